Context: an optimization exercise on an open-source flow, tuned for small area, a short achievable clock period and few clock cycles. The choices shown serve that exercise and are no tape-out recipe.
At most, simulation tests tie the RTL to the original design; equivalence was not proved.
The runs stand in the order in which they began. Some may have run side by side, so a run need not build on the results above it, and the first need not be the original design.
The series may have gaps, and a smaller design here may also do less where the tests do not look.
Function not checked in runs 1, 4, 5, 7 to 23, 28 to 30, 38, 39, 41, 44, 48, 51 to 54, 57, 58 and 67: the RTL went through the layout flow alone.

==> run.sh <==
#!/bin/bash
# synth_recipe.tcl (not shown) runs the flow's synth.tcl, then flattens the netlist and writes it again
# the make line also repeats each setting of config.mk as NAME=value (left out here)
make -C /OpenROAD-flow-scripts/flow DESIGN_CONFIG=/design/flow/config.mk WORK_HOME=/design/flow/orfs CLKGATE_MAP_FILE= SYNTH_SCRIPT=/design/flow/synth_recipe.tcl finish
==> config.mk <==
export PLATFORM = sky130hd
export DESIGN_NAME = MandelbrotGen
export DESIGN_NICKNAME = MandelbrotGen
export VERILOG_FILES = /design/flow/design.v
export SDC_FILE = /design/flow/constraint.sdc
export NUM_CORES = 8
export LEC_CHECK = 0
export CAP_MARGIN = 20
export CORE_MARGIN = 2
export CORE_UTILIZATION = 40
export SLEW_MARGIN = 20
==> constraint.sdc <==
create_clock -name core_clock -period 11.0 [get_ports {Clk_100M}]
set_input_delay 2.2000 -clock core_clock [delete_from_list [all_inputs] [get_ports {Clk_100M}]]
set_output_delay 2.2000 -clock core_clock [all_outputs]
set_load 0.01 [all_outputs]
==> design.v <==
module MandelbrotGen(
		input Clk_100M,           
		input  [4:0]BTNS,         
		input  SW0,               
		input  SW15,              
		output reg [18:0] addrA,  
		output reg [11:0] dinA,   
		output reg wea            
    );
reg [9:0] x_count;                  
reg [18:0] pix_addr;                
reg signed[17:0] shift_val;         
reg signed[17:0] C_real_start;      
reg signed[17:0] C_imag_start;      
reg signed [17:0] C_real;           
reg signed[17:0] C_imag ;           
reg [11:0] iterations;              
reg signed [17:0] Z_real;           
reg signed [17:0] Z_imag;           
reg signed[35:0] Temp_Z_imag_real;  
reg signed [35:0] temp_imag;        
reg signed [35:0] temp_real;        
reg signed[17:0] Z_real2;           
reg signed[17:0] Z_imag2;           
reg signed[17:0] Z_imag2_re2_sum;   
reg Count;                          
always @(posedge Clk_100M) begin
wea <= 1'b0;
if (SW15 == 1) begin
	x_count           = 0;
	pix_addr         <= 0;
	addrA            <= 0;
	dinA             <= 0;
	shift_val         = 18'sb0000_0000_0001_0000_00;  
	C_real            = 18'sb1110_1100_0000_0000_00;  
	C_imag            = 18'sb0000_1111_0000_0000_00;  
	C_real_start      = C_real;
	C_imag_start      = C_imag;
	Z_real            = C_real;
	Z_imag            = C_imag; 
	iterations       <= 1;
	Count            <= 0;
end  
else if (|BTNS) begin                                       
		pix_addr    <= 0;                                        
		x_count      = 0;                                        
		iterations  <= 1;                                        
		Count       <= Count + 1'b1;
		if (BTNS[0] == 1) begin                                  
			C_imag_start       = C_imag_start - (shift_val<<5);   
		end
		else if (BTNS[1] == 1) begin                             
			C_imag_start       = C_imag_start + (shift_val<<5) ;  
		end 
		else if (BTNS[3] == 1) begin                             
			C_real_start       = C_real_start  - (shift_val<<5);  
		end
		else if (BTNS[4] == 1) begin                             
			C_real_start       = C_real_start  + (shift_val<<5);  
		end
		if (SW0 == 0) begin                                     
			if(BTNS[2] == 1) begin                               
				shift_val          = shift_val <<1;               
				C_imag_start       = C_imag_start  <<1;
				C_real_start       = C_real_start  <<1;
			end
		end else begin                                          
			if(BTNS[2] == 1) begin		                          
				shift_val          = shift_val >> 1;              
				C_imag_start       = C_imag_start  >>>1;
				C_real_start       = C_real_start  >>>1;
			end
		end
		C_real           = C_real_start;                       
		C_imag           = C_imag_start;  
		Z_real           = C_real_start;
		Z_imag           = C_imag_start;   
end  
else begin
	Count <= Count + 1'b1;
	if (Count) begin
					temp_real       = Z_real*Z_real;             
					Z_real2         = temp_real[31:14];          
					temp_imag       = Z_imag*Z_imag;             
					Z_imag2         = temp_imag[31:14];			   
					Z_imag2_re2_sum = Z_real2 + Z_imag2;         
					if ((Z_imag2_re2_sum > (18'sb0100_0000_0000_0000_00)) || (iterations == 150)) begin   
						wea        <= 1'b1;                                      
						addrA      <= pix_addr;
						if (iterations == 150) begin                             
							dinA       <= 12'h000;                               
						end else begin
							dinA       <= iterations +12'b0100_0000_0000;        
						end
						C_real = C_real + shift_val;                            
						if (x_count == 639) begin                               
							x_count = 0;
							C_imag  = C_imag - shift_val;                        
							C_real  = C_real_start;                              
							if (pix_addr == 307199) begin                        
								C_imag = C_imag_start;                            
							end
						end else begin                                          
							x_count = x_count + 1;
						end
						if (pix_addr == 307199) pix_addr <= 0;                  
						else                    pix_addr <= pix_addr + 1'b1;
						Z_real      = C_real;                                   
						Z_imag      = C_imag;
						iterations <= 1;
					end else begin                                              
						Temp_Z_imag_real = Z_real*Z_imag;                        
						Temp_Z_imag_real = Temp_Z_imag_real<<1;                  
						Z_imag           = (Temp_Z_imag_real[31:14]) + C_imag;   
						Z_real           = Z_real2 - Z_imag2 + C_real;           
						iterations      <= iterations + 1'b1;                    
					end
	end 
end  
end
endmodule
==> summary.md, run 1 <==
| Metric | Value |
|---|---|
| Die height | 340 microns |
| DR iter-0 viols | 2,341 |
| Post-synth EDFFs | 0 |
| Later-pin clock latency in the skew report | 0.48 ns |
| Via density | 5.21 |
| Largest net degree at the start of global routing | just over 100 |
| Cell taking the most area after synthesis | fa_1 |
| Final core occ | between 40% and 50% |
| Fmax | slightly below 100 MHz |
| Area grow syn2layout | 6.10% |
| Drt drc | 0 |
| H-tree depth | 4 |
| Main synth FF type | dfxtp_1 |
| Total Routing Usage GR | between 20 and 25% |
| Critical path peak fanout | 14 |
| Crit path largest cell delay | between 0.6 and 0.7 ns |
| Fin crit period | slightly above 10 ns |
| Final #Nets | roughly 6,500 |
| Gate count after technology mapping | approximately 5,300 |
| Crit Path Class | reg2reg |
| Yosys cell types | 93 |
| Max-cap viol count | 0 |
| WL per Instance | approximately 19 microns |
| FF+latch count, synth | 200 |
| Cell area after synthesis | 45,300 sq um |
| Hold Path Class | reg2reg |
| Final standard cell count with taps included and fillers excluded | just under 7,000 |
| Area share of the largest cell type after synthesis | between 30 and 40% |
| Tightest Pin Transition | just over 1 ns |
| Critical Path RT | 11.35 ns |
| Slew Limit Fails | 0 |
| Largest cells by area after synthesis | fa_1, ha_1, inv_1 |
| CP max-delay cell | dfxtp_1 |
| CP Launch Type | register |
| Vias in the first global route | 36,700 |
| Routability cong. | around 0.94 |
| Worst Path Arrival | ~11 ns |
| Syn. warnings | 1 |
| Clock sink count | 200 |
| Setup Skew | between 0.015 and 0.02 ns |
| Post-route cell area | roughly 48,000 sq um |
| TritonCTS clock tree | yes |
| Row count | 123 |
| Starting Density | 40.3% |
| Inst Count DP | 6,726 |
| Mapped Avg Cell Area | ~8.5 sq um |
| Status | finished clean |
| Area of placed instances | roughly 47,000 sq um |
| First-pass iteration count of the detailed router | 6 |
| Max_slew headroom | about 33% |
| Clock Path Buffers | 2 |
| Final hold vios | 0 |
| Reg clk slew, reported paths | about 0.09 ns |
| DR vias | 35,200 |
| Die Area | 116,000 sq um |
| Post-detail-place hpwl | roughly 110 mm |
| Worst setup EP type | register |
| Ys async rst share | 0% |
| Crit-path most repeated cell | inv_1 |
| Detailed Route WL | roughly 130 mm |
| First-pass GRT wire length | about 210 mm |
| Share of cells above drive strength 1 | around 4% |
| Die X | 340 microns |
| Hold-fix buffers, CTS | 0 |
| Inserted Clock Buffers | 17 |
| Final Setup Violations | 0 |
| IO Port Bufs | 39 |
| Reg2reg setup slack | 0.61 ns |
| Ports | 40 |
| Grt ovf | 0 |
| Post-route antenna net violation count | 0 |
| Initial antenna violation count | 4 |
| CTS root buffer | clkbuf_16 |
| Post-route clock period utilization | 94.4% |
| Core box area | between 100,000 and 150,000 sq um |
| Sequential area share after synthesis | under 10% |
metrics by stage:
stage	hold slack (ns)	setup WS (ns)	TNS, ns
after floorplan	0.452	1.90	0
after global placement	0.442	0.499	0
after detailed placement	0.446	0.358	0
after CTS	0.460	0.363	0
after global routing	0.483	-0.0122	-0.0122
final	0.458	0.613	0
layout by cell type (no fill, tap or decap), types with 52 or more instances in the layout:
cell type	netlist	routed
inv_1	1160	1160
fa_1	843	843
nand2_1	592	592
ha_1	409	409
nor2_1	348	347
a21oi_1	230	230
dfxtp_1	200	192
and2_1	192	192
xnor2_1	161	161
o21ai_0	131	130
buf_4	5	113
xor2_1	73	73
nor3_1	68	68
nand3_1	54	54
a21o_1	52	52
mux2i_1	52	52
registers in the layout (all words and copies together) (netlist names):
register and count:
Count 1, addrA 19, dinA 12, x_count 10
shift_val 18, C_real 18, C_real_start 18, Z_real 18
Z_imag 18, C_imag_start 18, wea 1, iterations 12
pix_addr 19, C_imag 18
worst max-delay path: cells and delay by family, from the launching register on:
family	cells	cell delay (ns)
fa+ha+maj	8	3.22
buf+inv	6	0.69
compound gates	8	1.96
xor+xnor	1	0.21
simple gates	13	3.48
flops	1	0.68
repair_timing:
item | CTS | global route
setup endpoints to repair | 0 | 46
setup buffers | 0 | 0
gates resized for setup | 0 | 6
synthesized netlist by cell type (all sizes together), types with 23 or more instances:
library cell / number
and3: 25
a21oi: 232
o211ai: 25
and2: 193
ha: 409
xnor2: 162
mux2i: 52
o22ai: 23
nor2: 350
fa: 843
nand2: 594
nand2b: 39
o21ai: 142
nor3: 69
a211oi: 39
clkbuf: 192
inv: 1161
o21a: 30
nand3: 54
buf: 33
a21o: 52
nor2b: 39
xor2: 73
dfxtp: 200
layer usage:
metal | vias to the layer above | global-route usage, % | share of wire (%)
met5 | - | 0 | 0
met4 | 0 | 7.32 | 3.4
met3 | 205 | 3.59 | 6.5
met2 | 1070 | 38.4 | 47
met1 | 17600 | 31.3 | 43
li1 | 16300 | - | -
worst paths after layout:
path,startpoint,endpoint,cells after the start
worst max-delay path,Z_imag[2],Z_real[4],36
worst min-delay path,addrA[8],addrA[8],2
worst max register to register,Z_imag[2],Z_real[4],36
worst min register to register,addrA[8],addrA[8],2
kinds of logic after synthesis:
logic type,share of synthesized area (%)
AOI/OAI and AO/OA,10.1
DFF,8.85
buffers and inverters,11.8
adders and majority gates,48.6
xor gates and xnor gates,4.56
muxes,1.45
and+or+nand+nor,14.7
final cells by class:
| class | count | area [sq um] |
|---|---|---|
| clock buffers | 18 | 439 |
| inverters | 1168 | 4380 |
| multi-input cells | 3706 | 35900 |
| well taps | 1500 | 1880 |
| flip-flops and latches | 200 | 4010 |
| fillers | 11400 | 64300 |
| clock inverters | 12 | 111 |
| repair buffers | 152 | 1240 |
| diodes | 1 | 2.50 |
Power of run 1 is not shown: default switching activity piles up to over one toggle a cycle in this logic, so the estimate is an artifact.
--- run 2: outline of the changes from run 1 ---
design.v: 121 -> 1333 lines; modules unchanged: 0
  MandelbrotGen: edited, 121 -> 1325 lines, shown in part
  mfa: new, 4 lines
  mha: new, 4 lines
==> module MandelbrotGen as of run 2, first 19 of 1325 lines <==
module MandelbrotGen(
		input Clk_100M,           
		input  [4:0]BTNS,         
		input  SW0,               
		input  SW15,              
		output reg [18:0] addrA,  
		output reg [11:0] dinA,   
		output reg wea            
    );
reg [4:0] btn_q;
reg sw0_q, rst_q;
always @(posedge Clk_100M) begin
	btn_q <= BTNS;
	sw0_q <= SW0;
	rst_q <= SW15;
end
wire restart     = rst_q | (|btn_q);
wire raw_restart = SW15 | (|BTNS);
reg [17:0] shift, re0, im0;
==> module mfa as of run 2 <==
module mfa(input a, input b, input c, output s, output co);
	assign s  = a ^ b ^ c;
	assign co = (a & b) | (a & c) | (b & c);
endmodule
==> module mha as of run 2 <==
module mha(input a, input b, output s, output co);
	assign s  = a ^ b;
	assign co = a & b;
endmodule
--- a/config.mk
+++ b/config.mk
@@ -7,2 +7,3 @@
 export LEC_CHECK = 0
+export ABC_CLOCK_PERIOD_IN_PS = 3000
 export CAP_MARGIN = 20
@@ -10,2 +11,5 @@
 export CORE_UTILIZATION = 40
+export SETUP_SLACK_MARGIN = 5
 export SLEW_MARGIN = 20
+export SYNTH_HIERARCHICAL = 1
+export SYNTH_MINIMUM_KEEP_SIZE = 0
==> summary.md, run 2 <==
| Metric | Value |
|---|---|
| Critical Path RT | approximately 11 ns |
| Vias in the first global route | approximately 27,000 |
| WHS | ~0.32 ns |
| Syn. warnings | 7 |
| Synth Area in Compound Gates | between 10% and 20% |
| Mapped Avg Cell Area | 9.74 sq um |
| Post CTS Setup Buffer Count | 0 |
| Synth Area in Adders | between 30% and 40% |
| Later-pin clock latency in the skew report | 0.61 ns |
| Crit path buffers/inverters | 1 |
| Clock sink count | slightly below 400 |
| Via density | 5.64 |
| Cell taking the most area after synthesis | fa_1 |
| FF+latch count, synth | 386 |
| Commonest cells after routing, fill and taps aside | fa_1, nor2_1, nand2_1 |
| Main synth FF type | dfxtp_1 |
| Hold Path Class | reg2reg |
| Setup Skew | just under 0.05 ns |
| Post-route antenna net violation count | 0 |
| Die height | 302 microns |
| Reg with most FFs | addrA |
| Final Setup Violations | 0 |
| Reg clk slew, reported paths | around 0.060 ns |
| Commonest cells post-synth | fa_1, nor2_1, dfxtp_1 |
| Layout fillers | 8,595 |
| Simple-Gate Fraction of Synth Area | between 10% and 20% |
| Routability cong. | 0.874 |
| CP Launch Type | register |
| Crit path max-delay family | adder cells |
| Storage element area | ~8700 sq um |
| Final #Nets | ~4,300 |
| Largest net degree at the start of global routing | ~80 |
| Status | finished clean |
| Post-route cell area | around 38,000 sq um |
| Area grow syn2layout | 8.23% |
| Xor and xnor area share after synthesis | 6.01% |
| Initial antenna violation count | 0 |
| Setup TNS | 0 ns |
| Post-synth EDFFs | between 90 and 100 |
| Fmax | about 180 MHz |
| First-pass GRT wire length | between 150 and 200 mm |
| Area of placed instances | approximately 37,000 sq um |
| Fin crit period | between 5 and 6 ns |
| CP max-delay cell | dfxtp_1 |
| Cell with the most instances after synthesis | fa_1 |
| PnR worst setup slack | 5.44 ns |
| Grt ovf | 0 |
| Drt drc | 0 |
| Core box area | ~88,000 sq um |
| Total Routing Usage GR | between 20% and 30% |
| Post-synthesis mux area share | around 1.5% |
| Crit path largest cell delay | 1.07 ns |
| H-tree depth | 2 |
| Ports | 40 |
| Post-detail-place hpwl | between 70 and 80 mm |
| Hold-fix buffers, CTS | 0 |
| Inst Count DP | around 4,700 |
| Max_slew headroom | around a quarter |
| DR vias | approximately 27,000 |
| Crit Path Class | reg2reg |
| Largest family of logic cells by synthesized area | adder cells |
| Final standard cell count with taps included and fillers excluded | roughly 4,800 |
| # diodes | 0 |
| WL per Instance | roughly 21 microns |
| Row count | 109 |
| Worst Path Arrival | about 6.0 ns |
| Post-route clock period utilization | just over 50% |
| Final core occ | between 40% and 50% |
| Critical path peak fanout | 23 |
| Max-cap viol count | 0 |
| Worst setup EP type | register |
-- run 2: changes by cell type in the layout (fill, tap and decap cells not counted), sizes merged, moves of 22 or more --
| cell | change |
|---|---|
| buf | -66 |
| a21oi | -63 |
| and2 | -30 |
| dfxtp | +87 |
| nor2 | -24 |
| fa | -401 |
| a22oi | +98 |
| nand2 | -308 |
| edfxtp | +99 |
| ha | -155 |
| clkbuf | +48 |
| or3 | +22 |
| inv | -1023 |
-- run 2: modules after synthesis, one instance, submodules excluded --
module         cell area (sq um)  cells inside  copies in the design  flops+latches
mha                         12.5             1                    71              0
mfa                         20.0             1                   433              0
MandelbrotGen              25900          3133                     1            386
-- run 2: cells by family after synthesis --
| kind of cell | count (synthesis) |
|---|---|
| xor+xnor | 243 |
| compound gates | 769 |
| fa+ha+maj | 696 |
| buf+inv | 389 |
| other cells | 2 |
| flops | 386 |
| simple gates | 1101 |
| mux | 51 |
-- run 2: metal layers --
metal	part of all wire, %	track usage (%)
met5	0	0
met4	2.7	6.19
met3	6.5	3.08
met2	47	35.9
met1	44	30.8
-- run 2: area by class of cell --
type                       count  area share, %
multi-input combinational   2873           65.7
tap                         1165           3.80
clock inverter                22          0.685
inverter                     160           1.57
clock buffer                  66           3.54
sequential                   386           22.7
timing repair buffer          86           1.92
-- run 2: worst paths after layout --
check	start	end	slack (ns)	depth (start not counted)
worst max-delay path	zr1[8]	d1_q[12]	5.44	9
worst min-delay path	n1[6]	n2[6]	0.32	0
worst min register to register	n1[6]	n2[6]	0.32	0
worst max register to register	zr1[8]	d1_q[12]	5.44	9
Testbench counts for the RTL of run 2, summed over its fixed seeds: cycles 10,588,466.
Power of run 2 is left out for the same reason.
==> run 3, diff against run 2 <==
==> flow/run.sh (new file) <==
#!/bin/bash
# Standard synthesis, then the standard layout steps with a larger setup
# margin for the resizer's timing repair.
set -euo pipefail
MARGIN=${MARGIN:-7}
bash standard.sh synth > synth.log 2>&1
sed "s/SETUP_SLACK_MARGIN=[0-9.]*/SETUP_SLACK_MARGIN=$MARGIN/" standard.sh > layout.sh
bash layout.sh > layout.log 2>&1
==> standard.sh (new file) <==
#!/bin/bash
# synth_recipe.tcl (not shown) runs the flow's synth.tcl, then flattens the netlist and writes it again
# the make line also repeats each setting of config.mk as NAME=value (left out here)
make -C /OpenROAD-flow-scripts/flow DESIGN_CONFIG=/design/flow/config.mk WORK_HOME=/design/flow/orfs CLKGATE_MAP_FILE= SYNTH_SCRIPT=/design/flow/synth_recipe.tcl "${@:-finish}"
--- a/config.mk
+++ b/config.mk
@@ -8,3 +8,3 @@
 export ABC_CLOCK_PERIOD_IN_PS = 3000
-export CAP_MARGIN = 20
+export CAP_MARGIN = 70
 export CORE_MARGIN = 2
@@ -12,3 +12,3 @@
 export SETUP_SLACK_MARGIN = 5
-export SLEW_MARGIN = 20
+export SLEW_MARGIN = 70
 export SYNTH_HIERARCHICAL = 1
removed: run.sh
==> summary.md, run 3 <==
| Metric | Value |
|---|---|
| Core box area | ~88,000 sq um |
| Final hold vios | 0 |
| Cell with the most instances after synthesis | fa_1 |
| Inserted Clock Buffers | between 40 and 50 |
| FF+latch count, synth | between 300 and 400 |
| Starting Density | roughly two fifths |
| Reg clk slew, reported paths | ~0.060 ns |
| Commonest cells post-synth | fa_1, nor2_1, dfxtp_1 |
| Post-detail-place hpwl | ~74 mm |
| Area share of the largest cell type after synthesis | around a quarter |
| Crit Path Class | reg2reg |
| Crit-path most repeated cell | fa_2 |
| Max_slew headroom | roughly two thirds |
| Later-pin clock latency in the skew report | around 0.62 ns |
| Crit path largest cell delay | approximately 0.57 ns |
| Drt drc | 0 |
| CP max-delay cell | fa_1 |
| Mapped Avg Cell Area | a little under 10 sq um |
| IO Port Bufs | 36 |
| Fin crit period | about 4.2 ns |
| Initial antenna violation count | 0 |
| First-pass GRT wire length | ~170 mm |
| Largest cells by area after synthesis | fa_1, dfxtp_1, ha_1 |
| Final Setup Violations | 0 |
| Reg with most FFs | addrA |
| Total Routing Usage GR | between 20% and 30% |
| DR vias | between 20,000 and 30,000 |
| Slew Limit Fails | 0 |
| Commonest cells after routing, fill and taps aside | fa_1, nor2_1, nand2_1 |
| Die X | a little over 300 microns |
| Fmax | 236 MHz |
| Main synth FF type | dfxtp_1 |
| Commonest non-fill, non-tap cell in the layout | fa_1 |
| WL per Instance | roughly 23 microns |
| Hold Path Class | reg2reg |
| Share of cells above drive strength 1 | around a fifth |
| # diodes | 0 |
| Post-route antenna net violation count | 0 |
| Ports | 40 |
| Clock sink count | roughly 390 |
| Cell area after synthesis | about 35,000 sq um |
| Post CTS Setup Buffer Count | between 100 and 150 |
| Worst setup EP type | register |
| TritonCTS clock tree | yes |
| First-pass iteration count of the detailed router | 8 |
| Syn. warnings | 7 |
| CTS root buffer | clkbuf_16 |
| Worst Path Arrival | approximately 4.7 ns |
| Via density | about 5.7 |
| H-tree depth | 2 |
| Die height | between 300 and 400 microns |
| Area of placed instances | between 30,000 and 40,000 sq um |
| Largest net degree at the start of global routing | 64 |
| Max-cap viol count | 0 |
| DR iter-0 viols | 2,699 |
| Max FFs per register | 19 |
| Clock Path Buffers | 3 |
| Die Area | between 90,000 and 100,000 sq um |
| Gate count after technology mapping | 3,637 |
| RSZ-0062 raised after global routing | yes |
| CP cell instances | buf_12 -> clkinv_16 -> buf_8 -> nor2_4 -> fa_2 -> fa_2 -> fa_2 -> fa_1 -> ha_4 -> fa_2 -> fa_1 -> ha_4 |
| CP Launch Type | register |
| Critical Path RT | between 10 and 15 ns |
| Detailed Route WL | 113 mm |
| Vias in the first global route | 28,900 |
| Post-route clock period utilization | around 39% |
| Final #Nets | 4,495 |
| Sequential area share after synthesis | 24.6% |
| Setup Skew | around 0.039 ns |
| Hold-fix buffers, CTS | 0 |
| Tightest Pin Transition | roughly 0.49 ns |
| Post-CTS Resized | 248 |
| Row count | roughly 110 |
| Critical path peak fanout | 6 |
| Crit path max-delay family | adder cells |
| Area grow syn2layout | 21.4% |
| WHS | between 0.3 and 0.4 ns |
| Setup TNS | 0 ns |
| Post-route cell area | between 40,000 and 50,000 sq um |
| Routability cong. | between 0.8 and 0.9 |
| Post-synth EDFFs | slightly below 100 |
| Crit path buffers/inverters | 3 |
| Final core occ | around half |
| Cell taking the most area after synthesis | fa_1 |
| Ys async rst share | 0% |
| Grt ovf | 0 |
| Status | finished clean |
| Yosys cell types | 100 |
## run 3: final cells by class
cell class	count	area, sq um
clock buffer	60	1320
tap	1165	1460
multi-input combinational	2873	26300
inverter	160	947
timing repair buffer	321	3850
fill	8021	45100
sequential	386	8850
clock inverter	27	314
timing repair inverter	2	25.0
## run 3: cells by family (layout without fill, tap and decap cells)
kind of cell / Yosys count / after routing / synth area share (%)
AO/OA/AOI/OAI: 769 / 769 / 14.6
other: 2 / 13 / 0.0212
flip-flops: 386 / 386 / 24.6
AND/OR/NAND/NOR: 1101 / 1101 / 15.0
buffers and inverters: 389 / 570 / 4.40
multiplexers: 51 / 51 / 1.45
adder cells (fa/ha/maj): 696 / 696 / 33.9
XOR/XNOR: 243 / 243 / 6.01
## run 3: metrics by stage
step,std cells,setup slack (ns)
2_1_floorplan,3648,6.73
3_3_place_gp,4669,6.01
3_5_place_dp,4688,6.15
4_1_cts,4921,6.77
5_1_grt,4994,6.66
6_report,4994,6.76
## run 3: final timing paths
kind / start / to / slack [ns] / cells past startpoint
min: cr1[1] / cr2[1] / 0.32 / 0
max reg2reg: zr1[4] / d1_q[4] / 6.76 / 12
max: zr1[4] / d1_q[4] / 6.76 / 12
min reg2reg: cr1[1] / cr2[1] / 0.32 / 0
## run 3: per-layer routing
layer | share of wire [%] | routed length [microns] | vias to the layer above | global-route usage, %
li1 | - | - | 12900 | -
met1 | 41 | 46900 | 14200 | 33.4
met2 | 44 | 50400 | 1291 | 37.9
met3 | 9.4 | 10600 | 341 | 6.34
met4 | 4.7 | 5280 | 2 | 8.92
met5 | 0.067 | 76 | - | 0
Power of run 3 is left out for the same reason.
## Run 4: large edit since run 3, in outline
design.v: 1333 -> 1309 lines; modules unchanged: 2
  MandelbrotGen: edited, 1325 -> 1301 lines, not shown
removed: flow/run.sh
removed: standard.sh
==> run.sh (new file) <==
#!/bin/bash
# synth_recipe.tcl (not shown) runs the flow's synth.tcl, then flattens the netlist and writes it again
# the make line also repeats each setting of config.mk as NAME=value (left out here)
make -C /OpenROAD-flow-scripts/flow DESIGN_CONFIG=/design/flow/config.mk WORK_HOME=/design/flow/orfs CLKGATE_MAP_FILE= SYNTH_SCRIPT=/design/flow/synth_recipe.tcl finish
==> summary.md, run 4 <==
| Metric | Value |
|---|---|
| CTS root buffer | clkbuf_16 |
| Largest class | multi-input combinational cells |
| Largest cells by area after synthesis | fa_1, dfxtp_1, edfxtp_1 |
| Post-route clock period utilization | around 51% |
| Core box area | approximately 84,000 sq um |
| Final standard cell count with taps included and fillers excluded | 4,382 |
| CP max-delay cell | fa_1 |
| TritonCTS clock tree | yes |
| Crit path max-delay family | compound AO/OA/AOI/OAI gates |
| N_taps | 1,080 |
| Multi-input gate share of total cell area | between 60% and 70% |
| Area share of the largest cell type after synthesis | 26.0% |
| Inserted Clock Buffers | 44 |
| Vias in the first global route | 25,000 |
| FF-to-FF Start | xh0_q[1] |
| Fmax | between 150 and 200 MHz |
| IO Port Bufs | 36 |
| Clk_buf instances | between 60 and 70 |
| Post CTS Setup Buffer Count | 0 |
| Row count | around 110 |
| Area of placed instances | between 30,000 and 40,000 sq um |
| Reg with most FFs | addrA |
| CP cell instances | fa_1 -> fa_1 -> ha_1 -> a211oi_2 -> o211ai_1 -> a21o_1 -> a2111oi_2 -> o2111a_1 -> o2111ai_1 -> nor4_4 -> buf_2 -> buf_2 -> clkdlybuf4s15_2 -> o31ai_4 -> buf_4 -> nand2_2 -> buf_12 -> buf_12 -> mux2_2 |
| DR iter-0 viols | ~2,100 |
| Worst Path Arrival | around 6.1 ns |
| Clock-cell share | between 3 and 4% |
| Ys async rst share | 0% |
| Final Setup Violations | 0 |
| Sequential cell area share | a little under a quarter |
| Commonest cells post-synth | fa_1, dfxtp_1, nand2_1 |
| Setup TNS | 0 ns |
| RSZ-0062 raised after global routing | no |
| Max FFs per register | 19 |
| Crit Path Class | reg2reg |
| CP Launch Type | register |
| Storage element area | roughly 8800 sq um |
| Reg2reg setup slack | around 5.4 ns |
| Non-clock buffer count in the final layout | around 120 |
| Post-CTS Resized | 0 |
| Critical path peak fanout | 32 |
| Reg clk slew, reported paths | 0.07 ns |
| Commonest cells after routing, fill and taps aside | fa_1, dfxtp_1, nand2_1 |
| WL per Instance | 21.4 microns |
| Mapped Avg Cell Area | about 10 sq um |
| # diodes | 0 |
| Post-synth EDFFs | 99 |
| Status | finished clean |
| Final core occ | 44.6% |
| First-pass iteration count of the detailed router | 6 |
| Cell taking the most area after synthesis | fa_1 |
| Max-cap viol count | 0 |
| Post-Place Setup Slack | 5.38 ns |
| Post-detail-place hpwl | about 66 mm |
| Sequential area share after synthesis | approximately 26% |
| Total Routing Usage GR | ~22% |
| Final #Nets | just under 4,000 |
| Footprint of the multi-input gates | between 20,000 and 25,000 sq um |
| Yosys cell types | 87 |
| Syn. warnings | 7 |
| Slew Limit Fails | 0 |
| DR vias | ~25,000 |
| Inst Count DP | roughly 4,300 |
| PnR worst setup slack | between 5 and 6 ns |
| Post-route cell area | 37,200 sq um |
| FF+latch count, synth | 388 |
| Main synth FF type | dfxtp_1 |
| Ports | 40 |
| Hold path startpoint | ci1[4] |
| Die height | roughly 290 microns |
| Clock sink count | slightly below 400 |
| First-pass GRT wire length | between 100 and 150 mm |
run 4: cell types whose count changed after synthesis, sizes merged, moves of 11 or more:
| cell | before | now |
|---|---|---|
| nor2 | 326 | 166 |
| and2 | 163 | 262 |
| ha | 254 | 170 |
| mux2 | 4 | 63 |
| inv | 140 | 83 |
| xor2 | 60 | 25 |
| a21oi | 169 | 141 |
| nor3 | 58 | 35 |
| and3 | 30 | 50 |
| o21ai | 158 | 138 |
| or3 | 30 | 15 |
| clkbuf | 184 | 198 |
| a211oi | 46 | 35 |
| clkinv | 20 | 9 |
run 4: per-layer routing:
metal	vias to the layer above	GRT usage, %	part of all wire (%)
met2	849	35.2	47
met5	-	0	0
met4	0	6.20	2.4
met1	12500	30.6	44
met3	132	3.27	6.6
li1	11400	-	-
run 4: cells by family (layout without fill, tap and decap cells):
logic type / after synthesis / count (layout) / share of synthesized area (%)
buffers and inverters: 329 / 292 / 3.82
adders and majority gates: 607 / 607 / 32.3
AOI/OAI and AO/OA: 655 / 655 / 13.0
muxes: 118 / 118 / 3.92
and+or+nand+nor: 1024 / 1024 / 15.7
DFF: 388 / 388 / 26.0
xor gates and xnor gates: 205 / 205 / 5.33
other: 2 / 13 / 0.0223
run 4: worst max-delay path by stage:
stage               startpoint       to  slack (ns)  cells after the start
floorplan             btn_q[0]  re0[17]        6.04                     18
global placement         rst_q  re0[17]        5.22                     17
detailed placement    xh0_q[1]  ci1[17]        5.38                     19
CTS                   xh0_q[1]   zi1[0]        5.32                     19
global route          xh0_q[1]   zi1[0]        5.04                     19
finish                xh0_q[1]   zi1[0]        5.38                     19
Power of run 4 is left out for the same reason.
## Run 5: large edit since run 4, in outline
design.v: 1309 -> 1309 lines; modules unchanged: 2
  MandelbrotGen: edited, 1301 -> 1301 lines, shown in part
==> module MandelbrotGen, changes in run 5, first 25 of 872 lines <==
@@ -27,11 +27,15 @@
 reg v1, d1, t1;
+reg [8:0] bone1, btwo1;          
 reg [17:0] xh0_q;
 reg [17:0] xh1_q;
-reg [0:0] xc_q;
+reg [13:0] xl0_q;
+reg [13:0] xl1_q;
 reg [17:0] yh0_q;
 reg [17:0] yh1_q;
-reg [0:0] yc_q;
+reg [13:0] yl0_q;
+reg [13:0] yl1_q;
 reg [17:0] zh0_q;
 reg [17:0] zh1_q;
-reg [0:0] zc_q;
+reg [12:0] zl0_q;
+reg [12:0] zl1_q;
 reg [17:0] cr2, ci2;
@@ -277,3 +281,2 @@
 mha u_p236 (p231, p234, p236, p237);
-wire [14:0] x_lo = {1'b0, {p46, p31, p30, p17, p11, p7, p4, p1, (zr1[1] & zr1[2]), (zr1[0] & zr1[3]), (zr1[0] & zr1[2]), (zr1[1] & ~zr1[0]), 1'b0, zr1[0]}} + {1'b0, {p48, p38, p23, p22, p16, p10, p6, p2, p0, (zr1[2] & ~zr1[1]), (zr1[0] & zr1[1]), 1'b0, 1'b0, 1'b0}};
 wire p238, p239;
@@ -516,326 +519,325 @@
 mha u_p474 (p469, p472, p474, p475);
==> summary.md, run 5 <==
| Metric | Value |
|---|---|
| Final standard cell count with taps included and fillers excluded | approximately 4,600 |
| GRT met3 Usage | 3.12% |
| DR vias | roughly 25,000 |
| Largest net degree at the start of global routing | 65 |
| Routed wire length on met3 | ~6.0 mm |
| Critical path peak fanout | 50 |
| Die height | 301 microns |
| Hold Path Class | reg2reg |
| Crit path largest cell delay | around 0.57 ns |
| Status | finished clean |
| Post-detail-place hpwl | 65.4 mm |
| Total Routing Usage GR | between 20% and 30% |
| Via density | approximately 5.5 |
| Vias in the first global route | ~26,000 |
| Core box area | slightly below 90,000 sq um |
| Commonest cells after routing, fill and taps aside | fa_1, dfxtp_1, and2_1 |
| Post-Place Setup Slack | 4.74 ns |
| Cell area after synthesis | ~35,000 sq um |
| Final hold vios | 0 |
| Gate count after technology mapping | between 3,000 and 4,000 |
| FF+latch count, synth | about 470 |
| WHS | between 0.3 and 0.4 ns |
| Drt drc | 0 |
| Area of placed instances | approximately 37,000 sq um |
| Share of cells above drive strength 1 | about a tenth |
| CP Launch Type | register |
| Setup Skew | around 0.051 ns |
| Post-synth EDFFs | between 90 and 100 |
| Post-route antenna net violation count | 0 |
| Ys async rst share | 0% |
| Starting Density | 40.2% |
| Post-route clock period utilization | just over 50% |
| Commonest cells post-synth | fa_1, dfxtp_1, and2_1 |
| Met2 Routed Length | 43.2 mm |
| Worst r2r path cells | 28 |
| Layout fillers | a little over 8,000 |
| Initial antenna violation count | 1 |
| Post-route cell area | a little under 40,000 sq um |
| Setup crit start | xl0_q[4] |
| Cell taking the most area after synthesis | fa_1 |
| Cell with the most instances after synthesis | fa_1 |
| Met1 Use GR | around 30% |
| Sequential area share after synthesis | 29.4% |
| Die X | 301 microns |
| Main synth FF type | dfxtp_1 |
| FF-to-FF Start | xl0_q[4] |
| Clock sink count | 471 |
| Crit Path Class | reg2reg |
| Hold path startpoint | n1[7] |
| Final Setup Violations | 0 |
| Yosys cell types | 89 |
| Final core occ | roughly 45% |
| Inst Count DP | around 4,500 |
| Die Area | about 91,000 sq um |
| Grt ovf | 0 |
| Max FFs per register | 19 |
| RSZ-0062 raised after global routing | no |
| Mapped Avg Cell Area | 10.3 sq um |
| DR iter-0 viols | between 2,000 and 2,500 |
| Largest cells by area after synthesis | fa_1, dfxtp_1, edfxtp_1 |
| Worst setup EP type | register |
| Reg clk slew, reported paths | ~0.060 ns |
| Setup crit end | btwo1[5] |
| Commonest non-fill, non-tap cell in the layout | fa_1 |
| WL met1 | about 42 mm |
| Later-pin clock latency in the skew report | 0.66 ns |
| Reg with most FFs | addrA |
| Row count | approximately 110 |
| H-tree depth | 2 |
| Crit-path most repeated cell | a21oi_1 |
| First-pass iteration count of the detailed router | 6 |
-- run 5: changes by cell type in the layout (fill, tap and decap cells not counted), moves of 14 or more --
cell,before,now
a22oi_1,105,152
and2_1,260,288
dfxtp_1,279,339
dfxtp_4,3,18
inv_1,75,99
mux2_2,58,29
nand2b_1,30,13
nand3_1,69,30
o211ai_1,30,16
o21ai_0,114,130
xnor2_1,173,209
xor2_1,22,39
-- run 5: cell families (layout without fill, tap and decap cells) --
logic type | Yosys count | in the layout | synth area share, %
AO/OA/AOI/OAI | 688 | 688 | 13.0
XOR/XNOR | 266 | 266 | 6.58
adder cells (fa/ha/maj) | 593 | 593 | 30.2
buffers and inverters | 358 | 330 | 4.05
flip-flops | 471 | 471 | 29.4
multiplexers | 89 | 89 | 2.68
other | 2 | 13 | 0.0212
AND/OR/NAND/NOR | 967 | 967 | 14.0
-- run 5: critical path: cells and delay by family (launching register included) --
family / cells / cell delay (ns)
buffers and inverters: 4 / 0.76
adder cells (fa/ha/maj): 2 / 0.56
AND/OR/NAND/NOR: 7 / 1.42
AO/OA/AOI/OAI: 14 / 2.24
multiplexers: 1 / 0.19
flip-flops: 1 / 0.30
-- run 5: timing repair --
item,CTS,global route
pin swaps,2,2
gates cloned,0,2
setup buffers,1,1
gates resized for setup,4,6
setup endpoints to repair,35,57
-- run 5: area by class of cell --
class	instances	area (sq um)	area share, %
Multi-Input combinational cell	2616	23900	60.4
Sequential cell	471	10500	26.5
Clock buffer	77	1600	4.04
Tap cell	1165	1460	3.68
Timing Repair Buffer	121	1320	3.32
Clock inverter	29	423	1.07
Inverter	103	389	0.982
Power of run 5 is left out for the same reason.
==> run 6, diff against run 5 <==
==> design.v: back to that of run 2 <==
==> summary.md, run 6 <==
| Metric | Value |
|---|---|
| Drt drc | 0 |
| Crit path max-delay family | adder cells |
| Row count | between 100 and 150 |
| Setup Skew | around 0.040 ns |
| TritonCTS clock tree | yes |
| Commonest cells post-synth | fa_1, nor2_1, dfxtp_1 |
| Die Area | 91,000 sq um |
| Hold-fix buffers, CTS | 0 |
| Clock Path Buffers | 3 |
| Detailed Route WL | 100 mm |
| Largest net degree at the start of global routing | between 60 and 70 |
| Later-pin clock latency in the skew report | between 0.6 and 0.7 ns |
| Worst r2r path cells | 11 |
| RSZ-0062 raised after global routing | no |
| H-tree depth | 2 |
| First-pass iteration count of the detailed router | 6 |
| Ys async rst share | 0% |
| Hold path startpoint | cr1[1] |
| Clock sink count | 386 |
| Post-CTS Resized | 0 |
| Routability cong. | approximately 0.87 |
| Largest cells by area after synthesis | fa_1, dfxtp_1, ha_1 |
| CP cell instances | buf_4 -> clkinv_2 -> nor2_1 -> fa_1 -> fa_1 -> fa_1 -> fa_1 -> fa_1 -> fa_1 -> fa_1 -> ha_1 |
| Slew Limit Fails | 0 |
| FF+latch count, synth | approximately 390 |
| Post-route antenna net violation count | 0 |
| Starting Density | roughly two fifths |
| Share of cells above drive strength 1 | a little under 8% |
| # diodes | 0 |
| Crit path buffers/inverters | 2 |
| Critical Path RT | 11.49 ns |
| Post-route clock period utilization | 44.0% |
| Area share of the largest cell type after synthesis | around 25% |
| Fmax | roughly 210 MHz |
| Via density | 5.66 |
| Reg with most FFs | addrA |
| Post CTS Setup Buffer Count | 0 |
| Mapped Avg Cell Area | just under 10 sq um |
| IO Port Bufs | 36 |
| Setup TNS | 0 ns |
| Worst setup EP type | register |
| Syn. warnings | 7 |
| Worst Hold End | cr2[1] |
| Reg2reg setup slack | 6.16 ns |
| Cell with the most instances after synthesis | fa_1 |
| Status | finished clean |
| Total Routing Usage GR | 22.2% |
| Initial antenna violation count | 0 |
| Area grow syn2layout | 10.1% |
| Die X | approximately 300 microns |
| Reg2reg end | d1_q[6] |
| Setup crit start | zr1[11] |
| CTS root buffer | clkbuf_16 |
| Final #Nets | 4,280 |
| Cell taking the most area after synthesis | fa_1 |
| Worst Path Arrival | 5.34 ns |
| Crit Path Class | reg2reg |
| Yosys cell types | 100 |
| Max FFs per register | 19 |
| Critical path peak fanout | 23 |
| Final hold vios | 0 |
| Crit-path most repeated cell | fa_1 |
| CP max-delay cell | fa_1 |
| Die height | 302 microns |
| WL per Instance | roughly 21 microns |
| FF-to-FF Start | zr1[11] |
| Final core occ | about 44% |
| DR iter-0 viols | 2,109 |
| Crit path largest cell delay | approximately 0.58 ns |
| DR vias | 27,100 |
| Post-detail-place hpwl | around 74 mm |
run 6: changes by cell type after synthesis, moves of 20 or more:
cell and change:
a21oi_1 +27, ha_1 +98, xnor2_1 -37, inv_1 +38
nor3_1 +23, dfxtp_1 -85, mux2_2 -25, nand3_1 +32
or3_1 +23, and2_1 -125, a22oi_1 -49, a211oi_1 +20
nor2_1 +146
run 6: through the flow:
step                      std cells  area [sq um]  hold WS [ns]  setup slack, ns
after floorplan                3648         35500         0.310             6.19
after global placement         4670         36700         0.310             5.65
after detailed placement       4690         37200         0.312             6.17
after CTS                      4776         38900         0.322             6.14
after global routing           4779         39000         0.331             5.87
final                          4779         39000         0.324             6.16
run 6: kinds of logic after synthesis:
group,count (synthesis),share of synthesized area [%]
buffers and inverters,389,4.40
flip-flops,386,24.6
XOR/XNOR,243,6.01
multiplexers,51,1.45
AND/OR/NAND/NOR,1101,15.0
AO/OA/AOI/OAI,769,14.6
other,2,0.0212
adder cells (fa/ha/maj),696,33.9
run 6: per-module statistics from Yosys, one instance, submodules excluded:
module	area, sq um	cells inside
MandelbrotGen	25900	3133
mha	12.5	1
mfa	20.0	1
run 6: layer usage:
layer | share of wire, % | vias to the layer above | GRT usage (%)
li1 | - | 12400 | -
met1 | 44 | 13600 | 31.1
met2 | 47 | 905 | 36.3
met3 | 6.0 | 165 | 2.80
met4 | 2.7 | 0 | 5.63
met5 | 0 | - | 0
run 6: cell type report:
| type | instances | area (sq um) |
|---|---|---|
| Timing Repair Buffer | 109 | 1010 |
| Inverter | 160 | 624 |
| Clock inverter | 20 | 314 |
| Tap cell | 1165 | 1460 |
| Sequential cell | 386 | 8760 |
| Multi-Input combinational cell | 2873 | 25400 |
| Fill cell | 8502 | 49100 |
| Clock buffer | 66 | 1410 |
Testbench counts for the RTL of run 6, summed over its fixed seeds: cycles 10,588,466.
Power of run 6 is left out for the same reason.
--- run 7: outline of the changes from run 6 ---
design.v: 1333 -> 1317 lines; modules unchanged: 2
  MandelbrotGen: edited, 1325 -> 1309 lines, shown in part
==> module MandelbrotGen, changes in run 7, first 35 of 1516 lines <==
@@ -9,47 +9,26 @@
     );
-reg [4:0] btn_q;
-reg sw0_q, rst_q;
-always @(posedge Clk_100M) begin
-	btn_q <= BTNS;
-	sw0_q <= SW0;
-	rst_q <= SW15;
-end
-wire restart     = rst_q | (|btn_q);
+reg rst_q;        
+reg restart;      
+reg pan_im;       
+reg pan_re;       
+reg pan_sub;      
+reg zoom;         
+reg sw0_q;        
 wire raw_restart = SW15 | (|BTNS);
-reg [17:0] shift, re0, im0;
-reg [17:0] nshift, nre0, nim0;
-wire [17:0] sh32 = {shift[12:0], 5'b0};
-always @* begin
-	nshift = shift; nre0 = re0; nim0 = im0;
-	if (btn_q[0])      nim0 = im0 - sh32;
-	else if (btn_q[1]) nim0 = im0 + sh32;
-	else if (btn_q[3]) nre0 = re0 - sh32;
-	else if (btn_q[4]) nre0 = re0 + sh32;
-	if (btn_q[2]) begin
-		if (!sw0_q) begin
-			nshift = {shift[16:0], 1'b0};
-			nre0   = {nre0[16:0], 1'b0};
-			nim0   = {nim0[16:0], 1'b0};
-		end else begin
-			nshift = {1'b0, shift[17:1]};
-			nre0   = {nre0[17], nre0[17:1]};
--- a/config.mk
+++ b/config.mk
@@ -7,3 +7,2 @@
 export LEC_CHECK = 0
-export ABC_CLOCK_PERIOD_IN_PS = 3000
 export CAP_MARGIN = 70
==> summary.md, run 7 <==
| Metric | Value |
|---|---|
| Status | finished clean |
| Post-route cell area | 36,900 sq um |
| Cell with the most instances after synthesis | fa_1 |
| Instance count on the critical path | 14 |
| Sequential area share after synthesis | 26.3% |
| Final core occ | roughly 45% |
| PnR worst setup slack | approximately 6.4 ns |
| Reg2reg end | cin[14] |
| Crit path buffers/inverters | 2 |
| CP Launch Type | register |
| Setup Skew | about 0.030 ns |
| Max FFs per register | 19 |
| Ys async rst share | 0% |
| Core box area | approximately 82,000 sq um |
| IO Port Bufs | 36 |
| CP max-delay cell | dfxtp_2 |
| Critical Path RT | 11.33 ns |
| H-tree depth | 2 |
| Detailed Route WL | a little under 90 mm |
| Later-pin clock latency in the skew report | between 0.6 and 0.7 ns |
| Yosys cell types | 83 |
| Starting Density | 40.5% |
| Gate count after technology mapping | approximately 3,300 |
| Post-synth EDFFs | 99 |
| # diodes | 0 |
| Worst Path Arrival | a little under 5 ns |
| Layout fillers | around 8,000 |
| Fin crit period | around 4.6 ns |
| Crit path max-delay family | compound AO/OA/AOI/OAI gates |
| Setup crit end | cin[14] |
| Routed wire length on met3 | just under 6 mm |
| RSZ-0062 raised after global routing | no |
| Syn. warnings | 7 |
| Reg clk slew, reported paths | about 0.060 ns |
| Top Metal Used | met4 |
| Final Setup Violations | 0 |
| Die height | 293 microns |
| Post CTS Setup Buffer Count | 0 |
| Max-cap viol count | 0 |
| Die X | around 300 microns |
| Critical path peak fanout | 42 |
| Worst r2r path cells | 14 |
| Ports | 40 |
| Reg2reg setup slack | ~6.4 ns |
| Mapped Avg Cell Area | ~10 sq um |
| Crit Path Class | reg2reg |
| FF-to-FF Start | row_end |
| Area of placed instances | between 30,000 and 40,000 sq um |
| Die Area | roughly 86,000 sq um |
| Post-route clock period utilization | 42.0% |
| CP cell instances | buf_6 -> a21boi_1 -> buf_4 -> xor2_1 -> ha_1 -> a2111oi_0 -> o21ai_1 -> o21ai_0 -> o21ai_0 -> or4_1 -> and2_1 -> mux2_2 -> a222oi_1 -> a21oi_1 |
| Crit path largest cell delay | between 0.5 and 0.6 ns |
| Post-route antenna net violation count | 0 |
| Post-Place Setup Slack | 6.34 ns |
| Setup crit start | row_end |
| Cell taking the most area after synthesis | fa_1 |
| Grt ovf | 0 |
| Reg with most FFs | addrA |
| Largest cells by area after synthesis | fa_1, dfxtp_1, edfxtp_1 |
| Area share of the largest cell type after synthesis | 26.2% |
| Cell area after synthesis | roughly 33,000 sq um |
| Slew Limit Fails | 0 |
| WHS | between 0.3 and 0.4 ns |
| Final #Nets | between 3,000 and 4,000 |
| Inst Count DP | between 4,000 and 5,000 |
| Main synth FF type | dfxtp_1 |
| Hold Path Class | reg2reg |
| Post-detail-place hpwl | between 60 and 70 mm |
| First-pass iteration count of the detailed router | 6 |
| Clock sink count | ~400 |
| Crit-path most repeated cell | o21ai_0 |
==> run 7: changes by cell type after synthesis, sizes merged, moves of 20 or more <==
cell   delta
nand2    +51
a21oi    -25
ha       -83
nor3     -22
mux2i    +25
and2     +89
xnor2    -20
nor2    -138
nor2b    +27
inv      -54
==> run 7: modules after synthesis (local to each module, per instance) <==
module	flops+latches	copies in the design	cells inside
mha	0	53	1
mfa	0	433	1
MandelbrotGen	389	1	2856
==> run 7: worst min path at each step <==
stage,start,to,cells after the start
4_1_cts,cr1[5],cr2[5],0
5_1_grt,n1[6],n2[6],0
3_5_place_dp,n1[1],n2[1],0
3_3_place_gp,cr1[10],cr2[10],0
2_1_floorplan,ci1[0],ci2[0],0
6_report,cr1[5],cr2[5],0
==> run 7: layout make-up <==
type | count | area (sq um) | area share [%]
Inverter | 95 | 369 | 1.00
Clock inverter | 20 | 191 | 0.519
Clock buffer | 71 | 1430 | 3.88
Tap cell | 1070 | 1340 | 3.63
Multi-Input combinational cell | 2636 | 23700 | 64.2
Sequential cell | 389 | 8800 | 23.9
Timing Repair Buffer | 103 | 1060 | 2.89
==> run 7: per-layer routing <==
metal	vias to the layer above	GRT usage, %
li1	11200	-
met1	12100	30.3
met2	810	33.3
met3	119	3.08
met4	0	5.39
met5	-	0
==> run 7: kinds of logic (layout without fill, tap and decap cells) <==
logic type,after synthesis,in the layout,share of synthesized area (%)
and+or+nand+nor,1064,1064,15.9
DFF,389,389,26.3
other,2,13,0.0225
buffers and inverters,328,289,3.80
muxes,89,89,2.73
adders and majority gates,608,608,32.6
xor gates and xnor gates,229,229,6.01
AOI/OAI and AO/OA,633,633,12.5
Power of run 7 is left out for the same reason.
## Run 8: large edit since run 7, in outline
design.v: 1317 -> 1311 lines; modules unchanged: 2
  MandelbrotGen: edited, 1309 -> 1303 lines, shown in part
==> module MandelbrotGen as of run 8, first 41 of 1303 lines <==
module MandelbrotGen(
		input Clk_100M,           
		input  [4:0]BTNS,         
		input  SW0,               
		input  SW15,              
		output reg [18:0] addrA,  
		output reg [11:0] dinA,   
		output reg wea            
    );
reg rst_q;        
reg restart;      
reg pan_im;       
reg pan_re;       
reg pan_sub;      
reg zoom;         
reg sw0_q;        
wire raw_restart = SW15 | (|BTNS);
always @(posedge Clk_100M) begin
	rst_q   <= SW15;
	restart <= raw_restart;
	pan_im  <= ~SW15 & (BTNS[0] | BTNS[1]);
	pan_re  <= ~SW15 & ~BTNS[0] & ~BTNS[1] & (BTNS[3] | BTNS[4]);
	pan_sub <= BTNS[0] | (~BTNS[1] & BTNS[3]);
	zoom    <= BTNS[2];
	sw0_q   <= SW0;
end
reg [17:0] shift, re0, im0;    
reg [17:0] crn, cin;           
reg [9:0] xn;                  
reg [8:0] yn;                  
reg ipar;                      
reg row_end;                   
reg hpar;                      
reg [17:0] zr1, zi1, cr1, ci1;
reg [7:0] n1;
reg v1, d1, t1;
reg [8:0] bone1, btwo1;          
reg [17:0] xh0_q;
reg [17:0] xh1_q;
reg [0:0] xc_q;
reg [17:0] yh0_q;
==> summary.md, run 8 <==
| Metric | Value |
|---|---|
| Mapped Avg Cell Area | around 11 sq um |
| Row count | between 100 and 150 |
| Inst Count DP | 4,245 |
| Post-detail-place hpwl | ~60 mm |
| Final Setup Violations | 0 |
| Core box area | roughly 84,000 sq um |
| Max FFs per register | 19 |
| GR peak layer | met2 |
| DR iter-0 viols | ~1,700 |
| Critical path peak fanout | 3 |
| Die Area | 87,000 sq um |
| Worst r2r path cells | 21 |
| Detailed Route WL | roughly 87 mm |
| TritonCTS clock tree | yes |
| Yosys cell types | 85 |
| GRT met3 Usage | under 10% |
| WL per Instance | roughly 20 microns |
| Cell taking the most area after synthesis | fa_1 |
| Via density | roughly 5.4 |
| Footprint of the multi-input gates | about 23,000 sq um |
| Layout fillers | 7,893 |
| Drt drc | 0 |
| FF+latch count, synth | 430 |
| Worst Hold End | cr2[14] |
| Reg2reg setup slack | 6.25 ns |
| Hold-fix buffers, CTS | 0 |
| First-pass GRT wire length | 140 mm |
| Ys async rst share | 0% |
| Post-Place Setup Slack | between 6 and 7 ns |
| Die height | approximately 300 microns |
| PnR worst setup slack | roughly 6.2 ns |
| Largest cells by area after synthesis | fa_1, dfxtp_1, edfxtp_1 |
| Later-pin clock latency in the skew report | between 0.6 and 0.7 ns |
| Post-CTS Resized | 0 |
| Inserted Clock Buffers | slightly below 50 |
| Area grow syn2layout | 11.0% |
| Reg clk slew, reported paths | roughly 0.070 ns |
| Status | finished clean |
| Syn. warnings | 7 |
| Cell area after synthesis | about 34,000 sq um |
| Gate count after technology mapping | approximately 3,200 |
| Routing usage on met2 | between 30% and 40% |
| Clock sink count | 430 |
| Hold Path Class | reg2reg |
| Final #Nets | between 3,000 and 4,000 |
| Crit Path Class | reg2reg |
| Commonest cells post-synth | fa_1, dfxtp_1, and2_1 |
| Share of cells above drive strength 1 | between 8 and 9% |
| H-tree depth | 2 |
| RSZ-0062 raised after global routing | no |
| Final standard cell count with taps included and fillers excluded | roughly 4,300 |
| Total Routing Usage GR | about a fifth |
| Max-cap viol count | 0 |
| Fin crit period | ~4.8 ns |
| Clock Path Buffers | 3 |
| # diodes | 0 |
| Critical Path RT | between 10 and 15 ns |
| CP Launch Type | register |
| Setup crit end | btwo1[8] |
| Ports | 40 |
| Post-synth EDFFs | between 90 and 100 |
| Routability cong. | approximately 0.84 |
| Commonest cells after routing, fill and taps aside | fa_1, dfxtp_1, and2_1 |
| Main synth FF type | dfxtp_1 |
| Commonest non-fill, non-tap cell in the layout | fa_1 |
| IO Port Bufs | 36 |
| Area share of the largest cell type after synthesis | 25.8% |
| Slew Limit Fails | 0 |
| Post-route clock period utilization | a little over two fifths |
| Post CTS Setup Buffer Count | 0 |
| Grt ovf | 0 |
[run 8: cells by family after synthesis]
logic type / Yosys count / synth area share, %
and+or+nand+nor: 917 / 13.9
DFF: 430 / 28.3
xor gates and xnor gates: 272 / 7.03
adders and majority gates: 594 / 31.6
AOI/OAI and AO/OA: 577 / 11.5
buffers and inverters: 305 / 3.43
muxes: 128 / 4.18
other: 2 / 0.0222
[run 8: final cells by class]
class | count | share of cell area [%]
Timing Repair Buffer | 103 | 2.92
Clock inverter | 22 | 0.642
Clock buffer | 70 | 3.85
Tap cell | 1134 | 3.77
Multi-Input combinational cell | 2501 | 62.3
Sequential cell | 430 | 25.7
Inverter | 79 | 0.792
[run 8: critical path: stages (launching register included)]
cell      delay, ns
dfxtp_1        0.30
ha_1           0.28
a41o_1         0.18
a21o_1         0.17
a21o_1         0.17
a21oi_1        0.12
o21ai_0        0.11
a211oi_1       0.25
o21bai_1       0.11
a21o_1         0.18
a21o_1         0.17
ha_1           0.23
fa_1           0.42
a21o_1         0.20
a221oi_2       0.32
a31oi_2        0.21
a41oi_1        0.38
a21oi_1        0.13
a21oi_1        0.19
xnor2_1        0.08
a21boi_1       0.30
mux2i_1        0.21
[run 8: per-layer routing]
| metal | vias to the layer above | part of all wire [%] |
|---|---|---|
| met5 | - | 0 |
| met4 | 0 | 2.8 |
| met3 | 118 | 4.6 |
| met2 | 610 | 48 |
| met1 | 11900 | 44 |
| li1 | 10800 | - |
[run 8: stage by stage]
stage | utilization [%] | hold slack (ns) | instance area, sq um
after floorplan | - | 0.310 | 33900
after global placement | 42.1 | 0.310 | 35300
after detailed placement | 42.7 | 0.312 | 35700
after CTS | 44.7 | 0.320 | 37400
after global routing | 44.9 | 0.330 | 37600
final | 44.9 | 0.319 | 37600
Power of run 8 is left out for the same reason.
## Run 9: large edit since run 8, in outline
design.v: 1311 -> 1318 lines; modules unchanged: 2
  MandelbrotGen: edited, 1303 -> 1310 lines, shown in part
==> module MandelbrotGen, changes in run 9, first 27 of 897 lines <==
@@ -27,12 +27,11 @@
 reg [17:0] shift, re0, im0;    
-reg [17:0] crn, cin;           
 reg [9:0] xn;                  
 reg [8:0] yn;                  
+reg col0;                      
+reg pix0;                      
 reg ipar;                      
-reg row_end;                   
 reg hpar;                      
 reg [17:0] zr1, zi1, cr1, ci1;
-reg [7:0] n1;
-reg v1, d1, t1;
-reg [8:0] bone1, btwo1;          
+reg [7:0] n1;                  
+reg v1, d1, t1;                
 reg [17:0] xh0_q;
@@ -45,4 +44,3 @@
 reg [17:0] zh1_q;
-reg [12:0] zl0_q;
-reg [12:0] zl1_q;
+reg [0:0] zc_q;
 reg [17:0] cr2, ci2;
@@ -528,325 +526,325 @@
 wire [14:0] y_lo = {1'b0, {p284, p269, p268, p255, p249, p245, p242, p239, (zi1[1] & zi1[2]), (zi1[0] & zi1[3]), (zi1[0] & zi1[2]), (zi1[1] & ~zi1[0]), 1'b0, zi1[0]}} + {1'b0, {p286, p276, p261, p260, p254, p248, p244, p240, p238, (zi1[2] & ~zi1[1]), (zi1[0] & zi1[1]), 1'b0, 1'b0, 1'b0}};
-wire p476 = zi1[1] ^ (bone1[0] & zr1[0]);
-wire p477 = zi1[1] ^ ((bone1[0] & zr1[1]) | (btwo1[0] & zr1[0]));
==> summary.md, run 9 <==
| Metric | Value |
|---|---|
| Post-route antenna net violation count | 0 |
| Total Routing Usage GR | roughly a fifth |
| Setup TNS | 0 ns |
| Critical path peak fanout | 3 |
| Fmax | slightly above 200 MHz |
| FF+latch count, synth | roughly 350 |
| IO Port Bufs | 36 |
| Clock sink count | roughly 350 |
| Starting Density | 40.4% |
| Grt ovf | 0 |
| CP max-delay cell | fa_1 |
| Largest net degree at the start of global routing | 73 |
| Area of placed instances | approximately 34,000 sq um |
| Crit-path most repeated cell | fa_1 |
| Critical Path RT | approximately 12 ns |
| Die height | 287 microns |
| Initial antenna violation count | 1 |
| Post-route clock period utilization | between 40% and 50% |
| WL per Instance | roughly 20 microns |
| Cell area after synthesis | between 30,000 and 40,000 sq um |
| Worst setup EP type | register |
| Hold-fix buffers, CTS | 0 |
| Simple-Gate Fraction of Synth Area | 14.8% |
| Yosys cell types | slightly below 90 |
| Die X | around 290 microns |
| Inst Count DP | between 4,000 and 5,000 |
| Row count | 103 |
| Xor and xnor area share after synthesis | 6.63% |
| Largest cells by area after synthesis | fa_1, dfxtp_1, ha_1 |
| Crit path largest cell delay | around 0.56 ns |
| Via density | about 5.5 |
| TritonCTS clock tree | yes |
| Synth Area in Compound Gates | between 10% and 20% |
| Commonest cells after routing, fill and taps aside | fa_1, dfxtp_1, and2_1 |
| Reg with most FFs | addrA |
| Final core occ | 44.6% |
| Final Setup Violations | 0 |
| CP cell instances | inv_1 -> fa_1 -> fa_1 -> fa_1 -> ha_1 -> inv_1 -> fa_1 -> nand2b_1 -> a31oi_1 -> o221ai_1 -> a21oi_1 -> o41ai_2 -> buf_2 -> o21ai_0 -> xor2_1 -> mux2_2 |
| Detailed Route WL | between 80 and 90 mm |
| Slew Limit Fails | 0 |
| Syn. warnings | 7 |
| Hold Path Class | reg2reg |
| Reg clk slew, reported paths | about 0.07 ns |
| DR vias | roughly 23,000 |
| Post-route cell area | ~35,000 sq um |
| Crit Path Class | reg2reg |
| Area share of the largest cell type after synthesis | approximately 27% |
| H-tree depth | 2 |
| CTS root buffer | clkbuf_16 |
| Status | finished clean |
| Main synth FF type | dfxtp_1 |
| Fin crit period | between 4 and 5 ns |
| Worst Path Arrival | ~5.4 ns |
| Inserted Clock Buffers | 41 |
| Post-detail-place hpwl | between 60 and 70 mm |
| RSZ-0062 raised after global routing | no |
| Clock Path Buffers | 3 |
| Post-synthesis mux area share | about 3.3% |
| Drt drc | 0 |
| Cell taking the most area after synthesis | fa_1 |
| First-pass iteration count of the detailed router | 6 |
| Max-cap viol count | 0 |
| CP Launch Type | register |
| First-pass GRT wire length | 136 mm |
| Mapped Avg Cell Area | ~10 sq um |
| Max FFs per register | 19 |
| WHS | 0.321 ns |
| Commonest non-fill, non-tap cell in the layout | fa_1 |
| Post CTS Setup Buffer Count | 0 |
| Cell with the most instances after synthesis | fa_1 |
| Die Area | slightly above 80,000 sq um |
-- run 9: final cells by class --
class / count / area, sq um
clock inverter: 18 / 168
timing repair buffer: 100 / 1090
fill: 7451 / 43800
inverter: 95 / 373
clock buffer: 56 / 1230
sequential: 354 / 7740
multi-input combinational: 2528 / 23300
antenna: 2 / 5.00
tap: 1050 / 1310
-- run 9: worst max-delay path: cells and delay by family (launching register included) --
kind	cells	cell delay, ns
fa+ha+maj	5	2.23
compound gates	5	1.18
flops	1	0.35
xor+xnor	1	0.33
buf+inv	3	0.29
mux	1	0.21
simple gates	1	0.18
-- run 9: per-module statistics from Yosys, one instance, submodules excluded --
module | cells | copies in the design | flip-flops and latches
mha | 1 | 53 | 0
MandelbrotGen | 2703 | 1 | 354
mfa | 1 | 433 | 0
-- run 9: routing by layer --
metal / up-vias / global-route usage [%] / routed length (microns)
met2: 624 / 33.4 / 39400
met4: 0 / 6.90 / 2660
met3: 133 / 3.49 / 4710
met1: 11600 / 29.9 / 39200
li1: 10700 / - / -
met5: - / 0 / 0
-- run 9: path summary, 6_finish.rpt --
check | start | endpoint | slack, ns | depth (start not counted)
min reg2reg | n1[2] | n2[2] | 0.32 | 0
max reg2reg | yh0_q[0] | zr1[14] | 6.15 | 16
max | yh0_q[0] | zr1[14] | 6.15 | 16
min | n1[2] | n2[2] | 0.32 | 0
-- run 9: cell families after synthesis --
group,count (synthesis)
adder cells (fa/ha/maj),608
other,2
multiplexers,103
XOR/XNOR,242
AND/OR/NAND/NOR,940
buffers and inverters,318
AO/OA/AOI/OAI,622
flip-flops,354
Power of run 9 is left out for the same reason.
==> run 10: too many edits to list; what changed since run 9 <==
design.v: 1318 -> 1324 lines; modules unchanged: 2
  MandelbrotGen: edited, 1310 -> 1316 lines, shown in part
==> module MandelbrotGen, changes in run 10, first 40 of 1247 lines <==
@@ -36,6 +36,7 @@
 reg v1, d1, t1;                
-reg [17:0] xh0_q;
-reg [17:0] xh1_q;
 reg [0:0] xc_q;
-reg [17:0] yh0_q;
+reg [17:0] t0_q;
+reg [17:0] t1_q;
+reg [17:0] u0_q;
+reg [17:0] u1_q;
 reg [17:0] yh1_q;
@@ -44,3 +45,4 @@
 reg [17:0] zh1_q;
-reg [0:0] zc_q;
+reg [12:0] zl0_q;
+reg [12:0] zl1_q;
 reg [17:0] cr2, ci2;
@@ -525,697 +527,699 @@
 mha u_p474 (p469, p472, p474, p475);
+wire p476, p477;
+mfa u_p476 (p49, p58, p287, p476, p477);
+wire p478, p479;
+mfa u_p478 (p59, p70, p297, p478, p479);
+wire p480, p481;
+mfa u_p480 (p71, p82, p309, p480, p481);
+wire p482, p483;
+mfa u_p482 (p94, p96, p332, p482, p483);
+wire p484, p485;
+mfa u_p484 (p97, p112, p335, p484, p485);
+wire p486, p487;
+mfa u_p486 (p113, p128, p351, p486, p487);
+wire p488, p489;
+mfa u_p488 (p129, p142, p367, p488, p489);
+wire p490, p491;
+mfa u_p490 (p156, p143, p394, p490, p491);
+wire p492, p493;
+mfa u_p492 (p157, p168, p395, p492, p493);
+wire p494, p495;
+mfa u_p494 (p180, p169, p418, p494, p495);
+wire p496, p497;
==> summary.md, run 10 <==
| Metric | Value |
|---|---|
| GRT met3 Usage | about 4% |
| Critical path peak fanout | 38 |
| Fmax | between 200 and 250 MHz |
| Critical Path RT | around 11 ns |
| # diodes | 0 |
| Mapped Avg Cell Area | around 10 sq um |
| Post-synthesis mux area share | about 3.3% |
| DR vias | 23,600 |
| Inserted Clock Buffers | 45 |
| Worst r2r path cells | 12 |
| Commonest cells post-synth | fa_1, nor2_1, dfxtp_1 |
| Main synth FF type | dfxtp_1 |
| Post-CTS Resized | 0 |
| Die height | just under 300 microns |
| Post-route cell area | about 36,000 sq um |
| Core box area | 80,300 sq um |
| DR iter-0 viols | 2,016 |
| Vias in the first global route | approximately 24,000 |
| Commonest cells after routing, fill and taps aside | fa_1, nor2_1, dfxtp_1 |
| Status | finished clean |
| Tightest Pin Transition | between 0.4 and 0.5 ns |
| Reg2reg setup slack | between 6 and 7 ns |
| Reg with most FFs | addrA |
| FF+latch count, synth | ~400 |
| Routing usage on met2 | between 30% and 40% |
| Worst Path Arrival | ~5.1 ns |
| Clock sink count | roughly 400 |
| FF-to-FF Start | zi1[15] |
| Cell area after synthesis | around 32,000 sq um |
| RSZ-0062 raised after global routing | no |
| Setup crit end | zh1_q[9] |
| Simple-Gate Fraction of Synth Area | 12.8% |
| Post-Place Setup Slack | between 6 and 7 ns |
| Largest family of logic cells by synthesized area | adder cells |
| Total Routing Usage GR | 22.1% |
| Clock Path Buffers | 3 |
| Max-cap viol count | 0 |
| GR peak layer | met2 |
| Area grow syn2layout | 10.7% |
| Initial antenna violation count | 1 |
| Final hold vios | 0 |
| Post CTS Setup Buffer Count | 0 |
| Cell with the most instances after synthesis | fa_1 |
| Via density | around 5.5 |
| PnR worst setup slack | roughly 6.4 ns |
| Max_slew headroom | around 66% |
| Routability cong. | roughly 0.87 |
| Final #Nets | 3,791 |
| Met1 Use GR | 30.7% |
| Post-route clock period utilization | 42.2% |
| Inst Count DP | 4,183 |
| Yosys cell types | 85 |
| Largest cells by area after synthesis | fa_1, dfxtp_1, ha_1 |
| Hold Path Class | reg2reg |
| Die Area | 83,100 sq um |
| Detailed Route WL | just over 90 mm |
| Ports | 40 |
| Hold path startpoint | n1[2] |
| CTS root buffer | clkbuf_16 |
| Row count | about 100 |
| Die X | 288 microns |
| Setup TNS | 0 ns |
| WL per Instance | around 21 microns |
| Ys async rst share | 0% |
| Xor and xnor area share after synthesis | under 10% |
| Setup crit start | zi1[15] |
| Area share of the largest cell type after synthesis | 27.1% |
| Cell taking the most area after synthesis | fa_1 |
| Worst setup EP type | register |
| CP Launch Type | register |
| Largest net degree at the start of global routing | 67 |
[run 10: cell types whose count changed after synthesis, sizes merged, moves of 18 or more]
cell    delta
nor2     +175
dfxtp     +40
a211oi    +27
nand2     -34
nor2b     -25
and2     -137
nand2b    -18
[run 10: worst max-delay path: stages (launching register included)]
cell	delay (ns)
dfxtp_2	0.32
clkbuf_8	0.34
nand2_2	0.27
buf_4	0.28
a211oi_1	0.24
nor2_1	0.06
a221oi_1	0.25
clkdlybuf4s50_1	0.60
fa_1	0.45
fa_1	0.39
fa_1	0.40
fa_1	0.42
fa_1	0.46
[run 10: cells by family (layout without fill, tap and decap cells)]
family / after synthesis / after routing
AO/OA/AOI/OAI: 631 / 631
XOR/XNOR: 256 / 256
adder cells (fa/ha/maj): 608 / 608
buffers and inverters: 327 / 300
flip-flops: 394 / 394
multiplexers: 102 / 102
other: 2 / 14
AND/OR/NAND/NOR: 904 / 904
[run 10: final cells by class]
class / count / area [sq um]
multi-input combinational: 2515 / 23000
timing repair buffer: 108 / 1040
sequential: 394 / 8530
clock inverter: 18 / 138
inverter: 111 / 452
clock buffer: 63 / 1310
fill: 7532 / 44500
tap: 1060 / 1330
[run 10: modules after synthesis, one instance, submodules excluded]
| module | flops+latches | cells |
|---|---|---|
| mha | 0 | 1 |
| mfa | 0 | 1 |
| MandelbrotGen | 394 | 2738 |
[run 10: routing by layer]
metal  up-vias  part of all wire [%]
met5         -                     0
met4         0                   3.2
met3       170                   6.6
met2       767                    45
met1     11800                    45
li1      10800                     -
Power of run 10 is left out for the same reason.
==> run 11: too many edits to list; what changed since run 10 <==
design.v: 1324 -> 1321 lines; modules unchanged: 2
  MandelbrotGen: edited, 1316 -> 1313 lines, shown in part
==> module MandelbrotGen as of run 11, first 40 of 1313 lines <==
module MandelbrotGen(
		input Clk_100M,           
		input  [4:0]BTNS,         
		input  SW0,               
		input  SW15,              
		output reg [18:0] addrA,  
		output reg [11:0] dinA,   
		output reg wea            
    );
reg rst_q;        
reg restart;      
reg pan_im;       
reg pan_re;       
reg pan_sub;      
reg zoom;         
reg sw0_q;        
wire raw_restart = SW15 | (|BTNS);
always @(posedge Clk_100M) begin
	rst_q   <= SW15;
	restart <= raw_restart;
	pan_im  <= ~SW15 & (BTNS[0] | BTNS[1]);
	pan_re  <= ~SW15 & ~BTNS[0] & ~BTNS[1] & (BTNS[3] | BTNS[4]);
	pan_sub <= BTNS[0] | (~BTNS[1] & BTNS[3]);
	zoom    <= BTNS[2];
	sw0_q   <= SW0;
end
reg [17:0] shift, re0, im0;    
reg [9:0] xn;                  
reg [8:0] yn;                  
reg col0;                      
reg pix0;                      
reg ipar;                      
reg hpar;                      
reg [17:0] zr1, zi1, cr1, ci1;
reg [7:0] n1;                  
reg v1, d1, t1;                
reg [17:0] xh0_q;
reg [17:0] xh1_q;
reg [0:0] xc_q;
reg [17:0] yh0_q;
==> summary.md, run 11 <==
| Metric | Value |
|---|---|
| Setup crit start | zl0_q[2] |
| Routability cong. | slightly below 0.9 |
| Starting Density | around 40% |
| First-pass GRT wire length | about 140 mm |
| Clock sink count | 378 |
| CTS root buffer | clkbuf_16 |
| FF-to-FF Start | zl0_q[2] |
| RSZ-0062 raised after global routing | no |
| IO Port Bufs | 36 |
| Clock Path Buffers | 3 |
| Post-CTS Resized | 0 |
| Worst Path Arrival | around 5.2 ns |
| Mapped Avg Cell Area | approximately 10 sq um |
| Inserted Clock Buffers | 44 |
| DR vias | approximately 23,000 |
| Inst Count DP | 4,115 |
| Fin crit period | between 4 and 5 ns |
| H-tree depth | 2 |
| Commonest cells after routing, fill and taps aside | fa_1, nor2_1, dfxtp_1 |
| Final hold vios | 0 |
| GR peak layer | met2 |
| Slew Limit Fails | 0 |
| Share of cells above drive strength 1 | about 8.2% |
| Critical path peak fanout | 3 |
| First-pass iteration count of the detailed router | 6 |
| Yosys cell types | 85 |
| Post-detail-place hpwl | approximately 63 mm |
| Area of placed instances | around 33,000 sq um |
| Hold-fix buffers, CTS | 0 |
| Later-pin clock latency in the skew report | roughly 0.59 ns |
| Met1 Use GR | 29.8% |
| DR iter-0 viols | between 1,500 and 2,000 |
| Post-route clock period utilization | about 43% |
| Post-route antenna net violation count | 0 |
| Reg clk slew, reported paths | about 0.06 ns |
| Setup Skew | around 0.011 ns |
| Critical Path RT | about 11 ns |
| Max-cap viol count | 0 |
| WL per Instance | between 20 and 25 microns |
| Cell taking the most area after synthesis | fa_1 |
| Setup TNS | 0 ns |
| TritonCTS clock tree | yes |
| Core box area | between 70,000 and 80,000 sq um |
| Layout fillers | between 7,000 and 8,000 |
| Routing usage on met2 | 34.1% |
| Hold Path Class | reg2reg |
| Vias in the first global route | approximately 23,000 |
| Die X | roughly 290 microns |
| Die Area | a little over 80,000 sq um |
| Detailed Route WL | around 86 mm |
| Max FFs per register | 19 |
| Fmax | roughly 210 MHz |
| Largest net degree at the start of global routing | 62 |
| Row count | between 100 and 150 |
| Initial antenna violation count | 0 |
| Die height | between 200 and 300 microns |
| Total Routing Usage GR | 21.1% |
| Post-Place Setup Slack | approximately 6.3 ns |
| WHS | about 0.32 ns |
| Gate count after technology mapping | 3,173 |
| Final standard cell count with taps included and fillers excluded | roughly 4,200 |
| Sequential area share after synthesis | approximately a quarter |
| Top Metal Used | met4 |
| Post-route cell area | around 35,000 sq um |
| Cell area after synthesis | 31,800 sq um |
| Hold path startpoint | n1[0] |
| Post CTS Setup Buffer Count | 0 |
| Drt drc | 0 |
| Worst setup EP type | register |
| Crit Path Class | reg2reg |
| Largest cells by area after synthesis | fa_1, dfxtp_1, ha_1 |
| Routed wire length on met3 | 4.80 mm |
| Area grow syn2layout | 10.4% |
| Met2 Routed Length | 40.1 mm |
| Final #Nets | between 3,000 and 4,000 |
| Status | finished clean |
| Commonest cells post-synth | fa_1, nor2_1, dfxtp_1 |
| # diodes | 0 |
| Final Setup Violations | 0 |
| Reg with most FFs | addrA |
| Syn. warnings | 7 |
| CP Launch Type | register |
| GRT met3 Usage | ~2.6% |
| Grt ovf | 0 |
| PnR worst setup slack | ~6.3 ns |
| FF+latch count, synth | ~380 |
| Area share of the largest cell type after synthesis | about 28% |
| Ys async rst share | 0% |
| Commonest non-fill, non-tap cell in the layout | fa_1 |
| WL met1 | between 30 and 40 mm |
| Via density | between 5 and 6 |
| Final core occ | about 45% |
| Cell with the most instances after synthesis | fa_1 |
| Main synth FF type | dfxtp_1 |
| Post-synth EDFFs | 63 |
| Ports | 40 |
==> run 11: kinds of logic after synthesis <==
family / share of synthesized area (%)
xor+xnor: 7.06
mux: 3.46
simple gates: 12.5
fa+ha+maj: 34.3
buf+inv: 3.86
compound gates: 13.0
flops: 25.8
other cells: 0.0236
==> run 11: critical path: stages (launching register included) <==
cell       delay, ns
dfxtp_1         0.32
ha_1            0.28
a41o_1          0.19
a21o_1          0.18
a21o_1          0.17
a21o_1          0.18
a21o_1          0.17
a21oi_1         0.15
nor2b_1         0.07
o211ai_1        0.17
a21oi_1         0.16
ha_1            0.27
a211oi_1        0.36
nor2_1          0.14
o21a_1          0.27
a41o_1          0.31
o41ai_2         0.32
o2111ai_1       0.25
o31ai_1         0.29
xnor2_1         0.20
o211ai_1        0.11
==> run 11: final cells by class <==
cell class,instances,area [sq um],share of cell area [%]
Clock inverter,30,344,0.981
Sequential cell,378,8230,23.5
Multi-Input combinational cell,2485,22600,64.4
Clock buffer,51,1170,3.33
Inverter,105,424,1.21
Tap cell,1050,1310,3.75
Timing Repair Buffer,101,1000,2.86
==> run 11: Yosys stat by module (local to each module, per instance) <==
module | cell area [sq um] | copies in the design | flops+latches | cells
mha | 12.5 | 53 | 0 | 1
MandelbrotGen | 22400 | 1 | 378 | 2687
mfa | 20.0 | 433 | 0 | 1
==> run 11: worst paths after layout <==
path / end / slack [ns] / cells after the start
max: zi1[17] / 6.30 / 20
min reg2reg: n2[0] / 0.32 / 0
max reg2reg: zi1[17] / 6.30 / 20
min: n2[0] / 0.32 / 0
Power of run 11 is left out for the same reason.
--- run 12: outline of the changes from run 11 ---
design.v: 1321 -> 1321 lines; modules unchanged: 2
  MandelbrotGen: edited, 1313 -> 1313 lines, shown in part
==> module MandelbrotGen, changes in run 12, first 40 of 1247 lines <==
@@ -36,6 +36,7 @@
 reg v1, d1, t1;                
-reg [17:0] xh0_q;
-reg [17:0] xh1_q;
 reg [0:0] xc_q;
-reg [17:0] yh0_q;
+reg [17:0] t0_q;
+reg [17:0] t1_q;
+reg [17:0] u0_q;
+reg [17:0] u1_q;
 reg [17:0] yh1_q;
@@ -44,4 +45,3 @@
 reg [17:0] zh1_q;
-reg [12:0] zl0_q;
-reg [12:0] zl1_q;
+reg [0:0] zc_q;
 reg [17:0] cr2, ci2;
@@ -526,698 +526,698 @@
 mha u_p474 (p469, p472, p474, p475);
+wire p476, p477;
+mfa u_p476 (p49, p58, p287, p476, p477);
+wire p478, p479;
+mfa u_p478 (p59, p70, p297, p478, p479);
+wire p480, p481;
+mfa u_p480 (p71, p82, p309, p480, p481);
+wire p482, p483;
+mfa u_p482 (p94, p96, p332, p482, p483);
+wire p484, p485;
+mfa u_p484 (p97, p112, p335, p484, p485);
+wire p486, p487;
+mfa u_p486 (p113, p128, p351, p486, p487);
+wire p488, p489;
+mfa u_p488 (p129, p142, p367, p488, p489);
+wire p490, p491;
+mfa u_p490 (p156, p143, p394, p490, p491);
+wire p492, p493;
+mfa u_p492 (p157, p168, p395, p492, p493);
+wire p494, p495;
+mfa u_p494 (p180, p169, p418, p494, p495);
+wire p496, p497;
==> summary.md, run 12 <==
| Metric | Value |
|---|---|
| Status | finished clean |
| Later-pin clock latency in the skew report | 0.58 ns |
| Ports | 40 |
| FF-to-FF Start | pan_re |
| Die X | approximately 290 microns |
| Routing usage on met2 | 35.1% |
| Post-synth EDFFs | 63 |
| Final core occ | between 40 and 50% |
| Inserted Clock Buffers | 43 |
| Cell area after synthesis | about 32,000 sq um |
| Worst setup EP type | register |
| First-pass iteration count of the detailed router | 5 |
| Vias in the first global route | ~24,000 |
| H-tree depth | 2 |
| Reg2reg setup slack | 6.00 ns |
| FF+latch count, synth | 370 |
| Commonest cells post-synth | fa_1, dfxtp_1, and2_1 |
| Crit Path Class | reg2reg |
| Die Area | between 80,000 and 90,000 sq um |
| Via density | 5.54 |
| CP cell instances | buf_6 -> buf_12 -> nor2_2 -> buf_4 -> nor2_1 -> a21o_1 -> inv_1 -> ha_1 -> and2_1 -> a221oi_2 -> dlymetal6s2s_1 -> and2_1 -> o31ai_2 -> a31o_2 -> a221oi_1 -> clkdlybuf4s50_1 -> buf_1 -> nor2b_1 -> a211oi_1 |
| Critical path peak fanout | 35 |
| Post CTS Setup Buffer Count | 0 |
| Grt ovf | 0 |
| Slew Limit Fails | 0 |
| Reg with most FFs | addrA |
| Share of cells above drive strength 1 | under 10% |
| TritonCTS clock tree | yes |
| Clock Path Buffers | 3 |
| Commonest non-fill, non-tap cell in the layout | fa_1 |
| Fin crit period | 5.00 ns |
| Largest net degree at the start of global routing | 66 |
| Crit path largest cell delay | 0.58 ns |
| Worst Hold End | n2[4] |
| Post-detail-place hpwl | 65.0 mm |
| Commonest cells after routing, fill and taps aside | fa_1, dfxtp_1, and2_1 |
| Mapped Avg Cell Area | between 9 and 10 sq um |
| Final #Nets | about 3,800 |
| Routed wire length on met3 | around 5.4 mm |
| Crit path buffers/inverters | 7 |
| Reg clk slew, reported paths | around 0.060 ns |
| Cell taking the most area after synthesis | fa_1 |
| Top Metal Used | met4 |
| Hold depth | 0 |
| Layout fillers | between 7,000 and 8,000 |
| RSZ-0062 raised after global routing | no |
| Reg2reg end | im0[12] |
| CP Launch Type | register |
| Worst Path Arrival | between 5 and 6 ns |
| GR peak layer | met2 |
| Met1 Use GR | 31.8% |
| Total Routing Usage GR | about 22% |
| Initial antenna violation count | 0 |
| Ys async rst share | 0% |
| WL per Instance | 21.2 microns |
| Drt drc | 0 |
| First-pass GRT wire length | 144 mm |
| Core box area | between 80,000 and 90,000 sq um |
| Crit path max-delay family | buffers and inverters |
| CTS root buffer | clkbuf_16 |
| CP max-delay cell | dfxtp_2 |
| Starting Density | between 40% and 50% |
| Crit-path most repeated cell | and2_1 |
| Max FFs per register | 19 |
| Cell with the most instances after synthesis | fa_1 |
| DR vias | about 24,000 |
| Setup TNS | 0 ns |
| WL met1 | roughly 40 mm |
| Fmax | 200 MHz |
| Clock sink count | 370 |
| Inst Count DP | approximately 4,200 |
[run 12: cell types whose count changed in the layout (fill, tap and decap cells not counted), moves of 19 or more]
cell / change
and2_1: +127
nand2_1: +24
nand2b_1: +20
nor2_1: -160
nor2b_1: +40
nor3_1: +19
[run 12: stage by stage]
step	hold slack [ns]	area, sq um	setup WS (ns)
floorplan	0.310	32400	6.84
global placement	0.310	33600	6.03
detailed placement	0.312	34000	6.30
CTS	0.323	35500	6.30
global route	0.333	35900	5.77
finish	0.324	35900	6.00
[run 12: layout make-up]
class | count | area, sq um | share of cell area [%]
tap | 1060 | 1330 | 3.69
antenna | 1 | 2.50 | 0.00697
inverter | 92 | 359 | 1.00
clock buffer | 58 | 1210 | 3.38
timing repair buffer | 115 | 1240 | 3.45
clock inverter | 20 | 272 | 0.756
sequential | 370 | 8080 | 22.5
multi-input combinational | 2557 | 23400 | 65.2
[run 12: worst max path at each step]
stage | startpoint | to | slack, ns | depth (start not counted)
global placement | zi1[3] | zc_q | 6.03 | 15
global route | pan_re | im0[12] | 5.77 | 19
CTS | pan_re | re0[15] | 6.30 | 15
detailed placement | pan_re | re0[15] | 6.30 | 15
finish | pan_re | im0[12] | 6.00 | 19
floorplan | zi1[1] | zc_q | 6.84 | 16
[run 12: logic make-up (layout without fill, tap and decap cells)]
kind of cell             Yosys count  in the layout  share of synthesized area [%]
other                              2             15                         0.0232
AO/OA/AOI/OAI                    654            654                           13.7
buffers and inverters            321            285                           3.85
AND/OR/NAND/NOR                  961            961                           14.8
multiplexers                      85             85                           2.70
XOR/XNOR                         235            235                           6.39
adder cells (fa/ha/maj)          608            608                           33.7
flip-flops                       370            370                           24.9
Power of run 12 is left out for the same reason.
==> run 13, diff against run 12 <==
--- a/design.v
+++ b/design.v
@@ -45,3 +45,4 @@
 reg [17:0] zh1_q;
-reg [0:0] zc_q;
+reg [12:0] zl0_q;
+reg [12:0] zl1_q;
 reg [17:0] cr2, ci2;
@@ -1062,3 +1063,2 @@
 mfa u_p1009 (p1002, p1007, p1004, p1009, p1010);
-wire [13:0] z_lo = {1'b0, {p790, p780, p777, p767, p754, p751, p745, p739, p735, p732, p571, p551, zi1[1]}} + {1'b0, {p801, p789, p779, p769, p761, p753, p747, p741, p737, p733, p731, 1'b0, p550}};
 wire [0:0] xc_w = {x_lo[14]};
@@ -1072,3 +1072,5 @@
 wire [17:0] zh1_w = {p1009, p1000, p999, p986, p985, p968, p967, p946, p945, p920, p919, p890, p889, p873, p857, p841, p827, p813};
-wire [0:0] zc_w = {z_lo[13]};
+wire [12:0] zl0_w = {p790, p780, p777, p767, p754, p751, p745, p739, p735, p732, p571, p551, zi1[1]};
+wire [12:0] zl1_w = {p801, p789, p779, p769, p761, p753, p747, p741, p737, p733, p731, 1'b0, p550};
+wire [13:0] z_lo = {1'b0, zl0_q} + {1'b0, zl1_q};
 wire q0, q1;
@@ -1221,3 +1223,3 @@
 wire [17:0] nzr = nzr_t[18:1];
-wire [18:0] nzi_t = {{q142, q140, q138, q136, q134, q132, q130, q128, q126, q124, q122, q120, q118, q116, q114, q112, q110, q108}, 1'b0} + {{q141, q139, q137, q135, q133, q131, q129, q127, q125, q123, q121, q119, q117, q115, q113, q111, q109, zc_q[0]}, 1'b0};
+wire [18:0] nzi_t = {{q142, q140, q138, q136, q134, q132, q130, q128, q126, q124, q122, q120, q118, q116, q114, q112, q110, q108}, 1'b0} + {{q141, q139, q137, q135, q133, q131, q129, q127, q125, q123, q121, q119, q117, q115, q113, q111, q109, z_lo[13]}, 1'b0};
 wire [17:0] nzi = nzi_t[18:1];
@@ -1268,3 +1270,4 @@
 	zh1_q <= zh1_w;
-	zc_q <= zc_w;
+	zl0_q <= zl0_w;
+	zl1_q <= zl1_w;
 	cr2 <= cr1; ci2 <= ci1; n2 <= n1; d2 <= d1; t2 <= t1;
==> flow/run.sh (new file) <==
#!/bin/bash
# Standard synthesis, then the standard layout steps with a larger setup
# margin for the resizer's timing repair.
set -euo pipefail
MARGIN=6
bash standard.sh synth > synth.log 2>&1
sed "s/SETUP_SLACK_MARGIN=[0-9.]*/SETUP_SLACK_MARGIN=$MARGIN/" standard.sh > layout.sh
bash layout.sh > layout.log 2>&1
==> standard.sh (new file) <==
#!/bin/bash
# synth_recipe.tcl (not shown) runs the flow's synth.tcl, then flattens the netlist and writes it again
# the make line also repeats each setting of config.mk as NAME=value (left out here)
make -C /OpenROAD-flow-scripts/flow DESIGN_CONFIG=/design/flow/config.mk WORK_HOME=/design/flow/orfs CLKGATE_MAP_FILE= SYNTH_SCRIPT=/design/flow/synth_recipe.tcl "${@:-finish}"
removed: run.sh
==> summary.md, run 13 <==
| Metric | Value |
|---|---|
| Status | finished clean |
| Final #Nets | ~3,800 |
| N_taps | 1,060 |
| H-tree depth | 2 |
| Fmax | approximately 220 MHz |
| Clk_buf instances | 63 |
| Tightest Pin Transition | between 0.4 and 0.5 ns |
| Post-Place Setup Slack | roughly 6.4 ns |
| Gate count after technology mapping | ~3,200 |
| Crit path largest cell delay | around 0.60 ns |
| PnR worst setup slack | 6.36 ns |
| Crit-path most repeated cell | fa_1 |
| FF+latch count, synth | between 300 and 400 |
| Reg with most FFs | addrA |
| Seq cells | 394 |
| Largest net degree at the start of global routing | 67 |
| Drt drc | 0 |
| Starting Density | 40.3% |
| Layout fillers | 7,532 |
| Critical Path RT | approximately 11 ns |
| Met1 Use GR | roughly 30% |
| Commonest non-fill, non-tap cell in the layout | fa_1 |
| Routed wire length on met3 | about 6.0 mm |
| Later-pin clock latency in the skew report | ~0.60 ns |
| DR vias | 23,600 |
| Reg2reg setup slack | roughly 6.4 ns |
| Hold Path Class | reg2reg |
| Max_slew headroom | roughly two thirds |
| WL per Instance | approximately 21 microns |
| Share of cells above drive strength 1 | under 10% |
| Max FFs per register | 19 |
| Final core occ | approximately 45% |
| Core box area | around 80,000 sq um |
| Die X | between 200 and 300 microns |
| RSZ-0062 raised after global routing | no |
| Area share of the largest cell type after synthesis | between 20% and 30% |
| Non-clock buffer count in the final layout | around 110 |
| Setup Skew | roughly 0.042 ns |
| CP cell instances | clkbuf_8 -> nand2_2 -> buf_4 -> a211oi_1 -> nor2_1 -> a221oi_1 -> clkdlybuf4s50_1 -> fa_1 -> fa_1 -> fa_1 -> fa_1 -> fa_1 |
| Critical path peak fanout | 38 |
| Multi-input gate share of total cell area | between 60% and 70% |
| Clock sink count | slightly below 400 |
| Setup TNS | 0 ns |
| WHS | between 0.3 and 0.4 ns |
| Post-route antenna net violation count | 0 |
| Setup crit start | zi1[15] |
| Largest cells by area after synthesis | fa_1, dfxtp_1, ha_1 |
| Top Metal Used | met4 |
| Post-route clock period utilization | ~42% |
| Main synth FF type | dfxtp_1 |
| Routing usage on met2 | roughly a third |
| IO Port Bufs | 36 |
| Die height | about 290 microns |
| Grt ovf | 0 |
| Area grow syn2layout | 10.7% |
| Worst Path Arrival | about 5 ns |
| Ports | 40 |
| Storage element area | about 8500 sq um |
| Crit path buffers/inverters | 3 |
| First-pass iteration count of the detailed router | 6 |
| Post-synth EDFFs | between 60 and 70 |
| Mapped Avg Cell Area | ~10 sq um |
| Crit Path Class | reg2reg |
| Worst r2r path cells | 12 |
| Met2 Routed Length | slightly above 40 mm |
| CTS root buffer | clkbuf_16 |
| Crit path max-delay family | adder cells |
| Footprint of the multi-input gates | roughly 23,000 sq um |
| Total Routing Usage GR | between 20% and 30% |
| Via density | roughly 5.5 |
| Clock-cell share | 4.03% |
[run 13: cell count changes in the layout (fill, tap and decap cells not counted), sizes merged, moves of 13 or more]
cell,previous run,this run
nor2,227,389
and2,249,119
nor2b,55,21
nand2,235,210
dfxtp,307,331
a211oi,28,51
nand2b,27,11
o21ai,116,132
xor2,67,82
nand3,46,33
[run 13: what timing repair did]
action | 4_1_cts | 5_1_grt
endpoints found under the setup margin | 0 | 1
buffers inserted | 0 | 0
gates resized for setup | 0 | 1
[run 13: worst min path at each step]
stage	from	end	slack, ns	depth (start not counted)
6_report	n1[2]	n2[2]	0.32	0
3_3_place_gp	n1[2]	n2[2]	0.31	0
2_1_floorplan	d1	d2	0.31	0
4_1_cts	n1[4]	n2[4]	0.33	0
3_5_place_dp	n1[4]	n2[4]	0.31	0
5_1_grt	n1[0]	n2[0]	0.33	0
[run 13: worst register-to-register path, stage by stage (launching register included)]
cell             delay, ns
dfxtp_2               0.32
clkbuf_8              0.34
nand2_2               0.33
buf_4                 0.28
a211oi_1              0.24
nor2_1                0.06
a221oi_1              0.25
clkdlybuf4s50_1       0.60
fa_1                  0.45
fa_1                  0.39
fa_1                  0.40
fa_1                  0.42
fa_1                  0.46
[run 13: cell families after synthesis]
logic type      count (synthesis)  synth area share (%)
flops                         394                  26.3
compound gates                631                  13.0
fa+ha+maj                     608                  33.7
mux                           102                  3.29
simple gates                  904                  12.8
other cells                     2                0.0232
xor+xnor                      256                  6.94
buf+inv                       327                  3.86
[run 13: Yosys stat by module, one instance, submodules excluded]
module	area, sq um	flip-flops and latches	copies in the design	cells
mfa	20.0	0	434	1
MandelbrotGen	23000	394	1	2738
mha	12.5	0	52	1
Power of run 13 is left out for the same reason.
==> run 14, diff against run 13 <==
--- a/flow/run.sh
+++ b/flow/run.sh
@@ -4,3 +4,3 @@
 set -euo pipefail
-MARGIN=6
+MARGIN=7
 bash standard.sh synth > synth.log 2>&1
==> summary.md, run 14 <==
| Metric | Value |
|---|---|
| Status | finished clean |
| First-pass GRT wire length | ~150 mm |
| Slew Limit Fails | 0 |
| GR peak layer | met2 |
| Total Routing Usage GR | between 20% and 30% |
| Area of placed instances | approximately 34,000 sq um |
| WL per Instance | about 22 microns |
| Post-detail-place hpwl | between 60 and 70 mm |
| Inserted Clock Buffers | 46 |
| Largest cells by area after synthesis | fa_1, dfxtp_1, ha_1 |
| Max-cap viol count | 0 |
| Setup Skew | 0.0207 ns |
| Worst setup EP type | register |
| Setup crit start | zi1[3] |
| Final hold vios | 0 |
| Final #Nets | roughly 3,900 |
| Grt ovf | 0 |
| Hold-fix buffers, CTS | 0 |
| Reg with most FFs | addrA |
| Final standard cell count with taps included and fillers excluded | approximately 4,400 |
| Ys async rst share | 0% |
| Crit-path most repeated cell | fa_1 |
| Post-route clock period utilization | between 30% and 40% |
| Row count | about 100 |
| Syn. warnings | 7 |
| Worst r2r path cells | 12 |
| Via density | ~5.6 |
| Post-route cell area | approximately 38,000 sq um |
| Fmax | ~250 MHz |
| Area share of the largest cell type after synthesis | between 20 and 30% |
| RSZ-0062 raised after global routing | yes |
| WHS | ~0.33 ns |
| Layout fillers | roughly 7,400 |
| Final Setup Violations | 0 |
| Die X | roughly 290 microns |
| Die Area | about 83,000 sq um |
| Cell area after synthesis | approximately 32,000 sq um |
| Main synth FF type | dfxtp_1 |
| Sequential area share after synthesis | between 20% and 30% |
| Reg2reg end | zh1_q[9] |
| Routed wire length on met3 | between 7 and 8 mm |
| CP Launch Type | register |
| Ports | 40 |
| CTS root buffer | clkbuf_16 |
| Detailed Route WL | approximately 96 mm |
| Post-route antenna net violation count | 0 |
| Max FFs per register | 19 |
| Yosys cell types | 85 |
| CP max-delay cell | fa_1 |
| PnR worst setup slack | 6.98 ns |
| FF-to-FF Start | zi1[3] |
| DR iter-0 viols | 2,112 |
| Starting Density | about two fifths |
| Routability cong. | between 0.8 and 0.9 |
| Met2 Routed Length | 43.6 mm |
| Initial antenna violation count | 0 |
| DR vias | approximately 24,000 |
| Inst Count DP | 4,185 |
| # diodes | 0 |
| Commonest cells post-synth | fa_1, nor2_1, dfxtp_1 |
| Footprint of the multi-input gates | roughly 23,000 sq um |
| Commonest non-fill, non-tap cell in the layout | fa_1 |
| Setup crit end | zh1_q[9] |
| Crit Path Class | reg2reg |
| Later-pin clock latency in the skew report | around 0.62 ns |
| Reg clk slew, reported paths | 0.06 ns |
| H-tree depth | 2 |
| Largest net degree at the start of global routing | 67 |
| Cell taking the most area after synthesis | fa_1 |
| Post-Place Setup Slack | 6.34 ns |
| Drt drc | 0 |
-- run 14: cell counts after synthesis --
No cell type changed its count.
-- run 14: worst min path at each step --
stage | depth (start not counted) | end | start
after floorplan | 0 | d2 | d1
after global placement | 0 | t2 | t1
after detailed placement | 0 | t2 | t1
after CTS | 0 | n2[2] | n1[2]
after global routing | 0 | n2[2] | n1[2]
final | 0 | t2 | t1
-- run 14: timing repair --
item	4_1_cts	5_1_grt
pin swaps	20	45
buffers inserted	52	25
resized for setup	98	99
gates cloned	10	3
endpoints found under the setup margin	98	53
-- run 14: worst max-delay path: cells and delay by family (launching register included) --
kind / cells / cell delay [ns]
buffers and inverters: 3 / 0.36
adders and majority gates: 5 / 2.21
xor gates and xnor gates: 1 / 0.39
AOI/OAI and AO/OA: 2 / 0.15
and+or+nand+nor: 1 / 0.40
DFF: 1 / 0.38
-- run 14: cells by family (layout without fill, tap and decap cells) --
logic type	after synthesis	count (layout)	share of synthesized area (%)
other cells	2	14	0.0232
buf+inv	327	393	3.86
flops	394	394	26.3
compound gates	631	631	13.0
xor+xnor	256	256	6.94
fa+ha+maj	608	608	33.7
simple gates	904	904	12.8
mux	102	102	3.29
-- run 14: area by class of cell --
cell class / count / share of cell area [%]
Multi-Input combinational cell: 2515 / 62.1
Clock inverter: 24 / 0.821
Tap cell: 1060 / 3.51
Inverter: 111 / 1.40
Sequential cell: 394 / 22.7
Clock buffer: 61 / 3.47
Timing Repair Buffer: 197 / 6.03
-- run 14: modules after synthesis, one instance, submodules excluded --
module         copies in the design  cells inside  area (sq um)  flops+latches
mfa                             434             1          20.0              0
MandelbrotGen                     1          2738         23000            394
mha                              52             1          12.5              0
Power of run 14 is left out for the same reason.
==> run 15, diff against run 14 <==
==> design.v: back to that of run 11 <==
==> run.sh (new file) <==
#!/bin/bash
# synth_recipe.tcl (not shown) runs the flow's synth.tcl, then flattens the netlist and writes it again
# the make line also repeats each setting of config.mk as NAME=value (left out here)
make -C /OpenROAD-flow-scripts/flow DESIGN_CONFIG=/design/flow/config.mk WORK_HOME=/design/flow/orfs CLKGATE_MAP_FILE= SYNTH_SCRIPT=/design/flow/synth_recipe.tcl finish
--- a/config.mk
+++ b/config.mk
@@ -9,3 +9,5 @@
 export CORE_MARGIN = 2
-export CORE_UTILIZATION = 40
+export CORE_UTILIZATION = 55
+export CTS_BUF_LIST = sky130_fd_sc_hd__clkbuf_4 sky130_fd_sc_hd__clkbuf_8
+export PLACE_DENSITY = 0.7
 export SETUP_SLACK_MARGIN = 5
removed: flow/run.sh
removed: standard.sh
==> summary.md, run 15 <==
| Metric | Value |
|---|---|
| Status | finished clean |
| CTS root buffer | clkbuf_8 |
| Row count | 88 |
| Final #Nets | between 3,000 and 4,000 |
| Cell area after synthesis | about 32,000 sq um |
| Area grow syn2layout | 9.53% |
| Worst r2r path cells | 13 |
| Clock sink count | around 380 |
| IO Port Bufs | 36 |
| Worst Hold End | n2[2] |
| Largest cells by area after synthesis | fa_1, dfxtp_1, ha_1 |
| Post CTS Setup Buffer Count | 0 |
| Setup Skew | 0.0448 ns |
| First-pass GRT wire length | ~140 mm |
| Routability cong. | 0.929 |
| Gate count after technology mapping | 3,173 |
| Ys async rst share | 0% |
| Crit Path Class | reg2reg |
| Via density | a little over 6 |
| H-tree depth | 3 |
| Reg2reg end | zr1[11] |
| Commonest non-fill, non-tap cell in the layout | fa_1 |
| WL per Instance | roughly 22 microns |
| Hold depth | 0 |
| WL met1 | 36.4 mm |
| Fin crit period | roughly 4.7 ns |
| PnR worst setup slack | about 6.3 ns |
| Slew Limit Fails | 0 |
| Routed wire length on met3 | 7.22 mm |
| Post-route clock period utilization | a little over two fifths |
| DR iter-0 viols | 2,248 |
| Crit-path most repeated cell | fa_1 |
| Post-Place Setup Slack | 6.36 ns |
| Inst Count DP | between 3,000 and 4,000 |
| Mapped Avg Cell Area | 10.0 sq um |
| Die X | about 240 microns |
| Die height | roughly 240 microns |
| Post-detail-place hpwl | around 65 mm |
| CP Launch Type | register |
| GR peak layer | met2 |
| CP max-delay cell | fa_1 |
| Share of cells above drive strength 1 | ~9.8% |
| First-pass iteration count of the detailed router | 6 |
| Setup TNS | 0 ns |
| Critical Path RT | about 11 ns |
| Area share of the largest cell type after synthesis | 27.5% |
| Reg with most FFs | addrA |
| Final hold vios | 0 |
| Die Area | ~60,000 sq um |
| Core box area | roughly 57,000 sq um |
| Yosys cell types | 85 |
| Reg2reg setup slack | approximately 6.3 ns |
| Hold path startpoint | n1[2] |
| Top Metal Used | met4 |
| FF-to-FF Start | xh1_q[1] |
| Main synth FF type | dfxtp_1 |
| Drt drc | 0 |
| Grt ovf | 0 |
| Largest net degree at the start of global routing | 63 |
| Post-route antenna net violation count | 0 |
| Ports | 40 |
| Met1 Use GR | about two fifths |
| Routing usage on met2 | around 47% |
| Setup crit start | xh1_q[1] |
| Sequential area share after synthesis | 25.8% |
| RSZ-0062 raised after global routing | no |
| Max-cap viol count | 0 |
| CP cell instances | fa_1 -> fa_1 -> fa_1 -> ha_1 -> a211o_1 -> a211oi_1 -> o21bai_1 -> a21oi_1 -> o21ai_0 -> a21o_1 -> a21oi_1 -> xor2_1 -> o21ai_0 |
| Final standard cell count with taps included and fillers excluded | 3,967 |
| FF+latch count, synth | roughly 380 |
| GRT met3 Usage | approximately 6.2% |
[run 15: cell types whose count changed after synthesis, moves of 14 or more]
cell / previous run / this run
a21o_1: 54 / 75
a21oi_1: 139 / 157
dfxtp_1: 331 / 315
a211oi_1: 51 / 36
clkbuf_1: 179 / 165
nor3_1: 37 / 23
[run 15: per-stage QoR]
step / cell area [sq um] / hold slack (ns) / util (%)
final: 34800 / 0.311 / 60.6
after detailed placement: 33100 / 0.314 / 57.7
after CTS: 34600 / 0.314 / 60.3
after floorplan: 31800 / 0.310 / -
after global placement: 32700 / 0.312 / 57.0
after global routing: 34800 / 0.318 / 60.6
[run 15: kinds of logic after synthesis]
family          share of synthesized area (%)
xor+xnor                                 7.06
compound gates                           13.0
fa+ha+maj                                34.3
buf+inv                                  3.86
flops                                    25.8
mux                                      3.46
simple gates                             12.5
other cells                            0.0236
[run 15: critical path, delay by kind of cell (launching register included)]
| kind | cells | cell delay [ns] |
|---|---|---|
| DFF | 1 | 0.50 |
| AOI/OAI and AO/OA | 8 | 1.82 |
| xor gates and xnor gates | 1 | 0.31 |
| adders and majority gates | 4 | 1.92 |
[run 15: area by class of cell]
cell class | instances | area [sq um] | area share (%)
tap | 765 | 957 | 2.75
clock inverter | 22 | 196 | 0.565
antenna | 1 | 2.50 | 0.00719
multi-input combinational | 2485 | 22600 | 65.0
timing repair buffer | 107 | 1070 | 3.06
inverter | 105 | 425 | 1.22
clock buffer | 104 | 1300 | 3.74
sequential | 378 | 8220 | 23.6
[run 15: Yosys stat by module (local to each module, per instance)]
module | cells inside | times used
MandelbrotGen | 2687 | 1
mha | 1 | 53
mfa | 1 | 433
Power of run 15 is left out for the same reason.
==> run 16, diff against run 15 <==
==> flow/run.sh (new file) <==
#!/bin/bash
# Standard synthesis, then the standard layout steps with a larger setup
# margin for the resizer's timing repair.
set -euo pipefail
MARGIN=7
bash standard.sh synth > synth.log 2>&1
sed "s/SETUP_SLACK_MARGIN=[0-9.]*/SETUP_SLACK_MARGIN=$MARGIN/" standard.sh > layout.sh
bash layout.sh > layout.log 2>&1
==> standard.sh (new file) <==
#!/bin/bash
# synth_recipe.tcl (not shown) runs the flow's synth.tcl, then flattens the netlist and writes it again
# the make line also repeats each setting of config.mk as NAME=value (left out here)
make -C /OpenROAD-flow-scripts/flow DESIGN_CONFIG=/design/flow/config.mk WORK_HOME=/design/flow/orfs CLKGATE_MAP_FILE= SYNTH_SCRIPT=/design/flow/synth_recipe.tcl "${@:-finish}"
--- a/config.mk
+++ b/config.mk
@@ -9,5 +9,3 @@
 export CORE_MARGIN = 2
-export CORE_UTILIZATION = 55
-export CTS_BUF_LIST = sky130_fd_sc_hd__clkbuf_4 sky130_fd_sc_hd__clkbuf_8
-export PLACE_DENSITY = 0.7
+export CORE_UTILIZATION = 40
 export SETUP_SLACK_MARGIN = 5
removed: run.sh
==> summary.md, run 16 <==
| Metric | Value |
|---|---|
| Area of placed instances | about 34,000 sq um |
| Sequential area share after synthesis | roughly 26% |
| Met2 Routed Length | about 43 mm |
| FF-to-FF Start | yh0_q[0] |
| Largest cells by area after synthesis | fa_1, dfxtp_1, ha_1 |
| Die Area | 81,700 sq um |
| Grt ovf | 0 |
| First-pass iteration count of the detailed router | 6 |
| Die height | 286 microns |
| Vias in the first global route | around 24,000 |
| Crit Path Class | reg2reg |
| DR iter-0 viols | roughly 1,900 |
| Yosys cell types | 85 |
| Status | finished clean |
| Reg with most FFs | addrA |
| Inserted Clock Buffers | between 40 and 50 |
| WL met1 | just over 40 mm |
| PnR worst setup slack | around 6.7 ns |
| Hold Path Class | reg2reg |
| WL per Instance | between 20 and 25 microns |
| CP cell instances | inv_2 -> fa_2 -> fa_1 -> fa_1 -> ha_2 -> inv_2 -> fa_2 -> nor2b_2 -> o21ai_2 -> a31oi_4 -> o2111ai_2 -> a31o_2 -> a31oi_4 -> buf_12 -> a2111oi_2 -> a2bb2oi_1 |
| RSZ-0062 raised after global routing | yes |
| Commonest cells after routing, fill and taps aside | fa_1, nor2_1, dfxtp_1 |
| Max-cap viol count | 0 |
| Post-route cell area | ~37,000 sq um |
| Routability cong. | 0.906 |
| DR vias | 24,300 |
| H-tree depth | 2 |
| CP max-delay cell | fa_2 |
| Clock Path Buffers | 3 |
| Final standard cell count with taps included and fillers excluded | between 4,000 and 5,000 |
| Worst r2r path cells | 16 |
| Cell area after synthesis | around 32,000 sq um |
| Setup Skew | around 0.024 ns |
| Routed wire length on met3 | 7.23 mm |
| Mapped Avg Cell Area | around 10 sq um |
| Gate count after technology mapping | 3,173 |
| Area grow syn2layout | 17.3% |
| Largest net degree at the start of global routing | 62 |
| Syn. warnings | 7 |
| Slew Limit Fails | 0 |
| Final hold vios | 0 |
| Drt drc | 0 |
| Setup TNS | 0 ns |
| Final core occ | 47.3% |
| CP Launch Type | register |
| TritonCTS clock tree | yes |
| Post-Place Setup Slack | between 6 and 7 ns |
| GR peak layer | met2 |
| Clock sink count | around 380 |
| Area share of the largest cell type after synthesis | between 20 and 30% |
| Reg2reg end | zr1[16] |
| Inst Count DP | 4,122 |
| Total Routing Usage GR | between 20 and 25% |
| Reg2reg setup slack | 6.70 ns |
| Final #Nets | around 3,900 |
| Post-detail-place hpwl | between 60 and 70 mm |
| Commonest non-fill, non-tap cell in the layout | fa_1 |
| Hold depth | 0 |
| Starting Density | between 40% and 50% |
| Ports | 40 |
| GRT met3 Usage | between 4 and 5% |
| Later-pin clock latency in the skew report | 0.60 ns |
| WHS | roughly 0.33 ns |
| Main synth FF type | dfxtp_1 |
| Max FFs per register | 19 |
| Hold-fix buffers, CTS | 0 |
| Routing usage on met2 | about 36% |
| Post-route antenna net violation count | 0 |
| Detailed Route WL | about 96 mm |
| Core box area | roughly 79,000 sq um |
==> run 16: cell types whose count changed in the layout (fill, tap and decap cells not counted), moves of 12 or more <==
cell / change
a21oi_2: +12
o21ai_0: -15
clkbuf_8: -81
fa_1: -29
fa_2: +29
buf_4: +106
a21oi_1: -12
clkbuf_16: +51
ha_1: -12
clkbuf_4: -21
dfxtp_1: -17
==> run 16: kinds of logic after synthesis <==
logic type	share of synthesized area (%)
adders and majority gates	34.3
muxes	3.46
DFF	25.8
xor gates and xnor gates	7.06
and+or+nand+nor	12.5
other	0.0236
buffers and inverters	3.86
AOI/OAI and AO/OA	13.0
==> run 16: what timing repair did <==
action	in CTS	in global routing
buffers inserted	60	58
gates resized for setup	97	134
gates cloned	8	6
pin swaps	49	74
setup endpoints to repair	62	53
==> run 16: modules after synthesis (local to each module, per instance) <==
module | flip-flops and latches | cell area [sq um] | cells inside | times used
mha | 0 | 12.5 | 1 | 53
mfa | 0 | 20.0 | 1 | 433
MandelbrotGen | 378 | 22400 | 2687 | 1
==> run 16: how the worst min path moves through the flow <==
stage | endpoint | slack (ns) | from
floorplan | d2 | 0.31 | d1
global placement | n2[6] | 0.31 | n1[6]
detailed placement | n2[1] | 0.31 | n1[1]
CTS | n2[1] | 0.33 | n1[1]
global route | n2[1] | 0.33 | n1[1]
finish | n2[1] | 0.33 | n1[1]
==> run 16: cell type report <==
class	instances	area, sq um
tap	1050	1310
multi-input combinational	2486	23300
inverter	105	472
timing repair inverter	1	5.00
clock buffer	59	1230
clock inverter	20	173
sequential	378	8260
timing repair buffer	237	2470
fill	7239	41500
Power of run 16 is left out for the same reason.
==> run 17, diff against run 16 <==
--- a/flow/run.sh
+++ b/flow/run.sh
@@ -4,3 +4,3 @@
 set -euo pipefail
-MARGIN=7
+MARGIN=7.5
 bash standard.sh synth > synth.log 2>&1
==> summary.md, run 17 <==
| Metric | Value |
|---|---|
| Grt ovf | 0 |
| Slew Limit Fails | 0 |
| Hold Path Class | reg2reg |
| Inst Count DP | approximately 4,100 |
| Ys async rst share | 0% |
| Die X | between 200 and 300 microns |
| Reg with most FFs | addrA |
| Final hold vios | 0 |
| Final standard cell count with taps included and fillers excluded | 4,424 |
| Worst setup EP type | register |
| Routing usage on met2 | between 30 and 40% |
| Starting Density | approximately two fifths |
| Drt drc | 0 |
| Core box area | roughly 79,000 sq um |
| First-pass iteration count of the detailed router | 6 |
| Area grow syn2layout | 24.8% |
| Syn. warnings | 7 |
| Post-route clock period utilization | about two fifths |
| Crit path largest cell delay | ~0.6 ns |
| Status | finished clean |
| Post-route cell area | 39,600 sq um |
| Area share of the largest cell type after synthesis | approximately 28% |
| Post-Place Setup Slack | ~6.6 ns |
| CP cell instances | fa_1 -> fa_2 -> fa_1 -> ha_1 -> a211o_1 -> a211oi_2 -> o21bai_1 -> a21oi_2 -> buf_4 -> buf_6 -> o21ai_4 -> a21o_1 -> a21oi_2 -> xor2_2 -> o21ai_2 |
| Largest cells by area after synthesis | fa_1, dfxtp_1, ha_1 |
| Reg clk slew, reported paths | roughly 0.060 ns |
| Clock sink count | between 300 and 400 |
| Initial antenna violation count | 0 |
| Setup crit start | xh0_q[1] |
| Ports | 40 |
| Setup Skew | approximately 0.032 ns |
| Max-cap viol count | 0 |
| Routability cong. | ~0.85 |
| WL per Instance | about 22 microns |
| WHS | between 0.3 and 0.4 ns |
| Fmax | 237 MHz |
| Post CTS Setup Buffer Count | 105 |
| Via density | between 5 and 6 |
| Share of cells above drive strength 1 | between 20% and 30% |
| Setup TNS | 0 ns |
| Detailed Route WL | between 90 and 100 mm |
| Clock Path Buffers | 3 |
| Worst Path Arrival | ~4.7 ns |
| Commonest cells post-synth | fa_1, nor2_1, dfxtp_1 |
| Cell with the most instances after synthesis | fa_1 |
| Critical Path RT | 11.50 ns |
| Commonest cells after routing, fill and taps aside | nor2_1, fa_1, dfxtp_1 |
| Inserted Clock Buffers | 44 |
| RSZ-0062 raised after global routing | yes |
| Hold-fix buffers, CTS | 0 |
| Tightest Pin Transition | 0.503 ns |
| Yosys cell types | 85 |
| Die Area | roughly 80,000 sq um |
| GR peak layer | met2 |
| Row count | roughly 100 |
| DR vias | between 20,000 and 25,000 |
| Final core occ | roughly half |
| Post-route antenna net violation count | 0 |
| Area of placed instances | around 34,000 sq um |
| Commonest non-fill, non-tap cell in the layout | nor2_1 |
| FF-to-FF Start | xh0_q[1] |
| Total Routing Usage GR | 23.2% |
| PnR worst setup slack | around 6.8 ns |
| Final #Nets | slightly below 4,000 |
| IO Port Bufs | 36 |
| Layout fillers | slightly below 7,000 |
| Largest net degree at the start of global routing | 64 |
| Max FFs per register | 19 |
| Met1 Use GR | 33.1% |
| First-pass GRT wire length | around 150 mm |
| H-tree depth | 2 |
[run 17: per-module statistics from Yosys (local to each module, per instance)]
module / cells / flip-flops and latches
MandelbrotGen: 2687 / 378
mfa: 1 / 0
mha: 1 / 0
[run 17: area by class of cell]
class,instances,area [sq um],share of cell area (%)
repair inverters,1,16.3,0.0410
flip-flops and latches,378,8300,20.9
clock inverters,21,205,0.518
repair buffers,322,3530,8.91
well taps,1050,1310,3.31
multi-input cells,2486,24500,61.8
clock buffers,60,1240,3.12
inverters,105,543,1.37
diodes,1,2.50,0.00631
[run 17: metal layers]
metal,part of all wire [%],up-vias
met5,0.070,-
met4,3.0,2
met3,7.8,202
met2,46,976
met1,43,12400
li1,-,11000
[run 17: worst max-delay path, delay by kind of cell, from the launching register on]
family,cells,cell delay [ns]
fa+ha+maj,4,1.84
compound gates,8,1.41
flops,1,0.34
buf+inv,2,0.27
xor+xnor,1,0.27
[run 17: path summary, 6_finish.rpt]
kind | end | slack [ns] | depth (start not counted)
setup / recovery | zr1[11] | 6.78 | 15
setup reg to reg | zr1[11] | 6.78 | 15
hold reg to reg | n2[3] | 0.33 | 0
hold / removal | n2[3] | 0.33 | 0
[run 17: cell families (layout without fill, tap and decap cells)]
| kind of cell | count (synthesis) | in the layout | share of synthesized area (%) |
|---|---|---|---|
| flops | 378 | 378 | 25.8 |
| mux | 106 | 106 | 3.46 |
| fa+ha+maj | 608 | 608 | 34.3 |
| xor+xnor | 256 | 256 | 7.06 |
| other cells | 2 | 14 | 0.0236 |
| compound gates | 628 | 629 | 13.0 |
| buf+inv | 321 | 509 | 3.86 |
| simple gates | 874 | 874 | 12.5 |
Power of run 17 is left out for the same reason.
==> run 18, diff against run 17 <==
==> run.sh (new file) <==
#!/bin/bash
# synth_recipe.tcl (not shown) runs the flow's synth.tcl, then flattens the netlist and writes it again
# the make line also repeats each setting of config.mk as NAME=value (left out here)
make -C /OpenROAD-flow-scripts/flow DESIGN_CONFIG=/design/flow/config.mk WORK_HOME=/design/flow/orfs CLKGATE_MAP_FILE= SYNTH_SCRIPT=/design/flow/synth_recipe.tcl finish
--- a/config.mk
+++ b/config.mk
@@ -10,2 +10,4 @@
 export CORE_UTILIZATION = 40
+export CTS_CLUSTER_DIAMETER = 80
+export CTS_CLUSTER_SIZE = 40
 export SETUP_SLACK_MARGIN = 5
removed: flow/run.sh
removed: standard.sh
==> summary.md, run 18 <==
| Metric | Value |
|---|---|
| Worst setup EP type | register |
| Routability cong. | 0.885 |
| Largest family of logic cells by synthesized area | adder cells |
| GRT met3 Usage | between 2 and 2.5% |
| Clock sink count | between 300 and 400 |
| Ports | 40 |
| Setup TNS | 0 ns |
| Synth Area in Compound Gates | ~13% |
| Initial antenna violation count | 0 |
| Cell with the most instances after synthesis | fa_1 |
| Critical path peak fanout | 3 |
| Cell area after synthesis | between 30,000 and 40,000 sq um |
| FF+latch count, synth | approximately 380 |
| Post-detail-place hpwl | 63.0 mm |
| CP max-delay cell | a211oi_1 |
| Die Area | a little over 80,000 sq um |
| Largest net degree at the start of global routing | a little over 60 |
| WL per Instance | just over 20 microns |
| Reg clk slew, reported paths | around 0.10 ns |
| Post CTS Setup Buffer Count | 0 |
| Grt ovf | 0 |
| Reg with most FFs | addrA |
| Inserted Clock Buffers | 29 |
| Xor and xnor area share after synthesis | 7.06% |
| DR iter-0 viols | 1,628 |
| First-pass GRT wire length | about 130 mm |
| Post-route clock period utilization | roughly 43% |
| Max FFs per register | 19 |
| TritonCTS clock tree | yes |
| Crit path largest cell delay | 0.36 ns |
| Largest cells by area after synthesis | fa_1, dfxtp_1, ha_1 |
| RSZ-0062 raised after global routing | no |
| Hold-fix buffers, CTS | 0 |
| Post-CTS Resized | 0 |
| Crit path max-delay family | compound AO/OA/AOI/OAI gates |
| Total Routing Usage GR | 20.8% |
| Crit-path most repeated cell | a21o_1 |
| Drt drc | 0 |
| Crit path buffers/inverters | 0 |
| CP Launch Type | register |
| Die height | 286 microns |
| Detailed Route WL | approximately 85 mm |
| Status | finished clean |
| Critical Path RT | around 11 ns |
| DR vias | about 23,000 |
| Commonest non-fill, non-tap cell in the layout | fa_1 |
| Via density | approximately 5.4 |
| Share of cells above drive strength 1 | roughly 7.4% |
| Crit Path Class | reg2reg |
| Yosys cell types | 85 |
| CP cell instances | ha_1 -> a41o_1 -> a21o_1 -> a21o_1 -> a21o_1 -> a21o_1 -> a21oi_1 -> nor2b_1 -> o211ai_1 -> a21oi_1 -> ha_1 -> a211oi_1 -> nor2_1 -> o21a_1 -> a41o_1 -> o41ai_2 -> o2111ai_1 -> o31ai_1 -> xnor2_1 -> o211ai_1 |
| Simple-Gate Fraction of Synth Area | between 10 and 15% |
| Final Setup Violations | 0 |
| Fin crit period | approximately 4.8 ns |
| Commonest cells after routing, fill and taps aside | fa_1, nor2_1, dfxtp_1 |
| Core box area | 78,700 sq um |
| Area grow syn2layout | 9.07% |
| Met1 Use GR | roughly 30% |
| Layout fillers | ~7,500 |
| Commonest cells post-synth | fa_1, nor2_1, dfxtp_1 |
| Starting Density | between 40% and 50% |
| Post-synth EDFFs | 63 |
| Row count | about 100 |
| Cell taking the most area after synthesis | fa_1 |
| Later-pin clock latency in the skew report | roughly 0.61 ns |
| Vias in the first global route | around 23,000 |
| Post-route antenna net violation count | 0 |
| Die X | 286 microns |
| GR peak layer | met2 |
| Final hold vios | 0 |
| Mapped Avg Cell Area | ~10 sq um |
==> run 18: worst paths after layout <==
kind,start,end,slack (ns),cells after the start
min,n1[7],n2[7],0.33,0
max,zl0_q[2],zi1[17],6.24,20
max reg2reg,zl0_q[2],zi1[17],6.24,20
min reg2reg,n1[7],n2[7],0.33,0
==> run 18: final cells by class <==
type	instances	area, sq um	share of cell area [%]
Clock inverter	23	347	1.00
Sequential cell	378	8230	23.8
Multi-Input combinational cell	2485	22600	65.2
Clock buffer	30	729	2.11
Tap cell	1050	1310	3.79
Inverter	105	424	1.22
Timing Repair Buffer	101	998	2.88
==> run 18: metrics by stage <==
stage | hold WS [ns] | instances | util [%] | area (sq um) | worst slack [ns]
2_1_floorplan | 0.310 | 3184 | - | 31800 | 6.81
3_3_place_gp | 0.310 | 4105 | 42.0 | 33100 | 6.10
3_5_place_dp | 0.312 | 4115 | 42.4 | 33400 | 6.34
4_1_cts | 0.335 | 4168 | 43.8 | 34500 | 6.28
5_1_grt | 0.343 | 4172 | 44.0 | 34600 | 5.99
6_report | 0.329 | 4172 | 44.0 | 34600 | 6.24
==> run 18: cells by family after synthesis <==
logic type	Yosys count
mux	106
xor+xnor	256
compound gates	628
buf+inv	321
fa+ha+maj	608
other cells	2
flops	378
simple gates	874
==> run 18: metal layers <==
metal / wire (microns) / vias to the layer above
met5: 0 / -
met4: 2570 / 0
met3: 4430 / 98
met2: 39800 / 667
met1: 38200 / 11400
li1: - / 10600
==> run 18: Yosys stat by module (local to each module, per instance) <==
| module | cell area, sq um | flops+latches |
|---|---|---|
| mha | 12.5 | 0 |
| MandelbrotGen | 22400 | 378 |
| mfa | 20.0 | 0 |
Power of run 18 is left out for the same reason.
==> run 19: too many edits to list; what changed since run 18 <==
design.v: 1321 -> 1325 lines; modules unchanged: 2
  MandelbrotGen: edited, 1313 -> 1317 lines, shown in part
==> module MandelbrotGen, changes in run 19, first 6 of 1801 lines <==
@@ -27,6 +27,6 @@
 reg [17:0] shift, re0, im0;    
+reg [17:0] crn, cin;           
 reg [9:0] xn;                  
 reg [8:0] yn;                  
-reg col0;                      
removed: run.sh
==> flow/run.sh (new file) <==
#!/bin/bash
# Standard synthesis, then the standard layout steps with a larger setup
# margin for the resizer's timing repair.
set -euo pipefail
MARGIN=7
bash standard.sh synth > synth.log 2>&1
sed "s/SETUP_SLACK_MARGIN=[0-9.]*/SETUP_SLACK_MARGIN=$MARGIN/" standard.sh > layout.sh
bash layout.sh > layout.log 2>&1
==> standard.sh (new file) <==
#!/bin/bash
# synth_recipe.tcl (not shown) runs the flow's synth.tcl, then flattens the netlist and writes it again
# the make line also repeats each setting of config.mk as NAME=value (left out here)
make -C /OpenROAD-flow-scripts/flow DESIGN_CONFIG=/design/flow/config.mk WORK_HOME=/design/flow/orfs CLKGATE_MAP_FILE= SYNTH_SCRIPT=/design/flow/synth_recipe.tcl "${@:-finish}"
--- a/config.mk
+++ b/config.mk
@@ -10,4 +10,2 @@
 export CORE_UTILIZATION = 40
-export CTS_CLUSTER_DIAMETER = 80
-export CTS_CLUSTER_SIZE = 40
 export SETUP_SLACK_MARGIN = 5
@@ -16 +14,2 @@
 export SYNTH_MINIMUM_KEEP_SIZE = 0
+export TNS_END_PERCENT = 0
==> summary.md, run 19 <==
| Metric | Value |
|---|---|
| Reg clk slew, reported paths | about 0.070 ns |
| Cell taking the most area after synthesis | fa_1 |
| N_taps | roughly 1,100 |
| Post-route cell area | between 40,000 and 50,000 sq um |
| Sequential area share after synthesis | approximately 28% |
| Syn. warnings | 7 |
| FF+latch count, synth | between 400 and 500 |
| Multi-input gate share of total cell area | between 50% and 60% |
| Fmax | 194 MHz |
| Detailed Route WL | 101 mm |
| Inst Count DP | around 4,300 |
| Post-route antenna net violation count | 0 |
| DR iter-0 viols | 2,626 |
| Critical Path RT | between 10 and 15 ns |
| Clk_buf instances | 61 |
| PnR worst setup slack | approximately 5.8 ns |
| Main synth FF type | dfxtp_1 |
| Initial antenna violation count | 0 |
| Layout fillers | 7,441 |
| Mapped Avg Cell Area | ~10 sq um |
| Multi-In Gates | 2,596 |
| Clock sink count | around 430 |
| WL per Instance | between 20 and 25 microns |
| Status | finished clean |
| Final core occ | between 40% and 50% |
| Sequential cell area share | about a quarter |
| Starting Density | slightly above 40% |
| Grt ovf | 0 |
| TritonCTS clock tree | yes |
| Inserted Clock Buffers | 49 |
| CP Launch Type | register |
| Post-detail-place hpwl | about 67 mm |
| DR vias | roughly 26,000 |
| Row count | approximately 110 |
| Setup Skew | 0.0374 ns |
| Setup TNS | 0 ns |
| Area share of the largest cell type after synthesis | roughly a quarter |
| Max FFs per register | 19 |
| Ports | 40 |
| Post-route clock period utilization | a little under half |
| Post-Place Setup Slack | 4.83 ns |
| Crit Path Class | reg2reg |
| H-tree depth | 2 |
| Vias in the first global route | roughly 25,000 |
| Clock-cell share | between 4 and 5% |
| Critical path peak fanout | 11 |
| Worst Path Arrival | ~5.7 ns |
| Yosys cell types | 88 |
| Final standard cell count with taps included and fillers excluded | approximately 4,600 |
| Final Setup Violations | 0 |
| Storage element area | 9500 sq um |
| Post-synth EDFFs | 90 |
| Max-cap viol count | 0 |
| Area grow syn2layout | 20.7% |
| First-pass iteration count of the detailed router | 6 |
| Later-pin clock latency in the skew report | about 0.65 ns |
| Non-clock buffer count in the final layout | 294 |
| Cell area after synthesis | approximately 34,000 sq um |
| Commonest cells after routing, fill and taps aside | nor2_1, fa_1, dfxtp_1 |
| Core box area | 83,300 sq um |
| Buffering overhead | between 8 and 9% |
| Via density | about 5.6 |
| Drt drc | 0 |
| First-pass GRT wire length | 149 mm |
| Reg with most FFs | addrA |
| Die height | between 200 and 300 microns |
| Commonest non-fill, non-tap cell in the layout | nor2_1 |
| Final #Nets | about 4,100 |
| Share of cells above drive strength 1 | between 10% and 20% |
| # diodes | 0 |
| Worst setup EP type | register |
-- run 19: critical path, cell delays in order (launching register included) --
cell,delay [ns]
dfxtp_4,0.36
buf_16,0.14
buf_16,0.14
o31ai_4,0.24
buf_6,0.16
and2_4,0.19
buf_16,0.16
buf_16,0.16
nand2_2,0.07
and2_4,0.16
buf_12,0.14
buf_4,0.16
nor3_4,0.17
nor2_4,0.07
buf_12,0.16
o22ai_2,0.11
xnor2_1,0.15
fa_1,0.50
fa_2,0.42
fa_2,0.36
fa_1,0.53
fa_1,0.41
-- run 19: worst paths after layout --
path | from | to | slack, ns | cells past startpoint
hold / removal | cr2[7] | cr1[7] | 0.34 | 0
hold reg to reg | cr2[7] | cr1[7] | 0.34 | 0
setup reg to reg | restart | zh1_q[9] | 5.84 | 21
setup / recovery | restart | zh1_q[9] | 5.84 | 21
-- run 19: per-module statistics from Yosys (local to each module, per instance) --
module         cells  cell area (sq um)
MandelbrotGen   2857              24200
mfa                1               20.0
mha                1               12.5
-- run 19: logic make-up after synthesis --
family | after synthesis | synth area share (%)
other | 2 | 0.0224
adders and majority gates | 619 | 32.8
muxes | 112 | 3.46
DFF | 429 | 28.3
buffers and inverters | 331 | 4.21
and+or+nand+nor | 1012 | 13.1
AOI/OAI and AO/OA | 603 | 11.9
xor gates and xnor gates | 235 | 6.14
-- run 19: layer usage --
metal	vias up	track usage, %	share of wire [%]
met5	-	0	0
met4	0	8.26	4.3
met3	245	3.68	7.8
met2	1135	35.5	46
met1	12600	30.5	42
li1	11600	-	-
-- run 19: what timing repair did --
action,CTS,global route
gates cloned,7,18
buffers inserted,42,119
pin swaps,11,78
endpoints found under the setup margin,190,211
gates resized for setup,79,155
hold buffers,0,0
Power of run 19 is left out for the same reason.
==> run 20, diff against run 19 <==
==> run.sh (new file) <==
#!/bin/bash
# synth_recipe.tcl (not shown) runs the flow's synth.tcl, then flattens the netlist and writes it again
# the make line also repeats each setting of config.mk as NAME=value (left out here)
make -C /OpenROAD-flow-scripts/flow DESIGN_CONFIG=/design/flow/config.mk WORK_HOME=/design/flow/orfs CLKGATE_MAP_FILE= SYNTH_SCRIPT=/design/flow/synth_recipe.tcl finish
--- a/config.mk
+++ b/config.mk
@@ -14,2 +14 @@
 export SYNTH_MINIMUM_KEEP_SIZE = 0
-export TNS_END_PERCENT = 0
removed: flow/run.sh
removed: standard.sh
==> summary.md, run 20 <==
| Metric | Value |
|---|---|
| Mapped Avg Cell Area | 10.0 sq um |
| Yosys cell types | between 80 and 90 |
| Storage element area | 9500 sq um |
| Share of cells above drive strength 1 | 10.0% |
| Crit Path Class | reg2reg |
| Sequential area share after synthesis | between 20% and 30% |
| Routability cong. | 0.859 |
| Starting Density | between 40% and 50% |
| Later-pin clock latency in the skew report | roughly 0.63 ns |
| Non-clock buffer count in the final layout | approximately 130 |
| Commonest cells post-synth | nor2_1, fa_1, dfxtp_1 |
| Post-route clock period utilization | a little over half |
| Main synth FF type | dfxtp_1 |
| Post-CTS Resized | 11 |
| Critical Path RT | between 10 and 15 ns |
| DR iter-0 viols | around 2,100 |
| Final standard cell count with taps included and fillers excluded | 4,423 |
| Drt drc | 0 |
| Largest net degree at the start of global routing | 61 |
| Final Setup Violations | 0 |
| CP Launch Type | register |
| Core box area | about 83,000 sq um |
| Worst Path Arrival | 6.21 ns |
| Layout fillers | between 7,000 and 8,000 |
| Hold depth | 0 |
| # diodes | 1 |
| Syn. warnings | 7 |
| Largest cells by area after synthesis | fa_1, dfxtp_1, edfxtp_1 |
| Clock sink count | ~430 |
| Final #Nets | ~4,000 |
| Footprint of the multi-input gates | between 20,000 and 25,000 sq um |
| Detailed Route WL | 92.3 mm |
| Area grow syn2layout | 11.8% |
| IO Port Bufs | 36 |
| H-tree depth | 2 |
| Area of placed instances | between 30,000 and 40,000 sq um |
| Status | finished clean |
| Post-route cell area | around 37,000 sq um |
| Slew Limit Fails | 0 |
| WL per Instance | about 21 microns |
| TritonCTS clock tree | yes |
| Cell with the most instances after synthesis | nor2_1 |
| Reg with most FFs | addrA |
| Commonest cells after routing, fill and taps aside | nor2_1, fa_1, dfxtp_1 |
| Via density | between 5 and 6 |
| FF+latch count, synth | between 400 and 500 |
| Multi-In Gates | approximately 2,600 |
| Initial antenna violation count | 1 |
| Clk_buf instances | 67 |
| Gate count after technology mapping | between 3,000 and 4,000 |
| Sequential cell area share | between 20 and 30% |
| Clock-cell share | ~4.4% |
| Post-route antenna net violation count | 0 |
| Post-Place Setup Slack | between 4 and 5 ns |
| Die X | about 290 microns |
| Total Routing Usage GR | about 21% |
| PnR worst setup slack | approximately 5.3 ns |
| Max FFs per register | 19 |
| Grt ovf | 0 |
| Post-synth EDFFs | 90 |
| Reg clk slew, reported paths | roughly 0.060 ns |
| Ports | 40 |
| Inst Count DP | roughly 4,300 |
| Setup TNS | 0 ns |
| Buffering overhead | 3.71% |
| Final core occ | between 40 and 50% |
| Inverters | 97 |
| Hold-fix buffers, CTS | 0 |
| FF-to-FF Start | restart |
| Setup Skew | around 0.033 ns |
| DR vias | ~25,000 |
-- run 20: how the worst max path moves through the flow --
stage / end / slack [ns] / startpoint / cells after the start
2_1_floorplan: zh1_q[9] / 5.32 / restart / 17
3_3_place_gp: zh1_q[5] / 4.33 / t1 / 17
3_5_place_dp: zh1_q[5] / 4.83 / restart / 20
4_1_cts: zh1_q[9] / 5.00 / restart / 20
5_1_grt: zh1_q[7] / 5.01 / d1 / 19
6_report: zh1_q[9] / 5.26 / restart / 20
-- run 20: Yosys stat by module, one instance, submodules excluded --
| module | cell area, sq um | flip-flops and latches | cells | times used |
|---|---|---|---|---|
| MandelbrotGen | 24200 | 429 | 2857 | 1 |
| mha | 12.5 | 0 | 1 | 52 |
| mfa | 20.0 | 0 | 1 | 434 |
-- run 20: cell families after synthesis --
kind of cell	count (synthesis)	share of synthesized area, %
and+or+nand+nor	1012	13.1
adders and majority gates	619	32.8
AOI/OAI and AO/OA	603	11.9
DFF	429	28.3
buffers and inverters	331	4.21
xor gates and xnor gates	235	6.14
muxes	112	3.46
other	2	0.0224
-- run 20: per-layer routing --
metal,wire [microns],vias up,global-route usage (%)
met1,39300,12100,29.4
met2,42900,966,34.4
met5,0,-,0
met4,3370,0,7.75
met3,6730,195,3.54
li1,-,11300,-
-- run 20: worst max-delay path, cell delays in order, from the launching register on --
cell and delay, ns:
dfxtp_4 0.45, clkinvlp_4 0.19, buf_12 0.23, and2_4 0.22, buf_8 0.17, buf_16 0.16
buf_16 0.17, nand2_1 0.19, and2_4 0.27, clkinvlp_4 0.22, nor2_2 0.25, a21oi_4 0.08
buf_4 0.18, buf_4 0.19, o22ai_1 0.16, xnor2_1 0.17, fa_1 0.46, fa_1 0.40
fa_1 0.51, fa_1 0.41, fa_1 0.47
Power of run 20 is left out for the same reason.
==> run 21, diff against run 20 <==
==> design.v: back to that of run 10 <==
==> flow/run.sh (new file) <==
#!/bin/bash
# Standard synthesis, then the standard layout steps with a larger setup
# margin for the resizer's timing repair.
set -euo pipefail
MARGIN=6.8
bash standard.sh synth > synth.log 2>&1
sed "s/SETUP_SLACK_MARGIN=[0-9.]*/SETUP_SLACK_MARGIN=$MARGIN/" standard.sh > layout.sh
bash layout.sh > layout.log 2>&1
==> standard.sh (new file) <==
#!/bin/bash
# synth_recipe.tcl (not shown) runs the flow's synth.tcl, then flattens the netlist and writes it again
# the make line also repeats each setting of config.mk as NAME=value (left out here)
make -C /OpenROAD-flow-scripts/flow DESIGN_CONFIG=/design/flow/config.mk WORK_HOME=/design/flow/orfs CLKGATE_MAP_FILE= SYNTH_SCRIPT=/design/flow/synth_recipe.tcl "${@:-finish}"
--- a/config.mk
+++ b/config.mk
@@ -14 +14,2 @@
 export SYNTH_MINIMUM_KEEP_SIZE = 0
+export TNS_END_PERCENT = 0
removed: run.sh
==> summary.md, run 21 <==
| Metric | Value |
|---|---|
| WL per Instance | 21.4 microns |
| Ports | 40 |
| Commonest cells post-synth | fa_1, nor2_1, dfxtp_1 |
| Cell area after synthesis | 32,300 sq um |
| Cell with the most instances after synthesis | fa_1 |
| Die X | between 200 and 300 microns |
| Hold-fix buffers, CTS | 0 |
| First-pass iteration count of the detailed router | 5 |
| Reg clk slew, reported paths | 0.06 ns |
| Crit path max-delay family | adder cells |
| Inserted Clock Buffers | 45 |
| CP max-delay cell | fa_1 |
| CP Launch Type | register |
| Hold path startpoint | n1[1] |
| Routed wire length on met3 | between 5 and 6 mm |
| Setup TNS | 0 ns |
| Via density | 5.60 |
| FF-to-FF Start | zr1[1] |
| First-pass GRT wire length | 142 mm |
| Top Metal Used | met4 |
| DR vias | 24,100 |
| Largest net degree at the start of global routing | 67 |
| Routability cong. | between 0.8 and 0.9 |
| GR peak layer | met2 |
| Die height | 288 microns |
| IO Port Bufs | 36 |
| Detailed Route WL | 92.1 mm |
| Final #Nets | around 3,800 |
| Mapped Avg Cell Area | approximately 10 sq um |
| Reg2reg end | t0_q[6] |
| Main synth FF type | dfxtp_1 |
| Final core occ | 45.6% |
| Grt ovf | 0 |
| GRT met3 Usage | roughly 3.2% |
| Crit Path Class | reg2reg |
| Area share of the largest cell type after synthesis | 27.1% |
| Post-route clock period utilization | between 30% and 40% |
| WL met1 | ~41 mm |
| Commonest non-fill, non-tap cell in the layout | fa_1 |
| Initial antenna violation count | 1 |
| Total Routing Usage GR | between 20% and 30% |
| TritonCTS clock tree | yes |
| Cell taking the most area after synthesis | fa_1 |
| Max FFs per register | 19 |
| Post-route antenna net violation count | 0 |
| Post-CTS Resized | 33 |
| Reg with most FFs | addrA |
| Post-route cell area | between 30,000 and 40,000 sq um |
| Reg2reg setup slack | 6.78 ns |
| Gate count after technology mapping | roughly 3,200 |
| Worst r2r path cells | 9 |
| Layout fillers | about 7,500 |
| Worst Path Arrival | 4.68 ns |
| Share of cells above drive strength 1 | roughly a tenth |
| Setup Skew | 0.0321 ns |
| Vias in the first global route | 23,900 |
| Critical path peak fanout | 21 |
| Later-pin clock latency in the skew report | 0.62 ns |
| Slew Limit Fails | 0 |
| # diodes | 0 |
| Yosys cell types | 85 |
| Post CTS Setup Buffer Count | 17 |
| Clock sink count | a little under 400 |
| Sequential area share after synthesis | a little over a quarter |
| Status | finished clean |
| Hold depth | 0 |
| Post-detail-place hpwl | roughly 65 mm |
| Area grow syn2layout | 13.3% |
| DR iter-0 viols | a little over 2,000 |
| Worst setup EP type | register |
| Critical Path RT | between 10 and 15 ns |
## run 21: changes by cell type after synthesis, sizes merged, moves of 33 or more
cell    before  now
o22ai      147    6
a22oi       14  104
buf        125   37
nand2      297  210
nor2       473  389
clkbuf     109  179
and2        51  119
o21ai       97  132
xor2        49   82
## run 21: stage by stage
stage          cells  setup slack [ns]
2_1_floorplan   3236              6.80
3_3_place_gp    4172              5.95
3_5_place_dp    4184              6.24
4_1_cts         4283              6.72
5_1_grt         4298              6.67
6_report        4298              6.78
## run 21: Yosys stat by module, one instance, submodules excluded
module         cell area [sq um]  cells inside  copies in the design  flops+latches
MandelbrotGen              23000          2738                     1            394
mha                         12.5             1                    52              0
mfa                         20.0             1                   434              0
## run 21: cells by family (layout without fill, tap and decap cells)
kind of cell | Yosys count | in the layout | synth area share, %
xor gates and xnor gates | 256 | 256 | 6.94
DFF | 394 | 394 | 26.3
other | 2 | 14 | 0.0232
and+or+nand+nor | 904 | 904 | 12.8
muxes | 102 | 102 | 3.29
buffers and inverters | 327 | 329 | 3.86
AOI/OAI and AO/OA | 631 | 631 | 13.0
adders and majority gates | 608 | 608 | 33.7
## run 21: cell type report
type	count	area [sq um]	share of cell area (%)
Clock buffer	63	1310	3.57
Tap cell	1060	1330	3.62
Timing Repair Buffer	137	1440	3.93
Multi-Input combinational cell	2515	23300	63.5
Sequential cell	394	8550	23.3
Clock inverter	18	280	0.765
Inverter	111	479	1.31
## run 21: worst max-delay path by stage
stage,cells after the start,startpoint,to
detailed placement,15,pan_re,re0[16]
global route,15,pan_im,re0[16]
floorplan,15,pan_re,re0[16]
global placement,13,pan_re,re0[16]
finish,9,zr1[1],t0_q[6]
CTS,16,pan_im,re0[16]
Power of run 21 is left out for the same reason.
==> run 22, diff against run 21 <==
--- a/flow/run.sh
+++ b/flow/run.sh
@@ -4,3 +4,3 @@
 set -euo pipefail
-MARGIN=6.8
+MARGIN=7.2
 bash standard.sh synth > synth.log 2>&1
==> summary.md, run 22 <==
| Metric | Value |
|---|---|
| Reg2reg end | zh1_q[11] |
| Setup crit start | zi1[7] |
| Main synth FF type | dfxtp_1 |
| Final Setup Violations | 0 |
| Final hold vios | 0 |
| Simple-Gate Fraction of Synth Area | between 10% and 20% |
| Post-route antenna net violation count | 0 |
| Row count | approximately 100 |
| Die X | roughly 290 microns |
| Yosys cell types | 85 |
| Die Area | 83,100 sq um |
| Crit path buffers/inverters | 4 |
| Worst setup EP type | register |
| DR iter-0 viols | roughly 1,900 |
| Layout fillers | approximately 7,400 |
| Setup Skew | between 0.03 and 0.04 ns |
| Reg2reg setup slack | approximately 7 ns |
| Drt drc | 0 |
| CP cell instances | buf_8 -> buf_12 -> clkinvlp_4 -> nor2_1 -> a21o_4 -> buf_4 -> o21ai_1 -> xnor2_2 -> fa_1 -> fa_1 -> fa_1 -> fa_1 |
| Max-cap viol count | 0 |
| Routability cong. | between 0.8 and 0.9 |
| FF+latch count, synth | a little under 400 |
| Hold Path Class | reg2reg |
| Post-detail-place hpwl | 65.4 mm |
| First-pass GRT wire length | between 100 and 150 mm |
| Crit path largest cell delay | 0.51 ns |
| Crit-path most repeated cell | fa_1 |
| Instance count on the critical path | 12 |
| Crit path max-delay family | adder cells |
| Crit Path Class | reg2reg |
| Total Routing Usage GR | between 20% and 30% |
| Cell area after synthesis | roughly 32,000 sq um |
| Cell with the most instances after synthesis | fa_1 |
| Ports | 40 |
| Largest net degree at the start of global routing | 64 |
| Cell taking the most area after synthesis | fa_1 |
| Post-synth EDFFs | between 60 and 70 |
| Fin crit period | just under 4 ns |
| Die height | about 290 microns |
| WL per Instance | between 20 and 25 microns |
| Hold depth | 0 |
| TritonCTS clock tree | yes |
| Grt ovf | 0 |
| CP Launch Type | register |
| Starting Density | between 40% and 50% |
| Critical path peak fanout | 12 |
| Post-route clock period utilization | a little over a third |
| Clock sink count | just under 400 |
| Share of cells above drive strength 1 | 13.3% |
| Reg clk slew, reported paths | about 0.070 ns |
| RSZ-0062 raised after global routing | yes |
| Critical Path RT | ~11 ns |
| Status | finished clean |
| Via density | 5.59 |
| Synth Area in Adders | between 30% and 40% |
| Syn. warnings | 7 |
| Detailed Route WL | ~94 mm |
| Fmax | 252 MHz |
| Clock Path Buffers | 3 |
| Footprint of the multi-input gates | between 20,000 and 25,000 sq um |
| Slew Limit Fails | 0 |
| Core box area | approximately 80,000 sq um |
| Inst Count DP | between 4,000 and 5,000 |
| Later-pin clock latency in the skew report | around 0.62 ns |
| Final standard cell count with taps included and fillers excluded | approximately 4,300 |
| Worst Path Arrival | between 4 and 5 ns |
| Commonest cells post-synth | fa_1, nor2_1, dfxtp_1 |
| Gate count after technology mapping | between 3,000 and 4,000 |
| CP max-delay cell | fa_1 |
| Max_slew headroom | between 60% and 70% |
| Xor and xnor area share after synthesis | 6.94% |
[run 22: cell counts after synthesis]
Identical to the previous run, type by type.
[run 22: per-stage QoR]
| step | hold slack [ns] | area [sq um] | worst slack [ns] | utilization [%] |
|---|---|---|---|---|
| final | 0.324 | 37500 | 7.03 | 46.8 |
| after global routing | 0.328 | 37500 | 6.89 | 46.8 |
| after CTS | 0.326 | 37300 | 7.09 | 46.5 |
| after detailed placement | 0.314 | 34300 | 6.37 | 42.7 |
| after global placement | 0.310 | 33800 | 5.96 | 42.1 |
| after floorplan | 0.310 | 32700 | 7.18 | - |
[run 22: area by class of cell]
class / instances / share of cell area (%)
Clock buffer: 59 / 3.44
Timing Repair Buffer: 181 / 5.58
Clock inverter: 26 / 0.823
Multi-Input combinational cell: 2516 / 62.3
Tap cell: 1060 / 3.53
Sequential cell: 394 / 22.8
Inverter: 111 / 1.46
Antenna cell: 2 / 0.0133
[run 22: per-module statistics from Yosys (local to each module, per instance)]
| module | area (sq um) | times used |
|---|---|---|
| mfa | 20.0 | 434 |
| mha | 12.5 | 52 |
| MandelbrotGen | 23000 | 1 |
[run 22: what timing repair did]
item                                    4_1_cts  5_1_grt
setup buffers                                56        3
endpoints found under the setup margin      144      121
pin swaps                                    35       21
endpoints found under the hold margin         0        0
resized for setup                           146       15
cloned                                       12        0
[run 22: routing by layer]
| layer | wire length (microns) | part of all wire, % | track usage (%) | up-vias |
|---|---|---|---|---|
| li1 | - | - | - | 11000 |
| met1 | 41100 | 44 | 31.7 | 12300 |
| met2 | 42900 | 45 | 36.2 | 864 |
| met3 | 6770 | 7.2 | 4.00 | 200 |
| met4 | 3610 | 3.8 | 8.51 | 0 |
| met5 | 0 | 0 | 0 | - |
Power of run 22 is left out for the same reason.
==> run 23, diff against run 22 <==
--- a/flow/run.sh
+++ b/flow/run.sh
@@ -4,3 +4,3 @@
 set -euo pipefail
-MARGIN=7.2
+MARGIN=7.5
 bash standard.sh synth > synth.log 2>&1
==> summary.md, run 23 <==
| Metric | Value |
|---|---|
| Status | finished clean |
| Cell area after synthesis | about 32,000 sq um |
| Detailed Route WL | around 96 mm |
| CTS root buffer | clkbuf_16 |
| Setup crit end | zh1_q[5] |
| Cell taking the most area after synthesis | fa_1 |
| Drt drc | 0 |
| Commonest cells post-synth | fa_1, nor2_1, dfxtp_1 |
| Grt ovf | 0 |
| CP max-delay cell | fa_1 |
| FF+latch count, synth | between 300 and 400 |
| DR iter-0 viols | 2,062 |
| Crit path largest cell delay | between 0.5 and 0.6 ns |
| Ports | 40 |
| Post-route cell area | 37,600 sq um |
| Initial antenna violation count | 2 |
| Slew Limit Fails | 0 |
| Final core occ | a little under half |
| CP cell instances | buf_12 -> clkinvlp_4 -> nor2_1 -> a21o_4 -> a22oi_1 -> xnor2_1 -> fa_2 -> fa_2 -> fa_1 -> fa_1 -> fa_1 |
| WHS | 0.326 ns |
| Setup crit start | zi1[5] |
| Main synth FF type | dfxtp_1 |
| Routability cong. | a little under 0.9 |
| Final #Nets | between 3,000 and 4,000 |
| CP Launch Type | register |
| Footprint of the multi-input gates | 23,500 sq um |
| H-tree depth | 2 |
| Largest cells by area after synthesis | fa_1, dfxtp_1, ha_1 |
| Max-cap viol count | 0 |
| Final hold vios | 0 |
| Post-synth EDFFs | 63 |
| Commonest non-fill, non-tap cell in the layout | fa_1 |
| Die X | a little under 300 microns |
| Crit-path most repeated cell | fa_1 |
| Total Routing Usage GR | a little under a quarter |
| Inst Count DP | between 4,000 and 5,000 |
| Area grow syn2layout | 16.2% |
| Post-detail-place hpwl | 65.2 mm |
| Layout fillers | ~7,400 |
| Post-Place Setup Slack | ~6.5 ns |
| Via density | between 5 and 6 |
| Worst r2r path cells | 11 |
| First-pass GRT wire length | about 150 mm |
| Final standard cell count with taps included and fillers excluded | ~4,300 |
| PnR worst setup slack | 6.96 ns |
| Hold Path Class | reg2reg |
| Starting Density | around two fifths |
| Crit path buffers/inverters | 2 |
| Instance count on the critical path | 11 |
| Die Area | 83,100 sq um |
| Setup TNS | 0 ns |
| Critical Path RT | roughly 11 ns |
| Row count | 104 |
| Area share of the largest cell type after synthesis | 27.1% |
| Fin crit period | 4.04 ns |
| IO Port Bufs | 36 |
| Reg2reg setup slack | 6.96 ns |
| Reg with most FFs | addrA |
| Critical path peak fanout | 18 |
| RSZ-0062 raised after global routing | yes |
| TritonCTS clock tree | yes |
| Setup Skew | ~0.026 ns |
| Vias in the first global route | approximately 25,000 |
| Clock Path Buffers | 3 |
| Ys async rst share | 0% |
| Mapped Avg Cell Area | around 10 sq um |
| Cell with the most instances after synthesis | fa_1 |
| Gate count after technology mapping | approximately 3,200 |
| Post-route antenna net violation count | 0 |
| Sequential area share after synthesis | approximately a quarter |
| First-pass iteration count of the detailed router | 6 |
-- run 23: changes by cell type in the layout (fill, tap and decap cells not counted), moves of 6 or more --
| cell | previous run | this run |
|---|---|---|
| a22oi_2 | 15 | 8 |
| clkinvlp_4 | 10 | 4 |
| a22oi_1 | 89 | 96 |
| buf_4 | 78 | 66 |
| buf_8 | 12 | 6 |
| clkinv_2 | 6 | 14 |
-- run 23: timing repair --
action	CTS	global route
endpoints found under the setup margin	212	196
gates resized for setup	117	13
pin swaps	37	9
setup buffers	38	2
gates cloned	12	0
-- run 23: worst min-delay path by stage --
stage,startpoint,end,slack (ns),cells after the start
finish,n1[2],n2[2],0.33,0
floorplan,d1,d2,0.31,0
global placement,n1[1],n2[1],0.31,0
detailed placement,n1[2],n2[2],0.31,0
global route,n1[7],n2[7],0.33,0
CTS,n1[5],n2[5],0.33,0
-- run 23: logic make-up (layout without fill, tap and decap cells) --
family	count (synthesis)	in the layout	share of synthesized area, %
AO/OA/AOI/OAI	631	631	13.0
XOR/XNOR	256	256	6.94
multiplexers	102	102	3.29
buffers and inverters	327	358	3.86
other	2	15	0.0232
flip-flops	394	394	26.3
AND/OR/NAND/NOR	904	904	12.8
adder cells (fa/ha/maj)	608	608	33.7
-- run 23: layout make-up --
class | instances | area share, %
sequential | 394 | 22.8
timing repair buffer | 163 | 5.30
clock buffer | 61 | 3.52
multi-input combinational | 2515 | 62.6
antenna | 1 | 0.00666
tap | 1060 | 3.53
inverter | 111 | 1.39
clock inverter | 23 | 0.836
-- run 23: layer usage --
metal	track usage, %	part of all wire (%)	wire (microns)
met5	0	0.014	13
met4	8.17	3.6	3470
met3	4.16	7.4	7040
met2	36.0	45	42800
met1	32.6	44	42200
Power of run 23 is left out for the same reason.
==> run 24, diff against run 23 <==
--- a/design.v
+++ b/design.v
@@ -1311,5 +1311,5 @@
 		addrA <= (addrA == 19'd307199) ? 19'd0 : addrA + 19'd1;
-		dinA  <= (n2 == 8'd150) ? 12'h000 : {4'b0100, n2};
 		hpar  <= ~hpar;
 	end
+	dinA <= (n2 == 8'd150) ? 12'h000 : {4'b0100, n2};
 end
==> flow/run.sh (replaced) <==
#!/bin/bash
# Layout flow: the standard synthesis, then the standard ORFS layout steps
# with two changes: the resizer's timing repair aims for a larger setup slack
# margin (so that it shortens the critical paths below the clock period), and
# the port buffers are plain buffers. Each tool's output goes to a log here.
set -euo pipefail
MARGIN=${MARGIN:-7.2}
PORTBUF=sky130_fd_sc_hd__buf_2
bash standard.sh synth > synth.log 2>&1
sed -e "s/SETUP_SLACK_MARGIN=[0-9.]*/SETUP_SLACK_MARGIN=$MARGIN/" \
    -e "s/\"\${@:-finish}\"/BUFFER_PORTS_ARGS=\"-buffer_cell $PORTBUF\" \"\${@:-finish}\"/" standard.sh > layout.sh
bash layout.sh > layout.log 2>&1
==> summary.md, run 24 <==
| Metric | Value |
|---|---|
| Status | finished clean |
| CP cell instances | buf_12 -> buf_4 -> or3_1 -> o21ai_4 -> buf_6 -> a22oi_2 -> xnor2_1 -> fa_2 -> fa_2 -> fa_2 -> fa_1 -> fa_1 |
| Clock sink count | between 300 and 400 |
| Reg with most FFs | addrA |
| Yosys cell types | 80 |
| CP max-delay cell | fa_1 |
| # diodes | 0 |
| Max-cap viol count | 0 |
| Mapped Avg Cell Area | 9.97 sq um |
| FF-to-FF Start | zi1[11] |
| Layout fillers | about 7,500 |
| WL per Instance | 22.2 microns |
| IO Port Bufs | 36 |
| Post-detail-place hpwl | about 66 mm |
| Hold Path Class | reg2reg |
| Die Area | 82,900 sq um |
| Slew Limit Fails | 0 |
| Setup crit start | zi1[11] |
| Inserted Clock Buffers | 47 |
| Final hold vios | 0 |
| Syn. warnings | 7 |
| PnR worst setup slack | about 7.0 ns |
| Largest net degree at the start of global routing | 67 |
| Commonest cells after routing, fill and taps aside | fa_1, nor2_1, dfxtp_1 |
| Via density | 5.64 |
| Synth Area in Compound Gates | about an eighth |
| Footprint of the multi-input gates | approximately 23,000 sq um |
| Post-route clock period utilization | between 30% and 40% |
| Top Metal Used | met4 |
| Ports | 40 |
| Hold depth | 0 |
| Storage element area | 8500 sq um |
| Die height | 288 microns |
| Area grow syn2layout | 14.6% |
| Crit-path most repeated cell | fa_2 |
| Sequential area share after synthesis | between 20% and 30% |
| Cell area after synthesis | between 30,000 and 40,000 sq um |
| Critical Path RT | 11.45 ns |
| Core box area | ~80,000 sq um |
| RSZ-0062 raised after global routing | yes |
| Ys async rst share | 0% |
| WL met1 | a little over 40 mm |
| Crit path largest cell delay | 0.51 ns |
| Post-route antenna net violation count | 0 |
| Area of placed instances | 33,800 sq um |
| Inst Count DP | between 4,000 and 5,000 |
| Reg2reg end | zh1_q[5] |
| Final #Nets | approximately 3,900 |
| Detailed Route WL | 96.4 mm |
| Clock Path Buffers | 3 |
| Routability cong. | approximately 0.9 |
| Worst Path Arrival | approximately 4.5 ns |
| Fin crit period | ~4 ns |
| H-tree depth | 2 |
| Drt drc | 0 |
| Total Routing Usage GR | a little under a quarter |
| CTS root buffer | clkbuf_16 |
| Largest family of logic cells by synthesized area | adder cells |
| First-pass GRT wire length | 149 mm |
| Final Setup Violations | 0 |
| Hold path startpoint | n1[2] |
| Reg clk slew, reported paths | around 0.060 ns |
| Worst r2r path cells | 12 |
| Share of cells above drive strength 1 | between 10% and 20% |
| Simple-Gate Fraction of Synth Area | approximately an eighth |
| Initial antenna violation count | 2 |
| Commonest non-fill, non-tap cell in the layout | fa_1 |
| FF+latch count, synth | about 400 |
| Reg2reg setup slack | ~7.0 ns |
| Largest cells by area after synthesis | fa_1, dfxtp_1, ha_1 |
| Post-synth EDFFs | 54 |
run 24: changes by cell type in the layout (fill, tap and decap cells not counted), sizes merged, moves of 7 or more:
cell	change
buf	+41
clkdlybuf4s50	-35
nand2	-21
a21oi	+16
a211oi	-10
nor2b	+10
dfxtp	+9
edfxtp	-9
o211ai	-9
xnor2	+9
xor2	-9
or3	+7
run 24: worst max-delay path: cells and delay by family, from the launching register on:
family	cells	cell delay (ns)
compound gates	2	0.20
fa+ha+maj	5	2.18
xor+xnor	1	0.25
flops	1	0.35
simple gates	1	0.40
buf+inv	3	0.49
run 24: per-stage QoR:
step | hold WS [ns] | util, %
floorplan | 0.310 | -
global placement | 0.310 | 41.6
detailed placement | 0.312 | 42.2
CTS | 0.327 | 45.5
global route | 0.334 | 46.1
finish | 0.325 | 46.1
run 24: cell type report:
| cell class | instances | area share (%) |
|---|---|---|
| timing repair buffer | 168 | 4.74 |
| clock inverter | 26 | 0.732 |
| sequential | 394 | 23.0 |
| tap | 1060 | 3.59 |
| clock buffer | 62 | 3.58 |
| multi-input combinational | 2523 | 63.0 |
| inverter | 110 | 1.39 |
run 24: repair_timing:
item                                    CTS  global route
cloned                                   10             2
gates resized for setup                  99            26
endpoints found under the setup margin  112           119
hold endpoints to repair                  0             0
pin swaps                                28            15
buffers inserted                         44            14
hold buffers                              0             0
run 24: kinds of logic after synthesis:
group                    count (synthesis)
XOR/XNOR                               256
AO/OA/AOI/OAI                          639
AND/OR/NAND/NOR                        903
flip-flops                             394
adder cells (fa/ha/maj)                608
buffers and inverters                  329
other                                    2
multiplexers                           102
run 24: modules after synthesis (local to each module, per instance):
module | flops+latches | cells inside
mha | 0 | 1
MandelbrotGen | 394 | 2747
mfa | 0 | 1
Testbench counts for the RTL of run 24, summed over its fixed seeds: cycles 10,830,570.
Power of run 24 is left out for the same reason.
==> run 25, diff against run 24 <==
==> flow/run.sh (replaced) <==
#!/bin/bash
# Layout flow: the standard synthesis, then the standard ORFS layout steps
# with the resizer's timing repair aiming for a larger setup slack margin, so
# that it shortens the critical paths below the clock period. Each tool's
# output goes to a log here.
set -euo pipefail
MARGIN=7.2
bash standard.sh synth > synth.log 2>&1
sed -e "s/SETUP_SLACK_MARGIN=[0-9.]*/SETUP_SLACK_MARGIN=$MARGIN/" standard.sh > layout.sh
bash layout.sh > layout.log 2>&1
==> summary.md, run 25 <==
| Metric | Value |
|---|---|
| IO Port Bufs | 36 |
| Die height | around 290 microns |
| Yosys cell types | 80 |
| CP Launch Type | register |
| Largest cells by area after synthesis | fa_1, dfxtp_1, ha_1 |
| Reg clk slew, reported paths | 0.06 ns |
| Footprint of the multi-input gates | around 23,000 sq um |
| Crit path buffers/inverters | 1 |
| Post-route antenna net violation count | 0 |
| WL per Instance | ~22 microns |
| Syn. warnings | 7 |
| TritonCTS clock tree | yes |
| FF-to-FF Start | zr1[15] |
| Critical Path RT | 11.46 ns |
| Layout fillers | 7,593 |
| Later-pin clock latency in the skew report | about 0.60 ns |
| Fin crit period | between 3 and 4 ns |
| Detailed Route WL | roughly 96 mm |
| Starting Density | roughly two fifths |
| Cell taking the most area after synthesis | fa_1 |
| Max-cap viol count | 0 |
| Total Routing Usage GR | between 20% and 30% |
| First-pass iteration count of the detailed router | 6 |
| CP cell instances | clkinv_2 -> nor2_1 -> fa_1 -> fa_1 -> fa_1 -> fa_1 -> fa_1 -> fa_1 |
| Ports | 40 |
| Final #Nets | 3,856 |
| Simple-Gate Fraction of Synth Area | 13.0% |
| Worst Path Arrival | between 4 and 5 ns |
| Post CTS Setup Buffer Count | 49 |
| H-tree depth | 2 |
| Worst Hold End | n2[5] |
| Die X | about 290 microns |
| Area grow syn2layout | 14.4% |
| Clock sink count | 394 |
| Vias in the first global route | 24,500 |
| Grt ovf | 0 |
| Sequential area share after synthesis | 26.1% |
| Core box area | about 80,000 sq um |
| Die Area | around 83,000 sq um |
| Max FFs per register | 19 |
| Crit Path Class | reg2reg |
| Synth Area in Adders | about a third |
| Clock Path Buffers | 3 |
| FF+latch count, synth | 394 |
| Storage element area | 8500 sq um |
| Share of cells above drive strength 1 | a little under an eighth |
| Mapped Avg Cell Area | between 9 and 10 sq um |
| Commonest cells after routing, fill and taps aside | fa_1, nor2_1, dfxtp_1 |
| Largest family of logic cells by synthesized area | adder cells |
| Ys async rst share | 0% |
| Setup Skew | 0.0202 ns |
| Crit-path most repeated cell | fa_1 |
| Post-route clock period utilization | approximately 36% |
| Via density | 5.57 |
| Worst r2r path cells | 8 |
| CP max-delay cell | fa_1 |
| Cell area after synthesis | ~32,000 sq um |
| Crit path max-delay family | adder cells |
| Post-CTS Resized | between 100 and 150 |
| Cell with the most instances after synthesis | fa_1 |
| Largest net degree at the start of global routing | between 60 and 70 |
| Hold depth | 0 |
| Setup TNS | 0 ns |
| Final Setup Violations | 0 |
| CTS root buffer | clkbuf_16 |
| Status | finished clean |
| Commonest non-fill, non-tap cell in the layout | fa_1 |
| Commonest cells post-synth | fa_1, nor2_1, dfxtp_1 |
| Row count | roughly 100 |
| DR iter-0 viols | between 2,000 and 2,500 |
| Slew Limit Fails | 0 |
==> run 25: cell counts after synthesis <==
No cell type changed its count.
==> run 25: worst max path at each step <==
stage | cells after the start | to | from
after floorplan | 16 | im0[16] | pan_im
after global placement | 9 | zh1_q[5] | zr1[2]
after detailed placement | 12 | zh1_q[9] | zi1[3]
after CTS | 20 | zi1[16] | zl0_q[2]
after global routing | 14 | re0[12] | pan_re
final | 8 | t0_q[6] | zr1[15]
==> run 25: final cells by class <==
class / instances / share of cell area (%)
tap: 1060 / 3.60
clock buffer: 65 / 3.50
multi-input combinational: 2523 / 62.9
sequential: 394 / 23.0
inverter: 110 / 1.41
clock inverter: 16 / 0.502
antenna: 1 / 0.00678
timing repair buffer: 166 / 5.08
==> run 25: stage by stage <==
stage	hold WS [ns]	cell area, sq um	setup slack (ns)	util, %	std cells
5_1_grt	0.328	36900	6.91	46.0	4334
3_3_place_gp	0.310	33500	5.96	41.8	4171
3_5_place_dp	0.312	34000	6.32	42.5	4183
2_1_floorplan	0.310	32400	7.17	-	3245
6_report	0.325	36900	7.02	46.0	4335
4_1_cts	0.326	36600	7.06	45.7	4323
==> run 25: layer usage <==
layer / up-vias / share of wire (%) / GRT usage, %
li1: 11000 / - / -
met1: 12000 / 43 / 32.4
met2: 952 / 46 / 36.7
met3: 190 / 8.4 / 4.82
met4: 4 / 3.3 / 7.28
met5: - / 0.022 / 0
==> run 25: Yosys stat by module (local to each module, per instance) <==
module / times used / area [sq um] / cells / flops+latches
MandelbrotGen: 1 / 22900 / 2747 / 394
mfa: 434 / 20.0 / 1 / 0
mha: 52 / 12.5 / 1 / 0
Power of run 25 is left out for the same reason.
==> run 26, diff against run 25 <==
--- a/config.mk
+++ b/config.mk
@@ -9,3 +9,4 @@
 export CORE_MARGIN = 2
-export CORE_UTILIZATION = 40
+export CORE_UTILIZATION = 55
+export PLACE_DENSITY = 0.7
 export SETUP_SLACK_MARGIN = 5
==> summary.md, run 26 <==
| Metric | Value |
|---|---|
| Storage element area | between 8000 and 9000 sq um |
| Inserted Clock Buffers | between 40 and 50 |
| Gate count after technology mapping | between 3,000 and 4,000 |
| WL per Instance | approximately 24 microns |
| IO Port Bufs | 36 |
| H-tree depth | 2 |
| Die height | approximately 250 microns |
| Commonest cells after routing, fill and taps aside | fa_1, nor2_1, dfxtp_1 |
| Final #Nets | slightly below 4,000 |
| Synth Area in Compound Gates | between 10% and 20% |
| Post-route antenna net violation count | 0 |
| Synth Area in Adders | around a third |
| CP Launch Type | register |
| First-pass GRT wire length | roughly 150 mm |
| Setup crit end | zh1_q[11] |
| Reg2reg setup slack | around 7 ns |
| Largest net degree at the start of global routing | 56 |
| Status | finished clean |
| Ys async rst share | 0% |
| Core box area | approximately 58,000 sq um |
| Final hold vios | 0 |
| Hold path startpoint | d1 |
| Post CTS Setup Buffer Count | 45 |
| Simple-Gate Fraction of Synth Area | 13.0% |
| Slew Limit Fails | 0 |
| Hold Path Class | reg2reg |
| DR vias | roughly 25,000 |
| Critical path peak fanout | 10 |
| Crit Path Class | reg2reg |
| Drt drc | 0 |
| Clock Path Buffers | 3 |
| Row count | around 90 |
| Post-synthesis mux area share | 3.29% |
| Largest family of logic cells by synthesized area | adder cells |
| Yosys cell types | 80 |
| Ports | 40 |
| Hold-fix buffers, CTS | 0 |
| Post-route clock period utilization | 36.1% |
| Critical Path RT | between 10 and 15 ns |
| FF+latch count, synth | around 400 |
| Cell taking the most area after synthesis | fa_1 |
| Via density | a little over 6 |
| Grt ovf | 0 |
| Routability cong. | between 0.9 and 1 |
| Worst r2r path cells | 12 |
| Worst Path Arrival | between 4 and 5 ns |
| Initial antenna violation count | 1 |
| Setup Skew | about 0.027 ns |
| First-pass iteration count of the detailed router | 6 |
| Footprint of the multi-input gates | roughly 23,000 sq um |
| Final Setup Violations | 0 |
| TritonCTS clock tree | yes |
| Largest cells by area after synthesis | fa_1, dfxtp_1, ha_1 |
| Layout fillers | around 4,600 |
| Clock sink count | just under 400 |
| Setup TNS | 0 ns |
| Main synth FF type | dfxtp_1 |
| Share of cells above drive strength 1 | between 10% and 20% |
| Area of placed instances | about 34,000 sq um |
| Commonest cells post-synth | fa_1, nor2_1, dfxtp_1 |
| Area grow syn2layout | 13.8% |
| Setup crit start | zi1[5] |
| Fin crit period | roughly 4.0 ns |
| Area share of the largest cell type after synthesis | a little over a quarter |
| Reg2reg end | zh1_q[11] |
| Total Routing Usage GR | between 30% and 40% |
| Max FFs per register | 19 |
| Fmax | about 250 MHz |
| Max-cap viol count | 0 |
| Post-detail-place hpwl | roughly 65 mm |
| Cell area after synthesis | around 32,000 sq um |
run 26: layout make-up:
cell class / instances / area share, %
inverters: 110 / 1.43
clock buffers: 65 / 3.61
flip-flops and latches: 394 / 23.2
well taps: 765 / 2.61
diodes: 1 / 0.00682
clock inverters: 16 / 0.382
repair buffers: 168 / 5.39
multi-input cells: 2522 / 63.4
run 26: worst min path at each step:
stage / end / slack, ns
after floorplan: d2 / 0.31
after global placement: t2 / 0.31
after global routing: d2 / 0.33
final: d2 / 0.33
after detailed placement: d2 / 0.31
after CTS: n2[0] / 0.33
run 26: layer usage:
metal  vias to the layer above  routed length (microns)  share of wire, %  global-route usage, %
li1                      10900                        -                 -                      -
met1                     12600                    38600                40                   43.1
met2                      1348                    44000                46                   49.6
met3                       257                     8950               9.3                   6.34
met4                         0                     4240               4.4                   13.7
met5                         -                        0                 0                      0
run 26: stage by stage:
stage | utilization [%] | std cells | hold slack [ns] | setup slack [ns]
after floorplan | - | 3245 | 0.310 | 7.17
after global placement | 57.3 | 3871 | 0.311 | 5.75
after detailed placement | 58.1 | 3879 | 0.313 | 6.44
after CTS | 62.5 | 4016 | 0.327 | 7.05
after global routing | 63.4 | 4040 | 0.334 | 6.92
final | 63.4 | 4041 | 0.325 | 7.03
run 26: worst max-delay path: stages (launching register included):
cell        delay, ns
dfxtp_4          0.39
buf_12           0.13
clkinvlp_4       0.13
buf_4            0.16
and3_1           0.18
a21o_4           0.25
buf_4            0.19
o21ai_0          0.29
xnor2_2          0.19
fa_1             0.58
fa_1             0.49
fa_1             0.42
fa_1             0.45
run 26: modules after synthesis, one instance, submodules excluded:
module,cells,copies in the design
mha,1,52
MandelbrotGen,2747,1
mfa,1,434
Power of run 26 is left out for the same reason.
==> run 27, diff against run 26 <==
--- a/config.mk
+++ b/config.mk
@@ -7,8 +7,7 @@
 export LEC_CHECK = 0
-export CAP_MARGIN = 70
+export CAP_MARGIN = 20
 export CORE_MARGIN = 2
-export CORE_UTILIZATION = 55
-export PLACE_DENSITY = 0.7
+export CORE_UTILIZATION = 40
 export SETUP_SLACK_MARGIN = 5
-export SLEW_MARGIN = 70
+export SLEW_MARGIN = 20
 export SYNTH_HIERARCHICAL = 1
==> summary.md, run 27 <==
| Metric | Value |
|---|---|
| Footprint of the multi-input gates | between 20,000 and 25,000 sq um |
| Cell taking the most area after synthesis | fa_1 |
| Post-Place Setup Slack | around 6 ns |
| Ports | 40 |
| Crit path largest cell delay | approximately 0.64 ns |
| Critical Path RT | 11.48 ns |
| Met1 Use GR | 33.3% |
| Worst Path Arrival | ~4.6 ns |
| CP max-delay cell | dfxtp_2 |
| Commonest cells post-synth | fa_1, nor2_1, dfxtp_1 |
| FF+latch count, synth | 394 |
| Commonest non-fill, non-tap cell in the layout | fa_1 |
| Inserted Clock Buffers | between 40 and 50 |
| Slew Limit Fails | 0 |
| Critical path peak fanout | 17 |
| Cell area after synthesis | between 30,000 and 40,000 sq um |
| Setup TNS | 0 ns |
| Clock sink count | 394 |
| Setup Skew | 0.0547 ns |
| Die height | between 200 and 300 microns |
| Detailed Route WL | 98.7 mm |
| WL met1 | around 42 mm |
| Commonest cells after routing, fill and taps aside | fa_1, nor2_1, dfxtp_1 |
| Met2 Routed Length | around 45 mm |
| CP cell instances | clkinv_4 -> a21oi_1 -> a21oi_1 -> fa_1 -> fa_1 -> fa_1 -> fa_1 -> fa_1 |
| Max FFs per register | 19 |
| Ys async rst share | 0% |
| Largest net degree at the start of global routing | 70 |
| Cell with the most instances after synthesis | fa_1 |
| Gate count after technology mapping | around 3,200 |
| Routability cong. | between 0.9 and 1 |
| Final Setup Violations | 0 |
| Clock Path Buffers | 3 |
| Crit Path Class | reg2reg |
| WHS | roughly 0.33 ns |
| Grt ovf | 0 |
| GRT met3 Usage | under 10% |
| Post-route antenna net violation count | 0 |
| Top Metal Used | met5 |
| Die Area | a little over 80,000 sq um |
| Largest cells by area after synthesis | fa_1, dfxtp_1, ha_1 |
| Final #Nets | ~3,900 |
| Starting Density | between 40% and 50% |
| Status | finished clean |
| Main synth FF type | dfxtp_1 |
| CTS root buffer | clkbuf_16 |
| PnR worst setup slack | ~6.9 ns |
| Final standard cell count with taps included and fillers excluded | ~4,400 |
| Via density | 5.65 |
| TritonCTS clock tree | yes |
| Yosys cell types | 80 |
| Routing usage on met2 | between 30% and 40% |
| Core box area | ~80,000 sq um |
| Final core occ | between 40% and 50% |
| Worst setup EP type | register |
| Reg clk slew, reported paths | about 0.060 ns |
| Die X | 288 microns |
| Drt drc | 0 |
| Share of cells above drive strength 1 | 11.8% |
| Max_slew headroom | approximately a fifth |
| Area grow syn2layout | 14.4% |
| Storage element area | approximately 8500 sq um |
| Hold Path Class | reg2reg |
| Post-route clock period utilization | between 30% and 40% |
| Post-route cell area | 36,900 sq um |
| Fmax | 244 MHz |
| Tightest Pin Transition | 1.19 ns |
| Later-pin clock latency in the skew report | 0.63 ns |
| WL per Instance | between 20 and 25 microns |
| First-pass iteration count of the detailed router | 6 |
| Area of placed instances | 33,500 sq um |
-- run 27: cell count changes in the layout (fill, tap and decap cells not counted), moves of 6 or more --
| cell | previous run | this run |
|---|---|---|
| buf_4 | 74 | 105 |
| xnor2_1 | 171 | 179 |
| buf_8 | 6 | 0 |
| xnor2_2 | 12 | 4 |
| clkinvlp_4 | 8 | 25 |
-- run 27: cell families (layout without fill, tap and decap cells) --
kind of cell	after synthesis	after routing	synth area share, %
muxes	102	102	3.29
AOI/OAI and AO/OA	639	640	12.9
adders and majority gates	608	608	33.8
other	2	16	0.0233
xor gates and xnor gates	256	256	6.96
and+or+nand+nor	903	904	13.0
DFF	394	394	26.1
buffers and inverters	329	386	3.88
-- run 27: final cells by class --
cell class                      count  area share (%)
Clock buffer                       65            3.82
Antenna cell                        2          0.0136
Timing Repair Buffer              177            5.08
Inverter                          110            1.43
Multi-Input combinational cell   2524            62.3
Clock inverter                     23           0.533
Sequential cell                   394            23.0
Tap cell                         1060            3.60
Timing Repair inverter             11           0.183
-- run 27: what timing repair did --
action                                  in CTS  in global routing
cloned                                      22                  0
endpoints found under the setup margin     224                169
gates resized for setup                    163                 28
buffers inserted                            70                 13
pin swaps                                   31                 26
-- run 27: worst paths after layout --
path | start | endpoint | cells after the start
worst max-delay path | zr1[16] | zh1_q[7] | 8
worst min register to register | n1[0] | n2[0] | 0
worst max register to register | zr1[16] | zh1_q[7] | 8
worst min-delay path | n1[0] | n2[0] | 0
-- run 27: critical path, delay by kind of cell (launching register included) --
kind / cells / cell delay (ns)
fa+ha+maj: 5 / 2.37
buf+inv: 1 / 0.28
flops: 1 / 0.64
compound gates: 2 / 0.71
Power of run 27 is left out for the same reason.
## Run 28: large edit since run 27, in outline
design.v: 1324 -> 1320 lines; modules unchanged: 2
  MandelbrotGen: edited, 1316 -> 1312 lines, shown in part
==> module MandelbrotGen, changes in run 28, first 21 of 1347 lines <==
@@ -27,16 +27,17 @@
 reg [17:0] shift, re0, im0;    
+reg [17:0] crn, cin;           
 reg [9:0] xn;                  
 reg [8:0] yn;                  
-reg col0;                      
-reg pix0;                      
-reg ipar;                      
-reg hpar;                      
+reg row_end;                   
+reg [1:0] ipar;                
+reg [1:0] hpar;                
 reg [17:0] zr1, zi1, cr1, ci1;
 reg [7:0] n1;                  
-reg v1, d1, t1;                
+reg v1, d1;                    
+reg [1:0] t1;                  
+reg [8:0] bone1, btwo1;          
+reg [17:0] xh0_q;
+reg [17:0] xh1_q;
 reg [0:0] xc_q;
--- a/flow/run.sh
+++ b/flow/run.sh
@@ -6,3 +6,3 @@
 set -euo pipefail
-MARGIN=7.2
+MARGIN=7.6
 bash standard.sh synth > synth.log 2>&1
--- a/config.mk
+++ b/config.mk
@@ -7,3 +7,3 @@
 export LEC_CHECK = 0
-export CAP_MARGIN = 20
+export CAP_MARGIN = 70
 export CORE_MARGIN = 2
@@ -11,3 +11,3 @@
 export SETUP_SLACK_MARGIN = 5
-export SLEW_MARGIN = 20
+export SLEW_MARGIN = 70
 export SYNTH_HIERARCHICAL = 1
==> summary.md, run 28 <==
| Metric | Value |
|---|---|
| Post-synth EDFFs | 90 |
| IO Port Bufs | 36 |
| Via density | 5.29 |
| Area grow syn2layout | 11.5% |
| Crit path largest cell delay | approximately 0.46 ns |
| Ports | 40 |
| CP Launch Type | register |
| Post-CTS Resized | 11 |
| Vias in the first global route | 25,100 |
| Setup TNS | 0 ns |
| Sequential area share after synthesis | a little under a third |
| DR iter-0 viols | ~1,600 |
| First-pass iteration count of the detailed router | 6 |
| Crit Path Class | reg2reg |
| H-tree depth | 2 |
| Clock Path Buffers | 3 |
| Grt ovf | 0 |
| Clock sink count | 519 |
| Crit-path most repeated cell | buf_4 |
| Largest net degree at the start of global routing | 62 |
| Worst Path Arrival | 4.53 ns |
| Later-pin clock latency in the skew report | about 0.64 ns |
| Max-cap viol count | 0 |
| Cell taking the most area after synthesis | fa_1 |
| Final #Nets | slightly below 4,000 |
| Yosys cell types | 95 |
| Commonest non-fill, non-tap cell in the layout | fa_1 |
| # diodes | 0 |
| Routed wire length on met3 | 4.45 mm |
| Crit path max-delay family | simple AND/OR/NAND/NOR gates |
| Area share of the largest cell type after synthesis | roughly a quarter |
| Die Area | between 90,000 and 100,000 sq um |
| Post-route antenna net violation count | 0 |
| Hold Path Class | reg2reg |
| Largest cells by area after synthesis | fa_1, dfxtp_1, edfxtp_1 |
| Initial antenna violation count | 0 |
| FF+latch count, synth | just over 500 |
| Share of cells above drive strength 1 | ~9.0% |
| Top Metal Used | met4 |
| Starting Density | approximately two fifths |
| Detailed Route WL | 88.2 mm |
| Row count | 109 |
| Routability cong. | between 0.8 and 0.9 |
| Total Routing Usage GR | just under 20% |
| Post CTS Setup Buffer Count | 6 |
| Met2 Routed Length | between 40 and 50 mm |
| Fin crit period | approximately 4.1 ns |
| Fmax | approximately 240 MHz |
| Post-route clock period utilization | a little under two fifths |
| Layout fillers | 8,264 |
| DR vias | approximately 24,000 |
| Max FFs per register | 19 |
| Critical Path RT | between 10 and 15 ns |
| Status | finished clean |
| Mapped Avg Cell Area | between 10 and 15 sq um |
| Setup Skew | approximately 0.018 ns |
| RSZ-0062 raised after global routing | yes |
| Critical path peak fanout | 61 |
| Slew Limit Fails | 0 |
| Crit path buffers/inverters | 3 |
| CP max-delay cell | mux4_2 |
| Die X | 302 microns |
| Ys async rst share | 0% |
| Drt drc | 0 |
| Cell area after synthesis | 35,600 sq um |
| Main synth FF type | dfxtp_1 |
| Reg with most FFs | addrA |
| CP cell instances | buf_12 -> nor2_4 -> buf_4 -> mux2i_1 -> buf_4 -> xor2_1 -> ha_1 -> nor3_2 -> or2b_1 -> o2111ai_2 -> a21boi_2 -> or3_4 -> and2_4 -> mux4_2 -> a21bo_1 -> o21a_1 |
| First-pass GRT wire length | around 140 mm |
| Core box area | roughly 88,000 sq um |
| Post-detail-place hpwl | a little over 60 mm |
[run 28: layout make-up]
| type | count | area, sq um | area share (%) |
|---|---|---|---|
| flip-flops and latches | 519 | 11400 | 28.7 |
| multi-input cells | 2541 | 23400 | 59.0 |
| clock buffers | 79 | 1660 | 4.19 |
| repair buffers | 105 | 1130 | 2.86 |
| well taps | 1165 | 1460 | 3.67 |
| inverters | 85 | 320 | 0.807 |
| clock inverters | 27 | 288 | 0.725 |
[run 28: metal layers]
layer | track usage [%] | up-vias
li1 | - | 11200
met1 | 27.4 | 12000
met2 | 31.8 | 637
met3 | 2.75 | 133
met4 | 7.31 | 0
met5 | 0 | -
[run 28: final timing paths]
check | cells past startpoint | start | end | slack [ns]
min reg2reg | 0 | cr1[13] | cr2[13] | 0.32
max | 16 | pan_im | crn[15] | 6.86
max reg2reg | 16 | pan_im | crn[15] | 6.86
min | 0 | cr1[13] | cr2[13] | 0.32
[run 28: kinds of logic (layout without fill, tap and decap cells)]
| family | count (synthesis) | after routing | synth area share, % |
|---|---|---|---|
| fa+ha+maj | 594 | 594 | 30.1 |
| other cells | 2 | 13 | 0.0211 |
| flops | 519 | 519 | 31.7 |
| compound gates | 537 | 537 | 10.5 |
| simple gates | 1005 | 1005 | 14.2 |
| xor+xnor | 284 | 284 | 7.01 |
| buf+inv | 311 | 296 | 3.35 |
| mux | 108 | 108 | 3.14 |
[run 28: metrics by stage]
stage	hold slack, ns	cell area [sq um]	util (%)	setup slack [ns]	std cells
CTS	0.321	39500	44.8	6.80	4516
finish	0.319	39700	45.0	6.86	4521
floorplan	0.310	35700	-	7.10	3371
global route	0.331	39700	45.0	6.62	4521
detailed placement	0.312	37500	42.5	6.51	4404
global placement	0.310	37000	42.0	6.13	4396
Power of run 28 is left out for the same reason.
==> run 29, diff against run 28 <==
--- a/design.v
+++ b/design.v
@@ -40,6 +40,8 @@
 reg [17:0] xh1_q;
-reg [0:0] xc_q;
+reg [13:0] xl0_q;
+reg [13:0] xl1_q;
 reg [17:0] yh0_q;
 reg [17:0] yh1_q;
-reg [0:0] yc_q;
+reg [13:0] yl0_q;
+reg [13:0] yl1_q;
 reg [17:0] zh0_q;
@@ -294,3 +296,2 @@
 mha u_p236 (p231, p234, p236, p237);
-wire [14:0] x_lo = {1'b0, {p46, p31, p30, p17, p11, p7, p4, p1, (zr1[1] & zr1[2]), (zr1[0] & zr1[3]), (zr1[0] & zr1[2]), (zr1[1] & ~zr1[0]), 1'b0, zr1[0]}} + {1'b0, {p48, p38, p23, p22, p16, p10, p6, p2, p0, (zr1[2] & ~zr1[1]), (zr1[0] & zr1[1]), 1'b0, 1'b0, 1'b0}};
 wire p238, p239;
@@ -533,3 +534,2 @@
 mha u_p474 (p469, p472, p474, p475);
-wire [14:0] y_lo = {1'b0, {p284, p269, p268, p255, p249, p245, p242, p239, (zi1[1] & zi1[2]), (zi1[0] & zi1[3]), (zi1[0] & zi1[2]), (zi1[1] & ~zi1[0]), 1'b0, zi1[0]}} + {1'b0, {p286, p276, p261, p260, p254, p248, p244, p240, p238, (zi1[2] & ~zi1[1]), (zi1[0] & zi1[1]), 1'b0, 1'b0, 1'b0}};
 wire p476 = zi1[1] ^ (bone1[0] & zr1[0]);
@@ -981,6 +981,8 @@
 wire [17:0] xh1_w = {p233, p232, p223, p222, p209, p208, p191, p190, p169, p168, p143, p142, p128, p112, p96, p82, p70, p58};
-wire [0:0] xc_w = {x_lo[14]};
+wire [13:0] xl0_w = {p46, p31, p30, p17, p11, p7, p4, p1, (zr1[1] & zr1[2]), (zr1[0] & zr1[3]), (zr1[0] & zr1[2]), (zr1[1] & ~zr1[0]), 1'b0, zr1[0]};
+wire [13:0] xl1_w = {p48, p38, p23, p22, p16, p10, p6, p2, p0, (zr1[2] & ~zr1[1]), (zr1[0] & zr1[1]), 1'b0, 1'b0, 1'b0};
 wire [17:0] yh0_w = {p474, p467, p466, p455, p454, p439, p438, p419, p418, p395, p394, p367, p351, p335, p332, p309, p297, p287};
 wire [17:0] yh1_w = {p471, p470, p461, p460, p447, p446, p429, p428, p407, p406, p381, p380, p366, p350, p334, p320, p308, p296};
-wire [0:0] yc_w = {y_lo[14]};
+wire [13:0] yl0_w = {p284, p269, p268, p255, p249, p245, p242, p239, (zi1[1] & zi1[2]), (zi1[0] & zi1[3]), (zi1[0] & zi1[2]), (zi1[1] & ~zi1[0]), 1'b0, zi1[0]};
+wire [13:0] yl1_w = {p286, p276, p261, p260, p254, p248, p244, p240, p238, (zi1[2] & ~zi1[1]), (zi1[0] & zi1[1]), 1'b0, 1'b0, 1'b0};
 wire [17:0] zh0_w = {p916, p915, p904, p903, p888, p887, p868, p867, p844, p843, p816, p815, p784, p768, p752, p738, p724, p721};
@@ -989,2 +991,4 @@
 wire [12:0] zl1_w = {p711, p699, p689, p679, p671, p663, p657, p651, p647, p643, p641, 1'b0, p476};
+wire [14:0] x_lo = {1'b0, xl0_q} + {1'b0, xl1_q};
+wire [14:0] y_lo = {1'b0, yl0_q} + {1'b0, yl1_q};
 wire [13:0] z_lo = {1'b0, zl0_q} + {1'b0, zl1_q};
@@ -1135,3 +1139,3 @@
 wire q144, q145;
-mfa u_q144 (q108, xc_q[0], cr2[0], q144, q145);
+mfa u_q144 (q108, x_lo[14], cr2[0], q144, q145);
 wire q146, q147;
@@ -1206,5 +1210,5 @@
 mfa u_q214 (zh0_q[17], zh1_q[17], ci2[17], q214, q215);
-wire [18:0] s_sum_t = {{q70, q68, q66, q64, q62, q60, q58, q56, q54, q52, q50, q48, q46, q44, q42, q40, q38, q36}, yc_q[0]} + {{q69, q67, q65, q63, q61, q59, q57, q55, q53, q51, q49, q47, q45, q43, q41, q39, q37, xc_q[0]}, yc_q[0]};
+wire [18:0] s_sum_t = {{q70, q68, q66, q64, q62, q60, q58, q56, q54, q52, q50, q48, q46, q44, q42, q40, q38, q36}, y_lo[14]} + {{q69, q67, q65, q63, q61, q59, q57, q55, q53, q51, q49, q47, q45, q43, q41, q39, q37, x_lo[14]}, y_lo[14]};
 wire [17:0] s_sum = s_sum_t[18:1];
-wire [18:0] nzr_t = {{q178, q176, q174, q172, q170, q168, q166, q164, q162, q160, q158, q156, q154, q152, q150, q148, q146, q144}, 1'b0} + {{q177, q175, q173, q171, q169, q167, q165, q163, q161, q159, q157, q155, q153, q151, q149, q147, q145, ~yc_q[0]}, 1'b0};
+wire [18:0] nzr_t = {{q178, q176, q174, q172, q170, q168, q166, q164, q162, q160, q158, q156, q154, q152, q150, q148, q146, q144}, 1'b0} + {{q177, q175, q173, q171, q169, q167, q165, q163, q161, q159, q157, q155, q153, q151, q149, q147, q145, ~y_lo[14]}, 1'b0};
 wire [17:0] nzr = nzr_t[18:1];
@@ -1254,6 +1258,8 @@
 	xh1_q <= xh1_w;
-	xc_q <= xc_w;
+	xl0_q <= xl0_w;
+	xl1_q <= xl1_w;
 	yh0_q <= yh0_w;
 	yh1_q <= yh1_w;
-	yc_q <= yc_w;
+	yl0_q <= yl0_w;
+	yl1_q <= yl1_w;
 	zh0_q <= zh0_w;
==> summary.md, run 29 <==
| Metric | Value |
|---|---|
| CP max-delay cell | fa_1 |
| Yosys cell types | 82 |
| Routability cong. | about 0.91 |
| Ys async rst share | 0% |
| Final Setup Violations | 0 |
| Drt drc | 0 |
| Worst setup EP type | register |
| Starting Density | between 40% and 50% |
| WL met1 | roughly 41 mm |
| Post-route antenna net violation count | 0 |
| Critical path peak fanout | 3 |
| Initial antenna violation count | 0 |
| IO Port Bufs | 36 |
| Via density | between 5 and 6 |
| Detailed Route WL | 91.8 mm |
| Post-detail-place hpwl | ~64 mm |
| Area share of the largest cell type after synthesis | around 26% |
| Later-pin clock latency in the skew report | ~0.62 ns |
| Gate count after technology mapping | 3,440 |
| Die Area | ~94,000 sq um |
| GR peak layer | met2 |
| CP Launch Type | register |
| Mapped Avg Cell Area | 10.6 sq um |
| CTS root buffer | clkbuf_16 |
| Footprint of the multi-input gates | 23,400 sq um |
| Total Routing Usage GR | about a fifth |
| Reg with most FFs | addrA |
| Post-Place Setup Slack | 6.18 ns |
| Crit Path Class | reg2reg |
| Main synth FF type | dfxtp_1 |
| Share of cells above drive strength 1 | ~8.6% |
| Grt ovf | 0 |
| Routed wire length on met3 | between 4 and 5 mm |
| Commonest non-fill, non-tap cell in the layout | fa_1 |
| Layout fillers | between 8,000 and 9,000 |
| Post-route cell area | around 41,000 sq um |
| DR iter-0 viols | 1,683 |
| Area grow syn2layout | 12.3% |
| Crit path largest cell delay | 0.49 ns |
| Core box area | 90,100 sq um |
| Inst Count DP | about 4,500 |
| Clock Path Buffers | 3 |
| First-pass GRT wire length | 146 mm |
| Crit-path most repeated cell | a21o_1 |
| Vias in the first global route | 25,800 |
| PnR worst setup slack | 6.47 ns |
| RSZ-0062 raised after global routing | yes |
| Sequential area share after synthesis | 33.3% |
| Met1 Use GR | 27.1% |
| Setup crit start | xl1_q[4] |
| Final #Nets | between 3,000 and 4,000 |
| Largest cells by area after synthesis | dfxtp_1, fa_1, edfxtp_1 |
| Largest net degree at the start of global routing | slightly below 70 |
| FF+latch count, synth | roughly 560 |
| Clock sink count | between 500 and 600 |
| WL per Instance | 19.8 microns |
| Die height | ~300 microns |
| Setup Skew | roughly 0.039 ns |
| Setup TNS | 0 ns |
| Final core occ | between 40% and 50% |
| Inserted Clock Buffers | 66 |
| WHS | around 0.3 ns |
| H-tree depth | 3 |
| Top Metal Used | met4 |
| CP cell instances | ha_1 -> a31o_2 -> a21o_1 -> a21o_1 -> a21o_1 -> a21oi_2 -> o21ai_1 -> a211oi_2 -> nor2_2 -> or2_4 -> fa_1 -> ha_2 -> inv_2 -> fa_2 -> nor2b_2 -> o21ai_2 -> a21boi_2 -> o211ai_1 -> a21oi_2 -> o31ai_4 -> o211ai_1 -> a21oi_1 -> xnor2_1 |
| Reg clk slew, reported paths | 0.06 ns |
| Routing usage on met2 | about a third |
| Max FFs per register | 19 |
| Commonest cells after routing, fill and taps aside | fa_1, dfxtp_1, nand2_1 |
| TritonCTS clock tree | yes |
| Status | finished clean |
==> run 29: cell types whose count changed after synthesis, sizes merged, moves of 13 or more <==
cell	previous run	this run
nand4	10	23
o21ai	83	96
xnor2	225	212
dfxtp	429	471
nand2	320	335
inv	84	97
==> run 29: what timing repair did <==
item                                    in CTS  in global routing
hold endpoints to repair                     0                  0
endpoints found under the setup margin     142                156
hold buffers                                 0                  0
pin swaps                                   13                 11
cloned                                       0                  0
gates resized for setup                      9                  3
setup buffers                                2                  2
==> run 29: layout make-up <==
class,instances,share of cell area (%)
well taps,1176,3.60
clock buffers,94,4.60
inverters,100,0.920
multi-input cells,2566,57.2
repair buffers,102,2.91
clock inverters,27,0.874
flip-flops and latches,561,29.9
==> run 29: path summary, 6_finish.rpt <==
kind         cells past startpoint      end  slack [ns]
max                             23  zr3[16]        6.47
min                              0   cr2[4]        0.30
max reg2reg                     23  zr3[16]        6.47
min reg2reg                      0   cr2[4]        0.30
==> run 29: worst max-delay path: cells and delay by family (launching register included) <==
family | cells | cell delay (ns)
adders and majority gates | 4 | 1.29
AOI/OAI and AO/OA | 14 | 2.21
buffers and inverters | 1 | 0.04
and+or+nand+nor | 3 | 0.45
xor gates and xnor gates | 1 | 0.13
DFF | 1 | 0.30
==> run 29: kinds of logic (layout without fill, tap and decap cells) <==
family / after synthesis / in the layout / synth area share [%]
other cells: 2 / 13 / 0.0206
buf+inv: 324 / 323 / 3.39
mux: 104 / 104 / 2.92
compound gates: 568 / 568 / 10.6
flops: 561 / 561 / 33.3
fa+ha+maj: 594 / 594 / 29.4
simple gates: 1014 / 1014 / 13.8
xor+xnor: 273 / 273 / 6.56
Power of run 29 is left out for the same reason.
==> run 30, diff against run 29 <==
--- a/design.v
+++ b/design.v
@@ -40,8 +40,6 @@
 reg [17:0] xh1_q;
-reg [13:0] xl0_q;
-reg [13:0] xl1_q;
+reg [0:0] xc_q;
 reg [17:0] yh0_q;
 reg [17:0] yh1_q;
-reg [13:0] yl0_q;
-reg [13:0] yl1_q;
+reg [0:0] yc_q;
 reg [17:0] zh0_q;
@@ -296,2 +294,3 @@
 mha u_p236 (p231, p234, p236, p237);
+wire [14:0] x_lo = {1'b0, {p46, p31, p30, p17, p11, p7, p4, p1, (zr1[1] & zr1[2]), (zr1[0] & zr1[3]), (zr1[0] & zr1[2]), (zr1[1] & ~zr1[0]), 1'b0, zr1[0]}} + {1'b0, {p48, p38, p23, p22, p16, p10, p6, p2, p0, (zr1[2] & ~zr1[1]), (zr1[0] & zr1[1]), 1'b0, 1'b0, 1'b0}};
 wire p238, p239;
@@ -534,2 +533,3 @@
 mha u_p474 (p469, p472, p474, p475);
+wire [14:0] y_lo = {1'b0, {p284, p269, p268, p255, p249, p245, p242, p239, (zi1[1] & zi1[2]), (zi1[0] & zi1[3]), (zi1[0] & zi1[2]), (zi1[1] & ~zi1[0]), 1'b0, zi1[0]}} + {1'b0, {p286, p276, p261, p260, p254, p248, p244, p240, p238, (zi1[2] & ~zi1[1]), (zi1[0] & zi1[1]), 1'b0, 1'b0, 1'b0}};
 wire p476 = zi1[1] ^ (bone1[0] & zr1[0]);
@@ -981,8 +981,6 @@
 wire [17:0] xh1_w = {p233, p232, p223, p222, p209, p208, p191, p190, p169, p168, p143, p142, p128, p112, p96, p82, p70, p58};
-wire [13:0] xl0_w = {p46, p31, p30, p17, p11, p7, p4, p1, (zr1[1] & zr1[2]), (zr1[0] & zr1[3]), (zr1[0] & zr1[2]), (zr1[1] & ~zr1[0]), 1'b0, zr1[0]};
-wire [13:0] xl1_w = {p48, p38, p23, p22, p16, p10, p6, p2, p0, (zr1[2] & ~zr1[1]), (zr1[0] & zr1[1]), 1'b0, 1'b0, 1'b0};
+wire [0:0] xc_w = {x_lo[14]};
 wire [17:0] yh0_w = {p474, p467, p466, p455, p454, p439, p438, p419, p418, p395, p394, p367, p351, p335, p332, p309, p297, p287};
 wire [17:0] yh1_w = {p471, p470, p461, p460, p447, p446, p429, p428, p407, p406, p381, p380, p366, p350, p334, p320, p308, p296};
-wire [13:0] yl0_w = {p284, p269, p268, p255, p249, p245, p242, p239, (zi1[1] & zi1[2]), (zi1[0] & zi1[3]), (zi1[0] & zi1[2]), (zi1[1] & ~zi1[0]), 1'b0, zi1[0]};
-wire [13:0] yl1_w = {p286, p276, p261, p260, p254, p248, p244, p240, p238, (zi1[2] & ~zi1[1]), (zi1[0] & zi1[1]), 1'b0, 1'b0, 1'b0};
+wire [0:0] yc_w = {y_lo[14]};
 wire [17:0] zh0_w = {p916, p915, p904, p903, p888, p887, p868, p867, p844, p843, p816, p815, p784, p768, p752, p738, p724, p721};
@@ -991,4 +989,2 @@
 wire [12:0] zl1_w = {p711, p699, p689, p679, p671, p663, p657, p651, p647, p643, p641, 1'b0, p476};
-wire [14:0] x_lo = {1'b0, xl0_q} + {1'b0, xl1_q};
-wire [14:0] y_lo = {1'b0, yl0_q} + {1'b0, yl1_q};
 wire [13:0] z_lo = {1'b0, zl0_q} + {1'b0, zl1_q};
@@ -1139,3 +1135,3 @@
 wire q144, q145;
-mfa u_q144 (q108, x_lo[14], cr2[0], q144, q145);
+mfa u_q144 (q108, xc_q[0], cr2[0], q144, q145);
 wire q146, q147;
@@ -1210,5 +1206,5 @@
 mfa u_q214 (zh0_q[17], zh1_q[17], ci2[17], q214, q215);
-wire [18:0] s_sum_t = {{q70, q68, q66, q64, q62, q60, q58, q56, q54, q52, q50, q48, q46, q44, q42, q40, q38, q36}, y_lo[14]} + {{q69, q67, q65, q63, q61, q59, q57, q55, q53, q51, q49, q47, q45, q43, q41, q39, q37, x_lo[14]}, y_lo[14]};
+wire [18:0] s_sum_t = {{q70, q68, q66, q64, q62, q60, q58, q56, q54, q52, q50, q48, q46, q44, q42, q40, q38, q36}, yc_q[0]} + {{q69, q67, q65, q63, q61, q59, q57, q55, q53, q51, q49, q47, q45, q43, q41, q39, q37, xc_q[0]}, yc_q[0]};
 wire [17:0] s_sum = s_sum_t[18:1];
-wire [18:0] nzr_t = {{q178, q176, q174, q172, q170, q168, q166, q164, q162, q160, q158, q156, q154, q152, q150, q148, q146, q144}, 1'b0} + {{q177, q175, q173, q171, q169, q167, q165, q163, q161, q159, q157, q155, q153, q151, q149, q147, q145, ~y_lo[14]}, 1'b0};
+wire [18:0] nzr_t = {{q178, q176, q174, q172, q170, q168, q166, q164, q162, q160, q158, q156, q154, q152, q150, q148, q146, q144}, 1'b0} + {{q177, q175, q173, q171, q169, q167, q165, q163, q161, q159, q157, q155, q153, q151, q149, q147, q145, ~yc_q[0]}, 1'b0};
 wire [17:0] nzr = nzr_t[18:1];
@@ -1217,4 +1213,6 @@
 wire esc_s = ~s_sum[17] & s_sum[16] & (|s_sum[15:0]);
-wire retire = v3 & d3 & (t3 == hpar) & ~restart;
+wire fin    = v3 & (d3 | e3);
+wire retire = fin & (t3 == hpar) & ~restart;
 wire take   = (~v3 | retire) & ~restart;
+wire [7:0] n_fin = d3 ? n3 : n3 + 8'd1;    
 wire pan = pan_im | pan_re;
@@ -1258,8 +1256,6 @@
 	xh1_q <= xh1_w;
-	xl0_q <= xl0_w;
-	xl1_q <= xl1_w;
+	xc_q <= xc_w;
 	yh0_q <= yh0_w;
 	yh1_q <= yh1_w;
-	yl0_q <= yl0_w;
-	yl1_q <= yl1_w;
+	yc_q <= yc_w;
 	zh0_q <= zh0_w;
@@ -1281,3 +1277,3 @@
 		cr1 <= cr3; ci1 <= ci3;
-		n1 <= d3 ? n3 : n3 + 8'd1;
+		n1 <= n_fin;
 		d1 <= d3 | e3; t1 <= t3;
@@ -1315,3 +1311,3 @@
 	end
-	dinA <= (n3 == 8'd150) ? 12'h000 : {4'b0100, n3};
+	dinA <= (n_fin == 8'd150) ? 12'h000 : {4'b0100, n_fin};
 end
==> summary.md, run 30 <==
| Metric | Value |
|---|---|
| Via density | between 5 and 6 |
| Commonest cells post-synth | fa_1, dfxtp_1, nand2_1 |
| Ys async rst share | 0% |
| Core box area | 88,400 sq um |
| Die height | around 300 microns |
| Xor and xnor area share after synthesis | 7.01% |
| Fin crit period | just over 4 ns |
| WL per Instance | about 20 microns |
| Clock Path Buffers | 3 |
| Routability cong. | roughly 0.86 |
| Post-route antenna net violation count | 0 |
| Crit path largest cell delay | slightly below 0.5 ns |
| Synth Area in Adders | a little under a third |
| Mapped Avg Cell Area | between 10 and 15 sq um |
| Inserted Clock Buffers | 58 |
| Area grow syn2layout | 12.2% |
| Clock sink count | between 500 and 600 |
| RSZ-0062 raised after global routing | yes |
| Reg clk slew, reported paths | 0.06 ns |
| Top Metal Used | met4 |
| Main synth FF type | dfxtp_1 |
| Final Setup Violations | 0 |
| Share of cells above drive strength 1 | under 10% |
| Yosys cell types | a little under 90 |
| Routing usage on met2 | between 30% and 40% |
| Ports | 40 |
| Gate count after technology mapping | around 3,400 |
| Setup TNS | 0 ns |
| Inverters | 84 |
| Final #Nets | about 3,900 |
| Commonest cells after routing, fill and taps aside | fa_1, dfxtp_1, nand2_1 |
| WL met1 | 40.1 mm |
| Status | finished clean |
| Non-clock buffer count in the final layout | 110 |
| Post-synth EDFFs | 90 |
| Post-CTS Resized | 13 |
| Critical path peak fanout | 34 |
| Final core occ | a little under half |
| Initial antenna violation count | 0 |
| Post-detail-place hpwl | about 62 mm |
| Post-route clock period utilization | between 30% and 40% |
| Clock-cell share | between 5 and 6% |
| First-pass iteration count of the detailed router | 8 |
| GR peak layer | met2 |
| DR iter-0 viols | about 1,700 |
| Met2 Routed Length | about 43 mm |
| CTS root buffer | clkbuf_16 |
| Largest cells by area after synthesis | fa_1, dfxtp_1, edfxtp_1 |
| Worst setup EP type | register |
| Critical Path RT | between 10 and 15 ns |
| Die Area | between 90,000 and 100,000 sq um |
| Row count | roughly 110 |
| Starting Density | approximately 40% |
| DR vias | between 20,000 and 25,000 |
| Vias in the first global route | between 20,000 and 30,000 |
| Hold-fix buffers, CTS | 0 |
| Cell with the most instances after synthesis | fa_1 |
| Cell taking the most area after synthesis | fa_1 |
| Commonest non-fill, non-tap cell in the layout | fa_1 |
| Crit path max-delay family | compound AO/OA/AOI/OAI gates |
| TritonCTS clock tree | yes |
| N_taps | about 1,200 |
| Largest family of logic cells by synthesized area | adder cells |
| Max FFs per register | 19 |
| Largest net degree at the start of global routing | a little under 70 |
| Layout fillers | 8,304 |
| Setup Skew | 0.0374 ns |
| Cell area after synthesis | 35,600 sq um |
| Multi-In Gates | 2,574 |
| Drt drc | 0 |
| GRT met3 Usage | under 10% |
==> run 30: kinds of logic (layout without fill, tap and decap cells) <==
| group | after synthesis | after routing |
|---|---|---|
| and+or+nand+nor | 1012 | 1012 |
| adders and majority gates | 593 | 593 |
| AOI/OAI and AO/OA | 572 | 572 |
| DFF | 519 | 519 |
| buffers and inverters | 311 | 303 |
| xor gates and xnor gates | 285 | 285 |
| muxes | 99 | 99 |
| other | 2 | 15 |
==> run 30: worst reg2reg max path, cell delays in order, from the launching register on <==
cell	delay (ns)
dfxtp_2	0.36
buf_12	0.17
or2_4	0.31
mux2i_4	0.21
buf_4	0.18
xor2_1	0.16
ha_1	0.39
a21oi_4	0.20
o211ai_2	0.18
o21ai_2	0.28
o21ai_4	0.12
a2111o_1	0.49
nand2_1	0.16
a21oi_2	0.10
o211a_1	0.23
mux2_2	0.26
==> run 30: worst paths after layout <==
| check | startpoint | to | slack (ns) | depth (start not counted) |
|---|---|---|---|---|
| worst max register to register | pan_im | cin[17] | 6.96 | 15 |
| worst max-delay path | pan_im | cin[17] | 6.96 | 15 |
| worst min register to register | n1[5] | n2[5] | 0.32 | 0 |
| worst min-delay path | n1[5] | n2[5] | 0.32 | 0 |
==> run 30: through the flow <==
step | hold WS (ns) | instance area (sq um) | std cells | setup WS [ns]
after floorplan | 0.310 | 35700 | 3404 | 7.24
after global placement | 0.310 | 37000 | 4426 | 5.40
after detailed placement | 0.312 | 37500 | 4433 | 6.44
after CTS | 0.322 | 39700 | 4551 | 6.81
after global routing | 0.328 | 40000 | 4561 | 6.79
final | 0.324 | 40000 | 4563 | 6.96
Power of run 30 is left out for the same reason.
==> run 31, diff against run 30 <==
==> design.v: back to that of run 24 <==
--- a/flow/run.sh
+++ b/flow/run.sh
@@ -6,3 +6,3 @@
 set -euo pipefail
-MARGIN=7.6
+MARGIN=7.2
 bash standard.sh synth > synth.log 2>&1
--- a/config.mk
+++ b/config.mk
@@ -7,2 +7,3 @@
 export LEC_CHECK = 0
+export ABC_AREA = 1
 export CAP_MARGIN = 70
==> summary.md, run 31 <==
| Metric | Value |
|---|---|
| FF+latch count, synth | slightly below 400 |
| Initial antenna violation count | 1 |
| Final standard cell count with taps included and fillers excluded | 4,915 |
| Fmax | between 200 and 300 MHz |
| Row count | ~100 |
| Main synth FF type | dfxtp_1 |
| Met2 Routed Length | 42.9 mm |
| Post-route cell area | 37,300 sq um |
| CP cell instances | buf_12 -> clkinvlp_4 -> buf_4 -> ha_4 -> o22ai_1 -> xor2_1 -> fa_1 -> fa_1 -> fa_2 -> fa_2 -> fa_1 |
| Syn. warnings | 7 |
| DR vias | 26,100 |
| H-tree depth | 2 |
| Final Setup Violations | 0 |
| Post-route clock period utilization | 35.2% |
| Layout fillers | 7,662 |
| WL met1 | between 40 and 50 mm |
| Status | finished clean |
| Cell taking the most area after synthesis | fa_1 |
| Post-Place Setup Slack | between 6 and 7 ns |
| TritonCTS clock tree | yes |
| Largest net degree at the start of global routing | 60 |
| Worst setup EP type | register |
| GRT met3 Usage | between 4 and 5% |
| IO Port Bufs | 36 |
| PnR worst setup slack | 7.13 ns |
| Area share of the largest cell type after synthesis | roughly 27% |
| Final #Nets | approximately 4,400 |
| Crit path max-delay family | adder cells |
| Post-synth EDFFs | 54 |
| Core box area | about 81,000 sq um |
| Critical path peak fanout | 9 |
| Hold depth | 0 |
| Reg clk slew, reported paths | 0.06 ns |
| Largest cells by area after synthesis | fa_1, dfxtp_1, nand2_1 |
| WL per Instance | approximately 20 microns |
| Sequential area share after synthesis | about a quarter |
| Commonest cells after routing, fill and taps aside | nand2_1, inv_1, fa_1 |
| Hold-fix buffers, CTS | 0 |
| Post-route antenna net violation count | 0 |
| GR peak layer | met2 |
| Vias in the first global route | around 26,000 |
| WHS | about 0.32 ns |
| Total Routing Usage GR | between 20% and 30% |
| CTS root buffer | clkbuf_16 |
| Reg with most FFs | addrA |
| Routability cong. | between 0.9 and 1 |
| DR iter-0 viols | ~2,600 |
| Final core occ | 46.1% |
| Crit path largest cell delay | 0.54 ns |
| Commonest cells post-synth | nand2_1, inv_1, fa_1 |
| Hold Path Class | reg2reg |
| Gate count after technology mapping | roughly 3,800 |
| Via density | roughly 5.3 |
| Worst Hold End | d2 |
| Crit path buffers/inverters | 3 |
| Die height | 290 microns |
| Die X | roughly 290 microns |
| Yosys cell types | 64 |
| Final hold vios | 0 |
| Ys async rst share | 0% |
| Clock sink count | ~400 |
| Slew Limit Fails | 0 |
| Routing usage on met2 | 35.3% |
| CP max-delay cell | fa_1 |
| Starting Density | about two fifths |
| Share of cells above drive strength 1 | between 10% and 20% |
| Grt ovf | 0 |
| Reg2reg end | zh1_q[5] |
| Later-pin clock latency in the skew report | 0.61 ns |
| # diodes | 0 |
| Clock Path Buffers | 3 |
[run 31: changes by cell type after synthesis, moves of 137 or more]
cell	delta
xnor2_1	-198
a22oi_1	-145
inv_1	+462
nand2_1	+453
xor2_1	+137
and2_1	-272
o22ai_1	+162
[run 31: worst max path at each step]
stage / start / endpoint / slack [ns] / cells past startpoint
after CTS: zi1[11] / zh1_q[5] / 7.02 / 13
after floorplan: zi1[9] / zh1_q[7] / 7.18 / 12
final: zi1[11] / zh1_q[5] / 7.13 / 11
after detailed placement: zi1[1] / zh1_q[9] / 6.53 / 11
after global routing: zl0_q[4] / zi1[12] / 7.04 / 20
after global placement: zi1[5] / zh1_q[9] / 6.22 / 13
[run 31: layout make-up]
type / instances / area, sq um / share of cell area (%)
inverters: 573 / 2270 / 6.08
well taps: 1060 / 1330 / 3.56
repair inverters: 3 / 15.0 / 0.0403
flip-flops and latches: 394 / 8540 / 22.9
repair buffers: 157 / 1750 / 4.69
clock buffers: 60 / 1270 / 3.42
clock inverters: 23 / 204 / 0.547
multi-input cells: 2645 / 21900 / 58.8
[run 31: modules after synthesis, one instance, submodules excluded]
module / area, sq um / flip-flops and latches
mha: 12.5 / 0
MandelbrotGen: 23400 / 394
mfa: 20.0 / 0
[run 31: timing repair]
action	4_1_cts	5_1_grt
endpoints found under the hold margin	0	0
setup endpoints to repair	88	127
resized for setup	41	99
pin swaps	7	40
cloned	7	5
setup buffers	22	51
[run 31: cells by family after synthesis]
family	after synthesis	share of synthesized area, %
compound gates	603	10.7
xor+xnor	225	6.04
fa+ha+maj	608	33.2
buf+inv	767	8.95
flops	394	25.7
mux	2	0.0611
other cells	2	0.0229
simple gates	1193	15.3
Testbench counts for the RTL of run 31, summed over its fixed seeds: cycles 10,830,570.
Power of run 31 is left out for the same reason.
==> run 32, diff against run 31 <==
--- a/config.mk
+++ b/config.mk
@@ -7,3 +7,2 @@
 export LEC_CHECK = 0
-export ABC_AREA = 1
 export CAP_MARGIN = 70
@@ -11,2 +10,4 @@
 export CORE_UTILIZATION = 40
+export CTS_CLUSTER_DIAMETER = 60
+export CTS_CLUSTER_SIZE = 30
 export SETUP_SLACK_MARGIN = 5
==> summary.md, run 32 <==
| Metric | Value |
|---|---|
| Crit path buffers/inverters | 5 |
| Layout fillers | 7,585 |
| Post-detail-place hpwl | between 60 and 70 mm |
| Syn. warnings | 7 |
| Die X | 288 microns |
| Worst setup EP type | register |
| Detailed Route WL | about 96 mm |
| Largest family of logic cells by synthesized area | adder cells |
| Worst Path Arrival | approximately 4.5 ns |
| Reg clk slew, reported paths | roughly 0.090 ns |
| Crit Path Class | reg2reg |
| IO Port Bufs | 36 |
| Commonest cells post-synth | fa_1, nor2_1, dfxtp_1 |
| PnR worst setup slack | 6.98 ns |
| Yosys cell types | 80 |
| Xor and xnor area share after synthesis | under 10% |
| DR vias | roughly 24,000 |
| Max_slew headroom | 65.9% |
| Hold Path Class | reg2reg |
| Max-cap viol count | 0 |
| CP max-delay cell | fa_1 |
| Largest net degree at the start of global routing | 67 |
| Ys async rst share | 0% |
| First-pass GRT wire length | approximately 150 mm |
| Grt ovf | 0 |
| Starting Density | about two fifths |
| Final #Nets | between 3,000 and 4,000 |
| Post-route cell area | between 30,000 and 40,000 sq um |
| Via density | around 5.6 |
| Status | finished clean |
| Gate count after technology mapping | roughly 3,200 |
| Crit path max-delay family | adder cells |
| Die height | 288 microns |
| Total Routing Usage GR | a little under a quarter |
| TritonCTS clock tree | yes |
| Clock sink count | between 300 and 400 |
| Synth Area in Adders | roughly a third |
| Row count | ~100 |
| Ports | 40 |
| Cell area after synthesis | 32,200 sq um |
| Crit-path most repeated cell | fa_1 |
| Hold-fix buffers, CTS | 0 |
| RSZ-0062 raised after global routing | yes |
| Simple-Gate Fraction of Synth Area | between 10 and 15% |
| Die Area | approximately 83,000 sq um |
| Drt drc | 0 |
| CP cell instances | buf_12 -> clkinvlp_4 -> buf_4 -> and3_2 -> a21o_4 -> buf_4 -> buf_4 -> a22oi_1 -> xnor2_1 -> fa_1 -> fa_1 -> fa_1 -> fa_1 |
| Share of cells above drive strength 1 | 11.6% |
| Fmax | 249 MHz |
| Commonest non-fill, non-tap cell in the layout | fa_1 |
| Cell taking the most area after synthesis | fa_1 |
| Cell with the most instances after synthesis | fa_1 |
| Fin crit period | 4.02 ns |
| Largest cells by area after synthesis | fa_1, dfxtp_1, ha_1 |
| Main synth FF type | dfxtp_1 |
| CP Launch Type | register |
| First-pass iteration count of the detailed router | 9 |
| Mapped Avg Cell Area | about 10 sq um |
| DR iter-0 viols | between 2,000 and 2,500 |
| GR peak layer | met2 |
| Later-pin clock latency in the skew report | 0.63 ns |
| Commonest cells after routing, fill and taps aside | fa_1, nor2_1, dfxtp_1 |
| Setup TNS | 0 ns |
| Reg with most FFs | addrA |
| Met1 Use GR | between 30% and 40% |
| Crit path largest cell delay | about 0.52 ns |
| Area of placed instances | between 30,000 and 40,000 sq um |
| H-tree depth | 2 |
| Final hold vios | 0 |
| Area share of the largest cell type after synthesis | 27.2% |
| Post-route antenna net violation count | 0 |
## run 32: cell types whose count changed after synthesis, sizes merged, moves of 50 or more
| cell | delta |
|---|---|
| xnor2 | +157 |
| o22ai | -163 |
| nand2 | -613 |
| and2 | +113 |
| nand3 | -99 |
| xor2 | -126 |
| clkbuf | +50 |
| nor2 | +226 |
| mux2i | +81 |
| a22oi | +99 |
| inv | -451 |
| o21ai | -64 |
## run 32: final cells by class
cell class / count / area, sq um / share of cell area, %
multi-input cells: 2523 / 23200 / 62.8
flip-flops and latches: 394 / 8500 / 23.1
repair buffers: 161 / 1790 / 4.85
well taps: 1060 / 1330 / 3.60
clock buffers: 44 / 1070 / 2.90
inverters: 110 / 513 / 1.39
clock inverters: 34 / 495 / 1.34
repair inverters: 1 / 5.00 / 0.0136
diodes: 1 / 2.50 / 0.00679
## run 32: timing repair
action / CTS / global route
setup buffers: 47 / 5
pin swaps: 29 / 16
gates cloned: 10 / 1
resized for setup: 92 / 23
endpoints found under the setup margin: 158 / 141
## run 32: Yosys stat by module (local to each module, per instance)
module | flip-flops and latches | cell area [sq um] | times used | cells inside
MandelbrotGen | 394 | 22900 | 1 | 2747
mha | 0 | 12.5 | 52 | 1
mfa | 0 | 20.0 | 434 | 1
## run 32: path summary, 6_finish.rpt
path	end	startpoint	cells past startpoint	slack, ns
hold / removal	n2[7]	n1[7]	0	0.33
setup reg to reg	zh1_q[11]	zi1[11]	13	6.98
setup / recovery	zh1_q[11]	zi1[11]	13	6.98
hold reg to reg	n2[7]	n1[7]	0	0.33
## run 32: per-layer routing
layer  up-vias  share of wire, %
li1      11000                 -
met1     12100                43
met2      1059                45
met3       202               8.6
met4         4               3.7
met5         -             0.025
Power of run 32 is left out for the same reason.
==> run 33, diff against run 32 <==
==> flow/run.sh (replaced) <==
#!/bin/bash
# Layout flow: the standard synthesis (standard.sh synth), then the
# standard ORFS layout steps (standard.sh's make command) with these changes:
#  - the resizer's timing repair aims for a larger setup slack margin, so that
#    it shortens the critical paths below the clock period;
#  - extra ORFS variables given in EXTRA below.
# Each tool's output goes to a log file in this folder.
set -euo pipefail
MARGIN=7.2
EXTRA='RECOVER_POWER=100'
bash standard.sh synth > synth.log 2>&1
sed -e "s/SETUP_SLACK_MARGIN=[0-9.]*/SETUP_SLACK_MARGIN=$MARGIN/" \
    -e "s|\"\${@:-finish}\"|$EXTRA \"\${@:-finish}\"|" standard.sh > layout.sh
bash layout.sh > layout.log 2>&1
--- a/config.mk
+++ b/config.mk
@@ -10,4 +10,2 @@
 export CORE_UTILIZATION = 40
-export CTS_CLUSTER_DIAMETER = 60
-export CTS_CLUSTER_SIZE = 30
 export SETUP_SLACK_MARGIN = 5
==> summary.md, run 33 <==
| Metric | Value |
|---|---|
| Status | complete, but fails checks |
| Layout check faults | max-capacitance violations, max-slew violations |
| Hold-fix buffers, CTS | 0 |
| FF-to-FF Start | zr1[12] |
| Largest class | multi-input combinational cells |
| Share of cells above drive strength 1 | roughly a tenth |
| Max FFs per register | 19 |
| Crit Path Class | reg2reg |
| Vias in the first global route | between 20,000 and 25,000 |
| Worst setup EP type | register |
| Commonest non-fill, non-tap cell in the layout | fa_1 |
| Commonest cells after routing, fill and taps aside | fa_1, nor2_1, dfxtp_1 |
| Crit path largest cell delay | between 1 and 1.5 ns |
| FF+latch count, synth | slightly below 400 |
| Synth Area in Adders | around a third |
| Critical Path RT | between 10 and 15 ns |
| Largest family of logic cells by synthesized area | adder cells |
| IO Port Bufs | 36 |
| Post-route clock period utilization | between 50% and 60% |
| CP Launch Type | register |
| Post-synth EDFFs | 54 |
| Drt drc | 0 |
| Slew Limit Fails | roughly 180 |
| Sequential cell area share | a little under a quarter |
| Area share of the largest cell type after synthesis | a little over a quarter |
| Final Setup Violations | 0 |
| Core box area | around 80,000 sq um |
| Crit path max-delay family | buffers and inverters |
| Reg2reg setup slack | just under 5 ns |
| DR vias | roughly 24,000 |
| Largest net degree at the start of global routing | 67 |
| Setup TNS | 0 ns |
| Clk_buf instances | between 60 and 70 |
| Via density | about 5.6 |
| Crit path buffers/inverters | 2 |
| Layout fillers | approximately 7,700 |
| Cell area after synthesis | ~32,000 sq um |
| Max_slew headroom | -69.1% |
| Setup crit end | t0_q[6] |
| Multi-In Gates | about 2,500 |
| CTS root buffer | clkbuf_16 |
| Inserted Clock Buffers | 45 |
| Mapped Avg Cell Area | approximately 10 sq um |
| Storage element area | ~8500 sq um |
| Cell taking the most area after synthesis | fa_1 |
| Clock sink count | 394 |
| Clock-cell share | 4.05% |
| Syn. warnings | 7 |
| WHS | between 0.3 and 0.4 ns |
| Xor and xnor area share after synthesis | under 10% |
| RSZ-0062 raised after global routing | yes |
| Initial antenna violation count | 3 |
| CP max-delay cell | clkinvlp_2 |
| Instance count on the critical path | 9 |
| DR iter-0 viols | between 2,000 and 2,500 |
| Setup crit start | zr1[12] |
| Max-cap viol count | 5 |
| Reg with most FFs | addrA |
| Multi-input gate share of total cell area | 63.0% |
| Gate count after technology mapping | roughly 3,200 |
| Fin crit period | slightly above 6 ns |
| Worst r2r path cells | 9 |
| Area grow syn2layout | 13.1% |
| First-pass GRT wire length | roughly 150 mm |
| Reg clk slew, reported paths | 0.06 ns |
| TritonCTS clock tree | yes |
| Detailed Route WL | ~96 mm |
| Routability cong. | roughly 0.9 |
| Simple-Gate Fraction of Synth Area | approximately 13% |
| Die X | between 200 and 300 microns |
| WL per Instance | around 22 microns |
-- run 33: cell counts after synthesis --
No cell type changed its count.
-- run 33: through the flow --
stage / instances / util [%] / worst slack (ns) / instance area, sq um
4_1_cts: 4323 / 45.7 / 7.06 / 36600
3_3_place_gp: 4171 / 41.8 / 5.96 / 33500
6_report: 4335 / 45.5 / 4.92 / 36400
2_1_floorplan: 3245 / - / 7.17 / 32400
5_1_grt: 4334 / 45.5 / 4.53 / 36400
3_5_place_dp: 4183 / 42.5 / 6.32 / 34000
-- run 33: worst min path at each step --
stage               startpoint     to  slack [ns]
global placement         n1[6]  n2[6]        0.31
floorplan                   d1     d2        0.31
finish                   n1[5]  n2[5]        0.32
global route             n1[5]  n2[5]        0.33
detailed placement          d1     d2        0.31
CTS                      n1[5]  n2[5]        0.33
-- run 33: modules after synthesis, one instance, submodules excluded --
module         cells  copies in the design  cell area, sq um
mfa                1                   434              20.0
MandelbrotGen   2747                     1             22900
mha                1                    52              12.5
-- run 33: kinds of logic (layout without fill, tap and decap cells) --
kind of cell	after synthesis	in the layout
AOI/OAI and AO/OA	639	640
adders and majority gates	608	608
other	2	15
xor gates and xnor gates	256	256
DFF	394	394
muxes	102	102
buffers and inverters	329	357
and+or+nand+nor	903	903
-- run 33: routing by layer --
metal | vias to the layer above | share of wire, % | global-route usage (%)
met3 | 176 | 8.5 | 4.82
li1 | 11000 | - | -
met1 | 12000 | 43 | 32.4
met4 | 4 | 3.3 | 7.28
met5 | - | 0.022 | 0
met2 | 1023 | 46 | 36.7
-- run 33: what timing repair did --
item / CTS / global route
buffers inserted: 49 / 7
setup endpoints to repair: 151 / 130
gates cloned: 10 / 1
pin swaps: 33 / 17
gates resized for setup: 108 / 23
Power of run 33 is left out for the same reason.
==> run 34, diff against run 33 <==
--- a/flow/run.sh
+++ b/flow/run.sh
@@ -8,4 +8,4 @@
 set -euo pipefail
-MARGIN=7.2
-EXTRA='RECOVER_POWER=100'
+MARGIN=7.5
+EXTRA=''
 bash standard.sh synth > synth.log 2>&1
--- a/config.mk
+++ b/config.mk
@@ -7,2 +7,3 @@
 export LEC_CHECK = 0
+export ABC_AREA = 1
 export CAP_MARGIN = 70
==> summary.md, run 34 <==
| Metric | Value |
|---|---|
| Status | finished clean |
| Sequential area share after synthesis | 25.7% |
| Syn. warnings | 7 |
| Mapped Avg Cell Area | roughly 8.6 sq um |
| Final Setup Violations | 0 |
| Via density | ~5.3 |
| Post-route clock period utilization | roughly 34% |
| Hold path startpoint | n1[4] |
| Largest cells by area after synthesis | fa_1, dfxtp_1, nand2_1 |
| Commonest non-fill, non-tap cell in the layout | nand2_1 |
| Reg with most FFs | addrA |
| Worst Path Arrival | roughly 4.2 ns |
| FF+latch count, synth | approximately 400 |
| Final standard cell count with taps included and fillers excluded | 4,931 |
| FF-to-FF Start | zi1[1] |
| Inserted Clock Buffers | 45 |
| Cell with the most instances after synthesis | nand2_1 |
| WHS | roughly 0.32 ns |
| Starting Density | between 40% and 50% |
| Max FFs per register | 19 |
| Setup crit end | zh1_q[9] |
| Post-CTS Resized | 82 |
| Final hold vios | 0 |
| Worst setup EP type | register |
| Post-route antenna net violation count | 0 |
| # diodes | 0 |
| Yosys cell types | 64 |
| Critical Path RT | 11.47 ns |
| Area of placed instances | approximately 35,000 sq um |
| Fin crit period | about 3.8 ns |
| Area share of the largest cell type after synthesis | between 20% and 30% |
| Hold Path Class | reg2reg |
| Post CTS Setup Buffer Count | 43 |
| Crit Path Class | reg2reg |
| Later-pin clock latency in the skew report | slightly above 0.6 ns |
| Worst r2r path cells | 11 |
| Ports | 40 |
| Cell area after synthesis | around 33,000 sq um |
| Post-synth EDFFs | 54 |
| Detailed Route WL | between 90 and 100 mm |
| Layout fillers | ~7,600 |
| Commonest cells post-synth | nand2_1, inv_1, fa_1 |
| Cell taking the most area after synthesis | fa_1 |
| DR iter-0 viols | 2,579 |
| First-pass iteration count of the detailed router | 6 |
| PnR worst setup slack | slightly above 7 ns |
| Inst Count DP | ~4,800 |
| H-tree depth | 2 |
| Reg clk slew, reported paths | ~0.06 ns |
| Area grow syn2layout | 15.8% |
| Routability cong. | about 0.9 |
| TritonCTS clock tree | yes |
| Post-route cell area | roughly 38,000 sq um |
| Total Routing Usage GR | between 20% and 30% |
| Share of cells above drive strength 1 | roughly 12% |
| Clock sink count | 394 |
| Reg2reg end | zh1_q[9] |
| Fmax | around 270 MHz |
| Max-cap viol count | 0 |
| Hold depth | 0 |
| Critical path peak fanout | 4 |
| RSZ-0062 raised after global routing | yes |
| Footprint of the multi-input gates | 22,200 sq um |
| WL per Instance | roughly 20 microns |
| CTS root buffer | clkbuf_16 |
| Vias in the first global route | 26,000 |
| Largest net degree at the start of global routing | 60 |
| Setup crit start | zi1[1] |
| Core box area | roughly 80,000 sq um |
| Clock Path Buffers | 3 |
| Setup Skew | approximately 0.027 ns |
| Final core occ | 47.0% |
| DR vias | roughly 26,000 |
| Main synth FF type | dfxtp_1 |
| Setup TNS | 0 ns |
| Die height | about 290 microns |
| Gate count after technology mapping | 3,794 |
| Reg2reg setup slack | slightly above 7 ns |
| First-pass GRT wire length | roughly 150 mm |
| Row count | 104 |
| Storage element area | 8520 sq um |
| Commonest cells after routing, fill and taps aside | nand2_1, inv_1, fa_1 |
| Post-Place Setup Slack | 6.60 ns |
| Drt drc | 0 |
| Ys async rst share | 0% |
| Grt ovf | 0 |
| Die Area | about 84,000 sq um |
| Slew Limit Fails | 0 |
| Worst Hold End | n2[4] |
| CP Launch Type | register |
| Post-detail-place hpwl | around 69 mm |
| Initial antenna violation count | 0 |
| IO Port Bufs | 36 |
| Hold-fix buffers, CTS | 0 |
| Final #Nets | 4,450 |
| Die X | a little under 300 microns |
run 34: changes by cell type after synthesis, sizes merged, moves of 50 or more:
cell    previous run  this run
a22oi            104         5
and2             117         4
clkbuf           180       130
inv               96       547
mux2i             83         2
nand2            189       802
nand3             37       136
nor2             388       162
o21ai            136       200
o22ai             12       175
xnor2            183        26
xor2              73       199
run 34: worst max-delay path, cell delays in order, from the launching register on:
cell	delay [ns]
dfxtp_4	0.39
buf_12	0.12
clkinvlp_4	0.12
ha_4	0.30
inv_1	0.08
o21ai_4	0.18
xor2_2	0.26
fa_1	0.50
fa_2	0.37
fa_1	0.41
fa_1	0.50
fa_1	0.41
run 34: cell type report:
cell class	instances	share of cell area (%)
Clock buffer	60	3.46
Clock inverter	24	0.827
Inverter	573	6.01
Multi-Input combinational cell	2645	58.6
Sequential cell	394	22.4
Tap cell	1060	3.49
Timing Repair Buffer	171	5.11
Timing Repair inverter	4	0.0593
run 34: cell families after synthesis:
group	after synthesis	synth area share, %
and+or+nand+nor	1193	15.3
DFF	394	25.7
xor gates and xnor gates	225	6.04
buffers and inverters	767	8.95
muxes	2	0.0611
adders and majority gates	608	33.2
other	2	0.0229
AOI/OAI and AO/OA	603	10.7
run 34: routing by layer:
metal / GRT usage, % / part of all wire, % / up-vias
met5: 0 / 0 / -
met4: 7.52 / 3.4 / 0
met3: 4.30 / 8.0 / 190
met2: 36.5 / 46 / 1036
met1: 31.0 / 43 / 12700
li1: - / - / 12100
run 34: Yosys stat by module, one instance, submodules excluded:
module	times used	cells	flops+latches	cell area, sq um
MandelbrotGen	1	3308	394	23400
mfa	434	1	0	20.0
mha	52	1	0	12.5
Power of run 34 is left out for the same reason.
==> run 35, diff against run 34 <==
--- a/flow/run.sh
+++ b/flow/run.sh
@@ -8,4 +8,4 @@
 set -euo pipefail
-MARGIN=7.5
-EXTRA=''
+MARGIN=7.2
+EXTRA='BUFFER_PORTS_ARGS="-buffer_cell sky130_fd_sc_hd__buf_2"'
 bash standard.sh synth > synth.log 2>&1
==> summary.md, run 35 <==
| Metric | Value |
|---|---|
| Largest net degree at the start of global routing | 68 |
| Slew Limit Fails | 0 |
| Area grow syn2layout | 13.6% |
| # diodes | 0 |
| Status | finished clean |
| Routability cong. | slightly below 0.9 |
| Post-route cell area | approximately 37,000 sq um |
| Clock Path Buffers | 3 |
| Grt ovf | 0 |
| Vias in the first global route | 25,800 |
| Mapped Avg Cell Area | 8.64 sq um |
| TritonCTS clock tree | yes |
| Critical Path RT | approximately 11 ns |
| First-pass GRT wire length | about 150 mm |
| First-pass iteration count of the detailed router | 6 |
| Final Setup Violations | 0 |
| DR vias | between 20,000 and 30,000 |
| Clock sink count | ~400 |
| Area share of the largest cell type after synthesis | between 20% and 30% |
| Area of placed instances | 34,100 sq um |
| DR iter-0 viols | around 2,500 |
| Hold Path Class | reg2reg |
| Detailed Route WL | 94.7 mm |
| Worst Path Arrival | 4.34 ns |
| Final hold vios | 0 |
| Hold depth | 0 |
| Inserted Clock Buffers | 46 |
| Cell with the most instances after synthesis | nand2_1 |
| RSZ-0062 raised after global routing | yes |
| Die Area | roughly 84,000 sq um |
| Final standard cell count with taps included and fillers excluded | between 4,000 and 5,000 |
| Max-cap viol count | 0 |
| PnR worst setup slack | roughly 7.1 ns |
| Largest cells by area after synthesis | fa_1, dfxtp_1, nand2_1 |
| WL per Instance | 19.3 microns |
| Yosys cell types | 64 |
| Ys async rst share | 0% |
| Post-synth EDFFs | 54 |
| Fin crit period | 3.88 ns |
| Post CTS Setup Buffer Count | 44 |
| Commonest non-fill, non-tap cell in the layout | nand2_1 |
| Commonest cells post-synth | nand2_1, inv_1, fa_1 |
| Layout fillers | 7,685 |
| Worst setup EP type | register |
| Max FFs per register | 19 |
| Inst Count DP | 4,745 |
| Ports | 40 |
| Starting Density | about 40% |
| Critical path peak fanout | 7 |
| Fmax | between 200 and 300 MHz |
| Commonest cells after routing, fill and taps aside | nand2_1, inv_1, fa_1 |
| Post-route antenna net violation count | 0 |
| Setup TNS | 0 ns |
| Crit Path Class | reg2reg |
| Core box area | between 80,000 and 90,000 sq um |
| Post-Place Setup Slack | about 6.6 ns |
| Main synth FF type | dfxtp_1 |
| Drt drc | 0 |
| Total Routing Usage GR | between 20% and 30% |
| Cell area after synthesis | 32,800 sq um |
| WHS | 0.322 ns |
| Gate count after technology mapping | ~3,800 |
| Cell taking the most area after synthesis | fa_1 |
| Sequential area share after synthesis | about 26% |
| FF+latch count, synth | a little under 400 |
| Worst r2r path cells | 13 |
| Row count | roughly 100 |
| Hold-fix buffers, CTS | 0 |
| CTS root buffer | clkbuf_16 |
| H-tree depth | 2 |
| Reg with most FFs | addrA |
| Post-CTS Resized | between 70 and 80 |
| Post-route clock period utilization | roughly a third |
| Die X | between 200 and 300 microns |
| IO Port Bufs | 36 |
| Later-pin clock latency in the skew report | 0.59 ns |
| Share of cells above drive strength 1 | a little under an eighth |
| Die height | 290 microns |
| Final #Nets | ~4,400 |
| Setup Skew | ~0.021 ns |
| CP Launch Type | register |
| Reg clk slew, reported paths | around 0.060 ns |
| Via density | about 5.3 |
| Post-detail-place hpwl | 68.1 mm |
| Initial antenna violation count | 2 |
| Final core occ | 46.1% |
| Syn. warnings | 7 |
==> run 35: layer usage <==
layer / part of all wire (%) / vias to the layer above / routed length, microns / GRT usage [%]
met2: 45 / 1082 / 42800 / 35.2
met1: 43 / 12500 / 40800 / 30.2
li1: - / 12100 / - / -
met5: 0.011 / - / 10 / 0
met3: 7.6 / 221 / 7150 / 3.66
met4: 4.2 / 2 / 3930 / 9.04
==> run 35: modules after synthesis (local to each module, per instance) <==
module         copies in the design  cells
mfa                             434      1
mha                              52      1
MandelbrotGen                     1   3308
==> run 35: final cells by class <==
class                   count  area [sq um]  area share (%)
multi-input cells        2645         22000            59.0
clock inverters            19           168           0.450
repair inverters            2          11.3          0.0302
clock buffers              66          1390            3.73
flip-flops and latches    394          8540            22.9
inverters                 573          2280            6.12
repair buffers            155          1560            4.19
well taps                1060          1330            3.56
==> run 35: path summary, 6_finish.rpt <==
| path | slack (ns) | to | start |
|---|---|---|---|
| max reg2reg | 7.12 | zh1_q[0] | zi1[7] |
| max | 7.12 | zh1_q[0] | zi1[7] |
| min | 0.32 | n2[7] | n1[7] |
| min reg2reg | 0.32 | n2[7] | n1[7] |
==> run 35: kinds of logic after synthesis <==
group,after synthesis,synth area share [%]
other cells,2,0.0229
xor+xnor,225,6.04
simple gates,1193,15.3
mux,2,0.0611
buf+inv,767,8.95
fa+ha+maj,608,33.2
flops,394,25.7
compound gates,603,10.7
==> run 35: critical path, stage by stage (launching register included) <==
cell,delay (ns)
dfxtp_4,0.39
buf_12,0.12
clkinvlp_4,0.11
buf_4,0.16
ha_4,0.37
buf_6,0.17
buf_4,0.12
o22ai_1,0.09
xor2_1,0.18
fa_1,0.45
fa_1,0.48
fa_1,0.53
ha_1,0.25
ha_1,0.31
Power of run 35 is left out for the same reason.
==> run 36: too many edits to list; what changed since run 35 <==
design.v: 1324 -> 1302 lines; modules unchanged: 2
  MandelbrotGen: edited, 1316 -> 1294 lines, shown in part
==> module MandelbrotGen, changes in run 36, first 35 of 1063 lines <==
@@ -39,3 +39,2 @@
 reg [17:0] t1_q;
-reg [17:0] u0_q;
 reg [17:0] u1_q;
@@ -563,502 +562,483 @@
 mfa u_p510 (p236, p233, p474, p510, p511);
-wire p512, p513;
-mfa u_p512 (p49, p58, ~p287, p512, p513);
-wire p514, p515;
-mfa u_p514 (p59, p70, ~p297, p514, p515);
-wire p516, p517;
-mfa u_p516 (p71, p82, ~p309, p516, p517);
-wire p518, p519;
-mfa u_p518 (p94, p96, ~p332, p518, p519);
-wire p520, p521;
-mfa u_p520 (p97, p112, ~p335, p520, p521);
-wire p522, p523;
-mfa u_p522 (p113, p128, ~p351, p522, p523);
-wire p524, p525;
-mfa u_p524 (p129, p142, ~p367, p524, p525);
-wire p526, p527;
-mfa u_p526 (p156, p143, ~p394, p526, p527);
-wire p528, p529;
-mfa u_p528 (p157, p168, ~p395, p528, p529);
-wire p530, p531;
-mfa u_p530 (p180, p169, ~p418, p530, p531);
-wire p532, p533;
-mfa u_p532 (p181, p190, ~p419, p532, p533);
-wire p534, p535;
-mfa u_p534 (p200, p191, ~p438, p534, p535);
-wire p536, p537;
-mfa u_p536 (p201, p208, ~p439, p536, p537);
-wire p538, p539;
-mfa u_p538 (p216, p209, ~p454, p538, p539);
-wire p540, p541;
==> summary.md, run 36 <==
| Metric | Value |
|---|---|
| Status | finished clean |
| Crit path buffers/inverters | 2 |
| Mapped Avg Cell Area | ~8.5 sq um |
| Via density | between 5 and 6 |
| GRT met3 Usage | 3.87% |
| Cell with the most instances after synthesis | nand2_1 |
| CP cell instances | buf_4 -> inv_4 -> nand2_4 -> o22ai_1 -> xor2_1 -> fa_1 -> fa_1 -> fa_1 -> fa_1 -> fa_1 |
| Clock sink count | between 300 and 400 |
| Worst r2r path cells | 10 |
| Hold path startpoint | n1[0] |
| Setup Skew | 0.0210 ns |
| Reg2reg end | zh1_q[7] |
| Post-synthesis mux area share | 0% |
| Reg clk slew, reported paths | around 0.080 ns |
| Main synth FF type | dfxtp_1 |
| Post-CTS Resized | 52 |
| Die height | between 200 and 300 microns |
| Grt ovf | 0 |
| WHS | between 0.3 and 0.4 ns |
| Routability cong. | around 0.94 |
| Final Setup Violations | 0 |
| FF+latch count, synth | roughly 380 |
| Reg with most FFs | addrA |
| TritonCTS clock tree | yes |
| Die Area | 82,400 sq um |
| Drt drc | 0 |
| Area grow syn2layout | 13.6% |
| Post-route cell area | approximately 36,000 sq um |
| Layout fillers | roughly 7,700 |
| Storage element area | approximately 8100 sq um |
| Final core occ | 46.0% |
| First-pass iteration count of the detailed router | 6 |
| Ys async rst share | 0% |
| Cell taking the most area after synthesis | fa_1 |
| Post-route antenna net violation count | 0 |
| Largest family of logic cells by synthesized area | adder cells |
| Hold-fix buffers, CTS | 0 |
| Crit Path Class | reg2reg |
| Area of placed instances | 33,500 sq um |
| First-pass GRT wire length | ~150 mm |
| Crit-path most repeated cell | fa_1 |
| IO Port Bufs | 36 |
| Largest net degree at the start of global routing | 60 |
| Fin crit period | around 3.9 ns |
| Met1 Use GR | between 30% and 40% |
| Post-detail-place hpwl | about 69 mm |
| Worst Path Arrival | ~4.3 ns |
| Syn. warnings | 7 |
| Final standard cell count with taps included and fillers excluded | a little under 5,000 |
| Xor and xnor area share after synthesis | 5.98% |
| Instance count on the critical path | 10 |
| GR peak layer | met2 |
| Initial antenna violation count | 1 |
| Reg2reg setup slack | slightly above 7 ns |
| Post CTS Setup Buffer Count | 38 |
| WL met1 | between 40 and 50 mm |
| Commonest cells post-synth | nand2_1, inv_1, fa_1 |
| Final hold vios | 0 |
| Vias in the first global route | 25,700 |
| H-tree depth | 2 |
| Worst setup EP type | register |
| Yosys cell types | 54 |
| Crit path max-delay family | adder cells |
| DR vias | between 20,000 and 30,000 |
| Max FFs per register | 19 |
| Clock Path Buffers | 3 |
| CTS root buffer | clkbuf_16 |
| Max-cap viol count | 0 |
| WL per Instance | between 15 and 20 microns |
| Fmax | 259 MHz |
| Slew Limit Fails | 0 |
==> run 36: cell count changes in the layout (fill, tap and decap cells not counted), sizes merged, moves of 10 or more <==
cell	previous run	this run
nand2	802	779
fa	438	420
o221ai	13	2
dfxtp	340	322
a22oi	5	17
xor2	199	209
nand3	136	159
nor2	162	203
inv	548	535
xnor2	26	10
==> run 36: final cells by class <==
class / instances / share of cell area [%]
inverters: 558 / 6.07
repair inverters: 2 / 0.0344
well taps: 1050 / 3.61
clock inverters: 18 / 0.694
clock buffers: 61 / 3.45
flip-flops and latches: 376 / 22.3
multi-input cells: 2675 / 59.5
repair buffers: 160 / 4.32
==> run 36: worst max path at each step <==
stage	startpoint	end	slack (ns)
after floorplan	zi1[15]	zh1_q[7]	7.12
after CTS	zr1[12]	zh1_q[5]	7.10
after global placement	zi1[1]	zh1_q[9]	6.10
after detailed placement	zi1[1]	zh1_q[9]	6.59
after global routing	zi1[1]	zh1_q[5]	7.09
final	zi1[0]	zh1_q[7]	7.14
==> run 36: worst register-to-register path, cell delays in order, from the launching register on <==
cell and delay, ns:
dfxtp_1 0.31, buf_4 0.21, inv_4 0.23, nand2_4 0.19
o22ai_1 0.18, xor2_1 0.39, fa_1 0.50, fa_1 0.45
fa_1 0.40, fa_1 0.42, fa_1 0.45
==> run 36: cell families (layout without fill, tap and decap cells) <==
family	Yosys count	after routing
other	2	14
XOR/XNOR	219	219
AND/OR/NAND/NOR	1232	1232
flip-flops	376	376
AO/OA/AOI/OAI	620	620
buffers and inverters	751	799
adder cells (fa/ha/maj)	590	590
==> run 36: per-module statistics from Yosys (local to each module, per instance) <==
module | flip-flops and latches | copies in the design
mha | 0 | 52
mfa | 0 | 416
MandelbrotGen | 376 | 1
Testbench counts for the RTL of run 36, summed over its fixed seeds: cycles 10,830,570.
Power of run 36 is left out for the same reason.
==> run 37, diff against run 36 <==
--- a/flow/run.sh
+++ b/flow/run.sh
@@ -8,3 +8,3 @@
 set -euo pipefail
-MARGIN=7.2
+MARGIN=7.8
 EXTRA='BUFFER_PORTS_ARGS="-buffer_cell sky130_fd_sc_hd__buf_2"'
==> summary.md, run 37 <==
| Metric | Value |
|---|---|
| Status | finished clean |
| Row count | 103 |
| Setup TNS | 0 ns |
| Post-detail-place hpwl | between 60 and 70 mm |
| Final hold vios | 0 |
| Area share of the largest cell type after synthesis | between 20% and 30% |
| Detailed Route WL | 95.1 mm |
| Cell with the most instances after synthesis | nand2_1 |
| Final #Nets | 4,412 |
| DR iter-0 viols | 2,365 |
| First-pass iteration count of the detailed router | 6 |
| Fmax | 268 MHz |
| Top Metal Used | met5 |
| Post-route antenna net violation count | 0 |
| Crit path max-delay family | adder cells |
| Drt drc | 0 |
| Die X | 287 microns |
| Initial antenna violation count | 1 |
| Commonest non-fill, non-tap cell in the layout | nand2_1 |
| TritonCTS clock tree | yes |
| IO Port Bufs | 36 |
| Total Routing Usage GR | 23.2% |
| Sequential area share after synthesis | between 20% and 30% |
| Largest cells by area after synthesis | fa_1, dfxtp_1, nand2_1 |
| Routing usage on met2 | roughly two fifths |
| Routed wire length on met3 | 7.79 mm |
| Reg with most FFs | addrA |
| First-pass GRT wire length | ~150 mm |
| Later-pin clock latency in the skew report | 0.60 ns |
| Yosys cell types | 54 |
| Commonest cells after routing, fill and taps aside | nand2_1, inv_1, fa_1 |
| Syn. warnings | 7 |
| WL per Instance | around 19 microns |
| CP max-delay cell | fa_1 |
| Final Setup Violations | 0 |
| Critical Path RT | approximately 11 ns |
| Largest net degree at the start of global routing | 60 |
| Reg2reg setup slack | 7.27 ns |
| Area grow syn2layout | 14.3% |
| Max FFs per register | 19 |
| Vias in the first global route | approximately 26,000 |
| Core box area | between 70,000 and 80,000 sq um |
| Synth Area in Compound Gates | between 10 and 15% |
| Clock sink count | roughly 380 |
| Main synth FF type | dfxtp_1 |
| Gate count after technology mapping | roughly 3,800 |
| Simple-Gate Fraction of Synth Area | about 16% |
| Fin crit period | ~3.7 ns |
| Max-cap viol count | 0 |
| Worst Path Arrival | approximately 4.2 ns |
| Clock Path Buffers | 3 |
| Slew Limit Fails | 0 |
| Grt ovf | 0 |
| Hold Path Class | reg2reg |
| Critical path peak fanout | 13 |
| Largest family of logic cells by synthesized area | adder cells |
| GRT met3 Usage | approximately 4.0% |
| Commonest cells post-synth | nand2_1, inv_1, fa_1 |
| Cell area after synthesis | around 32,000 sq um |
| H-tree depth | 2 |
| Mapped Avg Cell Area | around 8.5 sq um |
| Hold-fix buffers, CTS | 0 |
| CP Launch Type | register |
| Synth Area in Adders | approximately a third |
| RSZ-0062 raised after global routing | yes |
| FF+latch count, synth | 376 |
| CTS root buffer | clkbuf_16 |
| WL met1 | 39.7 mm |
| Xor and xnor area share after synthesis | between 5 and 6% |
| Crit path largest cell delay | between 0.5 and 0.6 ns |
| CP cell instances | buf_12 -> inv_2 -> ha_4 -> inv_1 -> o21ai_1 -> xor2_2 -> fa_1 -> fa_1 -> fa_1 -> fa_1 |
run 37: cell count changes in the layout (fill, tap and decap cells not counted), moves of 4 or more:
| cell | delta |
|---|---|
| dfxtp_1 | -9 |
| clkbuf_16 | +4 |
| buf_2 | -4 |
| fa_1 | -24 |
| buf_4 | -14 |
| clkbuf_8 | -5 |
| clkinvlp_4 | -4 |
| clkinv_4 | +4 |
| fa_2 | +24 |
| nand2_2 | +4 |
| dfxtp_4 | +9 |
run 37: worst paths after layout:
kind                            depth (start not counted)    from        end
worst max-delay path                                   10  zi1[5]  zh1_q[11]
worst min-delay path                                    0   n1[2]      n2[2]
worst max register to register                         10  zi1[5]  zh1_q[11]
worst min register to register                          0   n1[2]      n2[2]
run 37: metrics by stage:
stage                     area, sq um  cells  setup slack (ns)  hold slack, ns  util [%]
final                           36600   4899              7.27           0.325      46.3
after global routing            36600   4899              7.18           0.329      46.3
after CTS                       36200   4879              7.32           0.325      45.8
after detailed placement        33600   4738              6.61           0.312      42.5
after global placement          33300   4729              6.25           0.310      42.1
after floorplan                 32500   3802              7.36           0.310         -
run 37: modules after synthesis (local to each module, per instance):
module	copies in the design	cell area, sq um
MandelbrotGen	1	23100
mfa	416	20.0
mha	52	12.5
run 37: cell type report:
class	count	area, sq um
clock inverters	19	225
well taps	1050	1310
fillers	7693	42500
multi-input cells	2676	21800
clock buffers	62	1290
inverters	558	2220
repair buffers	154	1610
flip-flops and latches	376	8150
repair inverters	4	20.0
run 37: what timing repair did:
action / CTS / global route
setup buffers: 48 / 10
resized for setup: 105 / 46
pin swaps: 35 / 25
cloned: 12 / 5
setup endpoints to repair: 218 / 213
Power of run 37 is left out for the same reason.
==> run 38, diff against run 37 <==
--- a/design.v
+++ b/design.v
@@ -26,3 +26,6 @@
 end
-reg [17:0] shift, re0, im0;    
+reg [17:0] re0, im0;           
+reg [4:0] sexp;                
+reg szero;                     
+wire [17:0] shift = szero ? 18'd0 : (18'd1 << sexp);
 reg [9:0] xn;                  
@@ -1217,8 +1220,11 @@
 wire [17:0] pim0 = pan_im ? add_r : im0;
-reg [17:0] nshift, nre0, nim0;
+reg [17:0] nre0, nim0;
+reg [4:0] nsexp;
+reg nszero;
 always @* begin
-	nshift = shift; nre0 = pre0; nim0 = pim0;
+	nsexp = sexp; nszero = szero; nre0 = pre0; nim0 = pim0;
 	if (zoom) begin
 		if (!sw0_q) begin
-			nshift = {shift[16:0], 1'b0};
+			if (sexp == 5'd17) nszero = 1'b1;
+			else               nsexp  = sexp + 5'd1;
 			nre0   = {pre0[16:0], 1'b0};
@@ -1226,3 +1232,4 @@
 		end else begin
-			nshift = {1'b0, shift[17:1]};
+			if (sexp == 5'd0)  nszero = 1'b1;
+			else               nsexp  = sexp - 5'd1;
 			nre0   = {pre0[17], pre0[17:1]};
@@ -1232,3 +1239,4 @@
 	if (rst_q) begin
-		nshift = 18'd64;
+		nsexp  = 5'd6;         
+		nszero = 1'b0;
 		nre0   = 18'h3B000;    
@@ -1264,3 +1272,3 @@
 	if (restart) begin
-		shift <= nshift; re0 <= nre0; im0 <= nim0;
+		sexp <= nsexp; szero <= nszero; re0 <= nre0; im0 <= nim0;
 		xn <= 10'd0; yn <= 9'd0; col0 <= 1'b1; pix0 <= 1'b1; ipar <= 1'b0;
--- a/flow/run.sh
+++ b/flow/run.sh
@@ -8,3 +8,3 @@
 set -euo pipefail
-MARGIN=7.8
+MARGIN=7.5
 EXTRA='BUFFER_PORTS_ARGS="-buffer_cell sky130_fd_sc_hd__buf_2"'
==> summary.md, run 38 <==
| Metric | Value |
|---|---|
| Main synth FF type | dfxtp_1 |
| Fin crit period | 3.77 ns |
| Final hold vios | 0 |
| Synth Area in Compound Gates | a little over a tenth |
| Commonest cells after routing, fill and taps aside | nand2_1, inv_1, fa_1 |
| Commonest non-fill, non-tap cell in the layout | nand2_1 |
| Die height | 287 microns |
| Area grow syn2layout | 15.9% |
| Post-detail-place hpwl | 68.2 mm |
| Crit Path Class | reg2reg |
| Grt ovf | 0 |
| CP cell instances | buf_12 -> clkinvlp_4 -> nor2_2 -> nand2_2 -> o21ai_4 -> inv_4 -> buf_4 -> o22ai_2 -> xor2_2 -> fa_1 -> fa_2 -> fa_2 -> fa_2 -> fa_1 |
| Largest family of logic cells by synthesized area | adder cells |
| Critical path peak fanout | 5 |
| Hold Path Class | reg2reg |
| DR vias | ~26,000 |
| Clock Path Buffers | 3 |
| Worst setup EP type | register |
| IO Port Bufs | 36 |
| DR iter-0 viols | 2,741 |
| Gate count after technology mapping | between 3,000 and 4,000 |
| Post-route antenna net violation count | 0 |
| Cell taking the most area after synthesis | fa_1 |
| Post-synthesis mux area share | 0.0940% |
| Worst Path Arrival | between 4 and 5 ns |
| Routability cong. | around 0.91 |
| Setup Skew | about 0.043 ns |
| Drt drc | 0 |
| Crit path buffers/inverters | 4 |
| Ports | 40 |
| # diodes | 0 |
| Cell area after synthesis | between 30,000 and 40,000 sq um |
| Final Setup Violations | 0 |
| Crit-path most repeated cell | fa_2 |
| Reg with most FFs | addrA |
| Starting Density | ~40% |
| Vias in the first global route | between 20,000 and 30,000 |
| CP Launch Type | register |
| Post-route cell area | approximately 37,000 sq um |
| Via density | ~5.4 |
| FF+latch count, synth | 364 |
| Cell with the most instances after synthesis | nand2_1 |
| Largest cells by area after synthesis | fa_1, dfxtp_1, nand2_1 |
| WL per Instance | a little under 20 microns |
| Die Area | slightly above 80,000 sq um |
| Simple-Gate Fraction of Synth Area | approximately 16% |
| Core box area | between 70,000 and 80,000 sq um |
| H-tree depth | 2 |
| Xor and xnor area share after synthesis | under 10% |
| Commonest cells post-synth | nand2_1, inv_1, fa_1 |
| First-pass GRT wire length | roughly 150 mm |
| Later-pin clock latency in the skew report | 0.61 ns |
| CTS root buffer | clkbuf_16 |
| Sequential area share after synthesis | about a quarter |
| Yosys cell types | 68 |
| Final core occ | a little under half |
| Detailed Route WL | 96.6 mm |
| Max-cap viol count | 0 |
| Synth Area in Adders | between 30% and 40% |
| Syn. warnings | 7 |
| Crit path max-delay family | adder cells |
| Ys async rst share | 0% |
| Clock sink count | about 360 |
| Slew Limit Fails | 0 |
| Share of cells above drive strength 1 | 13.8% |
| Critical Path RT | ~11 ns |
| Die X | between 200 and 300 microns |
| Fmax | approximately 270 MHz |
| CP max-delay cell | fa_1 |
| Status | finished clean |
| Crit path largest cell delay | ~0.5 ns |
run 38: cell count changes after synthesis, sizes merged, moves of 12 or more:
cell and delta:
o21ai -38, nand2 +25, nor2 -25, o22ai -17, a21oi +15, a22oi -15
edfxtp -12, xnor2 +12
run 38: worst paths after layout:
check / cells past startpoint / to / start / slack [ns]
setup / recovery: 14 / zh1_q[7] / zi1[3] / 7.23
hold / removal: 0 / d2 / d1 / 0.33
setup reg to reg: 14 / zh1_q[7] / zi1[3] / 7.23
hold reg to reg: 0 / d2 / d1 / 0.33
run 38: cell type report:
type                       instances  area, sq um
sequential                       364         7820
fill                            7481        42000
clock inverter                    24          295
timing repair inverter             5         28.8
clock buffer                      54         1220
timing repair buffer             181         1820
inverter                         548         2210
tap                             1050         1310
multi-input combinational       2679        22300
run 38: per-layer routing:
| layer | share of wire, % | track usage (%) | routed length, microns |
|---|---|---|---|
| met1 | 41 | 31.2 | 39900 |
| met2 | 45 | 36.5 | 43100 |
| met3 | 8.7 | 4.71 | 8370 |
| met4 | 5.5 | 11.4 | 5280 |
| met5 | 0 | 0 | 0 |
run 38: repair_timing:
item | CTS | global route
gates cloned | 14 | 5
pin swaps | 29 | 37
endpoints found under the hold margin | 0 | 0
buffers inserted | 53 | 31
endpoints found under the setup margin | 144 | 131
resized for setup | 112 | 97
run 38: Yosys stat by module, one instance, submodules excluded:
module / area, sq um / copies in the design
MandelbrotGen: 23000 / 1
mfa: 20.0 / 416
mha: 12.5 / 52
run 38: metrics by stage:
step	cells	hold slack, ns	setup slack [ns]
after floorplan	3789	0.310	7.36
after global placement	4710	0.310	6.34
after detailed placement	4722	0.312	6.67
after CTS	4867	0.326	7.32
after global routing	4905	0.331	7.06
final	4905	0.325	7.23
Power of run 38 is left out for the same reason.
==> run 39, diff against run 38 <==
--- a/design.v
+++ b/design.v
@@ -47,4 +47,3 @@
 reg [17:0] zh1_q;
-reg [12:0] zl0_q;
-reg [12:0] zl1_q;
+reg [0:0] zc_q;
 reg [17:0] cr2, ci2;
@@ -1046,2 +1045,3 @@
 mfa u_p990 (p983, p988, p985, p990, p991);
+wire [13:0] z_lo = {1'b0, {p771, p761, p758, p748, p735, p732, p726, p720, p716, p713, p552, p532, zi1[1]}} + {1'b0, {p782, p770, p760, p750, p742, p734, p728, p722, p718, p714, p712, 1'b0, p531}};
 wire [0:0] xc_w = {x_lo[14]};
@@ -1054,5 +1054,3 @@
 wire [17:0] zh1_w = {p990, p981, p980, p967, p966, p949, p948, p927, p926, p901, p900, p871, p870, p854, p838, p822, p808, p794};
-wire [12:0] zl0_w = {p771, p761, p758, p748, p735, p732, p726, p720, p716, p713, p552, p532, zi1[1]};
-wire [12:0] zl1_w = {p782, p770, p760, p750, p742, p734, p728, p722, p718, p714, p712, 1'b0, p531};
-wire [13:0] z_lo = {1'b0, zl0_q} + {1'b0, zl1_q};
+wire [0:0] zc_w = {z_lo[13]};
 wire q0, q1;
@@ -1205,3 +1203,3 @@
 wire [17:0] nzr = nzr_t[18:1];
-wire [18:0] nzi_t = {{q142, q140, q138, q136, q134, q132, q130, q128, q126, q124, q122, q120, q118, q116, q114, q112, q110, q108}, 1'b0} + {{q141, q139, q137, q135, q133, q131, q129, q127, q125, q123, q121, q119, q117, q115, q113, q111, q109, z_lo[13]}, 1'b0};
+wire [18:0] nzi_t = {{q142, q140, q138, q136, q134, q132, q130, q128, q126, q124, q122, q120, q118, q116, q114, q112, q110, q108}, 1'b0} + {{q141, q139, q137, q135, q133, q131, q129, q127, q125, q123, q121, q119, q117, q115, q113, q111, q109, zc_q[0]}, 1'b0};
 wire [17:0] nzi = nzi_t[18:1];
@@ -1256,4 +1254,3 @@
 	zh1_q <= zh1_w;
-	zl0_q <= zl0_w;
-	zl1_q <= zl1_w;
+	zc_q <= zc_w;
 	cr2 <= cr1; ci2 <= ci1; n2 <= n1; d2 <= d1; t2 <= t1;
==> summary.md, run 39 <==
| Metric | Value |
|---|---|
| Status | finished clean |
| Cell taking the most area after synthesis | fa_1 |
| Synth Area in Adders | roughly a third |
| Core box area | 77,700 sq um |
| Reg with most FFs | addrA |
| DR vias | around 26,000 |
| Die height | about 280 microns |
| Commonest non-fill, non-tap cell in the layout | nand2_1 |
| Simple-Gate Fraction of Synth Area | around 17% |
| TritonCTS clock tree | yes |
| Hold Path Class | reg2reg |
| DR iter-0 viols | 2,675 |
| Post-synth EDFFs | 42 |
| Die Area | just over 80,000 sq um |
| Final hold vios | 0 |
| Ports | 40 |
| Max-cap viol count | 0 |
| Post-detail-place hpwl | roughly 68 mm |
| Fin crit period | around 3.8 ns |
| Ys async rst share | 0% |
| Crit path largest cell delay | 0.47 ns |
| WHS | 0.324 ns |
| WL per Instance | approximately 20 microns |
| Gate count after technology mapping | roughly 3,800 |
| Setup Skew | between 0.03 and 0.04 ns |
| CP cell instances | buf_12 -> inv_6 -> nor2_4 -> nand2_1 -> nand2_4 -> clkinv_4 -> o22ai_1 -> xor2_1 -> fa_1 -> fa_1 -> fa_1 -> fa_2 -> fa_1 |
| Critical Path RT | between 10 and 15 ns |
| Vias in the first global route | about 26,000 |
| Yosys cell types | 64 |
| Worst setup EP type | register |
| Inserted Clock Buffers | 41 |
| Row count | ~100 |
| Setup TNS | 0 ns |
| Post-synthesis mux area share | less than 1% |
| CTS root buffer | clkbuf_16 |
| Fmax | roughly 260 MHz |
| Synth Area in Compound Gates | around 11% |
| Grt ovf | 0 |
| Largest net degree at the start of global routing | 68 |
| Drt drc | 0 |
| Area share of the largest cell type after synthesis | a little over a quarter |
| Final #Nets | approximately 4,400 |
| Starting Density | between 40 and 50% |
| Footprint of the multi-input gates | 22,400 sq um |
| IO Port Bufs | 36 |
| Critical path peak fanout | 8 |
| Crit path buffers/inverters | 3 |
| Routability cong. | a little over 0.9 |
| # diodes | 0 |
| Crit Path Class | reg2reg |
| Layout fillers | 7,388 |
| Largest family of logic cells by synthesized area | adder cells |
| Storage element area | roughly 7300 sq um |
| Initial antenna violation count | 0 |
| Reg clk slew, reported paths | roughly 0.060 ns |
| Worst Path Arrival | 4.24 ns |
| Max FFs per register | 19 |
| Cell with the most instances after synthesis | nand2_1 |
| Die X | 285 microns |
| Detailed Route WL | ~96 mm |
| Crit path max-delay family | adder cells |
| Area grow syn2layout | 15.8% |
| Final Setup Violations | 0 |
| First-pass iteration count of the detailed router | 6 |
| Share of cells above drive strength 1 | between 10% and 20% |
| Clock sink count | 340 |
| Clock Path Buffers | 3 |
| Post-route clock period utilization | about 34% |
| Xor and xnor area share after synthesis | between 6 and 7% |
| CP max-delay cell | fa_1 |
| Via density | 5.35 |
| Later-pin clock latency in the skew report | slightly below 0.6 ns |
| Total Routing Usage GR | 23.6% |
| Sequential area share after synthesis | approximately 23% |
| Syn. warnings | 7 |
| RSZ-0062 raised after global routing | yes |
| Cell area after synthesis | about 32,000 sq um |
| Crit-path most repeated cell | fa_1 |
| First-pass GRT wire length | 150 mm |
| Main synth FF type | dfxtp_1 |
| Commonest cells after routing, fill and taps aside | nand2_1, inv_1, fa_1 |
| Largest cells by area after synthesis | fa_1, dfxtp_1, nand2_1 |
| Mapped Avg Cell Area | roughly 8.4 sq um |
| Post-route antenna net violation count | 0 |
| Commonest cells post-synth | nand2_1, inv_1, fa_1 |
| H-tree depth | 2 |
| CP Launch Type | register |
| Slew Limit Fails | 0 |
| FF+latch count, synth | 340 |
[run 39: stage by stage]
stage          std cells  utilization [%]  setup WS (ns)  instance area [sq um]
2_1_floorplan       3782                -           7.24                  31900
6_report            4878             47.0           7.22                  36500
4_1_cts             4846             45.9           7.26                  35700
3_3_place_gp        4702             42.1           6.32                  32700
3_5_place_dp        4709             42.4           6.58                  33000
5_1_grt             4878             47.0           7.11                  36500
[run 39: timing repair]
action | 4_1_cts | 5_1_grt
setup endpoints to repair | 149 | 134
setup buffers | 48 | 28
cloned | 15 | 0
pin swaps | 35 | 53
hold buffers | 0 | 0
resized for setup | 115 | 105
[run 39: per-layer routing]
layer  vias to the layer above  global-route usage (%)  share of wire, %
li1                      12100                       -                 -
met1                     12700                    32.7                42
met2                      1128                    37.5                46
met3                       220                    3.75               7.8
met4                         0                    8.46               4.0
met5                         -                       0                 0
[run 39: final timing paths]
| kind | from | endpoint | slack [ns] | cells past startpoint |
|---|---|---|---|---|
| hold / removal | n1[7] | n2[7] | 0.32 | 0 |
| setup reg to reg | zi1[7] | zh1_q[7] | 7.22 | 13 |
| hold reg to reg | n1[7] | n2[7] | 0.32 | 0 |
| setup / recovery | zi1[7] | zh1_q[7] | 7.22 | 13 |
[run 39: area by class of cell]
cell class                 instances  area share, %
clock buffer                      55           3.35
clock inverter                    19          0.726
inverter                         550           6.05
multi-input combinational       2696           61.3
sequential                       340           20.0
tap                             1040           3.56
timing repair buffer             174           4.92
timing repair inverter             4         0.0822
[run 39: per-module statistics from Yosys (local to each module, per instance)]
module | cell area (sq um) | times used | cells inside
MandelbrotGen | 22600 | 1 | 3302
mfa | 20.0 | 416 | 1
mha | 12.5 | 52 | 1
Power of run 39 is left out for the same reason.
==> run 40, diff against run 39 <==
==> design.v: back to that of run 36 <==
==> summary.md, run 40 <==
| Metric | Value |
|---|---|
| Status | finished clean |
| Largest net degree at the start of global routing | 60 |
| DR iter-0 viols | between 2,000 and 2,500 |
| Ys async rst share | 0% |
| Inst Count DP | 4,738 |
| Drt drc | 0 |
| Die height | between 200 and 300 microns |
| Grt ovf | 0 |
| Area grow syn2layout | 14.3% |
| Worst setup EP type | register |
| Max-cap viol count | 0 |
| Final #Nets | around 4,400 |
| Vias in the first global route | 25,700 |
| Row count | 103 |
| Cell with the most instances after synthesis | nand2_1 |
| Commonest cells post-synth | nand2_1, inv_1, fa_1 |
| Share of cells above drive strength 1 | about an eighth |
| Gate count after technology mapping | 3,790 |
| Final hold vios | 0 |
| Area of placed instances | between 30,000 and 40,000 sq um |
| Hold Path Class | reg2reg |
| Routing usage on met2 | a little under two fifths |
| DR vias | roughly 26,000 |
| Clock sink count | 376 |
| Crit path max-delay family | adder cells |
| Final Setup Violations | 0 |
| Max FFs per register | 19 |
| Post-route antenna net violation count | 0 |
| GR peak layer | met2 |
| Routability cong. | roughly 0.91 |
| TritonCTS clock tree | yes |
| Commonest cells after routing, fill and taps aside | nand2_1, inv_1, fa_1 |
| Mapped Avg Cell Area | 8.46 sq um |
| PnR worst setup slack | a little over 7 ns |
| Commonest non-fill, non-tap cell in the layout | nand2_1 |
| Critical Path RT | 11.45 ns |
| Core box area | 79,100 sq um |
| Cell taking the most area after synthesis | fa_1 |
| Cell area after synthesis | around 32,000 sq um |
| First-pass GRT wire length | approximately 150 mm |
| Post-detail-place hpwl | approximately 68 mm |
| FF+latch count, synth | 376 |
| Yosys cell types | 54 |
| Crit path buffers/inverters | 3 |
| Ports | 40 |
| Die X | around 290 microns |
| Area share of the largest cell type after synthesis | a little over a quarter |
| WL met1 | between 30 and 40 mm |
| Post-route clock period utilization | 33.9% |
| # diodes | 0 |
| H-tree depth | 2 |
| Later-pin clock latency in the skew report | 0.60 ns |
| Crit Path Class | reg2reg |
| Detailed Route WL | approximately 95 mm |
| Post-synth EDFFs | 54 |
| CTS root buffer | clkbuf_16 |
| Worst Path Arrival | 4.18 ns |
| Clock Path Buffers | 3 |
| GRT met3 Usage | between 4 and 5% |
| Reg clk slew, reported paths | around 0.060 ns |
| CP cell instances | buf_12 -> inv_2 -> ha_4 -> inv_1 -> o21ai_1 -> xor2_2 -> fa_1 -> fa_1 -> fa_1 -> fa_1 |
| RSZ-0062 raised after global routing | yes |
| Met2 Routed Length | about 45 mm |
| Fmax | roughly 270 MHz |
| Final standard cell count with taps included and fillers excluded | about 4,900 |
| WL per Instance | 19.4 microns |
| Hold-fix buffers, CTS | 0 |
| Largest cells by area after synthesis | fa_1, dfxtp_1, nand2_1 |
| Starting Density | between 40% and 50% |
| First-pass iteration count of the detailed router | 6 |
| Met1 Use GR | about 31% |
-- run 40: cell families (layout without fill, tap and decap cells) --
logic type                 count (synthesis)  after routing  synth area share [%]
xor gates and xnor gates                 219            219                  5.98
buffers and inverters                    751            797                  8.89
adders and majority gates                590            590                  32.9
and+or+nand+nor                         1232           1233                  15.9
other                                      2             14                0.0234
DFF                                      376            376                  25.2
AOI/OAI and AO/OA                        620            620                  11.2
-- run 40: what timing repair did --
action,4_1_cts,5_1_grt
setup endpoints to repair,136,141
gates resized for setup,105,46
pin swaps,35,25
setup buffers,48,10
gates cloned,12,5
-- run 40: worst paths after layout --
path | startpoint | slack (ns) | end | cells past startpoint
max reg2reg | zi1[5] | 7.27 | zh1_q[11] | 10
max | zi1[5] | 7.27 | zh1_q[11] | 10
min | n1[2] | 0.32 | n2[2] | 0
min reg2reg | n1[2] | 0.32 | n2[2] | 0
-- run 40: metrics by stage --
step,util [%],hold WS [ns]
floorplan,-,0.310
global placement,42.1,0.310
detailed placement,42.5,0.312
CTS,45.8,0.325
global route,46.3,0.329
finish,46.3,0.325
-- run 40: layout make-up --
| cell class | instances | area (sq um) | share of cell area (%) |
|---|---|---|---|
| repair buffers | 154 | 1610 | 4.40 |
| clock inverters | 19 | 225 | 0.615 |
| flip-flops and latches | 376 | 8150 | 22.3 |
| multi-input cells | 2676 | 21800 | 59.5 |
| repair inverters | 4 | 20.0 | 0.0547 |
| well taps | 1050 | 1310 | 3.59 |
| clock buffers | 62 | 1290 | 3.53 |
| inverters | 558 | 2220 | 6.06 |
-- run 40: per-module statistics from Yosys, one instance, submodules excluded --
module,area [sq um],times used,flops+latches
MandelbrotGen,23100,1,376
mha,12.5,52,0
mfa,20.0,416,0
Testbench counts for the RTL of run 40, summed over its fixed seeds: cycles 10,830,570.
Power of run 40 is left out for the same reason.
==> run 41: too many edits to list; what changed since run 40 <==
design.v: 1302 -> 1307 lines; modules unchanged: 2
  MandelbrotGen: edited, 1294 -> 1299 lines, not shown
==> summary.md, run 41 <==
| Metric | Value |
|---|---|
| Status | finished clean |
| Crit-path most repeated cell | fa_1 |
| Final Setup Violations | 0 |
| Largest net degree at the start of global routing | between 50 and 60 |
| FF+latch count, synth | between 400 and 500 |
| Grt ovf | 0 |
| Setup TNS | 0 ns |
| Storage element area | 9000 sq um |
| Via density | between 5 and 6 |
| Sequential area share after synthesis | between 20% and 30% |
| Area share of the largest cell type after synthesis | 25.3% |
| Total Routing Usage GR | 22.5% |
| Post-route clock period utilization | around 33% |
| Hold path startpoint | n1[3] |
| CP max-delay cell | fa_1 |
| H-tree depth | 2 |
| Setup crit start | zi1n[5] |
| Vias in the first global route | approximately 27,000 |
| Seq cells | between 400 and 500 |
| Ports | 40 |
| Die X | roughly 290 microns |
| Largest cells by area after synthesis | fa_1, dfxtp_1, nand2_1 |
| Drt drc | 0 |
| CP Launch Type | register |
| Post-synth EDFFs | 54 |
| Commonest non-fill, non-tap cell in the layout | nand2_1 |
| TritonCTS clock tree | yes |
| Core box area | around 82,000 sq um |
| Fin crit period | 3.58 ns |
| Slew Limit Fails | 0 |
| Mapped Avg Cell Area | roughly 8.4 sq um |
| Critical path peak fanout | 6 |
| Ys async rst share | 0% |
| Commonest cells after routing, fill and taps aside | nand2_1, inv_1, fa_1 |
| Max FFs per register | 19 |
| # diodes | 1 |
| Yosys cell types | 66 |
| N_taps | roughly 1,100 |
| Gate count after technology mapping | around 3,900 |
| Critical Path RT | 11.47 ns |
| Crit Path Class | reg2reg |
| Fmax | ~280 MHz |
| Sequential cell area share | 23.4% |
| Row count | roughly 110 |
| Inserted Clock Buffers | between 40 and 50 |
| Worst Path Arrival | roughly 4.1 ns |
| Reg2reg end | zh1_q[9] |
| Setup Skew | approximately 0.036 ns |
| CP cell instances | nand2_2 -> inv_1 -> nor2_4 -> clkinv_4 -> buf_4 -> buf_4 -> o22ai_1 -> xor2_1 -> fa_2 -> fa_1 -> fa_1 -> fa_1 |
| First-pass iteration count of the detailed router | 6 |
| Hold depth | 0 |
| Multi-input gate share of total cell area | about 58% |
| Detailed Route WL | about 97 mm |
| Crit path largest cell delay | roughly 0.58 ns |
| FF-to-FF Start | zi1n[5] |
| DR iter-0 viols | 2,115 |
| DR vias | ~27,000 |
| Worst r2r path cells | 12 |
| Hold Path Class | reg2reg |
| Syn. warnings | 7 |
| WL per Instance | about 19 microns |
| Crit path max-delay family | adder cells |
| Reg clk slew, reported paths | ~0.060 ns |
| Cell with the most instances after synthesis | nand2_1 |
| Later-pin clock latency in the skew report | approximately 0.63 ns |
| Reg with most FFs | addrA |
| Max-cap viol count | 0 |
| Inst Count DP | between 4,000 and 5,000 |
| Largest class | multi-input combinational cells |
| Share of cells above drive strength 1 | around 14% |
| Inverters | approximately 630 |
## run 41: worst max path at each step
stage	end	slack, ns	cells after the start
2_1_floorplan	zh1_q[5]	7.45	11
3_3_place_gp	zh1_q[5]	6.41	9
3_5_place_dp	zh1_q[7]	6.96	12
4_1_cts	zh1_q[9]	7.45	11
5_1_grt	zh1_q[3]	7.32	12
6_report	zh1_q[9]	7.42	12
## run 41: what timing repair did
item / CTS / global route
endpoints found under the setup margin: 151 / 133
gates cloned: 7 / 7
setup buffers: 45 / 44
pin swaps: 28 / 72
gates resized for setup: 136 / 130
## run 41: metrics by stage
| step | hold slack, ns | setup WS [ns] | util, % | area [sq um] |
|---|---|---|---|---|
| 3_5_place_dp | 0.312 | 6.96 | 42.2 | 34700 |
| 2_1_floorplan | 0.310 | 7.45 | - | 33500 |
| 4_1_cts | 0.326 | 7.45 | 45.5 | 37400 |
| 3_3_place_gp | 0.311 | 6.41 | 41.7 | 34300 |
| 6_report | 0.325 | 7.42 | 46.7 | 38400 |
| 5_1_grt | 0.329 | 7.32 | 46.7 | 38400 |
## run 41: logic make-up (layout without fill, tap and decap cells)
logic type,after synthesis,count (layout),share of synthesized area [%]
AOI/OAI and AO/OA,595,595,10.5
muxes,4,4,0.120
buffers and inverters,826,892,9.51
xor gates and xnor gates,221,221,5.84
adders and majority gates,576,576,31.1
and+or+nand+nor,1306,1306,16.4
other,2,15,0.0226
DFF,412,412,26.4
## run 41: routing by layer
layer | GRT usage [%] | wire (microns)
met5 | 0 | 0
met4 | 8.53 | 4020
met3 | 2.97 | 6910
met2 | 35.9 | 43900
met1 | 31.1 | 41900
Power of run 41 is left out for the same reason.
==> run 42, diff against run 41 <==
==> design.v: back to that of run 36 <==
--- a/config.mk
+++ b/config.mk
@@ -10,3 +10,3 @@
 export CORE_MARGIN = 2
-export CORE_UTILIZATION = 40
+export CORE_UTILIZATION = 50
 export SETUP_SLACK_MARGIN = 5
==> summary.md, run 42 <==
| Metric | Value |
|---|---|
| Final #Nets | between 4,000 and 5,000 |
| Final Setup Violations | 0 |
| FF+latch count, synth | ~380 |
| Commonest cells after routing, fill and taps aside | nand2_1, inv_1, fa_1 |
| Post-route clock period utilization | around a third |
| Critical path peak fanout | 6 |
| Grt ovf | 0 |
| Mapped Avg Cell Area | 8.46 sq um |
| Layout fillers | between 5,000 and 6,000 |
| WHS | around 0.32 ns |
| Initial antenna violation count | 0 |
| Sequential area share after synthesis | 25.2% |
| Ports | 40 |
| Main synth FF type | dfxtp_1 |
| Post-CTS Resized | about 160 |
| Multi-In Gates | roughly 2,700 |
| Reg2reg end | zh1_q[5] |
| Setup TNS | 0 ns |
| Share of cells above drive strength 1 | a little over an eighth |
| Slew Limit Fails | 0 |
| Ys async rst share | 0% |
| CP Launch Type | register |
| Non-clock buffer count in the final layout | between 150 and 200 |
| Fin crit period | between 3 and 4 ns |
| Post-synth EDFFs | 54 |
| Inverters | 562 |
| Starting Density | 50.7% |
| H-tree depth | 2 |
| Total Routing Usage GR | between 20% and 30% |
| Reg with most FFs | addrA |
| Via density | ~5.6 |
| Status | finished clean |
| N_taps | between 800 and 900 |
| Final hold vios | 0 |
| Die X | roughly 260 microns |
| Hold path startpoint | n1[3] |
| Seq cells | about 380 |
| First-pass iteration count of the detailed router | 6 |
| Area of placed instances | approximately 33,000 sq um |
| Hold Path Class | reg2reg |
| Syn. warnings | 7 |
| Largest cells by area after synthesis | fa_1, dfxtp_1, nand2_1 |
| Detailed Route WL | approximately 99 mm |
| Max FFs per register | 19 |
| Sequential cell area share | between 20 and 25% |
| Row count | between 90 and 100 |
| Clock-cell share | 4.18% |
| Critical Path RT | 11.47 ns |
| IO Port Bufs | 36 |
| Later-pin clock latency in the skew report | roughly 0.6 ns |
| Die Area | ~66,000 sq um |
| CTS root buffer | clkbuf_16 |
| First-pass GRT wire length | 153 mm |
| Yosys cell types | 54 |
| Worst setup EP type | register |
| Hold-fix buffers, CTS | 0 |
| Commonest non-fill, non-tap cell in the layout | nand2_1 |
| Worst Hold End | n2[3] |
| Post-route cell area | between 30,000 and 40,000 sq um |
| Largest class | multi-input combinational cells |
| TritonCTS clock tree | yes |
| DR vias | 26,400 |
| Footprint of the multi-input gates | about 22,000 sq um |
| # diodes | 0 |
| Cell taking the most area after synthesis | fa_1 |
| Worst r2r path cells | 11 |
| Vias in the first global route | approximately 26,000 |
| Die height | between 200 and 300 microns |
| FF-to-FF Start | zi1[3] |
| Post-route antenna net violation count | 0 |
| Crit Path Class | reg2reg |
-- run 42: cell count changes in the layout (fill, tap and decap cells not counted), sizes merged, moves of 22 or more --
cell / previous run / this run
dfxtp: 358 / 322
inv: 616 / 546
o21ai: 153 / 207
nand2: 813 / 779
a21oi: 170 / 137
clkbuf: 83 / 61
-- run 42: how the worst max path moves through the flow --
stage	startpoint	endpoint	slack, ns	depth (start not counted)
6_report	zi1[3]	zh1_q[5]	7.30	11
3_5_place_dp	zi1[1]	zh1_q[9]	6.58	11
5_1_grt	pan_im	im0[17]	7.21	19
2_1_floorplan	zi1[13]	zh1_q[5]	7.36	12
3_3_place_gp	zr1[7]	zh1_q[9]	6.18	8
4_1_cts	zi1[3]	zh1_q[5]	7.38	13
-- run 42: through the flow --
step	worst slack, ns	util, %	std cells
after floorplan	7.36	-	3802
after global placement	6.18	52.3	4530
after detailed placement	6.58	52.7	4537
after CTS	7.38	57.6	4701
after global routing	7.21	58.4	4716
final	7.30	58.4	4716
-- run 42: logic make-up after synthesis --
logic type	share of synthesized area, %
flip-flops	25.2
buffers and inverters	8.89
adder cells (fa/ha/maj)	32.9
AND/OR/NAND/NOR	15.9
XOR/XNOR	5.98
AO/OA/AOI/OAI	11.2
other	0.0234
-- run 42: worst max-delay path, stage by stage, from the launching register on --
cell        delay [ns]
dfxtp_4           0.36
buf_12            0.11
clkinvlp_4        0.16
ha_4              0.29
buf_12            0.14
o22ai_4           0.16
xor2_2            0.11
fa_2              0.41
fa_1              0.48
fa_2              0.39
fa_1              0.54
fa_1              0.43
-- run 42: metal layers --
layer	GRT usage, %	routed length, microns	vias up
met5	0	0	-
met4	11.1	4050	0
met3	5.06	7780	226
met2	47.6	45900	1148
met1	41.2	41700	12800
li1	-	-	12200
Testbench counts for the RTL of run 42, summed over its fixed seeds: cycles 10,830,570.
Power of run 42 is left out for the same reason.
==> run 43, diff against run 42 <==
--- a/config.mk
+++ b/config.mk
@@ -10,3 +10,4 @@
 export CORE_MARGIN = 2
-export CORE_UTILIZATION = 50
+export CORE_UTILIZATION = 40
+export GPL_ROUTABILITY_DRIVEN = 0
 export SETUP_SLACK_MARGIN = 5
==> summary.md, run 43 <==
| Metric | Value |
|---|---|
| Post-route clock period utilization | approximately 34% |
| Post-Place Setup Slack | approximately 6.7 ns |
| Commonest non-fill, non-tap cell in the layout | nand2_1 |
| Sequential area share after synthesis | ~25% |
| Crit path buffers/inverters | 3 |
| Crit path max-delay family | adder cells |
| Final core occ | between 40% and 50% |
| Seq cells | about 380 |
| PnR worst setup slack | roughly 7.3 ns |
| Clock-cell share | 3.94% |
| Via density | 5.32 |
| Fin crit period | between 3 and 4 ns |
| Setup TNS | 0 ns |
| Instance count on the critical path | 11 |
| WL per Instance | ~20 microns |
| CP max-delay cell | fa_1 |
| Detailed Route WL | ~96 mm |
| First-pass GRT wire length | around 150 mm |
| Max-cap viol count | 0 |
| Largest cells by area after synthesis | fa_1, dfxtp_1, nand2_1 |
| Final Setup Violations | 0 |
| Later-pin clock latency in the skew report | roughly 0.60 ns |
| Reg clk slew, reported paths | 0.07 ns |
| Crit path largest cell delay | roughly 0.50 ns |
| Crit Path Class | reg2reg |
| Final standard cell count with taps included and fillers excluded | approximately 5,000 |
| Area share of the largest cell type after synthesis | around a quarter |
| Worst Path Arrival | between 4 and 5 ns |
| Vias in the first global route | ~26,000 |
| First-pass iteration count of the detailed router | 6 |
| Post-route antenna net violation count | 0 |
| Area grow syn2layout | 15.0% |
| Footprint of the multi-input gates | approximately 22,000 sq um |
| Final #Nets | around 4,400 |
| Initial antenna violation count | 0 |
| Critical path peak fanout | 5 |
| Sequential cell area share | between 20% and 30% |
| Max FFs per register | 19 |
| Commonest cells post-synth | nand2_1, inv_1, fa_1 |
| DR vias | around 26,000 |
| Largest net degree at the start of global routing | 59 |
| Non-clock buffer count in the final layout | 173 |
| Post-detail-place hpwl | 67.6 mm |
| Row count | around 100 |
| Status | finished clean |
| Syn. warnings | 7 |
| Worst r2r path cells | 11 |
| Inverters | ~560 |
| Storage element area | between 8000 and 9000 sq um |
| Mapped Avg Cell Area | ~8.5 sq um |
| Total Routing Usage GR | a little under a quarter |
| Cell taking the most area after synthesis | fa_1 |
| Commonest cells after routing, fill and taps aside | nand2_1, inv_1, fa_1 |
| Die Area | between 80,000 and 90,000 sq um |
| CP Launch Type | register |
| Share of cells above drive strength 1 | between 10% and 20% |
| Slew Limit Fails | 0 |
| Largest class | multi-input combinational cells |
| FF+latch count, synth | between 300 and 400 |
| Clock sink count | about 380 |
| Reg with most FFs | addrA |
| Area of placed instances | 33,600 sq um |
| N_taps | about 1,100 |
| Post-route cell area | approximately 37,000 sq um |
| Gate count after technology mapping | between 3,000 and 4,000 |
| Core box area | 79,100 sq um |
| Ports | 40 |
| Cell with the most instances after synthesis | nand2_1 |
| Die X | about 290 microns |
| # diodes | 0 |
| Main synth FF type | dfxtp_1 |
[run 43: cell counts after synthesis]
No cell type changed its count.
[run 43: kinds of logic after synthesis]
logic type	share of synthesized area (%)
AOI/OAI and AO/OA	11.2
and+or+nand+nor	15.9
other	0.0234
adders and majority gates	32.9
xor gates and xnor gates	5.98
DFF	25.2
buffers and inverters	8.89
[run 43: modules after synthesis, one instance, submodules excluded]
| module | copies in the design | flops+latches |
|---|---|---|
| MandelbrotGen | 1 | 376 |
| mfa | 416 | 0 |
| mha | 52 | 0 |
[run 43: final timing paths]
path,start,slack (ns),to
hold / removal,n1[0],0.32,n2[0]
setup / recovery,zi1[3],7.28,zh1_q[9]
hold reg to reg,n1[0],0.32,n2[0]
setup reg to reg,zi1[3],7.28,zh1_q[9]
[run 43: what timing repair did]
item / CTS / global route
setup buffers: 64 / 8
resized for setup: 148 / 38
cloned: 15 / 2
pin swaps: 48 / 23
endpoints found under the setup margin: 147 / 131
hold buffers: 0 / 0
[run 43: worst reg2reg max path: stages (launching register included)]
cell and delay (ns):
dfxtp_4 0.36, buf_12 0.11, clkinvlp_4 0.16, ha_4 0.30, buf_12 0.14, o22ai_2 0.18, xor2_2 0.18, fa_1 0.47
fa_2 0.39, fa_2 0.36, fa_1 0.50, fa_1 0.42
[run 43: layer usage]
metal / global-route usage (%) / share of wire, % / up-vias
met3: 4.12 / 8.5 / 216
li1: - / - / 12200
met4: 8.10 / 3.6 / 0
met5: 0 / 0 / -
met2: 38.3 / 47 / 1107
met1: 31.8 / 41 / 12600
Power of run 43 is left out for the same reason.
==> run 44: too many edits to list; what changed since run 43 <==
design.v: 1302 -> 1974 lines; modules unchanged: 2
  MandelbrotGen: edited, 1294 -> 1960 lines, shown in part
  mnor2: new, 3 lines
  mnand2: new, 3 lines
==> module MandelbrotGen as of run 44, first 26 of 1960 lines <==
module MandelbrotGen(
		input Clk_100M,           
		input  [4:0]BTNS,         
		input  SW0,               
		input  SW15,              
		output reg [18:0] addrA,  
		output reg [11:0] dinA,   
		output reg wea            
    );
reg rst_q;        
reg restart;      
reg pan_im;       
reg pan_re;       
reg pan_sub;      
reg zoom;         
reg sw0_q;        
wire raw_restart = SW15 | (|BTNS);
always @(posedge Clk_100M) begin
	rst_q   <= SW15;
	restart <= raw_restart;
	pan_im  <= ~SW15 & (BTNS[0] | BTNS[1]);
	pan_re  <= ~SW15 & ~BTNS[0] & ~BTNS[1] & (BTNS[3] | BTNS[4]);
	pan_sub <= BTNS[0] | (~BTNS[1] & BTNS[3]);
	zoom    <= BTNS[2];
	sw0_q   <= SW0;
end
==> module mnor2 as of run 44 <==
module mnor2(input a, input b, output y);
	assign y = ~(a | b);
endmodule
==> module mnand2 as of run 44 <==
module mnand2(input a, input b, output y);
	assign y = ~(a & b);
endmodule
--- a/config.mk
+++ b/config.mk
@@ -11,3 +11,2 @@
 export CORE_UTILIZATION = 40
-export GPL_ROUTABILITY_DRIVEN = 0
 export SETUP_SLACK_MARGIN = 5
==> summary.md, run 44 <==
| Metric | Value |
|---|---|
| TritonCTS clock tree | yes |
| First-pass iteration count of the detailed router | 6 |
| CP Launch Type | register |
| FF+latch count, synth | 376 |
| Final standard cell count with taps included and fillers excluded | between 4,000 and 5,000 |
| Row count | approximately 100 |
| Setup crit start | zi1[3] |
| Die Area | approximately 80,000 sq um |
| H-tree depth | 2 |
| Sequential area share after synthesis | 26.2% |
| WHS | 0.325 ns |
| Final Setup Violations | 0 |
| Main synth FF type | dfxtp_1 |
| Die height | ~280 microns |
| Initial antenna violation count | 1 |
| Final #Nets | roughly 4,200 |
| IO Port Bufs | 36 |
| Area share of the largest cell type after synthesis | approximately 27% |
| WL per Instance | ~21 microns |
| Syn. warnings | 7 |
| Final hold vios | 0 |
| Fin crit period | 3.67 ns |
| Reg with most FFs | addrA |
| Share of cells above drive strength 1 | between 10% and 20% |
| Gate count after technology mapping | roughly 3,500 |
| Mapped Avg Cell Area | 8.85 sq um |
| Post-detail-place hpwl | between 60 and 70 mm |
| First-pass GRT wire length | 155 mm |
| Grt ovf | 0 |
| Largest cells by area after synthesis | fa_1, dfxtp_1, nand2_1 |
| DR iter-0 viols | approximately 2,800 |
| Reg clk slew, reported paths | around 0.07 ns |
| WL met1 | approximately 41 mm |
| Routed wire length on met3 | 9.60 mm |
| Reg2reg setup slack | 7.33 ns |
| Ports | 40 |
| Total Routing Usage GR | about a quarter |
| Area of placed instances | approximately 33,000 sq um |
| Cell area after synthesis | approximately 31,000 sq um |
| Starting Density | around 40% |
| Commonest cells after routing, fill and taps aside | nand2_1, nor2_1, fa_1 |
| Area grow syn2layout | 18.6% |
| Post-route cell area | roughly 37,000 sq um |
| Detailed Route WL | slightly above 100 mm |
| Crit Path Class | reg2reg |
| RSZ-0062 raised after global routing | yes |
| Post-synth EDFFs | between 50 and 60 |
| Worst setup EP type | register |
| Die X | between 200 and 300 microns |
| Via density | around 5.6 |
| Critical Path RT | ~11 ns |
| Ys async rst share | 0% |
| Status | finished clean |
| Routing usage on met2 | about two fifths |
| Commonest non-fill, non-tap cell in the layout | nand2_1 |
| Critical path peak fanout | 8 |
| Drt drc | 0 |
| Layout fillers | 7,192 |
| Final core occ | 48.0% |
| Slew Limit Fails | 0 |
| Setup TNS | 0 ns |
| Max-cap viol count | 0 |
| Vias in the first global route | ~26,000 |
| Met2 Routed Length | approximately 45 mm |
| Routability cong. | a little over 0.9 |
| Post-route antenna net violation count | 0 |
| DR vias | ~26,000 |
| Core box area | around 76,000 sq um |
| Clock sink count | around 380 |
| Post-Place Setup Slack | ~6.5 ns |
| Hold path startpoint | n1[4] |
| Inserted Clock Buffers | 45 |
| PnR worst setup slack | approximately 7.3 ns |
| Setup Skew | 0.0266 ns |
| Top Metal Used | met5 |
| Fmax | roughly 270 MHz |
| Commonest cells post-synth | nand2_1, nor2_1, fa_1 |
| Max FFs per register | 19 |
| Cell with the most instances after synthesis | nand2_1 |
| Yosys cell types | 61 |
| Later-pin clock latency in the skew report | around 0.6 ns |
| CTS root buffer | clkbuf_16 |
| Post-route clock period utilization | around 33% |
| GRT met3 Usage | ~5.8% |
| Cell taking the most area after synthesis | fa_1 |
| GR peak layer | met2 |
| Hold Path Class | reg2reg |
| Inst Count DP | 4,477 |
| Clock Path Buffers | 3 |
| Met1 Use GR | between 30% and 40% |
| Worst Path Arrival | 4.15 ns |
| Largest net degree at the start of global routing | between 60 and 70 |
| FF-to-FF Start | zi1[3] |
run 44: changes by cell type in the layout (fill, tap and decap cells not counted), sizes merged, moves of 14 or more:
cell	delta
nor2	+268
inv	-249
xor2	-29
a22oi	-15
xnor2	+25
buf	+45
a21oi	+23
o21ai	-25
nand2	-223
ha	-14
run 44: area by class of cell:
type / instances / area (sq um) / share of cell area (%)
multi-input cells: 2688 / 21900 / 59.9
flip-flops and latches: 376 / 8170 / 22.3
repair buffers: 213 / 2140 / 5.84
inverters: 310 / 1390 / 3.78
well taps: 1030 / 1290 / 3.52
clock buffers: 62 / 1250 / 3.42
clock inverters: 22 / 300 / 0.821
repair inverters: 17 / 138 / 0.376
diodes: 1 / 2.50 / 0.00684
run 44: cells by family after synthesis:
kind of cell | Yosys count | share of synthesized area, %
xor+xnor | 215 | 6.10
mux | 3 | 0.0973
simple gates | 1263 | 16.9
buf+inv | 434 | 5.39
flops | 376 | 26.2
other cells | 2 | 0.0243
compound gates | 617 | 11.7
fa+ha+maj | 576 | 33.6
run 44: critical path, cell delays in order, from the launching register on:
cell and delay [ns]:
dfxtp_4 0.36, buf_12 0.13, buf_4 0.24, nand2_1 0.16, fa_1 0.49, fa_1 0.42
fa_1 0.50, fa_1 0.47, ha_1 0.35, fa_1 0.43
run 44: final timing paths:
check,endpoint,depth (start not counted)
worst max-delay path,t0_q[9],9
worst min register to register,n2[4],0
worst min-delay path,n2[4],0
worst max register to register,t0_q[9],9
run 44: repair_timing:
item	4_1_cts	5_1_grt
pin swaps	47	35
gates cloned	27	2
endpoints found under the hold margin	0	0
buffers inserted	104	20
setup endpoints to repair	168	132
gates resized for setup	183	72
hold buffers	0	0
Power of run 44 is left out for the same reason.
==> run 45: too many edits to list; what changed since run 44 <==
design.v: 1974 -> 1966 lines; modules unchanged: 4
  MandelbrotGen: edited, 1960 -> 1952 lines, shown in part
==> module MandelbrotGen, changes in run 45, first 31 of 1974 lines <==
@@ -481,1240 +481,1232 @@
 wire p264, p265;
-mfa u_p264 (1'b1, p15, p29, p264, p265);
+mfa u_p264 (p15, p29, p42, p264, p265);
 wire p266, p267;
-mfa u_p266 (p42, p54, p65, p266, p267);
+mfa u_p266 (p54, p65, p75, p266, p267);
 wire p268, p269;
-mfa u_p268 (p75, p84, p92, p268, p269);
+mfa u_p268 (p84, p92, p150, p268, p269);
 wire p270, p271;
-mfa u_p270 (p150, p251, p253, p270, p271);
+mfa u_p270 (p251, p253, p255, p270, p271);
 wire p272, p273;
-mfa u_p272 (p255, p264, p266, p272, p273);
+mfa u_p272 (p264, p266, p268, p272, p273);
 wire p274, p275;
-mfa u_p274 (p268, p270, p257, p274, p275);
+mfa u_p274 (p270, p257, p272, p274, p275);
 wire p276, p277;
-mfa u_p276 (p272, p259, p274, p276, p277);
+mfa u_p276 (p259, p274, p261, p276, p277);
 wire p278, p279;
-mha u_p278 (p261, p276, p278, p279);
+mfa u_p278 (p30, p43, p55, p278, p279);
 wire p280, p281;
-mfa u_p280 (p30, p43, p55, p280, p281);
+mfa u_p280 (p66, p76, p85, p280, p281);
 wire p282, p283;
-mfa u_p282 (p66, p76, p85, p282, p283);
+mfa u_p282 (p93, p100, p151, p282, p283);
==> summary.md, run 45 <==
| Metric | Value |
|---|---|
| Status | finished clean |
| Routed wire length on met3 | approximately 8.7 mm |
| WHS | 0.318 ns |
| DR vias | 26,000 |
| CP Launch Type | register |
| Fmax | roughly 270 MHz |
| Inserted Clock Buffers | between 40 and 50 |
| Main synth FF type | dfxtp_1 |
| Max-cap viol count | 0 |
| Met2 Routed Length | ~43 mm |
| Hold depth | 0 |
| Slew Limit Fails | 0 |
| Met1 Use GR | between 30% and 40% |
| Commonest cells after routing, fill and taps aside | nand2_1, nor2_1, fa_1 |
| Worst r2r path cells | 10 |
| Critical path peak fanout | 17 |
| Storage element area | between 8000 and 9000 sq um |
| Sequential area share after synthesis | between 20% and 30% |
| Detailed Route WL | ~96 mm |
| Crit path max-delay family | adder cells |
| DR iter-0 viols | approximately 2,500 |
| Ys async rst share | 0% |
| Critical Path RT | 11.49 ns |
| RSZ-0062 raised after global routing | yes |
| Clock sink count | ~380 |
| Synth Area in Compound Gates | between 10 and 15% |
| Die X | between 200 and 300 microns |
| Post-route antenna net violation count | 0 |
| Xor and xnor area share after synthesis | around 5.9% |
| Reg clk slew, reported paths | approximately 0.060 ns |
| First-pass iteration count of the detailed router | 7 |
| Layout fillers | ~7,400 |
| Area share of the largest cell type after synthesis | roughly 27% |
| Initial antenna violation count | 2 |
| Vias in the first global route | around 26,000 |
| Largest family of logic cells by synthesized area | adder cells |
| Setup Skew | roughly 0.049 ns |
| Syn. warnings | 7 |
| Routability cong. | between 0.9 and 1 |
| WL per Instance | between 20 and 25 microns |
| Worst Hold End | cr2[9] |
| Simple-Gate Fraction of Synth Area | around 18% |
| CTS root buffer | clkbuf_16 |
| Gate count after technology mapping | about 3,600 |
| FF-to-FF Start | zi1[12] |
| Final Setup Violations | 0 |
| Routing usage on met2 | between 30% and 40% |
| Post-synthesis mux area share | 0.0323% |
| Post-Place Setup Slack | roughly 6.5 ns |
| Setup TNS | 0 ns |
| Crit path buffers/inverters | 1 |
| Hold path startpoint | cr1[9] |
| Via density | 5.46 |
| Core box area | between 70,000 and 80,000 sq um |
| Footprint of the multi-input gates | between 20,000 and 25,000 sq um |
| Crit-path most repeated cell | fa_2 |
| Reg with most FFs | addrA |
| Share of cells above drive strength 1 | about an eighth |
| TritonCTS clock tree | yes |
| Largest cells by area after synthesis | fa_1, dfxtp_1, nand2_1 |
| Cell with the most instances after synthesis | nand2_1 |
| Final standard cell count with taps included and fillers excluded | between 4,000 and 5,000 |
| Reg2reg end | zh1_q[5] |
| Mapped Avg Cell Area | slightly below 9 sq um |
| CP max-delay cell | fa_1 |
| Total Routing Usage GR | ~24% |
| Post-route clock period utilization | approximately a third |
| Later-pin clock latency in the skew report | ~0.63 ns |
| Die Area | 79,800 sq um |
| FF+latch count, synth | between 300 and 400 |
| Yosys cell types | 61 |
-- run 45: stage by stage --
step	cell area [sq um]	util (%)
4_1_cts	35500	46.1
6_report	36100	46.8
5_1_grt	36100	46.8
3_3_place_gp	32400	42.0
2_1_floorplan	31500	-
3_5_place_dp	32800	42.5
-- run 45: per-module statistics from Yosys (local to each module, per instance) --
| module | area, sq um | copies in the design | flip-flops and latches | cells |
|---|---|---|---|---|
| MandelbrotGen | 20900 | 1 | 376 | 2777 |
| mnand2 | 3.75 | 28 | 0 | 1 |
| mnor2 | 3.75 | 298 | 0 | 1 |
| mha | 12.5 | 50 | 0 | 1 |
| mfa | 20.0 | 414 | 0 | 1 |
-- run 45: final cells by class --
cell class                 instances  share of cell area, %
inverter                         345                   4.04
antenna                            2                 0.0139
tap                             1040                   3.60
clock inverter                    27                  0.939
multi-input combinational       2731                   60.3
clock buffer                      56                   3.46
timing repair inverter            11                  0.239
sequential                       376                   22.6
timing repair buffer             166                   4.80
-- run 45: repair_timing --
item | in CTS | in global routing
setup buffers | 59 | 16
gates cloned | 15 | 4
gates resized for setup | 140 | 64
setup endpoints to repair | 165 | 130
pin swaps | 41 | 31
-- run 45: worst max path at each step --
stage	start	endpoint	depth (start not counted)	slack (ns)
2_1_floorplan	zi1[9]	zh1_q[5]	10	7.42
3_3_place_gp	zi1[15]	zh1_q[7]	9	6.43
3_5_place_dp	zi1[7]	zh1_q[9]	10	6.53
4_1_cts	zi1[13]	zh1_q[5]	13	7.34
5_1_grt	t0_q[2]	zr1[15]	13	7.23
6_report	zi1[12]	zh1_q[5]	10	7.33
Testbench counts for the RTL of run 45, summed over its fixed seeds: cycles 10,830,570.
Power of run 45 is left out for the same reason.
==> run 46, diff against run 45 <==
--- a/config.mk
+++ b/config.mk
@@ -11,2 +11,5 @@
 export CORE_UTILIZATION = 40
+export CTS_BUF_LIST = sky130_fd_sc_hd__clkbuf_8
+export CTS_CLUSTER_DIAMETER = 113
+export CTS_CLUSTER_SIZE = 14
 export SETUP_SLACK_MARGIN = 5
==> summary.md, run 46 <==
| Metric | Value |
|---|---|
| Status | finished clean |
| Commonest cells after routing, fill and taps aside | nand2_1, nor2_1, fa_1 |
| Reg2reg end | zh1_q[5] |
| Worst Path Arrival | 4.22 ns |
| Setup Skew | between 0.07 and 0.08 ns |
| Final Setup Violations | 0 |
| Final hold vios | 0 |
| WHS | about 0.33 ns |
| Fin crit period | roughly 3.7 ns |
| Routing usage on met2 | roughly 38% |
| Post-synth EDFFs | 54 |
| TritonCTS clock tree | yes |
| Routability cong. | 0.952 |
| Met1 Use GR | about a third |
| RSZ-0062 raised after global routing | yes |
| IO Port Bufs | 36 |
| Critical Path RT | ~12 ns |
| Inst Count DP | 4,573 |
| First-pass GRT wire length | 150 mm |
| WL met1 | ~41 mm |
| Final #Nets | ~4,300 |
| FF-to-FF Start | zi1[1] |
| Starting Density | around 40% |
| Post-detail-place hpwl | 67.4 mm |
| PnR worst setup slack | between 7 and 8 ns |
| Cell with the most instances after synthesis | nand2_1 |
| Grt ovf | 0 |
| DR iter-0 viols | ~2,600 |
| CP max-delay cell | fa_1 |
| Syn. warnings | 7 |
| Cell area after synthesis | 31,000 sq um |
| H-tree depth | 2 |
| Max-cap viol count | 0 |
| Drt drc | 0 |
| Gate count after technology mapping | 3,567 |
| Later-pin clock latency in the skew report | 0.66 ns |
| Met2 Routed Length | ~44 mm |
| Largest net degree at the start of global routing | between 50 and 60 |
| Commonest cells post-synth | nand2_1, nor2_1, fa_1 |
| Top Metal Used | met5 |
| Worst Hold End | cr2[9] |
| Core box area | 77,100 sq um |
| Crit path largest cell delay | roughly 0.52 ns |
| Via density | around 5.5 |
| Total Routing Usage GR | 24.4% |
| CP cell instances | buf_12 -> nand2_4 -> inv_2 -> nor2_4 -> clkinv_2 -> buf_12 -> o22ai_4 -> xor2_2 -> fa_2 -> fa_2 -> fa_2 -> fa_1 -> fa_1 |
| Clock sink count | approximately 380 |
| Row count | around 100 |
| Share of cells above drive strength 1 | between 10 and 15% |
| Reg with most FFs | addrA |
| Detailed Route WL | 97.9 mm |
| Initial antenna violation count | 2 |
| Largest cells by area after synthesis | fa_1, dfxtp_1, nand2_1 |
| Yosys cell types | 61 |
| Area share of the largest cell type after synthesis | between 20% and 30% |
| Routed wire length on met3 | 8.95 mm |
| Ys async rst share | 0% |
| Post-route antenna net violation count | 0 |
| Inserted Clock Buffers | 35 |
| CP Launch Type | register |
| Critical path peak fanout | 6 |
| FF+latch count, synth | approximately 380 |
| Crit Path Class | reg2reg |
| Area grow syn2layout | 15.5% |
| Fmax | around 270 MHz |
| Worst setup EP type | register |
| DR vias | roughly 26,000 |
| GRT met3 Usage | 5.03% |
| Post-route cell area | 35,800 sq um |
| Reg2reg setup slack | ~7.3 ns |
| First-pass iteration count of the detailed router | 6 |
run 46: cell families (layout without fill, tap and decap cells):
group	Yosys count	after routing	share of synthesized area, %
AND/OR/NAND/NOR	1326	1326	17.5
multiplexers	1	1	0.0323
buffers and inverters	470	622	5.85
other	2	14	0.0242
AO/OA/AOI/OAI	610	610	11.4
XOR/XNOR	210	210	5.93
flip-flops	376	376	26.0
adder cells (fa/ha/maj)	572	572	33.2
run 46: repair_timing:
item,in CTS,in global routing
hold buffers,0,0
setup buffers,73,41
pin swaps,49,51
gates cloned,18,6
setup endpoints to repair,169,139
gates resized for setup,169,98
run 46: critical path: cells and delay by family (launching register included):
kind	cells	cell delay (ns)
fa+ha+maj	5	2.20
buf+inv	4	0.48
flops	1	0.36
xor+xnor	1	0.19
compound gates	1	0.18
simple gates	2	0.16
run 46: cell type report:
class	count	area, sq um
Timing Repair inverter	12	91.3
Tap cell	1040	1300
Clock buffer	36	495
Clock inverter	20	135
Sequential cell	376	8170
Inverter	345	1470
Timing Repair Buffer	209	2170
Fill cell	7412	41300
Multi-Input combinational cell	2731	22000
Antenna cell	2	5.00
run 46: how the worst max path moves through the flow:
stage | from | end | slack (ns) | depth (start not counted)
floorplan | zi1[9] | zh1_q[5] | 7.42 | 10
global placement | zi1[15] | zh1_q[7] | 6.43 | 9
detailed placement | zi1[7] | zh1_q[9] | 6.53 | 10
CTS | zi1[13] | zh1_q[5] | 7.37 | 13
global route | zi1[1] | zh1_q[5] | 7.25 | 13
finish | zi1[1] | zh1_q[5] | 7.34 | 13
Power of run 46 is left out for the same reason.
==> run 47, diff against run 46 <==
--- a/config.mk
+++ b/config.mk
@@ -11,5 +11,3 @@
 export CORE_UTILIZATION = 40
-export CTS_BUF_LIST = sky130_fd_sc_hd__clkbuf_8
-export CTS_CLUSTER_DIAMETER = 113
-export CTS_CLUSTER_SIZE = 14
+export CTS_BUF_LIST = sky130_fd_sc_hd__clkbuf_8 sky130_fd_sc_hd__clkbuf_16
 export SETUP_SLACK_MARGIN = 5
==> summary.md, run 47 <==
| Metric | Value |
|---|---|
| PnR worst setup slack | ~7.3 ns |
| Status | finished clean |
| CP max-delay cell | fa_2 |
| Share of cells above drive strength 1 | between 10% and 20% |
| Max-cap viol count | 0 |
| First-pass iteration count of the detailed router | 12 |
| H-tree depth | 2 |
| Area grow syn2layout | 16.4% |
| Crit Path Class | reg2reg |
| Crit path buffers/inverters | 1 |
| Post-CTS Resized | between 100 and 150 |
| Main synth FF type | dfxtp_1 |
| Post-route antenna net violation count | 0 |
| Row count | 102 |
| Commonest cells after routing, fill and taps aside | nand2_1, nor2_1, fa_1 |
| Reg clk slew, reported paths | roughly 0.06 ns |
| Slew Limit Fails | 0 |
| Setup TNS | 0 ns |
| Hold Path Class | reg2reg |
| Fmax | around 270 MHz |
| FF+latch count, synth | ~380 |
| Post CTS Setup Buffer Count | 59 |
| Final #Nets | approximately 4,300 |
| Post-route clock period utilization | 33.8% |
| CTS root buffer | clkbuf_16 |
| Reg2reg end | zh1_q[9] |
| Mapped Avg Cell Area | 8.69 sq um |
| Setup Skew | roughly 0.047 ns |
| Post-Place Setup Slack | between 6 and 7 ns |
| Vias in the first global route | approximately 26,000 |
| DR iter-0 viols | 2,398 |
| Drt drc | 0 |
| Post-detail-place hpwl | 67.4 mm |
| Max FFs per register | 19 |
| TritonCTS clock tree | yes |
| Total Routing Usage GR | approximately a quarter |
| Largest net degree at the start of global routing | 56 |
| CP cell instances | nor2_1 -> nor2_2 -> clkinv_4 -> o22ai_2 -> xor2_1 -> fa_2 -> fa_1 -> fa_2 -> fa_2 -> fa_1 |
| Ports | 40 |
| Area share of the largest cell type after synthesis | a little over a quarter |
| Hold depth | 0 |
| Worst Path Arrival | 4.21 ns |
| Initial antenna violation count | 2 |
| Clock Path Buffers | 3 |
| Largest cells by area after synthesis | fa_1, dfxtp_1, nand2_1 |
| Cell taking the most area after synthesis | fa_1 |
| Fin crit period | about 3.7 ns |
| Later-pin clock latency in the skew report | between 0.6 and 0.7 ns |
| Cell with the most instances after synthesis | nand2_1 |
| Worst setup EP type | register |
| Detailed Route WL | 96.0 mm |
| Post-synth EDFFs | 54 |
| Gate count after technology mapping | between 3,000 and 4,000 |
| Post-route cell area | ~36,000 sq um |
| Clock sink count | 376 |
| Grt ovf | 0 |
| Critical path peak fanout | 17 |
| Core box area | 77,100 sq um |
| Worst Hold End | cr2[9] |
| Die height | between 200 and 300 microns |
| Yosys cell types | roughly 60 |
| Instance count on the critical path | 10 |
| Final core occ | 46.8% |
| Sequential area share after synthesis | a little over a quarter |
| Crit path largest cell delay | approximately 0.49 ns |
| Reg with most FFs | addrA |
| Crit-path most repeated cell | fa_2 |
| Hold path startpoint | cr1[9] |
| Final hold vios | 0 |
| FF-to-FF Start | zi1[12] |
| Crit path max-delay family | adder cells |
-- run 47: cell counts after synthesis --
No cell type changed its count.
-- run 47: routing by layer --
layer	part of all wire, %	GRT usage [%]	wire (microns)
met5	0.015	0	14
met4	3.9	8.56	3790
met3	8.9	4.67	8510
met2	45	38.2	43300
met1	42	32.8	40400
-- run 47: worst max-delay path by stage --
stage / from / endpoint / slack (ns)
6_report: zi1[12] / zh1_q[9] / 7.28
5_1_grt: t0_q[2] / zr1[15] / 7.23
4_1_cts: zi1[13] / zh1_q[5] / 7.34
3_5_place_dp: zi1[7] / zh1_q[9] / 6.53
3_3_place_gp: zi1[15] / zh1_q[7] / 6.43
2_1_floorplan: zi1[9] / zh1_q[5] / 7.42
-- run 47: stage by stage --
step,instances,hold slack [ns]
finish,4754,0.316
global route,4752,0.333
CTS,4730,0.313
detailed placement,4573,0.312
global placement,4554,0.310
floorplan,3577,0.310
-- run 47: logic make-up (layout without fill, tap and decap cells) --
group | after synthesis | in the layout | synth area share [%]
buf+inv | 470 | 605 | 5.85
compound gates | 610 | 610 | 11.4
flops | 376 | 376 | 26.0
fa+ha+maj | 572 | 572 | 33.2
other cells | 2 | 14 | 0.0242
xor+xnor | 210 | 210 | 5.93
simple gates | 1326 | 1326 | 17.5
mux | 1 | 1 | 0.0323
-- run 47: final cells by class --
class | count | area, sq um | area share (%)
antenna | 2 | 5.00 | 0.0139
clock inverter | 31 | 354 | 0.981
sequential | 376 | 8150 | 22.6
clock buffer | 52 | 1230 | 3.42
timing repair buffer | 166 | 1730 | 4.80
multi-input combinational | 2731 | 21800 | 60.3
timing repair inverter | 11 | 86.3 | 0.239
inverter | 345 | 1460 | 4.04
tap | 1040 | 1300 | 3.60
Power of run 47 is left out for the same reason.
==> run 48, diff against run 47 <==
--- a/design.v
+++ b/design.v
@@ -44,4 +44,3 @@
 reg [17:0] zh1_q;
-reg [12:0] zl0_q;
-reg [12:0] zl1_q;
+reg [0:0] zc_q;
 reg [17:0] cr2, ci2;
@@ -1701,2 +1700,3 @@
 mfa u_p1314 (p1307, p1312, p1309, p1314, p1315);
+wire [13:0] z_lo = {1'b0, {p1095, p1085, p1082, p1072, p1059, p1056, p1050, p1044, p1040, p1037, p876, p856, zi1[1]}} + {1'b0, {p1106, p1094, p1084, p1074, p1066, p1058, p1052, p1046, p1042, p1038, p1036, 1'b0, p855}};
 wire [0:0] xc_w = {x_lo[14]};
@@ -1709,5 +1709,3 @@
 wire [17:0] zh1_w = {p1314, p1305, p1304, p1291, p1290, p1273, p1272, p1251, p1250, p1225, p1224, p1195, p1194, p1178, p1162, p1146, p1132, p1118};
-wire [12:0] zl0_w = {p1095, p1085, p1082, p1072, p1059, p1056, p1050, p1044, p1040, p1037, p876, p856, zi1[1]};
-wire [12:0] zl1_w = {p1106, p1094, p1084, p1074, p1066, p1058, p1052, p1046, p1042, p1038, p1036, 1'b0, p855};
-wire [13:0] z_lo = {1'b0, zl0_q} + {1'b0, zl1_q};
+wire [0:0] zc_w = {z_lo[13]};
 wire q0, q1;
@@ -1860,3 +1858,3 @@
 wire [17:0] nzr = nzr_t[18:1];
-wire [18:0] nzi_t = {{q142, q140, q138, q136, q134, q132, q130, q128, q126, q124, q122, q120, q118, q116, q114, q112, q110, q108}, 1'b0} + {{q141, q139, q137, q135, q133, q131, q129, q127, q125, q123, q121, q119, q117, q115, q113, q111, q109, z_lo[13]}, 1'b0};
+wire [18:0] nzi_t = {{q142, q140, q138, q136, q134, q132, q130, q128, q126, q124, q122, q120, q118, q116, q114, q112, q110, q108}, 1'b0} + {{q141, q139, q137, q135, q133, q131, q129, q127, q125, q123, q121, q119, q117, q115, q113, q111, q109, zc_q[0]}, 1'b0};
 wire [17:0] nzi = nzi_t[18:1];
@@ -1906,4 +1904,3 @@
 	zh1_q <= zh1_w;
-	zl0_q <= zl0_w;
-	zl1_q <= zl1_w;
+	zc_q <= zc_w;
 	cr2 <= cr1; ci2 <= ci1; n2 <= n1; d2 <= d1; t2 <= t1;
--- a/config.mk
+++ b/config.mk
@@ -11,3 +11,5 @@
 export CORE_UTILIZATION = 40
-export CTS_BUF_LIST = sky130_fd_sc_hd__clkbuf_8 sky130_fd_sc_hd__clkbuf_16
+export CTS_BUF_LIST = sky130_fd_sc_hd__clkbuf_8
+export CTS_CLUSTER_DIAMETER = 100
+export CTS_CLUSTER_SIZE = 10
 export SETUP_SLACK_MARGIN = 5
==> summary.md, run 48 <==
| Metric | Value |
|---|---|
| Xor and xnor area share after synthesis | around 6.0% |
| Die Area | approximately 80,000 sq um |
| CTS root buffer | clkbuf_8 |
| TritonCTS clock tree | yes |
| Grt ovf | 0 |
| Area grow syn2layout | 11.4% |
| Gate count after technology mapping | 3,497 |
| Starting Density | about two fifths |
| Syn. warnings | 7 |
| Ports | 40 |
| Max FFs per register | 19 |
| Inserted Clock Buffers | 43 |
| Cell taking the most area after synthesis | fa_1 |
| First-pass iteration count of the detailed router | 6 |
| RSZ-0062 raised after global routing | yes |
| Vias in the first global route | around 26,000 |
| Setup Skew | around 0.07 ns |
| Post-synth EDFFs | 54 |
| Crit Path Class | reg2reg |
| Detailed Route WL | 88.7 mm |
| Ys async rst share | 0% |
| Clock sink count | 352 |
| Met2 Routed Length | around 40 mm |
| Max-cap viol count | 0 |
| Post-synthesis mux area share | less than 1% |
| Later-pin clock latency in the skew report | about 0.68 ns |
| Worst r2r path cells | 16 |
| Final Setup Violations | 0 |
| Final core occ | 44.8% |
| Final #Nets | 4,170 |
| Final standard cell count with taps included and fillers excluded | about 4,600 |
| H-tree depth | 2 |
| CP Launch Type | register |
| Main synth FF type | dfxtp_1 |
| Mapped Avg Cell Area | approximately 8.7 sq um |
| Routed wire length on met3 | 7.44 mm |
| Reg2reg setup slack | approximately 6.9 ns |
| Die height | approximately 280 microns |
| DR iter-0 viols | ~2,000 |
| Slew Limit Fails | 0 |
| Commonest cells post-synth | nand2_1, nor2_1, fa_1 |
| Largest cells by area after synthesis | fa_1, dfxtp_1, nand2_1 |
| Post-Place Setup Slack | a little over 6 ns |
| Die X | around 280 microns |
| Top Metal Used | met4 |
| Routability cong. | 0.901 |
| Hold Path Class | reg2reg |
| Post-detail-place hpwl | approximately 65 mm |
| DR vias | between 20,000 and 25,000 |
| Post-route cell area | around 34,000 sq um |
| First-pass GRT wire length | approximately 140 mm |
| IO Port Bufs | 36 |
| Synth Area in Adders | 33.9% |
| Status | finished clean |
| Cell area after synthesis | between 30,000 and 40,000 sq um |
| Post-route clock period utilization | between 30 and 40% |
| Core box area | roughly 76,000 sq um |
| Synth Area in Compound Gates | 11.8% |
| Cell with the most instances after synthesis | nand2_1 |
| Initial antenna violation count | 0 |
| Sequential area share after synthesis | 24.9% |
| Fin crit period | slightly above 4 ns |
| WL per Instance | between 15 and 20 microns |
| Hold-fix buffers, CTS | 0 |
| Critical Path RT | ~12 ns |
| Area share of the largest cell type after synthesis | between 20 and 30% |
| Share of cells above drive strength 1 | a little over a tenth |
| Yosys cell types | 60 |
| PnR worst setup slack | a little under 7 ns |
| Commonest cells after routing, fill and taps aside | nand2_1, nor2_1, fa_1 |
| Fmax | between 200 and 250 MHz |
[run 48: cell types whose count changed after synthesis, moves of 4 or more]
cell      previous run  this run
dfxtp_1            322       298
inv_1              317       297
nand2_1            614       600
nand3_1            141       127
nor2_1             470       457
xor2_1             183       174
nand2_2              5        10
clkinv_1            23        27
o21a_1               6         2
o22ai_1            173       169
xnor2_1             27        31
[run 48: area by class of cell]
cell class	instances	area (sq um)
diodes	1	2.50
multi-input cells	2707	21600
well taps	978	1220
repair inverters	3	20.0
inverters	330	1310
flip-flops and latches	352	7640
fillers	7467	41700
clock buffers	43	592
repair buffers	153	1350
clock inverters	21	123
[run 48: critical path, cell delays in order (launching register included)]
cell and delay (ns):
dfxtp_4 0.39, clkinvlp_4 0.12, buf_12 0.14, o21ai_4 0.15, buf_8 0.16, buf_4 0.16
o22ai_2 0.08, xor2_2 0.18, fa_1 0.53, fa_1 0.46, fa_1 0.43, ha_4 0.29
ha_4 0.19, nand4_1 0.14, inv_2 0.06, a2111oi_4 0.35, o41ai_2 0.12
[run 48: repair_timing]
| item | CTS | global route |
|---|---|---|
| cloned | 4 | 2 |
| pin swaps | 16 | 25 |
| resized for setup | 46 | 60 |
| endpoints found under the setup margin | 184 | 168 |
| buffers inserted | 35 | 31 |
[run 48: per-module statistics from Yosys, one instance, submodules excluded]
module	copies in the design	cells
MandelbrotGen	1	2707
mfa	414	1
mha	50	1
mnand2	28	1
mnor2	298	1
[run 48: metal layers]
layer,track usage [%],vias to the layer above
li1,-,11700
met2,36.2,922
met4,8.01,0
met3,5.10,169
met1,31.2,12100
met5,0,-
[run 48: worst paths after layout]
check          end    from
max           zc_q  zi1[3]
min          n2[6]   n1[6]
max reg2reg   zc_q  zi1[3]
min reg2reg  n2[6]   n1[6]
Power of run 48 is left out for the same reason.
==> run 49, diff against run 48 <==
--- a/design.v
+++ b/design.v
@@ -44,3 +44,4 @@
 reg [17:0] zh1_q;
-reg [0:0] zc_q;
+reg [12:0] zl0_q;
+reg [12:0] zl1_q;
 reg [17:0] cr2, ci2;
@@ -1700,3 +1701,2 @@
 mfa u_p1314 (p1307, p1312, p1309, p1314, p1315);
-wire [13:0] z_lo = {1'b0, {p1095, p1085, p1082, p1072, p1059, p1056, p1050, p1044, p1040, p1037, p876, p856, zi1[1]}} + {1'b0, {p1106, p1094, p1084, p1074, p1066, p1058, p1052, p1046, p1042, p1038, p1036, 1'b0, p855}};
 wire [0:0] xc_w = {x_lo[14]};
@@ -1709,3 +1709,5 @@
 wire [17:0] zh1_w = {p1314, p1305, p1304, p1291, p1290, p1273, p1272, p1251, p1250, p1225, p1224, p1195, p1194, p1178, p1162, p1146, p1132, p1118};
-wire [0:0] zc_w = {z_lo[13]};
+wire [12:0] zl0_w = {p1095, p1085, p1082, p1072, p1059, p1056, p1050, p1044, p1040, p1037, p876, p856, zi1[1]};
+wire [12:0] zl1_w = {p1106, p1094, p1084, p1074, p1066, p1058, p1052, p1046, p1042, p1038, p1036, 1'b0, p855};
+wire [13:0] z_lo = {1'b0, zl0_q} + {1'b0, zl1_q};
 wire q0, q1;
@@ -1858,3 +1860,3 @@
 wire [17:0] nzr = nzr_t[18:1];
-wire [18:0] nzi_t = {{q142, q140, q138, q136, q134, q132, q130, q128, q126, q124, q122, q120, q118, q116, q114, q112, q110, q108}, 1'b0} + {{q141, q139, q137, q135, q133, q131, q129, q127, q125, q123, q121, q119, q117, q115, q113, q111, q109, zc_q[0]}, 1'b0};
+wire [18:0] nzi_t = {{q142, q140, q138, q136, q134, q132, q130, q128, q126, q124, q122, q120, q118, q116, q114, q112, q110, q108}, 1'b0} + {{q141, q139, q137, q135, q133, q131, q129, q127, q125, q123, q121, q119, q117, q115, q113, q111, q109, z_lo[13]}, 1'b0};
 wire [17:0] nzi = nzi_t[18:1];
@@ -1904,3 +1906,4 @@
 	zh1_q <= zh1_w;
-	zc_q <= zc_w;
+	zl0_q <= zl0_w;
+	zl1_q <= zl1_w;
 	cr2 <= cr1; ci2 <= ci1; n2 <= n1; d2 <= d1; t2 <= t1;
--- a/flow/run.sh
+++ b/flow/run.sh
@@ -8,3 +8,3 @@
 set -euo pipefail
-MARGIN=7.5
+MARGIN=7.0
 EXTRA='BUFFER_PORTS_ARGS="-buffer_cell sky130_fd_sc_hd__buf_2"'
==> summary.md, run 49 <==
| Metric | Value |
|---|---|
| Fin crit period | 3.99 ns |
| Area share of the largest cell type after synthesis | a little over a quarter |
| Critical path peak fanout | 29 |
| WHS | 0.327 ns |
| Status | finished clean |
| Mapped Avg Cell Area | slightly below 9 sq um |
| Vias in the first global route | between 20,000 and 30,000 |
| Layout fillers | between 7,000 and 8,000 |
| Die Area | 79,800 sq um |
| Row count | 102 |
| Core box area | roughly 77,000 sq um |
| Cell taking the most area after synthesis | fa_1 |
| H-tree depth | 2 |
| Final standard cell count with taps included and fillers excluded | between 4,000 and 5,000 |
| Commonest non-fill, non-tap cell in the layout | nand2_1 |
| First-pass GRT wire length | 140 mm |
| WL per Instance | 18.9 microns |
| Post-route antenna net violation count | 0 |
| Ys async rst share | 0% |
| Cell area after synthesis | between 30,000 and 40,000 sq um |
| Setup crit start | zr1[2] |
| Worst setup EP type | register |
| Critical Path RT | approximately 12 ns |
| IO Port Bufs | 36 |
| Routability cong. | 0.886 |
| RSZ-0062 raised after global routing | yes |
| Commonest cells after routing, fill and taps aside | nand2_1, nor2_1, fa_1 |
| Via density | roughly 5.4 |
| Met1 Use GR | a little under a third |
| CP Launch Type | register |
| Main synth FF type | dfxtp_1 |
| Post CTS Setup Buffer Count | 3 |
| Final #Nets | ~4,200 |
| Initial antenna violation count | 1 |
| Worst Path Arrival | between 4 and 5 ns |
| GR peak layer | met2 |
| Hold Path Class | reg2reg |
| Post-synth EDFFs | between 50 and 60 |
| Total Routing Usage GR | between 20% and 30% |
| Gate count after technology mapping | 3,567 |
| Sequential area share after synthesis | 26.0% |
| Max FFs per register | 19 |
| Die X | approximately 280 microns |
| DR vias | 25,000 |
| Drt drc | 0 |
| Inst Count DP | about 4,600 |
| Fmax | about 250 MHz |
| Largest cells by area after synthesis | fa_1, dfxtp_1, nand2_1 |
| Max-cap viol count | 0 |
| Hold depth | 0 |
| CP max-delay cell | fa_1 |
| Hold-fix buffers, CTS | 0 |
| Routing usage on met2 | a little over a third |
| Die height | between 200 and 300 microns |
| Post-route cell area | 33,700 sq um |
| Slew Limit Fails | 0 |
| Worst r2r path cells | 9 |
| Setup TNS | 0 ns |
| Post-route clock period utilization | between 30% and 40% |
| Post-Place Setup Slack | approximately 6.7 ns |
| Detailed Route WL | about 90 mm |
| Post-CTS Resized | 34 |
| DR iter-0 viols | 2,007 |
| Share of cells above drive strength 1 | 7.29% |
| Cell with the most instances after synthesis | nand2_1 |
| Reg with most FFs | addrA |
| Setup crit end | t0_q[8] |
| PnR worst setup slack | roughly 7.0 ns |
| Later-pin clock latency in the skew report | roughly 0.70 ns |
| Instance count on the critical path | 9 |
| Commonest cells post-synth | nand2_1, nor2_1, fa_1 |
run 49: cell types whose count changed after synthesis, moves of 4 or more:
cell and change:
nand2_1 +14, inv_1 +20, xor2_1 +9, o22ai_1 +4, nand3_1 +14, nand2_2 -5
nor2_1 +13, o21a_1 +4, xnor2_1 -4, clkinv_1 -4, dfxtp_1 +24
run 49: modules after synthesis, one instance, submodules excluded:
module	cell area, sq um	flip-flops and latches	cells	copies in the design
MandelbrotGen	20900	376	2777	1
mfa	20.0	0	1	414
mnand2	3.75	0	1	28
mha	12.5	0	1	50
mnor2	3.75	0	1	298
run 49: layer usage:
layer	share of wire (%)	wire length, microns
met1	44	38700
met2	45	39800
met3	7.4	6460
met4	3.3	2890
met5	0	0
run 49: cells by family (layout without fill, tap and decap cells):
family,count (synthesis),in the layout,share of synthesized area (%)
XOR/XNOR,210,210,5.93
adder cells (fa/ha/maj),572,572,33.2
buffers and inverters,470,513,5.85
multiplexers,1,1,0.0323
other,2,13,0.0242
flip-flops,376,376,26.0
AND/OR/NAND/NOR,1326,1326,17.5
AO/OA/AOI/OAI,610,610,11.4
run 49: final cells by class:
| cell class | instances | area, sq um | area share, % |
|---|---|---|---|
| clock buffers | 46 | 633 | 1.88 |
| clock inverters | 19 | 141 | 0.419 |
| flip-flops and latches | 376 | 8100 | 24.0 |
| well taps | 1040 | 1300 | 3.86 |
| multi-input cells | 2731 | 21300 | 63.0 |
| repair inverters | 1 | 5.00 | 0.0148 |
| repair buffers | 102 | 932 | 2.76 |
| inverters | 345 | 1370 | 4.06 |
| diodes | 1 | 2.50 | 0.00741 |
Testbench counts for the RTL of run 49, summed over its fixed seeds: cycles 10,830,570.
Power of run 49 is left out for the same reason.
==> run 50, diff against run 49 <==
--- a/flow/run.sh
+++ b/flow/run.sh
@@ -8,3 +8,3 @@
 set -euo pipefail
-MARGIN=7.0
+MARGIN=7.5
 EXTRA='BUFFER_PORTS_ARGS="-buffer_cell sky130_fd_sc_hd__buf_2"'
==> summary.md, run 50 <==
| Metric | Value |
|---|---|
| Status | finished clean |
| Post-route clock period utilization | between 30% and 40% |
| Starting Density | 40.2% |
| CP cell instances | buf_16 -> clkinvlp_4 -> nand2_2 -> o21ai_4 -> buf_6 -> buf_6 -> o22ai_1 -> xor2_1 -> fa_2 -> fa_2 -> fa_2 -> fa_2 -> fa_1 |
| Buffering overhead | between 5 and 6% |
| Commonest cells after routing, fill and taps aside | nand2_1, nor2_1, fa_1 |
| Critical path peak fanout | 8 |
| DR vias | around 26,000 |
| Footprint of the multi-input gates | around 22,000 sq um |
| Crit path largest cell delay | 0.50 ns |
| H-tree depth | 2 |
| Multi-In Gates | about 2,700 |
| Clock sink count | 376 |
| Mapped Avg Cell Area | ~8.7 sq um |
| Max FFs per register | 19 |
| Routability cong. | about 0.95 |
| Inverters | between 300 and 400 |
| Vias in the first global route | approximately 26,000 |
| Hold Path Class | reg2reg |
| Reg with most FFs | addrA |
| Largest cells by area after synthesis | fa_1, dfxtp_1, nand2_1 |
| Synth Area in Compound Gates | 11.4% |
| Grt ovf | 0 |
| # diodes | 2 |
| Layout fillers | roughly 7,400 |
| CP max-delay cell | fa_2 |
| Ports | 40 |
| Commonest cells post-synth | nand2_1, nor2_1, fa_1 |
| Post CTS Setup Buffer Count | 82 |
| Largest family of logic cells by synthesized area | adder cells |
| Area grow syn2layout | 15.7% |
| Cell with the most instances after synthesis | nand2_1 |
| DR iter-0 viols | 2,606 |
| Total Routing Usage GR | 24.7% |
| Max-cap viol count | 0 |
| Final hold vios | 0 |
| Clock-cell share | between 2 and 2.5% |
| Simple-Gate Fraction of Synth Area | about 18% |
| Final #Nets | between 4,000 and 5,000 |
| Final standard cell count with taps included and fillers excluded | roughly 4,800 |
| Post-route antenna net violation count | 0 |
| Storage element area | around 8200 sq um |
| Gate count after technology mapping | approximately 3,600 |
| Area share of the largest cell type after synthesis | 27.0% |
| Die Area | roughly 80,000 sq um |
| Commonest non-fill, non-tap cell in the layout | nand2_1 |
| Detailed Route WL | 98.6 mm |
| Ys async rst share | 0% |
| Crit path buffers/inverters | 4 |
| Reg clk slew, reported paths | approximately 0.080 ns |
| FF+latch count, synth | 376 |
| Via density | between 5 and 6 |
| Syn. warnings | 7 |
| Seq cells | roughly 380 |
| CP Launch Type | register |
| Post-synth EDFFs | 54 |
| WL per Instance | about 21 microns |
| Worst setup EP type | register |
| First-pass iteration count of the detailed router | 6 |
| Drt drc | 0 |
| Later-pin clock latency in the skew report | around 0.72 ns |
| Largest net degree at the start of global routing | 56 |
| Die X | ~280 microns |
| Sequential cell area share | 22.7% |
| IO Port Bufs | 36 |
| Setup Skew | between 0.07 and 0.08 ns |
| Clk_buf instances | 47 |
| Initial antenna violation count | 2 |
| Main synth FF type | dfxtp_1 |
| Post-CTS Resized | 180 |
| Slew Limit Fails | 0 |
## run 50: cell types whose count changed in the layout (fill, tap and decap cells not counted), sizes merged, moves of 4 or more
cell      previous run  this run
clkinv              31        37
buf                 99       189
bufbuf               0         8
clkinvlp             2        15
clkbuf              47        51
## run 50: Yosys stat by module (local to each module, per instance)
module | cells inside | flip-flops and latches | times used | area (sq um)
MandelbrotGen | 2777 | 376 | 1 | 20900
mfa | 1 | 0 | 414 | 20.0
mha | 1 | 0 | 50 | 12.5
mnand2 | 1 | 0 | 28 | 3.75
mnor2 | 1 | 0 | 298 | 3.75
## run 50: final timing paths
path / from / endpoint / slack [ns] / depth (start not counted)
worst max register to register: zi1[13] / zh1_q[9] / 7.36 / 13
worst min register to register: ci1[7] / ci2[7] / 0.33 / 0
worst min-delay path: ci1[7] / ci2[7] / 0.33 / 0
worst max-delay path: zi1[13] / zh1_q[9] / 7.36 / 13
## run 50: metal layers
metal,part of all wire (%),vias to the layer above,wire length [microns],global-route usage [%]
li1,-,12000,-,-
met1,41,12800,40900,33.8
met2,44,1310,43700,38.3
met3,9.6,275,9430,4.83
met4,4.7,2,4600,9.90
met5,0.013,-,13,0
## run 50: stage by stage
stage / utilization [%] / area, sq um / setup WS, ns
after global placement: 42.0 / 32400 / 6.43
final: 46.6 / 35900 / 7.36
after detailed placement: 42.5 / 32800 / 6.53
after global routing: 46.6 / 35900 / 7.26
after floorplan: - / 31500 / 7.42
after CTS: 45.6 / 35200 / 7.39
## run 50: cell families after synthesis
family | count (synthesis)
simple gates | 1326
compound gates | 610
fa+ha+maj | 572
buf+inv | 470
flops | 376
xor+xnor | 210
other cells | 2
mux | 1
Power of run 50 is left out for the same reason.
==> run 51, diff against run 50 <==
--- a/design.v
+++ b/design.v
@@ -399,3 +399,3 @@
 wire p182, p183;
-mha u_p182 (p178, p180, p182, p183);
+mha u_p182 (p178, p177, p182, p183);
 wire p184, p185;
@@ -429,5 +429,5 @@
 wire p212, p213;
-mfa u_p212 (p206, p208, p210, p212, p213);
+mfa u_p212 (p206, p208, p203, p212, p213);
 wire p214, p215;
-mha u_p214 (p203, p205, p214, p215);
+mha u_p214 (p210, p205, p214, p215);
 wire p216, p217;
@@ -463,3 +463,3 @@
 wire p246, p247;
-mfa u_p246 (p231, p242, p233, p246, p247);
+mfa u_p246 (p231, p233, p242, p246, p247);
 wire p248, p249;
@@ -491,3 +491,3 @@
 wire p274, p275;
-mfa u_p274 (p270, p257, p272, p274, p275);
+mfa u_p274 (p257, p270, p272, p274, p275);
 wire p276, p277;
@@ -505,3 +505,3 @@
 wire p288, p289;
-mfa u_p288 (p271, p284, p273, p288, p289);
+mfa u_p288 (p271, p273, p284, p288, p289);
 wire p290, p291;
@@ -517,5 +517,5 @@
 wire p300, p301;
-mfa u_p300 (p294, p285, p296, p300, p301);
+mfa u_p300 (p294, p285, p287, p300, p301);
 wire p302, p303;
-mfa u_p302 (p287, p298, p289, p302, p303);
+mfa u_p302 (p296, p298, p289, p302, p303);
 wire p304, p305;
@@ -531,3 +531,3 @@
 wire p314, p315;
-mfa u_p314 (p297, p310, p299, p314, p315);
+mfa u_p314 (p297, p299, p310, p314, p315);
 wire p316, p317;
@@ -545,3 +545,3 @@
 wire p328, p329;
-mfa u_p328 (p324, p313, p315, p328, p329);
+mfa u_p328 (p313, p324, p315, p328, p329);
 wire p330, p331;
@@ -585,5 +585,5 @@
 wire p368, p369;
-mfa u_p368 (p357, p364, p366, p368, p369);
+mfa u_p368 (p357, p364, p359, p368, p369);
 wire p370, p371;
-mfa u_p370 (p359, p361, p368, p370, p371);
+mfa u_p370 (p366, p361, p368, p370, p371);
 wire p372, p373;
@@ -616,3 +616,3 @@
 mha u_p398 (p393, p396, p398, p399);
-wire [14:0] x_lo = {1'b0, {p212, p197, p196, p183, p177, p173, p170, p167, p137, p1, p0, p134, 1'b0, zr1[0]}} + {1'b0, {p214, p204, p189, p188, p182, p176, p172, p168, p166, p136, p135, 1'b0, 1'b0, 1'b0}};
+wire [14:0] x_lo = {1'b0, {p212, p197, p189, p183, p180, p173, p170, p167, p137, p1, p0, p134, 1'b0, zr1[0]}} + {1'b0, {p214, p204, p196, p188, p182, p176, p172, p168, p166, p136, p135, 1'b0, 1'b0, 1'b0}};
 wire [17:0] zi1_n = ~zi1;
@@ -967,3 +967,3 @@
 wire p582, p583;
-mha u_p582 (p578, p580, p582, p583);
+mha u_p582 (p578, p577, p582, p583);
 wire p584, p585;
@@ -997,5 +997,5 @@
 wire p612, p613;
-mfa u_p612 (p606, p608, p610, p612, p613);
+mfa u_p612 (p606, p608, p603, p612, p613);
 wire p614, p615;
-mha u_p614 (p603, p605, p614, p615);
+mha u_p614 (p610, p605, p614, p615);
 wire p616, p617;
@@ -1031,3 +1031,3 @@
 wire p646, p647;
-mfa u_p646 (p631, p642, p633, p646, p647);
+mfa u_p646 (p631, p633, p642, p646, p647);
 wire p648, p649;
@@ -1059,3 +1059,3 @@
 wire p674, p675;
-mfa u_p674 (p670, p657, p672, p674, p675);
+mfa u_p674 (p657, p670, p672, p674, p675);
 wire p676, p677;
@@ -1073,3 +1073,3 @@
 wire p688, p689;
-mfa u_p688 (p671, p684, p673, p688, p689);
+mfa u_p688 (p671, p673, p684, p688, p689);
 wire p690, p691;
@@ -1085,5 +1085,5 @@
 wire p700, p701;
-mfa u_p700 (p694, p685, p696, p700, p701);
+mfa u_p700 (p694, p685, p687, p700, p701);
 wire p702, p703;
-mfa u_p702 (p687, p698, p689, p702, p703);
+mfa u_p702 (p696, p698, p689, p702, p703);
 wire p704, p705;
@@ -1099,3 +1099,3 @@
 wire p714, p715;
-mfa u_p714 (p697, p710, p699, p714, p715);
+mfa u_p714 (p697, p699, p710, p714, p715);
 wire p716, p717;
@@ -1113,3 +1113,3 @@
 wire p728, p729;
-mfa u_p728 (p724, p713, p715, p728, p729);
+mfa u_p728 (p713, p724, p715, p728, p729);
 wire p730, p731;
@@ -1153,5 +1153,5 @@
 wire p768, p769;
-mfa u_p768 (p757, p764, p766, p768, p769);
+mfa u_p768 (p757, p764, p759, p768, p769);
 wire p770, p771;
-mfa u_p770 (p759, p761, p768, p770, p771);
+mfa u_p770 (p766, p761, p768, p770, p771);
 wire p772, p773;
@@ -1185,37 +1185,37 @@
 wire p800, p801;
-mfa u_p800 (p215, p224, p615, p800, p801);
+mfa u_p800 (p215, p615, p224, p800, p801);
 wire p802, p803;
-mfa u_p802 (p225, p236, p625, p802, p803);
+mfa u_p802 (p225, p625, p236, p802, p803);
 wire p804, p805;
-mfa u_p804 (p237, p248, p637, p804, p805);
+mfa u_p804 (p237, p637, p248, p804, p805);
 wire p806, p807;
-mfa u_p806 (p260, p262, p660, p806, p807);
+mfa u_p806 (p260, p660, p262, p806, p807);
 wire p808, p809;
-mfa u_p808 (p263, p276, p663, p808, p809);
+mfa u_p808 (p263, p663, p276, p808, p809);
 wire p810, p811;
-mfa u_p810 (p290, p277, p690, p810, p811);
+mfa u_p810 (p290, p690, p277, p810, p811);
 wire p812, p813;
-mfa u_p812 (p302, p304, p702, p812, p813);
+mfa u_p812 (p302, p702, p304, p812, p813);
 wire p814, p815;
-mfa u_p814 (p305, p318, p705, p814, p815);
+mfa u_p814 (p305, p705, p318, p814, p815);
 wire p816, p817;
-mfa u_p816 (p319, p330, p719, p816, p817);
+mfa u_p816 (p319, p719, p330, p816, p817);
 wire p818, p819;
-mfa u_p818 (p342, p331, p742, p818, p819);
+mfa u_p818 (p342, p742, p331, p818, p819);
 wire p820, p821;
-mfa u_p820 (p343, p352, p743, p820, p821);
+mfa u_p820 (p343, p743, p352, p820, p821);
 wire p822, p823;
-mfa u_p822 (p362, p353, p762, p822, p823);
+mfa u_p822 (p362, p762, p353, p822, p823);
 wire p824, p825;
-mfa u_p824 (p363, p370, p763, p824, p825);
+mfa u_p824 (p363, p763, p370, p824, p825);
 wire p826, p827;
-mfa u_p826 (p378, p371, p778, p826, p827);
+mfa u_p826 (p378, p778, p371, p826, p827);
 wire p828, p829;
-mfa u_p828 (p379, p384, p779, p828, p829);
+mfa u_p828 (p379, p779, p384, p828, p829);
 wire p830, p831;
-mfa u_p830 (p390, p385, p790, p830, p831);
+mfa u_p830 (p390, p790, p385, p830, p831);
 wire p832, p833;
-mfa u_p832 (p391, p394, p791, p832, p833);
+mfa u_p832 (p391, p791, p394, p832, p833);
 wire p834, p835;
-mfa u_p834 (p398, p395, p798, p834, p835);
+mfa u_p834 (p398, p798, p395, p834, p835);
 wire p836 = (p215 & p224) | (p215 & ~p615) | (p224 & ~p615);
@@ -1237,3 +1237,3 @@
 wire p852 = (p391 & p394) | (p391 & ~p791) | (p394 & ~p791);
-wire [14:0] y_lo = {1'b0, {p612, p597, p596, p583, p577, p573, p570, p567, p537, p401, p400, p534, 1'b0, zi1[0]}} + {1'b0, {p614, p604, p589, p588, p582, p576, p572, p568, p566, p536, p535, 1'b0, 1'b0, 1'b0}};
+wire [14:0] y_lo = {1'b0, {p612, p597, p589, p583, p580, p573, p570, p567, p537, p401, p400, p534, 1'b0, zi1[0]}} + {1'b0, {p614, p604, p596, p588, p582, p576, p572, p568, p566, p536, p535, 1'b0, 1'b0, 1'b0}};
 wire p853 = zi1[0] ^ 1'b0;
@@ -1707,4 +1707,4 @@
 wire [0:0] yc_w = {y_lo[14]};
-wire [17:0] zh0_w = {p1311, p1310, p1299, p1298, p1283, p1282, p1263, p1262, p1239, p1238, p1211, p1210, p1179, p1163, p1147, p1133, p1119, p1116};
-wire [17:0] zh1_w = {p1314, p1305, p1304, p1291, p1290, p1273, p1272, p1251, p1250, p1225, p1224, p1195, p1194, p1178, p1162, p1146, p1132, p1118};
+wire [17:0] zh0_w = {p1311, p1310, p1299, p1298, p1283, p1282, p1263, p1262, p1239, p1225, p1211, p1195, p1179, p1163, p1147, p1133, p1119, p1116};
+wire [17:0] zh1_w = {p1314, p1305, p1304, p1291, p1290, p1273, p1272, p1251, p1250, p1238, p1224, p1210, p1194, p1178, p1162, p1146, p1132, p1118};
 wire [12:0] zl0_w = {p1095, p1085, p1082, p1072, p1059, p1056, p1050, p1044, p1040, p1037, p876, p856, zi1[1]};
@@ -1785,37 +1785,37 @@
 wire q72, q73;
-mfa u_q72 (q36, xc_q[0], cr2[0], q72, q73);
+mfa u_q72 (cr2[0], q36, xc_q[0], q72, q73);
 wire q74, q75;
-mfa u_q74 (q38, q37, cr2[1], q74, q75);
+mfa u_q74 (cr2[1], q37, q38, q74, q75);
 wire q76, q77;
-mfa u_q76 (q40, q39, cr2[2], q76, q77);
+mfa u_q76 (cr2[2], q39, q40, q76, q77);
 wire q78, q79;
-mfa u_q78 (q42, q41, cr2[3], q78, q79);
+mfa u_q78 (cr2[3], q41, q42, q78, q79);
 wire q80, q81;
-mfa u_q80 (q44, q43, cr2[4], q80, q81);
+mfa u_q80 (cr2[4], q43, q44, q80, q81);
 wire q82, q83;
-mfa u_q82 (q46, q45, cr2[5], q82, q83);
+mfa u_q82 (cr2[5], q45, q46, q82, q83);
 wire q84, q85;
-mfa u_q84 (q48, q47, cr2[6], q84, q85);
+mfa u_q84 (cr2[6], q47, q48, q84, q85);
 wire q86, q87;
-mfa u_q86 (q50, q49, cr2[7], q86, q87);
+mfa u_q86 (cr2[7], q49, q50, q86, q87);
 wire q88, q89;
-mfa u_q88 (q52, q51, cr2[8], q88, q89);
+mfa u_q88 (cr2[8], q51, q52, q88, q89);
 wire q90, q91;
-mfa u_q90 (q54, q53, cr2[9], q90, q91);
+mfa u_q90 (cr2[9], q53, q54, q90, q91);
 wire q92, q93;
-mfa u_q92 (q56, q55, cr2[10], q92, q93);
+mfa u_q92 (cr2[10], q55, q56, q92, q93);
 wire q94, q95;
-mfa u_q94 (q58, q57, cr2[11], q94, q95);
+mfa u_q94 (cr2[11], q57, q58, q94, q95);
 wire q96, q97;
-mfa u_q96 (q60, q59, cr2[12], q96, q97);
+mfa u_q96 (cr2[12], q59, q60, q96, q97);
 wire q98, q99;
-mfa u_q98 (q62, q61, cr2[13], q98, q99);
+mfa u_q98 (cr2[13], q61, q62, q98, q99);
 wire q100, q101;
-mfa u_q100 (q64, q63, cr2[14], q100, q101);
+mfa u_q100 (cr2[14], q63, q64, q100, q101);
 wire q102, q103;
-mfa u_q102 (q66, q65, cr2[15], q102, q103);
+mfa u_q102 (cr2[15], q65, q66, q102, q103);
 wire q104, q105;
-mfa u_q104 (q68, q67, cr2[16], q104, q105);
+mfa u_q104 (cr2[16], q67, q68, q104, q105);
 wire q106, q107;
-mfa u_q106 (q70, q69, cr2[17], q106, q107);
+mfa u_q106 (cr2[17], q69, q70, q106, q107);
 wire q108, q109;
==> summary.md, run 51 <==
| Metric | Value |
|---|---|
| Setup Skew | about 0.036 ns |
| Crit path largest cell delay | approximately 0.53 ns |
| Initial antenna violation count | 0 |
| H-tree depth | 2 |
| Mapped Avg Cell Area | 8.69 sq um |
| Area share of the largest cell type after synthesis | 27.0% |
| Inserted Clock Buffers | 44 |
| FF+latch count, synth | about 380 |
| Post-route cell area | between 30,000 and 40,000 sq um |
| Commonest cells post-synth | nand2_1, nor2_1, fa_1 |
| DR vias | ~26,000 |
| Crit path max-delay family | adder cells |
| PnR worst setup slack | 7.25 ns |
| Sequential area share after synthesis | approximately a quarter |
| CP max-delay cell | fa_1 |
| Worst r2r path cells | 12 |
| Routability cong. | between 0.9 and 1 |
| Inst Count DP | approximately 4,600 |
| Hold path startpoint | n1[7] |
| Row count | between 100 and 150 |
| Largest cells by area after synthesis | fa_1, dfxtp_1, nand2_1 |
| Clock Path Buffers | 3 |
| Yosys cell types | 61 |
| Reg clk slew, reported paths | about 0.090 ns |
| Storage element area | around 8000 sq um |
| Max-cap viol count | 0 |
| Hold-fix buffers, CTS | 0 |
| IO Port Bufs | 36 |
| Hold Path Class | reg2reg |
| Crit Path Class | reg2reg |
| Final standard cell count with taps included and fillers excluded | roughly 4,700 |
| Detailed Route WL | 95.1 mm |
| Worst Path Arrival | ~4.3 ns |
| Critical Path RT | between 10 and 15 ns |
| Die Area | 79,800 sq um |
| Starting Density | 40.2% |
| Fin crit period | roughly 3.7 ns |
| WHS | between 0.3 and 0.4 ns |
| Grt ovf | 0 |
| Total Routing Usage GR | 24.4% |
| Drt drc | 0 |
| CTS root buffer | clkbuf_8 |
| WL per Instance | about 20 microns |
| Final hold vios | 0 |
| Ports | 40 |
| Cell with the most instances after synthesis | nand2_1 |
| Critical path peak fanout | 4 |
| Final #Nets | 4,248 |
| Setup TNS | 0 ns |
| TritonCTS clock tree | yes |
| Share of cells above drive strength 1 | about an eighth |
| Final core occ | between 40% and 50% |
| FF-to-FF Start | zi1[5] |
| Post-route clock period utilization | between 30% and 40% |
| Post-Place Setup Slack | between 6 and 7 ns |
| Layout fillers | 7,518 |
| # diodes | 0 |
| First-pass iteration count of the detailed router | 6 |
| Main synth FF type | dfxtp_1 |
| Footprint of the multi-input gates | ~22,000 sq um |
| Post-CTS Resized | ~160 |
| Post-detail-place hpwl | between 60 and 70 mm |
| CP Launch Type | register |
| Clock sink count | approximately 380 |
| Status | finished clean |
| DR iter-0 viols | between 2,000 and 2,500 |
| Ys async rst share | 0% |
| Syn. warnings | 7 |
| Commonest non-fill, non-tap cell in the layout | nand2_1 |
| Area of placed instances | around 33,000 sq um |
| Later-pin clock latency in the skew report | roughly 0.7 ns |
==> run 51: cell counts after synthesis <==
No cell type changed its count.
==> run 51: kinds of logic (layout without fill, tap and decap cells) <==
family,after synthesis,after routing,synth area share (%)
multiplexers,1,1,0.0323
adder cells (fa/ha/maj),572,572,33.2
buffers and inverters,470,577,5.85
XOR/XNOR,210,210,5.93
AND/OR/NAND/NOR,1326,1326,17.5
other,2,12,0.0242
flip-flops,376,376,26.0
AO/OA/AOI/OAI,610,611,11.4
==> run 51: routing by layer <==
layer / track usage, % / vias to the layer above / routed length [microns]
met5: 0 / - / 0
met4: 9.09 / 0 / 3680
met3: 4.76 / 247 / 8330
met2: 39.1 / 1187 / 43900
met1: 32.8 / 12600 / 39200
li1: - / 11900 / -
==> run 51: how the worst max path moves through the flow <==
| stage | startpoint | endpoint | depth (start not counted) |
|---|---|---|---|
| floorplan | zi1[9] | zh1_q[5] | 10 |
| global placement | zi1[3] | zh1_q[7] | 10 |
| detailed placement | zi1[7] | zh1_q[9] | 10 |
| CTS | zi1[6] | zh1_q[7] | 10 |
| global route | pan_im | re0[14] | 22 |
| finish | zi1[5] | zh1_q[9] | 12 |
==> run 51: cell type report <==
cell class / count / share of cell area (%)
clock buffers: 44 / 1.72
clock inverters: 19 / 0.324
inverters: 345 / 4.48
multi-input cells: 2732 / 61.8
flip-flops and latches: 376 / 23.3
well taps: 1040 / 3.71
repair buffers: 153 / 4.32
repair inverters: 16 / 0.378
==> run 51: worst reg2reg max path: cells and delay by family (launching register included) <==
kind,cells,cell delay (ns)
AOI/OAI and AO/OA,2,0.22
adders and majority gates,5,2.15
xor gates and xnor gates,1,0.20
and+or+nand+nor,1,0.16
buffers and inverters,3,0.48
DFF,1,0.43
Power of run 51 is left out for the same reason.
==> run 52: too many edits to list; what changed since run 51 <==
design.v: 1966 -> 3817 lines; modules unchanged: 4
  MandelbrotGen: edited, 1952 -> 3803 lines, shown in part
==> module MandelbrotGen as of run 52, first 38 of 3803 lines <==
module MandelbrotGen(
		input Clk_100M,           
		input  [4:0]BTNS,         
		input  SW0,               
		input  SW15,              
		output reg [18:0] addrA,  
		output reg [11:0] dinA,   
		output reg wea            
    );
reg rst_q;        
reg restart;      
reg pan_im;       
reg pan_re;       
reg pan_sub;      
reg zoom;         
reg sw0_q;        
wire raw_restart = SW15 | (|BTNS);
always @(posedge Clk_100M) begin
	rst_q   <= SW15;
	restart <= raw_restart;
	pan_im  <= ~SW15 & (BTNS[0] | BTNS[1]);
	pan_re  <= ~SW15 & ~BTNS[0] & ~BTNS[1] & (BTNS[3] | BTNS[4]);
	pan_sub <= BTNS[0] | (~BTNS[1] & BTNS[3]);
	zoom    <= BTNS[2];
	sw0_q   <= SW0;
end
reg [17:0] shift, re0, im0;    
reg [17:0] crn, cin;           
reg [9:0] xn;                  
reg [8:0] yn;                  
reg row_end;                   
reg [1:0] ipar;                
reg [1:0] hpar;                
reg [17:0] zr1a, zi1a, cr1a, ci1a, cr2a, ci2a;
reg [7:0] n1a, n2a;            
reg v1a, d1a, v2a, d2a;        
reg [1:0] t1a, t2a;            
wire [136-1:0] cuta_w;
==> summary.md, run 52 <==
| Metric | Value |
|---|---|
| Status | finished clean |
| Cell taking the most area after synthesis | fa_1 |
| Met1 Use GR | between 30% and 40% |
| Routed wire length on met3 | between 15 and 20 mm |
| Final Setup Violations | 0 |
| Inst Count DP | 7,767 |
| Worst Hold End | ci2b[4] |
| Post-CTS Resized | about 360 |
| Starting Density | approximately two fifths |
| Largest net degree at the start of global routing | 64 |
| Final standard cell count with taps included and fillers excluded | 8,078 |
| Hold path startpoint | ci1b[4] |
| Post-route antenna net violation count | 0 |
| Regs by FF count | cuta_q: 133 flops, cutb_q: 133 flops, addrA: 19 flops |
| Critical path peak fanout | 6 |
| Area share of the largest cell type after synthesis | between 30% and 40% |
| Detailed Route WL | around 170 mm |
| Commonest cells after routing, fill and taps aside | nand2_1, nor2_1, fa_1 |
| Setup crit start | zi1b[7] |
| Critical Path RT | 11.65 ns |
| Final #Nets | roughly 7,400 |
| Met2 Routed Length | between 70 and 80 mm |
| Reg clk slew, reported paths | roughly 0.080 ns |
| Gate count after technology mapping | around 6,000 |
| Final hold vios | 0 |
| Via density | 5.52 |
| FF-to-FF Start | zi1b[7] |
| Slew Limit Fails | 0 |
| Cell with the most instances after synthesis | nand2_1 |
| Grt ovf | 0 |
| Main synth FF type | dfxtp_1 |
| Post-Place Setup Slack | approximately 6.6 ns |
| Yosys cell types | approximately 70 |
| Area grow syn2layout | 14.7% |
| Synth Area in Compound Gates | 10.2% |
| Hold-fix buffers, CTS | 0 |
| Clock sink count | between 600 and 700 |
| Initial antenna violation count | 6 |
| Layout fillers | roughly 13,000 |
| Fin crit period | 3.69 ns |
| Top Metal Used | met4 |
| Final core occ | around 46% |
| IO Port Bufs | 36 |
| Die Area | between 100,000 and 150,000 sq um |
| Later-pin clock latency in the skew report | ~0.80 ns |
| Largest family of logic cells by synthesized area | adder cells |
| CTS root buffer | clkbuf_8 |
| Routability cong. | a little over 0.9 |
| Mapped Avg Cell Area | just over 9 sq um |
| GR peak layer | met2 |
| TritonCTS clock tree | yes |
| Row count | roughly 140 |
| PnR worst setup slack | ~7.3 ns |
| Reg2reg setup slack | 7.31 ns |
| Share of cells above drive strength 1 | 14.4% |
| Footprint of the multi-input gates | approximately 40,000 sq um |
| Drt drc | 0 |
| WL met1 | 71.3 mm |
| Vias in the first global route | 45,700 |
| First-pass iteration count of the detailed router | 6 |
| FF+latch count, synth | between 600 and 700 |
| Routing usage on met2 | a little under two fifths |
| Commonest cells post-synth | nand2_1, nor2_1, fa_1 |
| Hold Path Class | reg2reg |
| Post-detail-place hpwl | 118 mm |
| Xor and xnor area share after synthesis | ~6.5% |
| Total Routing Usage GR | 23.9% |
| Die height | around 380 microns |
| Worst r2r path cells | 10 |
| Post-synth EDFFs | 90 |
| Worst Path Arrival | roughly 4.4 ns |
## run 52: cell count changes after synthesis, sizes merged, moves of 44 or more
cell,before,now
fa,418,835
nor2,475,867
nand2,620,952
dfxtp,322,590
xor2,183,357
o22ai,173,323
ha,154,288
inv,320,431
o21ai,186,268
a21oi,155,235
nand3,143,203
buf,35,79
## run 52: stage by stage
stage | hold WS, ns | cell area, sq um
6_report | 0.316 | 63800
3_5_place_dp | 0.312 | 58900
4_1_cts | 0.318 | 63300
3_3_place_gp | 0.310 | 58100
5_1_grt | 0.319 | 63800
2_1_floorplan | 0.310 | 56500
## run 52: cell type report
cell class / count / share of cell area (%)
multi-input cells: 4685 / 62.3
flip-flops and latches: 680 / 23.0
repair buffers: 317 / 5.67
well taps: 1794 / 3.52
inverters: 474 / 3.25
clock buffers: 82 / 1.77
clock inverters: 30 / 0.276
repair inverters: 14 / 0.171
diodes: 2 / 0.00784
## run 52: modules after synthesis (local to each module, per instance)
module,cells inside,cell area [sq um]
mnand2,1,3.75
mha,1,12.5
mfa,1,20.0
MandelbrotGen,4443,35400
mnor2,1,3.75
## run 52: critical path, cell delays in order, from the launching register on
cell	delay [ns]
dfxtp_4	0.42
clkinvlp_4	0.20
o21ai_4	0.26
buf_6	0.15
o22ai_2	0.06
xor2_1	0.20
fa_2	0.42
fa_1	0.51
fa_2	0.39
fa_1	0.53
fa_1	0.41
## run 52: how the worst max path moves through the flow
| stage | end | cells past startpoint |
|---|---|---|
| after floorplan | cuta_q[97] | 10 |
| after global placement | cutb_q[101] | 10 |
| after detailed placement | cutb_q[101] | 11 |
| after CTS | cuta_q[97] | 13 |
| after global routing | crn[9] | 22 |
| final | cutb_q[97] | 10 |
Power of run 52 is left out for the same reason.
==> run 53, diff against run 52 <==
--- a/config.mk
+++ b/config.mk
@@ -11,5 +11,2 @@
 export CORE_UTILIZATION = 40
-export CTS_BUF_LIST = sky130_fd_sc_hd__clkbuf_8
-export CTS_CLUSTER_DIAMETER = 100
-export CTS_CLUSTER_SIZE = 10
 export SETUP_SLACK_MARGIN = 5
==> summary.md, run 53 <==
| Metric | Value |
|---|---|
| Post-CTS Resized | between 300 and 400 |
| Commonest cells after routing, fill and taps aside | nand2_1, nor2_1, fa_1 |
| Later-pin clock latency in the skew report | 0.71 ns |
| CP cell instances | buf_12 -> clkinvlp_4 -> o21ai_4 -> buf_6 -> buf_6 -> o22ai_1 -> xor2_1 -> fa_1 -> fa_2 -> fa_2 -> fa_1 -> ha_1 |
| Ports | 40 |
| Final core occ | a little under half |
| Final #Nets | between 7,000 and 8,000 |
| Crit path buffers/inverters | 4 |
| Largest net degree at the start of global routing | between 60 and 70 |
| Post-route cell area | ~66,000 sq um |
| Commonest non-fill, non-tap cell in the layout | nand2_1 |
| Critical path peak fanout | 11 |
| CTS root buffer | clkbuf_16 |
| Area share of the largest cell type after synthesis | a little under a third |
| Mapped Avg Cell Area | between 9 and 10 sq um |
| RSZ-0062 raised after global routing | yes |
| Sequential area share after synthesis | 26.1% |
| Post-route clock period utilization | about a third |
| Reg clk slew, reported paths | about 0.060 ns |
| Die height | 377 microns |
| First-pass GRT wire length | around 270 mm |
| Main synth FF type | dfxtp_1 |
| Fin crit period | between 3 and 4 ns |
| Setup TNS | 0 ns |
| Grt ovf | 0 |
| Gate count after technology mapping | around 6,000 |
| Crit Path Class | reg2reg |
| Setup Skew | a little under 0.03 ns |
| Hold-fix buffers, CTS | 0 |
| Largest cells by area after synthesis | fa_1, dfxtp_1, ha_1 |
| Detailed Route WL | between 150 and 200 mm |
| CP Launch Type | register |
| Final hold vios | 0 |
| DR vias | about 45,000 |
| Clock sink count | a little under 700 |
| FF+latch count, synth | slightly below 700 |
| Post-synth EDFFs | 90 |
| Total Routing Usage GR | between 20% and 30% |
| Post-route antenna net violation count | 0 |
| Initial antenna violation count | 4 |
| WL per Instance | approximately 21 microns |
| Row count | between 100 and 150 |
| Post-Place Setup Slack | approximately 6.6 ns |
| Final Setup Violations | 0 |
| Commonest cells post-synth | nand2_1, nor2_1, fa_1 |
| Crit path max-delay family | adder cells |
| Routability cong. | 0.924 |
| Inserted Clock Buffers | 84 |
| Critical Path RT | 11.57 ns |
| Regs by FF count | cuta_q: 133 flops, cutb_q: 133 flops, addrA: 19 flops |
| Share of cells above drive strength 1 | between 15 and 20% |
| TritonCTS clock tree | yes |
| Cell taking the most area after synthesis | fa_1 |
| Die X | about 380 microns |
| Cell with the most instances after synthesis | nand2_1 |
| Yosys cell types | slightly above 70 |
| Post-detail-place hpwl | 118 mm |
| Status | finished clean |
| Via density | around 5.5 |
| Post CTS Setup Buffer Count | 149 |
| Area of placed instances | 58,900 sq um |
| Area grow syn2layout | 17.7% |
| Ys async rst share | 0% |
| Worst setup EP type | register |
| First-pass iteration count of the detailed router | 6 |
| IO Port Bufs | 36 |
| Starting Density | between 40% and 50% |
| Core box area | roughly 140,000 sq um |
| Max-cap viol count | 0 |
| Syn. warnings | 7 |
| H-tree depth | 3 |
| Crit path largest cell delay | approximately 0.56 ns |
| Slew Limit Fails | 0 |
| Die Area | ~140,000 sq um |
| CP max-delay cell | fa_2 |
| Fmax | 270 MHz |
| Clock Path Buffers | 3 |
| Hold Path Class | reg2reg |
| Drt drc | 0 |
| Cell area after synthesis | ~56,000 sq um |
| PnR worst setup slack | between 7 and 8 ns |
| Vias in the first global route | around 46,000 |
| DR iter-0 viols | roughly 4,200 |
| Worst Path Arrival | between 4 and 5 ns |
==> run 53: stage by stage <==
step                hold WS (ns)  std cells
finish                     0.316       8124
CTS                        0.322       8099
floorplan                  0.310       6042
detailed placement         0.312       7767
global placement           0.310       7724
global route               0.321       8124
==> run 53: final cells by class <==
type,count,area [sq um]
diodes,1,2.50
inverters,474,2070
well taps,1794,2240
fillers,12800,72300
flip-flops and latches,680,14700
clock buffers,109,2370
clock inverters,45,557
repair inverters,13,103
repair buffers,323,3620
multi-input cells,4685,39900
==> run 53: kinds of logic after synthesis <==
kind of cell | after synthesis | share of synthesized area (%)
AO/OA/AOI/OAI | 967 | 10.2
buffers and inverters | 677 | 4.73
adder cells (fa/ha/maj) | 1123 | 36.5
XOR/XNOR | 411 | 6.48
flip-flops | 680 | 26.1
other | 2 | 0.0135
multiplexers | 4 | 0.0719
AND/OR/NAND/NOR | 2159 | 15.9
==> run 53: modules after synthesis (local to each module, per instance) <==
module / copies in the design / cells inside
mha: 100 / 1
mnand2: 56 / 1
mfa: 828 / 1
MandelbrotGen: 1 / 4443
mnor2: 596 / 1
==> run 53: final timing paths <==
check                           startpoint         end  depth (start not counted)  slack (ns)
worst max-delay path               zi1a[9]  cuta_q[95]                         12        7.30
worst min-delay path               ci1b[4]     ci2b[4]                          0        0.32
worst max register to register     zi1a[9]  cuta_q[95]                         12        7.30
worst min register to register     ci1b[4]     ci2b[4]                          0        0.32
==> run 53: per-layer routing <==
metal | wire length (microns) | GRT usage (%) | vias up
li1 | - | - | 20200
met1 | 70600 | 32.2 | 22000
met2 | 77400 | 38.1 | 2067
met3 | 15700 | 5.35 | 373
met4 | 5950 | 8.82 | 2
met5 | 13 | 0 | -
Power of run 53 is left out for the same reason.
--- run 54: outline of the changes from run 53 ---
design.v: 3817 -> 5670 lines; modules unchanged: 4
  MandelbrotGen: edited, 3803 -> 5656 lines, shown in part
==> module MandelbrotGen, changes in run 54, first 25 of 1918 lines <==
@@ -31,4 +31,4 @@
 reg row_end;                   
-reg [1:0] ipar;                
-reg [1:0] hpar;                
+reg [2:0] ipar;                
+reg [2:0] hpar;                
 reg [17:0] zr1a, zi1a, cr1a, ci1a, cr2a, ci2a;
@@ -36,3 +36,3 @@
 reg v1a, d1a, v2a, d2a;        
-reg [1:0] t1a, t2a;            
+reg [2:0] t1a, t2a;            
 wire [136-1:0] cuta_w;
@@ -1868,6 +1868,9 @@
 assign esca = (s_sum_u_s2a >= 18'd65505) & (s_sum_u_s2a <= 18'd131039);
+wire stopa = esca | (n2a == 8'd149);
+wire reta  = v2a & d2a & (t2a == hpar) & ~restart;
+wire freea = ~v2a | reta;
 reg [17:0] zr1b, zi1b, cr1b, ci1b, cr2b, ci2b;
-reg [7:0] n1b, n2b;
-reg v1b, d1b, v2b, d2b;
-reg [1:0] t1b, t2b;
+reg [7:0] n1b, n2b;            
+reg v1b, d1b, v2b, d2b;        
+reg [2:0] t1b, t2b;            
 wire [136-1:0] cutb_w;
--- a/config.mk
+++ b/config.mk
@@ -11,2 +11,5 @@
 export CORE_UTILIZATION = 40
+export CTS_BUF_LIST = sky130_fd_sc_hd__clkbuf_8
+export CTS_CLUSTER_DIAMETER = 100
+export CTS_CLUSTER_SIZE = 10
 export SETUP_SLACK_MARGIN = 5
==> summary.md, run 54 <==
| Metric | Value |
|---|---|
| Status | finished clean |
| CTS root buffer | clkbuf_8 |
| Clock Path Buffers | 3 |
| First-pass iteration count of the detailed router | 7 |
| RSZ-0062 raised after global routing | yes |
| Fmax | 258 MHz |
| Vias in the first global route | 66,000 |
| Post-detail-place hpwl | 174 mm |
| Largest family of logic cells by synthesized area | adder cells |
| Routing usage on met2 | slightly below 40% |
| Die height | ~450 microns |
| Worst setup EP type | register |
| CP cell instances | buf_12 -> nand2_1 -> inv_1 -> nor2_4 -> clkinv_2 -> o22ai_1 -> xor2_1 -> fa_2 -> fa_2 -> fa_2 -> fa_2 -> ha_1 |
| Setup Skew | between 0.08 and 0.09 ns |
| Total Routing Usage GR | between 20% and 30% |
| Area share of the largest cell type after synthesis | a little under a third |
| Commonest non-fill, non-tap cell in the layout | nor2_1 |
| Commonest cells post-synth | fa_1, nor2_1, nand2_1 |
| Simple-Gate Fraction of Synth Area | between 10% and 20% |
| Fin crit period | 3.88 ns |
| Setup TNS | 0 ns |
| Area grow syn2layout | 13.6% |
| Ys async rst share | 0% |
| Yosys cell types | 62 |
| Die X | approximately 450 microns |
| Detailed Route WL | 240 mm |
| Clock sink count | approximately 950 |
| CP Launch Type | register |
| Hold Path Class | reg2reg |
| Syn. warnings | 7 |
| Reg clk slew, reported paths | around 0.08 ns |
| Routed wire length on met3 | 18.7 mm |
| Crit path max-delay family | adder cells |
| Gate count after technology mapping | 8,450 |
| Drt drc | 0 |
| Post-route clock period utilization | a little over a third |
| IO Port Bufs | 36 |
| DR vias | roughly 63,000 |
| Final #Nets | roughly 10,000 |
| Die Area | 201,000 sq um |
| DR iter-0 viols | 5,691 |
| Worst Path Arrival | around 4.6 ns |
| Grt ovf | 0 |
| Post-route antenna net violation count | 0 |
| Cell taking the most area after synthesis | fa_1 |
| WL met1 | ~100 mm |
| Largest cells by area after synthesis | fa_1, dfxtp_1, ha_1 |
| Main synth FF type | dfxtp_1 |
| TritonCTS clock tree | yes |
| Later-pin clock latency in the skew report | 0.92 ns |
| Largest net degree at the start of global routing | 71 |
| H-tree depth | 3 |
| Slew Limit Fails | 0 |
| Routability cong. | roughly 0.91 |
| Met1 Use GR | 30.8% |
| Mapped Avg Cell Area | between 9 and 10 sq um |
| Core box area | between 150,000 and 200,000 sq um |
| Post-synthesis mux area share | less than 1% |
| Cell area after synthesis | 79,100 sq um |
| Synth Area in Adders | approximately two fifths |
| Commonest cells after routing, fill and taps aside | nor2_1, nand2_1, fa_1 |
| Regs by FF count | cuta_q: 133 flops, cutb_q: 133 flops, cutc_q: 133 flops |
| Via density | roughly 5.5 |
| Share of cells above drive strength 1 | between 10% and 20% |
| Hold-fix buffers, CTS | 0 |
| Post CTS Setup Buffer Count | 128 |
| Ports | 40 |
| GRT met3 Usage | under 10% |
| WL per Instance | around 21 microns |
| Final Setup Violations | 0 |
| Crit path largest cell delay | between 0.5 and 0.6 ns |
[run 54: worst register-to-register path, delay by kind of cell (launching register included)]
family	cells	cell delay [ns]
fa+ha+maj	5	2.17
buf+inv	3	0.43
flops	1	0.37
simple gates	2	0.29
compound gates	1	0.26
xor+xnor	1	0.26
[run 54: cell type report]
class                   count  area, sq um
multi-input cells        6615        57200
clock inverters            46          364
diodes                      6         15.0
repair buffers            434         4560
fillers                 18800       107000
repair inverters           10         65.1
clock buffers             109         1500
inverters                 632         2730
flip-flops and latches    953        20200
well taps                2640         3300
[run 54: modules after synthesis (local to each module, per instance)]
| module | flip-flops and latches | cell area [sq um] | times used |
|---|---|---|---|
| MandelbrotGen | 953 | 48700 | 1 |
| mfa | 0 | 20.0 | 1242 |
| mha | 0 | 12.5 | 150 |
| mnand2 | 0 | 3.75 | 84 |
| mnor2 | 0 | 3.75 | 894 |
[run 54: stage by stage]
step                hold slack [ns]  worst slack (ns)  instances  utilization, %  instance area [sq um]
floorplan                     0.310              7.41       8478               -                  80400
global placement              0.310              6.04      11000            42.0                  82700
detailed placement            0.312              6.58      11100            42.8                  84300
CTS                           0.284              7.21      11300            44.8                  88200
global route                  0.287              7.11      11400            45.6                  89900
finish                        0.285              7.12      11400            45.6                  89900
[run 54: worst paths after layout]
| path | startpoint | endpoint | slack (ns) | depth (start not counted) |
|---|---|---|---|---|
| max | zi1b[5] | cutb_q[96] | 7.12 | 12 |
| min | n1b[7] | n2b[7] | 0.29 | 0 |
| max reg2reg | zi1b[5] | cutb_q[96] | 7.12 | 12 |
| min reg2reg | n1b[7] | n2b[7] | 0.29 | 0 |
Power of run 54 is left out for the same reason.
==> run 55: too many edits to list; what changed since run 54 <==
design.v: 5670 -> 3817 lines; modules unchanged: 4
  MandelbrotGen: edited, 5656 -> 3803 lines, shown in part
==> module MandelbrotGen, changes in run 55, first 33 of 1901 lines <==
@@ -31,4 +31,4 @@
 reg row_end;                   
-reg [2:0] ipar;                
-reg [2:0] hpar;                
+reg [1:0] ipar;                
+reg [1:0] hpar;                
 reg [17:0] zr1a, zi1a, cr1a, ci1a, cr2a, ci2a;
@@ -36,3 +36,3 @@
 reg v1a, d1a, v2a, d2a;        
-reg [2:0] t1a, t2a;            
+reg [1:0] t1a, t2a;            
 wire [136-1:0] cuta_w;
@@ -1874,3 +1874,3 @@
 reg v1b, d1b, v2b, d2b;        
-reg [2:0] t1b, t2b;            
+reg [1:0] t1b, t2b;            
 wire [136-1:0] cutb_w;
@@ -3709,1846 +3709,7 @@
 wire freeb = ~v2b | retb;
-reg [17:0] zr1c, zi1c, cr1c, ci1c, cr2c, ci2c;
-reg [7:0] n1c, n2c;            
-reg v1c, d1c, v2c, d2c;        
-reg [2:0] t1c, t2c;            
-wire [136-1:0] cutc_w;
-reg  [136-1:0] cutc_q;
-wire [17:0] nzrc, nzic;
-wire escc;
-wire [17:0] zr1_n_u_s1c = ~zr1c;
-wire p0_u_s1c;
-mnor2 u_p0_u_s1c (zr1_n_u_s1c[0], zr1_n_u_s1c[2], p0_u_s1c);
-wire p1_u_s1c;
-mnor2 u_p1_u_s1c (zr1_n_u_s1c[0], zr1_n_u_s1c[3], p1_u_s1c);
-wire p2_u_s1c;
==> summary.md, run 55 <==
| Metric | Value |
|---|---|
| RSZ-0062 raised after global routing | yes |
| Commonest cells after routing, fill and taps aside | nand2_1, nor2_1, fa_1 |
| Hold path startpoint | ci1b[4] |
| Clock sink count | about 700 |
| Xor and xnor area share after synthesis | 6.48% |
| Largest net degree at the start of global routing | 64 |
| Commonest non-fill, non-tap cell in the layout | nand2_1 |
| Sequential cell area share | roughly 23% |
| Final hold vios | 0 |
| Setup Skew | 0.0543 ns |
| Cell area after synthesis | around 56,000 sq um |
| Post-CTS Resized | between 300 and 400 |
| Fmax | between 200 and 300 MHz |
| Hold Path Class | reg2reg |
| Clock-cell share | under 10% |
| Cell with the most instances after synthesis | nand2_1 |
| FF-to-FF Start | zi1b[7] |
| FF+latch count, synth | slightly below 700 |
| Post-route antenna net violation count | 0 |
| Worst Hold End | ci2b[4] |
| Crit Path Class | reg2reg |
| Multi-In Gates | 4,685 |
| Post-synth EDFFs | 90 |
| Slew Limit Fails | 0 |
| Layout fillers | roughly 13,000 |
| Synth Area in Compound Gates | between 10% and 20% |
| Reg2reg end | cutb_q[97] |
| Initial antenna violation count | 6 |
| Starting Density | 40.4% |
| Buffering overhead | under 10% |
| Simple-Gate Fraction of Synth Area | between 15 and 20% |
| CP max-delay cell | fa_1 |
| Final core occ | 46.3% |
| Storage element area | ~15,000 sq um |
| WL per Instance | between 20 and 25 microns |
| Final Setup Violations | 0 |
| IO Port Bufs | 36 |
| CTS root buffer | clkbuf_8 |
| # diodes | 2 |
| Seq cells | between 600 and 700 |
| DR iter-0 viols | 4,253 |
| Inverters | 488 |
| Commonest cells post-synth | nand2_1, nor2_1, fa_1 |
| Mapped Avg Cell Area | between 9 and 10 sq um |
| Clk_buf instances | about 80 |
| Inserted Clock Buffers | 80 |
| Footprint of the multi-input gates | approximately 40,000 sq um |
| Post CTS Setup Buffer Count | ~150 |
| Cell taking the most area after synthesis | fa_1 |
| Later-pin clock latency in the skew report | approximately 0.8 ns |
| Largest class | multi-input combinational cells |
| Largest cells by area after synthesis | fa_1, dfxtp_1, ha_1 |
| Post-detail-place hpwl | between 100 and 150 mm |
| Critical path peak fanout | 6 |
| Share of cells above drive strength 1 | between 10% and 20% |
| Final #Nets | between 7,000 and 8,000 |
| Regs by FF count | cuta_q: 133 flops, cutb_q: 133 flops, addrA: 19 flops |
| Post-synthesis mux area share | less than 1% |
| Worst r2r path cells | 10 |
| N_taps | approximately 1,800 |
| Area grow syn2layout | 14.7% |
| Core box area | about 140,000 sq um |
| Status | finished clean |
| Detailed Route WL | 169 mm |
| Syn. warnings | 7 |
| Worst setup EP type | register |
| Synth Area in Adders | a little over a third |
| Ys async rst share | 0% |
| Drt drc | 0 |
| TritonCTS clock tree | yes |
| Crit path largest cell delay | 0.53 ns |
[run 55: cell types whose count changed in the layout (fill, tap and decap cells not counted), moves of 40 or more]
cell,delta
o22ai_1,-154
xor2_1,-185
a21oi_1,-119
dfxtp_1,-266
nor2_1,-391
inv_1,-133
nand2_1,-279
ha_1,-134
fa_1,-401
nand3_1,-47
buf_4,-71
o21ai_0,-40
[run 55: routing by layer]
layer / up-vias / routed length (microns) / global-route usage [%] / share of wire [%]
met2: 2127 / 76700 / 37.7 / 45
li1: 20200 / - / - / -
met5: - / 0 / 0 / 0
met3: 358 / 15000 / 4.50 / 8.9
met1: 21900 / 71300 / 32.8 / 42
met4: 0 / 5830 / 8.48 / 3.5
[run 55: per-stage QoR]
step	hold WS, ns	setup WS, ns	instances	instance area [sq um]
after CTS	0.318	7.36	8056	63300
after floorplan	0.310	7.41	6042	56500
after global routing	0.319	7.20	8078	63800
final	0.316	7.31	8078	63800
after detailed placement	0.312	6.60	7767	58900
after global placement	0.310	6.44	7724	58100
[run 55: how the worst max path moves through the flow]
stage	start	end	slack (ns)	cells past startpoint
6_report	zi1b[7]	cutb_q[97]	7.31	10
5_1_grt	pan_im	crn[9]	7.20	22
4_1_cts	zi1a[7]	cuta_q[97]	7.36	13
3_5_place_dp	zi1b[15]	cutb_q[101]	6.60	11
3_3_place_gp	zi1b[3]	cutb_q[101]	6.44	10
2_1_floorplan	zi1a[9]	cuta_q[97]	7.41	10
[run 55: critical path, delay by kind of cell, from the launching register on]
kind	cells	cell delay, ns
buffers and inverters	2	0.35
adder cells (fa/ha/maj)	5	2.26
AO/OA/AOI/OAI	2	0.32
XOR/XNOR	1	0.20
flip-flops	1	0.42
Testbench counts for the RTL of run 55, summed over its fixed seeds: cycles 5,504,892.
Power of run 55 is left out for the same reason.
==> run 56: too many edits to list; what changed since run 55 <==
design.v: 3817 -> 7523 lines; modules unchanged: 4
  MandelbrotGen: edited, 3803 -> 7509 lines, shown in part
==> module MandelbrotGen, changes in run 56, first 28 of 3754 lines <==
@@ -31,4 +31,4 @@
 reg row_end;                   
-reg [1:0] ipar;                
-reg [1:0] hpar;                
+reg [2:0] ipar;                
+reg [2:0] hpar;                
 reg [17:0] zr1a, zi1a, cr1a, ci1a, cr2a, ci2a;
@@ -36,3 +36,3 @@
 reg v1a, d1a, v2a, d2a;        
-reg [1:0] t1a, t2a;            
+reg [2:0] t1a, t2a;            
 wire [136-1:0] cuta_w;
@@ -1874,3 +1874,3 @@
 reg v1b, d1b, v2b, d2b;        
-reg [1:0] t1b, t2b;            
+reg [2:0] t1b, t2b;            
 wire [136-1:0] cutb_w;
@@ -3709,7 +3709,3685 @@
 wire freeb = ~v2b | retb;
+reg [17:0] zr1c, zi1c, cr1c, ci1c, cr2c, ci2c;
+reg [7:0] n1c, n2c;            
+reg v1c, d1c, v2c, d2c;        
+reg [2:0] t1c, t2c;            
+wire [136-1:0] cutc_w;
+reg  [136-1:0] cutc_q;
+wire [17:0] nzrc, nzic;
+wire escc;
+wire [17:0] zr1_n_u_s1c = ~zr1c;
--- a/config.mk
+++ b/config.mk
@@ -11,5 +11,2 @@
 export CORE_UTILIZATION = 40
-export CTS_BUF_LIST = sky130_fd_sc_hd__clkbuf_8
-export CTS_CLUSTER_DIAMETER = 100
-export CTS_CLUSTER_SIZE = 10
 export SETUP_SLACK_MARGIN = 5
==> summary.md, run 56 <==
| Metric | Value |
|---|---|
| Crit Path Class | reg2reg |
| Post-route cell area | 118,000 sq um |
| First-pass iteration count of the detailed router | 6 |
| Starting Density | 40.3% |
| FF+latch count, synth | between 1,000 and 1,500 |
| Clock sink count | between 1,000 and 1,500 |
| Via density | 5.57 |
| CP Launch Type | register |
| Drt drc | 0 |
| H-tree depth | 4 |
| Ys async rst share | 0% |
| CP cell instances | nor2_1 -> nor2_2 -> clkinv_4 -> o22ai_2 -> xor2_1 -> fa_2 -> fa_2 -> fa_2 -> fa_2 -> ha_1 |
| DR iter-0 viols | between 7,000 and 8,000 |
| WL per Instance | around 22 microns |
| Post-synthesis mux area share | less than 1% |
| Crit path buffers/inverters | 1 |
| Die X | slightly above 500 microns |
| Detailed Route WL | 318 mm |
| CP max-delay cell | fa_2 |
| Die Area | ~260,000 sq um |
| Later-pin clock latency in the skew report | ~0.80 ns |
| Gate count after technology mapping | between 10,000 and 15,000 |
| Simple-Gate Fraction of Synth Area | between 10% and 20% |
| Syn. warnings | 7 |
| Final standard cell count with taps included and fillers excluded | 14,700 |
| First-pass GRT wire length | between 400 and 500 mm |
| Ports | 40 |
| Total Routing Usage GR | approximately 24% |
| Synth Area in Adders | between 30% and 40% |
| Post-synth EDFFs | 90 |
| PnR worst setup slack | 7.13 ns |
| Critical Path RT | approximately 12 ns |
| Crit path largest cell delay | about 0.56 ns |
| Largest cells by area after synthesis | fa_1, dfxtp_1, ha_1 |
| Die height | 510 microns |
| RSZ-0062 raised after global routing | yes |
| Commonest non-fill, non-tap cell in the layout | nor2_1 |
| Reg clk slew, reported paths | approximately 0.06 ns |
| Critical path peak fanout | 17 |
| Commonest cells after routing, fill and taps aside | nor2_1, fa_1, nand2_1 |
| Inst Count DP | approximately 14,000 |
| TritonCTS clock tree | yes |
| Mapped Avg Cell Area | 9.42 sq um |
| Row count | roughly 190 |
| Status | finished clean |
| Cell taking the most area after synthesis | fa_1 |
| Core box area | about 250,000 sq um |
| Main synth FF type | dfxtp_1 |
| Setup TNS | 0 ns |
| Area grow syn2layout | 14.9% |
| Routability cong. | just over 0.9 |
| Share of cells above drive strength 1 | approximately an eighth |
| Area share of the largest cell type after synthesis | between 30% and 40% |
| IO Port Bufs | 36 |
| Crit path max-delay family | adder cells |
| Post-Place Setup Slack | 6.49 ns |
| Max-cap viol count | 0 |
| Slew Limit Fails | 0 |
| Commonest cells post-synth | fa_1, nor2_1, nand2_1 |
| Reg2reg setup slack | around 7 ns |
| DR vias | a little over 80,000 |
| Cell area after synthesis | about 100,000 sq um |
| Grt ovf | 0 |
| Final hold vios | 0 |
| Hold Path Class | reg2reg |
| Clock Path Buffers | 3 |
| Post-route clock period utilization | a little over a third |
| Area of placed instances | approximately 110,000 sq um |
| Post-detail-place hpwl | between 200 and 250 mm |
| Worst setup EP type | register |
| Inserted Clock Buffers | 143 |
run 56: cell count changes in the layout (fill, tap and decap cells not counted), moves of 235 or more:
cell     delta
dfxtp_1   +525
inv_1     +235
xor2_1    +371
nand2_1   +593
ha_1      +274
nor2_1    +784
o22ai_1   +313
fa_1      +833
run 56: per-module statistics from Yosys, one instance, submodules excluded:
module | copies in the design | cell area [sq um] | flip-flops and latches
mha | 200 | 12.5 | 0
mnand2 | 112 | 3.75 | 0
mfa | 1656 | 20.0 | 0
MandelbrotGen | 1 | 61800 | 1220
mnor2 | 1192 | 3.75 | 0
run 56: cell type report:
cell class / count / area [sq um]
Clock inverter: 62 / 632
Tap cell: 3366 / 4210
Inverter: 805 / 3500
Sequential cell: 1220 / 25500
Timing Repair inverter: 15 / 105
Timing Repair Buffer: 501 / 5190
Multi-Input combinational cell: 8529 / 74300
Clock buffer: 199 / 4150
Antenna cell: 11 / 27.5
Fill cell: 23800 / 137000
run 56: repair_timing:
action                     4_1_cts  5_1_grt
gates cloned                    17       11
hold buffers                     0        0
pin swaps                       74       76
setup endpoints to repair      506      469
resized for setup              249      175
setup buffers                  168       47
run 56: per-layer routing:
metal | part of all wire, % | wire (microns) | global-route usage (%) | up-vias
met5 | 0.0085 | 27 | 0 | -
met4 | 4.4 | 13900 | 10.1 | 4
met3 | 7.9 | 25100 | 4.34 | 804
met2 | 47 | 148000 | 39.4 | 3758
met1 | 41 | 130000 | 31.7 | 41100
li1 | - | - | - | 36300
run 56: worst paths after layout:
path,from,endpoint,cells after the start
worst max register to register,zi1d[6],cutd_q[80],10
worst max-delay path,zi1d[6],cutd_q[80],10
worst min-delay path,ci1c[17],ci2c[17],0
worst min register to register,ci1c[17],ci2c[17],0
Testbench counts for the RTL of run 56, summed over its fixed seeds: cycles 2,839,990.
Power of run 56 is left out for the same reason.
==> run 57, diff against run 56 <==
--- a/design.v
+++ b/design.v
@@ -31,4 +31,4 @@
 reg row_end;                   
-reg [2:0] ipar;                
-reg [2:0] hpar;                
+reg [3:0] ipar;                
+reg [3:0] hpar;                
 reg [17:0] zr1a, zi1a, cr1a, ci1a, cr2a, ci2a;
@@ -36,3 +36,3 @@
 reg v1a, d1a, v2a, d2a;        
-reg [2:0] t1a, t2a;            
+reg [3:0] t1a, t2a;            
 wire [136-1:0] cuta_w;
@@ -1870,3 +1870,2 @@
 wire reta  = v2a & d2a & (t2a == hpar) & ~restart;
-wire freea = ~v2a | reta;
 reg [17:0] zr1b, zi1b, cr1b, ci1b, cr2b, ci2b;
@@ -1874,3 +1873,3 @@
 reg v1b, d1b, v2b, d2b;        
-reg [2:0] t1b, t2b;            
+reg [3:0] t1b, t2b;            
 wire [136-1:0] cutb_w;
@@ -3708,3 +3707,2 @@
 wire retb  = v2b & d2b & (t2b == hpar) & ~restart;
-wire freeb = ~v2b | retb;
 reg [17:0] zr1c, zi1c, cr1c, ci1c, cr2c, ci2c;
@@ -3712,3 +3710,3 @@
 reg v1c, d1c, v2c, d2c;        
-reg [2:0] t1c, t2c;            
+reg [3:0] t1c, t2c;            
 wire [136-1:0] cutc_w;
@@ -5546,3 +5544,2 @@
 wire retc  = v2c & d2c & (t2c == hpar) & ~restart;
-wire freec = ~v2c | retc;
 reg [17:0] zr1d, zi1d, cr1d, ci1d, cr2d, ci2d;
@@ -5550,3 +5547,3 @@
 reg v1d, d1d, v2d, d2d;        
-reg [2:0] t1d, t2d;            
+reg [3:0] t1d, t2d;            
 wire [136-1:0] cutd_w;
@@ -7384,3 +7381,25 @@
 wire retd  = v2d & d2d & (t2d == hpar) & ~restart;
-wire freed = ~v2d | retd;
+reg pv0;                
+reg [7:0] pn0;          
+reg [3:0] pt0;          
+wire phit0 = pv0 & (pt0 == hpar) & ~restart;
+reg pv1;                
+reg [7:0] pn1;          
+reg [3:0] pt1;          
+wire phit1 = pv1 & (pt1 == hpar) & ~restart;
+wire pret = phit0 | phit1;
+wire pfree = ~pv0 | ~pv1;
+wire parka = v2a & d2a & ~reta & ~restart & pfree;
+wire parkb = v2b & d2b & ~retb & ~restart & pfree & ~parka;
+wire parkc = v2c & d2c & ~retc & ~restart & pfree & ~parka & ~parkb;
+wire parkd = v2d & d2d & ~retd & ~restart & pfree & ~parka & ~parkb & ~parkc;
+wire park = parka | parkb | parkc | parkd;
+wire [7:0] pn_in = parka ? n2a : parkb ? n2b : parkc ? n2c : n2d;
+wire [3:0] pt_in = parka ? t2a : parkb ? t2b : parkc ? t2c : t2d;
+wire palloc0 = park & ~pv0;
+wire palloc1 = park & ~pv1 & pv0;
+wire freea = ~v2a | reta | parka;
+wire freeb = ~v2b | retb | parkb;
+wire freec = ~v2c | retc | parkc;
+wire freed = ~v2d | retd | parkd;
 wire takea = freea & ~restart;
@@ -7390,4 +7409,5 @@
 wire take  = takea | takeb | takec | taked;
-wire ret   = reta | retb | retc | retd;
-wire [7:0] n_out = reta ? n2a : retb ? n2b : retc ? n2c : n2d;
+wire cret  = reta | retb | retc | retd;
+wire ret   = cret | pret;
+wire [7:0] n_out = pret ? (phit0 ? pn0 : pn1) : (reta ? n2a : retb ? n2b : retc ? n2c : n2d);
 wire pan = pan_im | pan_re;
@@ -7433,3 +7453,3 @@
 	end
-	v1a <= ~restart & ((v2a & ~reta) | takea);
+	v1a <= ~restart & ((v2a & ~freea) | takea);
 	cutb_q <= cutb_w;
@@ -7447,3 +7467,3 @@
 	end
-	v1b <= ~restart & ((v2b & ~retb) | takeb);
+	v1b <= ~restart & ((v2b & ~freeb) | takeb);
 	cutc_q <= cutc_w;
@@ -7461,3 +7481,3 @@
 	end
-	v1c <= ~restart & ((v2c & ~retc) | takec);
+	v1c <= ~restart & ((v2c & ~freec) | takec);
 	cutd_q <= cutd_w;
@@ -7475,3 +7495,11 @@
 	end
-	v1d <= ~restart & ((v2d & ~retd) | taked);
+	v1d <= ~restart & ((v2d & ~freed) | taked);
+	if (restart | phit0) pv0 <= 1'b0;
+	else if (palloc0) begin
+		pv0 <= 1'b1; pn0 <= pn_in; pt0 <= pt_in;
+	end
+	if (restart | phit1) pv1 <= 1'b0;
+	else if (palloc1) begin
+		pv1 <= 1'b1; pn1 <= pn_in; pt1 <= pt_in;
+	end
 	if (restart) begin
@@ -7479,5 +7507,5 @@
 		crn <= nre0; cin <= nim0; xn <= 10'd0; yn <= 9'd0;
-		row_end <= 1'b0; ipar <= 3'd0;
+		row_end <= 1'b0; ipar <= 4'd0;
 	end else if (take) begin
-		ipar <= ipar + 3'd1;
+		ipar <= ipar + 4'd1;
 		row_end <= (xn == 10'd638);
@@ -7501,6 +7529,6 @@
 		addrA <= 19'd307199;
-		hpar  <= 3'd0;
+		hpar  <= 4'd0;
 	end else if (ret) begin
 		addrA <= (addrA == 19'd307199) ? 19'd0 : addrA + 19'd1;
-		hpar  <= hpar + 3'd1;
+		hpar  <= hpar + 4'd1;
 	end
--- a/config.mk
+++ b/config.mk
@@ -11,2 +11,5 @@
 export CORE_UTILIZATION = 40
+export CTS_BUF_LIST = sky130_fd_sc_hd__clkbuf_8
+export CTS_CLUSTER_DIAMETER = 100
+export CTS_CLUSTER_SIZE = 10
 export SETUP_SLACK_MARGIN = 5
==> summary.md, run 57 <==
| Metric | Value |
|---|---|
| Sequential cell area share | 22.2% |
| Reg2reg setup slack | between 7 and 8 ns |
| Clock Path Buffers | 3 |
| Instance count on the critical path | 12 |
| Crit path buffers/inverters | 4 |
| Status | finished clean |
| Hold depth | 0 |
| FF+latch count, synth | ~1,300 |
| First-pass GRT wire length | about 500 mm |
| DR iter-0 viols | ~8,500 |
| Via density | approximately 5.6 |
| Routability cong. | a little over 0.9 |
| Critical Path RT | between 10 and 15 ns |
| Commonest cells post-synth | fa_1, nor2_1, nand2_1 |
| Die Area | between 200,000 and 300,000 sq um |
| Row count | approximately 190 |
| Tightest Pin Transition | 0.514 ns |
| Largest family of logic cells by synthesized area | adder cells |
| Die height | around 520 microns |
| Critical path peak fanout | 6 |
| Clock-cell share | between 2 and 2.5% |
| Later-pin clock latency in the skew report | 0.98 ns |
| Final standard cell count with taps included and fillers excluded | roughly 15,000 |
| Xor and xnor area share after synthesis | slightly below 7% |
| Multi-In Gates | just under 9,000 |
| Reg clk slew, reported paths | ~0.080 ns |
| Synth Area in Compound Gates | between 10% and 20% |
| Largest cells by area after synthesis | fa_1, dfxtp_1, ha_1 |
| Inserted Clock Buffers | 151 |
| Grt ovf | 0 |
| CP Launch Type | register |
| Final #Nets | ~14,000 |
| Non-clock buffer count in the final layout | just over 600 |
| Setup TNS | 0 ns |
| CP max-delay cell | fa_1 |
| Drt drc | 0 |
| Hold-fix buffers, CTS | 0 |
| Slew Limit Fails | 0 |
| Fmax | 264 MHz |
| RSZ-0062 raised after global routing | yes |
| Final hold vios | 0 |
| Core box area | 260,000 sq um |
| Area grow syn2layout | 14.6% |
| CP cell instances | buf_16 -> clkinvlp_4 -> buf_6 -> o21ai_4 -> buf_6 -> o22ai_2 -> xor2_2 -> fa_2 -> fa_1 -> fa_2 -> fa_2 -> fa_1 |
| IO Port Bufs | 36 |
| Mapped Avg Cell Area | approximately 9.4 sq um |
| Post-synth EDFFs | roughly 110 |
| Cell with the most instances after synthesis | fa_1 |
| Storage element area | between 20,000 and 30,000 sq um |
| Detailed Route WL | ~330 mm |
| FF-to-FF Start | zi1c[9] |
| Post-detail-place hpwl | roughly 240 mm |
| Die X | approximately 500 microns |
| Ports | 40 |
| Hold path startpoint | t1c[1] |
| Crit Path Class | reg2reg |
| Inst Count DP | ~14,000 |
| Seq cells | 1,256 |
| Post-synthesis mux area share | 0% |
| Largest class | multi-input combinational cells |
| Layout fillers | about 24,000 |
| Post-route antenna net violation count | 0 |
| Max-cap viol count | 0 |
| # diodes | 11 |
| Area share of the largest cell type after synthesis | 32.0% |
| Vias in the first global route | roughly 87,000 |
| Share of cells above drive strength 1 | between 10% and 20% |
| Clock sink count | ~1,300 |
| Largest net degree at the start of global routing | 70 |
| Multi-input gate share of total cell area | between 60 and 70% |
| Total Routing Usage GR | between 20 and 25% |
-- run 57: per-module statistics from Yosys (local to each module, per instance) --
| module | area (sq um) | flip-flops and latches | cells inside | times used |
|---|---|---|---|---|
| mfa | 20.0 | 0 | 1 | 1656 |
| mnor2 | 3.75 | 0 | 1 | 1192 |
| mnand2 | 3.75 | 0 | 1 | 112 |
| MandelbrotGen | 64000 | 1256 | 7960 | 1 |
| mha | 12.5 | 0 | 1 | 200 |
-- run 57: cells by family (layout without fill, tap and decap cells) --
logic type	count (synthesis)	after routing
simple gates	3797	3799
fa+ha+maj	2227	2227
compound gates	1844	1844
flops	1256	1256
buf+inv	1174	1654
xor+xnor	820	820
other cells	2	50
-- run 57: what timing repair did --
action | CTS | global route
setup endpoints to repair | 618 | 588
cloned | 32 | 9
pin swaps | 115 | 153
gates resized for setup | 502 | 270
buffers inserted | 231 | 91
-- run 57: metrics by stage --
step	instance area, sq um	setup WS, ns	util, %	hold WS, ns
4_1_cts	118000	7.26	45.3	0.301
2_1_floorplan	106000	7.41	-	0.310
5_1_grt	120000	7.14	46.1	0.324
3_5_place_dp	111000	6.50	42.7	0.312
3_3_place_gp	109000	6.38	42.0	0.310
6_report	120000	7.22	46.1	0.310
-- run 57: metal layers --
layer / global-route usage (%) / share of wire [%] / vias to the layer above
met1: 34.4 / 43 / 42000
met5: 0 / 0.0073 / -
li1: - / - / 37400
met4: 9.47 / 4.0 / 4
met3: 4.53 / 8.9 / 787
met2: 37.6 / 44 / 4384
Power of run 57 is left out for the same reason.
==> run 58, diff against run 57 <==
--- a/design.v
+++ b/design.v
@@ -7389,4 +7389,12 @@
 wire phit1 = pv1 & (pt1 == hpar) & ~restart;
-wire pret = phit0 | phit1;
-wire pfree = ~pv0 | ~pv1;
+reg pv2;                
+reg [7:0] pn2;          
+reg [3:0] pt2;          
+wire phit2 = pv2 & (pt2 == hpar) & ~restart;
+reg pv3;                
+reg [7:0] pn3;          
+reg [3:0] pt3;          
+wire phit3 = pv3 & (pt3 == hpar) & ~restart;
+wire pret = phit0 | phit1 | phit2 | phit3;
+wire pfree = ~pv0 | ~pv1 | ~pv2 | ~pv3;
 wire parka = v2a & d2a & ~reta & ~restart & pfree;
@@ -7400,2 +7408,4 @@
 wire palloc1 = park & ~pv1 & pv0;
+wire palloc2 = park & ~pv2 & pv0 & pv1;
+wire palloc3 = park & ~pv3 & pv0 & pv1 & pv2;
 wire freea = ~v2a | reta | parka;
@@ -7411,3 +7421,3 @@
 wire ret   = cret | pret;
-wire [7:0] n_out = pret ? (phit0 ? pn0 : pn1) : (reta ? n2a : retb ? n2b : retc ? n2c : n2d);
+wire [7:0] n_out = pret ? (phit0 ? pn0 : phit1 ? pn1 : phit2 ? pn2 : pn3) : (reta ? n2a : retb ? n2b : retc ? n2c : n2d);
 wire pan = pan_im | pan_re;
@@ -7504,2 +7514,10 @@
 	end
+	if (restart | phit2) pv2 <= 1'b0;
+	else if (palloc2) begin
+		pv2 <= 1'b1; pn2 <= pn_in; pt2 <= pt_in;
+	end
+	if (restart | phit3) pv3 <= 1'b0;
+	else if (palloc3) begin
+		pv3 <= 1'b1; pn3 <= pn_in; pt3 <= pt_in;
+	end
 	if (restart) begin
==> summary.md, run 58 <==
| Metric | Value |
|---|---|
| Worst r2r path cells | 12 |
| Main synth FF type | dfxtp_1 |
| Reg clk slew, reported paths | about 0.1 ns |
| Area share of the largest cell type after synthesis | 31.6% |
| Setup Skew | 0.0708 ns |
| CTS root buffer | clkbuf_8 |
| Mapped Avg Cell Area | approximately 9.4 sq um |
| Setup TNS | 0 ns |
| H-tree depth | 4 |
| Die height | between 500 and 600 microns |
| First-pass GRT wire length | just over 500 mm |
| Met2 Routed Length | ~150 mm |
| Status | finished clean |
| Top Metal Used | met5 |
| Layout fillers | between 20,000 and 25,000 |
| DR vias | between 80,000 and 90,000 |
| Inserted Clock Buffers | 152 |
| DR iter-0 viols | between 7,000 and 8,000 |
| Hold depth | 0 |
| Worst setup EP type | register |
| Routed wire length on met3 | 27.4 mm |
| Post-route cell area | between 100,000 and 150,000 sq um |
| Final standard cell count with taps included and fillers excluded | roughly 15,000 |
| TritonCTS clock tree | yes |
| Total Routing Usage GR | roughly a quarter |
| Clock Path Buffers | 3 |
| Sequential area share after synthesis | between 20% and 30% |
| WL met1 | around 140 mm |
| GR peak layer | met2 |
| Post CTS Setup Buffer Count | 206 |
| Crit Path Class | reg2reg |
| Drt drc | 0 |
| Final Setup Violations | 0 |
| Detailed Route WL | 334 mm |
| Ys async rst share | 0% |
| Post-route clock period utilization | between 30% and 40% |
| Crit path max-delay family | adder cells |
| Die Area | about 270,000 sq um |
| Worst Path Arrival | between 4 and 5 ns |
| Core box area | 263,000 sq um |
| Commonest non-fill, non-tap cell in the layout | nor2_1 |
| Row count | around 190 |
| Post-route antenna net violation count | 0 |
| Final hold vios | 0 |
| Clock sink count | around 1,300 |
| Post-CTS Resized | about 380 |
| Post-detail-place hpwl | 237 mm |
| Cell area after synthesis | around 110,000 sq um |
| Initial antenna violation count | 11 |
| Cell with the most instances after synthesis | nor2_1 |
| Gate count after technology mapping | approximately 11,000 |
| Met1 Use GR | 32.2% |
| FF+latch count, synth | approximately 1,300 |
| Yosys cell types | 63 |
| IO Port Bufs | 36 |
| CP Launch Type | register |
| Commonest cells after routing, fill and taps aside | nor2_1, fa_1, nand2_1 |
| Area grow syn2layout | 15.1% |
| CP max-delay cell | fa_2 |
| Vias in the first global route | between 80,000 and 90,000 |
| WL per Instance | roughly 22 microns |
| Commonest cells post-synth | nor2_1, fa_1, nand2_1 |
| PnR worst setup slack | about 7.3 ns |
| Post-synth EDFFs | roughly 140 |
| Reg2reg end | cuta_q[99] |
| Max-cap viol count | 0 |
| Via density | 5.56 |
| Area of placed instances | ~110,000 sq um |
| Final #Nets | ~14,000 |
| Share of cells above drive strength 1 | about 14% |
| First-pass iteration count of the detailed router | 6 |
==> run 58: changes by cell type in the layout (fill, tap and decap cells not counted), sizes merged, moves of 13 or more <==
| cell | before | now |
|---|---|---|
| inv | 759 | 808 |
| o21ai | 506 | 470 |
| nand3 | 332 | 362 |
| nand2 | 1566 | 1595 |
| edfxtp | 114 | 138 |
| clkbuf | 155 | 176 |
| nor2 | 1667 | 1686 |
| xnor2 | 78 | 95 |
| a21oi | 467 | 453 |
| buf | 583 | 570 |
| clkinv | 93 | 80 |
==> run 58: logic make-up after synthesis <==
logic type | count (synthesis) | synth area share [%]
and+or+nand+nor | 3874 | 14.8
adders and majority gates | 2227 | 38.2
AOI/OAI and AO/OA | 1820 | 10.1
DFF | 1282 | 25.6
buffers and inverters | 1209 | 4.41
xor gates and xnor gates | 827 | 6.85
other | 2 | 0.00711
==> run 58: cell type report <==
cell class / instances / area, sq um / share of cell area [%]
Clock buffer: 156 / 2150 / 1.77
Antenna cell: 6 / 15.0 / 0.0123
Clock inverter: 66 / 428 / 0.352
Sequential cell: 1282 / 27400 / 22.5
Timing Repair inverter: 27 / 200 / 0.165
Multi-Input combinational cell: 8787 / 76800 / 63.1
Inverter: 840 / 3660 / 3.01
Timing Repair Buffer: 601 / 6590 / 5.42
Tap cell: 3515 / 4400 / 3.62
==> run 58: worst max-delay path by stage <==
stage | slack (ns) | to | depth (start not counted)
finish | 7.26 | cuta_q[99] | 12
global route | 7.13 | cin[16] | 24
CTS | 7.23 | addrA[10] | 1
detailed placement | 6.42 | cutb_q[80] | 10
global placement | 6.35 | cutc_q[99] | 10
floorplan | 7.40 | cutd_q[97] | 11
Power of run 58 is left out for the same reason.
==> run 59, diff against run 58 <==
==> design.v: back to that of run 56 <==
==> summary.md, run 59 <==
| Metric | Value |
|---|---|
| Status | finished clean |
| Instance count on the critical path | 11 |
| Met2 Routed Length | ~150 mm |
| Hold depth | 0 |
| DR iter-0 viols | 7,567 |
| Clock Path Buffers | 3 |
| Yosys cell types | 65 |
| Largest cells by area after synthesis | fa_1, dfxtp_1, ha_1 |
| Die X | between 500 and 600 microns |
| Main synth FF type | dfxtp_1 |
| Hold Path Class | reg2reg |
| Inserted Clock Buffers | between 100 and 150 |
| Max-cap viol count | 0 |
| Area of placed instances | 109,000 sq um |
| Post-synth EDFFs | 90 |
| Cell taking the most area after synthesis | fa_1 |
| First-pass GRT wire length | 490 mm |
| Starting Density | just over 40% |
| Ports | 40 |
| Final #Nets | 13,500 |
| Clock sink count | approximately 1,200 |
| Post-route antenna net violation count | 0 |
| RSZ-0062 raised after global routing | yes |
| Vias in the first global route | around 85,000 |
| WL per Instance | between 20 and 25 microns |
| Routing usage on met2 | 39.5% |
| Worst Hold End | cr2b[14] |
| TritonCTS clock tree | yes |
| CP max-delay cell | fa_2 |
| First-pass iteration count of the detailed router | 8 |
| Total Routing Usage GR | 24.2% |
| Sequential area share after synthesis | 24.7% |
| Detailed Route WL | ~320 mm |
| Critical path peak fanout | 13 |
| Commonest cells post-synth | fa_1, nor2_1, nand2_1 |
| Largest net degree at the start of global routing | a little under 60 |
| Crit path max-delay family | adder cells |
| Grt ovf | 0 |
| Drt drc | 0 |
| H-tree depth | 4 |
| Routability cong. | just over 0.9 |
| Routed wire length on met3 | roughly 25 mm |
| Commonest non-fill, non-tap cell in the layout | nor2_1 |
| Final Setup Violations | 0 |
| Worst r2r path cells | 11 |
| Mapped Avg Cell Area | about 9.4 sq um |
| CP Launch Type | register |
| Commonest cells after routing, fill and taps aside | nor2_1, fa_1, nand2_1 |
| Cell with the most instances after synthesis | fa_1 |
| Crit path buffers/inverters | 2 |
| Setup crit end | cutd_q[80] |
| Core box area | about 250,000 sq um |
| Setup Skew | 0.0765 ns |
| Hold-fix buffers, CTS | 0 |
| Row count | 185 |
| Later-pin clock latency in the skew report | around 0.96 ns |
| Setup TNS | 0 ns |
| Share of cells above drive strength 1 | between 10% and 20% |
| Ys async rst share | 0% |
| CTS root buffer | clkbuf_8 |
| WL met1 | approximately 130 mm |
| Die Area | between 200,000 and 300,000 sq um |
| Fin crit period | 3.85 ns |
| Critical Path RT | 11.83 ns |
| Syn. warnings | 7 |
| Final hold vios | 0 |
| GR peak layer | met2 |
| Reg2reg end | cutd_q[80] |
| Crit-path most repeated cell | fa_1 |
| Area grow syn2layout | 13.0% |
| Gate count after technology mapping | 10,900 |
## run 59: area by class of cell
cell class              instances  area, sq um  share of cell area (%)
well taps                    3366         4210                    3.64
repair buffers                521         5400                    4.67
flip-flops and latches       1220        25600                    22.1
diodes                          9         22.5                  0.0195
clock inverters                54          439                   0.380
inverters                     805         3500                    3.03
multi-input cells            8529        74400                    64.3
repair inverters               14          101                  0.0877
clock buffers                 145         2000                    1.73
## run 59: what timing repair did
| action | CTS | global route |
|---|---|---|
| setup buffers | 184 | 52 |
| pin swaps | 90 | 81 |
| resized for setup | 307 | 194 |
| cloned | 20 | 8 |
| setup endpoints to repair | 525 | 492 |
| endpoints found under the hold margin | 0 | 0 |
## run 59: metrics by stage
step                      setup slack [ns]  hold slack [ns]  instances  util (%)
after global placement                6.38            0.310      14100      42.1
after floorplan                       7.41            0.310      10900         -
final                                 7.15            0.306      14700      45.5
after detailed placement              6.49            0.312      14200      42.9
after global routing                  7.09            0.312      14700      45.5
after CTS                             7.21            0.301      14600      44.9
## run 59: kinds of logic after synthesis
group                    Yosys count  share of synthesized area [%]
AO/OA/AOI/OAI                   1742                           9.94
flip-flops                      1220                           24.7
buffers and inverters           1157                           4.35
XOR/XNOR                         795                           6.81
AND/OR/NAND/NOR                 3717                           14.6
multiplexers                       8                         0.0783
other                              2                        0.00734
adder cells (fa/ha/maj)         2227                           39.5
## run 59: per-module statistics from Yosys (local to each module, per instance)
module         cells  times used  area [sq um]  flip-flops and latches
mha                1         200          12.5                       0
mnor2              1        1192          3.75                       0
mnand2             1         112          3.75                       0
mfa                1        1656          20.0                       0
MandelbrotGen   7708           1         61800                    1220
Testbench counts for the RTL of run 59, summed over its fixed seeds: cycles 2,839,990.
Power of run 59 is left out for the same reason.
==> run 60, diff against run 59 <==
--- a/config.mk
+++ b/config.mk
@@ -10,3 +10,3 @@
 export CORE_MARGIN = 2
-export CORE_UTILIZATION = 40
+export CORE_UTILIZATION = 55
 export CTS_BUF_LIST = sky130_fd_sc_hd__clkbuf_8
@@ -14,2 +14,3 @@
 export CTS_CLUSTER_SIZE = 10
+export PLACE_DENSITY = 0.7
 export SETUP_SLACK_MARGIN = 5
==> summary.md, run 60 <==
| Metric | Value |
|---|---|
| Crit path max-delay family | adder cells |
| H-tree depth | 4 |
| Die Area | 190,000 sq um |
| Clock sink count | ~1,200 |
| WL per Instance | ~23 microns |
| PnR worst setup slack | just over 7 ns |
| Post-route clock period utilization | a little over a third |
| Inst Count DP | approximately 13,000 |
| Main synth FF type | dfxtp_1 |
| Critical path peak fanout | 6 |
| Status | finished clean |
| Final Setup Violations | 0 |
| Slew Limit Fails | 0 |
| Crit path buffers/inverters | 3 |
| Post-synth EDFFs | 90 |
| Ys async rst share | 0% |
| RSZ-0062 raised after global routing | yes |
| Mapped Avg Cell Area | around 9.4 sq um |
| Initial antenna violation count | 9 |
| Hold Path Class | reg2reg |
| Final hold vios | 0 |
| Cell with the most instances after synthesis | fa_1 |
| FF+latch count, synth | between 1,000 and 1,500 |
| Commonest non-fill, non-tap cell in the layout | nor2_1 |
| Max-cap viol count | 0 |
| Largest cells by area after synthesis | fa_1, dfxtp_1, ha_1 |
| Grt ovf | 0 |
| Worst Path Arrival | roughly 4.7 ns |
| Reg clk slew, reported paths | roughly 0.080 ns |
| Area grow syn2layout | 13.3% |
| Gate count after technology mapping | between 10,000 and 15,000 |
| IO Port Bufs | 36 |
| Fin crit period | about 3.8 ns |
| Commonest cells after routing, fill and taps aside | nor2_1, fa_1, nand2_1 |
| Post-route cell area | ~120,000 sq um |
| Area share of the largest cell type after synthesis | roughly a third |
| WHS | ~0.27 ns |
| Row count | between 150 and 200 |
| Die height | ~440 microns |
| Later-pin clock latency in the skew report | 1.00 ns |
| Commonest cells post-synth | fa_1, nor2_1, nand2_1 |
| CP Launch Type | register |
| Routability cong. | between 0.9 and 1 |
| CTS root buffer | clkbuf_8 |
| Final #Nets | about 14,000 |
| CP cell instances | buf_12 -> nand2_2 -> inv_1 -> nor2_4 -> clkinv_4 -> o22ai_2 -> xor2_2 -> fa_2 -> fa_1 -> fa_2 -> fa_2 -> fa_1 |
| DR vias | 84,000 |
| Cell taking the most area after synthesis | fa_1 |
| Crit Path Class | reg2reg |
| Largest net degree at the start of global routing | 58 |
| Layout fillers | around 15,000 |
| Cell area after synthesis | 102,000 sq um |
| Setup TNS | 0 ns |
| Worst setup EP type | register |
| Die X | approximately 440 microns |
| Post-route antenna net violation count | 0 |
| Post-Place Setup Slack | between 6 and 7 ns |
| Crit-path most repeated cell | fa_2 |
| Syn. warnings | 7 |
| Via density | 6.08 |
| TritonCTS clock tree | yes |
| First-pass GRT wire length | ~490 mm |
| Inserted Clock Buffers | 141 |
| Detailed Route WL | about 320 mm |
| Core box area | between 150,000 and 200,000 sq um |
| DR iter-0 viols | roughly 9,200 |
| Critical Path RT | between 10 and 15 ns |
| Clock Path Buffers | 3 |
| First-pass iteration count of the detailed router | 10 |
| Fmax | roughly 260 MHz |
| Final core occ | around 63% |
| Post-detail-place hpwl | 226 mm |
| Area of placed instances | about 110,000 sq um |
| Vias in the first global route | 86,800 |
| Setup Skew | 0.0656 ns |
| Total Routing Usage GR | about a third |
| Starting Density | 55.2% |
| Final standard cell count with taps included and fillers excluded | 13,800 |
| Hold-fix buffers, CTS | 0 |
| Crit path largest cell delay | 0.55 ns |
| Drt drc | 0 |
| CP max-delay cell | fa_1 |
| Share of cells above drive strength 1 | between 10% and 20% |
| Yosys cell types | between 60 and 70 |
| Ports | 40 |
| Sequential area share after synthesis | ~25% |
-- run 60: per-module statistics from Yosys (local to each module, per instance) --
module	cell area, sq um	flops+latches	times used
MandelbrotGen	61800	1220	1
mfa	20.0	0	1656
mha	12.5	0	200
mnand2	3.75	0	112
mnor2	3.75	0	1192
-- run 60: kinds of logic after synthesis --
family                     after synthesis  synth area share (%)
other                                    2               0.00734
buffers and inverters                 1157                  4.35
muxes                                    8                0.0783
adders and majority gates             2227                  39.5
and+or+nand+nor                       3717                  14.6
AOI/OAI and AO/OA                     1742                  9.94
xor gates and xnor gates               795                  6.81
DFF                                   1220                  24.7
-- run 60: area by class of cell --
type                            instances  area [sq um]  area share, %
Timing Repair inverter                 24           176          0.152
Inverter                              805          3520           3.04
Sequential cell                      1220         25700           22.1
Multi-Input combinational cell       8530         74900           64.6
Timing Repair Buffer                  564          6250           5.39
Clock buffer                          147          2020           1.75
Tap cell                             2480          3100           2.68
Clock inverter                         47           253          0.218
Antenna cell                            8          20.0         0.0173
-- run 60: path summary, 6_finish.rpt --
kind	depth (start not counted)	to	from	slack (ns)
max	12	cutc_q[97]	zi1c[3]	7.18
min	0	ci2b[2]	ci1b[2]	0.27
max reg2reg	12	cutc_q[97]	zi1c[3]	7.18
min reg2reg	0	ci2b[2]	ci1b[2]	0.27
-- run 60: repair_timing --
action                                  4_1_cts  5_1_grt
setup buffers                               191      105
cloned                                       32       15
endpoints found under the setup margin      486      438
pin swaps                                    91      137
gates resized for setup                     440      328
-- run 60: layer usage --
layer	vias to the layer above	wire (microns)	GRT usage (%)
li1	36400	-	-
met1	41500	124000	43.3
met2	4848	145000	52.2
met3	1268	32800	7.53
met4	14	19200	16.6
met5	-	93	0
Power of run 60 is left out for the same reason.
==> run 61, diff against run 60 <==
--- a/design.v
+++ b/design.v
@@ -33,3 +33,6 @@
 reg [2:0] hpar;                
-reg [17:0] zr1a, zi1a, cr1a, ci1a, cr2a, ci2a;
+reg [17:0] ci_even, ci_odd;
+reg [17:0] zr1a, zi1a, cr1a, cr2a;
+reg rp1a, rp2a;                    
+wire [17:0] ci2a = rp2a ? ci_odd : ci_even;
 reg [7:0] n1a, n2a;            
@@ -1871,3 +1874,5 @@
 wire freea = ~v2a | reta;
-reg [17:0] zr1b, zi1b, cr1b, ci1b, cr2b, ci2b;
+reg [17:0] zr1b, zi1b, cr1b, cr2b;
+reg rp1b, rp2b;                    
+wire [17:0] ci2b = rp2b ? ci_odd : ci_even;
 reg [7:0] n1b, n2b;            
@@ -3709,3 +3714,5 @@
 wire freeb = ~v2b | retb;
-reg [17:0] zr1c, zi1c, cr1c, ci1c, cr2c, ci2c;
+reg [17:0] zr1c, zi1c, cr1c, cr2c;
+reg rp1c, rp2c;                    
+wire [17:0] ci2c = rp2c ? ci_odd : ci_even;
 reg [7:0] n1c, n2c;            
@@ -5547,3 +5554,5 @@
 wire freec = ~v2c | retc;
-reg [17:0] zr1d, zi1d, cr1d, ci1d, cr2d, ci2d;
+reg [17:0] zr1d, zi1d, cr1d, cr2d;
+reg rp1d, rp2d;                    
+wire [17:0] ci2d = rp2d ? ci_odd : ci_even;
 reg [7:0] n1d, n2d;            
@@ -7421,3 +7430,3 @@
 	cuta_q <= cuta_w;
-	cr2a <= cr1a; ci2a <= ci1a; n2a <= n1a; d2a <= d1a; t2a <= t1a;
+	cr2a <= cr1a; rp2a <= rp1a; n2a <= n1a; d2a <= d1a; t2a <= t1a;
 	v2a <= v1a & ~restart;
@@ -7426,6 +7435,6 @@
 	if (takea) begin
-		cr1a <= crn; ci1a <= cin;
+		cr1a <= crn; rp1a <= yn[0];
 		n1a <= 8'd0; d1a <= 1'b0; t1a <= ipar;
 	end else begin
-		cr1a <= cr2a; ci1a <= ci2a;
+		cr1a <= cr2a; rp1a <= rp2a;
 		n1a <= d2a ? n2a : n2a + 8'd1;
@@ -7435,3 +7444,3 @@
 	cutb_q <= cutb_w;
-	cr2b <= cr1b; ci2b <= ci1b; n2b <= n1b; d2b <= d1b; t2b <= t1b;
+	cr2b <= cr1b; rp2b <= rp1b; n2b <= n1b; d2b <= d1b; t2b <= t1b;
 	v2b <= v1b & ~restart;
@@ -7440,6 +7449,6 @@
 	if (takeb) begin
-		cr1b <= crn; ci1b <= cin;
+		cr1b <= crn; rp1b <= yn[0];
 		n1b <= 8'd0; d1b <= 1'b0; t1b <= ipar;
 	end else begin
-		cr1b <= cr2b; ci1b <= ci2b;
+		cr1b <= cr2b; rp1b <= rp2b;
 		n1b <= d2b ? n2b : n2b + 8'd1;
@@ -7449,3 +7458,3 @@
 	cutc_q <= cutc_w;
-	cr2c <= cr1c; ci2c <= ci1c; n2c <= n1c; d2c <= d1c; t2c <= t1c;
+	cr2c <= cr1c; rp2c <= rp1c; n2c <= n1c; d2c <= d1c; t2c <= t1c;
 	v2c <= v1c & ~restart;
@@ -7454,6 +7463,6 @@
 	if (takec) begin
-		cr1c <= crn; ci1c <= cin;
+		cr1c <= crn; rp1c <= yn[0];
 		n1c <= 8'd0; d1c <= 1'b0; t1c <= ipar;
 	end else begin
-		cr1c <= cr2c; ci1c <= ci2c;
+		cr1c <= cr2c; rp1c <= rp2c;
 		n1c <= d2c ? n2c : n2c + 8'd1;
@@ -7463,3 +7472,3 @@
 	cutd_q <= cutd_w;
-	cr2d <= cr1d; ci2d <= ci1d; n2d <= n1d; d2d <= d1d; t2d <= t1d;
+	cr2d <= cr1d; rp2d <= rp1d; n2d <= n1d; d2d <= d1d; t2d <= t1d;
 	v2d <= v1d & ~restart;
@@ -7468,6 +7477,6 @@
 	if (taked) begin
-		cr1d <= crn; ci1d <= cin;
+		cr1d <= crn; rp1d <= yn[0];
 		n1d <= 8'd0; d1d <= 1'b0; t1d <= ipar;
 	end else begin
-		cr1d <= cr2d; ci1d <= ci2d;
+		cr1d <= cr2d; rp1d <= rp2d;
 		n1d <= d2d ? n2d : n2d + 8'd1;
@@ -7479,2 +7488,3 @@
 		crn <= nre0; cin <= nim0; xn <= 10'd0; yn <= 9'd0;
+		ci_even <= nim0;
 		row_end <= 1'b0; ipar <= 3'd0;
@@ -7489,2 +7499,3 @@
 				cin <= im0;
+				ci_even <= im0;
 			end else begin
@@ -7492,2 +7503,4 @@
 				cin <= add_r;
+				if (yn[0]) ci_even <= add_r;
+				else       ci_odd  <= add_r;
 			end
--- a/config.mk
+++ b/config.mk
@@ -10,3 +10,3 @@
 export CORE_MARGIN = 2
-export CORE_UTILIZATION = 55
+export CORE_UTILIZATION = 40
 export CTS_BUF_LIST = sky130_fd_sc_hd__clkbuf_8
@@ -14,3 +14,2 @@
 export CTS_CLUSTER_SIZE = 10
-export PLACE_DENSITY = 0.7
 export SETUP_SLACK_MARGIN = 5
==> summary.md, run 61 <==
| Metric | Value |
|---|---|
| Footprint of the multi-input gates | 75,100 sq um |
| Total Routing Usage GR | between 20% and 30% |
| Hold Path Class | reg2reg |
| Core box area | approximately 250,000 sq um |
| Syn. warnings | 7 |
| Die X | around 500 microns |
| Share of cells above drive strength 1 | a little over an eighth |
| Post-CTS Resized | ~660 |
| DR vias | roughly 83,000 |
| Cell with the most instances after synthesis | fa_1 |
| Ports | 40 |
| Initial antenna violation count | 18 |
| Post-route cell area | between 100,000 and 150,000 sq um |
| Reg clk slew, reported paths | 0.08 ns |
| Final core occ | 46.2% |
| Setup TNS | 0 ns |
| Die height | ~510 microns |
| Worst setup EP type | register |
| Status | finished clean |
| Slew Limit Fails | 0 |
| Fin crit period | between 3 and 4 ns |
| Top Metal Used | met5 |
| WL per Instance | 23.0 microns |
| Main synth FF type | dfxtp_1 |
| H-tree depth | 4 |
| Commonest cells after routing, fill and taps aside | fa_1, nor2_1, nand2_1 |
| Post-detail-place hpwl | roughly 240 mm |
| Post-route clock period utilization | about a third |
| CTS root buffer | clkbuf_8 |
| Gate count after technology mapping | 10,900 |
| Area grow syn2layout | 14.9% |
| Largest net degree at the start of global routing | 67 |
| Final Setup Violations | 0 |
| Detailed Route WL | around 340 mm |
| Fmax | about 260 MHz |
| CP Launch Type | register |
| Via density | roughly 5.6 |
| Inserted Clock Buffers | 138 |
| First-pass iteration count of the detailed router | 7 |
| Ys async rst share | 0% |
| Cell area after synthesis | 101,000 sq um |
| GRT met3 Usage | between 6 and 7% |
| Largest cells by area after synthesis | fa_1, dfxtp_1, ha_1 |
| FF+latch count, synth | 1,120 |
| TritonCTS clock tree | yes |
| Sequential area share after synthesis | 23.5% |
| Commonest cells post-synth | fa_1, nor2_1, nand2_1 |
| Final #Nets | ~13,000 |
| Post-Place Setup Slack | ~6.6 ns |
| Final standard cell count with taps included and fillers excluded | 14,700 |
| IO Port Bufs | 36 |
| Clock Path Buffers | 3 |
| Post-synth EDFFs | between 100 and 150 |
| Post-route antenna net violation count | 0 |
| Inst Count DP | about 14,000 |
| Later-pin clock latency in the skew report | approximately 0.97 ns |
| Post CTS Setup Buffer Count | ~150 |
| Max-cap viol count | 0 |
| First-pass GRT wire length | ~510 mm |
| Setup Skew | approximately 0.07 ns |
| Commonest non-fill, non-tap cell in the layout | fa_1 |
| WL met1 | between 100 and 150 mm |
| Drt drc | 0 |
| Yosys cell types | 61 |
| Routing usage on met2 | 39.4% |
| Die Area | about 260,000 sq um |
| PnR worst setup slack | just over 7 ns |
| Grt ovf | 0 |
| Cell taking the most area after synthesis | fa_1 |
| GR peak layer | met2 |
| WHS | 0.314 ns |
==> run 61: cell count changes after synthesis, moves of 15 or more <==
cell / delta
a22oi_1: +15
inv_1: +52
dfxtp_1: -136
clkbuf_1: +24
edfxtp_1: +36
nand2_1: -27
buf_2: -21
nand3_1: +20
o21ai_0: +93
==> run 61: worst max-delay path, stage by stage, from the launching register on <==
cell      delay, ns
dfxtp_2        0.55
inv_1          0.09
buf_4          0.25
a211oi_1       0.39
a21oi_2        0.13
fa_2           0.42
fa_1           0.51
fa_2           0.38
fa_1           0.53
fa_1           0.42
==> run 61: cells by family (layout without fill, tap and decap cells) <==
logic type                 Yosys count  count (layout)  synth area share (%)
and+or+nand+nor                   3702            3702                  14.7
buffers and inverters             1213            1607                  4.59
xor gates and xnor gates           800             800                  6.95
AOI/OAI and AO/OA                 1794            1794                  10.2
other                                2              55               0.00744
DFF                               1120            1120                  23.5
adders and majority gates         2227            2227                  40.0
==> run 61: final timing paths <==
| check | from | endpoint | slack (ns) | depth (start not counted) |
|---|---|---|---|---|
| worst max-delay path | zr1b[17] | cutb_q[101] | 7.19 | 9 |
| worst max register to register | zr1b[17] | cutb_q[101] | 7.19 | 9 |
| worst min-delay path | cr1b[14] | cr2b[14] | 0.31 | 0 |
| worst min register to register | cr1b[14] | cr2b[14] | 0.31 | 0 |
==> run 61: area by class of cell <==
| type | instances | share of cell area (%) |
|---|---|---|
| timing repair buffer | 555 | 5.70 |
| sequential | 1120 | 20.7 |
| inverter | 858 | 3.20 |
| clock inverter | 41 | 0.271 |
| timing repair inverter | 6 | 0.0399 |
| tap | 3348 | 3.61 |
| clock buffer | 147 | 1.74 |
| antenna | 16 | 0.0345 |
| multi-input combinational | 8562 | 64.7 |
Testbench counts for the RTL of run 61, summed over its fixed seeds: cycles 2,839,990.
Power of run 61 is left out for the same reason.
==> run 62, diff against run 61 <==
--- a/config.mk
+++ b/config.mk
@@ -18,2 +18,2 @@
 export SYNTH_MINIMUM_KEEP_SIZE = 0
-export TNS_END_PERCENT = 0
+export TNS_END_PERCENT = 5
==> summary.md, run 62 <==
| Metric | Value |
|---|---|
| Status | finished clean |
| Multi-In Gates | ~8,600 |
| Worst setup EP type | register |
| Inst Count DP | about 14,000 |
| Vias in the first global route | about 85,000 |
| GR peak layer | met2 |
| Critical Path RT | 11.86 ns |
| Worst r2r path cells | 12 |
| # diodes | 16 |
| Storage element area | about 24,000 sq um |
| CTS root buffer | clkbuf_8 |
| Footprint of the multi-input gates | between 70,000 and 80,000 sq um |
| CP max-delay cell | fa_1 |
| Largest net degree at the start of global routing | between 60 and 70 |
| N_taps | around 3,300 |
| Ys async rst share | 0% |
| Hold Path Class | reg2reg |
| Total Routing Usage GR | ~26% |
| Later-pin clock latency in the skew report | ~1 ns |
| Largest cells by area after synthesis | fa_1, dfxtp_1, ha_1 |
| Main synth FF type | dfxtp_1 |
| Cell area after synthesis | a little over 100,000 sq um |
| First-pass iteration count of the detailed router | 6 |
| Critical path peak fanout | 9 |
| Mapped Avg Cell Area | 9.30 sq um |
| Clock Path Buffers | 3 |
| Reg2reg end | cutb_q[97] |
| Cell taking the most area after synthesis | fa_1 |
| Seq cells | approximately 1,100 |
| Commonest cells post-synth | fa_1, nor2_1, nand2_1 |
| Final #Nets | around 14,000 |
| Row count | approximately 180 |
| IO Port Bufs | 36 |
| Routing usage on met2 | between 30 and 40% |
| First-pass GRT wire length | between 500 and 600 mm |
| Fmax | 261 MHz |
| WL met1 | around 140 mm |
| Die X | approximately 510 microns |
| Clock-cell share | 2.05% |
| Grt ovf | 0 |
| Reg2reg setup slack | between 7 and 8 ns |
| Post-detail-place hpwl | ~240 mm |
| Core box area | 251,000 sq um |
| Clock sink count | about 1,100 |
| DR vias | 82,800 |
| Hold path startpoint | cr1d[16] |
| Sequential cell area share | roughly a fifth |
| Final standard cell count with taps included and fillers excluded | between 10,000 and 15,000 |
| Met1 Use GR | 34.5% |
| Drt drc | 0 |
| Starting Density | 40.2% |
| Multi-input gate share of total cell area | between 60 and 70% |
| CP cell instances | buf_16 -> clkinvlp_4 -> buf_4 -> o21ai_4 -> buf_6 -> o22ai_1 -> xor2_1 -> fa_1 -> fa_2 -> fa_2 -> fa_1 -> fa_1 |
| Clk_buf instances | roughly 150 |
| Crit path largest cell delay | between 0.5 and 0.6 ns |
| Area of placed instances | about 110,000 sq um |
| Max-cap viol count | 0 |
| Hold depth | 0 |
| Crit-path most repeated cell | fa_1 |
| Layout fillers | 23,500 |
| Detailed Route WL | between 300 and 400 mm |
| Setup Skew | approximately 0.065 ns |
| Routability cong. | around 1 |
| Non-clock buffer count in the final layout | approximately 620 |
| H-tree depth | 4 |
| Top Metal Used | met5 |
| Reg clk slew, reported paths | around 0.08 ns |
| Yosys cell types | around 60 |
| Share of cells above drive strength 1 | about 14% |
| Commonest non-fill, non-tap cell in the layout | nor2_1 |
| Die height | about 510 microns |
[run 62: stage by stage]
step	hold WS, ns	util [%]	worst slack, ns
4_1_cts	0.299	45.5	7.25
2_1_floorplan	0.310	-	7.23
3_3_place_gp	0.310	42.1	6.36
5_1_grt	0.302	46.2	7.11
6_report	0.287	46.2	7.17
3_5_place_dp	0.312	42.8	6.49
[run 62: kinds of logic after synthesis]
family,after synthesis,share of synthesized area [%]
adder cells (fa/ha/maj),2227,40.0
XOR/XNOR,800,6.95
AO/OA/AOI/OAI,1794,10.2
flip-flops,1120,23.5
buffers and inverters,1213,4.59
AND/OR/NAND/NOR,3702,14.7
other,2,0.00744
[run 62: what timing repair did]
action                     4_1_cts  5_1_grt
resized for setup              516      241
pin swaps                      144      101
gates cloned                    25        4
setup buffers                  260       80
hold buffers                     0        0
setup endpoints to repair      483      428
[run 62: how the worst max path moves through the flow]
stage / slack, ns / cells past startpoint / from / end
floorplan: 7.23 / 9 / zr1a[3] / cuta_q[9]
global placement: 6.36 / 10 / zi1b[3] / cutb_q[99]
detailed placement: 6.49 / 10 / zi1c[11] / cutc_q[97]
CTS: 7.25 / 9 / zr1c[2] / cutc_q[9]
global route: 7.11 / 12 / zi1a[1] / cuta_q[97]
finish: 7.17 / 12 / zi1b[9] / cutb_q[97]
[run 62: per-module statistics from Yosys (local to each module, per instance)]
module / cells inside / flops+latches / cell area, sq um
mnor2: 1 / 0 / 3.75
mnand2: 1 / 0 / 3.75
MandelbrotGen: 7698 / 1120 / 60400
mha: 1 / 0 / 12.5
mfa: 1 / 0 / 20.0
Power of run 62 is left out for the same reason.
==> run 63, diff against run 62 <==
--- a/config.mk
+++ b/config.mk
@@ -18,2 +18,2 @@
 export SYNTH_MINIMUM_KEEP_SIZE = 0
-export TNS_END_PERCENT = 5
+export TNS_END_PERCENT = 20
==> summary.md, run 63 <==
| Metric | Value |
|---|---|
| Synth Area in Compound Gates | between 10% and 20% |
| Via density | around 5.7 |
| Reg clk slew, reported paths | 0.09 ns |
| Total Routing Usage GR | roughly a quarter |
| Clock sink count | 1,120 |
| Worst Hold End | cr2a[0] |
| Cell with the most instances after synthesis | fa_1 |
| Final standard cell count with taps included and fillers excluded | about 15,000 |
| Routability cong. | about 0.96 |
| Ports | 40 |
| FF+latch count, synth | roughly 1,100 |
| Largest net degree at the start of global routing | 55 |
| Share of cells above drive strength 1 | about a fifth |
| Starting Density | 40.2% |
| Post-route clock period utilization | 34.5% |
| DR vias | around 85,000 |
| First-pass GRT wire length | between 500 and 600 mm |
| RSZ-0062 raised after global routing | yes |
| Commonest cells after routing, fill and taps aside | nor2_1, nand2_1, fa_1 |
| Hold depth | 0 |
| Area share of the largest cell type after synthesis | around a third |
| Grt ovf | 0 |
| Ys async rst share | 0% |
| Max_slew headroom | roughly two thirds |
| WHS | ~0.30 ns |
| Die X | around 510 microns |
| Post-detail-place hpwl | roughly 240 mm |
| Setup TNS | 0 ns |
| Critical path peak fanout | 5 |
| Drt drc | 0 |
| Simple-Gate Fraction of Synth Area | around 15% |
| First-pass iteration count of the detailed router | 6 |
| Tightest Pin Transition | slightly below 0.5 ns |
| Main synth FF type | dfxtp_1 |
| Syn. warnings | 7 |
| Slew Limit Fails | 0 |
| Area grow syn2layout | 19.5% |
| Inst Count DP | about 14,000 |
| H-tree depth | 4 |
| Detailed Route WL | around 350 mm |
| IO Port Bufs | 36 |
| WL per Instance | 23.4 microns |
| Fin crit period | approximately 3.8 ns |
| Die Area | approximately 260,000 sq um |
| Crit Path Class | reg2reg |
| Vias in the first global route | about 87,000 |
| Status | finished clean |
| Largest cells by area after synthesis | fa_1, dfxtp_1, ha_1 |
| Initial antenna violation count | 14 |
| Yosys cell types | between 60 and 70 |
| Reg2reg setup slack | 7.21 ns |
| Setup crit start | zi1b[5] |
| Hold path startpoint | cr1a[0] |
| Post-synthesis mux area share | 0% |
| Worst r2r path cells | 11 |
| Critical Path RT | ~12 ns |
| Setup Skew | around 0.076 ns |
| Core box area | ~250,000 sq um |
| Row count | between 150 and 200 |
| Final Setup Violations | 0 |
| Fmax | roughly 260 MHz |
| Max-cap viol count | 0 |
| Post-synth EDFFs | roughly 130 |
| Final core occ | around half |
| Clock Path Buffers | 3 |
| Setup crit end | cutb_q[99] |
| FF-to-FF Start | zi1b[5] |
| CP Launch Type | register |
| Layout fillers | 23,000 |
| Later-pin clock latency in the skew report | 0.97 ns |
| Post-CTS Resized | roughly 750 |
==> run 63: changes by cell type in the layout (fill, tap and decap cells not counted), moves of 36 or more <==
cell      delta
buf_4      +188
clkinv_1    -42
clkinv_8    +47
dfxtp_1     -55
dfxtp_4     +47
fa_1       -125
fa_2       +125
nor2_1      -51
o22ai_1     -36
==> run 63: layout make-up <==
cell class,count,area (sq um),area share [%]
antenna,8,20.0,0.0166
clock buffer,142,1950,1.62
clock inverter,62,392,0.325
inverter,858,4240,3.52
multi-input combinational,8564,77000,63.8
sequential,1120,24200,20.0
tap,3348,4190,3.47
timing repair buffer,814,8250,6.84
timing repair inverter,49,412,0.341
==> run 63: per-module statistics from Yosys (local to each module, per instance) <==
module | times used | area, sq um | flip-flops and latches
mha | 200 | 12.5 | 0
mfa | 1656 | 20.0 | 0
mnor2 | 1192 | 3.75 | 0
mnand2 | 112 | 3.75 | 0
MandelbrotGen | 1 | 60400 | 1120
==> run 63: routing by layer <==
layer	wire length, microns	GRT usage (%)	vias up	share of wire, %
li1	-	-	36900	-
met1	142000	35.6	42100	41
met2	154000	40.2	4886	44
met3	37100	6.86	1112	11
met4	17600	11.4	14	5.0
met5	83	0	-	0.024
==> run 63: worst max-delay path, cell delays in order, from the launching register on <==
cell	delay (ns)
dfxtp_4	0.39
buf_16	0.13
clkinvlp_4	0.16
o21ai_4	0.25
buf_6	0.17
o22ai_2	0.07
xor2_1	0.19
fa_2	0.43
fa_1	0.56
fa_2	0.46
fa_2	0.39
fa_2	0.53
==> run 63: stage by stage <==
step                      area (sq um)  setup WS (ns)
final                           121000           7.21
after CTS                       116000           7.25
after global routing            121000           7.16
after global placement          106000           6.37
after floorplan                 103000           7.40
after detailed placement        107000           6.51
Power of run 63 is left out for the same reason.
==> run 64, diff against run 63 <==
--- a/config.mk
+++ b/config.mk
@@ -11,5 +11,5 @@
 export CORE_UTILIZATION = 40
-export CTS_BUF_LIST = sky130_fd_sc_hd__clkbuf_8
-export CTS_CLUSTER_DIAMETER = 100
-export CTS_CLUSTER_SIZE = 10
+export CTS_BUF_LIST = sky130_fd_sc_hd__clkbuf_16
+export CTS_CLUSTER_DIAMETER = 60
+export CTS_CLUSTER_SIZE = 20
 export SETUP_SLACK_MARGIN = 5
@@ -18,2 +18,2 @@
 export SYNTH_MINIMUM_KEEP_SIZE = 0
-export TNS_END_PERCENT = 20
+export TNS_END_PERCENT = 0
==> summary.md, run 64 <==
| Metric | Value |
|---|---|
| Status | finished clean |
| Commonest cells post-synth | fa_1, nor2_1, nand2_1 |
| Drt drc | 0 |
| GR peak layer | met2 |
| Post-detail-place hpwl | roughly 240 mm |
| Max_slew headroom | 60.7% |
| Reg2reg end | cutd_q[103] |
| Final #Nets | 13,500 |
| Cell taking the most area after synthesis | fa_1 |
| Hold path startpoint | n1a[0] |
| Worst Path Arrival | between 4 and 5 ns |
| Synth Area in Compound Gates | 10.2% |
| Simple-Gate Fraction of Synth Area | around 15% |
| Post CTS Setup Buffer Count | around 140 |
| Commonest cells after routing, fill and taps aside | fa_1, nor2_1, nand2_1 |
| First-pass GRT wire length | 510 mm |
| Largest net degree at the start of global routing | 67 |
| Max-cap viol count | 0 |
| Die height | around 500 microns |
| Core box area | roughly 250,000 sq um |
| GRT met3 Usage | approximately 6% |
| Routed wire length on met3 | between 30 and 40 mm |
| Routability cong. | approximately 0.95 |
| CP cell instances | buf_12 -> nand2_1 -> inv_1 -> nor2_2 -> clkinv_4 -> buf_4 -> o22ai_1 -> xor2_1 -> fa_1 -> fa_1 -> fa_1 -> fa_1 -> fa_1 |
| Worst setup EP type | register |
| Fmax | about 260 MHz |
| Setup TNS | 0 ns |
| Slew Limit Fails | 0 |
| Commonest non-fill, non-tap cell in the layout | fa_1 |
| Ys async rst share | 0% |
| Grt ovf | 0 |
| Xor and xnor area share after synthesis | 6.95% |
| WL met1 | approximately 140 mm |
| Row count | 184 |
| RSZ-0062 raised after global routing | yes |
| Worst r2r path cells | 13 |
| Yosys cell types | 61 |
| Hold depth | 0 |
| Vias in the first global route | about 84,000 |
| Cell with the most instances after synthesis | fa_1 |
| Post-synthesis mux area share | 0% |
| Crit-path most repeated cell | fa_1 |
| Share of cells above drive strength 1 | between 10% and 20% |
| Final hold vios | 0 |
| Cell area after synthesis | between 100,000 and 150,000 sq um |
| Main synth FF type | dfxtp_1 |
| Post-synth EDFFs | between 100 and 150 |
| WL per Instance | 22.9 microns |
| Reg2reg setup slack | around 7 ns |
| Syn. warnings | 7 |
| Met1 Use GR | between 30% and 40% |
| Instance count on the critical path | 13 |
| Footprint of the multi-input gates | around 75,000 sq um |
| Hold Path Class | reg2reg |
| DR vias | about 83,000 |
| Die Area | about 260,000 sq um |
| Largest cells by area after synthesis | fa_1, dfxtp_1, ha_1 |
| Ports | 40 |
| Reg clk slew, reported paths | 0.08 ns |
| Clock sink count | between 1,000 and 1,500 |
| Later-pin clock latency in the skew report | 0.84 ns |
| Initial antenna violation count | 23 |
| FF+latch count, synth | 1,120 |
| Hold-fix buffers, CTS | 0 |
| Met2 Routed Length | between 100 and 150 mm |
| Fin crit period | ~3.8 ns |
| Crit path largest cell delay | 0.50 ns |
| Setup crit start | zi1d[11] |
| Die X | 506 microns |
| Final Setup Violations | 0 |
| IO Port Bufs | 36 |
==> run 64: changes by cell type in the layout (fill, tap and decap cells not counted), moves of 35 or more <==
cell       delta
clkbuf_8    -142
ha_4         -40
fa_2        -164
ha_1         +44
buf_4       -246
nand2_2      -51
fa_1        +164
dfxtp_4      -72
dfxtp_1      +62
nor2_1       +35
nand2_1      +65
clkbuf_16   +135
clkinv_1     +38
==> run 64: per-stage QoR <==
step	cells	hold WS [ns]	setup WS, ns	area [sq um]	utilization (%)
floorplan	10900	0.310	7.16	101000	-
global placement	14100	0.310	6.22	105000	41.9
detailed placement	14100	0.312	6.57	107000	42.5
CTS	14600	0.313	7.23	115000	46.0
global route	14700	0.308	7.14	118000	47.1
finish	14700	0.316	7.21	118000	47.1
==> run 64: layout make-up <==
type | count | share of cell area, %
inverters | 858 | 3.15
clock inverters | 110 | 1.20
multi-input cells | 8563 | 63.5
diodes | 11 | 0.0233
flip-flops and latches | 1120 | 20.2
well taps | 3348 | 3.54
repair buffers | 556 | 5.51
clock buffers | 134 | 2.84
repair inverters | 8 | 0.0540
==> run 64: worst register-to-register path, cell delays in order (launching register included) <==
cell	delay [ns]
dfxtp_2	0.35
buf_12	0.17
nand2_1	0.12
inv_1	0.06
nor2_2	0.19
clkinv_4	0.14
buf_4	0.19
o22ai_1	0.18
xor2_1	0.12
fa_1	0.40
fa_1	0.43
fa_1	0.50
fa_1	0.40
fa_1	0.43
==> run 64: logic make-up after synthesis <==
| family | after synthesis |
|---|---|
| DFF | 1120 |
| buffers and inverters | 1213 |
| AOI/OAI and AO/OA | 1794 |
| xor gates and xnor gates | 800 |
| other | 2 |
| and+or+nand+nor | 3702 |
| adders and majority gates | 2227 |
Power of run 64 is left out for the same reason.
==> run 65, diff against run 64 <==
--- a/config.mk
+++ b/config.mk
@@ -8,10 +8,10 @@
 export ABC_AREA = 1
-export CAP_MARGIN = 70
+export CAP_MARGIN = 40
 export CORE_MARGIN = 2
 export CORE_UTILIZATION = 40
-export CTS_BUF_LIST = sky130_fd_sc_hd__clkbuf_16
-export CTS_CLUSTER_DIAMETER = 60
-export CTS_CLUSTER_SIZE = 20
+export CTS_BUF_LIST = sky130_fd_sc_hd__clkbuf_8
+export CTS_CLUSTER_DIAMETER = 100
+export CTS_CLUSTER_SIZE = 10
 export SETUP_SLACK_MARGIN = 5
-export SLEW_MARGIN = 70
+export SLEW_MARGIN = 40
 export SYNTH_HIERARCHICAL = 1
==> summary.md, run 65 <==
| Metric | Value |
|---|---|
| Status | finished clean |
| Grt ovf | 0 |
| CP max-delay cell | fa_1 |
| Core box area | 251,000 sq um |
| Fmax | ~260 MHz |
| Post-route antenna net violation count | 0 |
| Routability cong. | around 0.95 |
| Fin crit period | between 3 and 4 ns |
| TritonCTS clock tree | yes |
| Ys async rst share | 0% |
| Hold depth | 0 |
| Syn. warnings | 7 |
| Worst setup EP type | register |
| Ports | 40 |
| Clock Path Buffers | 3 |
| Worst r2r path cells | 11 |
| FF-to-FF Start | zi1b[3] |
| Cell area after synthesis | 101,000 sq um |
| Hold path startpoint | cr1a[13] |
| Gate count after technology mapping | around 11,000 |
| Inst Count DP | approximately 14,000 |
| Final core occ | between 40 and 50% |
| Hold-fix buffers, CTS | 0 |
| Initial antenna violation count | 17 |
| Max-cap viol count | 0 |
| Row count | 184 |
| Post-route cell area | 117,000 sq um |
| Setup Skew | slightly above 0.06 ns |
| Drt drc | 0 |
| Final #Nets | roughly 14,000 |
| DR iter-0 viols | between 8,000 and 9,000 |
| Crit path buffers/inverters | 2 |
| Share of cells above drive strength 1 | between 10% and 20% |
| Post-detail-place hpwl | around 240 mm |
| Largest cells by area after synthesis | fa_1, dfxtp_1, ha_1 |
| Crit-path most repeated cell | fa_1 |
| Crit path max-delay family | adder cells |
| Cell taking the most area after synthesis | fa_1 |
| Area of placed instances | roughly 110,000 sq um |
| WL per Instance | 23.3 microns |
| Post-route clock period utilization | between 30% and 40% |
| Vias in the first global route | approximately 86,000 |
| First-pass GRT wire length | 520 mm |
| Crit Path Class | reg2reg |
| IO Port Bufs | 36 |
| Final hold vios | 0 |
| Crit path largest cell delay | between 0.5 and 0.6 ns |
| Sequential area share after synthesis | 23.5% |
| Worst Path Arrival | 4.62 ns |
| Tightest Pin Transition | 0.962 ns |
| Die X | 506 microns |
| Detailed Route WL | roughly 350 mm |
| Slew Limit Fails | 0 |
| H-tree depth | 4 |
| Final standard cell count with taps included and fillers excluded | between 10,000 and 15,000 |
| CTS root buffer | clkbuf_8 |
| Reg2reg end | cutb_q[101] |
| Critical Path RT | between 10 and 15 ns |
| Starting Density | around 40% |
| WHS | around 0.31 ns |
| Later-pin clock latency in the skew report | 0.98 ns |
| Reg clk slew, reported paths | approximately 0.080 ns |
| DR vias | 84,100 |
| Footprint of the multi-input gates | around 75,000 sq um |
| Inserted Clock Buffers | ~140 |
| Mapped Avg Cell Area | around 9.3 sq um |
| Final Setup Violations | 0 |
| Yosys cell types | a little over 60 |
| Worst Hold End | cr2a[13] |
| Setup TNS | 0 ns |
| Area share of the largest cell type after synthesis | between 30% and 40% |
## run 65: cell counts after synthesis
Identical to the previous run, type by type.
## run 65: logic make-up after synthesis
family                     after synthesis  share of synthesized area (%)
and+or+nand+nor                       3702                           14.7
adders and majority gates             2227                           40.0
AOI/OAI and AO/OA                     1794                           10.2
buffers and inverters                 1213                           4.59
DFF                                   1120                           23.5
xor gates and xnor gates               800                           6.95
other                                    2                        0.00744
## run 65: worst max path at each step
stage / startpoint / to / slack (ns) / cells past startpoint
final: zi1b[3] / cutb_q[101] / 7.18 / 11
after global routing: zi1b[3] / cutb_q[101] / 7.13 / 11
after CTS: addrA[15] / addrA[15] / 7.25 / 1
after detailed placement: zi1b[7] / cutb_q[101] / 6.13 / 10
after global placement: zi1d[5] / cutd_q[99] / 6.22 / 10
after floorplan: zi1a[13] / cuta_q[99] / 7.16 / 10
## run 65: area by class of cell
class	instances	area share, %
Multi-Input combinational cell	8565	63.9
Sequential cell	1120	20.5
Timing Repair Buffer	699	6.63
Tap cell	3348	3.58
Inverter	858	3.19
Clock buffer	142	1.67
Clock inverter	46	0.318
Timing Repair inverter	40	0.197
Antenna cell	7	0.0150
## run 65: per-layer routing
metal | part of all wire, % | wire length [microns] | GRT usage, % | vias to the layer above
met4 | 5.4 | 18700 | 12.8 | 34
met3 | 10 | 35900 | 6.65 | 1028
met5 | 0.067 | 233 | 0 | -
met2 | 44 | 151000 | 39.8 | 4586
met1 | 40 | 139000 | 35.1 | 41900
li1 | - | - | - | 36600
## run 65: repair_timing
action | CTS | global route
setup endpoints to repair | 679 | 567
setup buffers | 312 | 152
cloned | 69 | 15
resized for setup | 815 | 309
pin swaps | 156 | 149
Power of run 65 is left out for the same reason.
==> run 66, diff against run 65 <==
--- a/design.v
+++ b/design.v
@@ -40,4 +40,4 @@
 reg [2:0] t1a, t2a;            
-wire [136-1:0] cuta_w;
-reg  [136-1:0] cuta_q;
+wire [117-1:0] cuta_w;
+reg  [117-1:0] cuta_q;
 wire [17:0] nzra, nzia;
@@ -1696,2 +1696,6 @@
 mfa u_p1314_u_s1a (p1307_u_s1a, p1312_u_s1a, p1309_u_s1a, p1314_u_s1a, p1315_u_s1a);
+wire [4:0] z_g0_u_s1a = {1'b0, {p1037_u_s1a, p876_u_s1a, p856_u_s1a, zi1a[1]}} + {1'b0, {p1038_u_s1a, p1036_u_s1a, 1'b0, p855_u_s1a}};
+wire [4:0] z_g1_u_s1a = {1'b0, {p1056_u_s1a, p1050_u_s1a, p1044_u_s1a, p1040_u_s1a}} + {1'b0, {p1058_u_s1a, p1052_u_s1a, p1046_u_s1a, p1042_u_s1a}};
+wire [4:0] z_g2_u_s1a = {1'b0, {p1085_u_s1a, p1082_u_s1a, p1072_u_s1a, p1059_u_s1a}} + {1'b0, {p1094_u_s1a, p1084_u_s1a, p1074_u_s1a, p1066_u_s1a}};
+wire [1:0] z_g3_u_s1a = {1'b0, {p1095_u_s1a}} + {1'b0, {p1106_u_s1a}};
 wire [0:0] xc_w_u_s1a = {x_lo_u_s1a[14]};
@@ -1704,5 +1708,4 @@
 wire [17:0] zh1_w_u_s1a = {p1314_u_s1a, p1305_u_s1a, p1304_u_s1a, p1291_u_s1a, p1290_u_s1a, p1273_u_s1a, p1272_u_s1a, p1251_u_s1a, p1250_u_s1a, p1225_u_s1a, p1224_u_s1a, p1195_u_s1a, p1194_u_s1a, p1178_u_s1a, p1162_u_s1a, p1146_u_s1a, p1132_u_s1a, p1118_u_s1a};
-wire [12:0] zl0_w_u_s1a = {p1095_u_s1a, p1085_u_s1a, p1082_u_s1a, p1072_u_s1a, p1059_u_s1a, p1056_u_s1a, p1050_u_s1a, p1044_u_s1a, p1040_u_s1a, p1037_u_s1a, p876_u_s1a, p856_u_s1a, zi1a[1]};
-wire [12:0] zl1_w_u_s1a = {p1106_u_s1a, p1094_u_s1a, p1084_u_s1a, p1074_u_s1a, p1066_u_s1a, p1058_u_s1a, p1052_u_s1a, p1046_u_s1a, p1042_u_s1a, p1038_u_s1a, p1036_u_s1a, 1'b0, p855_u_s1a};
-assign cuta_w = {zl1_w_u_s1a, zl0_w_u_s1a, zh1_w_u_s1a, zh0_w_u_s1a, yc_w_u_s1a, yh1_w_u_s1a, u1_w_u_s1a, t1_w_u_s1a, t0_w_u_s1a, xc_w_u_s1a};
+wire [6:0] zgp_w_u_s1a = {&({p1095_u_s1a} ^ {p1106_u_s1a}), z_g3_u_s1a[1], &({p1085_u_s1a, p1082_u_s1a, p1072_u_s1a, p1059_u_s1a} ^ {p1094_u_s1a, p1084_u_s1a, p1074_u_s1a, p1066_u_s1a}), z_g2_u_s1a[4], &({p1056_u_s1a, p1050_u_s1a, p1044_u_s1a, p1040_u_s1a} ^ {p1058_u_s1a, p1052_u_s1a, p1046_u_s1a, p1042_u_s1a}), z_g1_u_s1a[4], z_g0_u_s1a[4]};
+assign cuta_w = {zgp_w_u_s1a, zh1_w_u_s1a, zh0_w_u_s1a, yc_w_u_s1a, yh1_w_u_s1a, u1_w_u_s1a, t1_w_u_s1a, t0_w_u_s1a, xc_w_u_s1a};
 wire [0:0] xc_q_u_s2a = cuta_q[0:0];
@@ -1715,5 +1718,4 @@
 wire [17:0] zh1_q_u_s2a = cuta_q[109:92];
-wire [12:0] zl0_q_u_s2a = cuta_q[122:110];
-wire [12:0] zl1_q_u_s2a = cuta_q[135:123];
-wire [13:0] z_lo_u_s2a = {1'b0, zl0_q_u_s2a} + {1'b0, zl1_q_u_s2a};
+wire [6:0] zgp_q_u_s2a = cuta_q[116:110];
+wire z_c_u_s2a = (zgp_q_u_s2a[5] | (zgp_q_u_s2a[6] & (zgp_q_u_s2a[3] | (zgp_q_u_s2a[4] & (zgp_q_u_s2a[1] | (zgp_q_u_s2a[2] & zgp_q_u_s2a[0]))))));
 wire q0_u_s2a, q1_u_s2a;
@@ -1866,3 +1868,3 @@
 wire [17:0] nzr_u_s2a = nzr_t_u_s2a[18:1];
-wire [18:0] nzi_t_u_s2a = {{q142_u_s2a, q140_u_s2a, q138_u_s2a, q136_u_s2a, q134_u_s2a, q132_u_s2a, q130_u_s2a, q128_u_s2a, q126_u_s2a, q124_u_s2a, q122_u_s2a, q120_u_s2a, q118_u_s2a, q116_u_s2a, q114_u_s2a, q112_u_s2a, q110_u_s2a, q108_u_s2a}, 1'b0} + {{q141_u_s2a, q139_u_s2a, q137_u_s2a, q135_u_s2a, q133_u_s2a, q131_u_s2a, q129_u_s2a, q127_u_s2a, q125_u_s2a, q123_u_s2a, q121_u_s2a, q119_u_s2a, q117_u_s2a, q115_u_s2a, q113_u_s2a, q111_u_s2a, q109_u_s2a, z_lo_u_s2a[13]}, 1'b0};
+wire [18:0] nzi_t_u_s2a = {{q142_u_s2a, q140_u_s2a, q138_u_s2a, q136_u_s2a, q134_u_s2a, q132_u_s2a, q130_u_s2a, q128_u_s2a, q126_u_s2a, q124_u_s2a, q122_u_s2a, q120_u_s2a, q118_u_s2a, q116_u_s2a, q114_u_s2a, q112_u_s2a, q110_u_s2a, q108_u_s2a}, 1'b0} + {{q141_u_s2a, q139_u_s2a, q137_u_s2a, q135_u_s2a, q133_u_s2a, q131_u_s2a, q129_u_s2a, q127_u_s2a, q125_u_s2a, q123_u_s2a, q121_u_s2a, q119_u_s2a, q117_u_s2a, q115_u_s2a, q113_u_s2a, q111_u_s2a, q109_u_s2a, z_c_u_s2a}, 1'b0};
 wire [17:0] nzi_u_s2a = nzi_t_u_s2a[18:1];
@@ -1880,4 +1882,4 @@
 reg [2:0] t1b, t2b;            
-wire [136-1:0] cutb_w;
-reg  [136-1:0] cutb_q;
+wire [117-1:0] cutb_w;
+reg  [117-1:0] cutb_q;
 wire [17:0] nzrb, nzib;
@@ -3536,2 +3538,6 @@
 mfa u_p1314_u_s1b (p1307_u_s1b, p1312_u_s1b, p1309_u_s1b, p1314_u_s1b, p1315_u_s1b);
+wire [4:0] z_g0_u_s1b = {1'b0, {p1037_u_s1b, p876_u_s1b, p856_u_s1b, zi1b[1]}} + {1'b0, {p1038_u_s1b, p1036_u_s1b, 1'b0, p855_u_s1b}};
+wire [4:0] z_g1_u_s1b = {1'b0, {p1056_u_s1b, p1050_u_s1b, p1044_u_s1b, p1040_u_s1b}} + {1'b0, {p1058_u_s1b, p1052_u_s1b, p1046_u_s1b, p1042_u_s1b}};
+wire [4:0] z_g2_u_s1b = {1'b0, {p1085_u_s1b, p1082_u_s1b, p1072_u_s1b, p1059_u_s1b}} + {1'b0, {p1094_u_s1b, p1084_u_s1b, p1074_u_s1b, p1066_u_s1b}};
+wire [1:0] z_g3_u_s1b = {1'b0, {p1095_u_s1b}} + {1'b0, {p1106_u_s1b}};
 wire [0:0] xc_w_u_s1b = {x_lo_u_s1b[14]};
@@ -3544,5 +3550,4 @@
 wire [17:0] zh1_w_u_s1b = {p1314_u_s1b, p1305_u_s1b, p1304_u_s1b, p1291_u_s1b, p1290_u_s1b, p1273_u_s1b, p1272_u_s1b, p1251_u_s1b, p1250_u_s1b, p1225_u_s1b, p1224_u_s1b, p1195_u_s1b, p1194_u_s1b, p1178_u_s1b, p1162_u_s1b, p1146_u_s1b, p1132_u_s1b, p1118_u_s1b};
-wire [12:0] zl0_w_u_s1b = {p1095_u_s1b, p1085_u_s1b, p1082_u_s1b, p1072_u_s1b, p1059_u_s1b, p1056_u_s1b, p1050_u_s1b, p1044_u_s1b, p1040_u_s1b, p1037_u_s1b, p876_u_s1b, p856_u_s1b, zi1b[1]};
-wire [12:0] zl1_w_u_s1b = {p1106_u_s1b, p1094_u_s1b, p1084_u_s1b, p1074_u_s1b, p1066_u_s1b, p1058_u_s1b, p1052_u_s1b, p1046_u_s1b, p1042_u_s1b, p1038_u_s1b, p1036_u_s1b, 1'b0, p855_u_s1b};
-assign cutb_w = {zl1_w_u_s1b, zl0_w_u_s1b, zh1_w_u_s1b, zh0_w_u_s1b, yc_w_u_s1b, yh1_w_u_s1b, u1_w_u_s1b, t1_w_u_s1b, t0_w_u_s1b, xc_w_u_s1b};
+wire [6:0] zgp_w_u_s1b = {&({p1095_u_s1b} ^ {p1106_u_s1b}), z_g3_u_s1b[1], &({p1085_u_s1b, p1082_u_s1b, p1072_u_s1b, p1059_u_s1b} ^ {p1094_u_s1b, p1084_u_s1b, p1074_u_s1b, p1066_u_s1b}), z_g2_u_s1b[4], &({p1056_u_s1b, p1050_u_s1b, p1044_u_s1b, p1040_u_s1b} ^ {p1058_u_s1b, p1052_u_s1b, p1046_u_s1b, p1042_u_s1b}), z_g1_u_s1b[4], z_g0_u_s1b[4]};
+assign cutb_w = {zgp_w_u_s1b, zh1_w_u_s1b, zh0_w_u_s1b, yc_w_u_s1b, yh1_w_u_s1b, u1_w_u_s1b, t1_w_u_s1b, t0_w_u_s1b, xc_w_u_s1b};
 wire [0:0] xc_q_u_s2b = cutb_q[0:0];
@@ -3555,5 +3560,4 @@
 wire [17:0] zh1_q_u_s2b = cutb_q[109:92];
-wire [12:0] zl0_q_u_s2b = cutb_q[122:110];
-wire [12:0] zl1_q_u_s2b = cutb_q[135:123];
-wire [13:0] z_lo_u_s2b = {1'b0, zl0_q_u_s2b} + {1'b0, zl1_q_u_s2b};
+wire [6:0] zgp_q_u_s2b = cutb_q[116:110];
+wire z_c_u_s2b = (zgp_q_u_s2b[5] | (zgp_q_u_s2b[6] & (zgp_q_u_s2b[3] | (zgp_q_u_s2b[4] & (zgp_q_u_s2b[1] | (zgp_q_u_s2b[2] & zgp_q_u_s2b[0]))))));
 wire q0_u_s2b, q1_u_s2b;
@@ -3706,3 +3710,3 @@
 wire [17:0] nzr_u_s2b = nzr_t_u_s2b[18:1];
-wire [18:0] nzi_t_u_s2b = {{q142_u_s2b, q140_u_s2b, q138_u_s2b, q136_u_s2b, q134_u_s2b, q132_u_s2b, q130_u_s2b, q128_u_s2b, q126_u_s2b, q124_u_s2b, q122_u_s2b, q120_u_s2b, q118_u_s2b, q116_u_s2b, q114_u_s2b, q112_u_s2b, q110_u_s2b, q108_u_s2b}, 1'b0} + {{q141_u_s2b, q139_u_s2b, q137_u_s2b, q135_u_s2b, q133_u_s2b, q131_u_s2b, q129_u_s2b, q127_u_s2b, q125_u_s2b, q123_u_s2b, q121_u_s2b, q119_u_s2b, q117_u_s2b, q115_u_s2b, q113_u_s2b, q111_u_s2b, q109_u_s2b, z_lo_u_s2b[13]}, 1'b0};
+wire [18:0] nzi_t_u_s2b = {{q142_u_s2b, q140_u_s2b, q138_u_s2b, q136_u_s2b, q134_u_s2b, q132_u_s2b, q130_u_s2b, q128_u_s2b, q126_u_s2b, q124_u_s2b, q122_u_s2b, q120_u_s2b, q118_u_s2b, q116_u_s2b, q114_u_s2b, q112_u_s2b, q110_u_s2b, q108_u_s2b}, 1'b0} + {{q141_u_s2b, q139_u_s2b, q137_u_s2b, q135_u_s2b, q133_u_s2b, q131_u_s2b, q129_u_s2b, q127_u_s2b, q125_u_s2b, q123_u_s2b, q121_u_s2b, q119_u_s2b, q117_u_s2b, q115_u_s2b, q113_u_s2b, q111_u_s2b, q109_u_s2b, z_c_u_s2b}, 1'b0};
 wire [17:0] nzi_u_s2b = nzi_t_u_s2b[18:1];
@@ -3720,4 +3724,4 @@
 reg [2:0] t1c, t2c;            
-wire [136-1:0] cutc_w;
-reg  [136-1:0] cutc_q;
+wire [117-1:0] cutc_w;
+reg  [117-1:0] cutc_q;
 wire [17:0] nzrc, nzic;
@@ -5376,2 +5380,6 @@
 mfa u_p1314_u_s1c (p1307_u_s1c, p1312_u_s1c, p1309_u_s1c, p1314_u_s1c, p1315_u_s1c);
+wire [4:0] z_g0_u_s1c = {1'b0, {p1037_u_s1c, p876_u_s1c, p856_u_s1c, zi1c[1]}} + {1'b0, {p1038_u_s1c, p1036_u_s1c, 1'b0, p855_u_s1c}};
+wire [4:0] z_g1_u_s1c = {1'b0, {p1056_u_s1c, p1050_u_s1c, p1044_u_s1c, p1040_u_s1c}} + {1'b0, {p1058_u_s1c, p1052_u_s1c, p1046_u_s1c, p1042_u_s1c}};
+wire [4:0] z_g2_u_s1c = {1'b0, {p1085_u_s1c, p1082_u_s1c, p1072_u_s1c, p1059_u_s1c}} + {1'b0, {p1094_u_s1c, p1084_u_s1c, p1074_u_s1c, p1066_u_s1c}};
+wire [1:0] z_g3_u_s1c = {1'b0, {p1095_u_s1c}} + {1'b0, {p1106_u_s1c}};
 wire [0:0] xc_w_u_s1c = {x_lo_u_s1c[14]};
@@ -5384,5 +5392,4 @@
 wire [17:0] zh1_w_u_s1c = {p1314_u_s1c, p1305_u_s1c, p1304_u_s1c, p1291_u_s1c, p1290_u_s1c, p1273_u_s1c, p1272_u_s1c, p1251_u_s1c, p1250_u_s1c, p1225_u_s1c, p1224_u_s1c, p1195_u_s1c, p1194_u_s1c, p1178_u_s1c, p1162_u_s1c, p1146_u_s1c, p1132_u_s1c, p1118_u_s1c};
-wire [12:0] zl0_w_u_s1c = {p1095_u_s1c, p1085_u_s1c, p1082_u_s1c, p1072_u_s1c, p1059_u_s1c, p1056_u_s1c, p1050_u_s1c, p1044_u_s1c, p1040_u_s1c, p1037_u_s1c, p876_u_s1c, p856_u_s1c, zi1c[1]};
-wire [12:0] zl1_w_u_s1c = {p1106_u_s1c, p1094_u_s1c, p1084_u_s1c, p1074_u_s1c, p1066_u_s1c, p1058_u_s1c, p1052_u_s1c, p1046_u_s1c, p1042_u_s1c, p1038_u_s1c, p1036_u_s1c, 1'b0, p855_u_s1c};
-assign cutc_w = {zl1_w_u_s1c, zl0_w_u_s1c, zh1_w_u_s1c, zh0_w_u_s1c, yc_w_u_s1c, yh1_w_u_s1c, u1_w_u_s1c, t1_w_u_s1c, t0_w_u_s1c, xc_w_u_s1c};
+wire [6:0] zgp_w_u_s1c = {&({p1095_u_s1c} ^ {p1106_u_s1c}), z_g3_u_s1c[1], &({p1085_u_s1c, p1082_u_s1c, p1072_u_s1c, p1059_u_s1c} ^ {p1094_u_s1c, p1084_u_s1c, p1074_u_s1c, p1066_u_s1c}), z_g2_u_s1c[4], &({p1056_u_s1c, p1050_u_s1c, p1044_u_s1c, p1040_u_s1c} ^ {p1058_u_s1c, p1052_u_s1c, p1046_u_s1c, p1042_u_s1c}), z_g1_u_s1c[4], z_g0_u_s1c[4]};
+assign cutc_w = {zgp_w_u_s1c, zh1_w_u_s1c, zh0_w_u_s1c, yc_w_u_s1c, yh1_w_u_s1c, u1_w_u_s1c, t1_w_u_s1c, t0_w_u_s1c, xc_w_u_s1c};
 wire [0:0] xc_q_u_s2c = cutc_q[0:0];
@@ -5395,5 +5402,4 @@
 wire [17:0] zh1_q_u_s2c = cutc_q[109:92];
-wire [12:0] zl0_q_u_s2c = cutc_q[122:110];
-wire [12:0] zl1_q_u_s2c = cutc_q[135:123];
-wire [13:0] z_lo_u_s2c = {1'b0, zl0_q_u_s2c} + {1'b0, zl1_q_u_s2c};
+wire [6:0] zgp_q_u_s2c = cutc_q[116:110];
+wire z_c_u_s2c = (zgp_q_u_s2c[5] | (zgp_q_u_s2c[6] & (zgp_q_u_s2c[3] | (zgp_q_u_s2c[4] & (zgp_q_u_s2c[1] | (zgp_q_u_s2c[2] & zgp_q_u_s2c[0]))))));
 wire q0_u_s2c, q1_u_s2c;
@@ -5546,3 +5552,3 @@
 wire [17:0] nzr_u_s2c = nzr_t_u_s2c[18:1];
-wire [18:0] nzi_t_u_s2c = {{q142_u_s2c, q140_u_s2c, q138_u_s2c, q136_u_s2c, q134_u_s2c, q132_u_s2c, q130_u_s2c, q128_u_s2c, q126_u_s2c, q124_u_s2c, q122_u_s2c, q120_u_s2c, q118_u_s2c, q116_u_s2c, q114_u_s2c, q112_u_s2c, q110_u_s2c, q108_u_s2c}, 1'b0} + {{q141_u_s2c, q139_u_s2c, q137_u_s2c, q135_u_s2c, q133_u_s2c, q131_u_s2c, q129_u_s2c, q127_u_s2c, q125_u_s2c, q123_u_s2c, q121_u_s2c, q119_u_s2c, q117_u_s2c, q115_u_s2c, q113_u_s2c, q111_u_s2c, q109_u_s2c, z_lo_u_s2c[13]}, 1'b0};
+wire [18:0] nzi_t_u_s2c = {{q142_u_s2c, q140_u_s2c, q138_u_s2c, q136_u_s2c, q134_u_s2c, q132_u_s2c, q130_u_s2c, q128_u_s2c, q126_u_s2c, q124_u_s2c, q122_u_s2c, q120_u_s2c, q118_u_s2c, q116_u_s2c, q114_u_s2c, q112_u_s2c, q110_u_s2c, q108_u_s2c}, 1'b0} + {{q141_u_s2c, q139_u_s2c, q137_u_s2c, q135_u_s2c, q133_u_s2c, q131_u_s2c, q129_u_s2c, q127_u_s2c, q125_u_s2c, q123_u_s2c, q121_u_s2c, q119_u_s2c, q117_u_s2c, q115_u_s2c, q113_u_s2c, q111_u_s2c, q109_u_s2c, z_c_u_s2c}, 1'b0};
 wire [17:0] nzi_u_s2c = nzi_t_u_s2c[18:1];
@@ -5560,4 +5566,4 @@
 reg [2:0] t1d, t2d;            
-wire [136-1:0] cutd_w;
-reg  [136-1:0] cutd_q;
+wire [117-1:0] cutd_w;
+reg  [117-1:0] cutd_q;
 wire [17:0] nzrd, nzid;
@@ -7216,2 +7222,6 @@
 mfa u_p1314_u_s1d (p1307_u_s1d, p1312_u_s1d, p1309_u_s1d, p1314_u_s1d, p1315_u_s1d);
+wire [4:0] z_g0_u_s1d = {1'b0, {p1037_u_s1d, p876_u_s1d, p856_u_s1d, zi1d[1]}} + {1'b0, {p1038_u_s1d, p1036_u_s1d, 1'b0, p855_u_s1d}};
+wire [4:0] z_g1_u_s1d = {1'b0, {p1056_u_s1d, p1050_u_s1d, p1044_u_s1d, p1040_u_s1d}} + {1'b0, {p1058_u_s1d, p1052_u_s1d, p1046_u_s1d, p1042_u_s1d}};
+wire [4:0] z_g2_u_s1d = {1'b0, {p1085_u_s1d, p1082_u_s1d, p1072_u_s1d, p1059_u_s1d}} + {1'b0, {p1094_u_s1d, p1084_u_s1d, p1074_u_s1d, p1066_u_s1d}};
+wire [1:0] z_g3_u_s1d = {1'b0, {p1095_u_s1d}} + {1'b0, {p1106_u_s1d}};
 wire [0:0] xc_w_u_s1d = {x_lo_u_s1d[14]};
@@ -7224,5 +7234,4 @@
 wire [17:0] zh1_w_u_s1d = {p1314_u_s1d, p1305_u_s1d, p1304_u_s1d, p1291_u_s1d, p1290_u_s1d, p1273_u_s1d, p1272_u_s1d, p1251_u_s1d, p1250_u_s1d, p1225_u_s1d, p1224_u_s1d, p1195_u_s1d, p1194_u_s1d, p1178_u_s1d, p1162_u_s1d, p1146_u_s1d, p1132_u_s1d, p1118_u_s1d};
-wire [12:0] zl0_w_u_s1d = {p1095_u_s1d, p1085_u_s1d, p1082_u_s1d, p1072_u_s1d, p1059_u_s1d, p1056_u_s1d, p1050_u_s1d, p1044_u_s1d, p1040_u_s1d, p1037_u_s1d, p876_u_s1d, p856_u_s1d, zi1d[1]};
-wire [12:0] zl1_w_u_s1d = {p1106_u_s1d, p1094_u_s1d, p1084_u_s1d, p1074_u_s1d, p1066_u_s1d, p1058_u_s1d, p1052_u_s1d, p1046_u_s1d, p1042_u_s1d, p1038_u_s1d, p1036_u_s1d, 1'b0, p855_u_s1d};
-assign cutd_w = {zl1_w_u_s1d, zl0_w_u_s1d, zh1_w_u_s1d, zh0_w_u_s1d, yc_w_u_s1d, yh1_w_u_s1d, u1_w_u_s1d, t1_w_u_s1d, t0_w_u_s1d, xc_w_u_s1d};
+wire [6:0] zgp_w_u_s1d = {&({p1095_u_s1d} ^ {p1106_u_s1d}), z_g3_u_s1d[1], &({p1085_u_s1d, p1082_u_s1d, p1072_u_s1d, p1059_u_s1d} ^ {p1094_u_s1d, p1084_u_s1d, p1074_u_s1d, p1066_u_s1d}), z_g2_u_s1d[4], &({p1056_u_s1d, p1050_u_s1d, p1044_u_s1d, p1040_u_s1d} ^ {p1058_u_s1d, p1052_u_s1d, p1046_u_s1d, p1042_u_s1d}), z_g1_u_s1d[4], z_g0_u_s1d[4]};
+assign cutd_w = {zgp_w_u_s1d, zh1_w_u_s1d, zh0_w_u_s1d, yc_w_u_s1d, yh1_w_u_s1d, u1_w_u_s1d, t1_w_u_s1d, t0_w_u_s1d, xc_w_u_s1d};
 wire [0:0] xc_q_u_s2d = cutd_q[0:0];
@@ -7235,5 +7244,4 @@
 wire [17:0] zh1_q_u_s2d = cutd_q[109:92];
-wire [12:0] zl0_q_u_s2d = cutd_q[122:110];
-wire [12:0] zl1_q_u_s2d = cutd_q[135:123];
-wire [13:0] z_lo_u_s2d = {1'b0, zl0_q_u_s2d} + {1'b0, zl1_q_u_s2d};
+wire [6:0] zgp_q_u_s2d = cutd_q[116:110];
+wire z_c_u_s2d = (zgp_q_u_s2d[5] | (zgp_q_u_s2d[6] & (zgp_q_u_s2d[3] | (zgp_q_u_s2d[4] & (zgp_q_u_s2d[1] | (zgp_q_u_s2d[2] & zgp_q_u_s2d[0]))))));
 wire q0_u_s2d, q1_u_s2d;
@@ -7386,3 +7394,3 @@
 wire [17:0] nzr_u_s2d = nzr_t_u_s2d[18:1];
-wire [18:0] nzi_t_u_s2d = {{q142_u_s2d, q140_u_s2d, q138_u_s2d, q136_u_s2d, q134_u_s2d, q132_u_s2d, q130_u_s2d, q128_u_s2d, q126_u_s2d, q124_u_s2d, q122_u_s2d, q120_u_s2d, q118_u_s2d, q116_u_s2d, q114_u_s2d, q112_u_s2d, q110_u_s2d, q108_u_s2d}, 1'b0} + {{q141_u_s2d, q139_u_s2d, q137_u_s2d, q135_u_s2d, q133_u_s2d, q131_u_s2d, q129_u_s2d, q127_u_s2d, q125_u_s2d, q123_u_s2d, q121_u_s2d, q119_u_s2d, q117_u_s2d, q115_u_s2d, q113_u_s2d, q111_u_s2d, q109_u_s2d, z_lo_u_s2d[13]}, 1'b0};
+wire [18:0] nzi_t_u_s2d = {{q142_u_s2d, q140_u_s2d, q138_u_s2d, q136_u_s2d, q134_u_s2d, q132_u_s2d, q130_u_s2d, q128_u_s2d, q126_u_s2d, q124_u_s2d, q122_u_s2d, q120_u_s2d, q118_u_s2d, q116_u_s2d, q114_u_s2d, q112_u_s2d, q110_u_s2d, q108_u_s2d}, 1'b0} + {{q141_u_s2d, q139_u_s2d, q137_u_s2d, q135_u_s2d, q133_u_s2d, q131_u_s2d, q129_u_s2d, q127_u_s2d, q125_u_s2d, q123_u_s2d, q121_u_s2d, q119_u_s2d, q117_u_s2d, q115_u_s2d, q113_u_s2d, q111_u_s2d, q109_u_s2d, z_c_u_s2d}, 1'b0};
 wire [17:0] nzi_u_s2d = nzi_t_u_s2d[18:1];
--- a/config.mk
+++ b/config.mk
@@ -8,3 +8,3 @@
 export ABC_AREA = 1
-export CAP_MARGIN = 40
+export CAP_MARGIN = 70
 export CORE_MARGIN = 2
@@ -15,3 +15,3 @@
 export SETUP_SLACK_MARGIN = 5
-export SLEW_MARGIN = 40
+export SLEW_MARGIN = 70
 export SYNTH_HIERARCHICAL = 1
==> summary.md, run 66 <==
| Metric | Value |
|---|---|
| Status | finished clean |
| Final standard cell count with taps included and fillers excluded | ~15,000 |
| Post-Place Setup Slack | roughly 6.5 ns |
| Setup Skew | between 0.1 and 0.15 ns |
| Crit Path Class | reg2reg |
| Clock sink count | 1,048 |
| Post-synthesis mux area share | 0% |
| Post-route antenna net violation count | 0 |
| Final hold vios | 0 |
| Area of placed instances | 106,000 sq um |
| Post CTS Setup Buffer Count | ~250 |
| Starting Density | between 40% and 50% |
| H-tree depth | 3 |
| Largest family of logic cells by synthesized area | adder cells |
| Synth Area in Adders | 40.7% |
| Largest cells by area after synthesis | fa_1, dfxtp_1, ha_1 |
| Mapped Avg Cell Area | slightly above 9 sq um |
| Area grow syn2layout | 14.6% |
| Hold Path Class | reg2reg |
| Worst setup EP type | register |
| DR iter-0 viols | between 8,000 and 9,000 |
| Ports | 40 |
| Detailed Route WL | between 300 and 400 mm |
| Later-pin clock latency in the skew report | between 0.9 and 1 ns |
| Area share of the largest cell type after synthesis | approximately 34% |
| Reg clk slew, reported paths | approximately 0.10 ns |
| Cell taking the most area after synthesis | fa_1 |
| PnR worst setup slack | between 7 and 8 ns |
| Yosys cell types | between 60 and 70 |
| Crit path buffers/inverters | 4 |
| Max_slew headroom | between 60% and 70% |
| RSZ-0062 raised after global routing | yes |
| CP max-delay cell | fa_2 |
| First-pass GRT wire length | ~500 mm |
| Final #Nets | around 13,000 |
| Initial antenna violation count | 16 |
| Sequential area share after synthesis | 22.4% |
| Routing usage on met2 | around 39% |
| Die X | roughly 500 microns |
| Clock Path Buffers | 3 |
| Vias in the first global route | roughly 84,000 |
| Inst Count DP | 14,000 |
| Routed wire length on met3 | 32.7 mm |
| Xor and xnor area share after synthesis | under 10% |
| Via density | 5.61 |
| Core box area | approximately 250,000 sq um |
| Hold-fix buffers, CTS | 0 |
| Max-cap viol count | 0 |
| Setup TNS | 0 ns |
| Commonest non-fill, non-tap cell in the layout | nor2_1 |
| Routability cong. | between 0.9 and 1 |
| Critical path peak fanout | 9 |
| WHS | about 0.27 ns |
| Row count | 182 |
| Fmax | between 200 and 300 MHz |
| Slew Limit Fails | 0 |
| Commonest cells post-synth | fa_1, nor2_1, nand2_1 |
| Post-synth EDFFs | ~130 |
| Crit path largest cell delay | between 0.5 and 0.6 ns |
| Die Area | 252,000 sq um |
| Ys async rst share | 0% |
| Final core occ | approximately 46% |
| Top Metal Used | met5 |
| GRT met3 Usage | 6.25% |
| Critical Path RT | 11.84 ns |
| Post-CTS Resized | about 460 |
| Simple-Gate Fraction of Synth Area | between 10% and 20% |
| FF+latch count, synth | ~1,000 |
| Post-detail-place hpwl | 233 mm |
| Gate count after technology mapping | 10,700 |
| Post-route cell area | about 110,000 sq um |
run 66: cell count changes after synthesis, sizes merged, moves of 8 or more:
cell | previous run | this run
inv | 771 | 755
o21bai | 15 | 26
nand4 | 77 | 69
nand3 | 311 | 292
nor2 | 1641 | 1655
o21ai | 509 | 484
buf | 95 | 104
nand2 | 1527 | 1549
clkbuf | 260 | 245
dfxtp | 994 | 922
run 66: final cells by class:
type,count,area (sq um)
timing repair inverter,15,95.1
antenna,9,22.5
sequential,1048,22600
clock buffer,120,1650
clock inverter,49,389
fill,23300,133000
timing repair buffer,604,6470
inverter,840,3670
tap,3312,4140
multi-input combinational,8541,74900
run 66: worst reg2reg max path: cells and delay by family (launching register included):
family | cells | cell delay [ns]
adder cells (fa/ha/maj) | 5 | 2.19
buffers and inverters | 4 | 0.64
XOR/XNOR | 1 | 0.19
AO/OA/AOI/OAI | 2 | 0.29
flip-flops | 1 | 0.39
run 66: worst paths after layout:
| path | from | endpoint | slack [ns] | cells after the start |
|---|---|---|---|---|
| worst max-delay path | zi1a[9] | cuta_q[80] | 7.17 | 12 |
| worst min-delay path | cr1c[10] | cr2c[10] | 0.27 | 0 |
| worst max register to register | zi1a[9] | cuta_q[80] | 7.17 | 12 |
| worst min register to register | cr1c[10] | cr2c[10] | 0.27 | 0 |
run 66: modules after synthesis (local to each module, per instance):
| module | cells inside | copies in the design | flops+latches |
|---|---|---|---|
| MandelbrotGen | 7580 | 1 | 1048 |
| mfa | 1 | 1656 | 0 |
| mha | 1 | 200 | 0 |
| mnand2 | 1 | 112 | 0 |
| mnor2 | 1 | 1192 | 0 |
Testbench counts for the RTL of run 66, summed over its fixed seeds: cycles 2,839,990.
Power of run 66 is left out for the same reason.
==> run 67, diff against run 66 <==
--- a/design.v
+++ b/design.v
@@ -36,3 +36,3 @@
 reg rp1a, rp2a;                    
-wire [17:0] ci2a = rp2a ? ci_odd : ci_even;
+reg [17:0] ci2a;                      
 reg [7:0] n1a, n2a;            
@@ -1878,3 +1878,3 @@
 reg rp1b, rp2b;                    
-wire [17:0] ci2b = rp2b ? ci_odd : ci_even;
+reg [17:0] ci2b;                      
 reg [7:0] n1b, n2b;            
@@ -3720,3 +3720,3 @@
 reg rp1c, rp2c;                    
-wire [17:0] ci2c = rp2c ? ci_odd : ci_even;
+reg [17:0] ci2c;                      
 reg [7:0] n1c, n2c;            
@@ -5562,3 +5562,3 @@
 reg rp1d, rp2d;                    
-wire [17:0] ci2d = rp2d ? ci_odd : ci_even;
+reg [17:0] ci2d;                      
 reg [7:0] n1d, n2d;            
@@ -7439,2 +7439,3 @@
 	cr2a <= cr1a; rp2a <= rp1a; n2a <= n1a; d2a <= d1a; t2a <= t1a;
+	ci2a <= rp1a ? ci_odd : ci_even;
 	v2a <= v1a & ~restart;
@@ -7453,2 +7454,3 @@
 	cr2b <= cr1b; rp2b <= rp1b; n2b <= n1b; d2b <= d1b; t2b <= t1b;
+	ci2b <= rp1b ? ci_odd : ci_even;
 	v2b <= v1b & ~restart;
@@ -7467,2 +7469,3 @@
 	cr2c <= cr1c; rp2c <= rp1c; n2c <= n1c; d2c <= d1c; t2c <= t1c;
+	ci2c <= rp1c ? ci_odd : ci_even;
 	v2c <= v1c & ~restart;
@@ -7481,2 +7484,3 @@
 	cr2d <= cr1d; rp2d <= rp1d; n2d <= n1d; d2d <= d1d; t2d <= t1d;
+	ci2d <= rp1d ? ci_odd : ci_even;
 	v2d <= v1d & ~restart;
==> summary.md, run 67 <==
| Metric | Value |
|---|---|
| Reg clk slew, reported paths | approximately 0.08 ns |
| Sequential area share after synthesis | roughly a quarter |
| DR iter-0 viols | a little over 7,000 |
| Crit path max-delay family | adder cells |
| Routability cong. | approximately 0.91 |
| CP Launch Type | register |
| Post-route clock period utilization | 35.4% |
| Main synth FF type | dfxtp_1 |
| Inst Count DP | around 14,000 |
| CTS root buffer | clkbuf_8 |
| Top Metal Used | met5 |
| Crit path largest cell delay | between 0.5 and 0.6 ns |
| Total Routing Usage GR | about 25% |
| Hold Path Class | reg2reg |
| Vias in the first global route | 84,900 |
| Inserted Clock Buffers | 137 |
| Slew Limit Fails | 0 |
| Grt ovf | 0 |
| Commonest cells after routing, fill and taps aside | nor2_1, fa_1, nand2_1 |
| WL met1 | 135 mm |
| Die Area | 256,000 sq um |
| Clock Path Buffers | 3 |
| Final #Nets | 13,400 |
| Mapped Avg Cell Area | between 9 and 10 sq um |
| WL per Instance | between 20 and 25 microns |
| Fmax | around 260 MHz |
| Post-detail-place hpwl | around 240 mm |
| Status | finished clean |
| Detailed Route WL | around 330 mm |
| CP cell instances | buf_16 -> nand2_1 -> inv_1 -> nor2_2 -> clkinv_4 -> o22ai_1 -> xor2_1 -> fa_2 -> fa_2 -> fa_2 -> fa_1 -> fa_1 |
| Post-Place Setup Slack | between 6 and 7 ns |
| Yosys cell types | 62 |
| PnR worst setup slack | 7.10 ns |
| Post-CTS Resized | between 200 and 300 |
| First-pass iteration count of the detailed router | 6 |
| Worst setup EP type | register |
| Ports | 40 |
| Met1 Use GR | between 30% and 40% |
| Critical Path RT | ~12 ns |
| TritonCTS clock tree | yes |
| Largest net degree at the start of global routing | between 60 and 70 |
| DR vias | 81,000 |
| Worst Path Arrival | 4.73 ns |
| First-pass GRT wire length | between 500 and 600 mm |
| Final hold vios | 0 |
| H-tree depth | 4 |
| Die X | 506 microns |
| Later-pin clock latency in the skew report | roughly 0.99 ns |
| Commonest non-fill, non-tap cell in the layout | nor2_1 |
| Hold-fix buffers, CTS | 0 |
| Final standard cell count with taps included and fillers excluded | about 15,000 |
| Final Setup Violations | 0 |
| Crit path buffers/inverters | 3 |
| Post CTS Setup Buffer Count | 174 |
| FF+latch count, synth | ~1,100 |
| Drt drc | 0 |
| Share of cells above drive strength 1 | 11.1% |
| Setup Skew | about 0.083 ns |
| Critical path peak fanout | 16 |
| Clock sink count | roughly 1,100 |
| CP max-delay cell | fa_1 |
| Ys async rst share | 0% |
| Commonest cells post-synth | fa_1, nor2_1, nand2_1 |
| Cell with the most instances after synthesis | fa_1 |
| RSZ-0062 raised after global routing | yes |
| Routing usage on met2 | about two fifths |
| Met2 Routed Length | approximately 150 mm |
| IO Port Bufs | 36 |
| GRT met3 Usage | between 5 and 6% |
| Core box area | 251,000 sq um |
| Crit Path Class | reg2reg |
run 67: area by class of cell:
cell class / count / area [sq um]
fillers: 24000 / 138000
multi-input cells: 8566 / 74100
flip-flops and latches: 1120 / 23900
repair buffers: 474 / 4900
well taps: 3348 / 4190
inverters: 845 / 3640
clock buffers: 139 / 1910
clock inverters: 65 / 483
repair inverters: 7 / 40.0
diodes: 11 / 27.5
run 67: logic make-up after synthesis:
kind of cell	after synthesis	share of synthesized area, %
simple gates	3712	14.8
fa+ha+maj	2227	40.1
compound gates	1802	10.3
buf+inv	1193	4.51
flops	1120	23.5
xor+xnor	786	6.84
other cells	2	0.00745
run 67: final timing paths:
| path | start | end | slack (ns) | cells after the start |
|---|---|---|---|---|
| max | zi1b[5] | cutb_q[99] | 7.10 | 12 |
| min reg2reg | cr1c[12] | cr2c[12] | 0.31 | 0 |
| min | cr1c[12] | cr2c[12] | 0.31 | 0 |
| max reg2reg | zi1b[5] | cutb_q[99] | 7.10 | 12 |
run 67: worst register-to-register path: cells and delay by family (launching register included):
kind	cells	cell delay, ns
fa+ha+maj	5	2.27
compound gates	1	0.22
xor+xnor	1	0.24
flops	1	0.37
buf+inv	3	0.42
simple gates	2	0.30
run 67: per-module statistics from Yosys, one instance, submodules excluded:
module,cells,cell area (sq um),flops+latches,copies in the design
mnor2,1,3.75,0,1192
mfa,1,20.0,0,1656
mha,1,12.5,0,200
mnand2,1,3.75,0,112
MandelbrotGen,7682,60300,1120,1
run 67: per-stage QoR:
stage                     hold WS [ns]  instance area [sq um]
after CTS                        0.305                 113000
after global placement           0.310                 106000
after detailed placement         0.312                 108000
after floorplan                  0.310                 103000
after global routing             0.307                 113000
final                            0.310                 113000
Power of run 67 is left out for the same reason.
--- run 68: outline of the changes from run 67 ---
design.v: 7548 -> 7496 lines; modules unchanged: 4
  MandelbrotGen: edited, 7534 -> 7482 lines, not shown
==> summary.md, run 68 <==
| Metric | Value |
|---|---|
| Area of placed instances | between 100,000 and 150,000 sq um |
| Worst Hold End | cr2d[17] |
| Met1 Use GR | 34.1% |
| RSZ-0062 raised after global routing | yes |
| Cell with the most instances after synthesis | fa_1 |
| Starting Density | around 40% |
| GR peak layer | met2 |
| Vias in the first global route | between 80,000 and 90,000 |
| WHS | roughly 0.28 ns |
| Hold depth | 0 |
| Storage element area | 25,200 sq um |
| CP max-delay cell | dfxtp_4 |
| Footprint of the multi-input gates | ~74,000 sq um |
| Crit path largest cell delay | around 0.42 ns |
| IO Port Bufs | 36 |
| Final standard cell count with taps included and fillers excluded | around 15,000 |
| Ys async rst share | 0% |
| Area grow syn2layout | 11.4% |
| Hold Path Class | reg2reg |
| Reg2reg setup slack | approximately 7.3 ns |
| Crit Path Class | reg2out |
| Largest family of logic cells by synthesized area | adder cells |
| CP Launch Type | register |
| Mapped Avg Cell Area | between 9 and 10 sq um |
| Routing usage on met2 | around 39% |
| Via density | between 5 and 6 |
| Die height | 512 microns |
| Routability cong. | 0.945 |
| Post-detail-place hpwl | 247 mm |
| Later-pin clock latency in the skew report | between 0.9 and 1 ns |
| GRT met3 Usage | 5.37% |
| Inserted Clock Buffers | around 140 |
| H-tree depth | 4 |
| Simple-Gate Fraction of Synth Area | between 10 and 15% |
| Drt drc | 0 |
| Commonest cells post-synth | fa_1, nor2_1, nand2_1 |
| Clock sink count | about 1,200 |
| Post-route cell area | around 110,000 sq um |
| DR vias | about 83,000 |
| Fmax | around 270 MHz |
| Die Area | 262,000 sq um |
| Final #Nets | approximately 14,000 |
| Crit path max-delay family | flip-flops |
| Slew Limit Fails | 0 |
| Setup Skew | between 0.07 and 0.08 ns |
| Post-synth EDFFs | 126 |
| Worst Path Arrival | approximately 1.5 ns |
| Xor and xnor area share after synthesis | 7.26% |
| Core box area | ~260,000 sq um |
| Initial antenna violation count | 20 |
| Fin crit period | 3.72 ns |
| Synth Area in Compound Gates | under 10% |
| Status | finished clean |
| Area share of the largest cell type after synthesis | about a third |
| Worst setup EP type | primary output |
| Layout fillers | between 20,000 and 25,000 |
| Max-cap viol count | 0 |
| Die X | a little over 500 microns |
| Hold path startpoint | cr1d[17] |
| CP cell instances | buf_6 |
| Commonest non-fill, non-tap cell in the layout | fa_1 |
| Final core occ | 44.8% |
| Post-route clock period utilization | ~34% |
| First-pass GRT wire length | around 510 mm |
| Worst r2r path cells | 9 |
| Share of cells above drive strength 1 | 10.0% |
| CTS root buffer | clkbuf_8 |
| Sequential area share after synthesis | around a quarter |
| DR iter-0 viols | about 8,400 |
| Ports | 40 |
| Main synth FF type | dfxtp_1 |
==> run 68: per-module statistics from Yosys, one instance, submodules excluded <==
module         cell area [sq um]  flip-flops and latches
mnor2                       3.75                       0
MandelbrotGen              62600                    1188
mfa                         20.0                       0
mnand2                      3.75                       0
mha                         12.5                       0
==> run 68: what timing repair did <==
action,in CTS,in global routing
gates cloned,0,37
buffers inserted,7,108
endpoints found under the setup margin,424,450
pin swaps,4,38
resized for setup,189,463
==> run 68: per-layer routing <==
metal	vias to the layer above	share of wire, %	wire (microns)
li1	36500	-	-
met1	41400	41	141000
met2	4072	45	153000
met3	703	9.6	32500
met4	37	3.8	12900
met5	-	0.087	295
==> run 68: logic make-up after synthesis <==
logic type	Yosys count
buffers and inverters	1260
AND/OR/NAND/NOR	3759
XOR/XNOR	855
AO/OA/AOI/OAI	1740
other	2
flip-flops	1188
adder cells (fa/ha/maj)	2227
==> run 68: worst max path at each step <==
stage / start / to / slack, ns / cells after the start
2_1_floorplan: zi1b[7] / cutb_q[8] / 7.25 / 9
3_3_place_gp: hpar[0] / ci_even[3] / 6.02 / 12
3_5_place_dp: zr1a[0] / cuta_q[5] / 6.81 / 8
4_1_cts: wea / wea / 7.21 / 1
5_1_grt: zr1a[15] / cuta_q[9] / 7.25 / 10
6_report: wea / wea / 7.28 / 1
==> run 68: layout make-up <==
class | instances | area share (%)
antenna | 5 | 0.0109
timing repair inverter | 1 | 0.00435
clock buffer | 147 | 1.76
sequential | 1188 | 22.0
clock inverter | 57 | 0.331
inverter | 924 | 3.41
multi-input combinational | 8621 | 64.6
timing repair buffer | 410 | 4.24
tap | 3384 | 3.68
Testbench counts for the RTL of run 68, summed over its fixed seeds: cycles 2,839,990.
Power of run 68 is left out for the same reason.
==> run 69, diff against run 68 <==
--- a/flow/run.sh
+++ b/flow/run.sh
@@ -8,3 +8,3 @@
 set -euo pipefail
-MARGIN=7.5
+MARGIN=7.3
 EXTRA='BUFFER_PORTS_ARGS="-buffer_cell sky130_fd_sc_hd__buf_2"'
==> summary.md, run 69 <==
| Metric | Value |
|---|---|
| Status | finished clean |
| GR peak layer | met2 |
| Slew Limit Fails | 0 |
| Fmax | about 270 MHz |
| Commonest cells post-synth | fa_1, nor2_1, nand2_1 |
| Setup Skew | about 0.066 ns |
| Worst setup EP type | register |
| Main synth FF type | dfxtp_1 |
| Reg2reg setup slack | roughly 7.2 ns |
| Met1 Use GR | 34.1% |
| Post-synth EDFFs | around 130 |
| WL per Instance | 22.8 microns |
| Routability cong. | between 0.9 and 1 |
| Syn. warnings | 7 |
| First-pass GRT wire length | between 500 and 600 mm |
| Worst Hold End | cr2d[17] |
| Final core occ | about 44% |
| First-pass iteration count of the detailed router | 7 |
| Later-pin clock latency in the skew report | 0.98 ns |
| Storage element area | 25,200 sq um |
| Hold Path Class | reg2reg |
| Die X | a little over 500 microns |
| Area of placed instances | roughly 110,000 sq um |
| TritonCTS clock tree | yes |
| Sequential area share after synthesis | 24.3% |
| Layout fillers | roughly 25,000 |
| Footprint of the multi-input gates | around 74,000 sq um |
| Routing usage on met2 | 39.5% |
| Via density | ~5.6 |
| Clock Path Buffers | 3 |
| Commonest non-fill, non-tap cell in the layout | fa_1 |
| H-tree depth | 4 |
| CTS root buffer | clkbuf_8 |
| Cell with the most instances after synthesis | fa_1 |
| Clock sink count | 1,188 |
| Commonest cells after routing, fill and taps aside | fa_1, nor2_1, nand2_1 |
| Area grow syn2layout | 10.0% |
| Critical path peak fanout | 35 |
| Post-synthesis mux area share | 0% |
| FF-to-FF Start | zr1c[12] |
| Fin crit period | around 3.8 ns |
| Xor and xnor area share after synthesis | 7.26% |
| Share of cells above drive strength 1 | under 10% |
| Core box area | roughly 260,000 sq um |
| RSZ-0062 raised after global routing | yes |
| Vias in the first global route | roughly 85,000 |
| Post-route antenna net violation count | 0 |
| Starting Density | between 40% and 50% |
| IO Port Bufs | 36 |
| Hold-fix buffers, CTS | 0 |
| CP Launch Type | register |
| DR iter-0 viols | 8,005 |
| Area share of the largest cell type after synthesis | about a third |
| Gate count after technology mapping | roughly 11,000 |
| Synth Area in Adders | between 30% and 40% |
| Detailed Route WL | about 330 mm |
| Grt ovf | 0 |
| Inserted Clock Buffers | 144 |
| Max-cap viol count | 0 |
| Reg clk slew, reported paths | roughly 0.090 ns |
| Row count | 186 |
| Initial antenna violation count | 20 |
| Worst r2r path cells | 9 |
| Setup TNS | 0 ns |
| DR vias | about 82,000 |
| Drt drc | 0 |
| Synth Area in Compound Gates | under 10% |
| Hold depth | 0 |
| Largest cells by area after synthesis | fa_1, dfxtp_1, ha_1 |
| Final Setup Violations | 0 |
| Die Area | between 200,000 and 300,000 sq um |
-- run 69: worst max-delay path by stage --
stage / slack [ns] / endpoint / from
3_3_place_gp: 6.02 / ci_even[3] / hpar[0]
4_1_cts: 7.21 / addrA[13] / addrA[13]
3_5_place_dp: 6.81 / cuta_q[5] / zr1a[0]
2_1_floorplan: 7.25 / cutb_q[8] / zi1b[7]
5_1_grt: 7.19 / cutc_q[5] / zr1c[13]
6_report: 7.24 / cutc_q[5] / zr1c[12]
-- run 69: layout make-up --
cell class | count | share of cell area, %
diodes | 9 | 0.0198
clock buffers | 147 | 1.78
clock inverters | 57 | 0.335
inverters | 924 | 3.39
multi-input cells | 8621 | 65.3
flip-flops and latches | 1188 | 22.2
well taps | 3384 | 3.73
repair buffers | 343 | 3.28
repair inverters | 1 | 0.00441
-- run 69: critical path, stage by stage (launching register included) --
cell	delay, ns
dfxtp_2	0.40
clkinv_1	0.12
buf_12	0.19
nor2_1	0.18
fa_1	0.46
fa_1	0.42
fa_1	0.39
fa_1	0.39
fa_2	0.59
fa_1	0.43
-- run 69: layer usage --
metal / share of wire (%) / wire length (microns)
met4: 3.8 / 12800
met1: 42 / 140000
met5: 0.084 / 281
met2: 45 / 151000
met3: 9.1 / 30600
-- run 69: per-stage QoR --
step	std cells	worst slack, ns	hold WS, ns
2_1_floorplan	11100	7.25	0.310
3_3_place_gp	14300	6.02	0.310
3_5_place_dp	14400	6.81	0.312
4_1_cts	14600	7.21	0.296
5_1_grt	14700	7.19	0.308
6_report	14700	7.24	0.290
-- run 69: timing repair --
action / 4_1_cts / 5_1_grt
gates resized for setup: 185 / 302
buffers inserted: 7 / 64
endpoints found under the setup margin: 305 / 255
cloned: 0 / 14
pin swaps: 4 / 29
Power of run 69 is left out for the same reason.

==> re-timing with driven ports <==
In the flow no input, the clock included, has a driving cell. The finished layouts below were timed again as built, in two steps.
Step 1 (the two cells are an assumption about what drives the block):
set clk [get_ports {Clk_100M}]
set_driving_cell -lib_cell sky130_fd_sc_hd__clkbuf_16 $clk
set_driving_cell -lib_cell sky130_fd_sc_hd__buf_2 [delete_from_list [all_inputs] $clk]
Step 2 adds t to the input delays and takes it off the output delays; t is the mean of the earliest and latest rising clock arrival at the registers after step 1. Input paths then give back, and output paths get back, about the clock's delay inside the block.
Slacks: ideal / step 1 / step 2; pairs: ideal / step 1.
run | shift t [ns] | setup WS [ns] | hold WS [ns] | worst slew at a driven data input, ns
run 1 | 0.532 | 0.613 / 0.613 / 0.613 | 0.458 / 0.458 / 0.458 | 0.03
run 2 | 0.651 | 5.443 / 5.443 / 5.443 | 0.320 / 0.320 / 0.320 | 0.03
run 3 | 0.674 | 6.758 / 6.758 / 6.758 | 0.320 / 0.320 / 0.320 | 0.04
run 4 | 0.650 | 5.385 / 5.385 / 5.385 | 0.323 / 0.323 / 0.323 | 0.03
run 5 | 0.698 | 5.343 / 5.343 / 5.343 | 0.301 / 0.301 / 0.301 | 0.03
run 6 | 0.652 | 6.155 / 6.155 / 6.155 | 0.324 / 0.324 / 0.324 | 0.03
run 7 | 0.665 | 6.378 / 6.378 / 6.378 | 0.316 / 0.316 / 0.316 | 0.04
run 8 | 0.670 | 6.249 / 6.249 / 6.249 | 0.319 / 0.319 / 0.319 | 0.03
run 9 | 0.627 | 6.150 / 6.150 / 6.150 | 0.321 / 0.321 / 0.321 | 0.03
run 10 | 0.651 | 6.359 / 6.359 / 6.359 | 0.325 / 0.325 / 0.325 | 0.03
run 11 | 0.649 | 6.305 / 6.305 / 6.305 | 0.322 / 0.322 / 0.322 | 0.03
run 12 | 0.627 | 6.000 / 6.000 / 6.000 | 0.324 / 0.324 / 0.324 | 0.03
run 13 | 0.651 | 6.359 / 6.359 / 6.359 | 0.325 / 0.325 / 0.325 | 0.03
run 14 | 0.675 | 6.976 / 6.976 / 6.976 | 0.326 / 0.326 / 0.326 | 0.03
run 15 | 0.701 | 6.273 / 6.273 / 6.273 | 0.311 / 0.311 / 0.311 | 0.03
run 16 | 0.657 | 6.701 / 6.701 / 6.701 | 0.326 / 0.326 / 0.326 | 0.03
run 17 | 0.666 | 6.783 / 6.783 / 6.783 | 0.327 / 0.327 / 0.327 | 0.03
run 18 | 0.670 | 6.245 / 6.245 / 6.245 | 0.329 / 0.329 / 0.329 | 0.03
run 19 | 0.697 | 5.838 / 5.838 / 5.838 | 0.345 / 0.345 / 0.345 | 0.04
run 20 | 0.677 | 5.265 / 5.265 / 5.265 | 0.329 / 0.329 / 0.329 | 0.04
run 21 | 0.663 | 6.780 / 6.780 / 6.780 | 0.323 / 0.323 / 0.323 | 0.03
run 22 | 0.669 | 7.032 / 7.032 / 7.032 | 0.324 / 0.324 / 0.324 | 0.03
run 23 | 0.667 | 6.960 / 6.960 / 6.960 | 0.326 / 0.326 / 0.326 | 0.03
run 24 | 0.653 | 6.959 / 6.959 / 6.959 | 0.325 / 0.325 / 0.325 | 0.04
run 25 | 0.653 | 7.015 / 7.015 / 7.015 | 0.325 / 0.325 / 0.325 | 0.04
run 26 | 0.661 | 7.031 / 7.031 / 7.031 | 0.325 / 0.325 / 0.325 | 0.04
run 27 | 0.666 | 6.899 / 6.899 / 6.899 | 0.325 / 0.325 / 0.325 | 0.04
run 28 | 0.692 | 6.856 / 6.856 / 6.856 | 0.319 / 0.319 / 0.319 | 0.03
run 29 | 0.671 | 6.474 / 6.474 / 6.474 | 0.304 / 0.304 / 0.304 | 0.03
run 30 | 0.682 | 6.964 / 6.964 / 6.964 | 0.324 / 0.324 / 0.324 | 0.03
run 31 | 0.662 | 7.127 / 7.127 / 7.127 | 0.323 / 0.323 / 0.323 | 0.03
run 32 | 0.664 | 6.984 / 6.984 / 6.984 | 0.333 / 0.333 / 0.333 | 0.04
run 33 | 0.654 | 4.919 / 4.919 / 4.919 | 0.325 / 0.325 / 0.325 | 0.04
run 34 | 0.663 | 7.231 / 7.202 / 7.231 | 0.318 / 0.318 / 0.318 | 0.04
run 35 | 0.642 | 7.116 / 7.116 / 7.116 | 0.322 / 0.322 / 0.322 | 0.03
run 36 | 0.658 | 7.138 / 7.138 / 7.138 | 0.325 / 0.325 / 0.325 | 0.03
run 37 | 0.647 | 7.274 / 7.274 / 7.274 | 0.325 / 0.325 / 0.325 | 0.03
run 38 | 0.649 | 7.233 / 7.233 / 7.233 | 0.325 / 0.325 / 0.325 | 0.03
run 39 | 0.638 | 7.220 / 7.220 / 7.220 | 0.324 / 0.324 / 0.324 | 0.03
run 40 | 0.647 | 7.274 / 7.274 / 7.274 | 0.325 / 0.325 / 0.325 | 0.03
run 41 | 0.669 | 7.416 / 7.416 / 7.416 | 0.325 / 0.325 / 0.325 | 0.03
run 42 | 0.661 | 7.296 / 7.296 / 7.296 | 0.324 / 0.324 / 0.324 | 0.03
run 43 | 0.641 | 7.280 / 7.280 / 7.280 | 0.325 / 0.325 / 0.325 | 0.03
run 44 | 0.661 | 7.327 / 7.327 / 7.327 | 0.325 / 0.325 / 0.325 | 0.05
run 45 | 0.666 | 7.327 / 7.327 / 7.327 | 0.318 / 0.318 / 0.318 | 0.03
run 46 | 0.691 | 7.339 / 7.339 / 7.339 | 0.329 / 0.329 / 0.329 | 0.03
run 47 | 0.667 | 7.283 / 7.283 / 7.283 | 0.316 / 0.316 / 0.316 | 0.03
run 48 | 0.692 | 6.916 / 6.916 / 6.916 | 0.317 / 0.317 / 0.317 | 0.03
run 49 | 0.737 | 7.008 / 7.008 / 7.008 | 0.327 / 0.327 / 0.327 | 0.03
run 50 | 0.746 | 7.365 / 7.365 / 7.365 | 0.327 / 0.327 / 0.327 | 0.03
run 51 | 0.738 | 7.253 / 7.253 / 7.253 | 0.308 / 0.308 / 0.308 | 0.03
run 52 | 0.842 | 7.306 / 7.306 / 7.306 | 0.316 / 0.316 / 0.316 | 0.03
run 53 | 0.763 | 7.297 / 7.297 / 7.297 | 0.316 / 0.316 / 0.316 | 0.03
run 54 | 0.966 | 7.122 / 7.122 / 7.122 | 0.285 / 0.285 / 0.285 | 0.03
run 55 | 0.842 | 7.306 / 7.306 / 7.306 | 0.316 / 0.316 / 0.316 | 0.03
run 56 | 0.878 | 7.131 / 7.131 / 7.131 | 0.314 / 0.314 / 0.314 | 0.04
run 57 | 1.032 | 7.215 / 7.215 / 7.215 | 0.310 / 0.310 / 0.310 | 0.03
run 58 | 1.034 | 7.259 / 7.243 / 7.259 | 0.297 / 0.297 / 0.297 | 0.03
run 59 | 1.005 | 7.154 / 7.154 / 7.154 | 0.306 / 0.306 / 0.306 | 0.04
run 60 | 1.054 | 7.181 / 7.181 / 7.181 | 0.271 / 0.271 / 0.271 | 0.05
run 61 | 1.020 | 7.195 / 7.195 / 7.195 | 0.314 / 0.314 / 0.314 | 0.04
run 62 | 1.056 | 7.173 / 7.173 / 7.173 | 0.287 / 0.287 / 0.287 | 0.07
run 63 | 1.027 | 7.210 / 7.210 / 7.210 | 0.302 / 0.302 / 0.302 | 0.03
run 64 | 0.911 | 7.208 / 7.191 / 7.208 | 0.316 / 0.316 / 0.316 | 0.03
run 65 | 1.039 | 7.182 / 7.182 / 7.182 | 0.313 / 0.313 / 0.313 | 0.04
run 66 | 1.000 | 7.171 / 7.171 / 7.171 | 0.270 / 0.270 / 0.270 | 0.04
run 67 | 1.043 | 7.104 / 7.104 / 7.104 | 0.310 / 0.310 / 0.310 | 0.06
run 68 | 1.046 | 7.282 / 7.182 / 7.319 | 0.283 / 0.283 / 0.283 | 0.19
run 69 | 1.043 | 7.239 / 7.189 / 7.239 | 0.290 / 0.290 / 0.290 | 0.19
